From an optimization exercise on the open Yosys and OpenROAD flow, aimed at small area, a short achievable clock period and few clock cycles; shortcuts taken in it are not production practice.
RTL that was checked went through simulation tests only; none was proved equivalent to the original.
The runs stand in the order in which they began. Some may have run side by side, so a run need not build on the results above it, and the first need not be the original design.
The series may have gaps, and a smaller design here may also do less where the tests do not look.
Function not checked in runs 3 to 11, 14 to 16, 21, 22, 24, 25, 27, 30, 35, 37, 38, 40, 44, 45, 47, 49, 50, 52, 53, 57, 58, 61 and 62: the RTL went through the layout flow alone.
Power and IR drop assume default switching activity.

==> design.v <==
module drawLine
    (
        output logic [18:0] addr  ,
        output logic [31:0] data  ,
        output logic        wr    ,
        input  logic        busy  ,
        input  logic        clk   ,  
        input  logic        reset ,
        input  logic        clk_en,
        input  logic        start ,
        output logic        done  ,
        input  logic [31:0] dataa ,
        input  logic [31:0] datab ,
        input  logic  [7:0] n     ,
        output logic [31:0] result
    );
    typedef enum logic[5:0] {FETCH_DATA, WRITE_TO_VGA, CALCUL_LINE, CALCUL_INIT, CALC_TRANS1, CALC_TRANS2, CALC_TRANS3, CALC_NEXT_COOR, FINISH} etat_t;
    etat_t etat;
    logic [31:0] x0_temp;
    logic [31:0] y0_temp;
    logic [31:0] x1_temp;
    logic [31:0] y1_temp;
    logic [31:0] color;
    logic signed [31:0] xDraw;
    logic signed [31:0] yDraw;
    logic signed [31:0] x0;
    logic signed [31:0] y0;
    logic signed [31:0] x1;
    logic signed [31:0] y1;
    logic signed [31:0] Dx;
    logic signed [31:0] Dy;
    logic signed [31:0] steep;
    logic signed [31:0] ystep;
    logic signed [31:0] xstep;
    logic signed [31:0] TwoDy;
    logic signed [31:0] TwoDx;
    logic signed [31:0] TwoDyTwoDx;
    logic signed [31:0] DiffE;
    logic signed [31:0] x;
    logic signed [31:0] y;
    logic signed [31:0] abs_Dx;
    logic signed [31:0] abs_Dy;
    always @(posedge clk) begin
        if(reset) begin
            wr         <= 1'b0;
            etat       <= FETCH_DATA;
            done       <= 1'b0;
            addr       <= {19{1'b0}};
            result     <= {32{1'b0}};
            data       <= {32{1'b0}};
            xDraw      <= 0;
            yDraw      <= 0;
            TwoDy      <= 0;
            TwoDx      <= 0;
            TwoDyTwoDx <= 0;
            DiffE      <= 0;
            x          <= 0;
            y          <= 0;
            x0         <= 0;
            y0         <= 0;
            x1         <= 0;
            y1         <= 0;
            Dx         <= 0;
            Dy         <= 0;    
            steep      <= 0;
            ystep      <= 0;
            xstep      <= 0;
            abs_Dx     <= 0;
            abs_Dy     <= 0;
            end else begin
            if(clk_en) begin
                case(etat)
                    FETCH_DATA:
                        begin
                            if( start == 1'b1 ) begin
                                x0_temp   <= 32'(dataa[9:0]);
                                y0_temp   <= 32'(dataa[19:10]);
                                x1_temp   <= 32'(dataa[29:20]);
                                y1_temp   <= 32'(datab[9:0]);
                                color     <= 32'(datab[19:10]);
                                x0        <= 32'(dataa[9:0]);
                                y0        <= 32'(dataa[19:10]);
                                x1        <= 32'(dataa[29:20]);
                                y1        <= 32'(datab[9:0]);
                                Dx        <= dataa[29:20] - dataa[9:0];
                                Dy        <= datab[9:0]   - dataa[19:10];
                                etat      <= (n==0) ? WRITE_TO_VGA : CALC_TRANS1;
                            end else begin
                                etat   <=  FETCH_DATA;
                            end;
                            done   <= 1'b0;
                            wr     <= 1'b0;
                        end
                    CALC_TRANS1:
                        begin
                            abs_Dy <= (signed'(Dy)<0) ? -Dy : Dy;
                            abs_Dx <= (signed'(Dx)<0) ? -Dx : Dx;
                            etat <= CALC_TRANS2;
                       end
                    CALC_TRANS2:
                        begin
                            steep  <= (abs_Dy >= abs_Dx) ? 1:0;
                            if (abs_Dy >= abs_Dx) begin
                                x0 <= y0_temp;
                                x1 <= y1_temp;
                                y0 <= x0_temp;
                                y1 <= x1_temp;
                                Dx <= (y1_temp - y0_temp);
                                Dy <= (x1_temp - x0_temp);
                            end
                            etat <= CALC_TRANS3;
                        end                     
                    CALC_TRANS3:
                        begin
                            if((signed'(Dx)<0)) begin
                                xstep <= -1;
                                Dx    <= -Dx;
                            end else begin
                                xstep <= 1;
                            end
                            if((signed'(Dy))<0) begin
                                ystep <= -1;
                                Dy    <= -Dy;
                            end else begin
                                ystep <= 1;
                            end
                            etat <= CALCUL_INIT;
                        end
                    CALCUL_INIT:
                        begin
                            TwoDyTwoDx <= (Dy<<1) - (Dx<<1);
                            DiffE      <= (Dy<<1) - Dx;
                            y          <= y0;
                            x          <= x0;
                            etat       <= CALCUL_LINE;
                        end
                    CALCUL_LINE:
                        begin
                            if(x != x1) begin
                                if(steep) begin
                                    xDraw <= y;
                                    yDraw <= x;
                                end else begin
                                    xDraw <= x;
                                    yDraw <= y;
                                end
                                etat <= WRITE_TO_VGA;
                            end else begin
                                etat <= FINISH;                            
                            end
                        end 
                    WRITE_TO_VGA:
                        begin
                            if( busy == 1'b0 ) begin 
                                if(n==0) begin
                                    done   <= 1'b1;
                                    wr     <= 1'b1;
                                    result <= datab;
                                    addr   <= 19'(x0_temp + (y0_temp<<9) + (y0_temp<<7)) ;
                                    data   <= 32'(color);
                                    etat   <= FETCH_DATA  ;
                                end else begin
                                    wr     <= 1'b1;
                                    result <= datab;
                                    addr   <= 19'(xDraw + (yDraw<<9) + (yDraw<<7)) ;
                                    data   <= 32'(color);
                                    etat   <= CALC_NEXT_COOR;
                                end
                            end else begin
                                etat   <=  WRITE_TO_VGA ;
                            end
                        end
                    CALC_NEXT_COOR:
                        begin
                            wr     <= 1'b0;
                            if(signed'(DiffE)>0) begin
                                DiffE <= DiffE + TwoDyTwoDx;
                                y     <= y + ystep;
                            end else begin
                                DiffE <= DiffE + (Dy<<1);
                            end
                            x      <= x + xstep;
                            etat   <= CALCUL_LINE;
                        end
                    FINISH:
                        begin
                            done   <= 1'b1;
                            etat   <= FETCH_DATA;
                        end
                endcase
            end
        end
    end
endmodule  
==> run.sh <==
#!/bin/bash
# synth_recipe.tcl (not shown) runs the flow's synth.tcl, then flattens the netlist and writes it again
# the make line also repeats each setting of config.mk as NAME=value (left out here)
make -C /OpenROAD-flow-scripts/flow DESIGN_CONFIG=/design/flow/config.mk WORK_HOME=/design/flow/orfs CLKGATE_MAP_FILE= SYNTH_SCRIPT=/design/flow/synth_recipe.tcl finish
==> config.mk <==
export PLATFORM = sky130hd
export DESIGN_NAME = drawLine
export DESIGN_NICKNAME = drawLine
export VERILOG_FILES = /design/flow/design.v
export SDC_FILE = /design/flow/constraint.sdc
export NUM_CORES = 4
export LEC_CHECK = 0
export CAP_MARGIN = 20
export CORE_MARGIN = 2
export CORE_UTILIZATION = 40
export PLACE_DENSITY = 0.6
export SLEW_MARGIN = 20
==> constraint.sdc <==
create_clock -name core_clock -period 6.0 [get_ports {clk}]
set_input_delay 1.2000 -clock core_clock [delete_from_list [all_inputs] [get_ports {clk}]]
set_output_delay 1.2000 -clock core_clock [all_outputs]
set_load 0.01 [all_outputs]
==> results of run 1 <==
## worst paths after layout
check / startpoint / end / slack, ns / cells past startpoint
worst min-delay path: TwoDyTwoDx[5] / TwoDyTwoDx[5] / 0.45 / 2
worst max register to register: DiffE[3] / DiffE[29] / 0.96 / 18
worst max-delay path: DiffE[3] / DiffE[29] / 0.96 / 18
worst min register to register: TwoDyTwoDx[5] / TwoDyTwoDx[5] / 0.45 / 2
## metrics by stage
step | cells | power (W) | utilization (%) | area, um2 | setup WS (ns)
2_1_floorplan | 3525 | 0.00637 | - | 28500 | 0.879
3_3_place_gp | 4436 | 0.00740 | 43.6 | 30600 | 0.895
3_5_place_dp | 4436 | 0.00741 | 43.6 | 30600 | 0.944
4_1_cts | 4533 | 0.0106 | 46.0 | 32300 | 0.933
5_1_grt | 4537 | 0.0113 | 46.0 | 32300 | 0.477
6_report | 4537 | 0.0106 | 46.0 | 32300 | 0.961
## worst max-delay path, cell delays in order, from the launching register on
cell	delay, ns
dfxtp_1	0.33
nor4_1	0.35
nand4_1	0.22
nor2_1	0.24
or2_2	0.37
mux2_2	0.39
ha_1	0.21
fa_1	0.41
a21o_1	0.19
a221oi_1	0.42
o21ai_0	0.29
a21o_1	0.22
nor3_1	0.13
buf_4	0.15
o21a_1	0.17
o21ai_0	0.10
a21oi_1	0.31
xor2_1	0.12
a221oi_1	0.29
## registers in the layout, indices dropped and copies added, names as in the netlist, 31 cells and up
name / count
x: 32
DiffE: 32
Dx: 32
result: 32
Dy: 32
TwoDyTwoDx: 31
abs_Dx: 32
abs_Dy: 32
## synthesized netlist by cell type, types with 9 or more instances
cell type	number	area [um2]
edfxtp_1	50	1500
xor2_1	103	902
o31ai_1	24	180
inv_1	155	582
nand2b_1	23	144
clkbuf_1	174	653
nor3_1	81	405
o22ai_1	15	93.8
and3_1	23	144
a22o_1	9	78.8
or2_2	10	62.6
nor2b_1	38	238
mux2i_1	47	470
o221ai_1	9	78.8
nand4_1	24	150
a311oi_1	50	438
nand2_1	432	1620
buf_4	22	165
mux2_2	31	349
o211ai_1	22	165
a211oi_1	168	1260
nand3_1	44	220
a21oi_1	289	1450
or3_1	32	200
a21o_1	109	818
o21ai_0	161	806
dfxtp_1	374	7490
o21bai_1	20	150
nor2_1	353	1330
a22oi_1	13	97.6
nor4_1	30	188
fa_1	21	420
and2_1	10	62.6
o21a_1	31	233
a211o_1	10	87.6
ha_1	244	3050
a31oi_1	22	138
xnor2_1	131	1150
## layout by cell type, fill, tap and decap left out, types with 42 or more instances in the layout
master / netlist / layout
a211oi_1: 168 / 168
a21o_1: 109 / 109
a21oi_1: 289 / 289
a311oi_1: 50 / 50
clkbuf_16: 0 / 53
clkdlybuf4s50_1: 0 / 136
dfxtp_1: 374 / 373
edfxtp_1: 50 / 50
ha_1: 244 / 244
inv_1: 155 / 155
mux2i_1: 47 / 47
nand2_1: 432 / 432
nand3_1: 44 / 42
nor2_1: 353 / 350
nor3_1: 81 / 79
o21ai_0: 161 / 161
xnor2_1: 131 / 131
xor2_1: 103 / 103
## cells by family (layout without fill, tap and decap cells)
kind of cell / count (synthesis) / in the layout / share of synthesized area (%)
flip-flops: 424 / 424 / 31.6
AND/OR/NAND/NOR: 1135 / 1135 / 17.8
buffers and inverters: 358 / 426 / 5.02
other: 1 / 26 / 0.0132
multiplexers: 78 / 78 / 2.88
adder cells (fa/ha/maj): 265 / 265 / 12.2
AO/OA/AOI/OAI: 1009 / 1009 / 23.2
XOR/XNOR: 234 / 234 / 7.21
## area by class of cell
cell class / instances / area share, %
multi-input cells: 2743 / 56.3
flip-flops and latches: 424 / 27.9
repair buffers: 174 / 5.12
clock buffers: 75 / 4.55
well taps: 940 / 3.64
inverters: 155 / 1.80
clock inverters: 22 / 0.725
diodes: 4 / 0.0310
## report_power, final
group	internal [W]	leakage [nW]	switching, W
sequential	0.00307	3.48	0.000271
clock	0.00184	0.832	0.00133
combinational	0.00168	8.45	0.00241
total	0.00658	12.8	0.00401
## routing by layer
| layer | track usage, % | vias up |
|---|---|---|
| met1 | 32.3 | 11600 |
| met3 | 4.15 | 116 |
| li1 | - | 12600 |
| met4 | 6.09 | 0 |
| met5 | 0 | - |
| met2 | 33.8 | 541 |
==> flow_summary.json, run 1 <==
{
  "wl_met3_um": 4910,
  "grt_pass1_wl_um": 132000,
  "die_w_um": 271,
  "holdWs_ns": 0.449,
  "fin_crit_sh_pct": 84.0,
  "clk_latency_ns": 0.65,
  "p_leak_nw": 12.8,
  "syn_avg_cell_area_um2": 8.11,
  "skew_ns": 0.0697,
  "netlist_area_um2": 28400,
  "tns_ns": 0,
  "num_vias": 24900,
  "viasPerCell": 5.48,
  "cp.arrival_ns": 5.53,
  "end_kind": "register",
  "portBuffers": 137,
  "drive_above_1_share_pct": 5.26,
  "seqCellArea_um2": 8990,
  "grt.total_usage_pct": 22.3,
  "grt_pass1_vias": 23300,
  "fillCellCount": 7132,
  "wl_per_cell_um": 18.5,
  "drc": 0,
  "wl_met2_um": 36000,
  "hold_class": "register to register",
  "wirelength_um": 83800,
  "fin_nets": 3892,
  "ys_seq_area_share_pct": 31.6,
  "hold_buffers": 0,
  "synthDistinctLibCells": 75,
  "ys.flop_type": "dfxtp_1",
  "max-slew-margin-rel_pct": 28.0,
  "cts_max_path_buffers": 3,
  "cts-buffers-inserted": 52,
  "synth_enable_flop_cells": 50,
  "antenna_found_initial": 4,
  "cts_htree_levels": 2,
  "synth_cells": 3504,
  "fin_crit_ns": 5.04,
  "tightestPinTransition_ns": 1.08,
  "drv_cap": 0,
  "ys_seq_elements": 424,
  "drt_iter0_drc": 1947,
  "firstDrtPassIters": 5,
  "ant_nets": 0,
  "synth.yosys.warnings": 1,
  "critPathRequiredTime_ns": 6.49,
  "finalHoldViolCount": 0,
  "wl_met1_um": 41100,
  "place_congestion": 0.878,
  "io_pins": 162,
  "multi_input_area_um2": 18200,
  "core_area_um2": 70100,
  "grt_overflow": 0,
  "ys_async_sr_fraction_pct": 0,
  "dp_hpwl_um": 61300,
  "root_buffer": "clkbuf_16",
  "rsz0062_at_grt": "false",
  "initial_utilization_pct": 40.5,
  "area_growth_pct": 13.6,
  "run_status": "no timing/DRC/antenna violations",
  "cp_max_fo": 11,
  "cts_resized": 0,
  "fp-row-count": 97,
  "post_cts_buffers": 0,
  "die_h_um": 271,
  "setup_viol": 0,
  "top_layer_used": "met4",
  "grt_start_max_net_pins": 90,
  "crit_type": "register to register",
  "die_area_um2": 73200,
  "drv_slew": 0,
  "clk_pin_slew_worst_paths_ns": 0.06,
  "cp-start-kind": "register",
  "ir_drop_mv": 0.238,
  "cts_tree": "yes",
  "fmax_ghz": 0.198,
  "powerDensity_nw_per_um2": 328,
  "cts.sinks": 424
}
Testbench counts, summed over its fixed seeds: cycles 202,584.
==> run 2, diff against run 1 <==
==> design.v (replaced) <==
module drawLine
    (
        output logic [18:0] addr  ,
        output logic [31:0] data  ,
        output logic        wr    ,
        input  logic        busy  ,
        input  logic        clk   ,
        input  logic        reset ,
        input  logic        clk_en,
        input  logic        start ,
        output logic        done  ,
        input  logic [31:0] dataa ,
        input  logic [31:0] datab ,
        input  logic  [7:0] n     ,
        output logic [31:0] result
    );
    logic        s1, s2, run;     
    logic        single;          
    logic        first;           
    logic        steep, sgx, sgy;
    logic [10:0] kreg;            
    logic [11:0] ereg;            
    logic  [9:0] dreg;            
    logic  [9:0] cnt;             
    wire idle = ~(s1 | s2 | run);
    wire [9:0] x0 = dataa[9:0];
    wire [9:0] y0 = dataa[19:10];
    wire [9:0] x1 = dataa[29:20];
    wire [9:0] y1 = datab[9:0];
    wire [9:0] adx  = kreg[10] ? 10'(-kreg[9:0]) : kreg[9:0];
    wire [9:0] ady  = ereg[10] ? 10'(-ereg[9:0]) : ereg[9:0];
    wire       zero = (kreg == 11'd0) && (ereg[10:0] == 11'd0);
    wire [10:0] dyx   = {1'b0, cnt} - {1'b0, dreg};
    wire [10:0] dxy   = {1'b0, dreg} - {1'b0, cnt};
    wire        stp   = ~dyx[10];
    wire [11:0] e_st  = {1'b0, dreg, 1'b0} - {2'b0, cnt} - 12'd1;
    wire [11:0] e_fl  = {1'b0, cnt, 1'b0} - {2'b0, dreg} - 12'd1;
    wire  [9:0] bigD  = stp ? cnt : dreg;
    wire  [9:0] smalld = stp ? dreg : cnt;
    wire        d_is1 = ((dreg | cnt) == 10'd1);
    wire        g    = ~ereg[11];               
    wire        movx = ~steep | g;
    wire        movy = steep | g;
    wire [18:0] stepx = movx ? (sgx ? 19'h7FFFF : 19'd1) : 19'd0;
    wire [18:0] stepy = movy ? (sgy ? 19'(-640) : 19'd640) : 19'd0;
    wire [18:0] addend = first ? 19'd0 : 19'(stepx + stepy);
    wire [11:0] einc = g ? {kreg, 1'b0} : {1'b0, dreg, 1'b0};
    assign data = {22'd0, result[19:10]};
    always_ff @(posedge clk) begin
        if (reset) begin
            s1     <= 1'b0;
            s2     <= 1'b0;
            run    <= 1'b0;
            wr     <= 1'b0;
            done   <= 1'b0;
            result <= 32'd0;
        end else if (clk_en) begin
            wr   <= 1'b0;
            done <= 1'b0;
            if (idle) begin
                if (start) begin
                    s1         <= 1'b1;
                    single     <= (n == 8'd0);
                    kreg       <= {1'b0, x1} - {1'b0, x0};
                    ereg       <= {2'b0, y1} - {2'b0, y0};
                    addr[18:7] <= 12'({y0, 2'b00} + {2'b00, y0});
                    addr[6:0]  <= x0[6:0];
                end
            end
            if (s1) begin
                s1         <= 1'b0;
                addr[18:7] <= addr[18:7] + 12'(x0[9:7]);
                sgx        <= kreg[10];
                sgy        <= ereg[10];
                dreg       <= adx;
                cnt        <= single ? 10'd1 : ady;
                if (single || !zero)
                    result <= datab;
                if (single) begin
                    if (!busy) begin
                        wr   <= 1'b1;
                        done <= 1'b1;
                    end else begin
                        run   <= 1'b1;
                        first <= 1'b1;
                    end
                end else if (zero) begin
                    done <= 1'b1;
                end else begin
                    s2 <= 1'b1;
                end
            end
            if (s2) begin
                s2    <= 1'b0;
                steep <= stp;
                ereg  <= stp ? e_st : e_fl;
                kreg  <= stp ? dxy : dyx;
                dreg  <= smalld;
                if (!busy) begin
                    wr    <= 1'b1;
                    cnt   <= bigD - 10'd1;
                    first <= 1'b0;
                    if (d_is1) done <= 1'b1;
                    else       run  <= 1'b1;
                end else begin
                    cnt   <= bigD;
                    first <= 1'b1;
                    run   <= 1'b1;
                end
            end
            if (run && !busy) begin
                wr    <= 1'b1;
                addr  <= addr + addend;
                first <= 1'b0;
                if (!first)
                    ereg <= ereg + einc;
                cnt   <= cnt - 10'd1;
                if (cnt == 10'd1) begin
                    done <= 1'b1;
                    run  <= 1'b0;
                end
            end
        end
    end
endmodule
==> run 2 against run 1 <==
Total power down 81%; sequential power down 75%; first-iteration DRC count fell by 63%; via count decreased by 63%; global-route usage rose by 0.26 points; combinational power is 86% lower; non-clock buffer count shrank 19; utilization increased by 2.1 points; design area is 63% lower; sequential cell count fell by 320; largest power group is now sequential cells.
==> flow_summary.json, run 2 <==
{
  "syn_avg_cell_area_um2": 8.14,
  "end_kind": "register",
  "final_util_pct": 48.1,
  "die_w_um": 164,
  "r2r_slack_ns": 1.72,
  "largest_register_ffs": 32,
  "p_sw_share_pct": 32.1,
  "crit_start": "cnt[0]",
  "holdWs_ns": 0.453,
  "netlist_area_um2": 10200,
  "seq-power_w": 0.000836,
  "drive_above_1_share_pct": 4.54,
  "grt_start_max_net_pins": 68,
  "initial_utilization_pct": 40.6,
  "p_clk_w": 0.000627,
  "skew_ns": 0.0111,
  "cp-start-kind": "register",
  "cp.arrival_ns": 4.39,
  "cp_max_fo": 18,
  "cts_resized": 0,
  "crit_type": "register to register",
  "critPathRequiredTime_ns": 6.11,
  "largest_registers": "result x32, addr x19, ereg x12",
  "rr_endpoint": "cnt[6]",
  "viasPerCell": 5.44,
  "cpMostUsedCell": "a21oi_1",
  "cts_htree_levels": 3,
  "yosysTopAreaCellShare_pct": 19.7,
  "synthDistinctLibCells": 72,
  "max-slew-margin-rel_pct": 36.2,
  "crit_chain": "inv_1 -> ha_1 -> fa_1 -> o21ba_1 -> or4_4 -> nand4b_2 -> buf_4 -> a21oi_1 -> a21oi_1 -> ha_1 -> nor2b_1 -> buf_4 -> o2111ai_1 -> xor2_1 -> a221oi_1 -> a21oi_1",
  "critical-path-slowest-cell": "edfxtp_1",
  "synth_most_common_cell": "nand2_1",
  "fin_crit_sh_pct": 71.4,
  "p_comb_w": 0.000577,
  "portBuffers": 137,
  "area_growth_pct": 18.4,
  "layout_setup_ws_ns": 1.72,
  "clk_pin_slew_worst_paths_ns": 0.08,
  "synth.yosys.warnings": 1,
  "clk_latency_ns": 0.37,
  "synth_cells": 1252,
  "num_antenna_cells": 0,
  "cts.sinks": 104,
  "tightestPinTransition_ns": 0.953,
  "clkPwrFrac_pct": 30.7,
  "core_area_um2": 25100,
  "worst-path-buf-inv": 3,
  "cts_tree": "yes",
  "synth_enable_flop_cells": 67,
  "wirelength_um": 30200,
  "hold_class": "register to register",
  "dp_hpwl_um": 23800,
  "seq_power_share_pct": 41.0,
  "cp.depth": 16,
  "cts-buffers-inserted": 9,
  "stdcell_count": 1695,
  "grt.total_usage_pct": 22.6,
  "finalHoldViolCount": 0,
  "tns_ns": 0,
  "die_h_um": 164,
  "timing.rr.start": "cnt[0]",
  "firstDrtPassIters": 5,
  "grt_pass1_vias": 8723,
  "rsz0062_at_grt": "false",
  "fin_crit_ns": 4.28,
  "run_status": "no timing/DRC/antenna violations",
  "antenna_found_initial": 0,
  "fmax_ghz": 0.233,
  "power.switching_w": 0.000654,
  "cts_max_path_buffers": 2
}
run 2: cell types whose count changed in the layout (fill, tap and decap cells not counted), moves of 71 or more:
| cell | delta |
|---|---|
| ha_1 | -132 |
| o21ai_0 | -87 |
| a211oi_1 | -156 |
| a21o_1 | -99 |
| nand2_1 | -269 |
| nor2_1 | -278 |
| a21oi_1 | -156 |
| dfxtp_1 | -337 |
| inv_1 | -71 |
run 2: how the worst min path moves through the flow:
stage / cells after the start / to / start
final: 2 / result[28] / result[28]
after detailed placement: 2 / result[28] / result[28]
after floorplan: 0 / sgx / kreg[10]
after CTS: 2 / result[28] / result[28]
after global placement: 2 / result[22] / result[22]
after global routing: 2 / result[21] / result[21]
run 2: routing by layer:
layer  track usage, %  wire length (um)  up-vias
met5                0                 0        -
met4             6.78               641        0
met3             3.02              1450       27
met2             35.7             14000      256
met1             32.0             14100     4315
li1                 -                 -     4626
run 2: cell type report:
cell class | count | area [um2]
multi-input cells | 1004 | 6770
flip-flops and latches | 104 | 2750
clock buffers | 10 | 250
well taps | 330 | 413
clock inverters | 6 | 57.6
inverters | 86 | 323
repair buffers | 155 | 1510
fillers | 2494 | 13000
run 2: cell families (layout without fill, tap and decap cells):
logic type	count (synthesis)	in the layout	synth area share [%]
AND/OR/NAND/NOR	399	399	18.4
AO/OA/AOI/OAI	335	335	20.3
buffers and inverters	165	257	7.37
adder cells (fa/ha/maj)	122	122	15.7
XOR/XNOR	104	104	8.93
flip-flops	104	104	27.0
multiplexers	22	22	2.26
other	1	22	0.0368
run 2: through the flow:
stage	cell area, um2	total power (W)
6_report	12100	0.00204
5_1_grt	12100	0.00215
4_1_cts	12100	0.00205
3_5_place_dp	11800	0.00142
3_3_place_gp	11800	0.00142
2_1_floorplan	10300	0.00124
Testbench counts for the RTL of run 2, summed over its fixed seeds: cycles 73,697.
==> run 3, diff against run 2 <==
==> design.v (replaced) <==
module drawLine
    (
        output logic [18:0] addr  ,
        output logic [31:0] data  ,
        output logic        wr    ,
        input  logic        busy  ,
        input  logic        clk   ,
        input  logic        reset ,
        input  logic        clk_en,
        input  logic        start ,
        output logic        done  ,
        input  logic [31:0] dataa ,
        input  logic [31:0] datab ,
        input  logic  [7:0] n     ,
        output logic [31:0] result
    );
    logic        sb, sc, sd, se, sw, run;   
    logic        single;                    
    logic        first;                     
    logic        steep, sgx, sgy;
    logic  [9:0] mreg;                      
    logic [10:0] freg;                      
    logic  [9:0] dreg;                      
    logic  [9:0] cnt;                       
    wire idle = ~(sb | sc | sd | se | sw | run);
    wire [9:0] x0 = dataa[9:0];
    wire [9:0] y0 = dataa[19:10];
    wire [9:0] x1 = dataa[29:20];
    wire [9:0] y1 = datab[9:0];
    wire        cix = ~(sb & sgx);
    wire        ciy = ~(sb & sgy);
    wire [10:0] sx  = {1'b0, x1} + {1'b0, ~x0} + 11'(cix);
    wire [10:0] sy  = {1'b0, y1} + {1'b0, ~y0} + 11'(ciy);
    wire        cic = ~sd | steep;
    wire [10:0] sc_sum = {1'b0, cnt} + {1'b0, ~dreg} + 11'(cic);
    wire        zero = (dreg == 10'd0) && (cnt == 10'd0);
    wire  [9:0] bigD = steep ? cnt : dreg;
    wire        g    = ~freg[10];               
    wire        selk = run & g;
    wire [10:0] fop  = selk ? ~{1'b0, mreg} : {1'b0, dreg};
    wire [10:0] fsum = freg + fop + 11'(selk);
    wire        movx = ~steep | g;
    wire        movy = steep | g;
    wire [18:0] stepx = movx ? (sgx ? 19'h7FFFF : 19'd1) : 19'd0;
    wire [18:0] stepy = movy ? (sgy ? 19'(-640) : 19'd640) : 19'd0;
    wire [18:0] addend = sb ? {2'b00, mreg, 7'd0} :
                         sc ? {9'd0, freg[2:0], 7'd0} :
                         first ? 19'd0 : 19'(stepx + stepy);
    wire [18:0] asum = addr + addend;
    wire issue = ~busy;
    assign data = {22'd0, result[19:10]};
    always_ff @(posedge clk) begin
        if (reset) begin
            sb     <= 1'b0;
            sc     <= 1'b0;
            sd     <= 1'b0;
            se     <= 1'b0;
            sw     <= 1'b0;
            run    <= 1'b0;
            wr     <= 1'b0;
            done   <= 1'b0;
            result <= 32'd0;
        end else if (clk_en) begin
            wr   <= 1'b0;
            done <= 1'b0;
            if (idle && start) begin
                sb     <= 1'b1;
                single <= (n == 8'd0);
                sgx    <= ~sx[10];
                sgy    <= ~sy[10];
                addr   <= {y0, 2'b00, x0[6:0]};
                mreg   <= y0;
                freg   <= {8'd0, x0[9:7]};
            end
            if (sb) begin
                sb   <= 1'b0;
                sc   <= 1'b1;
                addr <= asum;
                dreg <= sx[9:0] ^ {10{sgx}};
                cnt  <= sy[9:0] ^ {10{sgy}};
            end
            if (sc) begin
                sc    <= 1'b0;
                addr  <= asum;
                steep <= sc_sum[10];
                if (single || !zero)
                    result <= datab;
                if (single) begin
                    if (issue) begin
                        wr   <= 1'b1;
                        done <= 1'b1;
                    end else begin
                        sw <= 1'b1;
                    end
                end else if (zero) begin
                    done <= 1'b1;
                end else begin
                    sd <= 1'b1;
                end
            end
            if (sw && issue) begin
                sw   <= 1'b0;
                wr   <= 1'b1;
                done <= 1'b1;
            end
            if (sd) begin
                sd   <= 1'b0;
                se   <= 1'b1;
                mreg <= sc_sum[9:0] ^ {10{~steep}};
                freg <= ~{2'b00, bigD[9:1]};
                if (!steep) begin
                    dreg <= cnt;
                    cnt  <= dreg;
                end
            end
            if (se) begin
                se   <= 1'b0;
                run  <= 1'b1;
                freg <= fsum;
                first <= 1'b1;
            end
            if ((se || run) && issue) begin
                wr    <= 1'b1;
                first <= 1'b0;
                cnt   <= cnt - 10'd1;
                if (cnt == 10'd1) begin
                    done <= 1'b1;
                    run  <= 1'b0;
                end
            end
            if (run && issue) begin
                addr <= asum;
                if (!first)
                    freg <= fsum;
            end
        end
    end
endmodule
--- a/config.mk
+++ b/config.mk
@@ -6,7 +6,9 @@
 export NUM_CORES = 4
 export LEC_CHECK = 0
+export ABC_CLOCK_PERIOD_IN_PS = 2500
 export CAP_MARGIN = 20
 export CORE_MARGIN = 2
 export CORE_UTILIZATION = 40
 export PLACE_DENSITY = 0.6
+export SETUP_SLACK_MARGIN = 3.3
 export SLEW_MARGIN = 20
==> run 3 against run 2 <==
Still clean on timing, DRC and antenna; worst setup slack improved by 1.2 ns; cell count decreased by 19%; sequential cell count increased by 1; area after synthesis decreased by 19%; clock skew increased by 0.0048 ns; maximum frequency increased by 38%; worst hold slack improved by 0.027 ns; synthesized cell count decreased by 26%; non-clock buffer count increased by 68; combinational power increased by 17%; largest cell class unchanged.
==> flow_summary.json, run 3 <==
{
  "final_common_cell": "clkdlybuf4s50_1",
  "ys.flop_type": "edfxtp_1",
  "cts_htree_levels": 3,
  "largest_register_ffs": 32,
  "wl_per_cell_um": 18.5,
  "max-slew-margin-rel_pct": 52.2,
  "ys_seq_elements": 105,
  "grt-busiest-layer": "met2",
  "cts_max_path_buffers": 2,
  "ant_nets": 0,
  "synth_top_cell_by_area": "edfxtp_1",
  "area_growth_pct": 40.2,
  "synth.yosys.warnings": 1,
  "rsz0062_at_grt": "true",
  "place_congestion": 0.895,
  "ir_drop_mv": 0.142,
  "finalHoldViolCount": 0,
  "crit_chain": "buf_6 -> buf_12 -> nand2b_4 -> o21ai_4 -> a21o_4 -> inv_4 -> a221o_1 -> ha_4 -> buf_6 -> and3_4 -> o221ai_4 -> a21boi_2 -> a31oi_2 -> xor2_1 -> a21oi_1",
  "synth_enable_flop_cells": 65,
  "fillCellCount": 1780,
  "grt_pass1_vias": 7295,
  "grt_use_met2_pct": 37.9,
  "tns_ns": 0,
  "grt_pass1_wl_um": 38900,
  "cp_max_fo": 4,
  "p_total_w": 0.00212,
  "dp_hpwl_um": 17100,
  "grt_util_met1_pct": 29.7,
  "end_kind": "register",
  "hold_class": "register to register",
  "run_status": "no timing/DRC/antenna violations",
  "num_antenna_cells": 0,
  "viasPerCell": 5.36,
  "largest_registers": "result x32, addr x19, freg x11",
  "num_vias": 7408,
  "grt_overflow": 0,
  "drc": 0,
  "yosys-top-cells-count": "87 x nor2_1, 81 x nand2_1, 69 x a21oi_1",
  "clk_pin_slew_worst_paths_ns": 0.08,
  "cts-buffers-inserted": 9,
  "initial_utilization_pct": 40.7,
  "ys_async_sr_fraction_pct": 0,
  "holdWs_ns": 0.480,
  "io_pins": 162,
  "root_buffer": "clkbuf_16",
  "powerDensity_nw_per_um2": 183,
  "final_cell_mix": "116 x clkdlybuf4s50_1, 80 x nor2_1, 71 x nand2_1",
  "drv_slew": 0,
  "hold_buffers": 0,
  "core_area_um2": 20200,
  "clk_latency_ns": 0.37,
  "firstDrtPassIters": 5,
  "setup_viol": 0,
  "netlist_area_um2": 8240,
  "top_register": "result",
  "critPathRequiredTime_ns": 6.11,
  "yosysTopAreaCellShare_pct": 23.7,
  "crit_type": "register to register",
  "cts_tree": "yes",
  "fin_crit_ns": 3.11,
  "wirelength_um": 25600,
  "fp-row-count": 52,
  "die_area_um2": 21800,
  "ys_seq_area_share_pct": 33.4,
  "drv_cap": 0,
  "cpPeakStageDelay_ns": 0.40,
  "cp-start-kind": "register",
  "antenna_found_initial": 0,
  "grt.total_usage_pct": 22.7,
  "critical-path-slowest-cell": "edfxtp_1",
  "synth_most_common_cell": "nor2_1",
  "cpMostUsedCell": "buf_6",
  "synth_area_leaders": "edfxtp_1 24%, dfxtp_1 9.7%, ha_1 8.8%, xnor2_1 6.3%, mux2i_1 5.3%",
  "cp.arrival_ns": 3.22,
  "fin_nets": 1250,
  "cts.sinks": 105,
  "tightestPinTransition_ns": 0.714,
  "drive_above_1_share_pct": 24.4,
  "die_w_um": 148,
  "portBuffers": 137,
  "place_area_um2": 9760,
  "p_leak_nw": 4.68,
  "synthDistinctLibCells": 67,
  "grtUsageMet3_pct": 3.92,
  "fin_area_um2": 11600,
  "syn_avg_cell_area_um2": 8.88,
  "skew_ns": 0.0159,
  "die_h_um": 148,
  "fin_crit_sh_pct": 51.9,
  "fmax_ghz": 0.321,
  "synth_cells": 928,
  "drt_iter0_drc": 559,
  "grt_start_max_net_pins": 46
}
## run 3: worst paths after layout
kind / start / to / slack, ns / cells after the start
setup / recovery: steep / addr[17] / 2.89 / 15
hold / removal: done / done / 0.48 / 2
setup reg to reg: steep / addr[17] / 2.89 / 15
hold reg to reg: done / done / 0.48 / 2
## run 3: cell type report
class	count	area (um2)	share of cell area, %
sequential	105	2760	23.9
clock buffer	10	229	1.98
tap	270	338	2.92
clock inverter	6	58.8	0.509
inverter	49	211	1.83
timing repair buffer	223	2130	18.4
multi-input combinational	718	5830	50.4
## run 3: timing repair
action | 4_1_cts | 5_1_grt
gates resized for setup | 167 | 66
buffers inserted | 54 | 23
pin swaps | 97 | 82
endpoints found under the setup margin | 149 | 58
endpoints found under the hold margin | 0 | 0
cloned | 3 | 0
## run 3: routing by layer
metal / part of all wire, % / up-vias
li1: - / 3602
met1: 43 / 3517
met2: 49 / 241
met3: 5.2 / 48
met4: 2.7 / 0
met5: 0 / -
## run 3: logic make-up after synthesis
group | count (synthesis) | synth area share (%)
xor+xnor | 77 | 8.18
simple gates | 257 | 15.0
compound gates | 247 | 18.6
other cells | 1 | 0.0455
mux | 46 | 5.62
fa+ha+maj | 67 | 11.0
buf+inv | 128 | 8.23
flops | 105 | 33.4
## run 3: worst max-delay path: cells and delay by family (launching register included)
family	cells	cell delay, ns
flops	1	0.40
buf+inv	4	0.39
compound gates	7	1.23
simple gates	2	0.33
xor+xnor	1	0.18
fa+ha+maj	1	0.33
## run 3: where the power goes
group / switching (W) / internal, W
sequential: 0.0000419 / 0.000802
combinational: 0.000329 / 0.000346
clock: 0.000308 / 0.000292
total: 0.000679 / 0.00144
## run 3: through the flow
step / worst slack, ns / instances / util, %
floorplan: 2.73 / 949 / -
global placement: 2.07 / 1285 / 48.2
detailed placement: 2.05 / 1285 / 48.2
CTS: 2.81 / 1358 / 55.0
global route: 2.77 / 1381 / 57.1
finish: 2.89 / 1381 / 57.1
==> run 4, diff against run 3 <==
--- a/config.mk
+++ b/config.mk
@@ -6,9 +6,7 @@
 export NUM_CORES = 4
 export LEC_CHECK = 0
-export ABC_CLOCK_PERIOD_IN_PS = 2500
 export CAP_MARGIN = 20
 export CORE_MARGIN = 2
 export CORE_UTILIZATION = 40
 export PLACE_DENSITY = 0.6
-export SETUP_SLACK_MARGIN = 3.3
 export SLEW_MARGIN = 20
==> run 4 against run 3 <==
Critical path depth decreased by 2; total power decreased by 8.9%; clock power decreased by 1%; routed wire length decreased by 11%; design area decreased by 14%; cell count decreased by 5.7%; highest routed layer unchanged.
==> flow_summary.json, run 4 <==
{
  "crit_type": "register to register",
  "clk_pin_slew_worst_paths_ns": 0.08,
  "fin_area_um2": 9890,
  "p_comb_w": 0.000502,
  "hold_buffers": 0,
  "drc": 0,
  "tightestPinTransition_ns": 0.988,
  "hold_end": "done",
  "post_cts_buffers": 0,
  "top_register": "result",
  "end_kind": "register",
  "grt_start_max_net_pins": 47,
  "place_ws_ns": 1.82,
  "grtUsageMet3_pct": 4.57,
  "num_antenna_cells": 0,
  "synth_most_common_cell": "nor2_1",
  "p_int_w": 0.00133,
  "hp-start": "done",
  "die_w_um": 148,
  "ant_nets": 0,
  "cp-start-kind": "register",
  "stdcell_count": 1302,
  "powerDensity_nw_per_um2": 195,
  "cpPeakStageDelay_ns": 0.49,
  "seq-power_w": 0.000836,
  "fin_crit_ns": 3.98,
  "synth.yosys.warnings": 1,
  "run_status": "no timing/DRC/antenna violations",
  "initial_utilization_pct": 40.7,
  "firstDrtPassIters": 5,
  "area_growth_pct": 20.0,
  "place_congestion": 0.883,
  "skew_ns": 0.00701,
  "die_area_um2": 21800,
  "io_pins": 162,
  "yosysTopAreaCellShare_pct": 23.7,
  "grt_overflow": 0,
  "clkPwrFrac_pct": 30.8,
  "p_total_w": 0.00193,
  "syn_avg_cell_area_um2": 8.88,
  "ys_seq_area_share_pct": 33.4,
  "cts_tree": "yes",
  "timing.rr.start": "freg[10]",
  "grt.total_usage_pct": 21.1,
  "synth_enable_flop_cells": 65,
  "setup_viol": 0,
  "rr_endpoint": "freg[10]",
  "final_cell_mix": "137 x clkdlybuf4s50_1, 87 x nor2_1, 81 x nand2_1",
  "fmax_ghz": 0.252,
  "place_area_um2": 9620,
  "yosys-top-cells-count": "87 x nor2_1, 81 x nand2_1, 69 x a21oi_1",
  "p_sw_share_pct": 31.1,
  "ir_drop_mv": 0.140,
  "cts-buffers-inserted": 9,
  "hold_class": "register to register",
  "clk_latency_ns": 0.36,
  "finalHoldViolCount": 0,
  "core_area_um2": 20200,
  "critPathRequiredTime_ns": 6.08,
  "fin_nets": 1171,
  "largest_registers": "result x32, addr x19, freg x11",
  "ys_async_sr_fraction_pct": 0,
  "final_common_cell": "clkdlybuf4s50_1",
  "synth_cells": 928,
  "dp_hpwl_um": 17200,
  "reg2reg_depth": 13,
  "wirelength_um": 22600,
  "min_path_cells": 2,
  "die_h_um": 148,
  "viasPerCell": 5.26,
  "drive_above_1_share_pct": 3.97
}
==> run 4: cell types whose count changed in the layout (fill, tap and decap cells not counted), sizes merged, moves of 2 or more <==
| cell | previous run | this run |
|---|---|---|
| buf | 89 | 9 |
| clkdlybuf4s15 | 2 | 0 |
| clkdlybuf4s50 | 116 | 137 |
| dlygate4sd2 | 11 | 0 |
| dlymetal6s2s | 3 | 0 |
==> run 4: routing by layer <==
layer  up-vias  part of all wire (%)  routed length (um)
met5         -                     0                   0
met4         0                   1.4                 312
met3        16                   6.1                1390
met2       204                    46               10300
met1      3198                    47               10600
li1       3433                     -                   -
==> run 4: area by class of cell <==
cell class / instances / area [um2] / share of cell area, %
clock inverter: 6 / 50.0 / 0.506
multi-input combinational: 716 / 4900 / 49.5
tap: 270 / 338 / 3.41
sequential: 105 / 2750 / 27.8
inverter: 49 / 184 / 1.86
clock buffer: 10 / 229 / 2.31
timing repair buffer: 146 / 1440 / 14.5
==> run 4: critical path: cells and delay by family (launching register included) <==
kind | cells | cell delay (ns)
buf+inv | 1 | 0.17
mux | 1 | 0.21
fa+ha+maj | 2 | 0.92
compound gates | 6 | 1.06
flops | 1 | 0.49
simple gates | 3 | 0.82
==> run 4: cell families (layout without fill, tap and decap cells) <==
logic type               after synthesis  after routing  share of synthesized area, %
adder cells (fa/ha/maj)               67             67                          11.0
XOR/XNOR                              77             77                          8.18
flip-flops                           105            105                          33.4
multiplexers                          46             46                          5.62
AND/OR/NAND/NOR                      257            257                          15.0
AO/OA/AOI/OAI                        247            247                          18.6
buffers and inverters                128            211                          8.23
other                                  1             22                        0.0455
==> run 4: worst max-delay path by stage <==
stage	start	endpoint	cells past startpoint
after floorplan	dataa[0]	dreg[8]	10
after global placement	dataa[0]	dreg[8]	11
after detailed placement	dataa[0]	dreg[8]	11
after CTS	freg[10]	freg[10]	13
after global routing	freg[10]	freg[10]	13
final	freg[10]	freg[10]	13
==> run 5, diff against run 4 <==
==> design.v (replaced) <==
module drawLine
    (
        output logic [18:0] addr  ,
        output logic [31:0] data  ,
        output logic        wr    ,
        input  logic        busy  ,
        input  logic        clk   ,
        input  logic        reset ,
        input  logic        clk_en,
        input  logic        start ,
        output logic        done  ,
        input  logic [31:0] dataa ,
        input  logic [31:0] datab ,
        input  logic  [7:0] n     ,
        output logic [31:0] result
    );
    logic        sb, sc, sd, se, sw, run;   
    logic        single;                    
    logic        first;                     
    logic        steep, sgx, sgy;
    logic [10:0] freg;                      
    logic  [9:0] cnt;                       
    wire [9:0] ra = result[9:0];            
    wire [9:0] rb = result[29:20];          
    wire idle = ~(sb | sc | sd | se | sw | run);
    wire [9:0] x0 = dataa[9:0];
    wire [9:0] y0 = dataa[19:10];
    wire [9:0] x1 = dataa[29:20];
    wire [9:0] y1 = datab[9:0];
    wire        cix = ~(sb & sgx);
    wire        ciy = ~(sb & sgy);
    wire [11:0] sxw = {1'b0, x1, 1'b1} + {1'b0, ~x0, cix};
    wire [11:0] syw = {1'b0, y1, 1'b1} + {1'b0, ~y0, ciy};
    wire        empty = (x0 == x1) && (y0 == y1) && (n != 8'd0);
    wire        cic = ~sd | steep;
    wire [11:0] ccw = {1'b0, cnt, 1'b1} + {1'b0, ~rb, cic};
    wire  [9:0] bigD = steep ? cnt : rb;
    wire        g    = ~freg[10];               
    wire        selk = run & g;
    wire [10:0] fop  = selk ? ~{1'b0, ra} : {1'b0, rb};
    wire [11:0] fsw  = {freg, 1'b1} + {fop, selk};
    wire        movx = ~steep | g;
    wire        movy = steep | g;
    logic [18:0] step;
    always_comb begin
        case ({movx, sgx, movy, sgy})
            4'b1000, 4'b1001: step = 19'd1;
            4'b1100, 4'b1101: step = 19'h7FFFF;
            4'b0010, 4'b0110: step = 19'd640;
            4'b0011, 4'b0111: step = 19'(-640);
            4'b1010:          step = 19'd641;
            4'b1011:          step = 19'(-639);
            4'b1110:          step = 19'd639;
            4'b1111:          step = 19'(-641);
            default:          step = 19'd0;
        endcase
    end
    wire [18:0] addend = sb ? {2'b00, ra, 7'd0} :
                         sc ? {9'd0, freg[2:0], 7'd0} :
                         first ? 19'd0 : step;
    wire [18:0] asum = addr + addend;
    wire issue = ~busy;
    assign data = {22'd0, result[19:10]};
    always_ff @(posedge clk) begin
        if (reset) begin
            sb     <= 1'b0;
            sc     <= 1'b0;
            sd     <= 1'b0;
            se     <= 1'b0;
            sw     <= 1'b0;
            run    <= 1'b0;
            wr     <= 1'b0;
            done   <= 1'b0;
            result <= 32'd0;
        end else if (clk_en) begin
            wr   <= 1'b0;
            done <= 1'b0;
            if (idle && start) begin
                if (empty) begin
                    done <= 1'b1;
                end else begin
                    sb             <= 1'b1;
                    single         <= (n == 8'd0);
                    sgx            <= ~sxw[11];
                    sgy            <= ~syw[11];
                    addr           <= {y0, 2'b00, x0[6:0]};
                    result[9:0]    <= y0;
                    result[19:10]  <= datab[19:10];
                    freg           <= {8'd0, x0[9:7]};
                end
            end
            if (sb) begin
                sb             <= 1'b0;
                sc             <= 1'b1;
                addr           <= asum;
                result[29:20]  <= sxw[10:1] ^ {10{sgx}};
                cnt            <= syw[10:1] ^ {10{sgy}};
            end
            if (sc) begin
                sc    <= 1'b0;
                addr  <= asum;
                steep <= ccw[11];
                if (single) begin
                    if (issue) begin
                        wr     <= 1'b1;
                        done   <= 1'b1;
                        result <= datab;
                    end else begin
                        sw <= 1'b1;
                    end
                end else begin
                    sd <= 1'b1;
                end
            end
            if (sw && issue) begin
                sw     <= 1'b0;
                wr     <= 1'b1;
                done   <= 1'b1;
                result <= datab;
            end
            if (sd) begin
                sd          <= 1'b0;
                se          <= 1'b1;
                result[9:0] <= ccw[10:1] ^ {10{~steep}};
                freg        <= ~{2'b00, bigD[9:1]};
                if (!steep) begin
                    result[29:20] <= cnt;
                    cnt           <= rb;
                end
            end
            if (se) begin
                se    <= 1'b0;
                run   <= 1'b1;
                freg  <= fsw[11:1];
                first <= 1'b1;
            end
            if ((se || run) && issue) begin
                wr    <= 1'b1;
                first <= 1'b0;
                cnt   <= cnt - 10'd1;
                if (cnt == 10'd1) begin
                    done   <= 1'b1;
                    run    <= 1'b0;
                    result <= datab;
                end
            end
            if (run && issue) begin
                addr <= asum;
                if (!first)
                    freg <= fsw[11:1];
            end
        end
    end
endmodule
--- a/config.mk
+++ b/config.mk
@@ -6,7 +6,9 @@
 export NUM_CORES = 4
 export LEC_CHECK = 0
+export ABC_CLOCK_PERIOD_IN_PS = 2500
 export CAP_MARGIN = 20
 export CORE_MARGIN = 2
 export CORE_UTILIZATION = 40
 export PLACE_DENSITY = 0.6
+export SETUP_SLACK_MARGIN = 3.3
 export SLEW_MARGIN = 20
==> run 5 against run 4 <==
Via count rose by 27%; synthesized cell count grew 7.1%; critical path type unchanged; highest routed layer unchanged; critical path depth grew 1; worst hold slack lost 0.027 ns; sequential power is 16% lower; sequential share of layout area fell by 10 points; routed wire length is 40% higher; cell count increased by 15%; maximum frequency is 22% higher; still clean on timing, DRC and antenna.
==> flow_summary.json, run 5 <==
{
  "place_congestion": 0.924,
  "cp-start-kind": "register",
  "num_vias": 8691,
  "syn_avg_cell_area_um2": 8.12,
  "skew_ns": 0.0110,
  "ys_async_sr_fraction_pct": 0,
  "min_path_cells": 2,
  "cpMostUsedCell": "a21o_1",
  "cts_max_path_buffers": 2,
  "grt_pass1_wl_um": 46600,
  "max-slew-margin-rel_pct": 32.5,
  "p_leak_nw": 4.97,
  "area_growth_pct": 52.4,
  "layout_setup_ws_ns": 2.75,
  "drt_iter0_drc": 875,
  "fin_area_um2": 12300,
  "synth.yosys.warnings": 1,
  "synth_area_leaders": "edfxtp_1 17%, dfxtp_1 9.9%, ha_1 9.3%, xnor2_1 5.4%, a21oi_1 5.1%",
  "portBuffers": 137,
  "worst-path-buf-inv": 2,
  "drv_cap": 0,
  "timing.rr.start": "steep",
  "crit_type": "register to register",
  "holdWs_ns": 0.459,
  "place_area_um2": 9970,
  "root_buffer": "clkbuf_16",
  "yosys-top-cells-count": "96 x nor2_1, 83 x a21oi_1, 80 x nand2_1",
  "grt_start_max_net_pins": 53,
  "core_area_um2": 19700,
  "final_cell_mix": "101 x buf_4, 89 x nor2_1, 86 x clkdlybuf4s50_1",
  "critical-path-slowest-cell": "edfxtp_1",
  "dpl.cell_count": 1346,
  "run_status": "no timing/DRC/antenna violations",
  "final_util_pct": 62.6,
  "grt-busiest-layer": "met2",
  "synth_top_cell_by_area": "edfxtp_1",
  "synthDistinctLibCells": 82,
  "crit_family": "compound AO/OA/AOI/OAI gates",
  "rr_endpoint": "addr[18]",
  "fmax_ghz": 0.308,
  "ir_drop_mv": 0.164,
  "tightestPinTransition_ns": 1.01,
  "fin_crit_ns": 3.25,
  "ys_seq_elements": 85,
  "cp_max_fo": 4,
  "powerDensity_nw_per_um2": 176,
  "reg2reg_depth": 14,
  "top_register": "result",
  "wl_met1_um": 13000,
  "cts_htree_levels": 3,
  "clk_pin_slew_worst_paths_ns": 0.07,
  "stdcell_count": 1492,
  "drive_above_1_share_pct": 33.9,
  "cp.arrival_ns": 3.36,
  "io_pins": 162,
  "setup_viol": 0,
  "critPathRequiredTime_ns": 6.11,
  "die_area_um2": 21300,
  "grt_overflow": 0,
  "seqCellArea_um2": 2170,
  "firstDrtPassIters": 5,
  "hp-start": "result[31]",
  "grt_pass1_vias": 8049,
  "grt_util_met1_pct": 37.2,
  "finalHoldViolCount": 0,
  "dp_hpwl_um": 21200,
  "cts_tree": "yes",
  "yosysTopAreaCellShare_pct": 16.7,
  "p_total_w": 0.00216,
  "ys.flop_type": "edfxtp_1",
  "hold_end": "result[31]",
  "die_h_um": 146,
  "largest_register_ffs": 32,
  "ys_seq_area_share_pct": 26.7,
  "fp-row-count": 51,
  "fin_nets": 1363,
  "synth_enable_flop_cells": 45,
  "antenna_found_initial": 1,
  "synth_most_common_cell": "nor2_1",
  "place_ws_ns": 1.49,
  "grtUsageMet3_pct": 6.22,
  "die_w_um": 146,
  "wl_per_cell_um": 21.3,
  "viasPerCell": 5.83,
  "grt_use_met2_pct": 44.7,
  "cts-buffers-inserted": 9,
  "end_kind": "register",
  "fillCellCount": 1698,
  "multi_input_area_um2": 6610,
  "rsz0062_at_grt": "true",
  "hold_class": "register to register",
  "drc": 0,
  "wirelength_um": 31700,
  "top_layer_used": "met4",
  "drv_slew": 0,
  "ant_nets": 0,
  "synth_cells": 994,
  "tns_ns": 0,
  "largest_registers": "result x32, addr x19, freg x11",
  "clk_latency_ns": 0.36,
  "fin_crit_sh_pct": 54.1,
  "wl_met3_um": 2890
}
-- run 5: cell count changes in the layout (fill, tap and decap cells not counted), moves of 24 or more --
cell | previous run | this run
buf_4 | 9 | 101
ha_4 | 0 | 29
clkdlybuf4s50_1 | 137 | 86
buf_6 | 0 | 45
ha_1 | 58 | 31
o21ai_0 | 64 | 40
-- run 5: layout make-up --
| class | count | share of cell area, % |
|---|---|---|
| diodes | 1 | 0.0203 |
| flip-flops and latches | 85 | 17.6 |
| inverters | 59 | 2.37 |
| repair buffers | 274 | 21.2 |
| multi-input cells | 792 | 53.7 |
| clock inverters | 7 | 0.529 |
| well taps | 265 | 2.69 |
| clock buffers | 9 | 1.83 |
-- run 5: worst max-delay path by stage --
| stage | startpoint | endpoint | depth (start not counted) |
|---|---|---|---|
| floorplan | dataa[2] | result[5] | 11 |
| global placement | dataa[13] | result[9] | 11 |
| detailed placement | dataa[12] | result[9] | 11 |
| CTS | freg[10] | addr[18] | 13 |
| global route | steep | addr[18] | 14 |
| finish | steep | addr[18] | 14 |
-- run 5: cell families after synthesis --
kind of cell	count (synthesis)	synth area share, %
buffers and inverters	140	8.37
multiplexers	27	3.46
AND/OR/NAND/NOR	280	16.3
other	1	0.0464
AO/OA/AOI/OAI	323	26.7
XOR/XNOR	73	7.92
adder cells (fa/ha/maj)	65	10.5
flip-flops	85	26.7
-- run 5: tightest hold or removal path, cell delays in order, from the launching register on --
cell and delay [ns]:
dfxtp_1 0.31, nand2_1 0.05, a21oi_1 0.05
-- run 5: power by group --
| part | internal, W | switching (W) |
|---|---|---|
| clock | 0.000321 | 0.000263 |
| sequential | 0.000651 | 0.0000527 |
| combinational | 0.000439 | 0.000438 |
| total | 0.00141 | 0.000754 |
-- run 5: repair_timing --
item                                    in CTS  in global routing
buffers inserted                            77                 46
hold buffers                                 0                  0
cloned                                       4                  2
endpoints found under the setup margin     108                 96
pin swaps                                  108                 98
gates resized for setup                    306                137
==> run 6, diff against run 5 <==
==> design.v (replaced) <==
module drawLine
    (
        output logic [18:0] addr  ,
        output logic [31:0] data  ,
        output logic        wr    ,
        input  logic        busy  ,
        input  logic        clk   ,
        input  logic        reset ,
        input  logic        clk_en,
        input  logic        start ,
        output logic        done  ,
        input  logic [31:0] dataa ,
        input  logic [31:0] datab ,
        input  logic  [7:0] n     ,
        output logic [31:0] result
    );
    logic        sb, sc, sd, se, sf, sg, sw, run;   
    logic        single;                            
    logic        first;                             
    logic        steep, sgx, sgy;
    logic [10:0] freg;
    logic  [9:0] cnt;
    wire [9:0] rp = result[9:0];
    wire [9:0] rq = result[29:20];
    wire idle = ~(sb | sc | sd | se | sf | sg | sw | run);
    wire [9:0] x0 = dataa[9:0];
    wire [9:0] y0 = dataa[19:10];
    wire [9:0] x1 = dataa[29:20];
    wire [9:0] y1 = datab[9:0];
    wire       empty = (x0 == x1) && (y0 == y1) && (n != 8'd0);
    wire        cci = sb | (sc & ~sgx) | (sf & ~steep);
    wire [11:0] ccw = {1'b0, cnt, 1'b1} + {1'b0, ~rq, cci};
    wire        ccout = ccw[11];
    wire  [9:0] cc = ccw[10:1];
    wire        g    = ~freg[10];               
    wire        fsel = sb | sc | (run & g);
    wire        fci  = sb | (sc & ~freg[10]) | (run & g);
    wire [10:0] fop  = fsel ? ~{1'b0, rp} : {1'b0, rq};
    wire [11:0] fsw  = {freg, 1'b1} + {fop, fci};
    wire [10:0] fs   = fsw[11:1];
    wire  [9:0] bigD = steep ? rq : cnt;
    wire        movx = ~first & (~steep | g);
    wire        movy = ~first & (steep | g);
    wire        xneg = movx & sgx;
    logic [11:0] hstep;                         
    always_comb begin
        case ({movy, sgy, xneg})
            3'b100:  hstep = 12'd5;
            3'b101:  hstep = 12'd4;
            3'b110:  hstep = 12'hFFB;           
            3'b111:  hstep = 12'hFFA;           
            3'b001, 3'b011: hstep = 12'hFFF;    
            default: hstep = 12'd0;
        endcase
    end
    wire [18:0] rstep  = {hstep, {6{xneg}}, movx};
    wire [18:0] addend = sb ? {2'b00, rp, 7'd0} :
                         sc ? {9'd0, rq[9:7], 7'd0} : rstep;
    wire [18:0] asum = addr + addend;
    wire issue = ~busy;
    assign data = {22'd0, result[19:10]};
    always_ff @(posedge clk) begin
        if (reset) begin
            sb     <= 1'b0;
            sc     <= 1'b0;
            sd     <= 1'b0;
            se     <= 1'b0;
            sf     <= 1'b0;
            sg     <= 1'b0;
            sw     <= 1'b0;
            run    <= 1'b0;
            wr     <= 1'b0;
            done   <= 1'b0;
            result <= 32'd0;
        end else if (clk_en) begin
            wr   <= 1'b0;
            done <= 1'b0;
            if (idle && start) begin
                if (empty) begin
                    done <= 1'b1;
                end else begin
                    sb             <= 1'b1;
                    single         <= (n == 8'd0);
                    addr           <= {y0, 2'b00, x0[6:0]};
                    result[29:20]  <= x0;
                    result[19:10]  <= datab[19:10];
                    result[9:0]    <= y0;
                    cnt            <= x1;
                    freg           <= {1'b0, y1};
                end
            end
            if (sb) begin
                sb          <= 1'b0;
                sc          <= 1'b1;
                sgx         <= ~ccout;
                freg        <= fs;
                result[9:0] <= 10'd0;
                addr        <= asum;
            end
            if (sc) begin
                sc    <= 1'b0;
                cnt   <= cc ^ {10{sgx}};
                sgy   <= freg[10];
                freg  <= fs;
                addr  <= asum;
                if (single) begin
                    if (issue) begin
                        wr     <= 1'b1;
                        done   <= 1'b1;
                        result <= datab;
                    end else begin
                        sw <= 1'b1;
                    end
                end else begin
                    sd <= 1'b1;
                end
            end
            if (sw && issue) begin
                sw     <= 1'b0;
                wr     <= 1'b1;
                done   <= 1'b1;
                result <= datab;
            end
            if (sd) begin
                sd            <= 1'b0;
                se            <= 1'b1;
                result[29:20] <= freg[9:0] ^ {10{sgy}};
            end
            if (se) begin
                se    <= 1'b0;
                sf    <= 1'b1;
                steep <= ~ccout;
            end
            if (sf) begin
                sf          <= 1'b0;
                sg          <= 1'b1;
                result[9:0] <= cc ^ {10{steep}};
                freg        <= ~{2'b00, bigD[9:1]};
                if (steep) begin
                    result[29:20] <= cnt;
                    cnt           <= rq;
                end
            end
            if (sg) begin
                sg    <= 1'b0;
                run   <= 1'b1;
                freg  <= fs;
                first <= 1'b1;
            end
            if ((sg || run) && issue) begin
                wr    <= 1'b1;
                first <= 1'b0;
                cnt   <= cnt - 10'd1;
                if (cnt == 10'd1) begin
                    done   <= 1'b1;
                    run    <= 1'b0;
                    result <= datab;
                end
            end
            if (run && issue) begin
                addr <= asum;
                if (!first)
                    freg <= fs;
            end
        end
    end
endmodule
==> run 6 against run 5 <==
Clock-buffer cell count is 1 higher; maximum frequency is 1.3% lower; register-to-register slack worse by 0.04 ns; highest routed layer unchanged; area after synthesis is 2.5% lower; non-clock buffer count is 24 lower.
==> flow_summary.json, run 6 <==
{
  "run_status": "no timing/DRC/antenna violations",
  "end_kind": "register",
  "cts_max_path_buffers": 2,
  "critPathRequiredTime_ns": 6.10,
  "ys_seq_area_share_pct": 27.8,
  "cp.arrival_ns": 3.38,
  "rsz0062_at_grt": "true",
  "final_util_pct": 59.0,
  "die_h_um": 144,
  "fin_area_um2": 11400,
  "synth.yosys.warnings": 1,
  "p_leak_nw": 4.61,
  "clk_latency_ns": 0.37,
  "p_sw_share_pct": 35.1,
  "crit_type": "register to register",
  "ys_seq_elements": 87,
  "wl_per_cell_um": 21.5,
  "crit_family": "simple AND/OR/NAND/NOR gates",
  "ant_nets": 0,
  "grt_start_max_net_pins": 58,
  "num_vias": 8189,
  "drv_slew": 0,
  "ys.flop_type": "edfxtp_1",
  "synth_cells": 942,
  "finalHoldViolCount": 0,
  "wl_met2_um": 14400,
  "area_growth_pct": 45.4,
  "synth_enable_flop_cells": 45,
  "critical-path-slowest-cell": "edfxtp_1",
  "grt_use_met2_pct": 45.5,
  "wl_met3_um": 2230,
  "grt-busiest-layer": "met2",
  "die_area_um2": 20800,
  "viasPerCell": 5.83,
  "power.switching_w": 0.000751,
  "yosysTopAreaCellShare_pct": 17.2,
  "p_comb_share_pct": 38.2,
  "cpMostUsedCell": "buf_4",
  "cts.sinks": 87,
  "place_congestion": 0.932,
  "io_pins": 162,
  "max-slew-margin-rel_pct": 53.6,
  "post_cts_buffers": 63,
  "wl_met1_um": 12700,
  "grtUsageMet3_pct": 3.44,
  "drive_above_1_share_pct": 29.7,
  "top_register": "result",
  "seq_power_share_pct": 33.5,
  "powerDensity_nw_per_um2": 187,
  "initial_utilization_pct": 40.6,
  "largest_register_ffs": 32,
  "firstDrtPassIters": 7,
  "drt_iter0_drc": 769,
  "tightestPinTransition_ns": 0.695,
  "clk_pin_slew_worst_paths_ns": 0.07,
  "hold_buffers": 0,
  "drv_cap": 0,
  "dpl.cell_count": 1293,
  "crit_chain": "and2b_2 -> mux2i_4 -> nor4_4 -> buf_4 -> buf_4 -> a21o_1 -> ha_1 -> and3_4 -> a41o_1 -> o41a_1 -> xnor2_1 -> a21oi_1",
  "synth_most_common_cell": "nor2_1",
  "yosys-top-cells-count": "104 x nor2_1, 79 x a21oi_1, 65 x nand2_1",
  "fmax_ghz": 0.304,
  "synth_top_cell_by_area": "edfxtp_1",
  "antenna_found_initial": 0,
  "dp_hpwl_um": 20400,
  "grt_overflow": 0,
  "cp_max_fo": 7,
  "p_total_w": 0.00214,
  "drc": 0,
  "grt_pass1_wl_um": 43200,
  "cp-start-kind": "register",
  "cpPeakStageDelay_ns": 0.49,
  "grt_util_met1_pct": 37.3,
  "synthDistinctLibCells": 70,
  "top_layer_used": "met4",
  "grt.total_usage_pct": 27.7,
  "place_area_um2": 9430,
  "grt_pass1_vias": 7444,
  "core_area_um2": 19400,
  "cts_resized": 345,
  "tns_ns": 0,
  "portBuffers": 137,
  "syn_avg_cell_area_um2": 8.36,
  "die_w_um": 144,
  "largest_registers": "result x32, addr x19, freg x11",
  "ys_async_sr_fraction_pct": 0,
  "clkPwrFrac_pct": 28.3,
  "root_buffer": "clkbuf_16",
  "hold_class": "register to register",
  "final_cell_mix": "100 x nor2_1, 86 x clkdlybuf4s50_1, 82 x buf_4",
  "netlist_area_um2": 7870,
  "wirelength_um": 30300,
  "num_antenna_cells": 0,
  "fp-row-count": 51,
  "fin_crit_sh_pct": 54.8,
  "fin_nets": 1255,
  "worst-path-buf-inv": 2,
  "stdcell_count": 1405,
  "p_int_w": 0.00139,
  "fin_crit_ns": 3.29,
  "setup_viol": 0,
  "cts_htree_levels": 3
}
run 6: power by group through the flow:
stage | sequential, W | combinational [W] | clock [W]
final | 0.000717 | 0.000818 | 0.000607
after detailed placement | 0.000728 | 0.000615 | 0
after global routing | 0.000720 | 0.000875 | 0.000635
after CTS | 0.000715 | 0.000731 | 0.000611
after floorplan | 0.000714 | 0.000430 | 0
after global placement | 0.000727 | 0.000611 | 0
run 6: worst register-to-register path, stage by stage, from the launching register on:
cell and delay, ns:
edfxtp_1 0.49, and2b_2 0.29, mux2i_4 0.20, nor4_4 0.30, buf_4 0.18, buf_4 0.15
a21o_1 0.09, ha_1 0.27, and3_4 0.24, a41o_1 0.26, o41a_1 0.33, xnor2_1 0.15
a21oi_1 0.08
run 6: area by class of cell:
| cell class | instances | area, um2 |
|---|---|---|
| inverters | 25 | 98.8 |
| multi-input cells | 762 | 6130 |
| clock inverters | 6 | 57.6 |
| clock buffers | 10 | 250 |
| repair buffers | 250 | 2370 |
| fillers | 1714 | 7950 |
| flip-flops and latches | 87 | 2210 |
| well taps | 265 | 332 |
run 6: kinds of logic (layout without fill, tap and decap cells):
family	after synthesis	in the layout	synth area share, %
and+or+nand+nor	297	297	18.7
muxes	47	47	6.17
adders and majority gates	43	43	7.12
AOI/OAI and AO/OA	263	265	22.5
buffers and inverters	116	291	7.53
other	1	22	0.0476
xor gates and xnor gates	88	88	10.1
DFF	87	87	27.8
run 6: worst paths after layout:
path                    from         end  slack [ns]  cells after the start
setup / recovery    freg[10]    addr[17]        2.71                     12
hold / removal    result[31]  result[31]        0.46                      2
setup reg to reg    freg[10]    addr[17]        2.71                     12
hold reg to reg   result[31]  result[31]        0.46                      2
run 6: through the flow:
stage	worst slack (ns)	hold WS, ns
global route	2.59	0.503
CTS	2.74	0.461
floorplan	2.61	0.421
finish	2.71	0.458
global placement	1.62	0.449
detailed placement	1.55	0.451
==> run 7, diff against run 6 <==
==> flow/run.sh (new file) <==
#!/bin/bash
# Standard layout, with the port buffers made of the smallest buffer cell
# (the resizer upsizes them where timing needs it).
set -euo pipefail
export BUFFER_PORTS_ARGS="-buffer_cell sky130_fd_sc_hd__buf_1"
bash standard.sh finish > make_finish.log 2>&1
==> standard.sh (new file) <==
#!/bin/bash
# synth_recipe.tcl (not shown) runs the flow's synth.tcl, then flattens the netlist and writes it again
# the make line also repeats each setting of config.mk as NAME=value (left out here)
make -C /OpenROAD-flow-scripts/flow DESIGN_CONFIG=/design/flow/config.mk WORK_HOME=/design/flow/orfs CLKGATE_MAP_FILE= SYNTH_SCRIPT=/design/flow/synth_recipe.tcl "${@:-finish}"
--- a/config.mk
+++ b/config.mk
@@ -11,4 +11,4 @@
 export CORE_UTILIZATION = 40
 export PLACE_DENSITY = 0.6
-export SETUP_SLACK_MARGIN = 3.3
+export SETUP_SLACK_MARGIN = 2.5
 export SLEW_MARGIN = 20
removed: run.sh
==> run 7 against run 6 <==
Still clean on timing, DRC and antenna; via count is 5.6% lower; largest power group is now sequential cells; combinational power is 28% lower; clock power is 5.3% lower; global-route usage is 3.2 points lower.
==> flow_summary.json, run 7 <==
{
  "run_status": "no timing/DRC/antenna violations",
  "setup_viol": 0,
  "netlist_area_um2": 7870,
  "hp-start": "result[31]",
  "num_antenna_cells": 0,
  "hold_buffers": 0,
  "cts_tree": "yes",
  "yosys-top-cells-count": "104 x nor2_1, 79 x a21oi_1, 65 x nand2_1",
  "hold_class": "register to register",
  "wl_met1_um": 12300,
  "drv_cap": 0,
  "tns_ns": 0,
  "die_h_um": 144,
  "wl_met2_um": 11900,
  "fmax_ghz": 0.290,
  "dp_hpwl_um": 19100,
  "ys_seq_area_share_pct": 27.8,
  "power.switching_w": 0.000670,
  "grt_start_max_net_pins": 58,
  "firstDrtPassIters": 5,
  "die_w_um": 144,
  "ys_seq_elements": 87,
  "area_growth_pct": 17.6,
  "synth_cells": 942,
  "drt_iter0_drc": 917,
  "core_area_um2": 19400,
  "grt-busiest-layer": "met2",
  "root_buffer": "clkbuf_16",
  "skew_ns": 0.0113,
  "r2r_slack_ns": 2.55,
  "top_register": "result",
  "min_path_cells": 2,
  "rsz0062_at_grt": "true",
  "ant_nets": 0,
  "synth.yosys.warnings": 1,
  "grt.total_usage_pct": 24.5,
  "cp-endpoint": "addr[18]",
  "ys.flop_type": "edfxtp_1",
  "die_area_um2": 20800,
  "drive_above_1_share_pct": 11.9,
  "end_kind": "register",
  "wl_met3_um": 2170,
  "cp-start-kind": "register",
  "synth_most_common_cell": "nor2_1",
  "antenna_found_initial": 0,
  "grt_use_met2_pct": 37.1,
  "hold_end": "result[31]",
  "syn_avg_cell_area_um2": 8.36,
  "cp.arrival_ns": 3.56,
  "synth_area_leaders": "edfxtp_1 17%, dfxtp_1 11%, ha_1 6.4%, xor2_1 5.3%, a21oi_1 5.0%",
  "cp_max_fo": 6,
  "largest_register_ffs": 32,
  "crit_type": "register to register",
  "cts.sinks": 87,
  "timing.rr.start": "sb",
  "max-slew-margin-rel_pct": 24.9,
  "place_congestion": 0.944,
  "initial_utilization_pct": 40.6,
  "clk_latency_ns": 0.36,
  "grt_util_met1_pct": 35.4,
  "largest_registers": "result x32, addr x19, freg x11",
  "cts-buffers-inserted": 9,
  "p_int_w": 0.00120,
  "p_sw_share_pct": 35.7,
  "ys_async_sr_fraction_pct": 0,
  "fin_crit_sh_pct": 57.5,
  "wl_per_cell_um": 20.2,
  "fin_crit_ns": 3.45,
  "finalHoldViolCount": 0,
  "rr_endpoint": "addr[18]",
  "final_common_cell": "buf_1",
  "viasPerCell": 5.75,
  "grtUsageMet3_pct": 4.57,
  "fin_nets": 1195,
  "synth_enable_flop_cells": 45,
  "final_cell_mix": "135 x buf_1, 102 x nor2_1, 74 x a21oi_1",
  "synthDistinctLibCells": 70,
  "crit_start": "sb",
  "p_comb_share_pct": 31.3,
  "top_layer_used": "met4",
  "drv_slew": 0,
  "grt_pass1_wl_um": 38700,
  "dpl.cell_count": 1289,
  "grt_overflow": 0,
  "io_pins": 162,
  "stdcell_count": 1345,
  "drc": 0,
  "synth_top_cell_by_area": "edfxtp_1",
  "clk_pin_slew_worst_paths_ns": 0.07,
  "p_leak_nw": 3.65,
  "powerDensity_nw_per_um2": 202,
  "ir_drop_mv": 0.164,
  "wirelength_um": 27100,
  "fp-row-count": 51,
  "seq_power_share_pct": 38.0,
  "portBuffers": 137,
  "critPathRequiredTime_ns": 6.10,
  "holdWs_ns": 0.464,
  "grt_pass1_vias": 6705,
  "tightestPinTransition_ns": 1.12,
  "num_vias": 7729,
  "yosysTopAreaCellShare_pct": 17.2,
  "cts_htree_levels": 3,
  "cts_max_path_buffers": 2,
  "clkPwrFrac_pct": 30.7,
  "reg2reg_depth": 14
}
## run 7: cells by family (layout without fill, tap and decap cells)
group           Yosys count  after routing  synth area share [%]
simple gates            297            297                  18.7
compound gates          263            263                  22.5
buf+inv                 116            233                  7.53
xor+xnor                 88             88                  10.1
flops                    87             87                  27.8
mux                      47             47                  6.17
fa+ha+maj                43             43                  7.12
other cells               1             22                0.0476
## run 7: critical path, cell delays in order, from the launching register on
cell	delay, ns
dfxtp_4	0.35
buf_12	0.13
or2_4	0.26
a211oi_4	0.29
nand2_2	0.12
inv_4	0.11
ha_4	0.22
nor2b_4	0.13
o31a_1	0.34
o41ai_2	0.36
o311ai_2	0.17
a31o_2	0.30
a21oi_2	0.16
a32oi_1	0.12
o31a_1	0.12
## run 7: stage by stage
step / total power, W / instance area [um2] / setup WS [ns] / util [%]
after detailed placement: 0.00127 / 8420 / 1.82 / 43.4
after CTS: 0.00185 / 8820 / 2.46 / 45.5
after global placement: 0.00126 / 8410 / 1.85 / 43.4
after global routing: 0.00197 / 9260 / 2.41 / 47.7
final: 0.00187 / 9260 / 2.55 / 47.7
after floorplan: 0.00112 / 7960 / 2.50 / -
## run 7: area by class of cell
type,instances,area [um2]
multi-input cells,760,5320
flip-flops and latches,87,2200
repair buffers,192,1030
well taps,265,332
clock inverters,7,61.3
fillers,1936,10100
clock buffers,9,225
inverters,25,96.3
## run 7: what timing repair did
action	CTS	global route
pin swaps	4	20
gates resized for setup	11	36
cloned	0	3
endpoints found under the setup margin	47	16
setup buffers	9	28
## run 7: power by group through the flow
stage / Clock, W / Combinational (W) / Sequential, W
after floorplan: 0 / 0.000410 / 0.000714
after global placement: 0 / 0.000538 / 0.000726
after detailed placement: 0 / 0.000542 / 0.000726
after CTS: 0.000584 / 0.000552 / 0.000712
after global routing: 0.000611 / 0.000644 / 0.000716
final: 0.000575 / 0.000587 / 0.000712
==> run 8, diff against run 7 <==
--- a/config.mk
+++ b/config.mk
@@ -11,4 +11,4 @@
 export CORE_UTILIZATION = 40
 export PLACE_DENSITY = 0.6
-export SETUP_SLACK_MARGIN = 2.5
+export SETUP_SLACK_MARGIN = 3.3
 export SLEW_MARGIN = 20
==> run 8 against run 7 <==
Still clean on timing, DRC and antenna; combinational power increased by 37%; clock power increased by 2%; via count rose by 7.5%; worst hold slack worse by 0.0066 ns; clock-buffer cell count up 2; largest power group is now combinational logic.
==> flow_summary.json, run 8 <==
{
  "run_status": "no timing/DRC/antenna violations",
  "holdWs_ns": 0.458,
  "grt_start_max_net_pins": 59,
  "rsz0062_at_grt": "true",
  "portBuffers": 137,
  "ys_seq_area_share_pct": 27.8,
  "synth.yosys.warnings": 1,
  "yosys-top-cells-count": "104 x nor2_1, 79 x a21oi_1, 65 x nand2_1",
  "dpl.cell_count": 1290,
  "hold_end": "result[30]",
  "synthSimpleGateAreaFrac_pct": 18.7,
  "cpMostUsedCell": "a21o_1",
  "num_antenna_cells": 0,
  "grt.total_usage_pct": 27.5,
  "wl_per_cell_um": 21.5,
  "synth_cells": 942,
  "antenna_found_initial": 0,
  "io_pins": 162,
  "cts_max_path_buffers": 2,
  "viasPerCell": 5.89,
  "power.switching_w": 0.000737,
  "worst-path-buf-inv": 1,
  "synth_most_common_cell": "nor2_1",
  "min_path_cells": 2,
  "root_buffer": "clkbuf_16",
  "finalHoldViolCount": 0,
  "drive_above_1_share_pct": 28.3,
  "drc": 0,
  "cp_max_fo": 3,
  "largest_registers": "result x32, addr x19, freg x11",
  "synth.area.mux_share_pct": 6.17,
  "hold_buffers": 0,
  "crit_chain": "and2b_2 -> mux2i_4 -> nor4_4 -> buf_4 -> a21o_1 -> ha_4 -> a21o_1 -> a21oi_2 -> o21ai_1 -> a41o_1 -> o41a_1 -> xnor2_1 -> a21oi_1",
  "powerDensity_nw_per_um2": 191,
  "cts-buffers-inserted": 9,
  "p_int_w": 0.00137,
  "crit_type": "register to register",
  "fp-row-count": 51,
  "final_cell_mix": "100 x nor2_1, 100 x buf_1, 73 x buf_4",
  "core_area_um2": 19400,
  "fmax_ghz": 0.293,
  "critical-path-slowest-cell": "edfxtp_1",
  "drt_iter0_drc": 826,
  "hold_class": "register to register",
  "dp_hpwl_um": 19700,
  "largest_register_ffs": 32,
  "clkPwrFrac_pct": 27.8,
  "synth_compound_area_share_pct": 22.5,
  "final_util_pct": 56.9,
  "clk_pin_slew_worst_paths_ns": 0.07,
  "initial_utilization_pct": 40.6,
  "cts_tree": "yes",
  "clk_latency_ns": 0.36,
  "die_h_um": 144,
  "stdcell_count": 1411,
  "end_kind": "register",
  "yosys.area_share.adder_pct": 7.12,
  "top_register": "result",
  "cts.sinks": 87,
  "p_comb_share_pct": 38.2,
  "cpPeakStageDelay_ns": 0.50,
  "ir_drop_mv": 0.130,
  "grt_pass1_wl_um": 42700,
  "r2r_slack_ns": 2.58,
  "num_vias": 8308,
  "hp-start": "result[30]",
  "drv_slew": 0,
  "cts_htree_levels": 3,
  "netlist_area_um2": 7870,
  "drv_cap": 0,
  "fin_nets": 1261
}
-- run 8: stage by stage --
stage               cell area, um2  setup WS, ns
global placement              8560          1.87
detailed placement            8570          1.83
floorplan                     8130          2.61
finish                       11000          2.58
global route                 11000          2.48
CTS                          10300          2.66
-- run 8: timing repair --
action                     4_1_cts  5_1_grt
setup buffers                   67       28
gates cloned                     9        1
setup endpoints to repair       88       87
gates resized for setup        174      121
pin swaps                       75       81
-- run 8: routing by layer --
layer  global-route usage [%]  vias up  routed length (um)
met5                        0        -                   0
met2                     43.4      451               14200
met3                     5.73       84                2770
met1                     36.7     3988               12200
li1                         -     3785                   -
met4                     11.3        0                1130
-- run 8: power groups by stage --
stage | clock [W] | sequential [W] | combinational [W]
floorplan | 0 | 0.000714 | 0.000430
global placement | 0 | 0.000726 | 0.000550
detailed placement | 0 | 0.000726 | 0.000555
CTS | 0.000596 | 0.000712 | 0.000696
global route | 0.000613 | 0.000718 | 0.000866
finish | 0.000588 | 0.000716 | 0.000807
-- run 8: area by class of cell --
cell class | count | area [um2]
Inverter | 25 | 98.8
Tap cell | 265 | 332
Sequential cell | 87 | 2200
Clock buffer | 11 | 264
Clock inverter | 5 | 37.5
Fill cell | 1711 | 8360
Timing Repair Buffer | 256 | 2010
Multi-Input combinational cell | 762 | 6090
-- run 8: worst max path at each step --
| stage | slack, ns | startpoint | end |
|---|---|---|---|
| CTS | 2.66 | freg[10] | addr[17] |
| detailed placement | 1.83 | dataa[5] | cnt[4] |
| floorplan | 2.61 | sc | addr[18] |
| global route | 2.48 | freg[10] | addr[17] |
| global placement | 1.87 | dataa[2] | cnt[9] |
| finish | 2.58 | freg[10] | addr[17] |
-- run 8: tightest hold or removal path, cell delays in order, from the launching register on --
cell	delay (ns)
dfxtp_1	0.31
nand2_1	0.05
a21oi_1	0.05
==> run 9, diff against run 8 <==
--- a/design.v
+++ b/design.v
@@ -15,5 +15,5 @@
         output logic [31:0] result
     );
-    logic        sb, sc, sd, se, sf, sg, sw, run;   
+    logic        sa, sb, sc, sd, se, sf, sg, sw, run;   
     logic        single;                            
     logic        first;                             
@@ -23,5 +23,5 @@
     wire [9:0] rp = result[9:0];
     wire [9:0] rq = result[29:20];
-    wire idle = ~(sb | sc | sd | se | sf | sg | sw | run);
+    wire idle = ~(sa | sb | sc | sd | se | sf | sg | sw | run);
     wire [9:0] x0 = dataa[9:0];
     wire [9:0] y0 = dataa[19:10];
@@ -62,4 +62,5 @@
     always_ff @(posedge clk) begin
         if (reset) begin
+            sa     <= 1'b0;
             sb     <= 1'b0;
             sc     <= 1'b0;
@@ -77,16 +78,19 @@
             done <= 1'b0;
             if (idle && start) begin
-                if (empty) begin
+                if (empty)
                     done <= 1'b1;
-                end else begin
-                    sb             <= 1'b1;
-                    single         <= (n == 8'd0);
-                    addr           <= {y0, 2'b00, x0[6:0]};
-                    result[29:20]  <= x0;
-                    result[19:10]  <= datab[19:10];
-                    result[9:0]    <= y0;
-                    cnt            <= x1;
-                    freg           <= {1'b0, y1};
-                end
+                else
+                    sa <= 1'b1;
+                single <= (n == 8'd0);
+                addr   <= {y0, 2'b00, x0[6:0]};
+                cnt    <= x1;
+                freg   <= {1'b0, y1};
+            end
+            if (sa) begin
+                sa            <= 1'b0;
+                sb            <= 1'b1;
+                result[29:20] <= x0;
+                result[19:10] <= datab[19:10];
+                result[9:0]   <= y0;
             end
             if (sb) begin
--- a/config.mk
+++ b/config.mk
@@ -11,4 +11,4 @@
 export CORE_UTILIZATION = 40
 export PLACE_DENSITY = 0.6
-export SETUP_SLACK_MARGIN = 3.3
+export SETUP_SLACK_MARGIN = 2.5
 export SLEW_MARGIN = 20
==> run 9 against run 8 <==
Still clean; clock skew up 0.00062 ns; worst setup slack gained 0.0059 ns; sequential share of layout area rose by 3.9 points; routed wire length down 5.7%; sequential power decreased by 3%; combinational power shrank 47%; first-iteration DRC count decreased by 16%; maximum frequency grew 0.17%; worst hold slack gained 0.032 ns; utilization shrank 11 points; critical path type unchanged; critical endpoint is now addr[16].
==> flow_summary.json, run 9 <==
{
  "rsz0062_at_grt": "true",
  "num_antenna_cells": 0,
  "yosysTopAreaCellShare_pct": 16.3,
  "io_pins": 162,
  "ys_async_sr_fraction_pct": 0,
  "p_total_w": 0.00168,
  "clk_pin_slew_worst_paths_ns": 0.07,
  "fmax_ghz": 0.293,
  "die_area_um2": 21900,
  "cpPeakStageDelay_ns": 0.45,
  "top_register": "result",
  "skew_ns": 0.0124,
  "end_kind": "register",
  "final_common_cell": "buf_1",
  "clk_latency_ns": 0.36,
  "rr_endpoint": "addr[16]",
  "largest_registers": "result x32, addr x19, freg x11",
  "final_cell_mix": "135 x buf_1, 93 x a21oi_1, 89 x nor2_1",
  "root_buffer": "clkbuf_16",
  "run_status": "no timing/DRC/antenna violations",
  "cts_tree": "yes",
  "dpl.cell_count": 1362,
  "drc": 0,
  "hold_buffers": 0,
  "critPathRequiredTime_ns": 6.10,
  "antenna_found_initial": 0,
  "wl_per_cell_um": 20.6,
  "finalHoldViolCount": 0,
  "critical-path-slowest-cell": "or3b_2",
  "final_util_pct": 45.8,
  "portBuffers": 137,
  "die_w_um": 148,
  "crit_type": "register to register",
  "synth_cells": 1010,
  "grt.total_usage_pct": 25.0,
  "fin_nets": 1234,
  "powerDensity_nw_per_um2": 180,
  "core_area_um2": 20300,
  "place_congestion": 0.935,
  "cts_max_path_buffers": 2,
  "grt_pass1_wl_um": 41800,
  "area_growth_pct": 12.0,
  "min_path_cells": 2,
  "synth_enable_flop_cells": 45,
  "tightestPinTransition_ns": 0.996,
  "grt_start_max_net_pins": 45,
  "ys_seq_area_share_pct": 26.7,
  "ir_drop_mv": 0.131,
  "synth.yosys.warnings": 1,
  "drv_slew": 0,
  "cp-endpoint": "addr[16]",
  "ant_nets": 0,
  "initial_utilization_pct": 40.9,
  "num_vias": 8027,
  "grt_pass1_vias": 7121,
  "drive_above_1_share_pct": 9.38,
  "stdcell_count": 1389,
  "r2r_slack_ns": 2.59,
  "synth_top_cell_by_area": "edfxtp_1",
  "synth_area_leaders": "edfxtp_1 16%, dfxtp_1 10%, ha_1 6.0%, mux2i_1 5.9%, a21oi_1 5.7%",
  "wirelength_um": 28600,
  "tns_ns": 0,
  "cts-buffers-inserted": 9,
  "layout_setup_ws_ns": 2.59,
  "drv_cap": 0,
  "timing.rr.start": "steep",
  "cp-start-kind": "register",
  "yosys-top-cells-count": "94 x a21oi_1, 92 x nor2_1, 89 x nand2_1",
  "synthDistinctLibCells": 85,
  "die_h_um": 148,
  "drt_iter0_drc": 696
}
==> run 9: changes by cell type after synthesis, sizes merged, moves of 9 or more <==
cell and delta:
o211ai +24, mux2i +14, nand2 +25, xnor2 +9
a22oi -17, nor3 +11, xor2 -17, nor2 -9
a21oi +15
==> run 9: layout make-up <==
| cell class | instances | area share (%) |
|---|---|---|
| clock buffer | 11 | 2.61 |
| clock inverter | 5 | 0.323 |
| inverter | 32 | 1.32 |
| multi-input combinational | 818 | 60.1 |
| sequential | 88 | 23.8 |
| tap | 270 | 3.63 |
| timing repair buffer | 165 | 8.19 |
==> run 9: what timing repair did <==
action	CTS	global route
pin swaps	2	2
endpoints found under the setup margin	11	14
setup buffers	6	4
gates cloned	0	1
gates resized for setup	3	21
==> run 9: worst max-delay path, delay by kind of cell (launching register included) <==
family	cells	cell delay, ns
AO/OA/AOI/OAI	3	0.58
buffers and inverters	3	0.50
adder cells (fa/ha/maj)	1	0.39
multiplexers	1	0.23
flip-flops	1	0.43
AND/OR/NAND/NOR	5	1.01
==> run 9: logic make-up (layout without fill, tap and decap cells) <==
family	Yosys count	after routing	share of synthesized area [%]
other cells	1	22	0.0452
xor+xnor	80	80	8.77
buf+inv	125	213	8.11
compound gates	283	283	21.9
fa+ha+maj	43	43	6.75
flops	88	88	26.7
mux	68	68	8.53
simple gates	322	322	19.3
==> run 9: how the worst min path moves through the flow <==
stage             start   end  slack, ns
3_5_place_dp       done  done       0.47
4_1_cts            done  done       0.48
3_3_place_gp       done  done       0.47
5_1_grt              wr    wr       0.52
2_1_floorplan  freg[10]   sgy       0.44
6_report           done  done       0.49
==> run 9: routing by layer <==
metal	GRT usage (%)	vias up	wire length (um)
met1	35.2	3783	12300
met3	4.66	41	2540
met5	0	-	0
met2	39.2	380	13000
li1	-	3823	-
met4	7.14	0	710
==> run 9: where the power goes <==
part           internal [W]  switching (W)
Combinational      0.000176       0.000251
Sequential         0.000660      0.0000369
Clock              0.000292       0.000261
==> run 10, diff against run 9 <==
--- a/config.mk
+++ b/config.mk
@@ -9,6 +9,6 @@
 export CAP_MARGIN = 20
 export CORE_MARGIN = 2
-export CORE_UTILIZATION = 40
-export PLACE_DENSITY = 0.6
-export SETUP_SLACK_MARGIN = 2.5
+export CORE_UTILIZATION = 60
+export PLACE_DENSITY = 0.7
+export SETUP_SLACK_MARGIN = 2.9
 export SLEW_MARGIN = 20
==> run 10 against run 9 <==
Still clean on timing, DRC and antenna; die area is 33% lower; clock power is 5.2% higher; register-to-register slack improved by 0.09 ns; critical path depth unchanged; worst setup slack improved by 0.092 ns; non-clock buffer count grew 36; clock-buffer cell count fell by 1; sequential cell count stayed put.
==> flow_summary.json, run 10 <==
{
  "run_status": "no timing/DRC/antenna violations",
  "hold_buffers": 0,
  "ys_seq_elements": 88,
  "post_cts_buffers": 19,
  "synth_enable_flop_cells": 45,
  "cts_resized": 40,
  "dp_hpwl_um": 19600,
  "synth_most_common_cell": "a21oi_1",
  "cts_htree_levels": 3,
  "cp.arrival_ns": 3.43,
  "synth_top_cell_by_area": "edfxtp_1",
  "cpMostUsedCell": "a21o_1",
  "final_util_pct": 74.6,
  "fin_nets": 1272,
  "num_vias": 8628,
  "synthDistinctLibCells": 85,
  "p_leak_nw": 3.88,
  "yosys.area_share.adder_pct": 6.75,
  "num_antenna_cells": 0,
  "critPathRequiredTime_ns": 6.11,
  "synthSimpleGateAreaFrac_pct": 19.3,
  "fin_crit_sh_pct": 55.3,
  "root_buffer": "clkbuf_16",
  "area_growth_pct": 20.5,
  "largest_register_ffs": 32,
  "place_congestion": 0.953,
  "grt.total_usage_pct": 37.8,
  "critical-path-slowest-cell": "edfxtp_1",
  "syn_avg_cell_area_um2": 8.22,
  "clk_latency_ns": 0.36,
  "grt_start_max_net_pins": 45,
  "finalHoldViolCount": 0,
  "viasPerCell": 6.47,
  "ys_seq_area_share_pct": 26.7,
  "cp_max_fo": 5,
  "wl_per_cell_um": 22.0,
  "grt_overflow": 0,
  "grt_pass1_vias": 7542,
  "initial_utilization_pct": 61.9,
  "netlist_area_um2": 8300,
  "synth_area_leaders": "edfxtp_1 16%, dfxtp_1 10%, ha_1 6.0%, mux2i_1 5.9%, a21oi_1 5.7%",
  "portBuffers": 137,
  "die_area_um2": 14800,
  "largest_registers": "result x32, addr x19, freg x11",
  "max-slew-margin-rel_pct": 31.7,
  "skew_ns": 0.00675,
  "die_h_um": 122,
  "setup_viol": 0,
  "cts_tree": "yes",
  "fp-row-count": 42,
  "firstDrtPassIters": 8,
  "ys_async_sr_fraction_pct": 0,
  "place_area_um2": 8670,
  "antenna_found_initial": 0,
  "die_w_um": 122,
  "cts-buffers-inserted": 9,
  "final_common_cell": "buf_1",
  "clk_pin_slew_worst_paths_ns": 0.07,
  "tightestPinTransition_ns": 1.02,
  "wirelength_um": 29300,
  "drive_above_1_share_pct": 17.3,
  "cts.sinks": 88,
  "drt_iter0_drc": 1037,
  "top_layer_used": "met4",
  "fin_crit_ns": 3.32,
  "fmax_ghz": 0.301,
  "drc": 0,
  "tns_ns": 0,
  "synth.area.mux_share_pct": 8.53,
  "powerDensity_nw_per_um2": 177,
  "ant_nets": 0
}
-- run 10: cell counts after synthesis --
No cell type changed its count.
-- run 10: path summary, 6_finish.rpt --
| check | cells past startpoint | from | end |
|---|---|---|---|
| max | 13 | freg[10] | addr[16] |
| min | 2 | sf | sf |
| max reg2reg | 13 | freg[10] | addr[16] |
| min reg2reg | 2 | sf | sf |
-- run 10: routing by layer --
layer | vias to the layer above | track usage (%)
met4 | 0 | 13.6
met1 | 4040 | 53.4
met3 | 97 | 7.68
met2 | 584 | 57.6
met5 | - | 0
li1 | 3907 | -
-- run 10: kinds of logic (layout without fill, tap and decap cells) --
group | Yosys count | in the layout
buffers and inverters | 125 | 250
xor gates and xnor gates | 80 | 80
adders and majority gates | 43 | 43
and+or+nand+nor | 322 | 323
muxes | 68 | 68
AOI/OAI and AO/OA | 283 | 283
DFF | 88 | 88
other | 1 | 22
-- run 10: worst register-to-register path, stage by stage, from the launching register on --
cell and delay, ns:
edfxtp_1 0.41, buf_6 0.16, and2b_2 0.23, mux2i_4 0.20
buf_4 0.16, nor4_4 0.26, a21o_1 0.13, ha_1 0.27
a21o_1 0.22, a21oi_2 0.20, nor3b_2 0.21, nand3_2 0.14
nand3_1 0.11, or3b_4 0.37
-- run 10: where the power goes --
group / leakage [nW] / switching [W] / internal [W]
sequential: 0.769 / 0.0000359 / 0.000660
clock: 0.149 / 0.000271 / 0.000311
combinational: 2.97 / 0.000280 / 0.000209
total: 3.88 / 0.000588 / 0.00118
-- run 10: layout make-up --
cell class              count  area, um2
multi-input cells         819       6000
flip-flops and latches     88       2220
repair inverters            1       5.00
fillers                  1065       3400
inverters                  32        131
clock buffers              10        250
well taps                 176        220
repair buffers            201       1130
clock inverters             6       48.8
-- run 10: through the flow --
stage          worst slack, ns  hold slack [ns]
2_1_floorplan             2.83            0.442
3_3_place_gp              2.08            0.461
3_5_place_dp              2.02            0.467
4_1_cts                   2.75            0.477
5_1_grt                   2.58            0.514
6_report                  2.68            0.476
==> run 11, diff against run 10 <==
--- a/design.v
+++ b/design.v
@@ -34,28 +34,23 @@
     wire  [9:0] cc = ccw[10:1];
     wire        g    = ~freg[10];               
-    wire        fsel = sb | sc | (run & g);
-    wire        fci  = sb | (sc & ~freg[10]) | (run & g);
+    wire        fsel = sb | sc | g;
+    wire        fci  = sb | g;
     wire [10:0] fop  = fsel ? ~{1'b0, rp} : {1'b0, rq};
     wire [11:0] fsw  = {freg, 1'b1} + {fop, fci};
     wire [10:0] fs   = fsw[11:1];
     wire  [9:0] bigD = steep ? rq : cnt;
-    wire        movx = ~first & (~steep | g);
-    wire        movy = ~first & (steep | g);
-    wire        xneg = movx & sgx;
-    logic [11:0] hstep;                         
-    always_comb begin
-        case ({movy, sgy, xneg})
-            3'b100:  hstep = 12'd5;
-            3'b101:  hstep = 12'd4;
-            3'b110:  hstep = 12'hFFB;           
-            3'b111:  hstep = 12'hFFA;           
-            3'b001, 3'b011: hstep = 12'hFFF;    
-            default: hstep = 12'd0;
-        endcase
-    end
-    wire [18:0] rstep  = {hstep, {6{xneg}}, movx};
-    wire [18:0] addend = sb ? {2'b00, rp, 7'd0} :
-                         sc ? {9'd0, rq[9:7], 7'd0} : rstep;
-    wire [18:0] asum = addr + addend;
+    wire        mx  = ~first & (~steep | g);
+    wire        my  = ~first & (steep | g);
+    wire        xn  = mx & sgx;
+    wire        h0  = my ^ xn;
+    wire        h1  = my ? sgy : xn;
+    wire        h2  = my ? ~sgy : xn;
+    wire [18:0] addend = {{9{h1}}, h2, h1, h0, {6{xn}}, mx}
+                       | {2'b00, rp & {10{sb}}, 7'd0}
+                       | {9'd0, rq[9:7] & {3{sc}}, 7'd0};
+    wire [10:0] alo   = {1'b0, addr[9:0]} + {1'b0, addend[9:0]};
+    wire  [8:0] ahi0  = addr[18:10] + addend[18:10];
+    wire  [8:0] ahi1  = addr[18:10] + addend[18:10] + 9'd1;
+    wire [18:0] asum  = {alo[10] ? ahi1 : ahi0, alo[9:0]};
     wire issue = ~busy;
     assign data = {22'd0, result[19:10]};
@@ -83,4 +78,5 @@
                     sa <= 1'b1;
                 single <= (n == 8'd0);
+                first  <= 1'b1;
                 addr   <= {y0, 2'b00, x0[6:0]};
                 cnt    <= x1;
@@ -150,5 +146,4 @@
                 run   <= 1'b1;
                 freg  <= fs;
-                first <= 1'b1;
             end
             if ((sg || run) && issue) begin
--- a/config.mk
+++ b/config.mk
@@ -9,6 +9,6 @@
 export CAP_MARGIN = 20
 export CORE_MARGIN = 2
-export CORE_UTILIZATION = 60
-export PLACE_DENSITY = 0.7
+export CORE_UTILIZATION = 40
+export PLACE_DENSITY = 0.6
 export SETUP_SLACK_MARGIN = 2.9
 export SLEW_MARGIN = 20
==> run 11 against run 10 <==
Combinational power is 5.3% lower; worst hold slack worse by 0.011 ns; sequential share of layout area up 1.1 points; critical path type unchanged.
==> flow_summary.json, run 11 <==
{
  "initial_utilization_pct": 40.9,
  "yosys-top-cells-count": "91 x nor2_1, 81 x nand2_1, 67 x a21oi_1",
  "area_growth_pct": 18.4,
  "drv_cap": 0,
  "crit_family": "simple AND/OR/NAND/NOR gates",
  "wl_per_cell_um": 21.2,
  "tns_ns": 0,
  "io_pins": 162,
  "ys_async_sr_fraction_pct": 0,
  "cp_max_fo": 8,
  "root_buffer": "clkbuf_16",
  "skew_ns": 0.00955,
  "num_antenna_cells": 0,
  "critPathRequiredTime_ns": 6.22,
  "fin_crit_ns": 3.26,
  "die_w_um": 146,
  "die_h_um": 146,
  "grt.total_usage_pct": 26.1,
  "multi_input_area_um2": 5490,
  "grt_overflow": 0,
  "holdWs_ns": 0.465,
  "power_top_consumer": "sequential cells",
  "core_area_um2": 19600,
  "fmax_ghz": 0.307,
  "worst-path-buf-inv": 2,
  "syn_avg_cell_area_um2": 8.32,
  "synth_top_cell_by_area": "edfxtp_1",
  "fillCellCount": 1986,
  "ys.flop_type": "edfxtp_1",
  "grt_start_max_net_pins": 46,
  "seq_power_share_pct": 38.8,
  "p_int_w": 0.00124,
  "drt_iter0_drc": 791,
  "drv_slew": 0,
  "largest_registers": "result x32, addr x19, freg x11",
  "cp.arrival_ns": 3.48,
  "place_congestion": 0.925,
  "antenna_found_initial": 0,
  "max-slew-margin-rel_pct": 28.4,
  "seqCellArea_um2": 2210,
  "clk_latency_ns": 0.36,
  "rsz0062_at_grt": "true",
  "final_util_pct": 48.5,
  "viasPerCell": 5.83,
  "p_leak_nw": 3.57,
  "netlist_area_um2": 8020,
  "p_comb_share_pct": 25.5,
  "cts_tree": "yes",
  "end_kind": "register",
  "cts_max_path_buffers": 2,
  "num_vias": 7911,
  "synthDistinctLibCells": 78,
  "yosysTopAreaCellShare_pct": 16.8,
  "grt_pass1_wl_um": 42500,
  "final_common_cell": "buf_1",
  "final_cell_mix": "134 x buf_1, 88 x nor2_1, 79 x nand2_1",
  "cts_htree_levels": 3,
  "cp-start-kind": "register",
  "hold_class": "register to register",
  "dp_hpwl_um": 20600,
  "powerDensity_nw_per_um2": 191,
  "synth_enable_flop_cells": 45,
  "portBuffers": 137,
  "critical-path-slowest-cell": "edfxtp_1",
  "firstDrtPassIters": 8,
  "seq-power_w": 0.000705,
  "fp-row-count": 51,
  "synth_most_common_cell": "nor2_1",
  "p_clk_w": 0.000647,
  "ant_nets": 0,
  "synth_area_leaders": "edfxtp_1 17%, dfxtp_1 11%, ha_1 6.6%, xnor2_1 6.6%, mux2i_1 4.6%",
  "tightestPinTransition_ns": 1.07,
  "p_comb_w": 0.000463,
  "fin_nets": 1210,
  "drive_above_1_share_pct": 14.3,
  "run_status": "no timing/DRC/antenna violations",
  "hold_buffers": 0,
  "power.switching_w": 0.000577,
  "wirelength_um": 28700,
  "top_register": "result",
  "synth_cells": 964,
  "setup_viol": 0,
  "ir_drop_mv": 0.134,
  "cpPeakStageDelay_ns": 0.58,
  "ys_seq_elements": 88,
  "grt_pass1_vias": 7317,
  "ys_seq_area_share_pct": 27.6,
  "finalHoldViolCount": 0,
  "clkPwrFrac_pct": 35.7,
  "cts.sinks": 88,
  "p_sw_share_pct": 31.8,
  "die_area_um2": 21200,
  "drc": 0,
  "fin_crit_sh_pct": 54.3,
  "crit_chain": "nor2b_4 -> nand2_2 -> a21oi_4 -> buf_6 -> a21o_1 -> ha_4 -> o21ai_2 -> a21oi_4 -> buf_6 -> o31a_1 -> a21oi_2 -> nand3_1 -> or4b_1 -> nand3_1",
  "clk_pin_slew_worst_paths_ns": 0.07,
  "crit_type": "register to register",
  "largest_register_ffs": 32,
  "cts-buffers-inserted": 9,
  "synth.yosys.warnings": 1
}
run 11: changes by cell type in the layout (fill, tap and decap cells not counted), sizes merged, moves of 11 or more:
cell / before / now
xnor2: 47 / 60
mux2i: 49 / 37
o211ai: 28 / 14
o21ai: 45 / 62
buf: 197 / 181
xor2: 31 / 19
a21oi: 95 / 68
a21o: 25 / 14
run 11: kinds of logic after synthesis:
logic type | share of synthesized area, %
flops | 27.6
other cells | 0.0467
buf+inv | 7.91
xor+xnor | 10.3
mux | 7.71
simple gates | 17.5
compound gates | 21.4
fa+ha+maj | 7.55
run 11: final cells by class:
cell class / instances / area share (%)
Clock inverter: 2 / 0.119
Sequential cell: 88 / 23.3
Multi-Input combinational cell: 766 / 57.8
Clock buffer: 14 / 3.45
Inverter: 38 / 1.54
Tap cell: 265 / 3.49
Timing Repair Buffer: 184 / 10.3
run 11: path summary, 6_finish.rpt:
kind         slack [ns]    endpoint       start  cells past startpoint
max                2.74    addr[17]    freg[10]                     14
min                0.46  result[31]  result[31]                      2
min reg2reg        0.46  result[31]  result[31]                      2
max reg2reg        2.74    addr[17]    freg[10]                     14
run 11: per-layer routing:
layer | track usage (%) | vias up | share of wire [%]
met5 | 0 | - | 0
met4 | 10.8 | 0 | 3.4
met3 | 4.45 | 60 | 8.0
met1 | 35.9 | 3762 | 43
li1 | - | 3701 | -
met2 | 40.6 | 388 | 45
run 11: through the flow:
step                      area [um2]  power, W  worst slack, ns  instances
after floorplan                 8120   0.00102             2.76        985
after global placement          8570   0.00114             2.09       1306
after detailed placement        8580   0.00115             2.06       1307
after CTS                       9230   0.00180             2.75       1338
after global routing            9500   0.00189             2.63       1357
final                           9500   0.00182             2.74       1357
run 11: timing repair:
item | in CTS | in global routing
endpoints found under the setup margin | 52 | 53
pin swaps | 17 | 19
buffers inserted | 14 | 17
gates resized for setup | 43 | 33
gates cloned | 1 | 2
==> run 12, diff against run 11 <==
==> design.v (replaced) <==
module drawLine
    (
        output logic [18:0] addr  ,
        output logic [31:0] data  ,
        output logic        wr    ,
        input  logic        busy  ,
        input  logic        clk   ,
        input  logic        reset ,
        input  logic        clk_en,
        input  logic        start ,
        output logic        done  ,
        input  logic [31:0] dataa ,
        input  logic [31:0] datab ,
        input  logic  [7:0] n     ,
        output logic [31:0] result
    );
    logic        sa, sb, sc, sd, se, sf, sg, sw, run;   
    logic        single;                            
    logic        first;                             
    logic        steep, sgx, sgy;
    logic [10:0] freg;
    logic  [9:0] cnt;
    wire [9:0] rp = result[9:0];
    wire [9:0] rq = result[29:20];
    wire idle = ~(sa | sb | sc | sd | se | sf | sg | sw | run);
    wire [9:0] x0 = dataa[9:0];
    wire [9:0] y0 = dataa[19:10];
    wire [9:0] x1 = dataa[29:20];
    wire [9:0] y1 = datab[9:0];
    wire       empty = (x0 == x1) && (y0 == y1) && (n != 8'd0);
    wire        cci = sb | (sc & ~sgx) | (sf & ~steep);
    wire [11:0] ccw = {1'b0, cnt, 1'b1} + {1'b0, ~rq, cci};
    wire        ccout = ccw[11];
    wire  [9:0] cc = ccw[10:1];
    wire        g    = ~freg[10];               
    wire        fsel = sb | sc | g;
    wire        fci  = sb | g;
    wire [10:0] fop  = fsel ? ~{1'b0, rp} : {1'b0, rq};
    wire [11:0] fsw  = {freg, 1'b1} + {fop, fci};
    wire [10:0] fs   = fsw[11:1];
    wire  [9:0] bigD = steep ? rq : cnt;
    wire        mx  = ~first & (~steep | g);
    wire        my  = ~first & (steep | g);
    wire        xn  = mx & sgx;
    wire        h0  = my ^ xn;
    wire        h1  = my ? sgy : xn;
    wire        h2  = my ? ~sgy : xn;
    wire [18:0] addend = {{9{h1}}, h2, h1, h0, {6{xn}}, mx}
                       | {2'b00, rp & {10{sb}}, 7'd0}
                       | {9'd0, rq[9:7] & {3{sc}}, 7'd0};
    wire [10:0] alo   = {1'b0, addr[9:0]} + {1'b0, addend[9:0]};
    wire  [8:0] ahi0  = addr[18:10] + addend[18:10];
    wire  [8:0] ahi1  = addr[18:10] + addend[18:10] + 9'd1;
    wire [18:0] asum  = {alo[10] ? ahi1 : ahi0, alo[9:0]};
    wire issue = ~busy;
    wire start_e = idle & start;
    wire ev_run  = (sg | run) & issue;           
    wire last    = (cnt == 10'd1);
    wire ev_one  = ((sc & single) | sw) & issue;  
    wire fin     = (ev_run & last) | ev_one;      
    wire        en_cnt  = start_e | sc | (sf & steep) | ev_run;
    wire  [9:0] d_cnt   = (sg | run) ? cnt - 10'd1 :
                          sc ? cc ^ {10{sgx}} :
                          sf ? rq : x1;
    wire        en_freg = start_e | sb | sc | sf | sg | (run & issue & ~first);
    wire [10:0] d_freg  = sf ? ~{2'b00, bigD[9:1]} :
                          idle ? {1'b0, y1} : fs;
    wire        en_addr = start_e | sb | sc | (run & issue);
    wire [18:0] d_addr  = idle ? {y0, 2'b00, x0[6:0]} : asum;
    wire        en_rp   = sa | sb | sf | fin;
    wire  [9:0] d_rp    = sa ? y0 : sb ? 10'd0 : sf ? cc ^ {10{steep}} : datab[9:0];
    wire        en_rq   = sa | sd | (sf & steep) | fin;
    wire  [9:0] d_rq    = sa ? x0 : sd ? freg[9:0] ^ {10{sgy}} : sf ? cnt : datab[29:20];
    wire        en_col  = sa | fin;
    assign data = {22'd0, result[19:10]};
    always_ff @(posedge clk) begin
        if (reset) begin
            sa     <= 1'b0;
            sb     <= 1'b0;
            sc     <= 1'b0;
            sd     <= 1'b0;
            se     <= 1'b0;
            sf     <= 1'b0;
            sg     <= 1'b0;
            sw     <= 1'b0;
            run    <= 1'b0;
            wr     <= 1'b0;
            done   <= 1'b0;
            result <= 32'd0;
        end else if (clk_en) begin
            sa   <= start_e & ~empty;
            sb   <= sa;
            sc   <= sb;
            sd   <= sc & ~single;
            se   <= sd;
            sf   <= se;
            sg   <= sf;
            sw   <= ((sc & single) | sw) & ~issue;
            run  <= (sg | run) & ~(issue & last);
            wr   <= ev_run | ev_one;
            done <= (start_e & empty) | fin;
            if (en_rp)  result[9:0]   <= d_rp;
            if (en_col) result[19:10] <= datab[19:10];
            if (en_rq)  result[29:20] <= d_rq;
            if (fin)    result[31:30] <= datab[31:30];
        end
    end
    always_ff @(posedge clk) begin
        if (clk_en) begin
            if (start_e) begin
                single <= (n == 8'd0);
            end
            if (start_e | ev_run)
                first <= start_e;
            if (sb)
                sgx <= ~ccout;
            if (sc)
                sgy <= freg[10];
            if (se)
                steep <= ~ccout;
            if (en_cnt)
                cnt <= d_cnt;
            if (en_freg)
                freg <= d_freg;
            if (en_addr)
                addr <= d_addr;
        end
    end
endmodule
--- a/config.mk
+++ b/config.mk
@@ -11,4 +11,4 @@
 export CORE_UTILIZATION = 40
 export PLACE_DENSITY = 0.6
-export SETUP_SLACK_MARGIN = 2.9
+export SETUP_SLACK_MARGIN = 2.5
 export SLEW_MARGIN = 20
==> run 12 against run 11 <==
Critical path depth did not move; critical path type unchanged; maximum frequency fell by 3.9%; clock power fell by 11%; still clean on timing, DRC and antenna; largest power group unchanged; first-iteration DRC count fell by 15%; total power fell by 1.1%; critical endpoint is now addr[18]; highest routed layer unchanged; via count fell by 17%; sequential share of layout area rose by 3.8 points.
==> flow_summary.json, run 12 <==
{
  "cp_max_fo": 6,
  "cts_tree": "yes",
  "drive_above_1_share_pct": 6.38,
  "portBuffers": 137,
  "drt_iter0_drc": 672,
  "place_congestion": 0.884,
  "tightestPinTransition_ns": 1.00,
  "yosysTopAreaCellShare_pct": 18.7,
  "ys_seq_elements": 88,
  "grt.total_usage_pct": 22.9,
  "hold_end": "result[30]",
  "fp-row-count": 49,
  "fin_crit_ns": 3.39,
  "powerDensity_nw_per_um2": 219,
  "synth_most_common_cell": "nor2_1",
  "largest_registers": "result x32, addr x19, freg x11",
  "cts_max_path_buffers": 2,
  "ys.flop_type": "edfxtp_1",
  "holdWs_ns": 0.514,
  "grt_pass1_wl_um": 34200,
  "drv_slew": 0,
  "fin_nets": 1090,
  "p_total_w": 0.00179,
  "reg2reg_depth": 14,
  "finalHoldViolCount": 0,
  "layout_setup_ws_ns": 2.61,
  "ir_drop_mv": 0.148,
  "die_area_um2": 19200,
  "synth_enable_flop_cells": 45,
  "tns_ns": 0,
  "cp-start-kind": "register",
  "ys_seq_area_share_pct": 30.5,
  "core_area_um2": 17800,
  "drc": 0,
  "synthDistinctLibCells": 61,
  "clk_latency_ns": 0.36,
  "fin_crit_sh_pct": 56.5,
  "netlist_area_um2": 7240,
  "synth_cells": 861,
  "crit_start": "steep",
  "num_antenna_cells": 0,
  "rr_endpoint": "addr[18]",
  "final_common_cell": "buf_1",
  "yosys-top-cells-count": "103 x nor2_1, 95 x a21oi_1, 71 x xnor2_1",
  "skew_ns": 0.00904,
  "fillCellCount": 1826,
  "stdcell_count": 1201,
  "initial_utilization_pct": 40.6,
  "r2r_slack_ns": 2.61,
  "setup_viol": 0,
  "grt_start_max_net_pins": 64,
  "place_ws_ns": 2.30,
  "die_h_um": 139,
  "die_w_um": 139,
  "largest_register_ffs": 32,
  "synth.yosys.warnings": 1,
  "grt_pass1_vias": 6057,
  "firstDrtPassIters": 5,
  "area_growth_pct": 12.9,
  "multi_input_area_um2": 4620,
  "io_pins": 162,
  "wirelength_um": 22500,
  "crit_type": "register to register",
  "cp.arrival_ns": 3.49,
  "p_leak_nw": 3.10,
  "dpl.cell_count": 1179,
  "num_vias": 6588,
  "hp-start": "result[30]",
  "end_kind": "register",
  "seqCellArea_um2": 2210,
  "critPathRequiredTime_ns": 6.10,
  "place_area_um2": 7780,
  "cts-buffers-inserted": 9,
  "root_buffer": "clkbuf_16",
  "synth_area_leaders": "edfxtp_1 19%, dfxtp_1 12%, xnor2_1 8.6%, ha_1 7.3%, a21oi_1 6.6%",
  "final_util_pct": 45.8,
  "fmax_ghz": 0.295,
  "antenna_found_initial": 0,
  "fin_area_um2": 8180,
  "timing.rr.start": "steep",
  "hold_class": "register to register",
  "top_register": "result",
  "viasPerCell": 5.49,
  "synth_top_cell_by_area": "edfxtp_1",
  "cts.sinks": 88,
  "cts_resized": 3,
  "wl_per_cell_um": 18.7,
  "max-slew-margin-rel_pct": 33.3,
  "cts_htree_levels": 3,
  "rsz0062_at_grt": "true",
  "min_path_cells": 2,
  "grt_overflow": 0,
  "syn_avg_cell_area_um2": 8.41,
  "drv_cap": 0,
  "hold_buffers": 0,
  "final_cell_mix": "136 x buf_1, 103 x nor2_1, 95 x a21oi_1",
  "dp_hpwl_um": 17100,
  "post_cts_buffers": 1,
  "ant_nets": 0,
  "clk_pin_slew_worst_paths_ns": 0.07,
  "run_status": "no timing/DRC/antenna violations",
  "ys_async_sr_fraction_pct": 0
}
==> run 12: power by group <==
part	switching, W	internal, W	total, W	leakage, nW
sequential	0.0000367	0.000672	0.000709	0.771
combinational	0.000302	0.000209	0.000511	2.18
clock	0.000276	0.000299	0.000575	0.146
total	0.000615	0.00118	0.00179	3.10
==> run 12: how the worst max path moves through the flow <==
stage | to | slack, ns
2_1_floorplan | addr[15] | 2.58
3_3_place_gp | addr[18] | 2.34
3_5_place_dp | addr[18] | 2.30
4_1_cts | addr[18] | 2.49
5_1_grt | addr[18] | 2.44
6_report | addr[18] | 2.61
==> run 12: cells by family (layout without fill, tap and decap cells) <==
family	Yosys count	after routing	share of synthesized area (%)
xor gates and xnor gates	95	95	11.7
and+or+nand+nor	243	243	15.7
other	1	22	0.0518
adders and majority gates	46	46	8.36
DFF	88	88	30.5
AOI/OAI and AO/OA	242	242	21.1
buffers and inverters	110	200	7.48
muxes	36	36	5.08
==> run 12: layer usage <==
metal | global-route usage (%) | vias to the layer above | wire [um]
li1 | - | 3233 | -
met1 | 31.2 | 3076 | 9840
met2 | 37.4 | 242 | 10500
met3 | 3.11 | 37 | 1430
met4 | 7.68 | 0 | 658
met5 | 0 | - | 0
==> run 12: cell type report <==
cell class / instances / share of cell area (%)
clock buffers: 10 / 2.92
clock inverters: 6 / 0.581
inverters: 32 / 1.47
multi-input cells: 684 / 56.5
flip-flops and latches: 88 / 27.1
well taps: 229 / 3.50
repair buffers: 152 / 7.93
==> run 12: critical path, cell delays in order, from the launching register on <==
cell      delay (ns)
edfxtp_1        0.47
nor2b_2         0.22
mux2i_2         0.29
nor2_4          0.09
buf_12          0.15
a21o_1          0.15
ha_1            0.33
a21oi_1         0.16
nand2_1         0.11
a221oi_2        0.32
xnor2_1         0.21
inv_1           0.09
nor4_1          0.32
xnor2_1         0.16
a21oi_1         0.08
Testbench counts for the RTL of run 12, summed over its fixed seeds: cycles 75,107.
==> run 13, diff against run 12 <==
--- a/config.mk
+++ b/config.mk
@@ -11,4 +11,4 @@
 export CORE_UTILIZATION = 40
 export PLACE_DENSITY = 0.6
-export SETUP_SLACK_MARGIN = 2.5
+export SETUP_SLACK_MARGIN = 3.2
 export SLEW_MARGIN = 20
==> run 13 against run 12 <==
Synthesized cell count is the same; cell count rose by 5.2%; worst hold slack got worse by 0.0084 ns; first-iteration DRC count fell by 14%; sequential power hardly changed; largest power group unchanged.
==> flow_summary.json, run 13 <==
{
  "ir_drop_mv": 0.160,
  "grt_pass1_vias": 6633,
  "wl_per_cell_um": 19.9,
  "multi_input_area_um2": 5170,
  "critPathRequiredTime_ns": 6.10,
  "seq_cells": 88,
  "ys_seq_area_share_pct": 30.5,
  "synth_top_cell_by_area": "edfxtp_1",
  "firstDrtPassIters": 5,
  "grt_overflow": 0,
  "tns_ns": 0,
  "clk_pin_slew_worst_paths_ns": 0.07,
  "synthDistinctLibCells": 61,
  "critical-path-slowest-cell": "edfxtp_1",
  "crit_type": "register to register",
  "yosys-top-cells-count": "103 x nor2_1, 95 x a21oi_1, 71 x xnor2_1",
  "synth_area_leaders": "edfxtp_1 19%, dfxtp_1 12%, xnor2_1 8.6%, ha_1 7.3%, a21oi_1 6.6%",
  "finalHoldViolCount": 0,
  "tapCellCount": 229,
  "fmax_ghz": 0.315,
  "die_area_um2": 19200,
  "signal_buffers": 213,
  "yosysTopAreaCellShare_pct": 18.7,
  "drive_above_1_share_pct": 20.6,
  "multi_input_area_share_pct": 55.5,
  "drv_slew": 0,
  "seq_share_pct": 23.9,
  "clk_latency_ns": 0.37,
  "final_cell_mix": "135 x buf_1, 98 x nor2_1, 79 x a21oi_1",
  "fp-row-count": 49,
  "multi_input_gates": 686,
  "top_register": "result",
  "ys_seq_elements": 88,
  "num_vias": 7005,
  "largest_register_ffs": 32,
  "portBuffers": 137,
  "fin_nets": 1153,
  "crit_chain": "buf_6 -> nor2b_4 -> mux2i_2 -> nor2_4 -> buf_6 -> a221o_1 -> ha_4 -> nand2_4 -> o31ai_4 -> buf_4 -> nand3_4 -> nor4_4 -> xnor2_1 -> a21oi_1",
  "netlist_area_um2": 7240,
  "cts-buffers-inserted": 9,
  "ant_nets": 0,
  "p_sw_share_pct": 34.8,
  "setup_viol": 0,
  "die_h_um": 139,
  "grt_pass1_wl_um": 37500,
  "worst-path-buf-inv": 3,
  "num_antenna_cells": 0,
  "synth_enable_flop_cells": 45,
  "clkPwrFrac_pct": 30.8,
  "clkCellAreaFrac_pct": 3.28,
  "drv_cap": 0,
  "largest_registers": "result x32, addr x19, freg x11",
  "rsz0062_at_grt": "true",
  "cpPeakStageDelay_ns": 0.38,
  "max-slew-margin-rel_pct": 29.5,
  "cpMostUsedCell": "buf_6",
  "num-clock-buffers": 11,
  "cts_htree_levels": 3,
  "synth_most_common_cell": "nor2_1",
  "cp-start-kind": "register",
  "run_status": "no timing/DRC/antenna violations",
  "antenna_found_initial": 0,
  "drt_iter0_drc": 578,
  "seqCellArea_um2": 2220,
  "grt_start_max_net_pins": 64,
  "ys_async_sr_fraction_pct": 0,
  "syn_avg_cell_area_um2": 8.41,
  "end_kind": "register",
  "p_int_w": 0.00129,
  "synth.yosys.warnings": 1,
  "stdcell_count": 1264,
  "dpl.cell_count": 1177,
  "root_buffer": "clkbuf_16",
  "cts.sinks": 88,
  "powerDensity_nw_per_um2": 212,
  "crit_family": "compound AO/OA/AOI/OAI gates",
  "viasPerCell": 5.54,
  "place_congestion": 0.883,
  "power.switching_w": 0.000687,
  "cts_tree": "yes",
  "p_total_w": 0.00198,
  "cts_max_path_buffers": 2,
  "fillCellCount": 1683,
  "initial_utilization_pct": 40.6,
  "holdWs_ns": 0.506,
  "wirelength_um": 25100,
  "synth_cells": 861,
  "largest_class": "multi-input combinational cells",
  "final_util_pct": 52.2,
  "area_growth_pct": 28.6,
  "fin_crit_ns": 3.17,
  "ys.flop_type": "edfxtp_1",
  "core_area_um2": 17800,
  "io_pins": 162,
  "tightestPinTransition_ns": 1.06,
  "drc": 0,
  "seq_power_share_pct": 35.9,
  "grt.total_usage_pct": 25.1,
  "layout.nonclk_buf_share_pct": 12.9,
  "p_comb_share_pct": 33.3,
  "hold_class": "register to register",
  "fin_crit_sh_pct": 52.9
}
[run 13: path summary, 6_finish.rpt]
path | from | to | slack, ns | cells after the start
setup / recovery | steep | addr[18] | 2.83 | 14
hold / removal | result[30] | result[30] | 0.51 | 2
setup reg to reg | steep | addr[18] | 2.83 | 14
hold reg to reg | result[30] | result[30] | 0.51 | 2
[run 13: through the flow]
stage	cell area (um2)	setup WS [ns]
after floorplan	7480	2.99
final	9320	2.83
after detailed placement	7880	2.31
after global placement	7880	2.33
after global routing	9320	2.63
after CTS	8940	2.88
[run 13: timing repair]
item,4_1_cts,5_1_grt
hold buffers,0,0
buffers inserted,52,16
hold endpoints to repair,0,0
cloned,3,0
setup endpoints to repair,92,72
pin swaps,54,59
gates resized for setup,74,59
[run 13: logic make-up (layout without fill, tap and decap cells)]
family          Yosys count  after routing  synth area share [%]
compound gates          242            242                  21.1
xor+xnor                 95             95                  11.7
fa+ha+maj                46             46                  8.36
buf+inv                 110            261                  7.48
flops                    88             88                  30.5
mux                      36             36                  5.08
other cells               1             22                0.0518
simple gates            243            245                  15.7
[run 13: power by group through the flow]
stage          logic [W]  clock network, W  registers, W
6_report        0.000658          0.000608      0.000710
5_1_grt         0.000714          0.000630      0.000713
4_1_cts         0.000584          0.000606      0.000709
2_1_floorplan   0.000386                 0      0.000717
3_5_place_dp    0.000507                 0      0.000725
3_3_place_gp    0.000504                 0      0.000723
[run 13: per-layer routing]
layer  track usage, %  vias up  share of wire, %
li1                 -     3361                 -
met1             33.7     3261                42
met2             39.9      314                47
met3             4.14       69               7.2
met4             11.5        0               4.1
met5                0        -                 0
[run 13: tightest hold or removal path: stages (launching register included)]
cell and delay (ns):
dfxtp_1 0.33, mux2i_1 0.07, nor2_1 0.07
==> run 14, diff against run 13 <==
--- a/design.v
+++ b/design.v
@@ -40,17 +40,10 @@
     wire [10:0] fs   = fsw[11:1];
     wire  [9:0] bigD = steep ? rq : cnt;
-    wire        mx  = ~first & (~steep | g);
-    wire        my  = ~first & (steep | g);
-    wire        xn  = mx & sgx;
-    wire        h0  = my ^ xn;
-    wire        h1  = my ? sgy : xn;
-    wire        h2  = my ? ~sgy : xn;
-    wire [18:0] addend = {{9{h1}}, h2, h1, h0, {6{xn}}, mx}
-                       | {2'b00, rp & {10{sb}}, 7'd0}
-                       | {9'd0, rq[9:7] & {3{sc}}, 7'd0};
-    wire [10:0] alo   = {1'b0, addr[9:0]} + {1'b0, addend[9:0]};
-    wire  [8:0] ahi0  = addr[18:10] + addend[18:10];
-    wire  [8:0] ahi1  = addr[18:10] + addend[18:10] + 9'd1;
-    wire [18:0] asum  = {alo[10] ? ahi1 : ahi0, alo[9:0]};
+    logic nf, kx, nkx, ky, nky, s_hi, s_9, s_7, s_lo, s_0;
+    wire [18:0] setup_op = {2'b00, rp & {10{sb}}, 7'd0}
+                         | {9'd0, rq[9:7] & {3{sc}}, 7'd0};
+    wire [18:0] add_d = {{9{ky}}, nky, ky, nkx, {6{kx}}, nf};
+    wire [18:0] add_s = {{9{s_hi}}, s_9, s_hi, s_7, {6{s_lo}}, s_0};
+    wire [18:0] asum = addr + ((g & run) ? add_d : (add_s | setup_op));
     wire issue = ~busy;
     wire start_e = idle & start;
@@ -113,4 +106,16 @@
             if (start_e | ev_run)
                 first <= start_e;
+            if (start_e | (ev_run & first)) begin
+                nf   <= ~start_e;
+                kx   <= ~start_e & sgx;
+                nkx  <= ~start_e & ~sgx;
+                ky   <= ~start_e & sgy;
+                nky  <= ~start_e & ~sgy;
+                s_hi <= ~start_e & (steep ? sgy : sgx);
+                s_9  <= ~start_e & (steep ? ~sgy : sgx);
+                s_7  <= ~start_e & (steep | sgx);
+                s_lo <= ~start_e & ~steep & sgx;
+                s_0  <= ~start_e & ~steep;
+            end
             if (sb)
                 sgx <= ~ccout;
--- a/config.mk
+++ b/config.mk
@@ -11,4 +11,4 @@
 export CORE_UTILIZATION = 40
 export PLACE_DENSITY = 0.6
-export SETUP_SLACK_MARGIN = 3.2
+export SETUP_SLACK_MARGIN = 2.9
 export SLEW_MARGIN = 20
==> run 14 against run 13 <==
Via count is 3.0% higher; synthesized cell count is 5.8% higher; clock skew is 0.0032 ns higher; largest power group unchanged; sequential share of layout area is 3.8 points higher; critical endpoint is now addr[12].
==> flow_summary.json, run 14 <==
{
  "top_register": "result",
  "cpPeakStageDelay_ns": 0.43,
  "cpMostUsedCell": "a21o_1",
  "synth_top_family_by_area": "compound AO/OA/AOI/OAI gates",
  "synth_compound_area_share_pct": 20.8,
  "largest_register_ffs": 32,
  "tightestPinTransition_ns": 0.845,
  "multi_input_area_um2": 5140,
  "grt_pass1_wl_um": 38200,
  "hold_end": "result[30]",
  "synth-xor-area-share_pct": 10.5,
  "drv_cap": 0,
  "stdcell_count": 1290,
  "fillCellCount": 1933,
  "end_kind": "register",
  "max-slew-margin-rel_pct": 43.5,
  "hold_class": "register to register",
  "ys_seq_area_share_pct": 31.7,
  "synth_enable_flop_cells": 55,
  "synthSimpleGateAreaFrac_pct": 16.7,
  "fin_crit_sh_pct": 51.7,
  "initial_utilization_pct": 40.7,
  "setup_viol": 0,
  "synth.area.mux_share_pct": 5.26,
  "cp-start-kind": "register",
  "fin_nets": 1139,
  "grt_pass1_vias": 6542,
  "critPathRequiredTime_ns": 6.10,
  "drv_slew": 0,
  "grt.total_usage_pct": 24.5,
  "cts-buffers-inserted": 9,
  "yosys.area_share.adder_pct": 7.07,
  "worst-path-buf-inv": 1,
  "final_common_cell": "buf_1",
  "cp_max_fo": 4,
  "rr_endpoint": "addr[12]",
  "power.switching_w": 0.000666,
  "clkPwrFrac_pct": 30.9,
  "wl_per_cell_um": 20.3,
  "crit_family": "compound AO/OA/AOI/OAI gates",
  "crit_type": "register to register",
  "hp-start": "result[30]",
  "reg2reg_depth": 12,
  "synthDistinctLibCells": 84,
  "firstDrtPassIters": 5,
  "rsz0062_at_grt": "true",
  "area_growth_pct": 14.9,
  "seq-power_w": 0.000793,
  "synth_cells": 911,
  "io_pins": 162,
  "core_area_um2": 19500,
  "place_congestion": 0.936,
  "skew_ns": 0.0120,
  "finalHoldViolCount": 0,
  "fin_crit_ns": 3.10,
  "seqCellArea_um2": 2520,
  "yosys-top-cells-count": "99 x nor2_1, 94 x a21oi_1, 67 x nand2_1",
  "ir_drop_mv": 0.135,
  "yosysTopAreaCellShare_pct": 20.8,
  "p_leak_nw": 3.35,
  "critical-path-slowest-cell": "edfxtp_1",
  "largest_registers": "result x32, addr x19, freg x11",
  "p_clk_w": 0.000615,
  "root_buffer": "clkbuf_16",
  "r2r_slack_ns": 2.90,
  "die_area_um2": 21000,
  "min_path_cells": 2,
  "cts_max_path_buffers": 2,
  "synth_most_common_cell": "nor2_1",
  "grt_overflow": 0,
  "syn_avg_cell_area_um2": 8.70,
  "synth_top_cell_by_area": "edfxtp_1",
  "p_int_w": 0.00132,
  "die_w_um": 145,
  "grt_start_max_net_pins": 46,
  "num_vias": 7217,
  "clk_latency_ns": 0.36,
  "cp.arrival_ns": 3.20,
  "antenna_found_initial": 1,
  "synth.yosys.warnings": 1,
  "netlist_area_um2": 7930,
  "p_sw_share_pct": 33.4,
  "cts.sinks": 98,
  "ys_async_sr_fraction_pct": 0,
  "fmax_ghz": 0.322,
  "drc": 0,
  "viasPerCell": 5.59,
  "dpl.cell_count": 1257,
  "ant_nets": 0,
  "run_status": "no timing/DRC/antenna violations",
  "seq_power_share_pct": 39.9,
  "powerDensity_nw_per_um2": 219,
  "p_comb_w": 0.000582,
  "timing.rr.start": "freg[10]",
  "final_util_pct": 46.8,
  "wirelength_um": 26200,
  "power_top_consumer": "sequential cells",
  "tns_ns": 0,
  "portBuffers": 137,
  "p_comb_share_pct": 29.2,
  "clk_pin_slew_worst_paths_ns": 0.08,
  "synth_area_leaders": "edfxtp_1 21%, dfxtp_1 11%, ha_1 6.3%, a21oi_1 5.9%, xnor2_1 5.1%"
}
-- run 14: cell types whose count changed in the layout (fill, tap and decap cells not counted), moves of 6 or more --
cell / delta
xor2_1: +16
a21oi_1: +7
nand2_1: +16
edfxtp_1: +10
a221oi_1: +6
buf_4: -37
buf_6: -12
o21ai_0: +18
xnor2_2: -10
a21oi_2: -8
xnor2_1: -13
-- run 14: through the flow --
stage               hold slack [ns]  instance area [um2]  total power [W]  setup WS (ns)
CTS                           0.462                 8850          0.00196           2.82
global route                  0.503                 9100          0.00208           2.77
finish                        0.462                 9100          0.00199           2.90
global placement              0.451                 8410          0.00133           2.41
floorplan                     0.449                 8010          0.00119           2.96
detailed placement            0.449                 8410          0.00133           2.35
-- run 14: worst max-delay path by stage --
| stage | startpoint | to | slack, ns | cells after the start |
|---|---|---|---|---|
| global route | freg[10] | addr[16] | 2.77 | 11 |
| global placement | freg[10] | addr[16] | 2.41 | 11 |
| detailed placement | freg[10] | addr[16] | 2.35 | 11 |
| CTS | freg[10] | freg[10] | 2.82 | 13 |
| floorplan | freg[10] | addr[16] | 2.96 | 12 |
| finish | freg[10] | addr[12] | 2.90 | 12 |
-- run 14: repair_timing --
item	4_1_cts	5_1_grt
gates resized for setup	21	45
setup buffers	8	6
hold buffers	0	0
gates cloned	1	1
endpoints found under the setup margin	62	49
pin swaps	5	19
-- run 14: routing by layer --
layer	vias up	GRT usage, %	routed length [um]	part of all wire, %
li1	3462	-	-	-
met1	3355	33.1	11300	43
met2	347	38.8	11600	44
met3	53	4.44	2270	8.7
met4	0	9.91	1030	3.9
met5	-	0	0	0
-- run 14: area by class of cell --
cell class	count	area share, %
tap	265	3.64
multi-input combinational	723	56.4
clock buffer	11	2.67
clock inverter	5	0.673
sequential	98	27.7
antenna	1	0.0275
timing repair buffer	160	7.64
inverter	27	1.25
==> run 15, diff against run 14 <==
--- a/design.v
+++ b/design.v
@@ -15,5 +15,5 @@
         output logic [31:0] result
     );
-    logic        sa, sb, sc, sd, se, sf, sg, sw, run;   
+    logic        sa, sb, sc, se, sf, sg, sw, run;   
     logic        single;                            
     logic        first;                             
@@ -23,5 +23,5 @@
     wire [9:0] rp = result[9:0];
     wire [9:0] rq = result[29:20];
-    wire idle = ~(sa | sb | sc | sd | se | sf | sg | sw | run);
+    wire idle = ~(sa | sb | sc | se | sf | sg | sw | run);
     wire [9:0] x0 = dataa[9:0];
     wire [9:0] y0 = dataa[19:10];
@@ -40,10 +40,17 @@
     wire [10:0] fs   = fsw[11:1];
     wire  [9:0] bigD = steep ? rq : cnt;
-    logic nf, kx, nkx, ky, nky, s_hi, s_9, s_7, s_lo, s_0;
-    wire [18:0] setup_op = {2'b00, rp & {10{sb}}, 7'd0}
-                         | {9'd0, rq[9:7] & {3{sc}}, 7'd0};
-    wire [18:0] add_d = {{9{ky}}, nky, ky, nkx, {6{kx}}, nf};
-    wire [18:0] add_s = {{9{s_hi}}, s_9, s_hi, s_7, {6{s_lo}}, s_0};
-    wire [18:0] asum = addr + ((g & run) ? add_d : (add_s | setup_op));
+    wire        mx  = ~first & (~steep | g);
+    wire        my  = ~first & (steep | g);
+    wire        xn  = mx & sgx;
+    wire        h0  = my ^ xn;
+    wire        h1  = my ? sgy : xn;
+    wire        h2  = my ? ~sgy : xn;
+    wire [18:0] addend = {{9{h1}}, h2, h1, h0, {6{xn}}, mx}
+                       | {2'b00, rp & {10{sb}}, 7'd0}
+                       | {9'd0, rq[9:7] & {3{sc}}, 7'd0};
+    wire [10:0] alo   = {1'b0, addr[9:0]} + {1'b0, addend[9:0]};
+    wire  [8:0] ahi0  = addr[18:10] + addend[18:10];
+    wire  [8:0] ahi1  = addr[18:10] + addend[18:10] + 9'd1;
+    wire [18:0] asum  = {alo[10] ? ahi1 : ahi0, alo[9:0]};
     wire issue = ~busy;
     wire start_e = idle & start;
@@ -63,6 +70,6 @@
     wire        en_rp   = sa | sb | sf | fin;
     wire  [9:0] d_rp    = sa ? y0 : sb ? 10'd0 : sf ? cc ^ {10{steep}} : datab[9:0];
-    wire        en_rq   = sa | sd | (sf & steep) | fin;
-    wire  [9:0] d_rq    = sa ? x0 : sd ? freg[9:0] ^ {10{sgy}} : sf ? cnt : datab[29:20];
+    wire        en_rq   = sa | (sc & ~single) | (sf & steep) | fin;
+    wire  [9:0] d_rq    = sa ? x0 : (sc & ~single) ? fs[9:0] ^ {10{freg[10]}} : sf ? cnt : datab[29:20];
     wire        en_col  = sa | fin;
     assign data = {22'd0, result[19:10]};
@@ -72,5 +79,4 @@
             sb     <= 1'b0;
             sc     <= 1'b0;
-            sd     <= 1'b0;
             se     <= 1'b0;
             sf     <= 1'b0;
@@ -85,6 +91,5 @@
             sb   <= sa;
             sc   <= sb;
-            sd   <= sc & ~single;
-            se   <= sd;
+            se   <= sc & ~single;
             sf   <= se;
             sg   <= sf;
@@ -106,16 +111,4 @@
             if (start_e | ev_run)
                 first <= start_e;
-            if (start_e | (ev_run & first)) begin
-                nf   <= ~start_e;
-                kx   <= ~start_e & sgx;
-                nkx  <= ~start_e & ~sgx;
-                ky   <= ~start_e & sgy;
-                nky  <= ~start_e & ~sgy;
-                s_hi <= ~start_e & (steep ? sgy : sgx);
-                s_9  <= ~start_e & (steep ? ~sgy : sgx);
-                s_7  <= ~start_e & (steep | sgx);
-                s_lo <= ~start_e & ~steep & sgx;
-                s_0  <= ~start_e & ~steep;
-            end
             if (sb)
                 sgx <= ~ccout;
==> run 15 against run 14 <==
Sequential cell count is 11 lower; utilization grew 2.8 points; register-to-register slack worse by 0.07 ns; non-clock buffer count rose by 25; critical endpoint is now addr[18]; sequential power fell by 12%; largest power group unchanged; area after synthesis fell by 7.6%; highest routed layer unchanged; worst hold slack better by 0.036 ns; largest cell class unchanged; clock power grew 4.1%.
==> flow_summary.json, run 15 <==
{
  "grt_util_met1_pct": 32.3,
  "wl_met1_um": 10700,
  "crit_family": "compound AO/OA/AOI/OAI gates",
  "final_cell_mix": "135 x buf_1, 93 x nor2_1, 71 x a21oi_1",
  "non_clock_inverter_count": 29,
  "fmax_ghz": 0.315,
  "yosys-top-cells-count": "97 x nor2_1, 81 x a21oi_1, 49 x nand2_1, 49 x xnor2_1, 45 x edfxtp_1",
  "die_h_um": 139,
  "place_ws_ns": 1.99,
  "syn_avg_cell_area_um2": 8.61,
  "yosysTopAreaCellShare_pct": 18.5,
  "tns_ns": 0,
  "grtUsageMet3_pct": 2.75,
  "largest_class": "multi-input combinational cells",
  "skew_ns": 0.0116,
  "stdcell_count": 1225,
  "root_buffer": "clkbuf_16",
  "ys_seq_area_share_pct": 29.9,
  "drc": 0,
  "synth_cells": 850,
  "initial_utilization_pct": 40.8,
  "cpPeakStageDelay_ns": 0.40,
  "multi_input_area_um2": 5030,
  "wl_met2_um": 11100,
  "ant_nets": 0,
  "seq_share_pct": 24.7,
  "clkCellAreaFrac_pct": 3.75,
  "drive_above_1_share_pct": 15.4,
  "fp-row-count": 49,
  "cts-buffers-inserted": 9,
  "cp-endpoint": "addr[18]",
  "fin_crit_ns": 3.18,
  "clk_latency_ns": 0.36,
  "synth_top_cell_by_area": "edfxtp_1",
  "critPathRequiredTime_ns": 6.11,
  "place_area_um2": 7900,
  "finalHoldViolCount": 0,
  "run_status": "no timing/DRC/antenna violations",
  "io_pins": 162,
  "die_area_um2": 19400,
  "grt_pass1_wl_um": 35400,
  "top_layer_used": "met4",
  "p_total_w": 0.00199,
  "seqCellArea_um2": 2190,
  "num_antenna_cells": 0,
  "synth_area_leaders": "edfxtp_1 18%, dfxtp_1 11%, ha_1 7.2%, xnor2_1 5.9%, a21oi_1 5.5%",
  "crit_type": "register to register",
  "layout.nonclk_buf_share_pct": 10.6,
  "num-clock-buffers": 10,
  "cts_max_path_buffers": 2,
  "wl_per_cell_um": 19.5,
  "setup_viol": 0,
  "drt_iter0_drc": 494,
  "largest_register_ffs": 32,
  "wirelength_um": 23900,
  "clk_pin_slew_worst_paths_ns": 0.07,
  "fin_crit_sh_pct": 53.0,
  "timing.rr.start": "freg[10]",
  "fillCellCount": 1715,
  "drv_slew": 0,
  "grt_start_max_net_pins": 70,
  "powerDensity_nw_per_um2": 223,
  "drv_cap": 0,
  "grt.total_usage_pct": 23.5,
  "max-slew-margin-rel_pct": 26.5,
  "cp.arrival_ns": 3.29,
  "reg2reg_depth": 16,
  "multi_input_gates": 679,
  "critical-path-slowest-cell": "edfxtp_1",
  "seq_cells": 87,
  "worst-path-buf-inv": 2
}
-- run 15: power by group --
part / switching (W) / internal, W / leakage [nW]
sequential: 0.0000347 / 0.000664 / 0.763
clock: 0.000281 / 0.000359 / 0.163
combinational: 0.000367 / 0.000280 / 2.57
-- run 15: worst min path at each step --
stage | startpoint | end | slack (ns) | cells past startpoint
2_1_floorplan | freg[10] | sgy | 0.43 | 0
3_3_place_gp | result[30] | result[30] | 0.48 | 2
3_5_place_dp | result[30] | result[30] | 0.49 | 2
4_1_cts | result[30] | result[30] | 0.51 | 2
5_1_grt | result[30] | result[30] | 0.54 | 2
6_report | result[30] | result[30] | 0.50 | 2
-- run 15: worst register-to-register path, cell delays in order (launching register included) --
cell	delay [ns]
edfxtp_1	0.40
buf_4	0.19
nand2b_4	0.10
mux2i_4	0.24
nor2_4	0.07
a21o_1	0.16
ha_2	0.18
inv_2	0.05
fa_2	0.23
nand2b_4	0.15
a21oi_4	0.06
o22a_4	0.24
or3b_4	0.38
a21oi_2	0.16
o211ai_2	0.10
xnor2_1	0.15
a21oi_1	0.08
-- run 15: repair_timing --
action,in CTS,in global routing
hold buffers,0,0
hold endpoints to repair,0,0
endpoints found under the setup margin,48,38
resized for setup,44,34
gates cloned,3,0
pin swaps,25,26
setup buffers,20,15
-- run 15: cell families (layout without fill, tap and decap cells) --
| logic type | count (synthesis) | count (layout) | share of synthesized area (%) |
|---|---|---|---|
| AOI/OAI and AO/OA | 237 | 237 | 21.2 |
| buffers and inverters | 107 | 230 | 7.49 |
| other | 1 | 22 | 0.0512 |
| DFF | 87 | 87 | 29.9 |
| adders and majority gates | 46 | 46 | 8.27 |
| xor gates and xnor gates | 93 | 93 | 11.2 |
| and+or+nand+nor | 233 | 235 | 15.4 |
| muxes | 46 | 46 | 6.43 |
==> run 16, diff against run 15 <==
--- a/config.mk
+++ b/config.mk
@@ -9,6 +9,8 @@
 export CAP_MARGIN = 20
 export CORE_MARGIN = 2
-export CORE_UTILIZATION = 40
-export PLACE_DENSITY = 0.6
+export CORE_UTILIZATION = 55
+export CTS_BUF_LIST = sky130_fd_sc_hd__clkbuf_4 sky130_fd_sc_hd__clkbuf_8
+export CTS_CLUSTER_SIZE = 30
+export PLACE_DENSITY = 0.65
 export SETUP_SLACK_MARGIN = 2.9
 export SLEW_MARGIN = 20
==> run 16 against run 15 <==
Clock power shrank 34%; utilization increased by 18 points; routed wire length fell by 3.3%; still clean on timing, DRC and antenna; total power down 9.4%; non-clock buffer count increased by 11; combinational power is 4.9% higher; critical endpoint unchanged; sequential cell count did not move.
==> flow_summary.json, run 16 <==
{
  "p_sw_share_pct": 37.2,
  "top_register": "result",
  "r2r_slack_ns": 2.76,
  "ir_drop_mv": 0.145,
  "drive_above_1_share_pct": 17.9,
  "synth_cells": 850,
  "ys_async_sr_fraction_pct": 0,
  "die_area_um2": 14200,
  "rsz0062_at_grt": "true",
  "power.switching_w": 0.000669,
  "critPathRequiredTime_ns": 6.15,
  "portBuffers": 137,
  "grt_overflow": 0,
  "cp.arrival_ns": 3.39,
  "wirelength_um": 23100,
  "synth_enable_flop_cells": 45,
  "crit_chain": "nand2b_4 -> mux2i_4 -> nor2_4 -> a21o_1 -> ha_2 -> inv_2 -> fa_2 -> nand2b_4 -> a21oi_4 -> o22a_4 -> xnor2_2 -> a211o_1 -> o211ai_2 -> xnor2_1 -> a21oi_1",
  "grt_util_met1_pct": 42.8,
  "viasPerCell": 5.94,
  "area_growth_pct": 21.5,
  "reg2reg_depth": 15,
  "fin_nets": 1125,
  "io_pins": 162,
  "synth_top_cell_by_area": "edfxtp_1",
  "wl_met3_um": 1880,
  "dp_hpwl_um": 16300,
  "wl_met1_um": 9660,
  "grt.total_usage_pct": 32.0,
  "grt-busiest-layer": "met2",
  "synth_most_common_cell": "nor2_1",
  "rr_endpoint": "addr[18]",
  "timing.rr.start": "steep",
  "tns_ns": 0,
  "largest_registers": "result x32, addr x19, freg x11",
  "tightestPinTransition_ns": 1.07,
  "fin_area_um2": 8890,
  "fp-row-count": 42,
  "root_buffer": "clkbuf_8",
  "worst-path-buf-inv": 1,
  "initial_utilization_pct": 55.7,
  "antenna_found_initial": 0,
  "drt_iter0_drc": 520,
  "drv_slew": 0,
  "yosys.area_share.adder_pct": 8.27,
  "final_common_cell": "buf_1",
  "fillCellCount": 1129,
  "final_util_pct": 67.7,
  "syn_avg_cell_area_um2": 8.61,
  "largest_register_ffs": 32,
  "ys_seq_area_share_pct": 29.9,
  "p_comb_share_pct": 37.7,
  "synth_top_family_by_area": "compound AO/OA/AOI/OAI gates",
  "cts_htree_levels": 3,
  "crit_start": "steep",
  "hp-start": "result[30]",
  "finalHoldViolCount": 0,
  "yosys-top-cells-count": "97 x nor2_1, 81 x a21oi_1, 49 x nand2_1, 49 x xnor2_1, 45 x edfxtp_1",
  "cts.sinks": 87,
  "end_kind": "register",
  "clk_latency_ns": 0.40,
  "clk_pin_slew_worst_paths_ns": 0.10,
  "cp-start-kind": "register",
  "netlist_area_um2": 7320,
  "die_w_um": 119,
  "crit_type": "register to register",
  "core_area_um2": 13100,
  "wl_per_cell_um": 19.5,
  "run_status": "no timing/DRC/antenna violations",
  "wl_met2_um": 10600,
  "synthDistinctLibCells": 71,
  "max-slew-margin-rel_pct": 28.9
}
-- run 16: cell types whose count changed in the layout (fill, tap and decap cells not counted), sizes merged --
cell    previous run  this run
bufinv             1         0
inv               32        35
bufbuf             1         2
buf              183       192
clkinv             2         0
clkbuf            11        12
-- run 16: logic make-up after synthesis --
kind of cell	Yosys count
flops	87
compound gates	237
buf+inv	107
other cells	1
xor+xnor	93
simple gates	233
fa+ha+maj	46
mux	46
-- run 16: layout make-up --
class	instances	area [um2]	share of cell area, %
Clock buffer	10	138	1.55
Clock inverter	6	47.5	0.535
Inverter	29	109	1.22
Multi-Input combinational cell	679	5110	57.5
Sequential cell	87	2200	24.7
Tap cell	176	220	2.48
Timing Repair Buffer	196	1060	12.0
-- run 16: power groups by stage --
stage	sequential, W	combinational [W]	clock (W)
2_1_floorplan	0.000706	0.000404	0
6_report	0.000698	0.000679	0.000423
3_3_place_gp	0.000709	0.000522	0
4_1_cts	0.000695	0.000595	0.000427
3_5_place_dp	0.000711	0.000534	0
5_1_grt	0.000701	0.000732	0.000453
-- run 16: repair_timing --
action,CTS,global route
pin swaps,27,44
hold buffers,0,0
gates resized for setup,43,59
cloned,4,0
buffers inserted,27,18
setup endpoints to repair,39,44
-- run 16: worst max path at each step --
stage                  to  slack, ns  depth (start not counted)
4_1_cts          addr[18]       2.78                         15
6_report         addr[18]       2.76                         15
2_1_floorplan    addr[18]       2.88                         15
5_1_grt          addr[18]       2.66                         15
3_3_place_gp      freg[9]       2.02                         13
3_5_place_dp   result[29]       1.95                         13
-- run 16: per-stage QoR --
stage	instances	setup slack [ns]	total power, W
floorplan	871	2.88	0.00111
global placement	1118	2.02	0.00123
detailed placement	1118	1.95	0.00125
CTS	1165	2.78	0.00172
global route	1183	2.66	0.00189
finish	1183	2.76	0.00180
==> run 17, diff against run 16 <==
--- a/design.v
+++ b/design.v
@@ -15,5 +15,5 @@
         output logic [31:0] result
     );
-    logic        sa, sb, sc, se, sf, sg, sw, run;   
+    logic        sa, sb, sc, sd, se, sf, sg, sw, run;   
     logic        single;                            
     logic        first;                             
@@ -23,5 +23,5 @@
     wire [9:0] rp = result[9:0];
     wire [9:0] rq = result[29:20];
-    wire idle = ~(sa | sb | sc | se | sf | sg | sw | run);
+    wire idle = ~(sa | sb | sc | sd | se | sf | sg | sw | run);
     wire [9:0] x0 = dataa[9:0];
     wire [9:0] y0 = dataa[19:10];
@@ -70,6 +70,6 @@
     wire        en_rp   = sa | sb | sf | fin;
     wire  [9:0] d_rp    = sa ? y0 : sb ? 10'd0 : sf ? cc ^ {10{steep}} : datab[9:0];
-    wire        en_rq   = sa | (sc & ~single) | (sf & steep) | fin;
-    wire  [9:0] d_rq    = sa ? x0 : (sc & ~single) ? fs[9:0] ^ {10{freg[10]}} : sf ? cnt : datab[29:20];
+    wire        en_rq   = sa | sd | (sf & steep) | fin;
+    wire  [9:0] d_rq    = sa ? x0 : sd ? freg[9:0] ^ {10{sgy}} : sf ? cnt : datab[29:20];
     wire        en_col  = sa | fin;
     assign data = {22'd0, result[19:10]};
@@ -79,4 +79,5 @@
             sb     <= 1'b0;
             sc     <= 1'b0;
+            sd     <= 1'b0;
             se     <= 1'b0;
             sf     <= 1'b0;
@@ -91,5 +92,6 @@
             sb   <= sa;
             sc   <= sb;
-            se   <= sc & ~single;
+            sd   <= sc & ~single;
+            se   <= sd;
             sf   <= se;
             sg   <= sf;
==> run 17 against run 16 <==
Largest cell class unchanged; maximum frequency up 1.0%; routed wire length up 3.9%; synthesized cell count up 1.3%; sequential share of layout area up 1.5 points; total power down 2.5%; non-clock buffer count down 24; largest power group unchanged; sequential cell count up 1; critical path depth down 2; via count down 1.2%; still clean on timing, DRC and antenna.
==> flow_summary.json, run 17 <==
{
  "run_status": "no timing/DRC/antenna violations",
  "end_kind": "register",
  "netlist_area_um2": 7240,
  "top_register": "result",
  "skew_ns": 0.0153,
  "drc": 0,
  "cpPeakStageDelay_ns": 0.45,
  "synthDistinctLibCells": 61,
  "finalHoldViolCount": 0,
  "p_leak_nw": 3.23,
  "fin_crit_ns": 3.21,
  "cts.sinks": 88,
  "drv_cap": 0,
  "synth_top_cell_by_area": "edfxtp_1",
  "crit_type": "register to register",
  "setup_viol": 0,
  "timing.rr.start": "steep",
  "viasPerCell": 5.95,
  "place_congestion": 0.936,
  "place_area_um2": 7730,
  "fmax_ghz": 0.311,
  "grt_pass1_vias": 6398,
  "dpl.cell_count": 1119,
  "holdWs_ns": 0.512,
  "cp-start-kind": "register",
  "clk_latency_ns": 0.39,
  "reg2reg_depth": 13,
  "hold_end": "result[30]",
  "stdcell_count": 1166,
  "p_total_w": 0.00175,
  "yosysTopAreaCellShare_pct": 18.7,
  "ys.flop_type": "edfxtp_1",
  "area_growth_pct": 16.7,
  "final_common_cell": "buf_1",
  "min_path_cells": 2,
  "firstDrtPassIters": 6,
  "antenna_found_initial": 0,
  "io_pins": 162,
  "synth.yosys.warnings": 1,
  "clk_pin_slew_worst_paths_ns": 0.10,
  "grt_pass1_wl_um": 35500,
  "fin_area_um2": 8450,
  "largest_register_ffs": 32,
  "cp.arrival_ns": 3.32,
  "crit_family": "compound AO/OA/AOI/OAI gates",
  "yosys-top-cells-count": "103 x nor2_1, 95 x a21oi_1, 71 x xnor2_1",
  "fin_crit_sh_pct": 53.5,
  "r2r_slack_ns": 2.79,
  "grt.total_usage_pct": 33.0,
  "worst-path-buf-inv": 1,
  "largest_registers": "result x32, addr x19, freg x11",
  "fillCellCount": 1131,
  "num_vias": 6940,
  "rsz0062_at_grt": "true",
  "cts_htree_levels": 3,
  "tns_ns": 0,
  "max-slew-margin-rel_pct": 32.1,
  "die_w_um": 119,
  "syn_avg_cell_area_um2": 8.41,
  "rr_endpoint": "addr[18]",
  "ys_seq_elements": 88,
  "final_util_pct": 66.4,
  "hp-start": "result[30]",
  "wirelength_um": 24000,
  "ant_nets": 0,
  "root_buffer": "clkbuf_8",
  "fin_nets": 1112,
  "num_antenna_cells": 0,
  "critPathRequiredTime_ns": 6.11,
  "grt_overflow": 0,
  "grt_start_max_net_pins": 64
}
run 17: changes by cell type in the layout (fill, tap and decap cells not counted), moves of 10 or more:
| cell | delta |
|---|---|
| xnor2_1 | +25 |
| a211oi_1 | +22 |
| a21oi_1 | +22 |
| buf_4 | -19 |
| xor2_1 | -19 |
| nor2_1 | +10 |
| nor2b_1 | +10 |
run 17: cell type report:
type	count	share of cell area [%]
flip-flops and latches	88	26.2
well taps	172	2.55
repair buffers	172	10.2
clock inverters	7	1.17
clock buffers	9	1.47
inverters	32	1.47
multi-input cells	686	57.0
run 17: worst max-delay path by stage:
stage | startpoint | to | slack, ns | depth (start not counted)
2_1_floorplan | steep | addr[18] | 2.91 | 13
3_3_place_gp | sgx | addr[18] | 2.34 | 13
3_5_place_dp | sgx | addr[18] | 2.28 | 13
4_1_cts | steep | addr[18] | 2.77 | 16
5_1_grt | steep | addr[18] | 2.64 | 13
6_report | steep | addr[18] | 2.79 | 13
run 17: layer usage:
layer  wire (um)  track usage (%)  vias to the layer above
met5           0                0                        -
met4        1030             15.5                        0
met3        2120             5.07                       66
met2       10900             51.5                      321
met1        9970             44.7                     3268
li1            -                -                     3285
run 17: cells by family after synthesis:
| family | after synthesis | synth area share, % |
|---|---|---|
| AOI/OAI and AO/OA | 242 | 21.1 |
| xor gates and xnor gates | 95 | 11.7 |
| adders and majority gates | 46 | 8.36 |
| buffers and inverters | 110 | 7.48 |
| DFF | 88 | 30.5 |
| muxes | 36 | 5.08 |
| other | 1 | 0.0518 |
| and+or+nand+nor | 243 | 15.7 |
run 17: what timing repair did:
action / in CTS / in global routing
gates resized for setup: 27 / 22
setup buffers: 17 / 10
pin swaps: 13 / 20
setup endpoints to repair: 24 / 23
gates cloned: 3 / 1
run 17: power breakdown:
| group | internal (W) | switching (W) |
|---|---|---|
| combinational | 0.000230 | 0.000323 |
| clock | 0.000238 | 0.000250 |
| sequential | 0.000672 | 0.0000397 |
| total | 0.00114 | 0.000613 |
Testbench counts for the RTL of run 17, summed over its fixed seeds: cycles 75,107.
==> run 18, diff against run 17 <==
--- a/config.mk
+++ b/config.mk
@@ -9,8 +9,6 @@
 export CAP_MARGIN = 20
 export CORE_MARGIN = 2
-export CORE_UTILIZATION = 55
-export CTS_BUF_LIST = sky130_fd_sc_hd__clkbuf_4 sky130_fd_sc_hd__clkbuf_8
-export CTS_CLUSTER_SIZE = 30
-export PLACE_DENSITY = 0.65
-export SETUP_SLACK_MARGIN = 2.9
+export CORE_UTILIZATION = 40
+export PLACE_DENSITY = 0.6
+export SETUP_SLACK_MARGIN = 2.7
 export SLEW_MARGIN = 20
==> run 18 against run 17 <==
Routed wire length fell by 4.0%; area after synthesis unchanged; clock skew fell by 0.0042 ns; sequential power is essentially flat; die area increased by 36%; synthesized cell count stayed put; worst hold slack lost 0.0089 ns; sequential cell count unchanged; global-route usage decreased by 9.9 points; clock-buffer cell count stayed put; non-clock buffer count fell by 7; critical endpoint unchanged; largest power group unchanged.
==> flow_summary.json, run 18 <==
{
  "p_leak_nw": 3.20,
  "fin_nets": 1104,
  "area_growth_pct": 16.8,
  "fp-row-count": 49,
  "io_pins": 162,
  "die_w_um": 139,
  "num_antenna_cells": 0,
  "die_h_um": 139,
  "synth_most_common_cell": "nor2_1",
  "ys.flop_type": "edfxtp_1",
  "synthDistinctLibCells": 61,
  "clkPwrFrac_pct": 32.3,
  "skew_ns": 0.0111,
  "grt.total_usage_pct": 23.1,
  "fillCellCount": 1766,
  "ys_async_sr_fraction_pct": 0,
  "drive_above_1_share_pct": 9.84,
  "place_congestion": 0.906,
  "drc": 0,
  "p_clk_w": 0.000595,
  "portBuffers": 137,
  "cts.sinks": 88,
  "drv_cap": 0,
  "p_int_w": 0.00119,
  "p_sw_share_pct": 35.3,
  "cts_htree_levels": 3,
  "end_kind": "register",
  "cp.arrival_ns": 3.34,
  "hold_class": "register to register",
  "fmax_ghz": 0.308,
  "r2r_slack_ns": 2.76,
  "syn_avg_cell_area_um2": 8.41,
  "cp_max_fo": 8,
  "place_ws_ns": 2.24,
  "synth_area_leaders": "edfxtp_1 19%, dfxtp_1 12%, xnor2_1 8.6%, ha_1 7.3%, a21oi_1 6.6%",
  "crit_chain": "buf_12 -> nor2b_4 -> mux2i_2 -> nor2_4 -> a21o_1 -> ha_2 -> inv_2 -> fa_2 -> nand3b_1 -> nand2_2 -> a221oi_4 -> xnor2_2 -> inv_2 -> nor4_4 -> xnor2_1 -> a21oi_1",
  "yosysTopAreaCellShare_pct": 18.7,
  "clk_pin_slew_worst_paths_ns": 0.08,
  "ant_nets": 0,
  "synth.yosys.warnings": 1,
  "yosys-top-cells-count": "103 x nor2_1, 95 x a21oi_1, 71 x xnor2_1",
  "multi_input_area_um2": 4740,
  "ys_seq_elements": 88,
  "final_cell_mix": "136 x buf_1, 102 x nor2_1, 92 x a21oi_1",
  "clk_latency_ns": 0.36,
  "p_comb_share_pct": 29.2,
  "power_top_consumer": "sequential cells",
  "cts_tree": "yes",
  "grt_start_max_net_pins": 64,
  "layout_setup_ws_ns": 2.76,
  "initial_utilization_pct": 40.6,
  "num_vias": 6695,
  "tightestPinTransition_ns": 1.06,
  "seq_power_share_pct": 38.5,
  "viasPerCell": 5.51,
  "tns_ns": 0,
  "setup_viol": 0,
  "powerDensity_nw_per_um2": 218,
  "rsz0062_at_grt": "true",
  "run_status": "no timing/DRC/antenna violations",
  "worst-path-buf-inv": 3,
  "place_area_um2": 7780,
  "firstDrtPassIters": 5,
  "crit_type": "register to register",
  "power.switching_w": 0.000650,
  "final_common_cell": "buf_1",
  "synth_top_cell_by_area": "edfxtp_1",
  "root_buffer": "clkbuf_16",
  "netlist_area_um2": 7240,
  "wirelength_um": 23000,
  "drv_slew": 0
}
## run 18: cell counts after synthesis
No cell type changed its count.
## run 18: logic make-up (layout without fill, tap and decap cells)
group           Yosys count  after routing  synth area share [%]
simple gates            243            244                  15.7
compound gates          242            242                  21.1
buf+inv                 110            213                  7.48
xor+xnor                 95             95                  11.7
flops                    88             88                  30.5
fa+ha+maj                46             46                  8.36
mux                      36             36                  5.08
other cells               1             22                0.0518
## run 18: tightest hold or removal path: stages (launching register included)
cell     delay (ns)
dfxtp_1        0.33
mux2i_1        0.07
nor2_1         0.07
## run 18: final timing paths
| path | from | endpoint | cells after the start |
|---|---|---|---|
| worst max-delay path | steep | addr[18] | 16 |
| worst min-delay path | result[31] | result[31] | 2 |
| worst max register to register | steep | addr[18] | 16 |
| worst min register to register | result[31] | result[31] | 2 |
## run 18: metal layers
metal / GRT usage [%] / wire [um] / up-vias / share of wire [%]
li1: - / - / 3264 / -
met1: 31.2 / 10100 / 3160 / 44
met5: 0 / 0 / - / 0
met2: 36.6 / 10700 / 226 / 47
met3: 2.97 / 1230 / 45 / 5.3
met4: 11.6 / 948 / 0 / 4.1
## run 18: timing repair
item | CTS | global route
gates cloned | 0 | 2
resized for setup | 18 | 27
buffers inserted | 5 | 13
pin swaps | 5 | 9
endpoints found under the setup margin | 14 | 8
## run 18: metrics by stage
stage	util (%)	hold slack, ns	power (W)
after floorplan	-	0.477	0.00109
after global placement	43.6	0.474	0.00121
after detailed placement	43.6	0.483	0.00122
after CTS	46.1	0.505	0.00183
after global routing	47.4	0.527	0.00193
final	47.4	0.503	0.00184
## run 18: layout make-up
type / instances / share of cell area [%]
clock buffers: 9 / 2.66
clock inverters: 7 / 0.961
inverters: 32 / 1.46
multi-input cells: 685 / 56.1
flip-flops and latches: 88 / 26.2
well taps: 229 / 3.39
repair buffers: 165 / 9.30
==> run 19, diff against run 18 <==
--- a/config.mk
+++ b/config.mk
@@ -11,4 +11,4 @@
 export CORE_UTILIZATION = 40
 export PLACE_DENSITY = 0.6
-export SETUP_SLACK_MARGIN = 2.7
+export SETUP_SLACK_MARGIN = 3.0
 export SLEW_MARGIN = 20
==> run 19 against run 18 <==
Design area rose by 6.6%; clock-buffer cell count rose by 2; maximum frequency rose by 2.2%; highest routed layer unchanged; routed wire length rose by 6.7%; sequential power barely moved; total power rose by 6.6%; largest cell class unchanged; sequential share of layout area fell by 1.6 points; still clean on timing, DRC and antenna; worst setup slack improved by 0.070 ns; utilization rose by 3.1 points; worst hold slack improved by 0.0033 ns; cell count rose by 2.3%.
==> flow_summary.json, run 19 <==
{
  "run_status": "no timing/DRC/antenna violations",
  "setup_viol": 0,
  "signal_buffers": 193,
  "post_cts_buffers": 17,
  "holdWs_ns": 0.507,
  "firstDrtPassIters": 5,
  "ys_seq_elements": 88,
  "end_kind": "register",
  "rr_endpoint": "addr[18]",
  "drive_above_1_share_pct": 16.4,
  "dp_hpwl_um": 17200,
  "fin_crit_sh_pct": 52.9,
  "largest_class": "multi-input combinational cells",
  "synth-xor-area-share_pct": 11.7,
  "synth_most_common_cell": "nor2_1",
  "drc": 0,
  "critPathRequiredTime_ns": 6.11,
  "final_common_cell": "buf_1",
  "clkCellAreaFrac_pct": 3.59,
  "fp-row-count": 49,
  "rsz0062_at_grt": "true",
  "drt_iter0_drc": 517,
  "wirelength_um": 24600,
  "fin_crit_ns": 3.17,
  "synth.area.mux_share_pct": 5.08,
  "grt-busiest-layer": "met2",
  "root_buffer": "clkbuf_16",
  "num-clock-buffers": 11,
  "grt.total_usage_pct": 24.2,
  "final_cell_mix": "135 x buf_1, 100 x nor2_1, 86 x a21oi_1",
  "place_area_um2": 7860,
  "initial_utilization_pct": 40.6,
  "fmax_ghz": 0.315,
  "tapCellCount": 229,
  "drv_slew": 0,
  "p_comb_share_pct": 31.3,
  "synth_enable_flop_cells": 45,
  "tightestPinTransition_ns": 1.06,
  "netlist_area_um2": 7240,
  "core_area_um2": 17800,
  "top_register": "result",
  "synth_compound_area_share_pct": 21.1,
  "clk_pin_slew_worst_paths_ns": 0.07,
  "fin_area_um2": 9020,
  "ys_seq_area_share_pct": 30.5,
  "tns_ns": 0,
  "crit_start": "freg[10]",
  "num_antenna_cells": 0,
  "powerDensity_nw_per_um2": 218,
  "grt_start_max_net_pins": 64,
  "cts-buffers-inserted": 9,
  "area_growth_pct": 24.5,
  "syn_avg_cell_area_um2": 8.41,
  "synth.yosys.warnings": 1,
  "cp-endpoint": "addr[18]",
  "hold_class": "register to register",
  "cts_htree_levels": 3,
  "largest_register_ffs": 32,
  "synthDistinctLibCells": 61,
  "grt_util_met1_pct": 32.7,
  "place_congestion": 0.930,
  "multi_input_area_share_pct": 55.8,
  "yosysTopAreaCellShare_pct": 18.7,
  "max-slew-margin-rel_pct": 29.7,
  "cp.arrival_ns": 3.28,
  "grtUsageMet3_pct": 4.52,
  "synth_area_leaders": "edfxtp_1 19%, dfxtp_1 12%, xnor2_1 8.6%, ha_1 7.3%, a21oi_1 6.6%",
  "seq_cells": 88,
  "fillCellCount": 1746,
  "fin_nets": 1132,
  "non_clock_inverter_count": 32
}
-- run 19: cell count changes in the layout (fill, tap and decap cells not counted), sizes merged --
cell,previous run,this run
clkbuf,11,15
inv,36,35
clkinv,2,1
buf,163,189
-- run 19: layer usage --
metal  up-vias  routed length, um
met4         0                821
met1      3276              10600
met2       271              11500
li1       3313                  -
met3        45               1650
met5         -                  0
-- run 19: worst min-delay path by stage --
stage,start,end,slack (ns)
finish,result[31],result[31],0.51
global route,result[30],result[30],0.54
CTS,result[30],result[30],0.51
detailed placement,result[30],result[30],0.49
global placement,wr,wr,0.47
floorplan,se,se,0.48
-- run 19: power by group through the flow --
stage	combinational (W)	clock [W]	sequential, W
after floorplan	0.000378	0	0.000717
after global placement	0.000498	0	0.000723
after detailed placement	0.000502	0	0.000724
after CTS	0.000532	0.000641	0.000709
after global routing	0.000668	0.000677	0.000715
final	0.000616	0.000637	0.000711
-- run 19: cells by family after synthesis --
group | count (synthesis)
and+or+nand+nor | 243
AOI/OAI and AO/OA | 242
buffers and inverters | 110
xor gates and xnor gates | 95
DFF | 88
adders and majority gates | 46
muxes | 36
other | 1
-- run 19: per-stage QoR --
| step | instances | power (W) | util [%] | worst slack [ns] |
|---|---|---|---|---|
| floorplan | 882 | 0.00110 | - | 3.00 |
| finish | 1243 | 0.00196 | 50.5 | 2.83 |
| detailed placement | 1178 | 0.00123 | 44.0 | 2.36 |
| CTS | 1212 | 0.00188 | 47.2 | 2.85 |
| global route | 1243 | 0.00206 | 50.5 | 2.74 |
| global placement | 1178 | 0.00122 | 44.0 | 2.35 |
-- run 19: critical path, stage by stage (launching register included) --
cell and delay, ns:
edfxtp_1 0.47, nor2b_4 0.18, mux2i_2 0.17, nor2_4 0.24
a21o_1 0.12, ha_2 0.18, inv_2 0.04, fa_2 0.33
nand3b_1 0.20, nand2_4 0.12, xor2_4 0.21, nand3_4 0.12
nor4_4 0.30, xnor2_1 0.15, a21oi_1 0.08
==> run 20, diff against run 19 <==
--- a/config.mk
+++ b/config.mk
@@ -9,6 +9,6 @@
 export CAP_MARGIN = 20
 export CORE_MARGIN = 2
-export CORE_UTILIZATION = 40
-export PLACE_DENSITY = 0.6
-export SETUP_SLACK_MARGIN = 3.0
+export CORE_UTILIZATION = 50
+export PLACE_DENSITY = 0.65
+export SETUP_SLACK_MARGIN = 2.9
 export SLEW_MARGIN = 20
==> run 20 against run 19 <==
Still clean; worst hold slack got worse by 0.0050 ns; worst setup slack lost 0.17 ns; clock-buffer cell count is 1 lower.
==> flow_summary.json, run 20 <==
{
  "synth_cells": 861,
  "dpl.cell_count": 1130,
  "cp-endpoint": "addr[18]",
  "fp-row-count": 43,
  "synth_enable_flop_cells": 45,
  "rsz0062_at_grt": "true",
  "largest_register_ffs": 32,
  "ys_seq_area_share_pct": 30.5,
  "root_buffer": "clkbuf_16",
  "r2r_slack_ns": 2.66,
  "cpPeakStageDelay_ns": 0.43,
  "grt_start_max_net_pins": 64,
  "crit_start": "steep",
  "final_cell_mix": "135 x buf_1, 99 x nor2_1, 91 x a21oi_1",
  "hold_class": "register to register",
  "ir_drop_mv": 0.144,
  "final_common_cell": "buf_1",
  "cts_htree_levels": 3,
  "synthDistinctLibCells": 61,
  "reg2reg_depth": 14,
  "num_antenna_cells": 0,
  "place_area_um2": 7750,
  "p_leak_nw": 3.25,
  "critPathRequiredTime_ns": 6.10,
  "rr_endpoint": "addr[18]",
  "grt_overflow": 0,
  "ant_nets": 0,
  "p_total_w": 0.00187,
  "critical-path-slowest-cell": "edfxtp_1",
  "cp.arrival_ns": 3.44,
  "tightestPinTransition_ns": 0.980,
  "final_util_pct": 60.7,
  "area_growth_pct": 17.7,
  "yosysTopAreaCellShare_pct": 18.7,
  "fin_nets": 1106,
  "top_register": "result",
  "drt_iter0_drc": 492,
  "wirelength_um": 22400,
  "grt_pass1_wl_um": 34000,
  "largest_registers": "result x32, addr x19, freg x11",
  "synth_most_common_cell": "nor2_1",
  "fin_crit_sh_pct": 55.7,
  "ys.flop_type": "edfxtp_1",
  "yosys-top-cells-count": "103 x nor2_1, 95 x a21oi_1, 71 x xnor2_1",
  "finalHoldViolCount": 0,
  "cts_max_path_buffers": 2,
  "drc": 0,
  "clk_pin_slew_worst_paths_ns": 0.07,
  "ys_async_sr_fraction_pct": 0,
  "run_status": "no timing/DRC/antenna violations",
  "dp_hpwl_um": 16000,
  "end_kind": "register",
  "portBuffers": 137,
  "ys_seq_elements": 88,
  "wl_per_cell_um": 19.2,
  "synth_top_cell_by_area": "edfxtp_1",
  "die_h_um": 124,
  "drv_slew": 0,
  "antenna_found_initial": 0,
  "grt_pass1_vias": 6221,
  "num_vias": 6763,
  "netlist_area_um2": 7240,
  "crit_type": "register to register",
  "crit_family": "compound AO/OA/AOI/OAI gates",
  "skew_ns": 0.00796,
  "synth_area_leaders": "edfxtp_1 19%, dfxtp_1 12%, xnor2_1 8.6%, ha_1 7.3%, a21oi_1 6.6%",
  "timing.rr.start": "steep",
  "viasPerCell": 5.79,
  "tns_ns": 0,
  "drv_cap": 0,
  "cts-buffers-inserted": 9,
  "fin_crit_ns": 3.34,
  "firstDrtPassIters": 5,
  "core_area_um2": 14000,
  "fin_area_um2": 8530,
  "syn_avg_cell_area_um2": 8.41,
  "cp.depth": 14,
  "min_path_cells": 2,
  "clk_latency_ns": 0.36,
  "die_area_um2": 15500,
  "powerDensity_nw_per_um2": 219,
  "stdcell_count": 1168,
  "cts_tree": "yes",
  "setup_viol": 0,
  "die_w_um": 124,
  "cp-start-kind": "register",
  "cp_max_fo": 7,
  "max-slew-margin-rel_pct": 34.7,
  "cts.sinks": 88,
  "synth.yosys.warnings": 1,
  "worst-path-buf-inv": 2,
  "initial_utilization_pct": 51.6,
  "place_congestion": 0.925,
  "drive_above_1_share_pct": 11.3,
  "io_pins": 162,
  "grt.total_usage_pct": 27.9,
  "fmax_ghz": 0.299,
  "crit_chain": "buf_12 -> nor2b_4 -> mux2i_4 -> nor2_4 -> a21o_1 -> ha_1 -> a211oi_2 -> a21oi_2 -> o41ai_2 -> xor2_1 -> buf_4 -> nor4_4 -> xnor2_1 -> a21oi_1"
}
-- run 20: cell count changes in the layout (fill, tap and decap cells not counted), moves of 4 or more --
cell,before,now
a21oi_2,9,5
clkbuf_16,14,10
a21oi_1,86,91
ha_1,32,38
ha_2,5,1
buf_4,48,23
-- run 20: how the worst min path moves through the flow --
| stage | from | end | slack [ns] |
|---|---|---|---|
| floorplan | se | se | 0.48 |
| global placement | wr | wr | 0.47 |
| detailed placement | result[31] | result[31] | 0.49 |
| CTS | result[31] | result[31] | 0.51 |
| global route | result[30] | result[30] | 0.54 |
| finish | result[31] | result[31] | 0.50 |
-- run 20: routing by layer --
metal	part of all wire, %	track usage (%)
met1	43	37.9
met3	8.8	5.71
met4	2.6	9.12
met5	0	0
met2	46	44.5
-- run 20: stage by stage --
stage,worst slack (ns),hold WS (ns)
6_report,2.66,0.502
3_5_place_dp,2.35,0.487
4_1_cts,2.75,0.506
2_1_floorplan,2.91,0.477
5_1_grt,2.54,0.540
3_3_place_gp,2.38,0.474
-- run 20: logic make-up after synthesis --
family                     share of synthesized area, %
xor gates and xnor gates                           11.7
other                                            0.0518
DFF                                                30.5
and+or+nand+nor                                    15.7
AOI/OAI and AO/OA                                  21.1
buffers and inverters                              7.48
adders and majority gates                          8.36
muxes                                              5.08
-- run 20: report_power, final --
group	switching [W]	leakage (nW)	internal, W	total (W)
combinational	0.000327	2.32	0.000234	0.000561
sequential	0.0000363	0.771	0.000672	0.000708
clock	0.000285	0.153	0.000316	0.000601
-- run 20: what timing repair did --
action	in CTS	in global routing
resized for setup	26	35
hold buffers	0	0
endpoints found under the setup margin	39	69
cloned	2	0
pin swaps	12	21
setup buffers	15	4
-- run 20: area by class of cell --
cell class                      instances  area (um2)
Clock buffer                           10         250
Clock inverter                          6        55.1
Fill cell                            1326        5510
Inverter                               32         123
Multi-Input combinational cell        685        4860
Sequential cell                        88        2210
Tap cell                              180         225
Timing Repair Buffer                  167         802
==> run 21, diff against run 20 <==
--- a/design.v
+++ b/design.v
@@ -15,5 +15,5 @@
         output logic [31:0] result
     );
-    logic        sa, sb, sc, sd, se, sf, sg, sw, run;   
+    logic        sa, sb, sc, se, sf, sg, sw, run;   
     logic        single;                            
     logic        first;                             
@@ -23,5 +23,5 @@
     wire [9:0] rp = result[9:0];
     wire [9:0] rq = result[29:20];
-    wire idle = ~(sa | sb | sc | sd | se | sf | sg | sw | run);
+    wire idle = ~(sa | sb | sc | se | sf | sg | sw | run);
     wire [9:0] x0 = dataa[9:0];
     wire [9:0] y0 = dataa[19:10];
@@ -70,6 +70,6 @@
     wire        en_rp   = sa | sb | sf | fin;
     wire  [9:0] d_rp    = sa ? y0 : sb ? 10'd0 : sf ? cc ^ {10{steep}} : datab[9:0];
-    wire        en_rq   = sa | sd | (sf & steep) | fin;
-    wire  [9:0] d_rq    = sa ? x0 : sd ? freg[9:0] ^ {10{sgy}} : sf ? cnt : datab[29:20];
+    wire        en_rq   = sa | (sc & ~single) | (sf & steep) | fin;
+    wire  [9:0] d_rq    = sa ? x0 : (sc & ~single) ? fs[9:0] ^ {10{freg[10]}} : sf ? cnt : datab[29:20];
     wire        en_col  = sa | fin;
     assign data = {22'd0, result[19:10]};
@@ -79,5 +79,4 @@
             sb     <= 1'b0;
             sc     <= 1'b0;
-            sd     <= 1'b0;
             se     <= 1'b0;
             sf     <= 1'b0;
@@ -92,6 +91,5 @@
             sb   <= sa;
             sc   <= sb;
-            sd   <= sc & ~single;
-            se   <= sd;
+            se   <= sc & ~single;
             sf   <= se;
             sg   <= sf;
--- a/config.mk
+++ b/config.mk
@@ -9,6 +9,6 @@
 export CAP_MARGIN = 20
 export CORE_MARGIN = 2
-export CORE_UTILIZATION = 50
-export PLACE_DENSITY = 0.65
-export SETUP_SLACK_MARGIN = 2.9
+export CORE_UTILIZATION = 40
+export PLACE_DENSITY = 0.6
+export SETUP_SLACK_MARGIN = 2.7
 export SLEW_MARGIN = 20
==> run 21 against run 20 <==
Routed wire length rose by 5.2%; first-iteration DRC count rose by 20%; sequential cell count fell by 1; combinational power rose by 6.4%; maximum frequency rose by 3.4%; worst hold slack got worse by 0.0045 ns; sequential share of layout area fell by 0.45 points; global-route usage fell by 4.8 points; area after synthesis rose by 1.1%; cell count rose by 3.6%; critical endpoint is now result[29]; largest cell class unchanged; largest power group unchanged.
==> flow_summary.json, run 21 <==
{
  "synth_top_cell_by_area": "edfxtp_1",
  "yosysTopAreaCellShare_pct": 18.5,
  "crit_family": "compound AO/OA/AOI/OAI gates",
  "p_leak_nw": 3.40,
  "fin_nets": 1099,
  "dpl.cell_count": 1171,
  "fin_crit_ns": 3.23,
  "crit_type": "register to register",
  "cts_tree": "yes",
  "worst-path-buf-inv": 1,
  "ys_async_sr_fraction_pct": 0,
  "rsz0062_at_grt": "true",
  "ys_seq_area_share_pct": 29.9,
  "end_kind": "register",
  "final_common_cell": "buf_1",
  "tightestPinTransition_ns": 1.01,
  "place_area_um2": 7860,
  "synth_area_leaders": "edfxtp_1 18%, dfxtp_1 11%, ha_1 7.2%, xnor2_1 5.9%, a21oi_1 5.5%",
  "fp-row-count": 49,
  "drive_above_1_share_pct": 12.2,
  "wl_met2_um": 11000,
  "synth_most_common_cell": "nor2_1",
  "cts.sinks": 87,
  "stdcell_count": 1210,
  "place_ws_ns": 1.82,
  "tns_ns": 0,
  "synth_enable_flop_cells": 45,
  "critPathRequiredTime_ns": 6.25,
  "viasPerCell": 5.60,
  "setup_viol": 0,
  "die_area_um2": 19400,
  "grt_overflow": 0,
  "ant_nets": 0,
  "max-slew-margin-rel_pct": 32.4,
  "initial_utilization_pct": 40.8,
  "cts_max_path_buffers": 2,
  "core_area_um2": 18000,
  "final_cell_mix": "135 x buf_1, 96 x nor2_1, 74 x a21oi_1",
  "skew_ns": 0.00975,
  "layout_setup_ws_ns": 2.77,
  "ys_seq_elements": 87,
  "run_status": "no timing/DRC/antenna violations",
  "fillCellCount": 1779,
  "drt_iter0_drc": 588,
  "cp.arrival_ns": 3.48,
  "top_layer_used": "met4",
  "antenna_found_initial": 0,
  "place_congestion": 0.950,
  "area_growth_pct": 17.7,
  "grt_pass1_wl_um": 35200,
  "wl_per_cell_um": 19.5,
  "critical-path-slowest-cell": "ha_1",
  "root_buffer": "clkbuf_16",
  "grt_pass1_vias": 6244,
  "cpMostUsedCell": "o21ai_1",
  "die_h_um": 139,
  "largest_registers": "result x32, addr x19, freg x11",
  "seqCellArea_um2": 2200,
  "wirelength_um": 23600,
  "fin_area_um2": 8620,
  "synth.yosys.warnings": 1,
  "cp_max_fo": 8,
  "dp_hpwl_um": 17300,
  "finalHoldViolCount": 0,
  "largest_register_ffs": 32,
  "hold_class": "register to register",
  "num_vias": 6782,
  "wl_met3_um": 1570,
  "io_pins": 162,
  "cts_htree_levels": 3,
  "powerDensity_nw_per_um2": 219
}
[run 21: final timing paths]
kind	start	to	slack [ns]	depth (start not counted)
worst max register to register	sb	result[29]	2.77	14
worst min register to register	result[31]	result[31]	0.50	2
worst min-delay path	result[31]	result[31]	0.50	2
worst max-delay path	sb	result[29]	2.77	14
[run 21: cell type report]
class / count / area share [%]
Sequential cell: 87 / 25.5
Multi-Input combinational cell: 679 / 56.9
Clock buffer: 11 / 3.06
Clock inverter: 5 / 0.508
Tap cell: 229 / 3.33
Inverter: 29 / 1.26
Timing Repair Buffer: 170 / 9.48
[run 21: timing repair]
action,in CTS,in global routing
hold buffers,0,0
hold endpoints to repair,0,0
cloned,1,2
resized for setup,21,42
endpoints found under the setup margin,29,30
pin swaps,6,20
setup buffers,6,14
[run 21: metal layers]
metal / global-route usage, % / up-vias
li1: - / 3254
met1: 31.7 / 3225
met2: 36.7 / 259
met3: 3.30 / 44
met4: 9.36 / 0
met5: 0 / -
[run 21: worst register-to-register path: cells and delay by family, from the launching register on]
family / cells / cell delay (ns)
XOR/XNOR: 1 / 0.27
AO/OA/AOI/OAI: 8 / 1.35
flip-flops: 1 / 0.35
buffers and inverters: 1 / 0.13
adder cells (fa/ha/maj): 1 / 0.39
AND/OR/NAND/NOR: 3 / 0.62
[run 21: report_power, final]
group          internal (W)  total (W)  switching [W]
clock network      0.000324   0.000596       0.000272
registers          0.000664   0.000697      0.0000334
logic              0.000247   0.000597       0.000350
[run 21: logic make-up (layout without fill, tap and decap cells)]
| group | count (synthesis) | after routing | share of synthesized area, % |
|---|---|---|---|
| DFF | 87 | 87 | 29.9 |
| buffers and inverters | 107 | 215 | 7.49 |
| xor gates and xnor gates | 93 | 93 | 11.2 |
| muxes | 46 | 46 | 6.43 |
| adders and majority gates | 46 | 46 | 8.27 |
| AOI/OAI and AO/OA | 237 | 237 | 21.2 |
| other | 1 | 22 | 0.0512 |
| and+or+nand+nor | 233 | 235 | 15.4 |
==> run 22, diff against run 21 <==
--- a/design.v
+++ b/design.v
@@ -40,6 +40,7 @@
     wire [10:0] fs   = fsw[11:1];
     wire  [9:0] bigD = steep ? rq : cnt;
-    wire        mx  = ~first & (~steep | g);
-    wire        my  = ~first & (steep | g);
+    logic       mxs, mys;                       
+    wire        mx  = g ? ~first : mxs;
+    wire        my  = g ? ~first : mys;
     wire        xn  = mx & sgx;
     wire        h0  = my ^ xn;
@@ -111,4 +112,8 @@
             if (start_e | ev_run)
                 first <= start_e;
+            if (start_e | (ev_run & first)) begin
+                mxs <= ~start_e & ~steep;
+                mys <= ~start_e & steep;
+            end
             if (sb)
                 sgx <= ~ccout;
--- a/config.mk
+++ b/config.mk
@@ -11,4 +11,4 @@
 export CORE_UTILIZATION = 40
 export PLACE_DENSITY = 0.6
-export SETUP_SLACK_MARGIN = 2.7
+export SETUP_SLACK_MARGIN = 2.9
 export SLEW_MARGIN = 20
==> run 22 against run 21 <==
Still clean; design area increased by 7.3%; total power increased by 5.3%; clock power decreased by 6.0%; first-iteration DRC count increased by 27%; area after synthesis increased by 3.3%; register-to-register slack about the same; utilization increased by 1.6 points; critical path type unchanged; largest power group is now combinational logic.
==> flow_summary.json, run 22 <==
{
  "clk_latency_ns": 0.36,
  "die_w_um": 141,
  "p_leak_nw": 3.52,
  "holdWs_ns": 0.459,
  "power.switching_w": 0.000717,
  "place_congestion": 0.895,
  "yosysTopAreaCellShare_pct": 18.7,
  "drv_slew": 0,
  "cp_max_fo": 5,
  "top_register": "result",
  "synthDistinctLibCells": 74,
  "drc": 0,
  "p_clk_w": 0.000560,
  "critPathRequiredTime_ns": 6.08,
  "fmax_ghz": 0.309,
  "largest_register_ffs": 32,
  "dp_hpwl_um": 17500,
  "finalHoldViolCount": 0,
  "fp-row-count": 50,
  "crit_type": "register to register",
  "synth.yosys.warnings": 1,
  "cts_htree_levels": 3,
  "max-slew-margin-rel_pct": 31.4,
  "seq_power_share_pct": 35.9,
  "ys_async_sr_fraction_pct": 0,
  "powerDensity_nw_per_um2": 215,
  "p_sw_share_pct": 36.0,
  "clk_pin_slew_worst_paths_ns": 0.07,
  "wl_per_cell_um": 20.0,
  "die_h_um": 141,
  "setup_viol": 0,
  "dpl.cell_count": 1198,
  "tightestPinTransition_ns": 1.03,
  "place_area_um2": 8090,
  "grt_start_max_net_pins": 52,
  "num_antenna_cells": 0,
  "fin_crit_sh_pct": 54.0,
  "hold_buffers": 0,
  "grt_pass1_wl_um": 37500,
  "run_status": "no timing/DRC/antenna violations",
  "grt_pass1_vias": 6522,
  "rsz0062_at_grt": "true",
  "skew_ns": 0.00753,
  "io_pins": 162,
  "layout_setup_ws_ns": 2.76,
  "drv_cap": 0,
  "fin_nets": 1150,
  "root_buffer": "clkbuf_16",
  "drt_iter0_drc": 749,
  "final_cell_mix": "136 x buf_1, 80 x nor2_1, 72 x a21oi_1",
  "p_int_w": 0.00127,
  "hold_class": "register to register",
  "portBuffers": 137,
  "viasPerCell": 5.70,
  "netlist_area_um2": 7560,
  "place_ws_ns": 2.14,
  "ir_drop_mv": 0.159,
  "synth_top_cell_by_area": "edfxtp_1",
  "ys_seq_elements": 89,
  "area_growth_pct": 22.3,
  "cts.sinks": 89,
  "synth_most_common_cell": "nor2_1",
  "core_area_um2": 18600,
  "min_path_cells": 2,
  "fin_area_um2": 9250,
  "post_cts_buffers": 26,
  "fin_crit_ns": 3.24,
  "tns_ns": 0,
  "final_common_cell": "buf_1",
  "grt_overflow": 0,
  "yosys-top-cells-count": "90 x nor2_1, 83 x a21oi_1, 62 x nand2_1",
  "seq-power_w": 0.000714,
  "p_comb_share_pct": 36.0,
  "largest_registers": "result x32, addr x19, freg x11",
  "ys.flop_type": "edfxtp_1",
  "p_comb_w": 0.000717,
  "synth_area_leaders": "edfxtp_1 19%, dfxtp_1 11%, ha_1 7.0%, xor2_1 5.7%, a21oi_1 5.5%",
  "final_util_pct": 49.6,
  "firstDrtPassIters": 5,
  "cp-start-kind": "register",
  "end_kind": "register",
  "cts_resized": 41,
  "cp.arrival_ns": 3.32,
  "wirelength_um": 25400,
  "synth_enable_flop_cells": 47,
  "drive_above_1_share_pct": 16.5,
  "initial_utilization_pct": 40.6,
  "clkPwrFrac_pct": 28.1,
  "cts-buffers-inserted": 9,
  "die_area_um2": 20000,
  "num_vias": 7217,
  "syn_avg_cell_area_um2": 8.61,
  "synth_cells": 878,
  "ant_nets": 0,
  "stdcell_count": 1266,
  "power_top_consumer": "combinational logic",
  "ys_seq_area_share_pct": 29.8,
  "cts_tree": "yes",
  "reg2reg_depth": 12,
  "p_total_w": 0.00199,
  "grt.total_usage_pct": 24.5,
  "cts_max_path_buffers": 2,
  "antenna_found_initial": 0
}
==> run 22: cell count changes after synthesis, moves of 5 or more <==
cell | previous run | this run
or3_1 | 3 | 8
nor2_1 | 97 | 90
nand2_1 | 49 | 62
a211oi_1 | 26 | 19
nand3_1 | 7 | 14
a311oi_1 | 0 | 10
a221oi_1 | 10 | 2
xor2_1 | 43 | 49
o21ai_0 | 39 | 45
==> run 22: final cells by class <==
type	count	area, um2
Sequential cell	89	2260
Timing Repair Buffer	194	1060
Multi-Input combinational cell	703	5230
Inverter	30	120
Fill cell	1808	9400
Clock inverter	7	50.0
Clock buffer	9	225
Tap cell	234	293
==> run 22: kinds of logic after synthesis <==
| group | Yosys count | synth area share, % |
|---|---|---|
| other | 1 | 0.0496 |
| AND/OR/NAND/NOR | 252 | 16.1 |
| adder cells (fa/ha/maj) | 46 | 8.01 |
| buffers and inverters | 110 | 7.53 |
| multiplexers | 50 | 6.79 |
| AO/OA/AOI/OAI | 234 | 20.2 |
| XOR/XNOR | 96 | 11.5 |
| flip-flops | 89 | 29.8 |
==> run 22: path summary, 6_finish.rpt <==
path / from / end / slack, ns
max: freg[10] / addr[18] / 2.76
min: result[30] / result[30] / 0.46
max reg2reg: freg[10] / addr[18] / 2.76
min reg2reg: result[30] / result[30] / 0.46
==> run 22: critical path: stages (launching register included) <==
cell      delay (ns)
edfxtp_1        0.40
buf_6           0.17
inv_8           0.07
mux2_4          0.34
xor2_1          0.15
a221o_1         0.31
ha_4            0.30
a21oi_4         0.07
o41ai_4         0.44
nand4_4         0.23
nor3_4          0.22
and4_1          0.19
o31ai_1         0.06
==> run 22: layer usage <==
| metal | track usage [%] | part of all wire (%) | vias to the layer above |
|---|---|---|---|
| met4 | 8.32 | 3.1 | 0 |
| met2 | 38.4 | 45 | 341 |
| li1 | - | - | 3407 |
| met3 | 3.54 | 7.9 | 46 |
| met5 | 0 | 0 | - |
| met1 | 34.6 | 44 | 3423 |
==> run 23, diff against run 22 <==
--- a/design.v
+++ b/design.v
@@ -15,5 +15,5 @@
         output logic [31:0] result
     );
-    logic        sa, sb, sc, se, sf, sg, sw, run;   
+    logic        sa, sb, sc, sd, se, sf, sg, sw, run;   
     logic        single;                            
     logic        first;                             
@@ -23,5 +23,5 @@
     wire [9:0] rp = result[9:0];
     wire [9:0] rq = result[29:20];
-    wire idle = ~(sa | sb | sc | se | sf | sg | sw | run);
+    wire idle = ~(sa | sb | sc | sd | se | sf | sg | sw | run);
     wire [9:0] x0 = dataa[9:0];
     wire [9:0] y0 = dataa[19:10];
@@ -40,7 +40,6 @@
     wire [10:0] fs   = fsw[11:1];
     wire  [9:0] bigD = steep ? rq : cnt;
-    logic       mxs, mys;                       
-    wire        mx  = g ? ~first : mxs;
-    wire        my  = g ? ~first : mys;
+    wire        mx  = ~first & (~steep | g);
+    wire        my  = ~first & (steep | g);
     wire        xn  = mx & sgx;
     wire        h0  = my ^ xn;
@@ -71,6 +70,6 @@
     wire        en_rp   = sa | sb | sf | fin;
     wire  [9:0] d_rp    = sa ? y0 : sb ? 10'd0 : sf ? cc ^ {10{steep}} : datab[9:0];
-    wire        en_rq   = sa | (sc & ~single) | (sf & steep) | fin;
-    wire  [9:0] d_rq    = sa ? x0 : (sc & ~single) ? fs[9:0] ^ {10{freg[10]}} : sf ? cnt : datab[29:20];
+    wire        en_rq   = sa | sd | (sf & steep) | fin;
+    wire  [9:0] d_rq    = sa ? x0 : sd ? freg[9:0] ^ {10{sgy}} : sf ? cnt : datab[29:20];
     wire        en_col  = sa | fin;
     assign data = {22'd0, result[19:10]};
@@ -80,4 +79,5 @@
             sb     <= 1'b0;
             sc     <= 1'b0;
+            sd     <= 1'b0;
             se     <= 1'b0;
             sf     <= 1'b0;
@@ -92,5 +92,6 @@
             sb   <= sa;
             sc   <= sb;
-            se   <= sc & ~single;
+            sd   <= sc & ~single;
+            se   <= sd;
             sf   <= se;
             sg   <= sf;
@@ -112,8 +113,4 @@
             if (start_e | ev_run)
                 first <= start_e;
-            if (start_e | (ev_run & first)) begin
-                mxs <= ~start_e & ~steep;
-                mys <= ~start_e & steep;
-            end
             if (sb)
                 sgx <= ~ccout;
==> run 23 against run 22 <==
Clock skew up 0.0033 ns; total power down 6.9%; design area down 8.3%; critical endpoint unchanged.
==> flow_summary.json, run 23 <==
{
  "root_buffer": "clkbuf_16",
  "antenna_found_initial": 0,
  "initial_utilization_pct": 40.6,
  "seq-power_w": 0.000709,
  "ys.flop_type": "edfxtp_1",
  "final_cell_mix": "135 x buf_1, 103 x nor2_1, 91 x a21oi_1",
  "crit_family": "simple AND/OR/NAND/NOR gates",
  "largest_register_ffs": 32,
  "die_area_um2": 19200,
  "cp.arrival_ns": 3.27,
  "fin_crit_sh_pct": 52.8,
  "drc": 0,
  "fin_nets": 1105,
  "p_leak_nw": 3.20,
  "yosys-top-cells-count": "103 x nor2_1, 95 x a21oi_1, 71 x xnor2_1",
  "stdcell_count": 1216,
  "grt_start_max_net_pins": 64,
  "clkPwrFrac_pct": 31.9,
  "dp_hpwl_um": 17200,
  "fmax_ghz": 0.315,
  "grt_pass1_vias": 6183,
  "ys_seq_area_share_pct": 30.5,
  "power.switching_w": 0.000655,
  "p_clk_w": 0.000590,
  "drv_slew": 0,
  "synth_area_leaders": "edfxtp_1 19%, dfxtp_1 12%, xnor2_1 8.6%, ha_1 7.3%, a21oi_1 6.6%",
  "synth.yosys.warnings": 1,
  "die_w_um": 139,
  "place_area_um2": 7810,
  "setup_viol": 0,
  "p_comb_share_pct": 29.9,
  "grt.total_usage_pct": 23.5,
  "hold_buffers": 0,
  "worst-path-buf-inv": 1,
  "seq_power_share_pct": 38.3,
  "cts_htree_levels": 3,
  "tightestPinTransition_ns": 1.07,
  "ys_async_sr_fraction_pct": 0,
  "synth_cells": 861,
  "powerDensity_nw_per_um2": 218,
  "critPathRequiredTime_ns": 6.10,
  "num_vias": 6632,
  "cpPeakStageDelay_ns": 0.48,
  "critical-path-slowest-cell": "edfxtp_1",
  "p_int_w": 0.00120,
  "drv_cap": 0,
  "yosys.area_share.adder_pct": 8.36,
  "die_h_um": 139,
  "viasPerCell": 5.45,
  "fp-row-count": 49,
  "holdWs_ns": 0.506,
  "synth_top_family_by_area": "compound AO/OA/AOI/OAI gates",
  "hold_class": "register to register",
  "ys_seq_elements": 88,
  "final_common_cell": "buf_1",
  "run_status": "no timing/DRC/antenna violations",
  "cts_tree": "yes",
  "cp-start-kind": "register",
  "syn_avg_cell_area_um2": 8.41,
  "top_register": "result",
  "drt_iter0_drc": 579,
  "dpl.cell_count": 1178,
  "power_top_consumer": "sequential cells",
  "ant_nets": 0,
  "fin_crit_ns": 3.17,
  "netlist_area_um2": 7240,
  "p_comb_w": 0.000553,
  "synthDistinctLibCells": 61,
  "clk_pin_slew_worst_paths_ns": 0.07,
  "cp_max_fo": 7,
  "area_growth_pct": 17.1,
  "p_sw_share_pct": 35.3,
  "cts_max_path_buffers": 2,
  "max-slew-margin-rel_pct": 28.9,
  "firstDrtPassIters": 5,
  "place_congestion": 0.890,
  "grt_pass1_wl_um": 35200,
  "synth_most_common_cell": "nor2_1",
  "largest_registers": "result x32, addr x19, freg x11",
  "crit_chain": "nor2b_2 -> mux2i_2 -> nor2_4 -> buf_4 -> a221o_1 -> ha_4 -> nand2_2 -> o31ai_4 -> nand3_2 -> nor4_4 -> xnor2_1 -> a21oi_1",
  "place_ws_ns": 2.25,
  "tns_ns": 0,
  "end_kind": "register",
  "synth-xor-area-share_pct": 11.7,
  "cts-buffers-inserted": 9,
  "core_area_um2": 17800,
  "portBuffers": 137,
  "clk_latency_ns": 0.36,
  "num_antenna_cells": 0,
  "p_total_w": 0.00185,
  "crit_type": "register to register",
  "finalHoldViolCount": 0,
  "rsz0062_at_grt": "true",
  "fin_area_um2": 8480,
  "synth_compound_area_share_pct": 21.1,
  "yosysTopAreaCellShare_pct": 18.7,
  "wirelength_um": 23100,
  "ir_drop_mv": 0.156,
  "synth.area.mux_share_pct": 5.08,
  "drive_above_1_share_pct": 10.7,
  "io_pins": 162,
  "wl_per_cell_um": 19.0
}
==> run 23: cell types whose count changed after synthesis, sizes merged, moves of 13 or more <==
cell,change
a211oi,+27
xnor2,+26
xor2,-26
nor2,+14
a21oi,+13
nor2b,+13
==> run 23: final cells by class <==
cell class / count / area [um2]
well taps: 229 / 287
inverters: 32 / 120
flip-flops and latches: 88 / 2210
multi-input cells: 685 / 4810
repair buffers: 166 / 751
fillers: 1783 / 9360
clock inverters: 7 / 71.3
clock buffers: 9 / 225
==> run 23: worst paths after layout <==
check        cells past startpoint  slack [ns]          to  startpoint
max reg2reg                     12        2.83    addr[18]       steep
min reg2reg                      2        0.51  result[30]  result[30]
min                              2        0.51  result[30]  result[30]
max                             12        2.83    addr[18]       steep
==> run 23: repair_timing <==
| item | in CTS | in global routing |
|---|---|---|
| pin swaps | 11 | 12 |
| buffers inserted | 13 | 8 |
| gates resized for setup | 26 | 24 |
| setup endpoints to repair | 20 | 22 |
| cloned | 1 | 0 |
==> run 23: worst register-to-register path, delay by kind of cell (launching register included) <==
family                   cells  cell delay (ns)
XOR/XNOR                     1             0.14
flip-flops                   1             0.48
multiplexers                 1             0.29
AND/OR/NAND/NOR              5             0.82
adder cells (fa/ha/maj)      1             0.30
buffers and inverters        1             0.15
AO/OA/AOI/OAI                3             0.73
==> run 23: cells by family after synthesis <==
kind of cell | after synthesis
AO/OA/AOI/OAI | 242
XOR/XNOR | 95
adder cells (fa/ha/maj) | 46
buffers and inverters | 110
flip-flops | 88
multiplexers | 36
other | 1
AND/OR/NAND/NOR | 243
==> run 23: routing by layer <==
metal | global-route usage (%) | up-vias | routed length, um
li1 | - | 3261 | -
met1 | 31.8 | 3083 | 9900
met2 | 38.5 | 260 | 11100
met3 | 4.28 | 28 | 1590
met4 | 7.25 | 0 | 535
met5 | 0 | - | 0
Testbench counts for the RTL of run 23, summed over its fixed seeds: cycles 75,107.
==> run 24, diff against run 23 <==
--- a/design.v
+++ b/design.v
@@ -15,5 +15,5 @@
         output logic [31:0] result
     );
-    logic        sa, sb, sc, sd, se, sf, sg, sw, run;   
+    logic        sa, sb, sc, se, sf, sg, sw, run;   
     logic        single;                            
     logic        first;                             
@@ -23,5 +23,5 @@
     wire [9:0] rp = result[9:0];
     wire [9:0] rq = result[29:20];
-    wire idle = ~(sa | sb | sc | sd | se | sf | sg | sw | run);
+    wire idle = ~(sa | sb | sc | se | sf | sg | sw | run);
     wire [9:0] x0 = dataa[9:0];
     wire [9:0] y0 = dataa[19:10];
@@ -70,6 +70,6 @@
     wire        en_rp   = sa | sb | sf | fin;
     wire  [9:0] d_rp    = sa ? y0 : sb ? 10'd0 : sf ? cc ^ {10{steep}} : datab[9:0];
-    wire        en_rq   = sa | sd | (sf & steep) | fin;
-    wire  [9:0] d_rq    = sa ? x0 : sd ? freg[9:0] ^ {10{sgy}} : sf ? cnt : datab[29:20];
+    wire        en_rq   = sa | (sc & ~single) | (sf & steep) | fin;
+    wire  [9:0] d_rq    = sa ? x0 : (sc & ~single) ? fs[9:0] ^ {10{freg[10]}} : sf ? cnt : datab[29:20];
     wire        en_col  = sa | fin;
     assign data = {22'd0, result[19:10]};
@@ -79,5 +79,4 @@
             sb     <= 1'b0;
             sc     <= 1'b0;
-            sd     <= 1'b0;
             se     <= 1'b0;
             sf     <= 1'b0;
@@ -92,6 +91,5 @@
             sb   <= sa;
             sc   <= sb;
-            sd   <= sc & ~single;
-            se   <= sd;
+            se   <= sc & ~single;
             sf   <= se;
             sg   <= sf;
--- a/config.mk
+++ b/config.mk
@@ -9,6 +9,6 @@
 export CAP_MARGIN = 20
 export CORE_MARGIN = 2
-export CORE_UTILIZATION = 40
-export PLACE_DENSITY = 0.6
+export CORE_UTILIZATION = 50
+export PLACE_DENSITY = 0.65
 export SETUP_SLACK_MARGIN = 2.9
 export SLEW_MARGIN = 20
==> run 24 against run 23 <==
Worst hold slack lost 0.015 ns; routed wire length down 3.1%; critical path depth increased by 4; sequential cell count decreased by 1; clock skew rose by 0.00089 ns; via count rose by 1.7%; sequential power fell by 2%; maximum frequency fell by 1.0%; global-route usage is 4.3 points higher; critical path type unchanged; critical endpoint unchanged; largest cell class unchanged.
==> flow_summary.json, run 24 <==
{
  "cp.arrival_ns": 3.27,
  "place_ws_ns": 1.98,
  "clkPwrFrac_pct": 30.1,
  "cts_htree_levels": 3,
  "num_antenna_cells": 0,
  "die_w_um": 125,
  "finalHoldViolCount": 0,
  "final_common_cell": "buf_1",
  "final_util_pct": 60.4,
  "num_vias": 6744,
  "seq-power_w": 0.000697,
  "grt.total_usage_pct": 27.9,
  "powerDensity_nw_per_um2": 218,
  "cts-buffers-inserted": 9,
  "yosys-top-cells-count": "97 x nor2_1, 81 x a21oi_1, 49 x nand2_1, 49 x xnor2_1, 45 x edfxtp_1",
  "synthDistinctLibCells": 71,
  "ir_drop_mv": 0.123,
  "root_buffer": "clkbuf_16",
  "firstDrtPassIters": 5,
  "p_clk_w": 0.000571,
  "die_area_um2": 15600,
  "p_comb_share_pct": 33.1,
  "syn_avg_cell_area_um2": 8.61,
  "grt_start_max_net_pins": 69,
  "power.switching_w": 0.000654,
  "synth_most_common_cell": "nor2_1",
  "largest_registers": "result x32, addr x19, freg x11",
  "p_total_w": 0.00190,
  "layout_setup_ws_ns": 2.80,
  "p_leak_nw": 3.44,
  "grt_pass1_vias": 6235,
  "synth_cells": 850,
  "antenna_found_initial": 0,
  "drv_slew": 0,
  "rsz0062_at_grt": "true",
  "post_cts_buffers": 22,
  "place_area_um2": 7830,
  "dp_hpwl_um": 16100,
  "setup_viol": 0,
  "cts_tree": "yes",
  "cts_resized": 37,
  "end_kind": "register",
  "synth_top_cell_by_area": "edfxtp_1",
  "wirelength_um": 22400,
  "drv_cap": 0,
  "holdWs_ns": 0.491,
  "cp-start-kind": "register",
  "stdcell_count": 1173,
  "die_h_um": 125,
  "clk_pin_slew_worst_paths_ns": 0.07,
  "core_area_um2": 14400,
  "synth.yosys.warnings": 1,
  "largest_register_ffs": 32,
  "ys_seq_elements": 87,
  "hold_class": "register to register",
  "viasPerCell": 5.75,
  "ys.flop_type": "edfxtp_1",
  "cts_max_path_buffers": 2,
  "drt_iter0_drc": 436,
  "area_growth_pct": 19.0,
  "drc": 0,
  "fmax_ghz": 0.312,
  "power_top_consumer": "sequential cells",
  "place_congestion": 0.915,
  "p_int_w": 0.00124,
  "ys_seq_area_share_pct": 29.9,
  "ys_async_sr_fraction_pct": 0,
  "run_status": "no timing/DRC/antenna violations",
  "fin_crit_sh_pct": 53.4,
  "seq_power_share_pct": 36.7,
  "final_cell_mix": "135 x buf_1, 95 x nor2_1, 72 x a21oi_1",
  "fin_nets": 1107,
  "synth_area_leaders": "edfxtp_1 18%, dfxtp_1 11%, ha_1 7.2%, xnor2_1 5.9%, a21oi_1 5.5%",
  "skew_ns": 0.0117,
  "clk_latency_ns": 0.36,
  "fin_area_um2": 8710,
  "tightestPinTransition_ns": 1.05,
  "portBuffers": 137,
  "p_comb_w": 0.000628,
  "cts.sinks": 87,
  "grt_pass1_wl_um": 34300,
  "netlist_area_um2": 7320,
  "p_sw_share_pct": 34.5,
  "fillCellCount": 1337,
  "io_pins": 162,
  "crit_type": "register to register",
  "ant_nets": 0,
  "synth_enable_flop_cells": 45,
  "dpl.cell_count": 1124,
  "initial_utilization_pct": 50.8,
  "grt_overflow": 0,
  "fp-row-count": 44,
  "top_register": "result",
  "drive_above_1_share_pct": 15.0,
  "cp_max_fo": 8,
  "yosysTopAreaCellShare_pct": 18.5,
  "fin_crit_ns": 3.20,
  "wl_per_cell_um": 19.1,
  "max-slew-margin-rel_pct": 30.2,
  "tns_ns": 0,
  "critPathRequiredTime_ns": 6.07,
  "hold_buffers": 0
}
run 24: changes by cell type after synthesis, moves of 6 or more:
| cell | previous run | this run |
|---|---|---|
| xnor2_1 | 71 | 49 |
| a211oi_1 | 46 | 26 |
| xor2_1 | 23 | 43 |
| a21oi_1 | 95 | 81 |
| nor2b_1 | 18 | 7 |
| mux2i_1 | 30 | 38 |
| a221oi_1 | 4 | 10 |
| nor2_1 | 103 | 97 |
run 24: cells by family after synthesis:
family / share of synthesized area, %
buffers and inverters: 7.49
and+or+nand+nor: 15.4
other: 0.0512
DFF: 29.9
AOI/OAI and AO/OA: 21.2
adders and majority gates: 8.27
xor gates and xnor gates: 11.2
muxes: 6.43
run 24: worst paths after layout:
kind | depth (start not counted) | slack (ns) | start | end
worst max-delay path | 16 | 2.80 | freg[10] | addr[18]
worst min-delay path | 2 | 0.49 | wr | wr
worst max register to register | 16 | 2.80 | freg[10] | addr[18]
worst min register to register | 2 | 0.49 | wr | wr
run 24: cell type report:
type	count	area [um2]	share of cell area [%]
tap	184	230	2.64
multi-input combinational	679	5010	57.6
clock inverter	5	37.5	0.431
sequential	87	2200	25.2
inverter	29	109	1.25
timing repair buffer	178	870	9.98
clock buffer	11	254	2.92
run 24: metal layers:
layer	vias up	global-route usage [%]	routed length [um]
li1	3266	-	-
met1	3176	37.9	9790
met2	263	45.4	10500
met3	39	5.01	1610
met4	0	8.69	548
met5	-	0	0
run 24: worst max-delay path, stage by stage, from the launching register on:
cell	delay (ns)
edfxtp_1	0.44
buf_6	0.15
nand2b_4	0.08
mux2i_4	0.25
nor2_4	0.08
a21o_1	0.18
ha_2	0.17
inv_2	0.05
fa_2	0.22
nand2b_4	0.14
a21oi_4	0.06
o22a_4	0.25
or3b_4	0.38
a21oi_2	0.15
o211ai_2	0.10
xnor2_1	0.14
a21oi_1	0.09
==> run 25, diff against run 24 <==
--- a/design.v
+++ b/design.v
@@ -29,10 +29,11 @@
     wire [9:0] y1 = datab[9:0];
     wire       empty = (x0 == x1) && (y0 == y1) && (n != 8'd0);
-    wire        cci = sb | (sc & ~sgx) | (sf & ~steep);
+    logic       cci;
     wire [11:0] ccw = {1'b0, cnt, 1'b1} + {1'b0, ~rq, cci};
     wire        ccout = ccw[11];
     wire  [9:0] cc = ccw[10:1];
     wire        g    = ~freg[10];               
-    wire        fsel = sb | sc | g;
+    logic       sbc;                            
+    wire        fsel = sbc | g;
     wire        fci  = sb | g;
     wire [10:0] fop  = fsel ? ~{1'b0, rp} : {1'b0, rq};
@@ -40,6 +41,7 @@
     wire [10:0] fs   = fsw[11:1];
     wire  [9:0] bigD = steep ? rq : cnt;
-    wire        mx  = ~first & (~steep | g);
-    wire        my  = ~first & (steep | g);
+    logic       mxs, mys;                       
+    wire        mx  = g ? ~first : mxs;
+    wire        my  = g ? ~first : mys;
     wire        xn  = mx & sgx;
     wire        h0  = my ^ xn;
@@ -109,6 +111,12 @@
                 single <= (n == 8'd0);
             end
+            cci <= sa | ((sb | se) & ccout);
+            sbc <= sa | sb;
             if (start_e | ev_run)
                 first <= start_e;
+            if (start_e | (ev_run & first)) begin
+                mxs <= ~start_e & ~steep;
+                mys <= ~start_e & steep;
+            end
             if (sb)
                 sgx <= ~ccout;
--- a/config.mk
+++ b/config.mk
@@ -9,6 +9,6 @@
 export CAP_MARGIN = 20
 export CORE_MARGIN = 2
-export CORE_UTILIZATION = 50
-export PLACE_DENSITY = 0.65
+export CORE_UTILIZATION = 40
+export PLACE_DENSITY = 0.6
 export SETUP_SLACK_MARGIN = 2.9
 export SLEW_MARGIN = 20
==> run 25 against run 24 <==
Via count up 8.4%; clock-buffer cell count down 2; register-to-register slack better by 0.07 ns; utilization shrank 11 points; largest power group is now combinational logic; non-clock buffer count up 7; first-iteration DRC count is 81% higher; sequential cell count increased by 4; largest cell class unchanged; highest routed layer unchanged; total power up 9.8%.
==> flow_summary.json, run 25 <==
{
  "run_status": "no timing/DRC/antenna violations",
  "cp-start-kind": "register",
  "grt.total_usage_pct": 24.5,
  "yosysTopAreaCellShare_pct": 19.3,
  "tightestPinTransition_ns": 1.10,
  "fp-row-count": 50,
  "setup_viol": 0,
  "grt_pass1_vias": 6596,
  "cts.sinks": 91,
  "drc": 0,
  "num_antenna_cells": 0,
  "viasPerCell": 5.69,
  "ir_drop_mv": 0.150,
  "wirelength_um": 25600,
  "drive_above_1_share_pct": 14.3,
  "die_area_um2": 20200,
  "tns_ns": 0,
  "cts_max_path_buffers": 2,
  "max-slew-margin-rel_pct": 26.3,
  "cts_resized": 25,
  "drv_cap": 0,
  "p_int_w": 0.00131,
  "powerDensity_nw_per_um2": 227,
  "top_register": "result",
  "drv_slew": 0,
  "crit_chain": "buf_12 -> a21o_1 -> and2_4 -> nand2_2 -> o21ai_2 -> a221o_1 -> ha_4 -> a21oi_2 -> and2_1 -> a22oi_2 -> nand4_1 -> buf_4 -> buf_4 -> xnor2_2 -> o21ai_1",
  "r2r_slack_ns": 2.87,
  "fin_crit_sh_pct": 52.2,
  "fin_nets": 1169,
  "reg2reg_depth": 15,
  "synth_top_cell_by_area": "edfxtp_1",
  "cts-buffers-inserted": 9,
  "critical-path-slowest-cell": "edfxtp_1",
  "place_congestion": 0.943,
  "clk_pin_slew_worst_paths_ns": 0.07,
  "p_comb_share_pct": 36.0,
  "cts_htree_levels": 3,
  "p_total_w": 0.00208,
  "power_top_consumer": "combinational logic",
  "place_ws_ns": 2.21,
  "final_util_pct": 49.0,
  "post_cts_buffers": 18,
  "critPathRequiredTime_ns": 6.10,
  "die_h_um": 142,
  "min_path_cells": 2,
  "portBuffers": 137,
  "hold_buffers": 0,
  "end_kind": "register",
  "largest_registers": "result x32, addr x19, freg x11",
  "netlist_area_um2": 7610,
  "crit_type": "register to register",
  "die_w_um": 142,
  "ys_seq_area_share_pct": 30.4,
  "rr_endpoint": "addr[15]",
  "power.switching_w": 0.000767,
  "fin_crit_ns": 3.13,
  "io_pins": 162,
  "synth_area_leaders": "edfxtp_1 19%, dfxtp_1 11%, ha_1 6.9%, a21oi_1 5.8%, nor2_1 5.3%",
  "grt_overflow": 0,
  "p_sw_share_pct": 36.8,
  "cts_tree": "yes",
  "largest_register_ffs": 32,
  "hold_end": "se",
  "ys_seq_elements": 91,
  "root_buffer": "clkbuf_16",
  "area_growth_pct": 20.5,
  "cpMostUsedCell": "buf_4",
  "p_clk_w": 0.000596,
  "core_area_um2": 18700,
  "ys_async_sr_fraction_pct": 0,
  "num_vias": 7313
}
## run 25: routing by layer
metal | share of wire (%) | wire length (um) | up-vias | global-route usage, %
met2 | 45 | 11500 | 377 | 38.2
met5 | 0 | 0 | - | 0
met3 | 8.6 | 2190 | 48 | 3.80
met4 | 2.5 | 630 | 0 | 8.63
met1 | 44 | 11200 | 3424 | 34.6
li1 | - | - | 3464 | -
## run 25: how the worst max path moves through the flow
stage / startpoint / endpoint / slack (ns) / depth (start not counted)
6_report: freg[10] / addr[15] / 2.87 / 15
3_3_place_gp: sgx / addr[18] / 2.23 / 12
5_1_grt: sgx / addr[17] / 2.79 / 15
4_1_cts: freg[10] / addr[17] / 2.85 / 14
3_5_place_dp: sgx / addr[17] / 2.21 / 12
2_1_floorplan: freg[10] / freg[9] / 2.93 / 13
## run 25: per-stage QoR
stage	std cells	hold WS, ns	cell area (um2)
6_report	1285	0.505	9170
5_1_grt	1285	0.534	9170
4_1_cts	1264	0.497	8730
3_5_place_dp	1229	0.486	8150
3_3_place_gp	1229	0.480	8150
2_1_floorplan	927	0.467	7710
## run 25: layout make-up
class	instances	area, um2
Sequential cell	91	2310
Clock inverter	7	68.8
Fill cell	1788	9530
Inverter	33	124
Tap cell	234	293
Clock buffer	9	225
Timing Repair Buffer	185	958
Multi-Input combinational cell	726	5190
## run 25: cells by family after synthesis
group           count (synthesis)  share of synthesized area, %
compound gates                238                          20.3
xor+xnor                       92                          11.2
fa+ha+maj                      46                          7.95
buf+inv                       112                          7.30
flops                          91                          30.4
mux                            42                          5.65
other cells                     1                        0.0492
simple gates                  284                          17.2
## run 25: critical path, delay by kind of cell, from the launching register on
kind | cells | cell delay [ns]
XOR/XNOR | 1 | 0.13
adder cells (fa/ha/maj) | 1 | 0.30
AO/OA/AOI/OAI | 6 | 0.93
buffers and inverters | 3 | 0.50
flip-flops | 1 | 0.43
AND/OR/NAND/NOR | 4 | 0.57
==> run 26, diff against run 25 <==
==> design.v: back to that of run 12 <==
==> flow/run.sh (replaced) <==
#!/bin/bash
# Standard layout, with the port buffers made of the smallest buffer cell
# (the resizer upsizes them where timing needs it), and the resizer's power
# recovery (downsizing gates off the critical paths) after global routing.
set -euo pipefail
export BUFFER_PORTS_ARGS="-buffer_cell sky130_fd_sc_hd__buf_1"
export RECOVER_POWER=100
bash standard.sh finish > make_finish.log 2>&1
==> run 26 against run 25 <==
Now fails the layout checks on max-capacitance violations, max-slew violations; total power fell by 12%; maximum frequency decreased by 28%; routed wire length is 9.6% lower; utilization down 2.2 points; sequential power down 3.7%; worst hold slack improved by 0.0010 ns; area after synthesis down 4.9%; combinational power is 28% lower; non-clock buffer count shrank 19; clock power down 2%; clock skew is 0.0017 ns higher; critical path type unchanged.
==> flow_summary.json, run 26 <==
{
  "drive_above_1_share_pct": 8.51,
  "crit_type": "register to register",
  "tns_ns": 0,
  "rr_endpoint": "addr[18]",
  "synthDistinctLibCells": 61,
  "cp_max_fo": 22,
  "grt_util_met1_pct": 31.8,
  "ir_drop_mv": 0.157,
  "die_area_um2": 19200,
  "final_common_cell": "buf_1",
  "cts-buffers-inserted": 9,
  "dpl.cell_count": 1178,
  "core_area_um2": 17800,
  "drv_cap": 4,
  "area_growth_pct": 15.3,
  "fin_crit_sh_pct": 72.1,
  "grt.total_usage_pct": 23.5,
  "syn_avg_cell_area_um2": 8.41,
  "synth.area.mux_share_pct": 5.08,
  "finalHoldViolCount": 0,
  "holdWs_ns": 0.506,
  "ys_seq_area_share_pct": 30.5,
  "fp-row-count": 49,
  "p_int_w": 0.00119,
  "synth-xor-area-share_pct": 11.7,
  "fin_area_um2": 8360,
  "skew_ns": 0.0104,
  "p_leak_nw": 3.14,
  "top_register": "result",
  "p_total_w": 0.00184,
  "synth_cells": 861,
  "antenna_found_initial": 0,
  "cp-start-kind": "register",
  "cp.arrival_ns": 4.43,
  "hold_buffers": 0,
  "synth_top_family_by_area": "compound AO/OA/AOI/OAI gates",
  "critPathRequiredTime_ns": 6.10,
  "synth.yosys.warnings": 1,
  "drc": 0,
  "wl_met2_um": 11100,
  "synth_area_leaders": "edfxtp_1 19%, dfxtp_1 12%, xnor2_1 8.6%, ha_1 7.3%, a21oi_1 6.6%",
  "grt-busiest-layer": "met2",
  "clk_pin_slew_worst_paths_ns": 0.07,
  "place_area_um2": 7810,
  "rsz0062_at_grt": "true",
  "netlist_area_um2": 7240,
  "grt_pass1_vias": 6183,
  "root_buffer": "clkbuf_16",
  "largest_registers": "result x32, addr x19, freg x11",
  "wl_met3_um": 1610,
  "synth_top_cell_by_area": "edfxtp_1",
  "fmax_ghz": 0.231,
  "portBuffers": 137,
  "synth_compound_area_share_pct": 21.1,
  "hold_class": "register to register",
  "grtUsageMet3_pct": 4.28,
  "r2r_slack_ns": 1.67,
  "stdcell_count": 1216,
  "clk_latency_ns": 0.36,
  "layout_setup_ws_ns": 1.67,
  "final_cell_mix": "136 x buf_1, 103 x nor2_1, 94 x a21oi_1",
  "io_pins": 162,
  "timing.rr.start": "steep",
  "cts_max_path_buffers": 2,
  "power.switching_w": 0.000644,
  "grt_use_met2_pct": 38.5,
  "min_path_cells": 2,
  "tightestPinTransition_ns": 2.23,
  "grt_pass1_wl_um": 35200,
  "die_w_um": 139,
  "seq_power_share_pct": 38.6,
  "dp_hpwl_um": 17200,
  "wl_met1_um": 9900,
  "synthSimpleGateAreaFrac_pct": 15.7,
  "so_faults": "max-capacitance violations, max-slew violations",
  "reg2reg_depth": 12,
  "end_kind": "register",
  "place_ws_ns": 2.25,
  "cts.sinks": 88,
  "wl_per_cell_um": 19.0,
  "synth_most_common_cell": "nor2_1",
  "ys.flop_type": "edfxtp_1",
  "final_util_pct": 46.8,
  "synth_enable_flop_cells": 45,
  "wirelength_um": 23100,
  "drv_slew": 116,
  "p_comb_share_pct": 29.4,
  "grt_overflow": 0,
  "cts_htree_levels": 3,
  "clkPwrFrac_pct": 32.0,
  "initial_utilization_pct": 40.6,
  "yosys.area_share.adder_pct": 8.36,
  "largest_register_ffs": 32,
  "run_status": "finished with violations",
  "fin_nets": 1105,
  "place_congestion": 0.890,
  "hp-start": "result[30]",
  "max-slew-margin-rel_pct": -48.6,
  "drt_iter0_drc": 535,
  "ys_seq_elements": 88,
  "setup_viol": 0,
  "viasPerCell": 5.43
}
## run 26: worst max-delay path, cell delays in order (launching register included)
cell,delay (ns)
edfxtp_1,0.40
clkbuf_1,1.18
a21oi_4,0.11
and2_0,0.39
ha_1,0.41
a21o_1,0.15
nand4_1,0.13
and3_1,0.21
o31ai_4,0.27
nand3_1,0.20
nor4_1,0.36
xnor2_1,0.16
a21oi_1,0.09
## run 26: cell families after synthesis
kind of cell,Yosys count
flip-flops,88
XOR/XNOR,95
AND/OR/NAND/NOR,243
AO/OA/AOI/OAI,242
other,1
adder cells (fa/ha/maj),46
multiplexers,36
buffers and inverters,110
## run 26: power by group through the flow
stage               Sequential (W)  Combinational, W  Clock (W)
floorplan                 0.000717          0.000374          0
global placement          0.000723          0.000496          0
detailed placement        0.000722          0.000500          0
CTS                       0.000709          0.000529   0.000601
global route              0.000714          0.000593   0.000627
finish                    0.000709          0.000540   0.000587
## run 26: timing repair
item / in CTS / in global routing
endpoints found under the setup margin: 20 / 22
cloned: 1 / 0
setup buffers: 13 / 8
resized for setup: 26 / 24
pin swaps: 11 / 12
## run 26: layout make-up
cell class / instances / area (um2)
tap: 229 / 287
clock inverter: 7 / 71.3
inverter: 32 / 120
fill: 1809 / 9490
clock buffer: 9 / 225
timing repair buffer: 166 / 713
sequential: 88 / 2210
multi-input combinational: 685 / 4730
## run 26: worst max path at each step
stage,start,to,slack (ns),depth (start not counted)
2_1_floorplan,steep,addr[18],2.91,13
3_3_place_gp,sgx,addr[18],2.28,13
3_5_place_dp,sgx,addr[18],2.25,13
4_1_cts,steep,addr[18],2.90,15
5_1_grt,steep,addr[18],1.38,12
6_report,steep,addr[18],1.67,12
Testbench counts for the RTL of run 26, summed over its fixed seeds: cycles 75,107.
==> run 27, diff against run 26 <==
==> design.v: back to that of run 25 <==
==> flow/run.sh (replaced) <==
#!/bin/bash
# Standard layout, with the port buffers made of the smallest buffer cell
# (the resizer upsizes them where timing needs it).
set -euo pipefail
export BUFFER_PORTS_ARGS="-buffer_cell sky130_fd_sc_hd__buf_1"
bash standard.sh finish > make_finish.log 2>&1
--- a/config.mk
+++ b/config.mk
@@ -11,4 +11,4 @@
 export CORE_UTILIZATION = 40
 export PLACE_DENSITY = 0.6
-export SETUP_SLACK_MARGIN = 2.9
+export SETUP_SLACK_MARGIN = 2.7
 export SLEW_MARGIN = 20
==> run 27 against run 26 <==
The run now finishes clean; combinational power is 25% higher; maximum frequency is 34% higher; first-iteration DRC count is 1.5% higher; worst hold slack worse by 0.0070 ns; routed wire length is 5.4% higher; clock power is 4.3% higher; critical path type unchanged; highest routed layer is now met5.
==> flow_summary.json, run 27 <==
{
  "finalHoldViolCount": 0,
  "place_congestion": 0.902,
  "io_pins": 162,
  "ys_async_sr_fraction_pct": 0,
  "firstDrtPassIters": 5,
  "tns_ns": 0,
  "run_status": "no timing/DRC/antenna violations",
  "synth_area_leaders": "edfxtp_1 19%, dfxtp_1 11%, ha_1 6.9%, a21oi_1 5.8%, nor2_1 5.3%",
  "p_total_w": 0.00202,
  "hold_class": "register to register",
  "powerDensity_nw_per_um2": 230,
  "timing.rr.start": "freg[10]",
  "fin_crit_ns": 3.24,
  "wl_per_cell_um": 19.3,
  "p_leak_nw": 3.28,
  "fin_nets": 1148,
  "clk_pin_slew_worst_paths_ns": 0.07,
  "ys_seq_area_share_pct": 30.4,
  "hold_end": "se",
  "hold_buffers": 0,
  "crit_type": "register to register",
  "largest_register_ffs": 32,
  "r2r_slack_ns": 2.76,
  "root_buffer": "clkbuf_16",
  "cts.sinks": 91,
  "dp_hpwl_um": 17700,
  "cts_htree_levels": 3,
  "synthSimpleGateAreaFrac_pct": 17.2,
  "grt.total_usage_pct": 23.9,
  "tightestPinTransition_ns": 1.05,
  "drive_above_1_share_pct": 9.32,
  "layout_setup_ws_ns": 2.76,
  "end_kind": "register",
  "synth_cells": 906,
  "die_h_um": 142,
  "min_path_cells": 2,
  "die_area_um2": 20200,
  "fp-row-count": 50,
  "cp_max_fo": 8,
  "top_register": "result",
  "fin_crit_sh_pct": 53.9,
  "post_cts_buffers": 9,
  "drc": 0,
  "grt_overflow": 0,
  "ys.flop_type": "edfxtp_1",
  "yosys.area_share.adder_pct": 7.95,
  "cp-start-kind": "register",
  "synthDistinctLibCells": 79,
  "hp-start": "se",
  "setup_viol": 0,
  "cts-buffers-inserted": 9,
  "rr_endpoint": "addr[17]",
  "drt_iter0_drc": 543,
  "area_growth_pct": 15.3,
  "place_ws_ns": 2.16,
  "grt_start_max_net_pins": 57,
  "initial_utilization_pct": 40.7,
  "viasPerCell": 5.65,
  "skew_ns": 0.0144,
  "ant_nets": 0,
  "fmax_ghz": 0.309,
  "largest_registers": "result x32, addr x19, freg x11",
  "synth.area.mux_share_pct": 5.65,
  "synth_enable_flop_cells": 49,
  "cp.arrival_ns": 3.35,
  "core_area_um2": 18700,
  "num_antenna_cells": 0,
  "yosys-top-cells-count": "107 x nor2_1, 89 x a21oi_1, 84 x nand2_1",
  "antenna_found_initial": 1,
  "cts_max_path_buffers": 2,
  "yosysTopAreaCellShare_pct": 19.3,
  "critPathRequiredTime_ns": 6.11,
  "max-slew-margin-rel_pct": 30.3,
  "die_w_um": 142,
  "drv_slew": 0,
  "synth_most_common_cell": "nor2_1",
  "drv_cap": 0,
  "ir_drop_mv": 0.140,
  "grt_pass1_vias": 6346,
  "cts_tree": "yes",
  "netlist_area_um2": 7610,
  "synth.yosys.warnings": 1,
  "synth_top_cell_by_area": "edfxtp_1",
  "ys_seq_elements": 91,
  "final_cell_mix": "136 x buf_1, 106 x nor2_1, 86 x a21oi_1",
  "synth_top_family_by_area": "compound AO/OA/AOI/OAI gates",
  "cts_resized": 11,
  "rsz0062_at_grt": "true",
  "wirelength_um": 24400,
  "grt_pass1_wl_um": 36600,
  "synth_compound_area_share_pct": 20.3,
  "syn_avg_cell_area_um2": 8.40,
  "portBuffers": 137,
  "clk_latency_ns": 0.37,
  "reg2reg_depth": 14,
  "holdWs_ns": 0.499,
  "synth-xor-area-share_pct": 11.2,
  "num_vias": 7142,
  "final_common_cell": "buf_1"
}
run 27: kinds of logic (layout without fill, tap and decap cells):
family	count (synthesis)	in the layout
multiplexers	42	42
other	1	22
flip-flops	91	91
buffers and inverters	112	215
AND/OR/NAND/NOR	284	284
XOR/XNOR	92	92
AO/OA/AOI/OAI	238	238
adder cells (fa/ha/maj)	46	46
run 27: routing by layer:
metal  track usage (%)  wire length (um)  vias up
li1                  -                 -     3433
met1              34.2             11000     3367
met2              36.8             10800      298
met3              3.94              1960       42
met4              7.79               610        2
met5                 0                17        -
run 27: final cells by class:
cell class	instances	area (um2)
multi-input cells	724	4960
well taps	234	293
fillers	1881	9920
repair buffers	166	778
flip-flops and latches	91	2310
clock buffers	10	250
inverters	33	124
clock inverters	6	62.6
run 27: stage by stage:
step                      instance area (um2)  util [%]  std cells
final                                    8780      47.0       1264
after global routing                     8780      47.0       1264
after CTS                                8620      46.1       1255
after detailed placement                 8150      43.6       1229
after global placement                   8150      43.6       1229
after floorplan                          7690         -        927
run 27: how the worst max path moves through the flow:
stage | cells after the start | slack (ns) | end | from
after floorplan | 15 | 2.72 | addr[17] | freg[10]
after global placement | 12 | 2.22 | addr[17] | sgx
after detailed placement | 12 | 2.16 | addr[17] | sgx
after CTS | 16 | 2.70 | addr[15] | freg[10]
after global routing | 12 | 2.66 | addr[18] | sgy
final | 14 | 2.76 | addr[17] | freg[10]
run 27: report_power, final:
group,leakage (nW),switching (W),internal (W)
Clock,0.154,0.000293,0.000319
Combinational,2.33,0.000399,0.000277
Sequential,0.803,0.0000363,0.000697
Total,3.28,0.000728,0.00129
run 27: worst max-delay path, stage by stage (launching register included):
cell and delay, ns:
edfxtp_1 0.43, buf_12 0.16, a21o_1 0.21, and2_4 0.20, nand2_2 0.07, o21ai_2 0.05, a221o_1 0.35, ha_4 0.31
a21oi_2 0.06, and2_1 0.15, a22oi_2 0.23, nand4_1 0.19, nor3_2 0.23, xnor2_1 0.09, mux2_2 0.26
==> run 28, diff against run 27 <==
==> design.v: back to that of run 12 <==
--- a/config.mk
+++ b/config.mk
@@ -6,9 +6,9 @@
 export NUM_CORES = 4
 export LEC_CHECK = 0
-export ABC_CLOCK_PERIOD_IN_PS = 2500
+export ABC_CLOCK_PERIOD_IN_PS = 3500
 export CAP_MARGIN = 20
 export CORE_MARGIN = 2
 export CORE_UTILIZATION = 40
 export PLACE_DENSITY = 0.6
-export SETUP_SLACK_MARGIN = 2.7
+export SETUP_SLACK_MARGIN = 2.9
 export SLEW_MARGIN = 20
==> run 28 against run 27 <==
Still clean on timing, DRC and antenna; utilization up 0.58 points; first-iteration DRC count grew 6.6%; critical path depth shrank 2; maximum frequency is 2.1% higher; non-clock buffer count unchanged; worst setup slack better by 0.067 ns; area after synthesis down 4.9%; cell count shrank 3.8%; die area fell by 4.7%; sequential cell count is 3 lower; clock skew down 0.0035 ns; combinational power shrank 18%; highest routed layer is now met4.
==> flow_summary.json, run 28 <==
{
  "run_status": "no timing/DRC/antenna violations",
  "seqCellArea_um2": 2210,
  "cts-buffers-inserted": 9,
  "place_ws_ns": 2.25,
  "largest_class": "multi-input combinational cells",
  "synth.yosys.warnings": 1,
  "yosysTopAreaCellShare_pct": 18.7,
  "grt_start_max_net_pins": 64,
  "end_kind": "register",
  "rsz0062_at_grt": "true",
  "tapCellCount": 229,
  "grtUsageMet3_pct": 4.28,
  "cts_htree_levels": 3,
  "powerDensity_nw_per_um2": 218,
  "firstDrtPassIters": 5,
  "tns_ns": 0,
  "fp-row-count": 49,
  "layout.nonclk_buf_share_pct": 8.85,
  "critPathRequiredTime_ns": 6.10,
  "multi_input_area_share_pct": 56.8,
  "drv_slew": 0,
  "top_register": "result",
  "wl_met1_um": 9900,
  "wl_per_cell_um": 19.0,
  "num-clock-buffers": 9,
  "grt_pass1_vias": 6183,
  "tightestPinTransition_ns": 1.07,
  "fin_crit_ns": 3.17,
  "ys.flop_type": "edfxtp_1",
  "ys_seq_area_share_pct": 30.5,
  "cts.sinks": 88,
  "wirelength_um": 23100,
  "drt_iter0_drc": 579,
  "grt.total_usage_pct": 23.5,
  "fillCellCount": 1783,
  "cts_tree": "yes",
  "seq_cells": 88,
  "synth_area_leaders": "edfxtp_1 19%, dfxtp_1 12%, xnor2_1 8.6%, ha_1 7.3%, a21oi_1 6.6%",
  "synth_top_cell_by_area": "edfxtp_1",
  "fin_crit_sh_pct": 52.8,
  "antenna_found_initial": 0,
  "fin_nets": 1105,
  "num_antenna_cells": 0,
  "p_total_w": 0.00185,
  "synth_top_family_by_area": "compound AO/OA/AOI/OAI gates",
  "dp_hpwl_um": 17200,
  "multi_input_gates": 685,
  "layout_setup_ws_ns": 2.83,
  "grt-busiest-layer": "met2",
  "io_pins": 162,
  "crit_type": "register to register",
  "finalHoldViolCount": 0,
  "drv_cap": 0,
  "wl_met3_um": 1590,
  "clk_latency_ns": 0.36,
  "critical-path-slowest-cell": "edfxtp_1",
  "signal_buffers": 166,
  "ir_drop_mv": 0.156,
  "ys_seq_elements": 88,
  "root_buffer": "clkbuf_16",
  "synth-xor-area-share_pct": 11.7,
  "drive_above_1_share_pct": 10.7,
  "setup_viol": 0,
  "num_vias": 6632,
  "cp_max_fo": 7,
  "top_layer_used": "met4",
  "crit_chain": "nor2b_2 -> mux2i_2 -> nor2_4 -> buf_4 -> a221o_1 -> ha_4 -> nand2_2 -> o31ai_4 -> nand3_2 -> nor4_4 -> xnor2_1 -> a21oi_1",
  "area_growth_pct": 17.1,
  "die_h_um": 139,
  "clk_pin_slew_worst_paths_ns": 0.07,
  "wl_met2_um": 11100
}
run 28: changes by cell type after synthesis, moves of 5 or more:
cell,delta
nand2_1,-32
xnor2_1,+28
a211oi_1,+24
xor2_1,-22
o21ai_1,-12
a21o_1,+9
nor2b_1,+7
a21oi_1,+6
a311oi_1,-6
o211ai_1,-6
or2_2,+5
run 28: through the flow:
stage	cells	instance area, um2	hold WS (ns)	util, %
after floorplan	882	7370	0.477	-
after global placement	1178	7810	0.474	43.8
after detailed placement	1178	7810	0.491	43.8
after CTS	1208	8350	0.512	46.8
after global routing	1216	8480	0.537	47.5
final	1216	8480	0.506	47.5
run 28: logic make-up (layout without fill, tap and decap cells):
group | after synthesis | count (layout)
XOR/XNOR | 95 | 95
buffers and inverters | 110 | 214
flip-flops | 88 | 88
multiplexers | 36 | 36
other | 1 | 22
AND/OR/NAND/NOR | 243 | 244
AO/OA/AOI/OAI | 242 | 242
adder cells (fa/ha/maj) | 46 | 46
run 28: worst paths after layout:
path                              endpoint  cells after the start       start  slack, ns
worst max-delay path              addr[18]                     12       steep       2.83
worst min-delay path            result[30]                      2  result[30]       0.51
worst max register to register    addr[18]                     12       steep       2.83
worst min register to register  result[30]                      2  result[30]       0.51
run 28: power breakdown:
part           internal [W]  total, W  leakage (nW)  switching, W
Clock              0.000295  0.000590         0.146      0.000295
Sequential         0.000672  0.000709         0.771     0.0000374
Combinational      0.000231  0.000553          2.28      0.000322
run 28: timing repair:
action                                  CTS  global route
gates resized for setup                  26            24
endpoints found under the setup margin   20            22
pin swaps                                11            12
hold endpoints to repair                  0             0
gates cloned                              1             0
setup buffers                            13             8
run 28: worst max-delay path: cells and delay by family (launching register included):
kind	cells	cell delay, ns
AOI/OAI and AO/OA	3	0.73
xor gates and xnor gates	1	0.14
buffers and inverters	1	0.15
muxes	1	0.29
DFF	1	0.48
adders and majority gates	1	0.30
and+or+nand+nor	5	0.82
Testbench counts for the RTL of run 28, summed over its fixed seeds: cycles 75,107.
==> run 29, diff against run 28 <==
--- a/config.mk
+++ b/config.mk
@@ -6,5 +6,5 @@
 export NUM_CORES = 4
 export LEC_CHECK = 0
-export ABC_CLOCK_PERIOD_IN_PS = 3500
+export ABC_CLOCK_PERIOD_IN_PS = 2000
 export CAP_MARGIN = 20
 export CORE_MARGIN = 2
==> run 29 against run 28 <==
Routed wire length unchanged; maximum frequency unchanged; highest routed layer unchanged; synthesized cell count stayed put; die area did not move; non-clock buffer count unchanged; worst hold slack stayed put; critical path type unchanged; register-to-register slack barely moved.
==> flow_summary.json, run 29 <==
{
  "finalHoldViolCount": 0,
  "end_kind": "register",
  "cts-buffers-inserted": 9,
  "fin_crit_sh_pct": 52.8,
  "max-slew-margin-rel_pct": 28.9,
  "dp_hpwl_um": 17200,
  "ant_nets": 0,
  "reg2reg_depth": 12,
  "grt_start_max_net_pins": 64,
  "clkPwrFrac_pct": 31.9,
  "synth_enable_flop_cells": 45,
  "drv_cap": 0,
  "power.switching_w": 0.000655,
  "grt.total_usage_pct": 23.5,
  "largest_registers": "result x32, addr x19, freg x11",
  "p_total_w": 0.00185,
  "ys_async_sr_fraction_pct": 0,
  "fin_nets": 1105,
  "drc": 0,
  "core_area_um2": 17800,
  "dpl.cell_count": 1178,
  "die_w_um": 139,
  "p_comb_share_pct": 29.9,
  "seq_power_share_pct": 38.3,
  "tns_ns": 0,
  "powerDensity_nw_per_um2": 218,
  "grt_pass1_vias": 6183,
  "ys_seq_elements": 88,
  "wirelength_um": 23100,
  "fin_crit_ns": 3.17,
  "place_area_um2": 7810,
  "largest_register_ffs": 32,
  "cp_max_fo": 7,
  "cp-start-kind": "register",
  "clk_latency_ns": 0.36,
  "cp.arrival_ns": 3.27,
  "clk_pin_slew_worst_paths_ns": 0.07,
  "area_growth_pct": 17.1,
  "skew_ns": 0.0109,
  "wl_per_cell_um": 19.0,
  "wl_met1_um": 9900,
  "final_common_cell": "buf_1",
  "netlist_area_um2": 7240,
  "final_cell_mix": "135 x buf_1, 103 x nor2_1, 91 x a21oi_1",
  "wl_met3_um": 1590,
  "synthDistinctLibCells": 61,
  "grtUsageMet3_pct": 4.28,
  "critPathRequiredTime_ns": 6.10,
  "top_register": "result",
  "num_antenna_cells": 0,
  "cts_htree_levels": 3,
  "cp-endpoint": "addr[18]",
  "die_h_um": 139,
  "grt_pass1_wl_um": 35200,
  "setup_viol": 0,
  "rsz0062_at_grt": "true",
  "die_area_um2": 19200,
  "yosys-top-cells-count": "103 x nor2_1, 95 x a21oi_1, 71 x xnor2_1",
  "p_sw_share_pct": 35.3,
  "syn_avg_cell_area_um2": 8.41,
  "portBuffers": 137,
  "cts_max_path_buffers": 2,
  "cts.sinks": 88,
  "antenna_found_initial": 0,
  "ys_seq_area_share_pct": 30.5,
  "top_layer_used": "met4",
  "viasPerCell": 5.45,
  "fp-row-count": 49,
  "wl_met2_um": 11100,
  "ys.flop_type": "edfxtp_1",
  "initial_utilization_pct": 40.6,
  "cts_tree": "yes",
  "tightestPinTransition_ns": 1.07,
  "drv_slew": 0,
  "r2r_slack_ns": 2.83,
  "p_int_w": 0.00120,
  "firstDrtPassIters": 5,
  "holdWs_ns": 0.506,
  "layout_setup_ws_ns": 2.83,
  "drive_above_1_share_pct": 10.7,
  "crit_type": "register to register",
  "fin_area_um2": 8480,
  "synth.yosys.warnings": 1,
  "hold_class": "register to register",
  "grt_overflow": 0,
  "root_buffer": "clkbuf_16",
  "synth_area_leaders": "edfxtp_1 19%, dfxtp_1 12%, xnor2_1 8.6%, ha_1 7.3%, a21oi_1 6.6%",
  "timing.rr.start": "steep",
  "grt_util_met1_pct": 31.8,
  "hold_buffers": 0,
  "place_congestion": 0.890,
  "synth_most_common_cell": "nor2_1",
  "fmax_ghz": 0.315,
  "yosysTopAreaCellShare_pct": 18.7,
  "p_leak_nw": 3.20,
  "synth_top_cell_by_area": "edfxtp_1",
  "place_ws_ns": 2.25,
  "final_util_pct": 47.5,
  "num_vias": 6632,
  "io_pins": 162,
  "drt_iter0_drc": 579,
  "rr_endpoint": "addr[18]",
  "run_status": "no timing/DRC/antenna violations",
  "stdcell_count": 1216,
  "grt_use_met2_pct": 38.5,
  "crit_start": "steep",
  "synth_cells": 861,
  "ir_drop_mv": 0.156,
  "grt-busiest-layer": "met2"
}
run 29: cell counts after synthesis:
Identical to the previous run, type by type.
run 29: kinds of logic after synthesis:
| group | Yosys count | share of synthesized area [%] |
|---|---|---|
| simple gates | 243 | 15.7 |
| buf+inv | 110 | 7.48 |
| xor+xnor | 95 | 11.7 |
| other cells | 1 | 0.0518 |
| flops | 88 | 30.5 |
| fa+ha+maj | 46 | 8.36 |
| compound gates | 242 | 21.1 |
| mux | 36 | 5.08 |
run 29: worst min path at each step:
| stage | slack (ns) | from | endpoint | depth (start not counted) |
|---|---|---|---|---|
| after detailed placement | 0.49 | result[30] | result[30] | 2 |
| after CTS | 0.51 | result[30] | result[30] | 2 |
| after floorplan | 0.48 | se | se | 2 |
| final | 0.51 | result[30] | result[30] | 2 |
| after global placement | 0.47 | wr | wr | 2 |
| after global routing | 0.54 | wr | wr | 2 |
run 29: repair_timing:
item,in CTS,in global routing
setup endpoints to repair,20,22
hold endpoints to repair,0,0
cloned,1,0
pin swaps,11,12
resized for setup,26,24
setup buffers,13,8
run 29: critical path, stage by stage, from the launching register on:
cell	delay (ns)
edfxtp_1	0.48
nor2b_2	0.20
mux2i_2	0.29
nor2_4	0.09
buf_4	0.15
a221o_1	0.31
ha_4	0.30
nand2_2	0.06
o31ai_4	0.33
nand3_2	0.18
nor4_4	0.29
xnor2_1	0.14
a21oi_1	0.09
run 29: power groups by stage:
stage               Sequential, W  Combinational [W]  Clock (W)
floorplan                0.000717           0.000374          0
global placement         0.000723           0.000496          0
detailed placement       0.000722           0.000500          0
CTS                      0.000709           0.000529   0.000601
global route             0.000713           0.000607   0.000627
finish                   0.000709           0.000553   0.000590
run 29: area by class of cell:
class	instances	area, um2
clock buffers	9	225
flip-flops and latches	88	2210
inverters	32	120
fillers	1783	9360
multi-input cells	685	4810
clock inverters	7	71.3
well taps	229	287
repair buffers	166	751
==> run 30, diff against run 29 <==
--- a/design.v
+++ b/design.v
@@ -49,8 +49,5 @@
                        | {2'b00, rp & {10{sb}}, 7'd0}
                        | {9'd0, rq[9:7] & {3{sc}}, 7'd0};
-    wire [10:0] alo   = {1'b0, addr[9:0]} + {1'b0, addend[9:0]};
-    wire  [8:0] ahi0  = addr[18:10] + addend[18:10];
-    wire  [8:0] ahi1  = addr[18:10] + addend[18:10] + 9'd1;
-    wire [18:0] asum  = {alo[10] ? ahi1 : ahi0, alo[9:0]};
+    wire [18:0] asum = addr + addend;
     wire issue = ~busy;
     wire start_e = idle & start;
--- a/config.mk
+++ b/config.mk
@@ -6,5 +6,5 @@
 export NUM_CORES = 4
 export LEC_CHECK = 0
-export ABC_CLOCK_PERIOD_IN_PS = 2000
+export ABC_CLOCK_PERIOD_IN_PS = 2500
 export CAP_MARGIN = 20
 export CORE_MARGIN = 2
==> run 30 against run 29 <==
Still clean; sequential share of layout area is 0.35 points lower; global-route usage rose by 0.60 points; via count rose by 4.9%; combinational power is 3% lower; critical path depth increased by 1; clock skew decreased by 0.0034 ns; sequential cell count stayed put.
==> flow_summary.json, run 30 <==
{
  "drive_above_1_share_pct": 11.8,
  "num_vias": 6957,
  "synth_cells": 877,
  "r2r_slack_ns": 2.77,
  "largest_registers": "result x32, addr x19, freg x11",
  "layout.nonclk_buf_share_pct": 8.80,
  "largest_class": "multi-input combinational cells",
  "fp-row-count": 49,
  "min_path_cells": 2,
  "netlist_area_um2": 7340,
  "grt_start_max_net_pins": 78,
  "cts_tree": "yes",
  "grt_pass1_wl_um": 36300,
  "synth_most_common_cell": "a21oi_1",
  "critical-path-slowest-cell": "edfxtp_1",
  "seq_share_pct": 25.8,
  "finalHoldViolCount": 0,
  "holdWs_ns": 0.462,
  "antenna_found_initial": 0,
  "clk_pin_slew_worst_paths_ns": 0.08,
  "cts_max_path_buffers": 2,
  "fin_nets": 1119,
  "cp.depth": 13,
  "cpPeakStageDelay_ns": 0.39,
  "cts-buffers-inserted": 9,
  "initial_utilization_pct": 40.9,
  "rr_endpoint": "addr[15]",
  "drc": 0,
  "hold_end": "result[30]",
  "critPathRequiredTime_ns": 6.10,
  "final_util_pct": 47.9,
  "drv_cap": 0,
  "powerDensity_nw_per_um2": 214,
  "yosys-top-cells-count": "100 x a21oi_1, 99 x nor2_1, 51 x a211oi_1",
  "firstDrtPassIters": 5,
  "run_status": "no timing/DRC/antenna violations",
  "p_leak_nw": 3.25,
  "synth.yosys.warnings": 1,
  "fin_crit_sh_pct": 53.8,
  "reg2reg_depth": 13,
  "core_area_um2": 18000,
  "place_ws_ns": 2.14,
  "seq_cells": 88,
  "end_kind": "register",
  "clk_latency_ns": 0.37,
  "synth_enable_flop_cells": 45,
  "portBuffers": 137,
  "non_clock_inverter_count": 29,
  "setup_viol": 0,
  "crit_type": "register to register",
  "fmax_ghz": 0.310,
  "multi_input_area_um2": 4940,
  "grt_overflow": 0,
  "signal_buffers": 168,
  "ir_drop_mv": 0.138,
  "yosysTopAreaCellShare_pct": 18.4,
  "hold_class": "register to register",
  "syn_avg_cell_area_um2": 8.37,
  "rsz0062_at_grt": "true",
  "cp.arrival_ns": 3.33,
  "die_area_um2": 19500,
  "final_cell_mix": "136 x buf_1, 97 x nor2_1, 93 x a21oi_1",
  "seqCellArea_um2": 2210,
  "tapCellCount": 229,
  "crit_family": "compound AO/OA/AOI/OAI gates",
  "grt_pass1_vias": 6285,
  "skew_ns": 0.00748,
  "synth_top_cell_by_area": "edfxtp_1",
  "largest_register_ffs": 32,
  "area_growth_pct": 17.1,
  "hp-start": "result[30]",
  "cp_max_fo": 22,
  "fin_crit_ns": 3.23,
  "io_pins": 162,
  "die_w_um": 139,
  "num-clock-buffers": 9,
  "num_antenna_cells": 0,
  "final_common_cell": "buf_1",
  "place_congestion": 0.942,
  "grt.total_usage_pct": 24.1,
  "top_register": "result",
  "synth_area_leaders": "edfxtp_1 18%, dfxtp_1 12%, a21oi_1 6.8%, ha_1 6.8%, xnor2_1 5.2%",
  "multi_input_area_share_pct": 57.4,
  "dp_hpwl_um": 17600,
  "ys_seq_elements": 88,
  "ys_async_sr_fraction_pct": 0,
  "tightestPinTransition_ns": 1.08,
  "multi_input_gates": 703,
  "clkCellAreaFrac_pct": 3.42,
  "root_buffer": "clkbuf_16",
  "tns_ns": 0,
  "viasPerCell": 5.64,
  "ys_seq_area_share_pct": 30.1,
  "synthDistinctLibCells": 65,
  "cp-start-kind": "register",
  "ant_nets": 0,
  "wirelength_um": 24100,
  "wl_per_cell_um": 19.6,
  "cts_htree_levels": 3,
  "max-slew-margin-rel_pct": 27.2,
  "fillCellCount": 1785,
  "layout_setup_ws_ns": 2.77
}
run 30: stage by stage:
stage          area [um2]  std cells  power, W
2_1_floorplan        7430        898   0.00107
3_3_place_gp         7890       1196   0.00121
3_5_place_dp         7900       1197   0.00121
4_1_cts              8390       1228   0.00182
5_1_grt              8600       1233   0.00192
6_report             8600       1233   0.00184
run 30: power by group:
group | internal [W] | leakage, nW | total (W) | switching, W
Clock | 0.000296 | 0.147 | 0.000596 | 0.000300
Sequential | 0.000672 | 0.771 | 0.000710 | 0.0000386
Combinational | 0.000217 | 2.33 | 0.000535 | 0.000318
run 30: logic make-up after synthesis:
family,after synthesis,share of synthesized area [%]
xor+xnor,83,10.2
flops,88,30.1
other cells,1,0.0511
buf+inv,108,7.35
simple gates,244,15.9
compound gates,275,23.8
mux,35,4.93
fa+ha+maj,43,7.64
run 30: metal layers:
layer / vias to the layer above / share of wire (%) / GRT usage (%)
met3: 34 / 7.2 / 3.61
li1: 3386 / - / -
met5: - / 0 / 0
met2: 266 / 44 / 36.8
met1: 3271 / 46 / 35.2
met4: 0 / 2.2 / 7.34
run 30: worst register-to-register path, cell delays in order (launching register included):
cell,delay (ns)
edfxtp_1,0.39
buf_6,0.20
nor2b_4,0.16
mux2i_2,0.27
nor2_4,0.06
a221o_1,0.30
ha_4,0.26
and4_1,0.19
and3_1,0.16
a21oi_2,0.22
a21boi_2,0.11
o311a_1,0.32
o311ai_2,0.23
a21oi_1,0.10
run 30: worst max-delay path by stage:
stage,slack [ns],endpoint,from
after detailed placement,2.14,addr[15],sgx
after floorplan,2.86,addr[15],steep
final,2.77,addr[15],steep
after global routing,2.70,addr[15],steep
after CTS,2.81,addr[15],freg[10]
after global placement,2.23,addr[15],sgx
run 30: timing repair:
item,in CTS,in global routing
setup buffers,15,4
hold buffers,0,0
pin swaps,10,14
gates cloned,0,1
setup endpoints to repair,27,30
gates resized for setup,25,45
==> run 31, diff against run 30 <==
--- a/design.v
+++ b/design.v
@@ -49,5 +49,8 @@
                        | {2'b00, rp & {10{sb}}, 7'd0}
                        | {9'd0, rq[9:7] & {3{sc}}, 7'd0};
-    wire [18:0] asum = addr + addend;
+    wire [10:0] alo   = {1'b0, addr[9:0]} + {1'b0, addend[9:0]};
+    wire  [8:0] ahi0  = addr[18:10] + addend[18:10];
+    wire  [8:0] ahi1  = addr[18:10] + addend[18:10] + 9'd1;
+    wire [18:0] asum  = {alo[10] ? ahi1 : ahi0, alo[9:0]};
     wire issue = ~busy;
     wire start_e = idle & start;
--- a/config.mk
+++ b/config.mk
@@ -11,4 +11,4 @@
 export CORE_UTILIZATION = 40
 export PLACE_DENSITY = 0.6
-export SETUP_SLACK_MARGIN = 2.9
+export SETUP_SLACK_MARGIN = 2.8
 export SLEW_MARGIN = 20
==> run 31 against run 30 <==
Still clean on timing, DRC and antenna; routed wire length decreased by 4.6%; total power increased by 1.6%; area after synthesis decreased by 1.3%; sequential power about the same; clock power increased by 4.9%; register-to-register slack improved by 0.03 ns; critical endpoint is now addr[18].
==> flow_summary.json, run 31 <==
{
  "top_layer_used": "met4",
  "drv_cap": 0,
  "cp.arrival_ns": 3.28,
  "grt-busiest-layer": "met2",
  "yosysTopAreaCellShare_pct": 18.7,
  "finalHoldViolCount": 0,
  "clk_latency_ns": 0.36,
  "wirelength_um": 23000,
  "ant_nets": 0,
  "drv_slew": 0,
  "antenna_found_initial": 0,
  "run_status": "no timing/DRC/antenna violations",
  "reg2reg_depth": 16,
  "cts-buffers-inserted": 9,
  "cts_tree": "yes",
  "ys_async_sr_fraction_pct": 0,
  "synth.area.mux_share_pct": 5.08,
  "hold_class": "register to register",
  "dp_hpwl_um": 17100,
  "hold_end": "result[31]",
  "synth-xor-area-share_pct": 11.7,
  "synth_cells": 861,
  "rsz0062_at_grt": "true",
  "clk_pin_slew_worst_paths_ns": 0.07,
  "drive_above_1_share_pct": 9.57,
  "synth_most_common_cell": "nor2_1",
  "end_kind": "register",
  "grt_start_max_net_pins": 64,
  "initial_utilization_pct": 40.6,
  "grt_overflow": 0,
  "synth_compound_area_share_pct": 21.1,
  "cts_htree_levels": 3,
  "largest_register_ffs": 32,
  "setup_viol": 0,
  "synthSimpleGateAreaFrac_pct": 15.7,
  "drt_iter0_drc": 553,
  "r2r_slack_ns": 2.80,
  "hold_buffers": 0,
  "final_common_cell": "buf_1",
  "cts_max_path_buffers": 2,
  "num_antenna_cells": 0,
  "fin_crit_ns": 3.20,
  "fin_crit_sh_pct": 53.3,
  "powerDensity_nw_per_um2": 222,
  "layout_setup_ws_ns": 2.80,
  "largest_registers": "result x32, addr x19, freg x11",
  "viasPerCell": 5.46,
  "fmax_ghz": 0.313,
  "die_h_um": 139,
  "fillCellCount": 1791,
  "grt_pass1_vias": 6155,
  "firstDrtPassIters": 5,
  "synth_top_cell_by_area": "edfxtp_1",
  "cpPeakStageDelay_ns": 0.50,
  "synth.yosys.warnings": 1,
  "fin_nets": 1100,
  "fp-row-count": 49,
  "wl_met3_um": 1340,
  "crit_start": "steep",
  "cp_max_fo": 7,
  "area_growth_pct": 16.1,
  "ys.flop_type": "edfxtp_1",
  "skew_ns": 0.00810,
  "timing.rr.start": "steep",
  "num_vias": 6615,
  "portBuffers": 137,
  "place_congestion": 0.879,
  "drc": 0,
  "hp-start": "result[31]",
  "ys_seq_elements": 88,
  "ir_drop_mv": 0.145
}
==> run 31: cell count changes after synthesis, moves of 6 or more <==
cell / before / now
nand2b_1: 10 / 3
nand2_1: 44 / 52
xnor2_1: 44 / 71
xor2_1: 37 / 23
o21a_1: 12 / 6
==> run 31: metrics by stage <==
stage | std cells | total power [W] | cell area (um2) | hold slack (ns)
2_1_floorplan | 882 | 0.00109 | 7330 | 0.477
3_3_place_gp | 1178 | 0.00122 | 7780 | 0.476
3_5_place_dp | 1179 | 0.00122 | 7790 | 0.494
4_1_cts | 1204 | 0.00186 | 8250 | 0.510
5_1_grt | 1211 | 0.00195 | 8410 | 0.539
6_report | 1211 | 0.00187 | 8410 | 0.509
==> run 31: layout make-up <==
| type | count | area (um2) | area share, % |
|---|---|---|---|
| clock inverters | 4 | 28.8 | 0.342 |
| inverters | 32 | 120 | 1.43 |
| flip-flops and latches | 88 | 2210 | 26.3 |
| repair buffers | 161 | 721 | 8.57 |
| well taps | 229 | 287 | 3.41 |
| clock buffers | 12 | 300 | 3.57 |
| multi-input cells | 685 | 4740 | 56.4 |
==> run 31: worst max-delay path, delay by kind of cell (launching register included) <==
kind | cells | cell delay, ns
multiplexers | 1 | 0.28
adder cells (fa/ha/maj) | 2 | 0.38
AO/OA/AOI/OAI | 5 | 0.76
XOR/XNOR | 2 | 0.29
flip-flops | 1 | 0.50
AND/OR/NAND/NOR | 4 | 0.51
buffers and inverters | 2 | 0.21
==> run 31: worst max-delay path by stage <==
stage                     to  slack, ns  cells past startpoint
detailed placement  addr[18]       2.30                     13
finish              addr[18]       2.80                     16
CTS                 addr[18]       2.72                     15
global placement    addr[18]       2.29                     14
floorplan           addr[18]       2.82                     15
global route        addr[18]       2.67                     16
==> run 31: power breakdown <==
group,switching [W],internal [W]
clock,0.000267,0.000358
sequential,0.0000368,0.000672
combinational,0.000315,0.000222
Testbench counts for the RTL of run 31, summed over its fixed seeds: cycles 75,107.
==> run 32, diff against run 31 <==
--- a/config.mk
+++ b/config.mk
@@ -10,5 +10,6 @@
 export CORE_MARGIN = 2
 export CORE_UTILIZATION = 40
+export GPL_TIMING_DRIVEN = 1
 export PLACE_DENSITY = 0.6
-export SETUP_SLACK_MARGIN = 2.8
+export SETUP_SLACK_MARGIN = 2.9
 export SLEW_MARGIN = 20
==> run 32 against run 31 <==
Total power decreased by 0.98%; sequential power is essentially flat; maximum frequency is 0.94% higher; non-clock buffer count increased by 5; utilization up 0.39 points; critical path depth decreased by 4; area after synthesis unchanged; global-route usage increased by 0.41 points; sequential cell count unchanged; still clean; routed wire length up 0.51%.
==> flow_summary.json, run 32 <==
{
  "portBuffers": 137,
  "fmax_ghz": 0.315,
  "synth.area.mux_share_pct": 5.08,
  "die_h_um": 139,
  "root_buffer": "clkbuf_16",
  "synth_top_family_by_area": "compound AO/OA/AOI/OAI gates",
  "largest_registers": "result x32, addr x19, freg x11",
  "cp-start-kind": "register",
  "antenna_found_initial": 0,
  "num_antenna_cells": 0,
  "final_common_cell": "buf_1",
  "cts-buffers-inserted": 9,
  "ys_seq_elements": 88,
  "drv_cap": 0,
  "synth_enable_flop_cells": 45,
  "drc": 0,
  "critPathRequiredTime_ns": 6.10,
  "fin_crit_sh_pct": 52.8,
  "dpl.cell_count": 1178,
  "p_sw_share_pct": 35.3,
  "fin_area_um2": 8480,
  "synth_top_cell_by_area": "edfxtp_1",
  "synthSimpleGateAreaFrac_pct": 15.7,
  "run_status": "no timing/DRC/antenna violations",
  "clkPwrFrac_pct": 31.9,
  "grt_pass1_vias": 6183,
  "syn_avg_cell_area_um2": 8.41,
  "clk_pin_slew_worst_paths_ns": 0.07,
  "ys_async_sr_fraction_pct": 0,
  "grt_start_max_net_pins": 64,
  "initial_utilization_pct": 40.6,
  "skew_ns": 0.0109,
  "io_pins": 162,
  "p_int_w": 0.00120,
  "place_area_um2": 7810,
  "grt_pass1_wl_um": 35200,
  "cts_htree_levels": 3,
  "seq-power_w": 0.000709,
  "cts.sinks": 88,
  "die_w_um": 139,
  "viasPerCell": 5.45,
  "drive_above_1_share_pct": 10.7,
  "crit_type": "register to register",
  "dp_hpwl_um": 17200,
  "setup_viol": 0,
  "stdcell_count": 1216,
  "holdWs_ns": 0.506,
  "drv_slew": 0,
  "powerDensity_nw_per_um2": 218,
  "drt_iter0_drc": 579,
  "synth-xor-area-share_pct": 11.7,
  "cts_max_path_buffers": 2,
  "synth_area_leaders": "edfxtp_1 19%, dfxtp_1 12%, xnor2_1 8.6%, ha_1 7.3%, a21oi_1 6.6%",
  "synth.yosys.warnings": 1,
  "grt_overflow": 0,
  "place_congestion": 0.890,
  "p_clk_w": 0.000590,
  "p_total_w": 0.00185,
  "cts_tree": "yes",
  "p_comb_w": 0.000553,
  "synth_cells": 861,
  "p_leak_nw": 3.20,
  "ant_nets": 0,
  "die_area_um2": 19200,
  "fin_crit_ns": 3.17,
  "yosys.area_share.adder_pct": 8.36,
  "fin_nets": 1105,
  "ys.flop_type": "edfxtp_1",
  "ir_drop_mv": 0.156,
  "largest_register_ffs": 32,
  "fillCellCount": 1783,
  "final_cell_mix": "135 x buf_1, 103 x nor2_1, 91 x a21oi_1",
  "wirelength_um": 23100,
  "num_vias": 6632,
  "ys_seq_area_share_pct": 30.5,
  "finalHoldViolCount": 0,
  "top_register": "result",
  "cp_max_fo": 7,
  "max-slew-margin-rel_pct": 28.9,
  "p_comb_share_pct": 29.9,
  "synthDistinctLibCells": 61,
  "core_area_um2": 17800,
  "firstDrtPassIters": 5,
  "yosysTopAreaCellShare_pct": 18.7,
  "hold_class": "register to register",
  "netlist_area_um2": 7240,
  "tns_ns": 0,
  "wl_per_cell_um": 19.0,
  "synth_compound_area_share_pct": 21.1,
  "seq_power_share_pct": 38.3,
  "power.switching_w": 0.000655,
  "area_growth_pct": 17.1,
  "yosys-top-cells-count": "103 x nor2_1, 95 x a21oi_1, 71 x xnor2_1",
  "end_kind": "register",
  "hold_buffers": 0,
  "synth_most_common_cell": "nor2_1",
  "tightestPinTransition_ns": 1.07,
  "clk_latency_ns": 0.36,
  "cp.arrival_ns": 3.27,
  "grt.total_usage_pct": 23.5,
  "rsz0062_at_grt": "true",
  "power_top_consumer": "sequential cells",
  "fp-row-count": 49
}
## run 32: cells by family (layout without fill, tap and decap cells)
logic type      after synthesis  count (layout)
simple gates                243             244
xor+xnor                     95              95
flops                        88              88
buf+inv                     110             214
compound gates              242             242
fa+ha+maj                    46              46
other cells                   1              22
mux                          36              36
## run 32: final timing paths
kind              startpoint          to  slack, ns  cells after the start
hold / removal    result[30]  result[30]       0.51                      2
setup reg to reg       steep    addr[18]       2.83                     12
setup / recovery       steep    addr[18]       2.83                     12
hold reg to reg   result[30]  result[30]       0.51                      2
## run 32: critical path: stages, from the launching register on
cell	delay (ns)
edfxtp_1	0.48
nor2b_2	0.20
mux2i_2	0.29
nor2_4	0.09
buf_4	0.15
a221o_1	0.31
ha_4	0.30
nand2_2	0.06
o31ai_4	0.33
nand3_2	0.18
nor4_4	0.29
xnor2_1	0.14
a21oi_1	0.09
## run 32: final cells by class
type	count	area, um2	area share (%)
Clock buffer	9	225	2.66
Clock inverter	7	71.3	0.841
Inverter	32	120	1.42
Multi-Input combinational cell	685	4810	56.8
Sequential cell	88	2210	26.1
Tap cell	229	287	3.38
Timing Repair Buffer	166	751	8.85
## run 32: metrics by stage
step | utilization, % | setup slack, ns
after global placement | 43.8 | 2.28
after floorplan | - | 2.91
after detailed placement | 43.8 | 2.25
final | 47.5 | 2.83
after CTS | 46.8 | 2.90
after global routing | 47.5 | 2.72
## run 32: timing repair
| action | in CTS | in global routing |
|---|---|---|
| pin swaps | 11 | 12 |
| endpoints found under the setup margin | 20 | 22 |
| gates resized for setup | 26 | 24 |
| setup buffers | 13 | 8 |
| cloned | 1 | 0 |
## run 32: routing by layer
layer  wire [um]  part of all wire (%)  GRT usage (%)  vias up
li1            -                     -              -     3261
met1        9900                    43           31.8     3083
met2       11100                    48           38.5      260
met3        1590                   6.9           4.28       28
met4         535                   2.3           7.25        0
met5           0                     0              0        -
==> run 33, diff against run 32 <==
--- a/config.mk
+++ b/config.mk
@@ -6,10 +6,8 @@
 export NUM_CORES = 4
 export LEC_CHECK = 0
-export ABC_CLOCK_PERIOD_IN_PS = 2500
 export CAP_MARGIN = 20
 export CORE_MARGIN = 2
 export CORE_UTILIZATION = 40
-export GPL_TIMING_DRIVEN = 1
 export PLACE_DENSITY = 0.6
-export SETUP_SLACK_MARGIN = 2.9
+export SETUP_SLACK_MARGIN = 2.85
 export SLEW_MARGIN = 20
==> run 33 against run 32 <==
Still clean on timing, DRC and antenna; area after synthesis did not move; clock-buffer cell count up 2; maximum frequency down 3.1%; clock power is 4.6% higher; register-to-register slack got worse by 0.10 ns; sequential cell count unchanged; total power is 2.4% higher; routed wire length rose by 3.4%; highest routed layer unchanged.
==> flow_summary.json, run 33 <==
{
  "run_status": "no timing/DRC/antenna violations",
  "tightestPinTransition_ns": 1.05,
  "p_sw_share_pct": 34.0,
  "tns_ns": 0,
  "synth_top_cell_by_area": "edfxtp_1",
  "num_vias": 6832,
  "cts.sinks": 88,
  "synth.yosys.warnings": 1,
  "core_area_um2": 17800,
  "final_common_cell": "buf_1",
  "netlist_area_um2": 7240,
  "place_congestion": 0.852,
  "stdcell_count": 1244,
  "drv_cap": 0,
  "portBuffers": 137,
  "drc": 0,
  "die_h_um": 139,
  "critPathRequiredTime_ns": 6.11,
  "root_buffer": "clkbuf_16",
  "fin_crit_ns": 3.27,
  "yosys-top-cells-count": "103 x nor2_1, 95 x a21oi_1, 71 x xnor2_1",
  "end_kind": "register",
  "p_int_w": 0.00125,
  "hold_buffers": 0,
  "grt.total_usage_pct": 23.4,
  "fmax_ghz": 0.306,
  "drive_above_1_share_pct": 13.5,
  "yosysTopAreaCellShare_pct": 18.7,
  "cts_tree": "yes",
  "setup_viol": 0,
  "p_total_w": 0.00190,
  "ir_drop_mv": 0.148,
  "largest_register_ffs": 32,
  "cts_htree_levels": 3,
  "dpl.cell_count": 1178,
  "drt_iter0_drc": 718,
  "clk_pin_slew_worst_paths_ns": 0.08,
  "die_area_um2": 19200,
  "cts_max_path_buffers": 2,
  "cp-start-kind": "register",
  "clkPwrFrac_pct": 32.5,
  "dp_hpwl_um": 16900,
  "synthDistinctLibCells": 61,
  "drv_slew": 0,
  "fillCellCount": 1733,
  "power.switching_w": 0.000644,
  "synth_most_common_cell": "nor2_1",
  "grtUsageMet3_pct": 3.31,
  "clk_latency_ns": 0.36,
  "place_area_um2": 7780,
  "cts-buffers-inserted": 9,
  "crit_chain": "nor2b_2 -> mux2i_2 -> nor2_4 -> a21o_1 -> ha_1 -> a211oi_2 -> a21oi_2 -> o41ai_2 -> xor2_1 -> nor4_4 -> xnor2_1 -> a21oi_1",
  "layout_setup_ws_ns": 2.73,
  "ys_seq_area_share_pct": 30.5,
  "ys.flop_type": "edfxtp_1",
  "ys_seq_elements": 88,
  "fp-row-count": 49,
  "rsz0062_at_grt": "true",
  "cpPeakStageDelay_ns": 0.50,
  "holdWs_ns": 0.510,
  "area_growth_pct": 22.0,
  "grt_use_met2_pct": 38.4,
  "top_register": "result",
  "grt_pass1_vias": 6085,
  "place_ws_ns": 2.15,
  "powerDensity_nw_per_um2": 215,
  "largest_registers": "result x32, addr x19, freg x11",
  "cp.arrival_ns": 3.37,
  "cp_max_fo": 5,
  "max-slew-margin-rel_pct": 29.8,
  "grt_overflow": 0,
  "grt_pass1_wl_um": 34900,
  "wl_per_cell_um": 19.2,
  "initial_utilization_pct": 40.6,
  "critical-path-slowest-cell": "edfxtp_1",
  "hold_class": "register to register",
  "fin_crit_sh_pct": 54.5,
  "synth_area_leaders": "edfxtp_1 19%, dfxtp_1 12%, xnor2_1 8.6%, ha_1 7.3%, a21oi_1 6.6%",
  "finalHoldViolCount": 0,
  "io_pins": 162,
  "fin_nets": 1133,
  "syn_avg_cell_area_um2": 8.41,
  "die_w_um": 139,
  "grt-busiest-layer": "met2",
  "fin_area_um2": 8840,
  "synth_enable_flop_cells": 45,
  "num_antenna_cells": 0,
  "p_leak_nw": 3.38,
  "ys_async_sr_fraction_pct": 0,
  "final_cell_mix": "135 x buf_1, 102 x nor2_1, 91 x a21oi_1",
  "ant_nets": 0,
  "firstDrtPassIters": 5,
  "skew_ns": 0.00952,
  "wirelength_um": 23900,
  "viasPerCell": 5.49,
  "synth_cells": 861,
  "grt_util_met1_pct": 31.6,
  "r2r_slack_ns": 2.73,
  "final_util_pct": 49.5,
  "antenna_found_initial": 0,
  "p_comb_share_pct": 30.1,
  "grt_start_max_net_pins": 64,
  "seq_power_share_pct": 37.4,
  "crit_type": "register to register"
}
-- run 33: kinds of logic after synthesis --
group,count (synthesis),synth area share [%]
simple gates,243,15.7
buf+inv,110,7.48
xor+xnor,95,11.7
other cells,1,0.0518
fa+ha+maj,46,8.36
mux,36,5.08
flops,88,30.5
compound gates,242,21.1
-- run 33: path summary, 6_finish.rpt --
path	start	end	cells after the start
min reg2reg	result[31]	result[31]	2
min	result[31]	result[31]	2
max	steep	addr[18]	12
max reg2reg	steep	addr[18]	12
-- run 33: power groups by stage --
| stage | Combinational [W] | Clock [W] | Sequential, W |
|---|---|---|---|
| after detailed placement | 0.000494 | 0 | 0.000723 |
| after CTS | 0.000521 | 0.000623 | 0.000709 |
| after global placement | 0.000492 | 0 | 0.000723 |
| after global routing | 0.000623 | 0.000646 | 0.000713 |
| final | 0.000571 | 0.000617 | 0.000709 |
| after floorplan | 0.000370 | 0 | 0.000716 |
-- run 33: layer usage --
metal / vias up / routed length, um
li1: 3323 / -
met1: 3207 / 10300
met2: 268 / 11300
met3: 34 / 1590
met4: 0 / 726
met5: - / 0
-- run 33: layout make-up --
class	instances	area (um2)	area share, %
clock buffers	11	275	3.12
clock inverters	5	42.5	0.481
inverters	32	124	1.40
multi-input cells	685	4820	54.6
flip-flops and latches	88	2220	25.1
well taps	229	287	3.24
repair buffers	194	1070	12.1
-- run 33: what timing repair did --
action                                  4_1_cts  5_1_grt
endpoints found under the setup margin       22       20
resized for setup                            24       44
buffers inserted                             14       32
cloned                                        1        3
pin swaps                                     9       24
-- run 33: critical path: cells and delay by family, from the launching register on --
kind	cells	cell delay, ns
compound gates	5	0.92
xor+xnor	2	0.37
fa+ha+maj	1	0.33
flops	1	0.50
mux	1	0.28
simple gates	3	0.62
==> run 34, diff against run 33 <==
--- a/config.mk
+++ b/config.mk
@@ -10,4 +10,4 @@
 export CORE_UTILIZATION = 40
 export PLACE_DENSITY = 0.6
-export SETUP_SLACK_MARGIN = 2.85
+export SETUP_SLACK_MARGIN = 2.95
 export SLEW_MARGIN = 20
==> run 34 against run 33 <==
Die area stayed put; cell count down 0.96%; via count up 0.56%; sequential share of layout area up 0.21 points; register-to-register slack gained 0.04 ns; sequential power about the same; worst setup slack improved by 0.039 ns; first-iteration DRC count fell by 15%; global-route usage increased by 0.31 points; critical endpoint is now cnt[9]; highest routed layer unchanged.
==> flow_summary.json, run 34 <==
{
  "run_status": "no timing/DRC/antenna violations",
  "ys_seq_elements": 88,
  "p_comb_w": 0.000578,
  "setup_viol": 0,
  "grt_pass1_vias": 6155,
  "finalHoldViolCount": 0,
  "ant_nets": 0,
  "powerDensity_nw_per_um2": 213,
  "final_common_cell": "buf_1",
  "cts_htree_levels": 3,
  "p_leak_nw": 3.33,
  "top_register": "result",
  "firstDrtPassIters": 6,
  "critPathRequiredTime_ns": 6.09,
  "cts-buffers-inserted": 9,
  "drc": 0,
  "hold_class": "register to register",
  "multi_input_area_um2": 4920,
  "drv_cap": 0,
  "fillCellCount": 1737,
  "p_comb_share_pct": 31.0,
  "largest_registers": "result x32, addr x19, freg x11",
  "die_h_um": 139,
  "crit_type": "register to register",
  "grt_overflow": 0,
  "yosysTopAreaCellShare_pct": 18.7,
  "p_sw_share_pct": 35.2,
  "fmax_ghz": 0.310,
  "drive_above_1_share_pct": 14.3,
  "syn_avg_cell_area_um2": 8.41,
  "synth_enable_flop_cells": 45,
  "skew_ns": 0.00958,
  "seq_power_share_pct": 38.1,
  "final_util_pct": 49.1,
  "die_w_um": 139,
  "wl_met3_um": 1780,
  "portBuffers": 137,
  "num_vias": 6870,
  "power.switching_w": 0.000657,
  "seqCellArea_um2": 2220,
  "rsz0062_at_grt": "true",
  "antenna_found_initial": 0,
  "synth_top_cell_by_area": "edfxtp_1",
  "seq-power_w": 0.000710,
  "largest_register_ffs": 32,
  "area_growth_pct": 20.9,
  "viasPerCell": 5.58,
  "p_clk_w": 0.000577,
  "ir_drop_mv": 0.140,
  "power_top_consumer": "sequential cells",
  "drv_slew": 0,
  "ys.flop_type": "edfxtp_1",
  "cp_max_fo": 4,
  "tns_ns": 0,
  "cp-start-kind": "register",
  "num_antenna_cells": 0,
  "p_int_w": 0.00121,
  "synth_area_leaders": "edfxtp_1 19%, dfxtp_1 12%, xnor2_1 8.6%, ha_1 7.3%, a21oi_1 6.6%",
  "fin_crit_ns": 3.23,
  "wl_per_cell_um": 19.4,
  "tightestPinTransition_ns": 1.02,
  "drt_iter0_drc": 609,
  "wl_met2_um": 11200,
  "die_area_um2": 19200,
  "ys_async_sr_fraction_pct": 0,
  "final_cell_mix": "135 x buf_1, 100 x nor2_1, 86 x a21oi_1",
  "fin_nets": 1121,
  "synthDistinctLibCells": 61,
  "fin_crit_sh_pct": 53.8,
  "grt_util_met1_pct": 31.8,
  "clkPwrFrac_pct": 30.9,
  "cts_max_path_buffers": 2,
  "synth_cells": 861,
  "cp.arrival_ns": 3.32,
  "core_area_um2": 17800,
  "grt_start_max_net_pins": 64,
  "place_congestion": 0.893,
  "grt_use_met2_pct": 37.6,
  "end_kind": "register",
  "io_pins": 162,
  "max-slew-margin-rel_pct": 31.8,
  "cts.sinks": 88,
  "synth_most_common_cell": "nor2_1",
  "yosys-top-cells-count": "103 x nor2_1, 95 x a21oi_1, 71 x xnor2_1",
  "ys_seq_area_share_pct": 30.5,
  "fp-row-count": 49,
  "grt_pass1_wl_um": 35300,
  "grt.total_usage_pct": 23.7,
  "wl_met1_um": 10000,
  "clk_latency_ns": 0.36,
  "wirelength_um": 23900,
  "top_layer_used": "met4",
  "dp_hpwl_um": 17000,
  "grtUsageMet3_pct": 3.69,
  "cts_tree": "yes",
  "grt-busiest-layer": "met2",
  "clk_pin_slew_worst_paths_ns": 0.07,
  "initial_utilization_pct": 40.6,
  "root_buffer": "clkbuf_16",
  "synth.yosys.warnings": 1,
  "netlist_area_um2": 7240
}
## run 34: cell counts after synthesis
Identical to the previous run, type by type.
## run 34: critical path, stage by stage (launching register included)
cell and delay [ns]:
edfxtp_1 0.52, buf_4 0.18, buf_6 0.09, buf_6 0.09, buf_12 0.09, nor2b_4 0.04, nor3_2 0.10, inv_1 0.08
fa_2 0.41, a21o_4 0.23, a221oi_4 0.28, o21a_1 0.24, buf_6 0.13, o21ai_4 0.06, xnor2_1 0.17, nand2_1 0.07
o211ai_1 0.08, o21ai_1 0.09
## run 34: cell type report
cell class	instances	share of cell area (%)
well taps	229	3.27
flip-flops and latches	88	25.3
multi-input cells	685	56.2
clock inverters	7	0.729
repair buffers	182	10.5
inverters	32	1.44
clock buffers	9	2.57
## run 34: path summary, 6_finish.rpt
path | depth (start not counted) | end | slack [ns] | start
max | 17 | cnt[9] | 2.77 | steep
min | 2 | wr | 0.50 | wr
max reg2reg | 17 | cnt[9] | 2.77 | steep
min reg2reg | 2 | wr | 0.50 | wr
## run 34: what timing repair did
| action | 4_1_cts | 5_1_grt |
|---|---|---|
| pin swaps | 19 | 37 |
| hold buffers | 0 | 0 |
| cloned | 1 | 1 |
| endpoints found under the setup margin | 45 | 43 |
| buffers inserted | 24 | 12 |
| gates resized for setup | 35 | 45 |
## run 34: cell families after synthesis
logic type	Yosys count	synth area share [%]
buf+inv	110	7.48
flops	88	30.5
compound gates	242	21.1
xor+xnor	95	11.7
other cells	1	0.0518
simple gates	243	15.7
mux	36	5.08
fa+ha+maj	46	8.36
## run 34: per-stage QoR
stage          total power [W]  instance area, um2  setup WS (ns)  std cells  hold WS (ns)
6_report               0.00187                8760           2.77       1232         0.502
5_1_grt                0.00195                8760           2.58       1232         0.540
4_1_cts                0.00182                8460           2.79       1219         0.510
3_5_place_dp           0.00122                7830           2.28       1178         0.487
3_3_place_gp           0.00122                7830           2.30       1178         0.473
2_1_floorplan          0.00109                7400           2.95        882         0.477
==> run 35, diff against run 34 <==
--- a/design.v
+++ b/design.v
@@ -15,5 +15,5 @@
         output logic [31:0] result
     );
-    logic        sa, sb, sc, sd, se, sf, sg, sw, run;   
+    logic        sb, sc, se, sf, sg, sw, run;   
     logic        single;                            
     logic        first;                             
@@ -23,5 +23,5 @@
     wire [9:0] rp = result[9:0];
     wire [9:0] rq = result[29:20];
-    wire idle = ~(sa | sb | sc | sd | se | sf | sg | sw | run);
+    wire idle = ~(sb | sc | se | sf | sg | sw | run);
     wire [9:0] x0 = dataa[9:0];
     wire [9:0] y0 = dataa[19:10];
@@ -68,16 +68,15 @@
     wire        en_addr = start_e | sb | sc | (run & issue);
     wire [18:0] d_addr  = idle ? {y0, 2'b00, x0[6:0]} : asum;
-    wire        en_rp   = sa | sb | sf | fin;
-    wire  [9:0] d_rp    = sa ? y0 : sb ? 10'd0 : sf ? cc ^ {10{steep}} : datab[9:0];
-    wire        en_rq   = sa | sd | (sf & steep) | fin;
-    wire  [9:0] d_rq    = sa ? x0 : sd ? freg[9:0] ^ {10{sgy}} : sf ? cnt : datab[29:20];
-    wire        en_col  = sa | fin;
+    wire        go      = start_e & ~empty;
+    wire        en_rp   = go | sb | sf | fin;
+    wire  [9:0] d_rp    = idle ? y0 : sb ? 10'd0 : sf ? cc ^ {10{steep}} : datab[9:0];
+    wire        en_rq   = go | (sc & ~single) | (sf & steep) | fin;
+    wire  [9:0] d_rq    = idle ? x0 : (sc & ~single) ? fs[9:0] ^ {10{freg[10]}} : sf ? cnt : datab[29:20];
+    wire        en_col  = go | fin;
     assign data = {22'd0, result[19:10]};
     always_ff @(posedge clk) begin
         if (reset) begin
-            sa     <= 1'b0;
             sb     <= 1'b0;
             sc     <= 1'b0;
-            sd     <= 1'b0;
             se     <= 1'b0;
             sf     <= 1'b0;
@@ -89,9 +88,7 @@
             result <= 32'd0;
         end else if (clk_en) begin
-            sa   <= start_e & ~empty;
-            sb   <= sa;
+            sb   <= start_e & ~empty;
             sc   <= sb;
-            sd   <= sc & ~single;
-            se   <= sd;
+            se   <= sc & ~single;
             sf   <= se;
             sg   <= sf;
--- a/config.mk
+++ b/config.mk
@@ -6,8 +6,9 @@
 export NUM_CORES = 4
 export LEC_CHECK = 0
+export ABC_CLOCK_PERIOD_IN_PS = 2500
 export CAP_MARGIN = 20
 export CORE_MARGIN = 2
 export CORE_UTILIZATION = 40
 export PLACE_DENSITY = 0.6
-export SETUP_SLACK_MARGIN = 2.95
+export SETUP_SLACK_MARGIN = 2.9
 export SLEW_MARGIN = 20
==> run 35 against run 34 <==
Still clean; die area down 0.77%; area after synthesis down 0.79%; sequential power rose by 1%; clock-buffer cell count rose by 1; clock power rose by 3.6%; critical path depth shrank 2; sequential cell count down 2; worst setup slack gained 0.064 ns; utilization grew 1.1 points; clock skew about the same; via count decreased by 2.3%; synthesized cell count decreased by 2.7%.
==> flow_summary.json, run 35 <==
{
  "end_kind": "register",
  "p_comb_share_pct": 39.6,
  "worst-path-buf-inv": 1,
  "ant_nets": 0,
  "crit_family": "simple AND/OR/NAND/NOR gates",
  "ys.flop_type": "edfxtp_1",
  "grt_overflow": 0,
  "synth_most_common_cell": "nor2_1",
  "dp_hpwl_um": 16800,
  "die_w_um": 138,
  "hp-start": "wr",
  "cp_max_fo": 4,
  "timing.rr.start": "steep",
  "critPathRequiredTime_ns": 6.09,
  "ir_drop_mv": 0.146,
  "antenna_found_initial": 0,
  "cts-buffers-inserted": 9,
  "drive_above_1_share_pct": 17.0,
  "crit_chain": "nand2b_4 -> mux2i_4 -> nor2_4 -> a21o_1 -> ha_2 -> inv_2 -> fa_2 -> nand2b_4 -> a21oi_4 -> o21ai_2 -> a21oi_2 -> and3_4 -> nand4_1 -> xnor2_1 -> o21ai_1",
  "top_layer_used": "met4",
  "synth_enable_flop_cells": 45,
  "wirelength_um": 23600,
  "largest_register_ffs": 32,
  "clkPwrFrac_pct": 27.4,
  "top_register": "result",
  "cp.depth": 15,
  "netlist_area_um2": 7190,
  "setup_viol": 0,
  "io_pins": 162,
  "fp-row-count": 49,
  "die_h_um": 138,
  "hold_class": "register to register",
  "portBuffers": 137,
  "run_status": "no timing/DRC/antenna violations",
  "firstDrtPassIters": 6,
  "die_area_um2": 19100,
  "wl_met2_um": 11400,
  "skew_ns": 0.00969,
  "rr_endpoint": "addr[18]",
  "max-slew-margin-rel_pct": 48.0,
  "drv_cap": 0,
  "cpPeakStageDelay_ns": 0.45,
  "tightestPinTransition_ns": 0.779,
  "grtUsageMet3_pct": 3.95,
  "cpMostUsedCell": "nand2b_4",
  "hold_buffers": 0,
  "synthDistinctLibCells": 67,
  "num_antenna_cells": 0,
  "grt_util_met1_pct": 32.3,
  "cp-start-kind": "register",
  "cts.sinks": 86,
  "power_top_consumer": "combinational logic",
  "cts_max_path_buffers": 2,
  "seq-power_w": 0.000719,
  "critical-path-slowest-cell": "edfxtp_1",
  "drc": 0,
  "drt_iter0_drc": 609,
  "synth_area_leaders": "edfxtp_1 19%, dfxtp_1 11%, ha_1 7.3%, xnor2_1 7.1%, mux2i_1 5.6%",
  "final_cell_mix": "136 x buf_1, 96 x nor2_1, 58 x a21oi_1",
  "p_int_w": 0.00137,
  "final_common_cell": "buf_1",
  "min_path_cells": 2,
  "p_leak_nw": 3.50,
  "synth_cells": 838,
  "rsz0062_at_grt": "true",
  "cts_htree_levels": 3,
  "fin_crit_sh_pct": 52.8,
  "fmax_ghz": 0.316,
  "synth_top_cell_by_area": "edfxtp_1",
  "r2r_slack_ns": 2.83,
  "hold_end": "wr"
}
-- run 35: final cells by class --
type,instances,area (um2),area share (%)
well taps,229,287,3.21
repair buffers,190,995,11.1
clock buffers,10,250,2.80
multi-input cells,670,5060,56.6
flip-flops and latches,86,2180,24.4
inverters,29,109,1.22
clock inverters,6,57.6,0.644
-- run 35: worst max-delay path by stage --
stage	start	end
floorplan	steep	addr[18]
global placement	datab[4]	result[15]
detailed placement	datab[9]	result[11]
CTS	steep	addr[18]
global route	steep	addr[18]
finish	steep	addr[18]
-- run 35: repair_timing --
item,CTS,global route
setup endpoints to repair,94,44
endpoints found under the hold margin,0,0
resized for setup,56,46
setup buffers,25,17
pin swaps,24,52
cloned,4,0
-- run 35: worst register-to-register path: stages, from the launching register on --
cell,delay [ns]
edfxtp_1,0.45
nand2b_4,0.20
mux2i_4,0.20
nor2_4,0.23
a21o_1,0.12
ha_2,0.18
inv_2,0.04
fa_2,0.34
nand2b_4,0.17
a21oi_4,0.18
o21ai_2,0.07
a21oi_2,0.15
and3_4,0.20
nand4_1,0.11
xnor2_1,0.19
o21ai_1,0.08
-- run 35: cell families after synthesis --
kind of cell             count (synthesis)  share of synthesized area, %
buffers and inverters                  106                          7.36
other                                    1                        0.0522
XOR/XNOR                                93                          12.1
adder cells (fa/ha/maj)                 46                          8.43
AND/OR/NAND/NOR                        240                          15.7
flip-flops                              86                          30.2
multiplexers                            47                          6.67
AO/OA/AOI/OAI                          219                          19.5
-- run 35: metrics by stage --
step	setup WS (ns)	instance area, um2	power (W)	util (%)	cells
2_1_floorplan	2.90	7310	0.00125	-	859
3_3_place_gp	1.86	7750	0.00142	43.6	1158
3_5_place_dp	1.79	7750	0.00142	43.6	1158
4_1_cts	2.81	8560	0.00211	48.2	1203
5_1_grt	2.67	8930	0.00230	50.2	1220
6_report	2.83	8930	0.00218	50.2	1220
==> run 36, diff against run 35 <==
--- a/design.v
+++ b/design.v
@@ -15,5 +15,5 @@
         output logic [31:0] result
     );
-    logic        sb, sc, se, sf, sg, sw, run;   
+    logic        sa, sb, sc, sd, se, sf, sg, sw, run;   
     logic        single;                            
     logic        first;                             
@@ -23,5 +23,5 @@
     wire [9:0] rp = result[9:0];
     wire [9:0] rq = result[29:20];
-    wire idle = ~(sb | sc | se | sf | sg | sw | run);
+    wire idle = ~(sa | sb | sc | sd | se | sf | sg | sw | run);
     wire [9:0] x0 = dataa[9:0];
     wire [9:0] y0 = dataa[19:10];
@@ -68,15 +68,16 @@
     wire        en_addr = start_e | sb | sc | (run & issue);
     wire [18:0] d_addr  = idle ? {y0, 2'b00, x0[6:0]} : asum;
-    wire        go      = start_e & ~empty;
-    wire        en_rp   = go | sb | sf | fin;
-    wire  [9:0] d_rp    = idle ? y0 : sb ? 10'd0 : sf ? cc ^ {10{steep}} : datab[9:0];
-    wire        en_rq   = go | (sc & ~single) | (sf & steep) | fin;
-    wire  [9:0] d_rq    = idle ? x0 : (sc & ~single) ? fs[9:0] ^ {10{freg[10]}} : sf ? cnt : datab[29:20];
-    wire        en_col  = go | fin;
+    wire        en_rp   = sa | sb | sf | fin;
+    wire  [9:0] d_rp    = sa ? y0 : sb ? 10'd0 : sf ? cc ^ {10{steep}} : datab[9:0];
+    wire        en_rq   = sa | sd | (sf & steep) | fin;
+    wire  [9:0] d_rq    = sa ? x0 : sd ? freg[9:0] ^ {10{sgy}} : sf ? cnt : datab[29:20];
+    wire        en_col  = sa | fin;
     assign data = {22'd0, result[19:10]};
     always_ff @(posedge clk) begin
         if (reset) begin
+            sa     <= 1'b0;
             sb     <= 1'b0;
             sc     <= 1'b0;
+            sd     <= 1'b0;
             se     <= 1'b0;
             sf     <= 1'b0;
@@ -88,7 +89,9 @@
             result <= 32'd0;
         end else if (clk_en) begin
-            sb   <= start_e & ~empty;
+            sa   <= start_e & ~empty;
+            sb   <= sa;
             sc   <= sb;
-            se   <= sc & ~single;
+            sd   <= sc & ~single;
+            se   <= sd;
             sf   <= se;
             sg   <= sf;
--- a/config.mk
+++ b/config.mk
@@ -10,4 +10,5 @@
 export CORE_MARGIN = 2
 export CORE_UTILIZATION = 40
+export CTS_CLUSTER_SIZE = 30
 export PLACE_DENSITY = 0.6
 export SETUP_SLACK_MARGIN = 2.9
==> run 36 against run 35 <==
Still clean on timing, DRC and antenna; critical endpoint unchanged; utilization is 2.7 points lower; area after synthesis rose by 0.80%; clock skew up 0.0012 ns; global-route usage fell by 0.28 points; via count fell by 1.2%.
==> flow_summary.json, run 36 <==
{
  "run_status": "no timing/DRC/antenna violations",
  "p_comb_share_pct": 29.9,
  "num_antenna_cells": 0,
  "power_top_consumer": "sequential cells",
  "portBuffers": 137,
  "drv_cap": 0,
  "antenna_found_initial": 0,
  "ys_seq_area_share_pct": 30.5,
  "ys_async_sr_fraction_pct": 0,
  "largest_register_ffs": 32,
  "initial_utilization_pct": 40.6,
  "dp_hpwl_um": 17200,
  "ys.flop_type": "edfxtp_1",
  "grt_pass1_wl_um": 35200,
  "ys_seq_elements": 88,
  "synth_top_family_by_area": "compound AO/OA/AOI/OAI gates",
  "netlist_area_um2": 7240,
  "fillCellCount": 1783,
  "final_cell_mix": "135 x buf_1, 103 x nor2_1, 91 x a21oi_1",
  "cts_tree": "yes",
  "yosys.area_share.adder_pct": 8.36,
  "synth_cells": 861,
  "p_int_w": 0.00120,
  "synth_most_common_cell": "nor2_1",
  "drc": 0,
  "fmax_ghz": 0.315,
  "die_w_um": 139,
  "p_comb_w": 0.000553,
  "max-slew-margin-rel_pct": 28.9,
  "cts-buffers-inserted": 9,
  "synth_area_leaders": "edfxtp_1 19%, dfxtp_1 12%, xnor2_1 8.6%, ha_1 7.3%, a21oi_1 6.6%",
  "multi_input_area_um2": 4810,
  "cp_max_fo": 7,
  "synthDistinctLibCells": 61,
  "grt.total_usage_pct": 23.5,
  "cts_htree_levels": 3,
  "yosysTopAreaCellShare_pct": 18.7,
  "clk_latency_ns": 0.36,
  "seqCellArea_um2": 2210,
  "synth-xor-area-share_pct": 11.7,
  "setup_viol": 0,
  "core_area_um2": 17800,
  "ir_drop_mv": 0.156,
  "skew_ns": 0.0109,
  "synth_top_cell_by_area": "edfxtp_1",
  "fin_area_um2": 8480,
  "fp-row-count": 49,
  "top_register": "result",
  "seq_power_share_pct": 38.3,
  "rsz0062_at_grt": "true",
  "largest_registers": "result x32, addr x19, freg x11",
  "clkPwrFrac_pct": 31.9,
  "place_area_um2": 7810,
  "fin_nets": 1105,
  "p_clk_w": 0.000590,
  "synth_compound_area_share_pct": 21.1,
  "io_pins": 162,
  "die_h_um": 139,
  "yosys-top-cells-count": "103 x nor2_1, 95 x a21oi_1, 71 x xnor2_1",
  "tightestPinTransition_ns": 1.07,
  "synth.yosys.warnings": 1,
  "p_sw_share_pct": 35.3,
  "cp-start-kind": "register",
  "grt_pass1_vias": 6183,
  "clk_pin_slew_worst_paths_ns": 0.07,
  "end_kind": "register",
  "fin_crit_ns": 3.17,
  "power.switching_w": 0.000655,
  "place_congestion": 0.890,
  "cp.arrival_ns": 3.27,
  "num_vias": 6632,
  "critPathRequiredTime_ns": 6.10,
  "p_leak_nw": 3.20,
  "wirelength_um": 23100,
  "syn_avg_cell_area_um2": 8.41,
  "final_common_cell": "buf_1",
  "holdWs_ns": 0.506,
  "viasPerCell": 5.45,
  "drv_slew": 0,
  "firstDrtPassIters": 5,
  "synth.area.mux_share_pct": 5.08,
  "grt_start_max_net_pins": 64,
  "root_buffer": "clkbuf_16",
  "seq-power_w": 0.000709,
  "drt_iter0_drc": 579,
  "cts.sinks": 88,
  "synth_enable_flop_cells": 45,
  "crit_type": "register to register",
  "grt_overflow": 0,
  "fin_crit_sh_pct": 52.8,
  "drive_above_1_share_pct": 10.7,
  "cts_max_path_buffers": 2,
  "hold_buffers": 0,
  "area_growth_pct": 17.1,
  "hold_class": "register to register",
  "p_total_w": 0.00185,
  "final_util_pct": 47.5,
  "wl_per_cell_um": 19.0,
  "powerDensity_nw_per_um2": 218,
  "die_area_um2": 19200,
  "synthSimpleGateAreaFrac_pct": 15.7,
  "tns_ns": 0,
  "finalHoldViolCount": 0,
  "ant_nets": 0
}
## run 36: cell count changes after synthesis, sizes merged, moves of 5 or more
cell    delta
xnor2     +13
a211o      -6
a31oi      -8
nand3      -5
xor2       -8
o21ai      -8
nand2b     -7
nor2b     +18
a21oi     +24
mux2i     -10
a211oi    +26
## run 36: per-layer routing
layer,GRT usage (%),up-vias,wire length [um]
met4,7.25,0,535
met2,38.5,260,11100
met3,4.28,28,1590
met5,0,-,0
li1,-,3261,-
met1,31.8,3083,9900
## run 36: path summary, 6_finish.rpt
| kind | cells after the start | startpoint | slack, ns | end |
|---|---|---|---|---|
| setup reg to reg | 12 | steep | 2.83 | addr[18] |
| hold / removal | 2 | result[30] | 0.51 | result[30] |
| setup / recovery | 12 | steep | 2.83 | addr[18] |
| hold reg to reg | 2 | result[30] | 0.51 | result[30] |
## run 36: final cells by class
| type | count | share of cell area, % |
|---|---|---|
| multi-input combinational | 685 | 56.8 |
| sequential | 88 | 26.1 |
| timing repair buffer | 166 | 8.85 |
| tap | 229 | 3.38 |
| clock buffer | 9 | 2.66 |
| inverter | 32 | 1.42 |
| clock inverter | 7 | 0.841 |
## run 36: timing repair
action                                  CTS  global route
endpoints found under the setup margin   20            22
buffers inserted                         13             8
pin swaps                                11            12
gates cloned                              1             0
hold endpoints to repair                  0             0
gates resized for setup                  26            24
## run 36: critical path: stages, from the launching register on
cell and delay, ns:
edfxtp_1 0.48, nor2b_2 0.20, mux2i_2 0.29, nor2_4 0.09
buf_4 0.15, a221o_1 0.31, ha_4 0.30, nand2_2 0.06
o31ai_4 0.33, nand3_2 0.18, nor4_4 0.29, xnor2_1 0.14
a21oi_1 0.09
## run 36: metrics by stage
step	instances	setup slack, ns
6_report	1216	2.83
5_1_grt	1216	2.72
4_1_cts	1208	2.90
3_5_place_dp	1178	2.25
3_3_place_gp	1178	2.28
2_1_floorplan	882	2.91
Testbench counts for the RTL of run 36, summed over its fixed seeds: cycles 75,107.
==> run 37, diff against run 36 <==
--- a/design.v
+++ b/design.v
@@ -15,5 +15,5 @@
         output logic [31:0] result
     );
-    logic        sa, sb, sc, sd, se, sf, sg, sw, run;   
+    logic        sb, sc, se, sf, sg, sw, run;   
     logic        single;                            
     logic        first;                             
@@ -23,5 +23,5 @@
     wire [9:0] rp = result[9:0];
     wire [9:0] rq = result[29:20];
-    wire idle = ~(sa | sb | sc | sd | se | sf | sg | sw | run);
+    wire idle = ~(sb | sc | se | sf | sg | sw | run);
     wire [9:0] x0 = dataa[9:0];
     wire [9:0] y0 = dataa[19:10];
@@ -29,10 +29,11 @@
     wire [9:0] y1 = datab[9:0];
     wire       empty = (x0 == x1) && (y0 == y1) && (n != 8'd0);
-    wire        cci = sb | (sc & ~sgx) | (sf & ~steep);
+    logic       cci;
     wire [11:0] ccw = {1'b0, cnt, 1'b1} + {1'b0, ~rq, cci};
     wire        ccout = ccw[11];
     wire  [9:0] cc = ccw[10:1];
     wire        g    = ~freg[10];               
-    wire        fsel = sb | sc | g;
+    logic       sbc;                            
+    wire        fsel = sbc | g;
     wire        fci  = sb | g;
     wire [10:0] fop  = fsel ? ~{1'b0, rp} : {1'b0, rq};
@@ -49,8 +50,5 @@
                        | {2'b00, rp & {10{sb}}, 7'd0}
                        | {9'd0, rq[9:7] & {3{sc}}, 7'd0};
-    wire [10:0] alo   = {1'b0, addr[9:0]} + {1'b0, addend[9:0]};
-    wire  [8:0] ahi0  = addr[18:10] + addend[18:10];
-    wire  [8:0] ahi1  = addr[18:10] + addend[18:10] + 9'd1;
-    wire [18:0] asum  = {alo[10] ? ahi1 : ahi0, alo[9:0]};
+    wire [18:0] asum = addr + addend;
     wire issue = ~busy;
     wire start_e = idle & start;
@@ -68,16 +66,15 @@
     wire        en_addr = start_e | sb | sc | (run & issue);
     wire [18:0] d_addr  = idle ? {y0, 2'b00, x0[6:0]} : asum;
-    wire        en_rp   = sa | sb | sf | fin;
-    wire  [9:0] d_rp    = sa ? y0 : sb ? 10'd0 : sf ? cc ^ {10{steep}} : datab[9:0];
-    wire        en_rq   = sa | sd | (sf & steep) | fin;
-    wire  [9:0] d_rq    = sa ? x0 : sd ? freg[9:0] ^ {10{sgy}} : sf ? cnt : datab[29:20];
-    wire        en_col  = sa | fin;
+    wire        go      = start_e & ~empty;
+    wire        en_rp   = go | sb | sf | fin;
+    wire  [9:0] d_rp    = idle ? y0 : sb ? 10'd0 : sf ? cc ^ {10{steep}} : datab[9:0];
+    wire        en_rq   = go | (sc & ~single) | (sf & steep) | fin;
+    wire  [9:0] d_rq    = idle ? x0 : (sc & ~single) ? fs[9:0] ^ {10{freg[10]}} : sf ? cnt : datab[29:20];
+    wire        en_col  = go | fin;
     assign data = {22'd0, result[19:10]};
     always_ff @(posedge clk) begin
         if (reset) begin
-            sa     <= 1'b0;
             sb     <= 1'b0;
             sc     <= 1'b0;
-            sd     <= 1'b0;
             se     <= 1'b0;
             sf     <= 1'b0;
@@ -89,9 +86,7 @@
             result <= 32'd0;
         end else if (clk_en) begin
-            sa   <= start_e & ~empty;
-            sb   <= sa;
+            sb   <= start_e & ~empty;
             sc   <= sb;
-            sd   <= sc & ~single;
-            se   <= sd;
+            se   <= sc & ~single;
             sf   <= se;
             sg   <= sf;
@@ -111,4 +106,6 @@
                 single <= (n == 8'd0);
             end
+            cci <= go | ((sb | se) & ccout);
+            sbc <= go | sb;
             if (start_e | ev_run)
                 first <= start_e;
--- a/config.mk
+++ b/config.mk
@@ -10,5 +10,4 @@
 export CORE_MARGIN = 2
 export CORE_UTILIZATION = 40
-export CTS_CLUSTER_SIZE = 30
 export PLACE_DENSITY = 0.6
 export SETUP_SLACK_MARGIN = 2.9
==> run 37 against run 36 <==
Via count grew 2.4%; largest power group is now combinational logic; utilization rose by 1.2 points; combinational power grew 37%; area after synthesis shrank 0.48%; die area decreased by 0.47%; register-to-register slack worse by 0.02 ns; critical endpoint is now freg[10]; still clean.
==> flow_summary.json, run 37 <==
{
  "grt.total_usage_pct": 23.7,
  "antenna_found_initial": 0,
  "crit_chain": "buf_6 -> nand2b_4 -> nor2_1 -> a21oi_2 -> ha_4 -> a21o_1 -> a31oi_4 -> o211ai_1 -> a2111o_1 -> a31o_2 -> a21oi_4 -> xnor2_2 -> a21o_1",
  "clk_pin_slew_worst_paths_ns": 0.07,
  "max-slew-margin-rel_pct": 32.5,
  "cts.sinks": 88,
  "grt_pass1_vias": 6139,
  "die_h_um": 138,
  "wl_met1_um": 10400,
  "cts_max_path_buffers": 2,
  "end_kind": "register",
  "synth_most_common_cell": "nor2_1",
  "skew_ns": 0.00793,
  "wirelength_um": 23700,
  "cp.arrival_ns": 3.31,
  "syn_avg_cell_area_um2": 8.54,
  "final_common_cell": "buf_1",
  "dp_hpwl_um": 17300,
  "grt_overflow": 0,
  "largest_registers": "result x32, addr x19, freg x11",
  "clk_latency_ns": 0.37,
  "drc": 0,
  "cpMostUsedCell": "a21o_1",
  "cts_htree_levels": 3,
  "ant_nets": 0,
  "netlist_area_um2": 7210,
  "run_status": "no timing/DRC/antenna violations",
  "drive_above_1_share_pct": 13.2,
  "top_layer_used": "met4",
  "top_register": "result",
  "finalHoldViolCount": 0,
  "die_area_um2": 19100,
  "critPathRequiredTime_ns": 6.12,
  "yosys-top-cells-count": "90 x nor2_1, 76 x a21oi_1, 59 x nand2_1",
  "root_buffer": "clkbuf_16",
  "synthSimpleGateAreaFrac_pct": 15.9,
  "r2r_slack_ns": 2.81,
  "synth_area_leaders": "edfxtp_1 20%, dfxtp_1 11%, ha_1 6.9%, xnor2_1 5.3%, a21oi_1 5.3%",
  "wl_per_cell_um": 19.6,
  "yosysTopAreaCellShare_pct": 19.6,
  "yosys.area_share.adder_pct": 7.78,
  "grt_pass1_wl_um": 35200,
  "crit_type": "register to register",
  "final_util_pct": 48.7,
  "drv_slew": 0,
  "area_growth_pct": 20.5,
  "p_leak_nw": 3.39,
  "viasPerCell": 5.59,
  "worst-path-buf-inv": 1,
  "synth_top_cell_by_area": "edfxtp_1",
  "synth_cells": 844,
  "core_area_um2": 17800,
  "tightestPinTransition_ns": 1.01,
  "cts_tree": "yes",
  "drv_cap": 0,
  "num_vias": 6792,
  "fp-row-count": 49,
  "place_area_um2": 7780,
  "final_cell_mix": "135 x buf_1, 87 x nor2_1, 65 x a21oi_1",
  "grt_util_met1_pct": 33.2,
  "synth_enable_flop_cells": 47,
  "synth-xor-area-share_pct": 10.7,
  "cpPeakStageDelay_ns": 0.53,
  "fin_crit_ns": 3.19,
  "ys.flop_type": "edfxtp_1",
  "fmax_ghz": 0.314,
  "firstDrtPassIters": 6,
  "num_antenna_cells": 0,
  "ys_async_sr_fraction_pct": 0,
  "synth_top_family_by_area": "compound AO/OA/AOI/OAI gates",
  "powerDensity_nw_per_um2": 240
}
==> run 37: cell types whose count changed after synthesis, moves of 8 or more <==
| cell | before | now |
|---|---|---|
| a211oi_1 | 46 | 17 |
| xnor2_1 | 71 | 44 |
| a21oi_1 | 95 | 76 |
| xor2_1 | 23 | 39 |
| nor2_1 | 103 | 90 |
| nor2b_1 | 18 | 8 |
| o21ai_0 | 37 | 46 |
| and2_1 | 7 | 15 |
| mux2i_1 | 30 | 38 |
| nand2b_1 | 3 | 11 |
| o211ai_1 | 2 | 10 |
==> run 37: through the flow <==
stage	hold slack [ns]	std cells
after global placement	0.455	1166
after CTS	0.470	1202
after detailed placement	0.459	1166
after global routing	0.525	1214
after floorplan	0.486	865
final	0.466	1214
==> run 37: power by group <==
group	switching (W)	internal [W]	total, W
logic	0.000437	0.000319	0.000755
registers	0.0000512	0.000686	0.000737
clock network	0.000283	0.000313	0.000596
==> run 37: what timing repair did <==
action	in CTS	in global routing
resized for setup	41	40
setup buffers	18	12
endpoints found under the setup margin	40	35
hold buffers	0	0
pin swaps	15	39
gates cloned	2	0
==> run 37: path summary, 6_finish.rpt <==
kind                            startpoint       end  cells after the start
worst max-delay path              freg[10]  freg[10]                     13
worst min register to register        done      done                      2
worst min-delay path                  done      done                      2
worst max register to register    freg[10]  freg[10]                     13
==> run 37: area by class of cell <==
cell class                      count  area [um2]  share of cell area (%)
Sequential cell                    88        2230                    25.7
Multi-Input combinational cell    673        4870                    56.1
Clock inverter                      5        42.5                   0.490
Clock buffer                       11         254                    2.92
Timing Repair Buffer              178         877                    10.1
Tap cell                          229         287                    3.30
Inverter                           30         118                    1.35
==> run 37: worst min-delay path, stage by stage, from the launching register on <==
cell and delay [ns]:
dfxtp_1 0.31, nand2_1 0.06, a21oi_1 0.05
==> run 38, diff against run 37 <==
--- a/design.v
+++ b/design.v
@@ -29,11 +29,10 @@
     wire [9:0] y1 = datab[9:0];
     wire       empty = (x0 == x1) && (y0 == y1) && (n != 8'd0);
-    logic       cci;
+    wire        cci = sb | (sc & ~sgx) | (sf & ~steep);
     wire [11:0] ccw = {1'b0, cnt, 1'b1} + {1'b0, ~rq, cci};
     wire        ccout = ccw[11];
     wire  [9:0] cc = ccw[10:1];
     wire        g    = ~freg[10];               
-    logic       sbc;                            
-    wire        fsel = sbc | g;
+    wire        fsel = sb | sc | g;
     wire        fci  = sb | g;
     wire [10:0] fop  = fsel ? ~{1'b0, rp} : {1'b0, rq};
@@ -50,5 +49,8 @@
                        | {2'b00, rp & {10{sb}}, 7'd0}
                        | {9'd0, rq[9:7] & {3{sc}}, 7'd0};
-    wire [18:0] asum = addr + addend;
+    wire [10:0] alo   = {1'b0, addr[9:0]} + {1'b0, addend[9:0]};
+    wire  [8:0] ahi0  = addr[18:10] + addend[18:10];
+    wire  [8:0] ahi1  = addr[18:10] + addend[18:10] + 9'd1;
+    wire [18:0] asum  = {alo[10] ? ahi1 : ahi0, alo[9:0]};
     wire issue = ~busy;
     wire start_e = idle & start;
@@ -106,6 +108,4 @@
                 single <= (n == 8'd0);
             end
-            cci <= go | ((sb | se) & ccout);
-            sbc <= go | sb;
             if (start_e | ev_run)
                 first <= start_e;
--- a/config.mk
+++ b/config.mk
@@ -11,4 +11,4 @@
 export CORE_UTILIZATION = 40
 export PLACE_DENSITY = 0.6
-export SETUP_SLACK_MARGIN = 2.9
+export SETUP_SLACK_MARGIN = 2.7
 export SLEW_MARGIN = 20
==> run 38 against run 37 <==
Clock-buffer cell count down 2; maximum frequency down 5.2%; global-route usage down 0.12 points; critical path type unchanged.
==> flow_summary.json, run 38 <==
{
  "run_status": "no timing/DRC/antenna violations",
  "p_total_w": 0.00217,
  "rr_endpoint": "result[27]",
  "finalHoldViolCount": 0,
  "crit_start": "freg[10]",
  "critPathRequiredTime_ns": 6.29,
  "drive_above_1_share_pct": 16.9,
  "drv_cap": 0,
  "reg2reg_depth": 17,
  "crit_type": "register to register",
  "top_register": "result",
  "wl_met2_um": 11600,
  "drv_slew": 0,
  "grtUsageMet3_pct": 2.42,
  "drc": 0,
  "cts_htree_levels": 3,
  "grt_overflow": 0,
  "tightestPinTransition_ns": 0.823,
  "grt_pass1_wl_um": 35100,
  "place_area_um2": 7730,
  "grt_use_met2_pct": 39.6,
  "ant_nets": 0,
  "hp-start": "wr",
  "grt_pass1_vias": 6165,
  "ys_seq_elements": 86,
  "drt_iter0_drc": 590,
  "initial_utilization_pct": 40.4,
  "ys.flop_type": "edfxtp_1",
  "die_w_um": 138,
  "setup_viol": 0,
  "netlist_area_um2": 7190,
  "max-slew-margin-rel_pct": 45.0,
  "grt_util_met1_pct": 32.0,
  "synth_area_leaders": "edfxtp_1 19%, dfxtp_1 11%, ha_1 7.3%, xnor2_1 7.1%, mux2i_1 5.6%",
  "synthDistinctLibCells": 67,
  "yosysTopAreaCellShare_pct": 18.8,
  "io_pins": 162,
  "viasPerCell": 5.59,
  "largest_register_ffs": 32,
  "powerDensity_nw_per_um2": 245,
  "min_path_cells": 2,
  "cp-start-kind": "register",
  "grt.total_usage_pct": 23.6,
  "rsz0062_at_grt": "true",
  "syn_avg_cell_area_um2": 8.58,
  "synth_top_cell_by_area": "edfxtp_1",
  "layout_setup_ws_ns": 2.64,
  "fin_nets": 1102,
  "clk_latency_ns": 0.36,
  "die_h_um": 138,
  "fp-row-count": 49,
  "synth_cells": 838,
  "cp_max_fo": 7,
  "hold_class": "register to register",
  "tns_ns": 0,
  "ys_seq_area_share_pct": 30.2,
  "final_common_cell": "buf_1",
  "end_kind": "register",
  "portBuffers": 137,
  "num_antenna_cells": 0,
  "cts_tree": "yes",
  "skew_ns": 0.00630,
  "antenna_found_initial": 0,
  "wl_met3_um": 1430,
  "area_growth_pct": 23.5,
  "grt-busiest-layer": "met2",
  "largest_registers": "result x32, addr x19, freg x11",
  "holdWs_ns": 0.496,
  "synth.yosys.warnings": 1,
  "final_cell_mix": "136 x buf_1, 94 x nor2_1, 58 x a21oi_1",
  "clk_pin_slew_worst_paths_ns": 0.07,
  "yosys-top-cells-count": "103 x nor2_1, 70 x a21oi_1, 58 x xnor2_1",
  "cts_max_path_buffers": 2,
  "timing.rr.start": "freg[10]",
  "cts.sinks": 86,
  "cp.arrival_ns": 3.65,
  "ir_drop_mv": 0.156,
  "hold_end": "wr",
  "p_leak_nw": 3.42,
  "place_ws_ns": 1.81,
  "cts-buffers-inserted": 9,
  "num_vias": 6784,
  "synth_most_common_cell": "nor2_1",
  "dp_hpwl_um": 16900,
  "fin_crit_ns": 3.36,
  "cp-endpoint": "result[27]",
  "core_area_um2": 17800,
  "die_area_um2": 19100,
  "fin_crit_sh_pct": 56.0,
  "place_congestion": 0.881,
  "grt_start_max_net_pins": 56,
  "ys_async_sr_fraction_pct": 0,
  "wl_per_cell_um": 19.9,
  "fmax_ghz": 0.298,
  "r2r_slack_ns": 2.64,
  "root_buffer": "clkbuf_16",
  "wl_met1_um": 10500,
  "firstDrtPassIters": 5,
  "fin_area_um2": 8870,
  "wirelength_um": 24200,
  "synth_enable_flop_cells": 45,
  "top_layer_used": "met4"
}
## run 38: logic make-up (layout without fill, tap and decap cells)
logic type / count (synthesis) / count (layout) / share of synthesized area (%)
multiplexers: 47 / 47 / 6.67
AND/OR/NAND/NOR: 240 / 243 / 15.7
buffers and inverters: 106 / 228 / 7.36
adder cells (fa/ha/maj): 46 / 46 / 8.43
other: 1 / 22 / 0.0522
AO/OA/AOI/OAI: 219 / 219 / 19.5
flip-flops: 86 / 86 / 30.2
XOR/XNOR: 93 / 93 / 12.1
## run 38: cell type report
class / count / area [um2]
inverters: 29 / 109
repair buffers: 183 / 918
flip-flops and latches: 86 / 2180
clock inverters: 7 / 60.1
multi-input cells: 670 / 5100
well taps: 229 / 287
clock buffers: 9 / 225
fillers: 1701 / 8910
## run 38: report_power, final
group / leakage [nW] / total, W / switching, W / internal (W)
sequential: 0.760 / 0.000722 / 0.0000507 / 0.000671
combinational: 2.51 / 0.000879 / 0.000496 / 0.000383
clock: 0.145 / 0.000571 / 0.000279 / 0.000291
total: 3.42 / 0.00217 / 0.000826 / 0.00135
## run 38: timing repair
item / CTS / global route
hold buffers: 0 / 0
setup buffers: 25 / 11
endpoints found under the setup margin: 79 / 31
pin swaps: 16 / 41
hold endpoints to repair: 0 / 0
gates resized for setup: 61 / 58
cloned: 1 / 2
## run 38: metrics by stage
step                      cells  util [%]
after floorplan             859         -
after global placement     1158      43.5
after detailed placement   1158      43.5
after CTS                  1200      47.8
after global routing       1213      49.9
final                      1213      49.9
## run 38: worst max-delay path, cell delays in order (launching register included)
cell and delay (ns):
edfxtp_1 0.40, buf_4 0.13, buf_6 0.08, buf_6 0.11
nand2b_4 0.08, or2_4 0.29, buf_4 0.16, nor2_2 0.08
a21oi_1 0.06, ha_2 0.22, or3_4 0.37, or2_4 0.25
nand3_4 0.10, xor2_4 0.20, xnor2_2 0.15, nor2_1 0.07
or3_4 0.41, a21oi_2 0.12
==> run 39, diff against run 38 <==
--- a/design.v
+++ b/design.v
@@ -15,5 +15,5 @@
         output logic [31:0] result
     );
-    logic        sb, sc, se, sf, sg, sw, run;   
+    logic        sa, sb, sc, sd, se, sf, sg, sw, run;   
     logic        single;                            
     logic        first;                             
@@ -23,5 +23,5 @@
     wire [9:0] rp = result[9:0];
     wire [9:0] rq = result[29:20];
-    wire idle = ~(sb | sc | se | sf | sg | sw | run);
+    wire idle = ~(sa | sb | sc | sd | se | sf | sg | sw | run);
     wire [9:0] x0 = dataa[9:0];
     wire [9:0] y0 = dataa[19:10];
@@ -29,10 +29,11 @@
     wire [9:0] y1 = datab[9:0];
     wire       empty = (x0 == x1) && (y0 == y1) && (n != 8'd0);
-    wire        cci = sb | (sc & ~sgx) | (sf & ~steep);
+    logic       cci;
     wire [11:0] ccw = {1'b0, cnt, 1'b1} + {1'b0, ~rq, cci};
     wire        ccout = ccw[11];
     wire  [9:0] cc = ccw[10:1];
     wire        g    = ~freg[10];               
-    wire        fsel = sb | sc | g;
+    logic       sbc;                            
+    wire        fsel = sbc | g;
     wire        fci  = sb | g;
     wire [10:0] fop  = fsel ? ~{1'b0, rp} : {1'b0, rq};
@@ -49,8 +50,5 @@
                        | {2'b00, rp & {10{sb}}, 7'd0}
                        | {9'd0, rq[9:7] & {3{sc}}, 7'd0};
-    wire [10:0] alo   = {1'b0, addr[9:0]} + {1'b0, addend[9:0]};
-    wire  [8:0] ahi0  = addr[18:10] + addend[18:10];
-    wire  [8:0] ahi1  = addr[18:10] + addend[18:10] + 9'd1;
-    wire [18:0] asum  = {alo[10] ? ahi1 : ahi0, alo[9:0]};
+    wire [18:0] asum = addr + addend;
     wire issue = ~busy;
     wire start_e = idle & start;
@@ -68,15 +66,16 @@
     wire        en_addr = start_e | sb | sc | (run & issue);
     wire [18:0] d_addr  = idle ? {y0, 2'b00, x0[6:0]} : asum;
-    wire        go      = start_e & ~empty;
-    wire        en_rp   = go | sb | sf | fin;
-    wire  [9:0] d_rp    = idle ? y0 : sb ? 10'd0 : sf ? cc ^ {10{steep}} : datab[9:0];
-    wire        en_rq   = go | (sc & ~single) | (sf & steep) | fin;
-    wire  [9:0] d_rq    = idle ? x0 : (sc & ~single) ? fs[9:0] ^ {10{freg[10]}} : sf ? cnt : datab[29:20];
-    wire        en_col  = go | fin;
+    wire        en_rp   = sa | sb | sf | fin;
+    wire  [9:0] d_rp    = sa ? y0 : sb ? 10'd0 : sf ? cc ^ {10{steep}} : datab[9:0];
+    wire        en_rq   = sa | sd | (sf & steep) | fin;
+    wire  [9:0] d_rq    = sa ? x0 : sd ? freg[9:0] ^ {10{sgy}} : sf ? cnt : datab[29:20];
+    wire        en_col  = sa | fin;
     assign data = {22'd0, result[19:10]};
     always_ff @(posedge clk) begin
         if (reset) begin
+            sa     <= 1'b0;
             sb     <= 1'b0;
             sc     <= 1'b0;
+            sd     <= 1'b0;
             se     <= 1'b0;
             sf     <= 1'b0;
@@ -88,7 +87,9 @@
             result <= 32'd0;
         end else if (clk_en) begin
-            sb   <= start_e & ~empty;
+            sa   <= start_e & ~empty;
+            sb   <= sa;
             sc   <= sb;
-            se   <= sc & ~single;
+            sd   <= sc & ~single;
+            se   <= sd;
             sf   <= se;
             sg   <= sf;
@@ -108,4 +109,6 @@
                 single <= (n == 8'd0);
             end
+            cci <= sa | ((sb | se) & ccout);
+            sbc <= sa | sb;
             if (start_e | ev_run)
                 first <= start_e;
--- a/config.mk
+++ b/config.mk
@@ -11,4 +11,5 @@
 export CORE_UTILIZATION = 40
 export PLACE_DENSITY = 0.6
-export SETUP_SLACK_MARGIN = 2.7
+export SETUP_SLACK_MARGIN = 2.9
 export SLEW_MARGIN = 20
+export TNS_END_PERCENT = 0
==> run 39 against run 38 <==
Register-to-register slack improved by 0.23 ns; die area rose by 3.4%; cell count rose by 2.3%; still clean on timing, DRC and antenna; critical path depth is 2 lower; combinational power down 41%.
==> flow_summary.json, run 39 <==
{
  "p_comb_share_pct": 28.7,
  "fmax_ghz": 0.319,
  "die_area_um2": 19700,
  "drt_iter0_drc": 584,
  "crit_start": "steep",
  "seq-power_w": 0.000730,
  "cpPeakStageDelay_ns": 0.45,
  "max-slew-margin-rel_pct": 30.6,
  "clk_latency_ns": 0.36,
  "skew_ns": 0.00967,
  "stdcell_count": 1241,
  "final_util_pct": 47.7,
  "cp.arrival_ns": 3.24,
  "die_h_um": 140,
  "cts_max_path_buffers": 2,
  "hold_class": "register to register",
  "hold_end": "done",
  "hp-start": "done",
  "final_common_cell": "buf_1",
  "critPathRequiredTime_ns": 6.10,
  "layout_setup_ws_ns": 2.87,
  "crit_family": "compound AO/OA/AOI/OAI gates",
  "synth_most_common_cell": "nor2_1",
  "num_antenna_cells": 0,
  "firstDrtPassIters": 8,
  "top_layer_used": "met4",
  "place_ws_ns": 2.25,
  "drv_cap": 0,
  "synth_cells": 879,
  "ys_seq_elements": 90,
  "dp_hpwl_um": 17900,
  "fin_crit_sh_pct": 52.2,
  "core_area_um2": 18100,
  "largest_register_ffs": 32,
  "portBuffers": 137,
  "viasPerCell": 5.74,
  "worst-path-buf-inv": 3,
  "critical-path-slowest-cell": "edfxtp_1",
  "initial_utilization_pct": 41.1,
  "wirelength_um": 24900,
  "seq_power_share_pct": 40.4,
  "p_leak_nw": 3.31,
  "ys.flop_type": "edfxtp_1",
  "synth.yosys.warnings": 1,
  "grt_overflow": 0,
  "p_sw_share_pct": 33.6,
  "ir_drop_mv": 0.147,
  "io_pins": 162,
  "cts-buffers-inserted": 9,
  "wl_met2_um": 11600,
  "reg2reg_depth": 15,
  "p_int_w": 0.00120,
  "tns_ns": 0,
  "tightestPinTransition_ns": 1.04,
  "yosys-top-cells-count": "115 x nor2_1, 79 x a21oi_1, 60 x a211oi_1",
  "fillCellCount": 1795,
  "grt_util_met1_pct": 33.0,
  "min_path_cells": 2,
  "cts.sinks": 90,
  "die_w_um": 140,
  "netlist_area_um2": 7440,
  "synthDistinctLibCells": 66,
  "crit_type": "register to register",
  "p_clk_w": 0.000559,
  "drive_above_1_share_pct": 9.58,
  "power_top_consumer": "sequential cells",
  "powerDensity_nw_per_um2": 210,
  "grt-busiest-layer": "met2",
  "run_status": "no timing/DRC/antenna violations",
  "place_congestion": 0.949,
  "wl_met3_um": 1930,
  "root_buffer": "clkbuf_16",
  "antenna_found_initial": 0,
  "syn_avg_cell_area_um2": 8.46,
  "grtUsageMet3_pct": 4.14,
  "ys_async_sr_fraction_pct": 0,
  "ant_nets": 0,
  "cts_htree_levels": 3,
  "grt.total_usage_pct": 24.0,
  "drv_slew": 0,
  "clkPwrFrac_pct": 30.9,
  "num_vias": 7125,
  "synth_enable_flop_cells": 47,
  "finalHoldViolCount": 0,
  "grt_start_max_net_pins": 61,
  "wl_met1_um": 10800,
  "drc": 0,
  "final_cell_mix": "135 x buf_1, 113 x nor2_1, 78 x a21oi_1",
  "fin_crit_ns": 3.13,
  "yosysTopAreaCellShare_pct": 19.0,
  "synth_area_leaders": "edfxtp_1 19%, dfxtp_1 12%, ha_1 6.7%, xnor2_1 6.7%, a211oi_1 6.1%",
  "rr_endpoint": "addr[11]",
  "wl_per_cell_um": 20.1,
  "grt_pass1_wl_um": 36500,
  "fin_nets": 1127,
  "ys_seq_area_share_pct": 30.6,
  "cpMostUsedCell": "nor2_1",
  "cp-start-kind": "register",
  "cts_tree": "yes",
  "area_growth_pct": 16.0,
  "clk_pin_slew_worst_paths_ns": 0.07,
  "hold_buffers": 0
}
==> run 39: changes by cell type after synthesis, sizes merged, moves of 7 or more <==
cell,previous run,this run
a2111oi,0,7
a211oi,20,60
mux2i,40,30
nand2,54,43
nor2b,1,22
xor2,31,21
a21oi,72,80
o21ai,47,38
nor2,103,117
a21o,16,23
nor3,13,20
==> run 39: logic make-up after synthesis <==
family | count (synthesis) | share of synthesized area [%]
other | 1 | 0.0504
AND/OR/NAND/NOR | 266 | 17.0
multiplexers | 35 | 4.79
flip-flops | 90 | 30.6
XOR/XNOR | 79 | 9.49
buffers and inverters | 105 | 7.57
adder cells (fa/ha/maj) | 43 | 7.54
AO/OA/AOI/OAI | 260 | 23.0
==> run 39: area by class of cell <==
cell class | count | area [um2] | share of cell area, %
clock buffer | 13 | 260 | 3.02
clock inverter | 3 | 15.0 | 0.174
inverter | 26 | 97.6 | 1.13
multi-input combinational | 705 | 4830 | 56.0
sequential | 90 | 2270 | 26.4
tap | 229 | 287 | 3.32
timing repair buffer | 175 | 866 | 10.0
==> run 39: per-stage QoR <==
| step | power [W] | hold slack, ns | area (um2) |
|---|---|---|---|
| after global placement | 0.00122 | 0.478 | 7920 |
| after detailed placement | 0.00123 | 0.487 | 7930 |
| after floorplan | 0.00109 | 0.500 | 7520 |
| after CTS | 0.00179 | 0.505 | 8260 |
| after global routing | 0.00189 | 0.539 | 8630 |
| final | 0.00181 | 0.509 | 8630 |
==> run 39: worst max path at each step <==
stage,end,depth (start not counted)
2_1_floorplan,addr[15],11
3_3_place_gp,addr[16],11
3_5_place_dp,result[22],7
4_1_cts,addr[16],12
5_1_grt,addr[14],13
6_report,addr[11],15
==> run 39: tightest hold or removal path: stages (launching register included) <==
cell and delay [ns]:
dfxtp_1 0.32, nand2_1 0.06, a31oi_1 0.08
==> run 39: repair_timing <==
item	CTS	global route
gates cloned	0	2
pin swaps	1	11
setup endpoints to repair	38	54
resized for setup	7	30
setup buffers	4	24
Testbench counts for the RTL of run 39, summed over its fixed seeds: cycles 75,107.
==> run 40, diff against run 39 <==
--- a/design.v
+++ b/design.v
@@ -15,5 +15,5 @@
         output logic [31:0] result
     );
-    logic        sa, sb, sc, sd, se, sf, sg, sw, run;   
+    logic        sb, sc, se, sf, sg, sw, run;   
     logic        single;                            
     logic        first;                             
@@ -23,5 +23,5 @@
     wire [9:0] rp = result[9:0];
     wire [9:0] rq = result[29:20];
-    wire idle = ~(sa | sb | sc | sd | se | sf | sg | sw | run);
+    wire idle = ~(sb | sc | se | sf | sg | sw | run);
     wire [9:0] x0 = dataa[9:0];
     wire [9:0] y0 = dataa[19:10];
@@ -66,16 +66,15 @@
     wire        en_addr = start_e | sb | sc | (run & issue);
     wire [18:0] d_addr  = idle ? {y0, 2'b00, x0[6:0]} : asum;
-    wire        en_rp   = sa | sb | sf | fin;
-    wire  [9:0] d_rp    = sa ? y0 : sb ? 10'd0 : sf ? cc ^ {10{steep}} : datab[9:0];
-    wire        en_rq   = sa | sd | (sf & steep) | fin;
-    wire  [9:0] d_rq    = sa ? x0 : sd ? freg[9:0] ^ {10{sgy}} : sf ? cnt : datab[29:20];
-    wire        en_col  = sa | fin;
+    wire        go      = start_e & ~empty;
+    wire        en_rp   = go | sb | sf | fin;
+    wire  [9:0] d_rp    = idle ? y0 : sb ? 10'd0 : sf ? cc ^ {10{steep}} : datab[9:0];
+    wire        en_rq   = go | (sc & ~single) | (sf & steep) | fin;
+    wire  [9:0] d_rq    = idle ? x0 : (sc & ~single) ? fs[9:0] ^ {10{freg[10]}} : sf ? cnt : datab[29:20];
+    wire        en_col  = go | fin;
     assign data = {22'd0, result[19:10]};
     always_ff @(posedge clk) begin
         if (reset) begin
-            sa     <= 1'b0;
             sb     <= 1'b0;
             sc     <= 1'b0;
-            sd     <= 1'b0;
             se     <= 1'b0;
             sf     <= 1'b0;
@@ -87,9 +86,7 @@
             result <= 32'd0;
         end else if (clk_en) begin
-            sa   <= start_e & ~empty;
-            sb   <= sa;
+            sb   <= start_e & ~empty;
             sc   <= sb;
-            sd   <= sc & ~single;
-            se   <= sd;
+            se   <= sc & ~single;
             sf   <= se;
             sg   <= sf;
@@ -109,6 +106,6 @@
                 single <= (n == 8'd0);
             end
-            cci <= sa | ((sb | se) & ccout);
-            sbc <= sa | sb;
+            cci <= go | ((sb | se) & ccout);
+            sbc <= go | sb;
             if (start_e | ev_run)
                 first <= start_e;
--- a/config.mk
+++ b/config.mk
@@ -11,5 +11,4 @@
 export CORE_UTILIZATION = 40
 export PLACE_DENSITY = 0.6
-export SETUP_SLACK_MARGIN = 2.9
+export SETUP_SLACK_MARGIN = 2.8
 export SLEW_MARGIN = 20
-export TNS_END_PERCENT = 0
==> run 40 against run 39 <==
Still clean; via count shrank 5.8%; combinational power rose by 39%; worst hold slack worse by 0.029 ns; clock-buffer cell count fell by 3; sequential share of layout area shrank 0.34 points; sequential power rose by 1%; total power up 15%; critical endpoint is now freg[10]; largest power group unchanged.
==> flow_summary.json, run 40 <==
{
  "ys.flop_type": "edfxtp_1",
  "die_area_um2": 19100,
  "worst-path-buf-inv": 1,
  "drv_slew": 0,
  "final_common_cell": "buf_1",
  "tns_ns": 0,
  "grt_start_max_net_pins": 65,
  "reg2reg_depth": 13,
  "ys_seq_elements": 88,
  "power.switching_w": 0.000746,
  "timing.rr.start": "freg[10]",
  "die_w_um": 138,
  "setup_viol": 0,
  "ir_drop_mv": 0.157,
  "max-slew-margin-rel_pct": 38.5,
  "fin_crit_ns": 3.19,
  "critPathRequiredTime_ns": 6.12,
  "num_vias": 6714,
  "synthDistinctLibCells": 67,
  "grt_pass1_vias": 6166,
  "crit_type": "register to register",
  "yosysTopAreaCellShare_pct": 19.6,
  "hold_class": "register to register",
  "fin_crit_sh_pct": 53.2,
  "yosys-top-cells-count": "90 x nor2_1, 76 x a21oi_1, 59 x nand2_1",
  "cts_tree": "yes",
  "crit_start": "freg[10]",
  "post_cts_buffers": 9,
  "seqCellArea_um2": 2230,
  "p_sw_share_pct": 36.0,
  "clkPwrFrac_pct": 29.5,
  "portBuffers": 137,
  "rsz0062_at_grt": "true",
  "io_pins": 162,
  "drc": 0,
  "place_congestion": 0.957,
  "drive_above_1_share_pct": 11.9,
  "skew_ns": 0.00664,
  "synth_enable_flop_cells": 47,
  "fin_nets": 1100,
  "r2r_slack_ns": 2.81,
  "grt_pass1_wl_um": 35900,
  "viasPerCell": 5.53,
  "clk_pin_slew_worst_paths_ns": 0.07,
  "rr_endpoint": "freg[10]",
  "seq_power_share_pct": 35.6,
  "fmax_ghz": 0.313,
  "ys_seq_area_share_pct": 31.0,
  "powerDensity_nw_per_um2": 242,
  "final_util_pct": 48.1,
  "initial_utilization_pct": 40.4,
  "largest_register_ffs": 32,
  "hp-start": "done",
  "cts-buffers-inserted": 9,
  "layout_setup_ws_ns": 2.81,
  "tightestPinTransition_ns": 0.923,
  "root_buffer": "clkbuf_16",
  "critical-path-slowest-cell": "edfxtp_1",
  "top_register": "result",
  "cts_resized": 23,
  "wl_per_cell_um": 19.4,
  "wirelength_um": 23600,
  "clk_latency_ns": 0.35,
  "multi_input_area_um2": 4760,
  "netlist_area_um2": 7210,
  "place_ws_ns": 1.74,
  "p_leak_nw": 3.37,
  "cts_max_path_buffers": 2,
  "synth_cells": 844,
  "core_area_um2": 17800,
  "syn_avg_cell_area_um2": 8.54,
  "hold_buffers": 0,
  "fillCellCount": 1762,
  "antenna_found_initial": 0,
  "synth.yosys.warnings": 1,
  "synth_area_leaders": "edfxtp_1 20%, dfxtp_1 11%, ha_1 6.9%, xnor2_1 5.3%, a21oi_1 5.3%",
  "num_antenna_cells": 0,
  "grt_overflow": 0,
  "area_growth_pct": 19.1,
  "end_kind": "register",
  "largest_registers": "result x32, addr x19, freg x11",
  "cpMostUsedCell": "a21o_1",
  "cp_max_fo": 10,
  "ys_async_sr_fraction_pct": 0,
  "die_h_um": 138,
  "synth_top_cell_by_area": "edfxtp_1",
  "crit_chain": "buf_4 -> nand2b_4 -> nor2_1 -> a21oi_1 -> ha_1 -> a21o_1 -> a31oi_4 -> o211ai_1 -> a2111o_1 -> a31o_2 -> a21oi_2 -> xnor2_1 -> a21o_1",
  "firstDrtPassIters": 5,
  "run_status": "no timing/DRC/antenna violations",
  "ant_nets": 0,
  "cts_htree_levels": 3,
  "fp-row-count": 49,
  "cts.sinks": 88,
  "finalHoldViolCount": 0,
  "drv_cap": 0,
  "cp.depth": 13,
  "cp-start-kind": "register",
  "synth_most_common_cell": "nor2_1",
  "cp.arrival_ns": 3.31,
  "p_int_w": 0.00133,
  "crit_family": "compound AO/OA/AOI/OAI gates",
  "final_cell_mix": "136 x buf_1, 89 x nor2_1, 69 x a21oi_1"
}
==> run 40: worst max path at each step <==
stage	end	slack, ns
finish	freg[10]	2.81
global route	addr[17]	2.66
CTS	addr[18]	2.73
detailed placement	addr[18]	1.74
global placement	addr[18]	1.87
floorplan	addr[18]	2.81
==> run 40: kinds of logic (layout without fill, tap and decap cells) <==
kind of cell / Yosys count / after routing / synth area share (%)
compound gates: 231 / 231 / 20.4
xor+xnor: 85 / 85 / 10.7
fa+ha+maj: 43 / 43 / 7.78
buf+inv: 105 / 224 / 7.32
flops: 88 / 88 / 31.0
mux: 48 / 48 / 6.84
other cells: 1 / 22 / 0.0520
simple gates: 243 / 244 / 15.9
==> run 40: metal layers <==
layer	share of wire, %	GRT usage (%)	up-vias
li1	-	-	3256
met1	45	34.0	3164
met2	45	36.8	258
met3	7.1	4.47	36
met4	3.0	8.92	0
met5	0	0	-
==> run 40: final cells by class <==
class,count,area share (%)
Timing Repair Buffer,178,10.2
Clock buffer,10,2.78
Clock inverter,6,0.860
Sequential cell,88,26.0
Inverter,30,1.40
Multi-Input combinational cell,673,55.4
Tap cell,229,3.34
==> run 40: power groups by stage <==
stage          Combinational [W]  Clock (W)  Sequential [W]
2_1_floorplan           0.000478          0        0.000739
3_3_place_gp            0.000636          0        0.000753
3_5_place_dp            0.000637          0        0.000753
4_1_cts                 0.000668   0.000626        0.000737
5_1_grt                 0.000789   0.000645        0.000743
6_report                0.000723   0.000613        0.000739
==> run 40: metrics by stage <==
step	area [um2]	std cells	hold slack, ns	power, W
4_1_cts	8300	1193	0.490	0.00203
6_report	8590	1214	0.480	0.00207
3_5_place_dp	7760	1166	0.466	0.00139
3_3_place_gp	7760	1166	0.451	0.00139
5_1_grt	8590	1214	0.528	0.00218
2_1_floorplan	7310	865	0.486	0.00122
==> run 41, diff against run 40 <==
==> design.v: back to that of run 12 <==
--- a/config.mk
+++ b/config.mk
@@ -11,4 +11,5 @@
 export CORE_UTILIZATION = 40
 export PLACE_DENSITY = 0.6
-export SETUP_SLACK_MARGIN = 2.8
+export SETUP_SLACK_MARGIN = 2.9
 export SLEW_MARGIN = 20
+export TNS_END_PERCENT = 0
==> run 41 against run 40 <==
Global-route usage is 0.19 points lower; synthesized cell count grew 2.0%; worst hold slack gained 0.028 ns; utilization down 1.5 points; total power shrank 12%.
==> flow_summary.json, run 41 <==
{
  "run_status": "no timing/DRC/antenna violations",
  "cp_max_fo": 19,
  "drt_iter0_drc": 576,
  "syn_avg_cell_area_um2": 8.41,
  "viasPerCell": 5.51,
  "grt_overflow": 0,
  "grt_pass1_wl_um": 35500,
  "cp-start-kind": "register",
  "cts_htree_levels": 3,
  "synth.yosys.warnings": 1,
  "fp-row-count": 49,
  "grtUsageMet3_pct": 3.04,
  "place_area_um2": 7800,
  "fin_crit_ns": 3.23,
  "grt_pass1_vias": 6200,
  "netlist_area_um2": 7240,
  "clkPwrFrac_pct": 32.3,
  "fin_crit_sh_pct": 53.9,
  "drc": 0,
  "power_top_consumer": "sequential cells",
  "initial_utilization_pct": 40.6,
  "yosysTopAreaCellShare_pct": 18.7,
  "clk_pin_slew_worst_paths_ns": 0.08,
  "cts_max_path_buffers": 2,
  "drv_cap": 0,
  "ys_async_sr_fraction_pct": 0,
  "finalHoldViolCount": 0,
  "cts.sinks": 88,
  "crit_type": "register to register",
  "r2r_slack_ns": 2.77,
  "synth_enable_flop_cells": 45,
  "dpl.cell_count": 1178,
  "die_h_um": 139,
  "final_common_cell": "buf_1",
  "p_clk_w": 0.000590,
  "holdWs_ns": 0.508,
  "ys.flop_type": "edfxtp_1",
  "largest_register_ffs": 32,
  "num_vias": 6664,
  "critPathRequiredTime_ns": 6.10,
  "skew_ns": 0.00917,
  "core_area_um2": 17800,
  "hold_buffers": 0,
  "cts_tree": "yes",
  "place_ws_ns": 2.21,
  "tns_ns": 0,
  "synth_most_common_cell": "nor2_1",
  "grt_util_met1_pct": 32.2,
  "portBuffers": 137,
  "p_total_w": 0.00183,
  "largest_registers": "result x32, addr x19, freg x11",
  "final_util_pct": 46.6,
  "ant_nets": 0,
  "crit_start": "sb",
  "fmax_ghz": 0.309,
  "p_leak_nw": 3.15,
  "grt_start_max_net_pins": 64,
  "powerDensity_nw_per_um2": 220,
  "clk_latency_ns": 0.36,
  "max-slew-margin-rel_pct": 31.5,
  "drv_slew": 0,
  "synth_top_cell_by_area": "edfxtp_1",
  "drive_above_1_share_pct": 8.06,
  "antenna_found_initial": 0,
  "rr_endpoint": "freg[9]",
  "hp-start": "result[31]",
  "cp.arrival_ns": 3.34,
  "fillCellCount": 1802,
  "yosys-top-cells-count": "103 x nor2_1, 95 x a21oi_1, 71 x xnor2_1",
  "power.switching_w": 0.000646,
  "synth_area_leaders": "edfxtp_1 19%, dfxtp_1 12%, xnor2_1 8.6%, ha_1 7.3%, a21oi_1 6.6%",
  "num_antenna_cells": 0,
  "seq_power_share_pct": 38.7,
  "timing.rr.start": "sb",
  "firstDrtPassIters": 6,
  "dp_hpwl_um": 17200,
  "fin_nets": 1098,
  "final_cell_mix": "135 x buf_1, 103 x nor2_1, 94 x a21oi_1",
  "grt_use_met2_pct": 38.4,
  "stdcell_count": 1209,
  "place_congestion": 0.904,
  "grt-busiest-layer": "met2",
  "cts-buffers-inserted": 9,
  "grt.total_usage_pct": 23.9,
  "synth_cells": 861,
  "setup_viol": 0,
  "p_int_w": 0.00118,
  "ys_seq_elements": 88,
  "hold_end": "result[31]",
  "seqCellArea_um2": 2210,
  "area_growth_pct": 14.8,
  "top_register": "result",
  "wl_per_cell_um": 19.3,
  "fin_area_um2": 8310,
  "seq-power_w": 0.000709,
  "p_comb_w": 0.000531,
  "end_kind": "register",
  "root_buffer": "clkbuf_16",
  "rsz0062_at_grt": "true",
  "ys_seq_area_share_pct": 30.5,
  "layout_setup_ws_ns": 2.77,
  "p_sw_share_pct": 35.3,
  "multi_input_area_um2": 4700,
  "min_path_cells": 2,
  "die_area_um2": 19200,
  "tightestPinTransition_ns": 1.03,
  "reg2reg_depth": 15,
  "hold_class": "register to register",
  "io_pins": 162,
  "p_comb_share_pct": 29.0,
  "ir_drop_mv": 0.156,
  "die_w_um": 139,
  "synthDistinctLibCells": 61,
  "wirelength_um": 23400
}
==> run 41: repair_timing <==
action,CTS,global route
resized for setup,22,1
buffers inserted,13,0
cloned,2,0
pin swaps,11,0
endpoints found under the setup margin,24,33
==> run 41: worst max-delay path: stages, from the launching register on <==
cell	delay, ns
dfxtp_1	0.31
buf_6	0.17
nand2b_1	0.18
inv_1	0.17
nand2_4	0.13
nor2_1	0.13
a21oi_1	0.06
ha_1	0.33
nor2b_1	0.15
o21ai_0	0.15
nand2b_1	0.11
a21o_1	0.22
a31o_2	0.27
a311oi_2	0.29
xor2_1	0.20
o21ai_0	0.09
==> run 41: area by class of cell <==
type,instances,area share [%]
multi-input combinational,686,56.6
sequential,88,26.6
timing repair buffer,158,8.35
tap,229,3.45
clock buffer,9,2.71
inverter,32,1.44
clock inverter,7,0.858
==> run 41: how the worst max path moves through the flow <==
| stage | end | cells after the start |
|---|---|---|
| floorplan | addr[18] | 13 |
| global placement | addr[18] | 13 |
| detailed placement | addr[18] | 13 |
| CTS | addr[18] | 15 |
| global route | addr[18] | 15 |
| finish | freg[9] | 15 |
==> run 41: kinds of logic (layout without fill, tap and decap cells) <==
kind of cell / Yosys count / count (layout) / synth area share (%)
simple gates: 243 / 245 / 15.7
mux: 36 / 36 / 5.08
fa+ha+maj: 46 / 46 / 8.36
buf+inv: 110 / 206 / 7.48
compound gates: 242 / 242 / 21.1
xor+xnor: 95 / 95 / 11.7
other cells: 1 / 22 / 0.0518
flops: 88 / 88 / 30.5
==> run 41: per-layer routing <==
metal / routed length [um] / up-vias / part of all wire, %
li1: - / 3251 / -
met1: 10300 / 3107 / 44
met2: 10800 / 265 / 46
met3: 1460 / 41 / 6.2
met4: 879 / 0 / 3.8
met5: 0 / - / 0
Testbench counts for the RTL of run 41, summed over its fixed seeds: cycles 75,107.
==> run 42, diff against run 41 <==
--- a/design.v
+++ b/design.v
@@ -29,10 +29,11 @@
     wire [9:0] y1 = datab[9:0];
     wire       empty = (x0 == x1) && (y0 == y1) && (n != 8'd0);
-    wire        cci = sb | (sc & ~sgx) | (sf & ~steep);
+    logic       cci;
     wire [11:0] ccw = {1'b0, cnt, 1'b1} + {1'b0, ~rq, cci};
     wire        ccout = ccw[11];
     wire  [9:0] cc = ccw[10:1];
     wire        g    = ~freg[10];               
-    wire        fsel = sb | sc | g;
+    logic       sbc;                            
+    wire        fsel = sbc | g;
     wire        fci  = sb | g;
     wire [10:0] fop  = fsel ? ~{1'b0, rp} : {1'b0, rq};
@@ -49,8 +50,5 @@
                        | {2'b00, rp & {10{sb}}, 7'd0}
                        | {9'd0, rq[9:7] & {3{sc}}, 7'd0};
-    wire [10:0] alo   = {1'b0, addr[9:0]} + {1'b0, addend[9:0]};
-    wire  [8:0] ahi0  = addr[18:10] + addend[18:10];
-    wire  [8:0] ahi1  = addr[18:10] + addend[18:10] + 9'd1;
-    wire [18:0] asum  = {alo[10] ? ahi1 : ahi0, alo[9:0]};
+    wire [18:0] asum = addr + addend;
     wire issue = ~busy;
     wire start_e = idle & start;
@@ -111,4 +109,6 @@
                 single <= (n == 8'd0);
             end
+            cci <= sa | ((sb | se) & ccout);
+            sbc <= sa | sb;
             if (start_e | ev_run)
                 first <= start_e;
--- a/config.mk
+++ b/config.mk
@@ -13,3 +13,2 @@
 export SETUP_SLACK_MARGIN = 2.9
 export SLEW_MARGIN = 20
-export TNS_END_PERCENT = 0
==> run 42 against run 41 <==
Critical path depth is 1 lower; design area is 3.5% higher; first-iteration DRC count is 16% higher; worst hold slack better by 0.0012 ns; critical endpoint is now addr[15].
==> flow_summary.json, run 42 <==
{
  "fin_crit_sh_pct": 51.3,
  "drv_slew": 0,
  "yosys-top-cells-count": "115 x nor2_1, 79 x a21oi_1, 60 x a211oi_1",
  "final_cell_mix": "135 x buf_1, 112 x nor2_1, 78 x a21oi_1",
  "largest_registers": "result x32, addr x19, freg x11",
  "root_buffer": "clkbuf_16",
  "cts_tree": "yes",
  "place_congestion": 0.949,
  "ys_seq_elements": 90,
  "fillCellCount": 1796,
  "num_vias": 7099,
  "run_status": "no timing/DRC/antenna violations",
  "portBuffers": 137,
  "place_area_um2": 7930,
  "timing.rr.start": "steep",
  "reg2reg_depth": 14,
  "wl_per_cell_um": 19.9,
  "hold_buffers": 0,
  "synth_top_family_by_area": "compound AO/OA/AOI/OAI gates",
  "syn_avg_cell_area_um2": 8.46,
  "layout_setup_ws_ns": 2.92,
  "firstDrtPassIters": 5,
  "synthSimpleGateAreaFrac_pct": 17.0,
  "fp-row-count": 49,
  "clk_latency_ns": 0.36,
  "r2r_slack_ns": 2.92,
  "rsz0062_at_grt": "true",
  "end_kind": "register",
  "top_register": "result",
  "ant_nets": 0,
  "cts_htree_levels": 3,
  "cp.arrival_ns": 3.17,
  "largest_register_ffs": 32,
  "critPathRequiredTime_ns": 6.09,
  "yosysTopAreaCellShare_pct": 19.0,
  "rr_endpoint": "addr[15]",
  "cp_max_fo": 4,
  "hold_class": "register to register",
  "num_antenna_cells": 0,
  "die_w_um": 140,
  "holdWs_ns": 0.510,
  "final_common_cell": "buf_1",
  "core_area_um2": 18100,
  "die_area_um2": 19700,
  "viasPerCell": 5.74,
  "cts.sinks": 90,
  "antenna_found_initial": 0,
  "cts-buffers-inserted": 9,
  "ir_drop_mv": 0.147,
  "final_util_pct": 47.6,
  "synthDistinctLibCells": 66,
  "powerDensity_nw_per_um2": 211,
  "min_path_cells": 2,
  "drv_cap": 0,
  "fin_area_um2": 8600,
  "place_ws_ns": 2.25,
  "area_growth_pct": 15.7,
  "dp_hpwl_um": 17900,
  "cp-start-kind": "register",
  "synth_enable_flop_cells": 47,
  "netlist_area_um2": 7440,
  "crit_start": "steep",
  "crit_type": "register to register",
  "drc": 0,
  "fmax_ghz": 0.325,
  "tns_ns": 0,
  "yosys.area_share.adder_pct": 7.54,
  "grt_pass1_wl_um": 36800,
  "drive_above_1_share_pct": 9.63,
  "drt_iter0_drc": 667,
  "hp-start": "done",
  "ys_seq_area_share_pct": 30.6,
  "stdcell_count": 1236,
  "initial_utilization_pct": 41.1,
  "wirelength_um": 24700,
  "die_h_um": 140,
  "io_pins": 162,
  "synth.yosys.warnings": 1,
  "max-slew-margin-rel_pct": 32.4,
  "fin_crit_ns": 3.08,
  "synth_most_common_cell": "nor2_1",
  "setup_viol": 0,
  "synth_area_leaders": "edfxtp_1 19%, dfxtp_1 12%, ha_1 6.7%, xnor2_1 6.7%, a211oi_1 6.1%",
  "finalHoldViolCount": 0,
  "grt_start_max_net_pins": 61,
  "grt_pass1_vias": 6372,
  "hold_end": "done",
  "fin_nets": 1122,
  "ys_async_sr_fraction_pct": 0,
  "clk_pin_slew_worst_paths_ns": 0.07,
  "grt_overflow": 0,
  "synth.area.mux_share_pct": 4.79,
  "p_total_w": 0.00181,
  "dpl.cell_count": 1195,
  "cts_max_path_buffers": 2,
  "p_leak_nw": 3.28,
  "ys.flop_type": "edfxtp_1",
  "skew_ns": 0.00773,
  "synth_top_cell_by_area": "edfxtp_1",
  "synth_cells": 879,
  "grt.total_usage_pct": 24.2,
  "synth_compound_area_share_pct": 23.0,
  "synth-xor-area-share_pct": 9.49,
  "tightestPinTransition_ns": 1.01
}
run 42: cell count changes in the layout (fill, tap and decap cells not counted), moves of 8 or more:
cell      delta
xnor2_1     -13
a21oi_1     -16
a211oi_1    +10
nor2_1       +9
nand2_1      -8
buf_4       +12
run 42: worst max-delay path, stage by stage (launching register included):
cell      delay, ns
edfxtp_1       0.43
buf_12         0.16
nor2b_4        0.13
mux2i_2        0.28
nor2_4         0.08
a221o_1        0.31
ha_4           0.32
nand2_4        0.05
a211oi_2       0.23
a221oi_2       0.10
buf_4          0.16
o21ai_1        0.17
a31oi_2        0.12
xor2_1         0.17
o21ai_0        0.09
run 42: what timing repair did:
item / 4_1_cts / 5_1_grt
hold endpoints to repair: 0 / 0
buffers inserted: 9 / 15
gates resized for setup: 18 / 25
pin swaps: 4 / 20
endpoints found under the setup margin: 38 / 49
cloned: 1 / 0
run 42: routing by layer:
layer	wire [um]	vias up	GRT usage [%]
met5	0	-	0
met4	758	0	7.18
met3	1890	53	4.17
met2	11500	323	39.4
met1	10600	3330	33.0
li1	-	3393	-
run 42: where the power goes:
part | switching, W | total [W] | internal (W)
registers | 0.0000417 | 0.000730 | 0.000688
logic | 0.000312 | 0.000525 | 0.000214
clock network | 0.000254 | 0.000556 | 0.000302
total | 0.000607 | 0.00181 | 0.00120
run 42: final cells by class:
cell class	instances	area, um2	area share, %
Clock buffer	13	260	3.03
Clock inverter	3	15.0	0.175
Inverter	26	97.6	1.13
Multi-Input combinational cell	705	4860	56.5
Sequential cell	90	2270	26.4
Tap cell	229	287	3.33
Timing Repair Buffer	170	806	9.37
run 42: worst max-delay path by stage:
stage,end,slack [ns]
6_report,addr[15],2.92
5_1_grt,addr[15],2.81
4_1_cts,addr[16],2.83
3_5_place_dp,result[22],2.25
3_3_place_gp,addr[16],2.25
2_1_floorplan,addr[15],2.93
Testbench counts for the RTL of run 42, summed over its fixed seeds: cycles 75,107.
==> run 43, diff against run 42 <==
--- a/config.mk
+++ b/config.mk
@@ -11,4 +11,4 @@
 export CORE_UTILIZATION = 40
 export PLACE_DENSITY = 0.6
-export SETUP_SLACK_MARGIN = 2.9
+export SETUP_SLACK_MARGIN = 3.1
 export SLEW_MARGIN = 20
==> run 43 against run 42 <==
First-iteration DRC count is 12% lower; sequential share of layout area down 0.98 points; critical path depth is the same; synthesized cell count is the same; critical endpoint is now addr[14]; largest cell class unchanged.
==> flow_summary.json, run 43 <==
{
  "netlist_area_um2": 7440,
  "antenna_found_initial": 0,
  "final_common_cell": "buf_1",
  "crit_family": "compound AO/OA/AOI/OAI gates",
  "synth_area_leaders": "edfxtp_1 19%, dfxtp_1 12%, ha_1 6.7%, xnor2_1 6.7%, a211oi_1 6.1%",
  "grt_overflow": 0,
  "fin_crit_ns": 3.09,
  "finalHoldViolCount": 0,
  "seq_power_share_pct": 38.2,
  "wl_met1_um": 10700,
  "die_h_um": 140,
  "hold_class": "register to register",
  "p_total_w": 0.00190,
  "synth_top_cell_by_area": "edfxtp_1",
  "grt_use_met2_pct": 39.6,
  "syn_avg_cell_area_um2": 8.46,
  "ant_nets": 0,
  "setup_viol": 0,
  "viasPerCell": 5.75,
  "powerDensity_nw_per_um2": 213,
  "yosys-top-cells-count": "115 x nor2_1, 79 x a21oi_1, 60 x a211oi_1",
  "largest_register_ffs": 32,
  "grt.total_usage_pct": 24.4,
  "fmax_ghz": 0.324,
  "die_area_um2": 19700,
  "hold_end": "result[31]",
  "cpPeakStageDelay_ns": 0.43,
  "rr_endpoint": "addr[14]",
  "io_pins": 162,
  "clkPwrFrac_pct": 32.1,
  "cts_max_path_buffers": 2,
  "crit_chain": "buf_12 -> nor2b_4 -> mux2i_2 -> nor2_4 -> buf_6 -> a21o_1 -> ha_4 -> nand3_4 -> nor2_2 -> a2111oi_4 -> nand2_1 -> a21o_1 -> a211oi_2 -> o31ai_2",
  "worst-path-buf-inv": 2,
  "clk_pin_slew_worst_paths_ns": 0.07,
  "drt_iter0_drc": 584,
  "end_kind": "register",
  "ir_drop_mv": 0.156,
  "skew_ns": 0.00885,
  "portBuffers": 137,
  "wl_per_cell_um": 19.9,
  "cts_htree_levels": 3,
  "fp-row-count": 49,
  "fin_crit_sh_pct": 51.5,
  "area_growth_pct": 20.1,
  "p_leak_nw": 3.40,
  "drv_cap": 0,
  "place_congestion": 0.883,
  "cp.arrival_ns": 3.18,
  "grt_pass1_vias": 6472,
  "p_int_w": 0.00126,
  "synth_most_common_cell": "nor2_1",
  "ys.flop_type": "edfxtp_1",
  "synth_cells": 879,
  "cts.sinks": 90,
  "drv_slew": 0,
  "hp-start": "result[31]",
  "tightestPinTransition_ns": 0.955,
  "num_antenna_cells": 0,
  "power.switching_w": 0.000642,
  "wirelength_um": 25000,
  "initial_utilization_pct": 41.1,
  "p_comb_share_pct": 29.7,
  "final_util_pct": 49.4,
  "p_sw_share_pct": 33.7,
  "cp-endpoint": "addr[14]",
  "fillCellCount": 1785,
  "grt_start_max_net_pins": 45,
  "grtUsageMet3_pct": 4.65,
  "reg2reg_depth": 14,
  "firstDrtPassIters": 5,
  "timing.rr.start": "steep",
  "critical-path-slowest-cell": "edfxtp_1",
  "wl_met3_um": 1900,
  "wl_met2_um": 11600,
  "num_vias": 7206,
  "tns_ns": 0,
  "drive_above_1_share_pct": 13.2,
  "synth_enable_flop_cells": 47,
  "grt_pass1_wl_um": 37000,
  "ys_async_sr_fraction_pct": 0,
  "top_register": "result",
  "cts-buffers-inserted": 9,
  "dp_hpwl_um": 17500,
  "clk_latency_ns": 0.36,
  "grt_util_met1_pct": 32.4,
  "hold_buffers": 0,
  "cp_max_fo": 5,
  "core_area_um2": 18100,
  "run_status": "no timing/DRC/antenna violations",
  "max-slew-margin-rel_pct": 36.2,
  "r2r_slack_ns": 2.91,
  "cpMostUsedCell": "a21o_1",
  "final_cell_mix": "135 x buf_1, 109 x nor2_1, 73 x a21oi_1",
  "crit_type": "register to register",
  "top_layer_used": "met4",
  "ys_seq_elements": 90,
  "rsz0062_at_grt": "true",
  "drc": 0,
  "fin_nets": 1140,
  "cts_tree": "yes",
  "grt-busiest-layer": "met2",
  "crit_start": "steep"
}
## run 43: cell counts after synthesis
Identical to the previous run, type by type.
## run 43: power by group through the flow
stage / sequential (W) / clock, W / combinational (W)
2_1_floorplan: 0.000732 / 0 / 0.000362
3_3_place_gp: 0.000740 / 0 / 0.000488
6_report: 0.000728 / 0.000610 / 0.000565
3_5_place_dp: 0.000740 / 0 / 0.000490
4_1_cts: 0.000726 / 0.000623 / 0.000518
5_1_grt: 0.000731 / 0.000644 / 0.000614
## run 43: kinds of logic after synthesis
| group | synth area share [%] |
|---|---|
| other | 0.0504 |
| muxes | 4.79 |
| adders and majority gates | 7.54 |
| DFF | 30.6 |
| buffers and inverters | 7.57 |
| and+or+nand+nor | 17.0 |
| AOI/OAI and AO/OA | 23.0 |
| xor gates and xnor gates | 9.49 |
## run 43: final cells by class
type / instances / area (um2) / share of cell area, %
timing repair buffer: 186 / 941 / 10.5
inverter: 26 / 101 / 1.13
sequential: 90 / 2270 / 25.5
clock inverter: 5 / 37.5 / 0.420
tap: 229 / 287 / 3.21
clock buffer: 11 / 275 / 3.08
multi-input combinational: 707 / 5020 / 56.2
## run 43: metrics by stage
| stage | hold slack, ns | cells | setup slack, ns | instance area (um2) |
|---|---|---|---|---|
| 3_3_place_gp | 0.478 | 1199 | 2.31 | 7980 |
| 6_report | 0.499 | 1254 | 2.91 | 8930 |
| 4_1_cts | 0.505 | 1239 | 2.87 | 8630 |
| 3_5_place_dp | 0.485 | 1199 | 2.30 | 7980 |
| 2_1_floorplan | 0.500 | 900 | 3.09 | 7560 |
| 5_1_grt | 0.549 | 1254 | 2.76 | 8930 |
## run 43: repair_timing
action                                  in CTS  in global routing
resized for setup                           28                 44
cloned                                       1                  2
endpoints found under the setup margin      57                 42
setup buffers                               23                 13
pin swaps                                   22                 30
==> run 44, diff against run 43 <==
--- a/design.v
+++ b/design.v
@@ -15,5 +15,5 @@
         output logic [31:0] result
     );
-    logic        sa, sb, sc, sd, se, sf, sg, sw, run;   
+    logic        sb, sc, se, sf, sg, sw, run;   
     logic        single;                            
     logic        first;                             
@@ -23,5 +23,5 @@
     wire [9:0] rp = result[9:0];
     wire [9:0] rq = result[29:20];
-    wire idle = ~(sa | sb | sc | sd | se | sf | sg | sw | run);
+    wire idle = ~(sb | sc | se | sf | sg | sw | run);
     wire [9:0] x0 = dataa[9:0];
     wire [9:0] y0 = dataa[19:10];
@@ -66,16 +66,15 @@
     wire        en_addr = start_e | sb | sc | (run & issue);
     wire [18:0] d_addr  = idle ? {y0, 2'b00, x0[6:0]} : asum;
-    wire        en_rp   = sa | sb | sf | fin;
-    wire  [9:0] d_rp    = sa ? y0 : sb ? 10'd0 : sf ? cc ^ {10{steep}} : datab[9:0];
-    wire        en_rq   = sa | sd | (sf & steep) | fin;
-    wire  [9:0] d_rq    = sa ? x0 : sd ? freg[9:0] ^ {10{sgy}} : sf ? cnt : datab[29:20];
-    wire        en_col  = sa | fin;
+    wire        go      = start_e & ~empty;
+    wire        en_rp   = go | sb | sf | fin;
+    wire  [9:0] d_rp    = idle ? y0 : sb ? 10'd0 : sf ? cc ^ {10{steep}} : datab[9:0];
+    wire        en_rq   = go | (sc & ~single) | (sf & steep) | fin;
+    wire  [9:0] d_rq    = idle ? x0 : (sc & ~single) ? fs[9:0] ^ {10{freg[10]}} : sf ? cnt : datab[29:20];
+    wire        en_col  = go | fin;
     assign data = {22'd0, result[19:10]};
     always_ff @(posedge clk) begin
         if (reset) begin
-            sa     <= 1'b0;
             sb     <= 1'b0;
             sc     <= 1'b0;
-            sd     <= 1'b0;
             se     <= 1'b0;
             sf     <= 1'b0;
@@ -87,9 +86,7 @@
             result <= 32'd0;
         end else if (clk_en) begin
-            sa   <= start_e & ~empty;
-            sb   <= sa;
+            sb   <= start_e & ~empty;
             sc   <= sb;
-            sd   <= sc & ~single;
-            se   <= sd;
+            se   <= sc & ~single;
             sf   <= se;
             sg   <= sf;
@@ -109,6 +106,6 @@
                 single <= (n == 8'd0);
             end
-            cci <= sa | ((sb | se) & ccout);
-            sbc <= sa | sb;
+            cci <= go | ((sb | se) & ccout);
+            sbc <= go | sb;
             if (start_e | ev_run)
                 first <= start_e;
--- a/config.mk
+++ b/config.mk
@@ -11,4 +11,5 @@
 export CORE_UTILIZATION = 40
 export PLACE_DENSITY = 0.6
-export SETUP_SLACK_MARGIN = 3.1
+export SETUP_SLACK_MARGIN = 2.9
 export SLEW_MARGIN = 20
+export TNS_END_PERCENT = 0
==> run 44 against run 43 <==
Still clean on timing, DRC and antenna; sequential share of layout area up 0.70 points; register-to-register slack worse by 0.08 ns; sequential cell count down 2; clock skew up 0.0015 ns; clock power about the same; cell count down 3.7%; worst hold slack better by 0.0035 ns; critical endpoint is now freg[10].
==> flow_summary.json, run 44 <==
{
  "run_status": "no timing/DRC/antenna violations",
  "fin_crit_sh_pct": 52.8,
  "p_total_w": 0.00206,
  "skew_ns": 0.0104,
  "place_congestion": 0.927,
  "antenna_found_initial": 0,
  "fin_crit_ns": 3.17,
  "fp-row-count": 49,
  "rr_endpoint": "freg[10]",
  "final_util_pct": 47.9,
  "grt_pass1_vias": 6198,
  "io_pins": 162,
  "area_growth_pct": 18.5,
  "grt.total_usage_pct": 24.0,
  "wl_met2_um": 10900,
  "cp-start-kind": "register",
  "cp.arrival_ns": 3.29,
  "netlist_area_um2": 7210,
  "synth.yosys.warnings": 1,
  "dp_hpwl_um": 17400,
  "grt_overflow": 0,
  "cts_tree": "yes",
  "grt-busiest-layer": "met2",
  "viasPerCell": 5.59,
  "reg2reg_depth": 13,
  "r2r_slack_ns": 2.83,
  "largest_registers": "result x32, addr x19, freg x11",
  "synthDistinctLibCells": 67,
  "powerDensity_nw_per_um2": 241,
  "synth_top_cell_by_area": "edfxtp_1",
  "wl_met3_um": 1580,
  "portBuffers": 137,
  "cts_max_path_buffers": 2,
  "syn_avg_cell_area_um2": 8.54,
  "firstDrtPassIters": 6,
  "drv_slew": 0,
  "num_vias": 6743,
  "largest_register_ffs": 32,
  "final_cell_mix": "136 x buf_1, 89 x nor2_1, 69 x a21oi_1",
  "grt_util_met1_pct": 33.3,
  "synth_area_leaders": "edfxtp_1 20%, dfxtp_1 11%, ha_1 6.9%, xnor2_1 5.3%, a21oi_1 5.3%",
  "yosys-top-cells-count": "90 x nor2_1, 76 x a21oi_1, 59 x nand2_1",
  "ys_async_sr_fraction_pct": 0,
  "wl_per_cell_um": 19.9,
  "dpl.cell_count": 1165,
  "grt_use_met2_pct": 37.3,
  "synth_most_common_cell": "nor2_1",
  "cts.sinks": 88,
  "timing.rr.start": "freg[10]",
  "drive_above_1_share_pct": 11.0,
  "core_area_um2": 17800,
  "clk_latency_ns": 0.36,
  "top_register": "result",
  "ant_nets": 0,
  "critPathRequiredTime_ns": 6.12,
  "setup_viol": 0,
  "die_w_um": 138,
  "tightestPinTransition_ns": 0.875,
  "synth_enable_flop_cells": 47,
  "end_kind": "register",
  "holdWs_ns": 0.502,
  "ir_drop_mv": 0.156,
  "die_h_um": 138,
  "ys.flop_type": "edfxtp_1",
  "place_area_um2": 7750,
  "fin_nets": 1093,
  "hold_class": "register to register",
  "grtUsageMet3_pct": 4.05,
  "wirelength_um": 24000,
  "wl_met1_um": 10600,
  "final_common_cell": "buf_1",
  "yosysTopAreaCellShare_pct": 19.6,
  "cts-buffers-inserted": 9,
  "drt_iter0_drc": 570,
  "num_antenna_cells": 0,
  "grt_pass1_wl_um": 35800,
  "rsz0062_at_grt": "true",
  "grt_start_max_net_pins": 65,
  "cp-endpoint": "freg[10]",
  "clk_pin_slew_worst_paths_ns": 0.07,
  "cts_htree_levels": 3,
  "stdcell_count": 1207,
  "finalHoldViolCount": 0,
  "ys_seq_area_share_pct": 31.0,
  "layout_setup_ws_ns": 2.83,
  "cp_max_fo": 5,
  "drc": 0,
  "die_area_um2": 19100,
  "fin_area_um2": 8540,
  "top_layer_used": "met4",
  "place_ws_ns": 1.69,
  "max-slew-margin-rel_pct": 41.7,
  "crit_type": "register to register",
  "tns_ns": 0,
  "drv_cap": 0,
  "ys_seq_elements": 88,
  "initial_utilization_pct": 40.4,
  "root_buffer": "clkbuf_16",
  "synth_cells": 844,
  "fmax_ghz": 0.316,
  "p_leak_nw": 3.35,
  "crit_start": "freg[10]"
}
==> run 44: cell types whose count changed after synthesis, moves of 9 or more <==
cell | previous run | this run
a211oi_1 | 60 | 17
nor2_1 | 115 | 90
xor2_1 | 21 | 39
nand2_1 | 43 | 59
nor2b_1 | 22 | 8
xnor2_1 | 57 | 44
and2_1 | 6 | 15
o21ai_0 | 37 | 46
==> run 44: worst min-delay path by stage <==
stage | cells after the start | to | from
global route | 2 | wr | wr
finish | 2 | done | done
CTS | 2 | wr | wr
global placement | 2 | done | done
detailed placement | 2 | done | done
floorplan | 2 | done | done
==> run 44: cell type report <==
cell class	count	area [um2]
Clock buffer	9	225
Clock inverter	7	87.6
Fill cell	1773	9300
Inverter	30	115
Multi-Input combinational cell	674	4770
Sequential cell	88	2230
Tap cell	229	287
Timing Repair Buffer	170	822
==> run 44: what timing repair did <==
action                     4_1_cts  5_1_grt
setup endpoints to repair       39       46
resized for setup               30       27
hold buffers                     0        0
cloned                           2        2
buffers inserted                 6       16
pin swaps                        5       14
==> run 44: logic make-up after synthesis <==
family,synth area share (%)
XOR/XNOR,10.7
AND/OR/NAND/NOR,15.9
AO/OA/AOI/OAI,20.4
other,0.0520
buffers and inverters,7.32
adder cells (fa/ha/maj),7.78
multiplexers,6.84
flip-flops,31.0
==> run 44: report_power, final <==
group	total, W	switching, W	internal [W]	leakage, nW
logic	0.000709	0.000419	0.000290	2.42
registers	0.000740	0.0000535	0.000686	0.779
clock network	0.000613	0.000281	0.000333	0.154
total	0.00206	0.000753	0.00131	3.35
==> run 44: worst max-delay path: stages, from the launching register on <==
cell and delay [ns]:
edfxtp_1 0.40, buf_4 0.20, nand2b_4 0.13, nor2_1 0.06, a21oi_1 0.16, ha_2 0.32
a21o_1 0.19, a31oi_4 0.17, o211ai_1 0.14, a2111o_1 0.44, a31o_2 0.25, a21oi_2 0.17
xnor2_1 0.09, a21o_1 0.18
==> run 45, diff against run 44 <==
--- a/design.v
+++ b/design.v
@@ -15,5 +15,5 @@
         output logic [31:0] result
     );
-    logic        sb, sc, se, sf, sg, sw, run;   
+    logic        sa, sb, sc, sd, se, sf, sg, sw, run;   
     logic        single;                            
     logic        first;                             
@@ -23,5 +23,5 @@
     wire [9:0] rp = result[9:0];
     wire [9:0] rq = result[29:20];
-    wire idle = ~(sb | sc | se | sf | sg | sw | run);
+    wire idle = ~(sa | sb | sc | sd | se | sf | sg | sw | run);
     wire [9:0] x0 = dataa[9:0];
     wire [9:0] y0 = dataa[19:10];
@@ -57,4 +57,5 @@
     wire ev_one  = ((sc & single) | sw) & issue;  
     wire fin     = (ev_run & last) | ev_one;      
+    wire fin_ld  = ((sg | run) & last) | (sc & single) | sw;
     wire        en_cnt  = start_e | sc | (sf & steep) | ev_run;
     wire  [9:0] d_cnt   = (sg | run) ? cnt - 10'd1 :
@@ -66,15 +67,16 @@
     wire        en_addr = start_e | sb | sc | (run & issue);
     wire [18:0] d_addr  = idle ? {y0, 2'b00, x0[6:0]} : asum;
-    wire        go      = start_e & ~empty;
-    wire        en_rp   = go | sb | sf | fin;
-    wire  [9:0] d_rp    = idle ? y0 : sb ? 10'd0 : sf ? cc ^ {10{steep}} : datab[9:0];
-    wire        en_rq   = go | (sc & ~single) | (sf & steep) | fin;
-    wire  [9:0] d_rq    = idle ? x0 : (sc & ~single) ? fs[9:0] ^ {10{freg[10]}} : sf ? cnt : datab[29:20];
-    wire        en_col  = go | fin;
+    wire        en_rp   = sa | sb | sf | fin_ld;
+    wire  [9:0] d_rp    = sa ? y0 : sb ? 10'd0 : sf ? cc ^ {10{steep}} : datab[9:0];
+    wire        en_rq   = sa | sd | (sf & steep) | fin_ld;
+    wire  [9:0] d_rq    = sa ? x0 : sd ? freg[9:0] ^ {10{sgy}} : sf ? cnt : datab[29:20];
+    wire        en_col  = sa | fin_ld;
     assign data = {22'd0, result[19:10]};
     always_ff @(posedge clk) begin
         if (reset) begin
+            sa     <= 1'b0;
             sb     <= 1'b0;
             sc     <= 1'b0;
+            sd     <= 1'b0;
             se     <= 1'b0;
             sf     <= 1'b0;
@@ -86,7 +88,9 @@
             result <= 32'd0;
         end else if (clk_en) begin
-            sb   <= start_e & ~empty;
+            sa   <= start_e & ~empty;
+            sb   <= sa;
             sc   <= sb;
-            se   <= sc & ~single;
+            sd   <= sc & ~single;
+            se   <= sd;
             sf   <= se;
             sg   <= sf;
@@ -98,5 +102,5 @@
             if (en_col) result[19:10] <= datab[19:10];
             if (en_rq)  result[29:20] <= d_rq;
-            if (fin)    result[31:30] <= datab[31:30];
+            if (fin_ld) result[31:30] <= datab[31:30];
         end
     end
@@ -106,6 +110,6 @@
                 single <= (n == 8'd0);
             end
-            cci <= go | ((sb | se) & ccout);
-            sbc <= go | sb;
+            cci <= sa | ((sb | se) & ccout);
+            sbc <= sa | sb;
             if (start_e | ev_run)
                 first <= start_e;
--- a/config.mk
+++ b/config.mk
@@ -13,3 +13,2 @@
 export SETUP_SLACK_MARGIN = 2.9
 export SLEW_MARGIN = 20
-export TNS_END_PERCENT = 0
==> run 45 against run 44 <==
Global-route usage increased by 1.0 points; still clean; worst setup slack improved by 0.098 ns; combinational power decreased by 27%; clock-buffer cell count unchanged; critical endpoint is now addr[16]; via count increased by 6.3%; clock power decreased by 4.1%.
==> flow_summary.json, run 45 <==
{
  "skew_ns": 0.0106,
  "crit_type": "register to register",
  "ys.flop_type": "edfxtp_1",
  "hp-start": "result[16]",
  "fin_crit_ns": 3.07,
  "die_area_um2": 19700,
  "cts_max_path_buffers": 2,
  "netlist_area_um2": 7430,
  "top_register": "result",
  "synth_enable_flop_cells": 47,
  "place_congestion": 0.938,
  "synth_top_family_by_area": "compound AO/OA/AOI/OAI gates",
  "critical-path-slowest-cell": "edfxtp_1",
  "final_cell_mix": "136 x buf_1, 93 x nor2_1, 89 x a21oi_1",
  "wirelength_um": 25300,
  "hold_buffers": 0,
  "largest_register_ffs": 32,
  "cpPeakStageDelay_ns": 0.44,
  "cp_max_fo": 7,
  "drv_cap": 0,
  "largest_registers": "result x32, addr x19, freg x11",
  "post_cts_buffers": 14,
  "finalHoldViolCount": 0,
  "io_pins": 162,
  "drc": 0,
  "fin_crit_sh_pct": 51.1,
  "ys_seq_elements": 90,
  "fin_nets": 1138,
  "cp-start-kind": "register",
  "synth.yosys.warnings": 1,
  "grt_start_max_net_pins": 65,
  "reg2reg_depth": 12,
  "fp-row-count": 49,
  "num_vias": 7166,
  "cp.arrival_ns": 3.17,
  "max-slew-margin-rel_pct": 34.5,
  "powerDensity_nw_per_um2": 214,
  "synth_compound_area_share_pct": 22.9,
  "num_antenna_cells": 0,
  "grt_overflow": 0,
  "ys_async_sr_fraction_pct": 0,
  "hold_class": "register to register",
  "die_h_um": 140,
  "crit_chain": "buf_12 -> nor2b_4 -> mux2i_2 -> nor2_4 -> a221o_1 -> ha_4 -> nand4_1 -> buf_4 -> o311ai_4 -> a31oi_1 -> xor2_1 -> a21oi_1",
  "run_status": "no timing/DRC/antenna violations",
  "viasPerCell": 5.72,
  "firstDrtPassIters": 5,
  "synth_top_cell_by_area": "edfxtp_1",
  "antenna_found_initial": 0,
  "grt.total_usage_pct": 25.1,
  "synth_cells": 891,
  "tns_ns": 0,
  "final_util_pct": 47.5,
  "initial_utilization_pct": 41.1,
  "grt_pass1_vias": 6556,
  "synth_area_leaders": "edfxtp_1 19%, dfxtp_1 12%, ha_1 6.7%, a21oi_1 6.3%, xor2_1 4.8%",
  "seqCellArea_um2": 2270,
  "yosys.area_share.adder_pct": 7.55,
  "setup_viol": 0,
  "ys_seq_area_share_pct": 30.6,
  "cts-buffers-inserted": 9,
  "crit_family": "compound AO/OA/AOI/OAI gates",
  "cts_htree_levels": 3,
  "worst-path-buf-inv": 2,
  "dp_hpwl_um": 18000,
  "p_leak_nw": 3.26,
  "cts.sinks": 90,
  "yosysTopAreaCellShare_pct": 19.0,
  "ir_drop_mv": 0.148,
  "drt_iter0_drc": 623,
  "holdWs_ns": 0.474
}
-- run 45: cell count changes after synthesis, sizes merged, moves of 6 or more --
cell	change
a211oi	+25
a21oi	+20
nand3	+19
mux2i	-12
nor2b	+12
and2	-8
o211ai	-8
xnor2	-8
clkbuf	+6
inv	+6
o21a	+6
-- run 45: worst max-delay path by stage --
stage	startpoint	to	slack (ns)	cells past startpoint
global route	steep	addr[18]	2.78	13
finish	steep	addr[16]	2.93	12
floorplan	steep	addr[18]	2.91	12
CTS	sb	addr[18]	2.90	10
global placement	freg[10]	freg[9]	2.56	12
detailed placement	freg[10]	freg[9]	2.52	12
-- run 45: where the power goes --
group          internal [W]  leakage, nW  switching [W]
Sequential         0.000688        0.791      0.0000438
Combinational      0.000208         2.33       0.000311
Clock              0.000294        0.146       0.000294
Total               0.00119         3.26       0.000649
-- run 45: worst register-to-register path, delay by kind of cell (launching register included) --
kind                     cells  cell delay (ns)
AO/OA/AOI/OAI                4             0.89
flip-flops                   1             0.44
AND/OR/NAND/NOR              3             0.36
buffers and inverters        2             0.36
multiplexers                 1             0.29
adder cells (fa/ha/maj)      1             0.29
XOR/XNOR                     1             0.18
-- run 45: through the flow --
step / instance area (um2) / setup WS [ns] / cells
final: 8590 / 2.93 / 1252
after global routing: 8590 / 2.78 / 1252
after CTS: 8460 / 2.90 / 1240
after detailed placement: 7950 / 2.52 / 1209
after global placement: 7950 / 2.56 / 1209
after floorplan: 7510 / 2.91 / 912
-- run 45: metal layers --
layer | track usage (%) | vias to the layer above | share of wire (%)
li1 | - | 3420 | -
met4 | 8.51 | 0 | 3.1
met3 | 4.89 | 47 | 8.4
met5 | 0 | - | 0
met1 | 35.0 | 3372 | 43
met2 | 38.9 | 327 | 45
-- run 45: cell type report --
cell class,instances,share of cell area [%]
Multi-Input combinational cell,709,55.7
Sequential cell,90,26.5
Timing Repair Buffer,174,9.67
Tap cell,229,3.33
Clock buffer,9,2.62
Inverter,34,1.49
Clock inverter,7,0.743
==> run 46, diff against run 45 <==
--- a/design.v
+++ b/design.v
@@ -57,5 +57,4 @@
     wire ev_one  = ((sc & single) | sw) & issue;  
     wire fin     = (ev_run & last) | ev_one;      
-    wire fin_ld  = ((sg | run) & last) | (sc & single) | sw;
     wire        en_cnt  = start_e | sc | (sf & steep) | ev_run;
     wire  [9:0] d_cnt   = (sg | run) ? cnt - 10'd1 :
@@ -67,9 +66,9 @@
     wire        en_addr = start_e | sb | sc | (run & issue);
     wire [18:0] d_addr  = idle ? {y0, 2'b00, x0[6:0]} : asum;
-    wire        en_rp   = sa | sb | sf | fin_ld;
+    wire        en_rp   = sa | sb | sf | fin;
     wire  [9:0] d_rp    = sa ? y0 : sb ? 10'd0 : sf ? cc ^ {10{steep}} : datab[9:0];
-    wire        en_rq   = sa | sd | (sf & steep) | fin_ld;
+    wire        en_rq   = sa | sd | (sf & steep) | fin;
     wire  [9:0] d_rq    = sa ? x0 : sd ? freg[9:0] ^ {10{sgy}} : sf ? cnt : datab[29:20];
-    wire        en_col  = sa | fin_ld;
+    wire        en_col  = sa | fin;
     assign data = {22'd0, result[19:10]};
     always_ff @(posedge clk) begin
@@ -102,5 +101,5 @@
             if (en_col) result[19:10] <= datab[19:10];
             if (en_rq)  result[29:20] <= d_rq;
-            if (fin_ld) result[31:30] <= datab[31:30];
+            if (fin)    result[31:30] <= datab[31:30];
         end
     end
--- a/config.mk
+++ b/config.mk
@@ -11,4 +11,4 @@
 export CORE_UTILIZATION = 40
 export PLACE_DENSITY = 0.6
-export SETUP_SLACK_MARGIN = 2.9
+export SETUP_SLACK_MARGIN = 2.7
 export SLEW_MARGIN = 20
==> run 46 against run 45 <==
Still clean on timing, DRC and antenna; utilization shrank 0.53 points; clock skew shrank 0.0046 ns; worst setup slack got worse by 0.12 ns; synthesized cell count down 1.3%; via count down 1.8%; register-to-register slack worse by 0.12 ns; global-route usage shrank 1.0 points; highest routed layer unchanged.
==> flow_summary.json, run 46 <==
{
  "fmax_ghz": 0.314,
  "grt_pass1_vias": 6373,
  "seq_power_share_pct": 40.3,
  "final_cell_mix": "135 x buf_1, 112 x nor2_1, 77 x a21oi_1",
  "dp_hpwl_um": 17800,
  "cts_tree": "yes",
  "wl_met1_um": 10600,
  "yosys-top-cells-count": "115 x nor2_1, 79 x a21oi_1, 60 x a211oi_1",
  "rsz0062_at_grt": "false",
  "wl_met2_um": 11100,
  "critical-path-slowest-cell": "edfxtp_1",
  "drv_cap": 0,
  "synth.yosys.warnings": 1,
  "cts_htree_levels": 3,
  "finalHoldViolCount": 0,
  "wirelength_um": 24200,
  "tightestPinTransition_ns": 0.881,
  "antenna_found_initial": 0,
  "syn_avg_cell_area_um2": 8.46,
  "fin_nets": 1115,
  "area_growth_pct": 14.2,
  "max-slew-margin-rel_pct": 41.2,
  "wl_per_cell_um": 19.7,
  "fp-row-count": 49,
  "crit_family": "compound AO/OA/AOI/OAI gates",
  "cp.arrival_ns": 3.29,
  "synth_top_cell_by_area": "edfxtp_1",
  "place_congestion": 0.914,
  "crit_type": "register to register",
  "cts_max_path_buffers": 2,
  "num_vias": 7035,
  "skew_ns": 0.00600,
  "ys_seq_elements": 90,
  "cp-start-kind": "register",
  "drt_iter0_drc": 657,
  "worst-path-buf-inv": 2,
  "place_ws_ns": 2.11,
  "ant_nets": 0,
  "portBuffers": 137,
  "layout_setup_ws_ns": 2.81,
  "drv_slew": 0,
  "firstDrtPassIters": 5,
  "wl_met3_um": 1890,
  "die_w_um": 140,
  "cp_max_fo": 6,
  "synth_cells": 879,
  "io_pins": 162,
  "initial_utilization_pct": 41.1,
  "tns_ns": 0,
  "p_leak_nw": 3.23,
  "clk_latency_ns": 0.36,
  "grt_use_met2_pct": 38.3,
  "clkPwrFrac_pct": 31.6,
  "p_comb_share_pct": 28.1,
  "p_sw_share_pct": 34.6,
  "fin_crit_sh_pct": 53.1,
  "synth_most_common_cell": "nor2_1",
  "die_h_um": 140,
  "synth_area_leaders": "edfxtp_1 19%, dfxtp_1 12%, ha_1 6.7%, xnor2_1 6.7%, a211oi_1 6.1%",
  "cts.sinks": 90,
  "synthDistinctLibCells": 66,
  "grt_pass1_wl_um": 36600,
  "stdcell_count": 1229,
  "fin_area_um2": 8500,
  "grtUsageMet3_pct": 4.44,
  "run_status": "no timing/DRC/antenna violations",
  "cpMostUsedCell": "nor2_1",
  "largest_registers": "result x32, addr x19, freg x11",
  "critPathRequiredTime_ns": 6.10,
  "setup_viol": 0,
  "yosysTopAreaCellShare_pct": 19.0
}
## run 46: changes by cell type after synthesis, sizes merged, moves of 12 or more
cell	change
xnor2	+21
xor2	-20
a21oi	-16
nor2	+21
nand2	-13
a211oi	+18
nand3	-12
## run 46: what timing repair did
| action | 4_1_cts | 5_1_grt |
|---|---|---|
| hold buffers | 0 | 0 |
| gates cloned | 0 | 1 |
| gates resized for setup | 20 | 6 |
| setup buffers | 2 | 14 |
| pin swaps | 1 | 10 |
| setup endpoints to repair | 50 | 38 |
## run 46: path summary, 6_finish.rpt
kind,from,endpoint,slack (ns),cells after the start
worst max register to register,steep,addr[11],2.81,14
worst min-delay path,done,done,0.49,2
worst min register to register,done,done,0.49,2
worst max-delay path,steep,addr[11],2.81,14
## run 46: cell type report
type | count | area, um2
inverters | 26 | 97.6
well taps | 229 | 287
multi-input cells | 705 | 4780
flip-flops and latches | 90 | 2270
repair buffers | 163 | 779
clock inverters | 7 | 56.3
clock buffers | 9 | 225
fillers | 1749 | 9590
## run 46: through the flow
stage	power (W)	util [%]
floorplan	0.00109	-
global placement	0.00122	43.8
detailed placement	0.00123	43.8
CTS	0.00180	45.9
global route	0.00190	47.0
finish	0.00181	47.0
## run 46: cells by family (layout without fill, tap and decap cells)
group | count (synthesis) | in the layout | synth area share (%)
AO/OA/AOI/OAI | 260 | 260 | 23.0
XOR/XNOR | 79 | 79 | 9.49
adder cells (fa/ha/maj) | 43 | 43 | 7.54
buffers and inverters | 105 | 205 | 7.57
flip-flops | 90 | 90 | 30.6
multiplexers | 35 | 35 | 4.79
other | 1 | 22 | 0.0504
AND/OR/NAND/NOR | 266 | 266 | 17.0
## run 46: power by group through the flow
stage,Combinational (W),Sequential [W],Clock [W]
finish,0.000509,0.000729,0.000571
global route,0.000561,0.000732,0.000606
CTS,0.000494,0.000728,0.000583
detailed placement,0.000484,0.000742,0
global placement,0.000481,0.000742,0
floorplan,0.000359,0.000732,0
Testbench counts for the RTL of run 46, summed over its fixed seeds: cycles 75,107.
==> run 47, diff against run 46 <==
--- a/design.v
+++ b/design.v
@@ -57,4 +57,5 @@
     wire ev_one  = ((sc & single) | sw) & issue;  
     wire fin     = (ev_run & last) | ev_one;      
+    wire fin_ld  = ((sg | run) & last) | (sc & single) | sw;
     wire        en_cnt  = start_e | sc | (sf & steep) | ev_run;
     wire  [9:0] d_cnt   = (sg | run) ? cnt - 10'd1 :
@@ -66,9 +67,9 @@
     wire        en_addr = start_e | sb | sc | (run & issue);
     wire [18:0] d_addr  = idle ? {y0, 2'b00, x0[6:0]} : asum;
-    wire        en_rp   = sa | sb | sf | fin;
+    wire        en_rp   = sa | sb | sf | fin_ld;
     wire  [9:0] d_rp    = sa ? y0 : sb ? 10'd0 : sf ? cc ^ {10{steep}} : datab[9:0];
-    wire        en_rq   = sa | sd | (sf & steep) | fin;
+    wire        en_rq   = sa | sd | (sf & steep) | fin_ld;
     wire  [9:0] d_rq    = sa ? x0 : sd ? freg[9:0] ^ {10{sgy}} : sf ? cnt : datab[29:20];
-    wire        en_col  = sa | fin;
+    wire        en_col  = sa | fin_ld;
     assign data = {22'd0, result[19:10]};
     always_ff @(posedge clk) begin
@@ -101,5 +102,5 @@
             if (en_col) result[19:10] <= datab[19:10];
             if (en_rq)  result[29:20] <= d_rq;
-            if (fin)    result[31:30] <= datab[31:30];
+            if (fin_ld) result[31:30] <= datab[31:30];
         end
     end
--- a/config.mk
+++ b/config.mk
@@ -11,4 +11,4 @@
 export CORE_UTILIZATION = 40
 export PLACE_DENSITY = 0.6
-export SETUP_SLACK_MARGIN = 2.7
+export SETUP_SLACK_MARGIN = 3.1
 export SLEW_MARGIN = 20
==> run 47 against run 46 <==
Worst hold slack got worse by 0.019 ns; critical path depth down 2; maximum frequency grew 7.2%; die area is 0.15% lower; still clean; highest routed layer unchanged; first-iteration DRC count up 9.7%; sequential cell count did not move; combinational power grew 8.3%; synthesized cell count increased by 1.4%; cell count increased by 2.8%; worst setup slack better by 0.21 ns.
==> flow_summary.json, run 47 <==
{
  "run_status": "no timing/DRC/antenna violations",
  "num_vias": 7271,
  "largest_registers": "result x32, addr x19, freg x11",
  "layout_setup_ws_ns": 3.03,
  "grt-busiest-layer": "met2",
  "root_buffer": "clkbuf_16",
  "cts_max_path_buffers": 2,
  "drt_iter0_drc": 721,
  "fin_nets": 1150,
  "cts-buffers-inserted": 9,
  "grtUsageMet3_pct": 4.41,
  "cts_htree_levels": 3,
  "fp-row-count": 49,
  "fmax_ghz": 0.336,
  "ys_seq_elements": 90,
  "tightestPinTransition_ns": 0.952,
  "tns_ns": 0,
  "place_congestion": 1.00,
  "cp_max_fo": 5,
  "wl_per_cell_um": 20.1,
  "powerDensity_nw_per_um2": 212,
  "hold_class": "register to register",
  "drv_cap": 0,
  "die_h_um": 140,
  "synth_enable_flop_cells": 47,
  "drv_slew": 0,
  "cp-start-kind": "register",
  "area_growth_pct": 19.1,
  "grt_pass1_vias": 6388,
  "synth.yosys.warnings": 1,
  "viasPerCell": 5.75,
  "synthDistinctLibCells": 69,
  "antenna_found_initial": 0,
  "grt_use_met2_pct": 38.6,
  "die_w_um": 140,
  "ir_drop_mv": 0.123,
  "synth_top_cell_by_area": "edfxtp_1",
  "grt_pass1_wl_um": 37400,
  "final_common_cell": "buf_1",
  "ant_nets": 0,
  "drc": 0,
  "top_register": "result",
  "firstDrtPassIters": 5,
  "p_total_w": 0.00187,
  "wl_met2_um": 11400,
  "yosys-top-cells-count": "94 x a21oi_1, 93 x nor2_1, 56 x nand2_1",
  "grt.total_usage_pct": 24.8,
  "cp.arrival_ns": 3.08,
  "skew_ns": 0.00901,
  "hold_buffers": 0,
  "wirelength_um": 25400,
  "cts.sinks": 90,
  "portBuffers": 137,
  "p_leak_nw": 3.34,
  "critPathRequiredTime_ns": 6.11,
  "fin_crit_sh_pct": 49.5,
  "cp.depth": 12,
  "grt_start_max_net_pins": 65,
  "wl_met1_um": 11100,
  "dpl.cell_count": 1209,
  "io_pins": 162,
  "ys_async_sr_fraction_pct": 0,
  "synth_cells": 891,
  "core_area_um2": 18100,
  "die_area_um2": 19700,
  "syn_avg_cell_area_um2": 8.33,
  "largest_register_ffs": 32,
  "worst-path-buf-inv": 2,
  "clk_pin_slew_worst_paths_ns": 0.08,
  "drive_above_1_share_pct": 12.5,
  "wl_met3_um": 2080,
  "min_path_cells": 2,
  "setup_viol": 0,
  "r2r_slack_ns": 3.03,
  "ys.flop_type": "edfxtp_1",
  "grt_util_met1_pct": 34.7,
  "crit_family": "compound AO/OA/AOI/OAI gates",
  "grt_overflow": 0,
  "place_area_um2": 7980,
  "end_kind": "register",
  "yosysTopAreaCellShare_pct": 19.0,
  "top_layer_used": "met4",
  "post_cts_buffers": 24,
  "cts_resized": 31,
  "crit_chain": "buf_12 -> nor2b_4 -> mux2i_4 -> nor2_4 -> a221o_1 -> ha_4 -> nand4_1 -> buf_4 -> o311ai_4 -> a31oi_2 -> xor2_1 -> a21oi_1",
  "crit_type": "register to register",
  "synth_most_common_cell": "a21oi_1",
  "final_cell_mix": "136 x buf_1, 92 x nor2_1, 88 x a21oi_1",
  "initial_utilization_pct": 41.1,
  "cts_tree": "yes",
  "dp_hpwl_um": 18000,
  "max-slew-margin-rel_pct": 36.4,
  "netlist_area_um2": 7430,
  "rsz0062_at_grt": "true",
  "critical-path-slowest-cell": "edfxtp_1",
  "place_ws_ns": 2.56,
  "num_antenna_cells": 0,
  "clk_latency_ns": 0.36,
  "ys_seq_area_share_pct": 30.6,
  "fin_area_um2": 8850,
  "finalHoldViolCount": 0,
  "stdcell_count": 1264
}
==> run 47: cell count changes in the layout (fill, tap and decap cells not counted), sizes merged, moves of 16 or more <==
cell,delta
buf,+21
xnor2,-21
a211oi,-18
a21oi,+16
nor2,-21
xor2,+20
==> run 47: report_power, final <==
group / leakage, nW / switching (W) / internal, W / total [W]
registers: 0.791 / 0.0000460 / 0.000688 / 0.000734
clock network: 0.147 / 0.000293 / 0.000294 / 0.000587
logic: 2.40 / 0.000322 / 0.000230 / 0.000551
==> run 47: worst register-to-register path, cell delays in order (launching register included) <==
cell and delay [ns]:
edfxtp_1 0.44, buf_12 0.17, nor2b_4 0.15, mux2i_4 0.26, nor2_4 0.07, a221o_1 0.30, ha_4 0.30, nand4_1 0.12
buf_4 0.19, o311ai_4 0.36, a31oi_2 0.14, xor2_1 0.14, a21oi_1 0.08
==> run 47: cell type report <==
| class | instances | area (um2) |
|---|---|---|
| clock buffers | 9 | 225 |
| multi-input cells | 711 | 4940 |
| fillers | 1783 | 9240 |
| inverters | 34 | 131 |
| flip-flops and latches | 90 | 2270 |
| repair buffers | 184 | 917 |
| well taps | 229 | 287 |
| clock inverters | 7 | 71.3 |
==> run 47: worst paths after layout <==
check                                 from         end
worst max-delay path                 steep    addr[16]
worst max register to register       steep    addr[16]
worst min-delay path            result[17]  result[17]
worst min register to register  result[17]  result[17]
==> run 47: cell families after synthesis <==
family          after synthesis  share of synthesized area [%]
xor+xnor                     77                           9.08
fa+ha+maj                    43                           7.55
simple gates                271                           18.0
flops                        90                           30.6
buf+inv                     113                           7.55
compound gates              265                           22.9
other cells                   1                         0.0505
mux                          31                           4.26
==> run 47: metrics by stage <==
stage	utilization (%)	hold slack, ns
global placement	44.1	0.457
finish	48.9	0.473
floorplan	-	0.493
global route	48.9	0.498
detailed placement	44.1	0.465
CTS	47.7	0.477
==> run 48, diff against run 47 <==
--- a/design.v
+++ b/design.v
@@ -41,6 +41,7 @@
     wire [10:0] fs   = fsw[11:1];
     wire  [9:0] bigD = steep ? rq : cnt;
-    wire        mx  = ~first & (~steep | g);
-    wire        my  = ~first & (steep | g);
+    logic       mxs, mys;                       
+    wire        mx  = g ? ~first : mxs;
+    wire        my  = g ? ~first : mys;
     wire        xn  = mx & sgx;
     wire        h0  = my ^ xn;
@@ -114,4 +115,8 @@
             if (start_e | ev_run)
                 first <= start_e;
+            if (start_e | (ev_run & first)) begin
+                mxs <= ~start_e & ~steep;
+                mys <= ~start_e & steep;
+            end
             if (sb)
                 sgx <= ~ccout;
==> run 48 against run 47 <==
Maximum frequency decreased by 0.64%; clock-buffer cell count unchanged; largest cell class unchanged; critical path depth increased by 1; clock power increased by 7.5%; sequential cell count increased by 2; worst hold slack got worse by 0.014 ns; largest power group unchanged; worst setup slack got worse by 0.019 ns.
==> flow_summary.json, run 48 <==
{
  "skew_ns": 0.00859,
  "dpl.cell_count": 1196,
  "reg2reg_depth": 13,
  "die_w_um": 140,
  "max-slew-margin-rel_pct": 34.1,
  "p_leak_nw": 3.26,
  "clk_latency_ns": 0.36,
  "ys_async_sr_fraction_pct": 0,
  "yosys-top-cells-count": "95 x a21oi_1, 88 x nor2_1, 79 x nand2_1",
  "cp.arrival_ns": 3.08,
  "grt_overflow": 0,
  "ys_seq_elements": 92,
  "largest_registers": "result x32, addr x19, freg x11",
  "die_h_um": 140,
  "drc": 0,
  "cp-start-kind": "register",
  "cts_htree_levels": 3,
  "fillCellCount": 1824,
  "portBuffers": 137,
  "synthDistinctLibCells": 62,
  "drt_iter0_drc": 535,
  "place_congestion": 0.880,
  "tightestPinTransition_ns": 0.988,
  "grt_pass1_vias": 6376,
  "crit_type": "register to register",
  "min_path_cells": 2,
  "dp_hpwl_um": 16800,
  "synth_most_common_cell": "a21oi_1",
  "tns_ns": 0,
  "grt_pass1_wl_um": 35700,
  "wl_per_cell_um": 18.9,
  "final_common_cell": "buf_1",
  "wl_met2_um": 10600,
  "top_layer_used": "met4",
  "layout_setup_ws_ns": 3.01,
  "synth_top_cell_by_area": "edfxtp_1",
  "holdWs_ns": 0.459,
  "num_antenna_cells": 0,
  "setup_viol": 0,
  "finalHoldViolCount": 0,
  "synth.yosys.warnings": 1,
  "clk_pin_slew_worst_paths_ns": 0.07,
  "cts.sinks": 92,
  "syn_avg_cell_area_um2": 8.36,
  "ys_seq_area_share_pct": 31.7,
  "place_ws_ns": 2.20,
  "hold_end": "result[31]",
  "ys.flop_type": "edfxtp_1",
  "ir_drop_mv": 0.137,
  "firstDrtPassIters": 5,
  "fin_crit_ns": 2.99,
  "stdcell_count": 1246,
  "place_area_um2": 7900,
  "grt_start_max_net_pins": 74,
  "core_area_um2": 18000,
  "synth_area_leaders": "edfxtp_1 20%, dfxtp_1 12%, ha_1 6.8%, a21oi_1 6.5%, xnor2_1 6.0%",
  "wl_met1_um": 11000,
  "fmax_ghz": 0.334,
  "r2r_slack_ns": 3.01,
  "run_status": "no timing/DRC/antenna violations",
  "hold_class": "register to register",
  "ant_nets": 0,
  "root_buffer": "clkbuf_16",
  "fin_area_um2": 8740,
  "timing.rr.start": "sgx",
  "wl_met3_um": 1260,
  "initial_utilization_pct": 40.8,
  "final_util_pct": 48.5,
  "viasPerCell": 5.49,
  "largest_register_ffs": 32,
  "drive_above_1_share_pct": 11.0,
  "p_total_w": 0.00195,
  "antenna_found_initial": 0,
  "area_growth_pct": 18.9,
  "yosysTopAreaCellShare_pct": 20.0,
  "num_vias": 6844,
  "powerDensity_nw_per_um2": 224,
  "grt.total_usage_pct": 23.4,
  "wirelength_um": 23500,
  "synth_cells": 880,
  "synth_enable_flop_cells": 49,
  "cts_tree": "yes",
  "fin_nets": 1132,
  "drv_slew": 0,
  "critPathRequiredTime_ns": 6.09,
  "rsz0062_at_grt": "true",
  "die_area_um2": 19500,
  "cp_max_fo": 3,
  "drv_cap": 0,
  "top_register": "result",
  "hold_buffers": 0,
  "hp-start": "result[31]",
  "fin_crit_sh_pct": 49.9,
  "io_pins": 162,
  "rr_endpoint": "addr[14]",
  "cts_max_path_buffers": 2,
  "fp-row-count": 49,
  "end_kind": "register",
  "netlist_area_um2": 7350,
  "final_cell_mix": "136 x buf_1, 88 x a21oi_1, 86 x nor2_1",
  "cts-buffers-inserted": 9
}
[run 48: how the worst max path moves through the flow]
| stage | end | from | cells past startpoint | slack, ns |
|---|---|---|---|---|
| finish | addr[14] | sgx | 13 | 3.01 |
| global route | addr[16] | mys | 13 | 2.91 |
| CTS | addr[16] | sgx | 13 | 3.05 |
| detailed placement | addr[16] | sgx | 13 | 2.20 |
| global placement | addr[16] | sgx | 13 | 2.18 |
| floorplan | addr[16] | sgx | 13 | 3.08 |
[run 48: where the power goes]
part	internal (W)	total, W	switching, W
logic	0.000251	0.000579	0.000329
clock network	0.000364	0.000631	0.000267
registers	0.000705	0.000744	0.0000389
[run 48: layer usage]
layer  global-route usage (%)  vias to the layer above
met5                        0                        -
met4                     9.21                        0
met2                     36.5                      213
li1                         -                     3377
met1                     33.7                     3219
met3                     2.17                       35
[run 48: what timing repair did]
action | CTS | global route
setup endpoints to repair | 72 | 56
cloned | 2 | 1
pin swaps | 15 | 19
resized for setup | 32 | 25
buffers inserted | 19 | 12
[run 48: cells by family after synthesis]
kind of cell	share of synthesized area [%]
buffers and inverters	7.23
adder cells (fa/ha/maj)	7.62
AO/OA/AOI/OAI	23.1
multiplexers	3.52
AND/OR/NAND/NOR	15.8
flip-flops	31.7
XOR/XNOR	11.0
other	0.0510
[run 48: area by class of cell]
class | instances | area, um2 | area share [%]
clock inverter | 7 | 90.1 | 1.03
tap | 229 | 287 | 3.28
clock buffer | 9 | 225 | 2.58
timing repair buffer | 178 | 881 | 10.1
sequential | 92 | 2330 | 26.7
inverter | 27 | 106 | 1.22
multi-input combinational | 704 | 4820 | 55.1
[run 48: critical path, cell delays in order (launching register included)]
cell and delay (ns):
edfxtp_1 0.48, nand2_2 0.12, o21ai_2 0.08, a21oi_4 0.18
inv_2 0.05, a221o_1 0.30, ha_4 0.18, or3_4 0.33
a211o_1 0.24, o21ai_2 0.20, o21a_1 0.22, buf_4 0.13
xor2_1 0.14, a21oi_1 0.08
Testbench counts for the RTL of run 48, summed over its fixed seeds: cycles 75,107.
==> run 49, diff against run 48 <==
--- a/design.v
+++ b/design.v
@@ -41,15 +41,10 @@
     wire [10:0] fs   = fsw[11:1];
     wire  [9:0] bigD = steep ? rq : cnt;
-    logic       mxs, mys;                       
-    wire        mx  = g ? ~first : mxs;
-    wire        my  = g ? ~first : mys;
-    wire        xn  = mx & sgx;
-    wire        h0  = my ^ xn;
-    wire        h1  = my ? sgy : xn;
-    wire        h2  = my ? ~sgy : xn;
-    wire [18:0] addend = {{9{h1}}, h2, h1, h0, {6{xn}}, mx}
-                       | {2'b00, rp & {10{sb}}, 7'd0}
-                       | {9'd0, rq[9:7] & {3{sc}}, 7'd0};
-    wire [18:0] asum = addr + addend;
+    logic nf, kx, nkx, ky, nky, s_hi, s_9, s_7, s_lo, s_0;
+    wire [18:0] setup_op = {2'b00, rp & {10{sb}}, 7'd0}
+                         | {9'd0, rq[9:7] & {3{sc}}, 7'd0};
+    wire [18:0] add_d = {{9{ky}}, nky, ky, nkx, {6{kx}}, nf};
+    wire [18:0] add_s = {{9{s_hi}}, s_9, s_hi, s_7, {6{s_lo}}, s_0};
+    wire [18:0] asum = addr + ((g & run) ? add_d : (add_s | setup_op));
     wire issue = ~busy;
     wire start_e = idle & start;
@@ -116,6 +111,14 @@
                 first <= start_e;
             if (start_e | (ev_run & first)) begin
-                mxs <= ~start_e & ~steep;
-                mys <= ~start_e & steep;
+                nf   <= ~start_e;
+                kx   <= ~start_e & sgx;
+                nkx  <= ~start_e & ~sgx;
+                ky   <= ~start_e & sgy;
+                nky  <= ~start_e & ~sgy;
+                s_hi <= ~start_e & (steep ? sgy : sgx);
+                s_9  <= ~start_e & (steep ? ~sgy : sgx);
+                s_7  <= ~start_e & (steep | sgx);
+                s_lo <= ~start_e & ~steep & sgx;
+                s_0  <= ~start_e & ~steep;
             end
             if (sb)
==> run 49 against run 48 <==
Still clean; global-route usage grew 1.6 points; total power grew 2.4%; first-iteration DRC count grew 28%; maximum frequency shrank 8.5%; worst setup slack lost 0.28 ns; worst hold slack gained 0.0080 ns; largest cell class unchanged; largest power group unchanged.
==> flow_summary.json, run 49 <==
{
  "ant_nets": 0,
  "synth_most_common_cell": "nand2_1",
  "fin_nets": 1167,
  "clk_pin_slew_worst_paths_ns": 0.07,
  "die_area_um2": 20800,
  "core_area_um2": 19300,
  "synth_compound_area_share_pct": 23.2,
  "power.switching_w": 0.000684,
  "rr_endpoint": "addr[14]",
  "die_w_um": 144,
  "grt_pass1_vias": 6794,
  "r2r_slack_ns": 2.73,
  "firstDrtPassIters": 5,
  "crit_family": "compound AO/OA/AOI/OAI gates",
  "synth.yosys.warnings": 1,
  "run_status": "no timing/DRC/antenna violations",
  "yosys-top-cells-count": "90 x nand2_1, 86 x a21oi_1, 85 x nor2_1",
  "ys_seq_area_share_pct": 32.8,
  "place_congestion": 0.913,
  "synth_enable_flop_cells": 57,
  "drive_above_1_share_pct": 12.5,
  "viasPerCell": 5.72,
  "final_common_cell": "buf_1",
  "hold_class": "register to register",
  "setup_viol": 0,
  "initial_utilization_pct": 40.6,
  "synthSimpleGateAreaFrac_pct": 17.1,
  "place_area_um2": 8440,
  "cts.sinks": 100,
  "synth_cells": 919,
  "worst-path-buf-inv": 0,
  "crit_type": "register to register",
  "p_int_w": 0.00132,
  "max-slew-margin-rel_pct": 22.6,
  "cts-buffers-inserted": 9,
  "stdcell_count": 1317,
  "holdWs_ns": 0.467,
  "netlist_area_um2": 7850,
  "seq_power_share_pct": 40.7,
  "grt_overflow": 0,
  "dpl.cell_count": 1268,
  "grt_pass1_wl_um": 39000,
  "cp_max_fo": 7,
  "portBuffers": 137,
  "grt.total_usage_pct": 25.0,
  "critical-path-slowest-cell": "edfxtp_1",
  "root_buffer": "clkbuf_16",
  "wl_per_cell_um": 20.0,
  "largest_register_ffs": 32,
  "yosys.area_share.adder_pct": 7.14,
  "rsz0062_at_grt": "true",
  "hold_end": "result[30]",
  "top_register": "result",
  "tightestPinTransition_ns": 1.16,
  "io_pins": 162,
  "drv_cap": 0,
  "yosysTopAreaCellShare_pct": 21.8,
  "cts_htree_levels": 3,
  "ys_seq_elements": 100,
  "final_util_pct": 48.1,
  "num_vias": 7529,
  "hp-start": "result[30]",
  "cp.arrival_ns": 3.36,
  "powerDensity_nw_per_um2": 215,
  "synth_area_leaders": "edfxtp_1 22%, dfxtp_1 11%, ha_1 6.4%, a21oi_1 5.5%, xnor2_1 4.9%",
  "drt_iter0_drc": 683,
  "fp-row-count": 51,
  "ir_drop_mv": 0.147,
  "cts_max_path_buffers": 2,
  "p_comb_share_pct": 30.0,
  "cpPeakStageDelay_ns": 0.46,
  "skew_ns": 0.0118,
  "grt_start_max_net_pins": 77,
  "clk_latency_ns": 0.36,
  "ys.flop_type": "edfxtp_1",
  "fin_crit_sh_pct": 54.5,
  "finalHoldViolCount": 0,
  "critPathRequiredTime_ns": 6.09,
  "syn_avg_cell_area_um2": 8.54,
  "drv_slew": 0,
  "fillCellCount": 1913,
  "synth_top_cell_by_area": "edfxtp_1",
  "die_h_um": 144,
  "crit_chain": "nand2b_4 -> mux2_4 -> ha_4 -> fa_2 -> a211o_1 -> a2111o_1 -> a21oi_4 -> o21bai_1 -> a211oi_1 -> o31ai_1",
  "cts_tree": "yes",
  "synthDistinctLibCells": 68,
  "fin_area_um2": 9300,
  "area_growth_pct": 18.5,
  "dp_hpwl_um": 18900,
  "fin_crit_ns": 3.27,
  "hold_buffers": 0,
  "cp-start-kind": "register",
  "antenna_found_initial": 0,
  "final_cell_mix": "136 x buf_1, 88 x nand2_1, 80 x nor2_1",
  "ys_async_sr_fraction_pct": 0,
  "tns_ns": 0,
  "synth_top_family_by_area": "compound AO/OA/AOI/OAI gates",
  "p_sw_share_pct": 34.2,
  "drc": 0,
  "clkPwrFrac_pct": 29.3,
  "num_antenna_cells": 0,
  "largest_registers": "result x32, addr x19, freg x11"
}
run 49: worst max-delay path by stage:
stage	from	endpoint	slack (ns)	cells after the start
final	freg[10]	addr[14]	2.73	10
after global routing	freg[10]	addr[14]	2.66	10
after CTS	freg[10]	addr[14]	2.82	10
after detailed placement	sb	addr[17]	1.81	9
after global placement	sb	addr[18]	1.88	9
after floorplan	freg[10]	addr[14]	2.88	11
run 49: cell type report:
class,count,area [um2],share of cell area (%)
Clock buffer,10,239,2.57
Clock inverter,6,48.8,0.525
Inverter,32,123,1.32
Multi-Input combinational cell,727,5120,55.1
Sequential cell,100,2580,27.7
Tap cell,265,332,3.57
Timing Repair Buffer,177,856,9.20
run 49: repair_timing:
| action | 4_1_cts | 5_1_grt |
|---|---|---|
| cloned | 1 | 0 |
| pin swaps | 5 | 15 |
| setup endpoints to repair | 99 | 90 |
| resized for setup | 32 | 44 |
| setup buffers | 18 | 13 |
run 49: power by group through the flow:
stage	combinational, W	sequential (W)	clock (W)
after floorplan	0.000379	0.000817	0
after global placement	0.000513	0.000828	0
after detailed placement	0.000515	0.000829	0
after CTS	0.000544	0.000813	0.000592
after global routing	0.000659	0.000817	0.000618
final	0.000601	0.000814	0.000586
run 49: layer usage:
layer / GRT usage [%] / wire length (um) / vias up
met5: 0 / 0 / -
li1: - / - / 3564
met3: 3.51 / 2000 / 75
met1: 33.3 / 11100 / 3506
met2: 41.1 / 12200 / 384
met4: 9.91 / 1090 / 0
run 49: per-stage QoR:
stage               worst slack, ns  total power (W)
detailed placement             1.81          0.00134
global placement               1.88          0.00134
CTS                            2.82          0.00195
global route                   2.66          0.00209
floorplan                      2.88          0.00120
finish                         2.73          0.00200
==> run 50, diff against run 49 <==
--- a/config.mk
+++ b/config.mk
@@ -11,4 +11,4 @@
 export CORE_UTILIZATION = 40
 export PLACE_DENSITY = 0.6
-export SETUP_SLACK_MARGIN = 3.1
+export SETUP_SLACK_MARGIN = 3.3
 export SLEW_MARGIN = 20
==> run 50 against run 49 <==
Maximum frequency rose by 0.80%; sequential power barely moved; register-to-register slack improved by 0.03 ns; first-iteration DRC count fell by 4.8%; worst setup slack improved by 0.026 ns; combinational power rose by 5.2%; area after synthesis did not move; utilization rose by 1.9 points; routed wire length rose by 1.4%; non-clock buffer count rose by 22; design area rose by 4.0%; sequential cell count did not move; critical path type unchanged; critical endpoint unchanged.
==> flow_summary.json, run 50 <==
{
  "synth_enable_flop_cells": 57,
  "drc": 0,
  "hold_buffers": 0,
  "synth_top_cell_by_area": "edfxtp_1",
  "fin_nets": 1189,
  "area_growth_pct": 23.2,
  "root_buffer": "clkbuf_16",
  "stdcell_count": 1339,
  "ant_nets": 0,
  "fp-row-count": 51,
  "p_leak_nw": 3.62,
  "wl_per_cell_um": 20.0,
  "grt_pass1_wl_um": 39300,
  "fmax_ghz": 0.308,
  "antenna_found_initial": 0,
  "ir_drop_mv": 0.161,
  "fin_crit_sh_pct": 54.1,
  "critPathRequiredTime_ns": 6.10,
  "tns_ns": 0,
  "synth_area_leaders": "edfxtp_1 22%, dfxtp_1 11%, ha_1 6.4%, a21oi_1 5.5%, xnor2_1 4.9%",
  "layout_setup_ws_ns": 2.76,
  "seqCellArea_um2": 2580,
  "p_total_w": 0.00207,
  "max-slew-margin-rel_pct": 24.3,
  "final_cell_mix": "135 x buf_1, 88 x nand2_1, 80 x nor2_1",
  "fillCellCount": 1884,
  "synthDistinctLibCells": 68,
  "core_area_um2": 19300,
  "yosys-top-cells-count": "90 x nand2_1, 86 x a21oi_1, 85 x nor2_1",
  "cts.sinks": 100,
  "hold_class": "register to register",
  "place_ws_ns": 1.78,
  "setup_viol": 0,
  "worst-path-buf-inv": 0,
  "largest_registers": "result x32, addr x19, freg x11",
  "holdWs_ns": 0.463,
  "dpl.cell_count": 1268,
  "ys_seq_elements": 100,
  "cp_max_fo": 5,
  "run_status": "no timing/DRC/antenna violations",
  "final_util_pct": 50.0,
  "syn_avg_cell_area_um2": 8.54,
  "rsz0062_at_grt": "true",
  "die_area_um2": 20800,
  "critical-path-slowest-cell": "a2111o_1",
  "firstDrtPassIters": 5,
  "portBuffers": 137,
  "synth.yosys.warnings": 1,
  "crit_type": "register to register",
  "wl_met3_um": 1940,
  "place_area_um2": 8440,
  "io_pins": 162,
  "multi_input_area_um2": 5270,
  "ys.flop_type": "edfxtp_1",
  "grt_pass1_vias": 6973,
  "fin_crit_ns": 3.24,
  "cp.arrival_ns": 3.34,
  "powerDensity_nw_per_um2": 214,
  "drv_cap": 0,
  "cts-buffers-inserted": 9,
  "fin_area_um2": 9670,
  "place_congestion": 0.941,
  "cts_htree_levels": 3,
  "cts_max_path_buffers": 2,
  "drt_iter0_drc": 650,
  "viasPerCell": 5.68,
  "wl_met2_um": 12400,
  "end_kind": "register",
  "num_vias": 7606,
  "top_layer_used": "met4",
  "netlist_area_um2": 7850
}
run 50: cell counts after synthesis:
Identical to the previous run, type by type.
run 50: kinds of logic after synthesis:
kind of cell / count (synthesis) / synth area share, %
simple gates: 285 / 17.1
compound gates: 274 / 23.2
buf+inv: 114 / 6.98
flops: 100 / 32.8
xor+xnor: 73 / 8.87
fa+ha+maj: 43 / 7.14
mux: 29 / 3.86
other cells: 1 / 0.0478
run 50: worst register-to-register path: cells and delay by family (launching register included):
kind | cells | cell delay (ns)
AO/OA/AOI/OAI | 6 | 1.46
adder cells (fa/ha/maj) | 2 | 0.52
flip-flops | 1 | 0.45
multiplexers | 1 | 0.33
AND/OR/NAND/NOR | 1 | 0.22
run 50: worst paths after layout:
check | endpoint | slack [ns] | start | depth (start not counted)
worst max-delay path | addr[14] | 2.76 | freg[10] | 10
worst min-delay path | result[31] | 0.46 | result[31] | 2
worst max register to register | addr[14] | 2.76 | freg[10] | 10
worst min register to register | result[31] | 0.46 | result[31] | 2
run 50: cell type report:
type,count,area share [%]
clock buffer,9,2.33
clock inverter,7,0.802
inverter,32,1.31
multi-input combinational,727,54.5
sequential,100,26.7
tap,265,3.43
timing repair buffer,199,10.9
run 50: where the power goes:
group / switching, W / internal [W]
Combinational: 0.000364 / 0.000268
Sequential: 0.0000436 / 0.000769
Clock: 0.000294 / 0.000331
Total: 0.000702 / 0.00137
run 50: what timing repair did:
| item | 4_1_cts | 5_1_grt |
|---|---|---|
| endpoints found under the setup margin | 127 | 95 |
| cloned | 3 | 0 |
| setup buffers | 20 | 32 |
| gates resized for setup | 56 | 59 |
| pin swaps | 9 | 34 |
run 50: per-layer routing:
layer | track usage [%] | vias up
met1 | 32.9 | 3607
met4 | 10.6 | 0
met3 | 4.34 | 66
li1 | - | 3597
met5 | 0 | -
met2 | 41.4 | 336
==> run 51, diff against run 50 <==
--- a/design.v
+++ b/design.v
@@ -41,10 +41,15 @@
     wire [10:0] fs   = fsw[11:1];
     wire  [9:0] bigD = steep ? rq : cnt;
-    logic nf, kx, nkx, ky, nky, s_hi, s_9, s_7, s_lo, s_0;
-    wire [18:0] setup_op = {2'b00, rp & {10{sb}}, 7'd0}
-                         | {9'd0, rq[9:7] & {3{sc}}, 7'd0};
-    wire [18:0] add_d = {{9{ky}}, nky, ky, nkx, {6{kx}}, nf};
-    wire [18:0] add_s = {{9{s_hi}}, s_9, s_hi, s_7, {6{s_lo}}, s_0};
-    wire [18:0] asum = addr + ((g & run) ? add_d : (add_s | setup_op));
+    logic       mxs, mys;                       
+    wire        mx  = g ? ~first : mxs;
+    wire        my  = g ? ~first : mys;
+    wire        xn  = mx & sgx;
+    wire        h0  = my ^ xn;
+    wire        h1  = my ? sgy : xn;
+    wire        h2  = my ? ~sgy : xn;
+    wire [18:0] addend = {{9{h1}}, h2, h1, h0, {6{xn}}, mx}
+                       | {2'b00, rp & {10{sb}}, 7'd0}
+                       | {9'd0, rq[9:7] & {3{sc}}, 7'd0};
+    wire [18:0] asum = addr + addend;
     wire issue = ~busy;
     wire start_e = idle & start;
@@ -111,14 +116,6 @@
                 first <= start_e;
             if (start_e | (ev_run & first)) begin
-                nf   <= ~start_e;
-                kx   <= ~start_e & sgx;
-                nkx  <= ~start_e & ~sgx;
-                ky   <= ~start_e & sgy;
-                nky  <= ~start_e & ~sgy;
-                s_hi <= ~start_e & (steep ? sgy : sgx);
-                s_9  <= ~start_e & (steep ? ~sgy : sgx);
-                s_7  <= ~start_e & (steep | sgx);
-                s_lo <= ~start_e & ~steep & sgx;
-                s_0  <= ~start_e & ~steep;
+                mxs <= ~start_e & ~steep;
+                mys <= ~start_e & steep;
             end
             if (sb)
--- a/config.mk
+++ b/config.mk
@@ -11,4 +11,4 @@
 export CORE_UTILIZATION = 40
 export PLACE_DENSITY = 0.6
-export SETUP_SLACK_MARGIN = 3.3
+export SETUP_SLACK_MARGIN = 2.9
 export SLEW_MARGIN = 20
==> run 51 against run 50 <==
Sequential cell count shrank 8; sequential power is 8.7% lower; utilization is 2.9 points lower; worst hold slack got worse by 0.0088 ns; area after synthesis fell by 6.3%; clock skew increased by 0.0010 ns; first-iteration DRC count is 25% lower; maximum frequency up 6.4%; total power fell by 5.3%; non-clock buffer count shrank 38; die area down 6.1%; critical endpoint is now freg[10]; highest routed layer unchanged.
==> flow_summary.json, run 51 <==
{
  "grt_use_met2_pct": 36.7,
  "largest_registers": "result x32, addr x19, freg x11",
  "yosys-top-cells-count": "95 x a21oi_1, 88 x nor2_1, 79 x nand2_1",
  "drive_above_1_share_pct": 8.31,
  "critPathRequiredTime_ns": 6.11,
  "grt.total_usage_pct": 23.0,
  "clk_pin_slew_worst_paths_ns": 0.07,
  "wl_met3_um": 1410,
  "cp-start-kind": "register",
  "p_sw_share_pct": 31.7,
  "root_buffer": "clkbuf_16",
  "cts_max_path_buffers": 2,
  "ir_drop_mv": 0.138,
  "ys_async_sr_fraction_pct": 0,
  "wl_met1_um": 10400,
  "drv_cap": 0,
  "grt_overflow": 0,
  "ys_seq_area_share_pct": 31.7,
  "p_leak_nw": 3.17,
  "syn_avg_cell_area_um2": 8.36,
  "wl_per_cell_um": 18.6,
  "layout_setup_ws_ns": 2.95,
  "ys.flop_type": "edfxtp_1",
  "grt_start_max_net_pins": 74,
  "rr_endpoint": "freg[10]",
  "cp_max_fo": 10,
  "place_congestion": 0.913,
  "powerDensity_nw_per_um2": 231,
  "ys_seq_elements": 92,
  "netlist_area_um2": 7350,
  "io_pins": 162,
  "r2r_slack_ns": 2.95,
  "worst-path-buf-inv": 1,
  "min_path_cells": 2,
  "run_status": "no timing/DRC/antenna violations",
  "crit_chain": "buf_4 -> nand2b_4 -> nor2_1 -> a21oi_1 -> ha_1 -> a21oi_2 -> o21ai_2 -> a221o_1 -> or3_4 -> a311oi_2 -> xnor2_1 -> a21o_1",
  "grtUsageMet3_pct": 3.44,
  "die_w_um": 140,
  "fin_nets": 1114,
  "synth_cells": 880,
  "fillCellCount": 1787,
  "hold_end": "result[30]",
  "grt_pass1_wl_um": 35000,
  "setup_viol": 0,
  "rsz0062_at_grt": "true",
  "seq_power_share_pct": 37.9,
  "cts-buffers-inserted": 9,
  "tns_ns": 0,
  "hold_class": "register to register",
  "yosysTopAreaCellShare_pct": 20.0,
  "seqCellArea_um2": 2330,
  "antenna_found_initial": 0,
  "dp_hpwl_um": 16900,
  "ant_nets": 0,
  "hp-start": "result[30]",
  "viasPerCell": 5.49,
  "final_common_cell": "buf_1",
  "num_vias": 6743,
  "skew_ns": 0.0104,
  "end_kind": "register",
  "die_h_um": 140,
  "top_register": "result",
  "top_layer_used": "met4",
  "fin_crit_sh_pct": 50.8,
  "timing.rr.start": "freg[10]",
  "core_area_um2": 18000,
  "critical-path-slowest-cell": "edfxtp_1",
  "wirelength_um": 22900,
  "synth_most_common_cell": "a21oi_1",
  "clkPwrFrac_pct": 34.4,
  "grt_pass1_vias": 6252
}
-- run 51: through the flow --
step                      std cells  cell area, um2  utilization [%]  power [W]
after floorplan                 901            7440                -    0.00113
after CTS                      1220            8340             46.3    0.00194
after global routing           1228            8500             47.1    0.00205
final                          1228            8500             47.1    0.00196
after detailed placement       1195            7870             43.7    0.00126
after global placement         1195            7870             43.7    0.00125
-- run 51: cell families (layout without fill, tap and decap cells) --
| family | count (synthesis) | in the layout | share of synthesized area (%) |
|---|---|---|---|
| DFF | 92 | 92 | 31.7 |
| buffers and inverters | 107 | 204 | 7.23 |
| AOI/OAI and AO/OA | 266 | 266 | 23.1 |
| and+or+nand+nor | 254 | 255 | 15.8 |
| other | 1 | 22 | 0.0510 |
| xor gates and xnor gates | 92 | 92 | 11.0 |
| muxes | 25 | 25 | 3.52 |
| adders and majority gates | 43 | 43 | 7.62 |
-- run 51: worst max path at each step --
stage / end / depth (start not counted) / slack [ns] / from
3_3_place_gp: addr[16] / 13 / 2.00 / sgx
5_1_grt: addr[15] / 13 / 2.81 / freg[10]
6_report: freg[10] / 12 / 2.95 / freg[10]
4_1_cts: addr[17] / 12 / 2.90 / freg[10]
2_1_floorplan: addr[16] / 13 / 2.96 / sgx
3_5_place_dp: addr[18] / 13 / 2.00 / sgx
-- run 51: cell type report --
| class | instances | area share, % |
|---|---|---|
| well taps | 229 | 3.37 |
| multi-input cells | 703 | 55.3 |
| repair buffers | 161 | 8.62 |
| clock inverters | 7 | 1.34 |
| clock buffers | 9 | 2.65 |
| inverters | 27 | 1.19 |
| flip-flops and latches | 92 | 27.5 |
-- run 51: power groups by stage --
stage	combinational, W	sequential (W)	clock, W
floorplan	0.000377	0.000750	0
global placement	0.000496	0.000757	0
detailed placement	0.000501	0.000757	0
CTS	0.000519	0.000742	0.000680
global route	0.000600	0.000746	0.000704
finish	0.000543	0.000742	0.000674
Testbench counts for the RTL of run 51, summed over its fixed seeds: cycles 75,107.
==> run 52, diff against run 51 <==
--- a/design.v
+++ b/design.v
@@ -15,5 +15,5 @@
         output logic [31:0] result
     );
-    logic        sa, sb, sc, sd, se, sf, sg, sw, run;   
+    logic        sb, sc, se, sf, sg, sw, run;   
     logic        single;                            
     logic        first;                             
@@ -23,5 +23,5 @@
     wire [9:0] rp = result[9:0];
     wire [9:0] rq = result[29:20];
-    wire idle = ~(sa | sb | sc | sd | se | sf | sg | sw | run);
+    wire idle = ~(sb | sc | se | sf | sg | sw | run);
     wire [9:0] x0 = dataa[9:0];
     wire [9:0] y0 = dataa[19:10];
@@ -68,16 +68,15 @@
     wire        en_addr = start_e | sb | sc | (run & issue);
     wire [18:0] d_addr  = idle ? {y0, 2'b00, x0[6:0]} : asum;
-    wire        en_rp   = sa | sb | sf | fin_ld;
-    wire  [9:0] d_rp    = sa ? y0 : sb ? 10'd0 : sf ? cc ^ {10{steep}} : datab[9:0];
-    wire        en_rq   = sa | sd | (sf & steep) | fin_ld;
-    wire  [9:0] d_rq    = sa ? x0 : sd ? freg[9:0] ^ {10{sgy}} : sf ? cnt : datab[29:20];
-    wire        en_col  = sa | fin_ld;
+    wire        go      = start_e & ~empty;
+    wire        en_rp   = go | sb | sf | fin_ld;
+    wire  [9:0] d_rp    = idle ? y0 : sb ? 10'd0 : sf ? cc ^ {10{steep}} : datab[9:0];
+    wire        en_rq   = go | (sc & ~single) | (sf & steep) | fin_ld;
+    wire  [9:0] d_rq    = idle ? x0 : (sc & ~single) ? fs[9:0] ^ {10{freg[10]}} : sf ? cnt : datab[29:20];
+    wire        en_col  = go | fin_ld;
     assign data = {22'd0, result[19:10]};
     always_ff @(posedge clk) begin
         if (reset) begin
-            sa     <= 1'b0;
             sb     <= 1'b0;
             sc     <= 1'b0;
-            sd     <= 1'b0;
             se     <= 1'b0;
             sf     <= 1'b0;
@@ -89,9 +88,7 @@
             result <= 32'd0;
         end else if (clk_en) begin
-            sa   <= start_e & ~empty;
-            sb   <= sa;
+            sb   <= start_e & ~empty;
             sc   <= sb;
-            sd   <= sc & ~single;
-            se   <= sd;
+            se   <= sc & ~single;
             sf   <= se;
             sg   <= sf;
@@ -111,6 +108,6 @@
                 single <= (n == 8'd0);
             end
-            cci <= sa | ((sb | se) & ccout);
-            sbc <= sa | sb;
+            cci <= go | ((sb | se) & ccout);
+            sbc <= go | sb;
             if (start_e | ev_run)
                 first <= start_e;
==> run 52 against run 51 <==
Worst setup slack worse by 0.11 ns; via count increased by 4.1%; clock-buffer cell count is the same; clock skew about the same; clock power decreased by 15%; design area increased by 1.9%; combinational power rose by 51%; critical path depth increased by 1; sequential power rose by 3.2%; maximum frequency down 3.5%.
==> flow_summary.json, run 52 <==
{
  "power.switching_w": 0.000835,
  "fmax_ghz": 0.316,
  "fin_crit_ns": 3.16,
  "ys_async_sr_fraction_pct": 0,
  "rr_endpoint": "addr[18]",
  "synthSimpleGateAreaFrac_pct": 16.9,
  "fin_crit_sh_pct": 52.7,
  "synth_compound_area_share_pct": 21.6,
  "drv_cap": 0,
  "seq_power_share_pct": 35.5,
  "multi_input_area_um2": 4960,
  "stdcell_count": 1242,
  "final_cell_mix": "136 x buf_1, 92 x nor2_1, 76 x a21oi_1",
  "die_w_um": 141,
  "run_status": "no timing/DRC/antenna violations",
  "critPathRequiredTime_ns": 6.23,
  "rsz0062_at_grt": "true",
  "timing.rr.start": "freg[10]",
  "die_h_um": 141,
  "synthDistinctLibCells": 74,
  "final_util_pct": 46.6,
  "clkPwrFrac_pct": 26.4,
  "grt_overflow": 0,
  "drt_iter0_drc": 613,
  "ant_nets": 0,
  "final_common_cell": "buf_1",
  "yosys-top-cells-count": "95 x nor2_1, 80 x a21oi_1, 75 x nand2_1",
  "synth_cells": 887,
  "p_leak_nw": 3.37,
  "tightestPinTransition_ns": 0.691,
  "synth.area.mux_share_pct": 5.84,
  "core_area_um2": 18600,
  "crit_start": "freg[10]",
  "fin_nets": 1122,
  "fillCellCount": 1876,
  "crit_family": "compound AO/OA/AOI/OAI gates",
  "p_comb_w": 0.000822,
  "drive_above_1_share_pct": 10.0,
  "portBuffers": 137,
  "tns_ns": 0,
  "wl_per_cell_um": 20.1,
  "crit_chain": "buf_6 -> a21o_1 -> nand2_4 -> mux2i_1 -> a221o_1 -> ha_4 -> a21oi_2 -> nor2_2 -> a211oi_2 -> o31ai_2 -> a31o_1 -> or4b_1 -> nand3_1",
  "cp.depth": 13,
  "synth_top_cell_by_area": "edfxtp_1",
  "syn_avg_cell_area_um2": 8.51,
  "largest_registers": "result x32, addr x19, freg x11",
  "r2r_slack_ns": 2.84,
  "worst-path-buf-inv": 1,
  "synth_area_leaders": "edfxtp_1 19%, dfxtp_1 11%, ha_1 6.6%, a21oi_1 5.3%, xor2_1 5.1%",
  "critical-path-slowest-cell": "or4b_1",
  "end_kind": "register",
  "antenna_found_initial": 1,
  "cts_htree_levels": 3,
  "crit_type": "register to register",
  "cpPeakStageDelay_ns": 0.50,
  "top_register": "result",
  "reg2reg_depth": 13,
  "cp-endpoint": "addr[18]",
  "netlist_area_um2": 7550,
  "powerDensity_nw_per_um2": 249,
  "grt_start_max_net_pins": 49,
  "p_int_w": 0.00132,
  "max-slew-margin-rel_pct": 53.9,
  "firstDrtPassIters": 5,
  "viasPerCell": 5.65,
  "p_total_w": 0.00216,
  "synth_top_family_by_area": "compound AO/OA/AOI/OAI gates",
  "die_area_um2": 20000,
  "seq-power_w": 0.000766,
  "largest_register_ffs": 32,
  "initial_utilization_pct": 40.6
}
==> run 52: cell types whose count changed in the layout (fill, tap and decap cells not counted), moves of 6 or more <==
| cell | change |
|---|---|
| xnor2_1 | -15 |
| a21oi_1 | -13 |
| o21ai_0 | -6 |
| a311oi_1 | +6 |
| mux2i_1 | +17 |
| nor3b_1 | +7 |
| o211ai_1 | +7 |
| nor2_1 | +6 |
| o21a_1 | -6 |
| a211oi_1 | -33 |
| nor2b_1 | -8 |
| a31oi_1 | +6 |
==> run 52: timing repair <==
action,CTS,global route
setup buffers,8,4
cloned,0,1
setup endpoints to repair,61,50
resized for setup,15,24
pin swaps,5,5
==> run 52: cell families after synthesis <==
kind of cell | Yosys count
AOI/OAI and AO/OA | 246
xor gates and xnor gates | 83
adders and majority gates | 43
buffers and inverters | 110
DFF | 90
muxes | 43
other | 1
and+or+nand+nor | 271
==> run 52: layer usage <==
layer | track usage (%) | vias up | wire [um]
met4 | 8.00 | 0 | 706
met5 | 0 | - | 0
met1 | 32.9 | 3331 | 10900
met2 | 39.2 | 269 | 11600
li1 | - | 3383 | -
met3 | 4.35 | 35 | 1750
==> run 52: cell type report <==
type	instances	area share, %
Timing Repair Buffer	160	7.99
Inverter	32	1.39
Clock buffer	9	2.60
Antenna cell	1	0.0289
Tap cell	234	3.38
Multi-Input combinational cell	709	57.4
Clock inverter	7	0.752
Sequential cell	90	26.5
==> run 52: per-stage QoR <==
step | hold slack, ns | instance area (um2) | setup WS, ns
after CTS | 0.480 | 8480 | 2.72
after floorplan | 0.495 | 7630 | 2.92
after global routing | 0.510 | 8650 | 2.71
after detailed placement | 0.464 | 8080 | 2.00
after global placement | 0.463 | 8080 | 2.00
final | 0.478 | 8660 | 2.84
==> run 52: worst min path at each step <==
stage,depth (start not counted),end,from
after detailed placement,2,done,done
after CTS,2,done,done
final,2,done,done
after global placement,2,done,done
after floorplan,2,done,done
after global routing,2,done,done
==> run 53, diff against run 52 <==
--- a/config.mk
+++ b/config.mk
@@ -11,4 +11,4 @@
 export CORE_UTILIZATION = 40
 export PLACE_DENSITY = 0.6
-export SETUP_SLACK_MARGIN = 2.9
+export SETUP_SLACK_MARGIN = 3.1
 export SLEW_MARGIN = 20
==> run 53 against run 52 <==
Still clean; clock power grew 5.1%; cell count is 1.9% higher; sequential power increased by 0.5%; critical path depth stayed put; total power increased by 7.9%; combinational power increased by 17%; sequential share of layout area decreased by 1.8 points; largest power group unchanged.
==> flow_summary.json, run 53 <==
{
  "drv_slew": 0,
  "fin_crit_sh_pct": 52.8,
  "initial_utilization_pct": 40.6,
  "ir_drop_mv": 0.153,
  "largest_registers": "result x32, addr x19, freg x11",
  "clk_pin_slew_worst_paths_ns": 0.08,
  "stdcell_count": 1266,
  "p_sw_share_pct": 38.8,
  "synth_enable_flop_cells": 49,
  "cts_htree_levels": 3,
  "post_cts_buffers": 19,
  "p_comb_w": 0.000958,
  "ys_seq_elements": 90,
  "portBuffers": 137,
  "ys_seq_area_share_pct": 30.4,
  "die_w_um": 141,
  "area_growth_pct": 23.4,
  "synth.yosys.warnings": 1,
  "final_common_cell": "buf_1",
  "skew_ns": 0.0133,
  "crit_type": "register to register",
  "final_cell_mix": "130 x buf_1, 89 x nor2_1, 72 x nand2_1",
  "core_area_um2": 18600,
  "clk_latency_ns": 0.36,
  "grt_pass1_wl_um": 39300,
  "synthDistinctLibCells": 74,
  "netlist_area_um2": 7550,
  "hold_class": "register to register",
  "synth_top_cell_by_area": "edfxtp_1",
  "dp_hpwl_um": 18600,
  "seq_power_share_pct": 33.1,
  "fp-row-count": 50,
  "grt_overflow": 0,
  "cp.arrival_ns": 3.39,
  "cts_max_path_buffers": 2,
  "power.switching_w": 0.000903,
  "p_comb_share_pct": 41.2,
  "layout_setup_ws_ns": 2.83,
  "syn_avg_cell_area_um2": 8.51,
  "cts.sinks": 90,
  "powerDensity_nw_per_um2": 250,
  "yosysTopAreaCellShare_pct": 19.5,
  "wl_per_cell_um": 21.0,
  "drt_iter0_drc": 719,
  "fin_crit_ns": 3.17,
  "place_congestion": 0.885,
  "grt_start_max_net_pins": 49,
  "synth_cells": 887,
  "fin_area_um2": 9310,
  "root_buffer": "clkbuf_16",
  "run_status": "no timing/DRC/antenna violations",
  "seq-power_w": 0.000770,
  "cts-buffers-inserted": 9,
  "max-slew-margin-rel_pct": 14.9,
  "drive_above_1_share_pct": 18.7,
  "p_leak_nw": 3.60,
  "viasPerCell": 5.85,
  "clkPwrFrac_pct": 25.7,
  "hold_buffers": 0,
  "ys.flop_type": "edfxtp_1",
  "io_pins": 162,
  "yosys-top-cells-count": "95 x nor2_1, 80 x a21oi_1, 75 x nand2_1",
  "die_h_um": 141,
  "synth_most_common_cell": "nor2_1",
  "synth_area_leaders": "edfxtp_1 19%, dfxtp_1 11%, ha_1 6.6%, a21oi_1 5.3%, xor2_1 5.1%",
  "end_kind": "register",
  "p_clk_w": 0.000599,
  "fmax_ghz": 0.316,
  "ys_async_sr_fraction_pct": 0,
  "drc": 0,
  "tightestPinTransition_ns": 1.26,
  "largest_register_ffs": 32,
  "num_antenna_cells": 0,
  "setup_viol": 0,
  "place_ws_ns": 2.00,
  "antenna_found_initial": 0,
  "drv_cap": 0,
  "power_top_consumer": "combinational logic",
  "cts_resized": 44,
  "cts_tree": "yes",
  "min_path_cells": 2,
  "firstDrtPassIters": 5,
  "num_vias": 7404,
  "reg2reg_depth": 13,
  "rsz0062_at_grt": "true",
  "finalHoldViolCount": 0,
  "p_int_w": 0.00143,
  "critPathRequiredTime_ns": 6.23,
  "top_register": "result",
  "wirelength_um": 26600,
  "dpl.cell_count": 1211,
  "cp_max_fo": 4,
  "grt_pass1_vias": 6607,
  "die_area_um2": 20000,
  "grt.total_usage_pct": 25.8,
  "place_area_um2": 8100,
  "cp-start-kind": "register",
  "ant_nets": 0,
  "tns_ns": 0,
  "fin_nets": 1147
}
## run 53: cell count changes in the layout (fill, tap and decap cells not counted), moves of 6 or more
cell     before  now
ha_1         35   28
a21oi_2       4   15
a21oi_1      76   62
buf_1       136  130
buf_4        22   38
buf_6         1    7
## run 53: routing by layer
metal | vias to the layer above | part of all wire, % | GRT usage (%)
li1 | 3434 | - | -
met1 | 3527 | 42 | 35.8
met2 | 379 | 46 | 40.5
met3 | 64 | 7.7 | 4.02
met4 | 0 | 3.7 | 10.1
met5 | - | 0 | 0
## run 53: cell families after synthesis
group	Yosys count	share of synthesized area (%)
buffers and inverters	110	7.54
XOR/XNOR	83	10.2
other	1	0.0497
AND/OR/NAND/NOR	271	16.9
AO/OA/AOI/OAI	246	21.6
adder cells (fa/ha/maj)	43	7.43
flip-flops	90	30.4
multiplexers	43	5.84
## run 53: through the flow
stage	utilization (%)	total power (W)	hold WS (ns)
6_report	50.1	0.00233	0.479
2_1_floorplan	-	0.00133	0.495
4_1_cts	47.3	0.00220	0.482
3_5_place_dp	43.6	0.00154	0.467
3_3_place_gp	43.6	0.00154	0.464
5_1_grt	50.1	0.00243	0.521
## run 53: area by class of cell
class | count | area [um2]
clock inverter | 6 | 50.0
multi-input combinational | 713 | 5420
inverter | 32 | 124
sequential | 90 | 2300
timing repair buffer | 180 | 877
fill | 1787 | 9270
clock buffer | 10 | 250
timing repair inverter | 1 | 5.00
tap | 234 | 293
## run 53: final timing paths
check	from	to	slack, ns
setup reg to reg	freg[10]	addr[18]	2.83
setup / recovery	freg[10]	addr[18]	2.83
hold / removal	done	done	0.48
hold reg to reg	done	done	0.48
## run 53: critical path, stage by stage, from the launching register on
cell	delay, ns
edfxtp_1	0.50
buf_6	0.18
a21o_1	0.17
nand2_2	0.12
mux2i_1	0.08
a221o_1	0.33
ha_4	0.26
a21oi_4	0.18
nor2_2	0.05
a211oi_2	0.22
o31ai_4	0.12
a31o_1	0.24
or4b_1	0.50
nand3_1	0.09
==> run 54, diff against run 53 <==
--- a/design.v
+++ b/design.v
@@ -15,5 +15,5 @@
         output logic [31:0] result
     );
-    logic        sb, sc, se, sf, sg, sw, run;   
+    logic        sa, sb, sc, sd, se, sf, sg, sw, run;   
     logic        single;                            
     logic        first;                             
@@ -23,5 +23,5 @@
     wire [9:0] rp = result[9:0];
     wire [9:0] rq = result[29:20];
-    wire idle = ~(sb | sc | se | sf | sg | sw | run);
+    wire idle = ~(sa | sb | sc | sd | se | sf | sg | sw | run);
     wire [9:0] x0 = dataa[9:0];
     wire [9:0] y0 = dataa[19:10];
@@ -68,15 +68,16 @@
     wire        en_addr = start_e | sb | sc | (run & issue);
     wire [18:0] d_addr  = idle ? {y0, 2'b00, x0[6:0]} : asum;
-    wire        go      = start_e & ~empty;
-    wire        en_rp   = go | sb | sf | fin_ld;
-    wire  [9:0] d_rp    = idle ? y0 : sb ? 10'd0 : sf ? cc ^ {10{steep}} : datab[9:0];
-    wire        en_rq   = go | (sc & ~single) | (sf & steep) | fin_ld;
-    wire  [9:0] d_rq    = idle ? x0 : (sc & ~single) ? fs[9:0] ^ {10{freg[10]}} : sf ? cnt : datab[29:20];
-    wire        en_col  = go | fin_ld;
+    wire        en_rp   = sa | sb | sf | fin_ld;
+    wire  [9:0] d_rp    = sa ? y0 : sb ? 10'd0 : sf ? cc ^ {10{steep}} : datab[9:0];
+    wire        en_rq   = sa | sd | (sf & steep) | fin_ld;
+    wire  [9:0] d_rq    = sa ? x0 : sd ? freg[9:0] ^ {10{sgy}} : sf ? cnt : datab[29:20];
+    wire        en_col  = sa | fin_ld;
     assign data = {22'd0, result[19:10]};
     always_ff @(posedge clk) begin
         if (reset) begin
+            sa     <= 1'b0;
             sb     <= 1'b0;
             sc     <= 1'b0;
+            sd     <= 1'b0;
             se     <= 1'b0;
             sf     <= 1'b0;
@@ -88,7 +89,9 @@
             result <= 32'd0;
         end else if (clk_en) begin
-            sb   <= start_e & ~empty;
+            sa   <= start_e & ~empty;
+            sb   <= sa;
             sc   <= sb;
-            se   <= sc & ~single;
+            sd   <= sc & ~single;
+            se   <= sd;
             sf   <= se;
             sg   <= sf;
@@ -108,6 +111,6 @@
                 single <= (n == 8'd0);
             end
-            cci <= go | ((sb | se) & ccout);
-            sbc <= go | sb;
+            cci <= sa | ((sb | se) & ccout);
+            sbc <= sa | sb;
             if (start_e | ev_run)
                 first <= start_e;
--- a/config.mk
+++ b/config.mk
@@ -9,6 +9,6 @@
 export CAP_MARGIN = 20
 export CORE_MARGIN = 2
-export CORE_UTILIZATION = 40
+export CORE_UTILIZATION = 45
 export PLACE_DENSITY = 0.6
-export SETUP_SLACK_MARGIN = 3.1
+export SETUP_SLACK_MARGIN = 2.9
 export SLEW_MARGIN = 20
==> run 54 against run 53 <==
Still clean on timing, DRC and antenna; sequential share of layout area grew 3.0 points; routed wire length shrank 15%; clock-buffer cell count grew 1; die area shrank 13%; area after synthesis shrank 2.6%; utilization grew 2.8 points; register-to-register slack gained 0.09 ns; sequential cell count grew 2; total power shrank 20%; largest power group is now sequential cells; highest routed layer unchanged.
==> flow_summary.json, run 54 <==
{
  "synth_most_common_cell": "a21oi_1",
  "area_growth_pct": 14.8,
  "p_sw_share_pct": 33.2,
  "core_area_um2": 15900,
  "rsz0062_at_grt": "true",
  "synth_top_cell_by_area": "edfxtp_1",
  "skew_ns": 0.0117,
  "cp_max_fo": 4,
  "cts_htree_levels": 3,
  "p_int_w": 0.00124,
  "ys_async_sr_fraction_pct": 0,
  "yosys-top-cells-count": "95 x a21oi_1, 88 x nor2_1, 79 x nand2_1",
  "synth_enable_flop_cells": 49,
  "place_congestion": 0.955,
  "cp-start-kind": "register",
  "hold_class": "register to register",
  "grt_start_max_net_pins": 74,
  "place_area_um2": 7860,
  "cp.arrival_ns": 3.14,
  "power.switching_w": 0.000616,
  "p_comb_share_pct": 29.3,
  "ys.flop_type": "edfxtp_1",
  "fin_area_um2": 8440,
  "synth_area_leaders": "edfxtp_1 20%, dfxtp_1 12%, ha_1 6.8%, a21oi_1 6.5%, xnor2_1 6.0%",
  "synthDistinctLibCells": 62,
  "ys_seq_area_share_pct": 31.7,
  "ir_drop_mv": 0.160,
  "synth_cells": 880,
  "drive_above_1_share_pct": 8.59,
  "ant_nets": 0,
  "portBuffers": 137,
  "worst-path-buf-inv": 2,
  "critical-path-slowest-cell": "edfxtp_1",
  "seq_power_share_pct": 40.0,
  "p_clk_w": 0.000569,
  "initial_utilization_pct": 46.1,
  "num_vias": 6662,
  "setup_viol": 0,
  "synth.yosys.warnings": 1,
  "max-slew-margin-rel_pct": 33.5,
  "drc": 0,
  "layout_setup_ws_ns": 2.93,
  "p_comb_w": 0.000544,
  "die_w_um": 132,
  "critPathRequiredTime_ns": 6.07,
  "clkPwrFrac_pct": 30.7,
  "yosysTopAreaCellShare_pct": 20.0,
  "grt_overflow": 0,
  "powerDensity_nw_per_um2": 220,
  "end_kind": "register",
  "drt_iter0_drc": 546,
  "fp-row-count": 46,
  "fin_crit_ns": 3.07,
  "cts_tree": "yes",
  "drv_slew": 0,
  "final_util_pct": 52.9,
  "p_total_w": 0.00186,
  "final_common_cell": "buf_1",
  "cts-buffers-inserted": 9,
  "viasPerCell": 5.47,
  "largest_registers": "result x32, addr x19, freg x11",
  "ys_seq_elements": 92,
  "seq-power_w": 0.000743,
  "clk_latency_ns": 0.36,
  "power_top_consumer": "sequential cells",
  "finalHoldViolCount": 0,
  "run_status": "no timing/DRC/antenna violations",
  "cpPeakStageDelay_ns": 0.46,
  "crit_type": "register to register",
  "grt.total_usage_pct": 25.4,
  "num_antenna_cells": 0
}
==> run 54: cell types whose count changed after synthesis, moves of 7 or more <==
cell,before,now
clkbuf_1,24,32
xnor2_1,36,50
mux2i_1,35,18
o211ai_1,9,2
nor2_1,95,88
o21ai_0,38,45
a21oi_1,80,95
a211oi_1,11,44
o21a_1,7,14
a31oi_1,12,4
nor2b_1,10,18
==> run 54: routing by layer <==
metal,GRT usage [%],share of wire [%],up-vias
met5,0,0,-
met4,7.13,1.5,0
met3,3.34,5.9,20
met2,40.5,46,219
met1,36.0,47,3091
li1,-,-,3332
==> run 54: what timing repair did <==
| action | 4_1_cts | 5_1_grt |
|---|---|---|
| pin swaps | 2 | 15 |
| gates cloned | 1 | 1 |
| setup endpoints to repair | 55 | 57 |
| hold buffers | 0 | 0 |
| buffers inserted | 9 | 7 |
| gates resized for setup | 9 | 33 |
| hold endpoints to repair | 0 | 0 |
==> run 54: final timing paths <==
kind / depth (start not counted) / from / end
hold reg to reg: 2 / result[30] / result[30]
setup reg to reg: 13 / sgy / addr[14]
hold / removal: 2 / result[30] / result[30]
setup / recovery: 13 / sgy / addr[14]
==> run 54: per-stage QoR <==
step | std cells | hold WS [ns]
2_1_floorplan | 901 | 0.421
3_3_place_gp | 1183 | 0.443
3_5_place_dp | 1183 | 0.449
4_1_cts | 1209 | 0.458
5_1_grt | 1217 | 0.475
6_report | 1217 | 0.456
==> run 54: kinds of logic (layout without fill, tap and decap cells) <==
family	count (synthesis)	count (layout)	synth area share, %
compound gates	266	266	23.1
flops	92	92	31.7
mux	25	25	3.52
xor+xnor	92	92	11.0
other cells	1	22	0.0510
simple gates	254	256	15.8
fa+ha+maj	43	43	7.62
buf+inv	107	205	7.23
==> run 54: final cells by class <==
cell class                 count  area, um2
clock buffer                  11        254
clock inverter                 5       35.0
fill                        1586       7500
inverter                      27        101
multi-input combinational    704       4710
sequential                    92       2330
tap                          216        270
timing repair buffer         162        736
Testbench counts for the RTL of run 54, summed over its fixed seeds: cycles 75,107.
==> run 55, diff against run 54 <==
--- a/config.mk
+++ b/config.mk
@@ -9,6 +9,6 @@
 export CAP_MARGIN = 20
 export CORE_MARGIN = 2
-export CORE_UTILIZATION = 45
-export PLACE_DENSITY = 0.6
+export CORE_UTILIZATION = 40
+export PLACE_DENSITY = 0.7
 export SETUP_SLACK_MARGIN = 2.9
 export SLEW_MARGIN = 20
==> run 55 against run 54 <==
Area after synthesis is the same; global-route usage shrank 2.9 points; maximum frequency grew 0.13%; clock power grew 1%; cell count grew 0.82%; largest cell class unchanged; sequential share of layout area is essentially flat; largest power group unchanged; sequential cell count is the same; first-iteration DRC count shrank 23%; clock skew shrank 0.0041 ns.
==> flow_summary.json, run 55 <==
{
  "min_path_cells": 2,
  "cts_tree": "yes",
  "firstDrtPassIters": 5,
  "crit_chain": "buf_6 -> nand2b_4 -> nor2_2 -> a21oi_2 -> ha_4 -> a21oi_2 -> o21ai_2 -> a221o_1 -> or3_4 -> a311oi_2 -> xnor2_1 -> a21o_1",
  "final_util_pct": 46.9,
  "cpMostUsedCell": "a21oi_2",
  "p_int_w": 0.00126,
  "cts.sinks": 92,
  "final_common_cell": "buf_1",
  "ys_seq_elements": 92,
  "fmax_ghz": 0.326,
  "critical-path-slowest-cell": "edfxtp_1",
  "crit_family": "compound AO/OA/AOI/OAI gates",
  "tns_ns": 0,
  "crit_type": "register to register",
  "layout_setup_ws_ns": 2.93,
  "p_total_w": 0.00187,
  "cp_max_fo": 7,
  "skew_ns": 0.00764,
  "initial_utilization_pct": 40.8,
  "clk_pin_slew_worst_paths_ns": 0.06,
  "setup_viol": 0,
  "core_area_um2": 18000,
  "clk_latency_ns": 0.36,
  "hold_class": "register to register",
  "final_cell_mix": "136 x buf_1, 89 x a21oi_1, 84 x nor2_1",
  "syn_avg_cell_area_um2": 8.36,
  "holdWs_ns": 0.460,
  "cpPeakStageDelay_ns": 0.52,
  "grt.total_usage_pct": 22.4,
  "drt_iter0_drc": 419,
  "wirelength_um": 22600,
  "die_area_um2": 19500,
  "seqCellArea_um2": 2340,
  "antenna_found_initial": 0,
  "end_kind": "register",
  "p_comb_share_pct": 29.3,
  "hold_buffers": 0,
  "fp-row-count": 49,
  "viasPerCell": 5.64,
  "ys_seq_area_share_pct": 31.7,
  "yosysTopAreaCellShare_pct": 20.0,
  "wl_per_cell_um": 18.4,
  "cp-start-kind": "register",
  "ys_async_sr_fraction_pct": 0,
  "root_buffer": "clkbuf_16",
  "portBuffers": 137,
  "cts_resized": 10,
  "cp.arrival_ns": 3.18,
  "power.switching_w": 0.000605,
  "run_status": "no timing/DRC/antenna violations",
  "multi_input_area_um2": 4730,
  "worst-path-buf-inv": 1,
  "grt_pass1_vias": 6300,
  "io_pins": 162,
  "grt_pass1_wl_um": 34500,
  "dp_hpwl_um": 16600,
  "fin_crit_ns": 3.07,
  "top_register": "result",
  "largest_registers": "result x32, addr x19, freg x11",
  "tightestPinTransition_ns": 0.987,
  "rsz0062_at_grt": "true",
  "fillCellCount": 1775,
  "reg2reg_depth": 12,
  "die_w_um": 140,
  "place_congestion": 0.880,
  "fin_nets": 1112,
  "area_growth_pct": 14.9,
  "max-slew-margin-rel_pct": 33.8,
  "grt_start_max_net_pins": 73,
  "fin_area_um2": 8450,
  "drv_cap": 0,
  "ant_nets": 0,
  "synthDistinctLibCells": 62,
  "synth_cells": 880,
  "powerDensity_nw_per_um2": 221,
  "fin_crit_sh_pct": 51.1,
  "netlist_area_um2": 7350,
  "dpl.cell_count": 1195,
  "clkPwrFrac_pct": 30.8,
  "cts-buffers-inserted": 9,
  "largest_register_ffs": 32,
  "stdcell_count": 1227,
  "ir_drop_mv": 0.154,
  "grt_overflow": 0,
  "post_cts_buffers": 9,
  "synth_enable_flop_cells": 49,
  "critPathRequiredTime_ns": 6.11,
  "p_leak_nw": 3.14,
  "synth_most_common_cell": "a21oi_1",
  "cts_max_path_buffers": 2,
  "cp.depth": 12,
  "num_vias": 6924,
  "synth_top_cell_by_area": "edfxtp_1",
  "finalHoldViolCount": 0,
  "cts_htree_levels": 3,
  "synth.yosys.warnings": 1,
  "place_ws_ns": 2.07,
  "drive_above_1_share_pct": 8.83,
  "p_sw_share_pct": 32.5,
  "drv_slew": 0,
  "seq_power_share_pct": 39.9
}
-- run 55: cell counts after synthesis --
Identical to the previous run, type by type.
-- run 55: worst register-to-register path: stages, from the launching register on --
cell and delay [ns]:
edfxtp_1 0.52, buf_6 0.20, nand2b_4 0.11, nor2_2 0.05, a21oi_2 0.17, ha_4 0.24, a21oi_2 0.14, o21ai_2 0.09
a221o_1 0.39, or3_4 0.41, a311oi_2 0.25, xnor2_1 0.10, a21o_1 0.17
-- run 55: final timing paths --
path / startpoint / to / slack (ns)
worst max-delay path: freg[10] / freg[10] / 2.93
worst max register to register: freg[10] / freg[10] / 2.93
worst min-delay path: result[30] / result[30] / 0.46
worst min register to register: result[30] / result[30] / 0.46
-- run 55: layer usage --
layer | global-route usage [%] | wire length [um] | vias up
met5 | 0 | 0 | -
met4 | 9.89 | 911 | 0
met3 | 3.72 | 1890 | 56
met2 | 35.0 | 10300 | 319
met1 | 30.7 | 9480 | 3214
li1 | - | - | 3335
-- run 55: power groups by stage --
| stage | logic, W | clock network, W | registers [W] |
|---|---|---|---|
| after floorplan | 0.000377 | 0 | 0.000750 |
| after global placement | 0.000490 | 0 | 0.000757 |
| after detailed placement | 0.000498 | 0 | 0.000757 |
| after CTS | 0.000515 | 0.000583 | 0.000742 |
| after global routing | 0.000601 | 0.000608 | 0.000748 |
| final | 0.000546 | 0.000575 | 0.000744 |
-- run 55: area by class of cell --
cell class	instances	area share (%)
flip-flops and latches	92	27.7
inverters	27	1.20
repair buffers	158	8.21
multi-input cells	704	56.0
diodes	1	0.0296
clock buffers	15	3.41
well taps	229	3.39
clock inverters	1	0.0593
-- run 55: kinds of logic after synthesis --
kind of cell    count (synthesis)  share of synthesized area [%]
buf+inv                       107                           7.23
compound gates                266                           23.1
simple gates                  254                           15.8
xor+xnor                       92                           11.0
fa+ha+maj                      43                           7.62
flops                          92                           31.7
mux                            25                           3.52
other cells                     1                         0.0510
==> run 56, diff against run 55 <==
--- a/config.mk
+++ b/config.mk
@@ -10,5 +10,5 @@
 export CORE_MARGIN = 2
 export CORE_UTILIZATION = 40
-export PLACE_DENSITY = 0.7
-export SETUP_SLACK_MARGIN = 2.9
+export PLACE_DENSITY = 0.6
+export SETUP_SLACK_MARGIN = 3.0
 export SLEW_MARGIN = 20
==> run 56 against run 55 <==
Die area stayed put; area after synthesis stayed put; maximum frequency is 2.0% higher; global-route usage is 0.56 points higher; combinational power is 1% higher; sequential power hardly changed; sequential share of layout area is 0.078 points lower; utilization is 0.13 points higher; critical path depth stayed put; routed wire length is 2.5% higher; worst setup slack better by 0.060 ns; critical endpoint unchanged; largest power group unchanged.
==> flow_summary.json, run 56 <==
{
  "die_area_um2": 19500,
  "fin_area_um2": 8470,
  "grtUsageMet3_pct": 2.68,
  "rr_endpoint": "freg[10]",
  "cts_tree": "yes",
  "grt_pass1_wl_um": 35100,
  "run_status": "no timing/DRC/antenna violations",
  "grt-busiest-layer": "met2",
  "place_area_um2": 7870,
  "drc": 0,
  "cp-endpoint": "freg[10]",
  "grt_pass1_vias": 6156,
  "grt.total_usage_pct": 23.0,
  "cpPeakStageDelay_ns": 0.45,
  "cts-buffers-inserted": 9,
  "portBuffers": 137,
  "tightestPinTransition_ns": 1.06,
  "area_growth_pct": 15.2,
  "fmax_ghz": 0.332,
  "ant_nets": 0,
  "wl_per_cell_um": 18.8,
  "cts_max_path_buffers": 2,
  "crit_chain": "buf_4 -> nand2b_4 -> nor2_1 -> a21oi_1 -> ha_1 -> a21oi_2 -> o21ai_2 -> a221o_1 -> or3_4 -> a311oi_2 -> xnor2_1 -> a21o_1",
  "cp-start-kind": "register",
  "setup_viol": 0,
  "max-slew-margin-rel_pct": 29.4,
  "grt_util_met1_pct": 32.5,
  "fin_crit_ns": 3.01,
  "firstDrtPassIters": 5,
  "grt_use_met2_pct": 37.1,
  "die_w_um": 140,
  "num_vias": 6759,
  "r2r_slack_ns": 2.99,
  "cp.depth": 12,
  "drv_slew": 0,
  "crit_start": "freg[10]",
  "fin_nets": 1115,
  "dpl.cell_count": 1195,
  "tns_ns": 0,
  "synth_enable_flop_cells": 49,
  "critPathRequiredTime_ns": 6.12,
  "synth.yosys.warnings": 1,
  "yosys-top-cells-count": "95 x a21oi_1, 88 x nor2_1, 79 x nand2_1",
  "ys_seq_area_share_pct": 31.7,
  "synth_most_common_cell": "a21oi_1",
  "drive_above_1_share_pct": 9.60,
  "critical-path-slowest-cell": "edfxtp_1",
  "largest_registers": "result x32, addr x19, freg x11",
  "holdWs_ns": 0.459,
  "crit_family": "compound AO/OA/AOI/OAI gates",
  "synth_cells": 880,
  "netlist_area_um2": 7350,
  "clk_pin_slew_worst_paths_ns": 0.07,
  "cp.arrival_ns": 3.13,
  "antenna_found_initial": 0,
  "wirelength_um": 23100,
  "reg2reg_depth": 12,
  "dp_hpwl_um": 16800,
  "rsz0062_at_grt": "true",
  "fp-row-count": 49,
  "worst-path-buf-inv": 1,
  "top_register": "result",
  "hold_class": "register to register",
  "drt_iter0_drc": 395,
  "finalHoldViolCount": 0,
  "die_h_um": 140,
  "ys_async_sr_fraction_pct": 0,
  "place_congestion": 0.906,
  "clk_latency_ns": 0.36,
  "layout_setup_ws_ns": 2.99,
  "grt_start_max_net_pins": 73
}
==> run 56: layout make-up <==
class	instances	area (um2)
flip-flops and latches	92	2340
inverters	27	104
well taps	229	287
clock buffers	9	225
clock inverters	7	51.3
fillers	1809	9560
multi-input cells	704	4740
repair buffers	161	723
==> run 56: layer usage <==
metal	up-vias	share of wire (%)
met3	25	6.8
met2	266	46
met1	3144	45
li1	3324	-
met4	0	1.8
met5	-	0
==> run 56: worst min-delay path by stage <==
| stage | endpoint | depth (start not counted) | from | slack [ns] |
|---|---|---|---|---|
| detailed placement | result[31] | 2 | result[31] | 0.45 |
| CTS | result[31] | 2 | result[31] | 0.46 |
| floorplan | sgy | 0 | freg[10] | 0.42 |
| finish | result[30] | 2 | result[30] | 0.46 |
| global route | result[15] | 2 | result[15] | 0.49 |
| global placement | result[31] | 2 | result[31] | 0.44 |
==> run 56: cell families after synthesis <==
kind of cell             count (synthesis)  share of synthesized area (%)
AO/OA/AOI/OAI                          266                           23.1
AND/OR/NAND/NOR                        254                           15.8
buffers and inverters                  107                           7.23
XOR/XNOR                                92                           11.0
flip-flops                              92                           31.7
adder cells (fa/ha/maj)                 43                           7.62
multiplexers                            25                           3.52
other                                    1                         0.0510
==> run 56: report_power, final <==
| part | internal [W] | switching [W] |
|---|---|---|
| registers | 0.000705 | 0.0000383 |
| logic | 0.000231 | 0.000322 |
| clock network | 0.000283 | 0.000274 |
| total | 0.00122 | 0.000634 |
==> run 56: tightest hold or removal path: stages (launching register included) <==
cell and delay (ns):
dfxtp_1 0.31, nand2_1 0.05, a21oi_1 0.05
==> run 56: repair_timing <==
action	in CTS	in global routing
hold buffers	0	0
endpoints found under the setup margin	63	39
cloned	1	1
pin swaps	7	14
buffers inserted	10	6
resized for setup	23	33
==> run 57, diff against run 56 <==
--- a/design.v
+++ b/design.v
@@ -15,5 +15,5 @@
         output logic [31:0] result
     );
-    logic        sa, sb, sc, sd, se, sf, sg, sw, run;   
+    logic        sa, sb, sc, se, sf, sg, sw, run;   
     logic        single;                            
     logic        first;                             
@@ -23,5 +23,5 @@
     wire [9:0] rp = result[9:0];
     wire [9:0] rq = result[29:20];
-    wire idle = ~(sa | sb | sc | sd | se | sf | sg | sw | run);
+    wire idle = ~(sa | sb | sc | se | sf | sg | sw | run);
     wire [9:0] x0 = dataa[9:0];
     wire [9:0] y0 = dataa[19:10];
@@ -70,6 +70,6 @@
     wire        en_rp   = sa | sb | sf | fin_ld;
     wire  [9:0] d_rp    = sa ? y0 : sb ? 10'd0 : sf ? cc ^ {10{steep}} : datab[9:0];
-    wire        en_rq   = sa | sd | (sf & steep) | fin_ld;
-    wire  [9:0] d_rq    = sa ? x0 : sd ? freg[9:0] ^ {10{sgy}} : sf ? cnt : datab[29:20];
+    wire        en_rq   = sa | (sc & ~single) | (sf & steep) | fin_ld;
+    wire  [9:0] d_rq    = sa ? x0 : (sc & ~single) ? fs[9:0] ^ {10{freg[10]}} : sf ? cnt : datab[29:20];
     wire        en_col  = sa | fin_ld;
     assign data = {22'd0, result[19:10]};
@@ -79,5 +79,4 @@
             sb     <= 1'b0;
             sc     <= 1'b0;
-            sd     <= 1'b0;
             se     <= 1'b0;
             sf     <= 1'b0;
@@ -92,6 +91,5 @@
             sb   <= sa;
             sc   <= sb;
-            sd   <= sc & ~single;
-            se   <= sd;
+            se   <= sc & ~single;
             sf   <= se;
             sg   <= sf;
==> run 57 against run 56 <==
Clock-buffer cell count did not move; worst setup slack got worse by 0.33 ns; total power rose by 8.9%; critical path type unchanged; maximum frequency fell by 10%; utilization rose by 2.6 points; first-iteration DRC count rose by 100%; largest power group unchanged; largest cell class unchanged; sequential share of layout area fell by 1.8 points; routed wire length rose by 5.4%.
==> flow_summary.json, run 57 <==
{
  "final_common_cell": "buf_1",
  "drv_cap": 0,
  "initial_utilization_pct": 41.0,
  "die_h_um": 140,
  "ant_nets": 0,
  "num_antenna_cells": 0,
  "crit_family": "compound AO/OA/AOI/OAI gates",
  "cts_max_path_buffers": 2,
  "fin_area_um2": 8960,
  "root_buffer": "clkbuf_16",
  "ys_async_sr_fraction_pct": 0,
  "die_area_um2": 19700,
  "powerDensity_nw_per_um2": 225,
  "skew_ns": 0.00880,
  "portBuffers": 137,
  "rsz0062_at_grt": "true",
  "place_congestion": 0.942,
  "place_area_um2": 7960,
  "tightestPinTransition_ns": 1.06,
  "critPathRequiredTime_ns": 6.09,
  "critical-path-slowest-cell": "edfxtp_1",
  "hold_class": "register to register",
  "ir_drop_mv": 0.130,
  "largest_registers": "result x32, addr x19, freg x11",
  "synthDistinctLibCells": 71,
  "netlist_area_um2": 7420,
  "ys_seq_elements": 91,
  "synth_cells": 860,
  "crit_chain": "buf_12 -> clkinv_8 -> mux2_4 -> xnor2_2 -> a221o_1 -> ha_4 -> a21o_1 -> or3_4 -> o2111ai_4 -> a31oi_4 -> buf_6 -> buf_6 -> nor2_4 -> xor2_1 -> o21ai_1",
  "grt_start_max_net_pins": 68,
  "grt_util_met1_pct": 34.0,
  "cts.sinks": 91,
  "clk_pin_slew_worst_paths_ns": 0.07,
  "cpMostUsedCell": "buf_6",
  "worst-path-buf-inv": 4,
  "run_status": "no timing/DRC/antenna violations",
  "viasPerCell": 5.65,
  "stdcell_count": 1224,
  "grt_pass1_wl_um": 36100,
  "num_vias": 6917,
  "tns_ns": 0,
  "grt_overflow": 0,
  "cp.arrival_ns": 3.43,
  "firstDrtPassIters": 5,
  "synth_most_common_cell": "nor2_1",
  "grtUsageMet3_pct": 3.08,
  "grt.total_usage_pct": 23.9,
  "p_leak_nw": 3.41,
  "drc": 0,
  "fillCellCount": 1758,
  "dp_hpwl_um": 17500,
  "syn_avg_cell_area_um2": 8.63,
  "max-slew-margin-rel_pct": 29.1,
  "synth.yosys.warnings": 1,
  "layout_setup_ws_ns": 2.66,
  "largest_register_ffs": 32,
  "fin_crit_sh_pct": 55.7,
  "synth_enable_flop_cells": 49,
  "fin_crit_ns": 3.34,
  "ys_seq_area_share_pct": 31.2,
  "place_ws_ns": 1.72,
  "wirelength_um": 24400,
  "die_w_um": 140,
  "yosysTopAreaCellShare_pct": 19.8,
  "finalHoldViolCount": 0,
  "top_register": "result",
  "crit_type": "register to register",
  "drive_above_1_share_pct": 13.7,
  "cts_htree_levels": 3,
  "yosys-top-cells-count": "94 x nor2_1, 73 x a21oi_1, 68 x nand2_1",
  "grt-busiest-layer": "met2"
}
[run 57: cell count changes after synthesis, moves of 9 or more]
cell and change:
xnor2_1 -9, nand2_1 -11, a211oi_1 -15, nor2b_1 -12
mux2i_1 +19, a21oi_1 -22
[run 57: cells by family (layout without fill, tap and decap cells)]
group | count (synthesis) | in the layout | synth area share (%)
xor+xnor | 83 | 83 | 10.7
flops | 91 | 91 | 31.2
simple gates | 237 | 239 | 14.8
fa+ha+maj | 43 | 43 | 7.55
other cells | 1 | 22 | 0.0505
compound gates | 252 | 252 | 22.2
mux | 44 | 44 | 6.05
buf+inv | 109 | 221 | 7.45
[run 57: what timing repair did]
item	4_1_cts	5_1_grt
setup endpoints to repair	47	32
setup buffers	19	11
resized for setup	51	43
hold endpoints to repair	0	0
cloned	1	1
pin swaps	22	33
[run 57: layout make-up]
| type | count | share of cell area (%) |
|---|---|---|
| clock inverters | 7 | 0.712 |
| repair buffers | 174 | 9.24 |
| inverters | 31 | 1.44 |
| flip-flops and latches | 91 | 25.8 |
| multi-input cells | 683 | 57.1 |
| clock buffers | 9 | 2.51 |
| well taps | 229 | 3.20 |
[run 57: routing by layer]
layer  wire length [um]  vias up
met5                  0        -
met4                415        0
met3               1950       34
met2              11300      336
met1              10700     3202
li1                   -     3345
[run 57: worst min-delay path, stage by stage (launching register included)]
cell and delay, ns:
dfxtp_1 0.31, nand2_1 0.05, a21oi_1 0.05
[run 57: worst paths after layout]
check / cells after the start / end / start / slack, ns
setup / recovery: 15 / addr[16] / freg[10] / 2.66
hold reg to reg: 2 / result[31] / result[31] / 0.46
hold / removal: 2 / result[31] / result[31] / 0.46
setup reg to reg: 15 / addr[16] / freg[10] / 2.66
[run 57: power by group]
group / internal (W) / leakage (nW) / switching (W)
clock network: 0.000293 / 0.145 / 0.000287
registers: 0.000698 / 0.803 / 0.0000379
logic: 0.000304 / 2.47 / 0.000396
==> run 58, diff against run 57 <==
--- a/design.v
+++ b/design.v
@@ -15,5 +15,5 @@
         output logic [31:0] result
     );
-    logic        sa, sb, sc, se, sf, sg, sw, run;   
+    logic        sb, sc, se, sf, sg, sw, run;   
     logic        single;                            
     logic        first;                             
@@ -23,5 +23,5 @@
     wire [9:0] rp = result[9:0];
     wire [9:0] rq = result[29:20];
-    wire idle = ~(sa | sb | sc | se | sf | sg | sw | run);
+    wire idle = ~(sb | sc | se | sf | sg | sw | run);
     wire [9:0] x0 = dataa[9:0];
     wire [9:0] y0 = dataa[19:10];
@@ -68,13 +68,13 @@
     wire        en_addr = start_e | sb | sc | (run & issue);
     wire [18:0] d_addr  = idle ? {y0, 2'b00, x0[6:0]} : asum;
-    wire        en_rp   = sa | sb | sf | fin_ld;
-    wire  [9:0] d_rp    = sa ? y0 : sb ? 10'd0 : sf ? cc ^ {10{steep}} : datab[9:0];
-    wire        en_rq   = sa | (sc & ~single) | (sf & steep) | fin_ld;
-    wire  [9:0] d_rq    = sa ? x0 : (sc & ~single) ? fs[9:0] ^ {10{freg[10]}} : sf ? cnt : datab[29:20];
-    wire        en_col  = sa | fin_ld;
+    wire        go      = start_e & ~empty;
+    wire        en_rp   = go | sb | sf | fin_ld;
+    wire  [9:0] d_rp    = idle ? y0 : sb ? 10'd0 : sf ? cc ^ {10{steep}} : datab[9:0];
+    wire        en_rq   = go | (sc & ~single) | (sf & steep) | fin_ld;
+    wire  [9:0] d_rq    = idle ? x0 : (sc & ~single) ? fs[9:0] ^ {10{freg[10]}} : sf ? cnt : datab[29:20];
+    wire        en_col  = go | fin_ld;
     assign data = {22'd0, result[19:10]};
     always_ff @(posedge clk) begin
         if (reset) begin
-            sa     <= 1'b0;
             sb     <= 1'b0;
             sc     <= 1'b0;
@@ -88,6 +88,5 @@
             result <= 32'd0;
         end else if (clk_en) begin
-            sa   <= start_e & ~empty;
-            sb   <= sa;
+            sb   <= start_e & ~empty;
             sc   <= sb;
             se   <= sc & ~single;
@@ -109,6 +108,6 @@
                 single <= (n == 8'd0);
             end
-            cci <= sa | ((sb | se) & ccout);
-            sbc <= sa | sb;
+            cci <= go | ((sb | se) & ccout);
+            sbc <= go | sb;
             if (start_e | ev_run)
                 first <= start_e;
==> run 58 against run 57 <==
Utilization down 0.42 points; via count up 5.6%; worst hold slack better by 0.016 ns; sequential cell count down 1; register-to-register slack better by 0.21 ns; clock skew up 0.0027 ns; area after synthesis up 1.7%; critical path depth down 2; die area up 1.6%; critical path type unchanged; critical endpoint is now addr[18]; largest power group is now combinational logic.
==> flow_summary.json, run 58 <==
{
  "synth_area_leaders": "edfxtp_1 19%, dfxtp_1 11%, ha_1 6.6%, a21oi_1 5.3%, xor2_1 5.1%",
  "setup_viol": 0,
  "syn_avg_cell_area_um2": 8.51,
  "seq-power_w": 0.000769,
  "final_common_cell": "buf_1",
  "cp-start-kind": "register",
  "crit_start": "freg[10]",
  "wirelength_um": 26700,
  "seq_power_share_pct": 34.1,
  "p_sw_share_pct": 38.9,
  "fin_nets": 1147,
  "finalHoldViolCount": 0,
  "viasPerCell": 5.77,
  "ant_nets": 0,
  "grt.total_usage_pct": 24.6,
  "die_area_um2": 20000,
  "synth_top_cell_by_area": "edfxtp_1",
  "largest_registers": "result x32, addr x19, freg x11",
  "netlist_area_um2": 7550,
  "cpPeakStageDelay_ns": 0.50,
  "power.switching_w": 0.000878,
  "grt_overflow": 0,
  "max-slew-margin-rel_pct": 20.5,
  "cts_htree_levels": 3,
  "synthSimpleGateAreaFrac_pct": 16.9,
  "cp.depth": 13,
  "p_comb_w": 0.000912,
  "clk_latency_ns": 0.36,
  "ys_seq_area_share_pct": 30.4,
  "hold_class": "register to register",
  "tightestPinTransition_ns": 1.18,
  "rr_endpoint": "addr[18]",
  "reg2reg_depth": 13,
  "cts_max_path_buffers": 2,
  "yosysTopAreaCellShare_pct": 19.5,
  "p_comb_share_pct": 40.4,
  "p_clk_w": 0.000575,
  "synth_top_family_by_area": "compound AO/OA/AOI/OAI gates",
  "r2r_slack_ns": 2.87,
  "critical-path-slowest-cell": "or4b_1",
  "crit_chain": "buf_6 -> a21o_1 -> nand2_2 -> mux2i_1 -> a221o_1 -> ha_4 -> a21oi_4 -> nor2_2 -> a211oi_2 -> o31ai_4 -> a31o_1 -> or4b_1 -> nand3_1",
  "dp_hpwl_um": 18800,
  "synth_compound_area_share_pct": 21.6,
  "fin_crit_sh_pct": 52.2,
  "portBuffers": 137,
  "io_pins": 162,
  "core_area_um2": 18600,
  "layout_setup_ws_ns": 2.87,
  "cp.arrival_ns": 3.36,
  "ir_drop_mv": 0.157,
  "synth_enable_flop_cells": 49,
  "cp-endpoint": "addr[18]",
  "hold_buffers": 0,
  "min_path_cells": 2,
  "wl_per_cell_um": 21.1,
  "crit_family": "compound AO/OA/AOI/OAI gates",
  "num_antenna_cells": 0,
  "grt_pass1_wl_um": 37400,
  "p_total_w": 0.00226,
  "place_ws_ns": 1.84,
  "power_top_consumer": "combinational logic",
  "p_leak_nw": 3.54,
  "synth-xor-area-share_pct": 10.2,
  "rsz0062_at_grt": "true",
  "die_w_um": 141,
  "drive_above_1_share_pct": 15.8,
  "synth_cells": 887,
  "hold_end": "done",
  "synthDistinctLibCells": 74,
  "grt_start_max_net_pins": 49,
  "critPathRequiredTime_ns": 6.22,
  "cts.sinks": 90,
  "p_int_w": 0.00138,
  "tns_ns": 0,
  "cp_max_fo": 4,
  "die_h_um": 141,
  "drv_slew": 0,
  "initial_utilization_pct": 40.6,
  "final_cell_mix": "134 x buf_1, 89 x nor2_1, 73 x nand2_1",
  "fillCellCount": 1822,
  "synth.yosys.warnings": 1,
  "worst-path-buf-inv": 1,
  "drc": 0,
  "fmax_ghz": 0.319,
  "antenna_found_initial": 0,
  "ys.flop_type": "edfxtp_1",
  "hp-start": "done",
  "firstDrtPassIters": 5,
  "run_status": "no timing/DRC/antenna violations",
  "end_kind": "register",
  "drv_cap": 0,
  "top_register": "result",
  "powerDensity_nw_per_um2": 247,
  "place_congestion": 0.965,
  "grt_pass1_vias": 6512,
  "cts_tree": "yes",
  "num_vias": 7306,
  "drt_iter0_drc": 772,
  "fin_crit_ns": 3.13,
  "crit_type": "register to register",
  "yosys-top-cells-count": "95 x nor2_1, 80 x a21oi_1, 75 x nand2_1",
  "area_growth_pct": 21.0
}
run 58: changes by cell type after synthesis, moves of 7 or more:
cell      before  now
or3_1          9    2
a21oi_1       73   80
o211ai_1       2    9
a211oi_1      29   11
xor2_1        37   44
o21ai_0       51   38
nand2_1       68   75
nand3_1        7   14
run 58: repair_timing:
item / 4_1_cts / 5_1_grt
pin swaps: 10 / 37
gates resized for setup: 22 / 64
buffers inserted: 15 / 17
cloned: 1 / 5
endpoints found under the setup margin: 54 / 51
run 58: area by class of cell:
| cell class | count | area [um2] | area share [%] |
|---|---|---|---|
| sequential | 90 | 2290 | 25.1 |
| inverter | 32 | 126 | 1.38 |
| clock buffer | 9 | 225 | 2.47 |
| multi-input combinational | 713 | 5240 | 57.4 |
| timing repair inverter | 1 | 5.00 | 0.0548 |
| clock inverter | 7 | 68.8 | 0.754 |
| tap | 234 | 293 | 3.21 |
| timing repair buffer | 180 | 881 | 9.65 |
run 58: through the flow:
stage	instance area (um2)	hold slack [ns]	std cells
2_1_floorplan	7670	0.495	908
4_1_cts	8650	0.481	1244
3_3_place_gp	8100	0.464	1212
6_report	9130	0.479	1266
5_1_grt	9130	0.499	1266
3_5_place_dp	8100	0.464	1212
run 58: routing by layer:
metal	GRT usage, %	wire length, um	vias to the layer above
li1	-	-	3441
met1	32.1	11000	3437
met2	40.0	12400	361
met3	5.47	2290	67
met4	8.95	1020	0
met5	0	0	-
run 58: cell families (layout without fill, tap and decap cells):
| logic type | count (synthesis) | count (layout) |
|---|---|---|
| xor+xnor | 83 | 83 |
| simple gates | 271 | 276 |
| other cells | 1 | 22 |
| buf+inv | 110 | 229 |
| mux | 43 | 43 |
| fa+ha+maj | 43 | 43 |
| flops | 90 | 90 |
| compound gates | 246 | 246 |
==> run 59, diff against run 58 <==
--- a/design.v
+++ b/design.v
@@ -15,5 +15,5 @@
         output logic [31:0] result
     );
-    logic        sb, sc, se, sf, sg, sw, run;   
+    logic        sa, sb, sc, sd, se, sf, sg, sw, run;   
     logic        single;                            
     logic        first;                             
@@ -23,5 +23,5 @@
     wire [9:0] rp = result[9:0];
     wire [9:0] rq = result[29:20];
-    wire idle = ~(sb | sc | se | sf | sg | sw | run);
+    wire idle = ~(sa | sb | sc | sd | se | sf | sg | sw | run);
     wire [9:0] x0 = dataa[9:0];
     wire [9:0] y0 = dataa[19:10];
@@ -68,15 +68,16 @@
     wire        en_addr = start_e | sb | sc | (run & issue);
     wire [18:0] d_addr  = idle ? {y0, 2'b00, x0[6:0]} : asum;
-    wire        go      = start_e & ~empty;
-    wire        en_rp   = go | sb | sf | fin_ld;
-    wire  [9:0] d_rp    = idle ? y0 : sb ? 10'd0 : sf ? cc ^ {10{steep}} : datab[9:0];
-    wire        en_rq   = go | (sc & ~single) | (sf & steep) | fin_ld;
-    wire  [9:0] d_rq    = idle ? x0 : (sc & ~single) ? fs[9:0] ^ {10{freg[10]}} : sf ? cnt : datab[29:20];
-    wire        en_col  = go | fin_ld;
+    wire        en_rp   = sa | sb | sf | fin_ld;
+    wire  [9:0] d_rp    = sa ? y0 : sb ? 10'd0 : sf ? cc ^ {10{steep}} : datab[9:0];
+    wire        en_rq   = sa | sd | (sf & steep) | fin_ld;
+    wire  [9:0] d_rq    = sa ? x0 : sd ? freg[9:0] ^ {10{sgy}} : sf ? cnt : datab[29:20];
+    wire        en_col  = sa | fin_ld;
     assign data = {22'd0, result[19:10]};
     always_ff @(posedge clk) begin
         if (reset) begin
+            sa     <= 1'b0;
             sb     <= 1'b0;
             sc     <= 1'b0;
+            sd     <= 1'b0;
             se     <= 1'b0;
             sf     <= 1'b0;
@@ -88,7 +89,9 @@
             result <= 32'd0;
         end else if (clk_en) begin
-            sb   <= start_e & ~empty;
+            sa   <= start_e & ~empty;
+            sb   <= sa;
             sc   <= sb;
-            se   <= sc & ~single;
+            sd   <= sc & ~single;
+            se   <= sd;
             sf   <= se;
             sg   <= sf;
@@ -108,6 +111,6 @@
                 single <= (n == 8'd0);
             end
-            cci <= go | ((sb | se) & ccout);
-            sbc <= go | sb;
+            cci <= sa | ((sb | se) & ccout);
+            sbc <= sa | sb;
             if (start_e | ev_run)
                 first <= start_e;
--- a/config.mk
+++ b/config.mk
@@ -9,5 +9,5 @@
 export CAP_MARGIN = 20
 export CORE_MARGIN = 2
-export CORE_UTILIZATION = 40
+export CORE_UTILIZATION = 45
 export PLACE_DENSITY = 0.6
 export SETUP_SLACK_MARGIN = 3.0
==> run 59 against run 58 <==
Worst setup slack gained 0.14 ns; via count down 7.5%; die area decreased by 13%; total power down 17%; combinational power fell by about 40%; clock power barely moved; clock skew is 0.0036 ns lower; critical path depth unchanged; sequential power decreased by 3.5%; worst hold slack worse by 0.018 ns; area after synthesis shrank 2.6%.
==> flow_summary.json, run 59 <==
{
  "yosys-top-cells-count": "95 x a21oi_1, 88 x nor2_1, 79 x nand2_1",
  "crit_start": "freg[10]",
  "ys.flop_type": "edfxtp_1",
  "cts_tree": "yes",
  "netlist_area_um2": 7350,
  "fillCellCount": 1607,
  "cts.sinks": 92,
  "rr_endpoint": "addr[17]",
  "place_congestion": 0.931,
  "synth.area.mux_share_pct": 3.52,
  "viasPerCell": 5.54,
  "p_comb_share_pct": 29.5,
  "yosys.area_share.adder_pct": 7.62,
  "clk_latency_ns": 0.35,
  "synth_top_cell_by_area": "edfxtp_1",
  "power.switching_w": 0.000618,
  "hold_buffers": 0,
  "seq_power_share_pct": 39.8,
  "hp-start": "result[30]",
  "p_clk_w": 0.000573,
  "ir_drop_mv": 0.133,
  "cts-buffers-inserted": 9,
  "tns_ns": 0,
  "ys_seq_elements": 92,
  "run_status": "no timing/DRC/antenna violations",
  "wl_per_cell_um": 18.4,
  "cp.arrival_ns": 3.09,
  "grt_pass1_vias": 6412,
  "r2r_slack_ns": 3.00,
  "fin_crit_sh_pct": 50.0,
  "rsz0062_at_grt": "true",
  "cts_max_path_buffers": 2,
  "crit_chain": "buf_4 -> buf_4 -> a21oi_4 -> inv_2 -> a221o_1 -> ha_4 -> a22oi_1 -> and3_1 -> o31a_1 -> o31ai_2 -> a311o_1 -> xnor2_1 -> o21ai_0",
  "powerDensity_nw_per_um2": 220,
  "setup_viol": 0,
  "synth-xor-area-share_pct": 11.0,
  "ant_nets": 0,
  "grt_start_max_net_pins": 73,
  "area_growth_pct": 15.5,
  "synth_cells": 880,
  "largest_register_ffs": 32,
  "cp-start-kind": "register",
  "critPathRequiredTime_ns": 6.09,
  "fin_crit_ns": 3.00,
  "hold_end": "result[30]",
  "die_h_um": 132,
  "top_register": "result",
  "crit_family": "compound AO/OA/AOI/OAI gates",
  "grt_pass1_wl_um": 35400,
  "max-slew-margin-rel_pct": 30.6,
  "wirelength_um": 22500,
  "fin_nets": 1120,
  "grt_overflow": 0,
  "fp-row-count": 46,
  "cts_resized": 27,
  "num_vias": 6759,
  "drt_iter0_drc": 438,
  "cpPeakStageDelay_ns": 0.44,
  "drive_above_1_share_pct": 9.65,
  "post_cts_buffers": 14,
  "die_w_um": 132,
  "drv_slew": 0,
  "largest_registers": "result x32, addr x19, freg x11",
  "syn_avg_cell_area_um2": 8.36,
  "worst-path-buf-inv": 3,
  "root_buffer": "clkbuf_16",
  "p_total_w": 0.00187,
  "die_area_um2": 17400,
  "ys_seq_area_share_pct": 31.7,
  "cts_htree_levels": 3,
  "finalHoldViolCount": 0
}
-- run 59: changes by cell type after synthesis, moves of 7 or more --
| cell | previous run | this run |
|---|---|---|
| a211oi_1 | 11 | 44 |
| mux2i_1 | 35 | 18 |
| a21oi_1 | 80 | 95 |
| xnor2_1 | 36 | 50 |
| a31oi_1 | 12 | 4 |
| clkbuf_1 | 24 | 32 |
| nor2b_1 | 10 | 18 |
| nor2_1 | 95 | 88 |
| o211ai_1 | 9 | 2 |
| o21a_1 | 7 | 14 |
| o21ai_0 | 38 | 45 |
-- run 59: worst max path at each step --
stage	end	slack (ns)	cells after the start
2_1_floorplan	addr[17]	3.01	13
4_1_cts	addr[17]	3.00	13
5_1_grt	addr[17]	2.85	13
3_3_place_gp	freg[3]	1.99	10
6_report	addr[17]	3.00	13
3_5_place_dp	freg[0]	1.91	10
-- run 59: final cells by class --
type	count	area (um2)	share of cell area [%]
clock buffer	11	254	2.99
clock inverter	5	38.8	0.457
inverter	27	104	1.22
multi-input combinational	703	4720	55.6
sequential	92	2330	27.5
tap	216	270	3.18
timing repair buffer	167	772	9.09
-- run 59: through the flow --
step	hold slack (ns)	instance area, um2	instances	utilization [%]	setup slack [ns]
4_1_cts	0.464	8370	1214	52.5	3.00
6_report	0.461	8490	1221	53.3	3.00
2_1_floorplan	0.421	7440	901	-	3.01
3_5_place_dp	0.455	7860	1183	49.3	1.91
3_3_place_gp	0.444	7860	1183	49.3	1.99
5_1_grt	0.479	8490	1221	53.3	2.85
-- run 59: layer usage --
layer  vias up  global-route usage [%]  share of wire [%]
li1       3339                       -                  -
met1      3171                    36.1                 46
met2       218                    41.1                 46
met3        31                    4.08                5.9
met4         0                    7.49                2.0
met5         -                       0                  0
-- run 59: tightest hold or removal path: cells and delay by family (launching register included) --
family	cells	cell delay (ns)
AOI/OAI and AO/OA	1	0.05
DFF	1	0.31
and+or+nand+nor	1	0.05
Testbench counts for the RTL of run 59, summed over its fixed seeds: cycles 75,107.
==> run 60, diff against run 59 <==
--- a/config.mk
+++ b/config.mk
@@ -9,6 +9,6 @@
 export CAP_MARGIN = 20
 export CORE_MARGIN = 2
-export CORE_UTILIZATION = 45
-export PLACE_DENSITY = 0.6
+export CORE_UTILIZATION = 40
+export PLACE_DENSITY = 0.7
 export SETUP_SLACK_MARGIN = 3.0
 export SLEW_MARGIN = 20
==> run 60 against run 59 <==
Area after synthesis did not move; worst setup slack got worse by 0.063 ns; cell count rose by 0.90%; first-iteration DRC count rose by 34%; synthesized cell count did not move; clock skew barely moved; utilization fell by 6.2 points; routed wire length rose by 0.58%; clock-buffer cell count rose by 2; design area fell by 0.19%; global-route usage fell by 3.0 points; combinational power barely moved; critical path type unchanged; critical endpoint unchanged; largest cell class unchanged; largest power group unchanged.
==> flow_summary.json, run 60 <==
{
  "grt_overflow": 0,
  "crit_chain": "buf_6 -> nor3b_1 -> a21oi_4 -> buf_4 -> nand2_1 -> ha_1 -> a21o_1 -> a21o_1 -> a21oi_2 -> o31ai_4 -> a311o_1 -> xnor2_1 -> o21ai_0",
  "fin_area_um2": 8480,
  "p_total_w": 0.00183,
  "rsz0062_at_grt": "true",
  "yosysTopAreaCellShare_pct": 20.0,
  "synth_top_family_by_area": "compound AO/OA/AOI/OAI gates",
  "cts_max_path_buffers": 2,
  "cp.arrival_ns": 3.15,
  "p_leak_nw": 3.14,
  "run_status": "no timing/DRC/antenna violations",
  "grt_pass1_wl_um": 35200,
  "initial_utilization_pct": 40.8,
  "setup_viol": 0,
  "r2r_slack_ns": 2.94,
  "worst-path-buf-inv": 2,
  "ys.flop_type": "edfxtp_1",
  "max-slew-margin-rel_pct": 33.7,
  "hold_buffers": 0,
  "ir_drop_mv": 0.131,
  "clk_latency_ns": 0.35,
  "synth_most_common_cell": "a21oi_1",
  "synth-xor-area-share_pct": 11.0,
  "synth_top_cell_by_area": "edfxtp_1",
  "place_congestion": 0.877,
  "wirelength_um": 22600,
  "cpMostUsedCell": "a21o_1",
  "dp_hpwl_um": 16500,
  "hold_class": "register to register",
  "drt_iter0_drc": 588,
  "cts_htree_levels": 3,
  "fp-row-count": 49,
  "final_cell_mix": "136 x buf_1, 89 x a21oi_1, 85 x nor2_1",
  "ys_seq_area_share_pct": 31.7,
  "firstDrtPassIters": 5,
  "drive_above_1_share_pct": 9.17,
  "cts_tree": "yes",
  "syn_avg_cell_area_um2": 8.36,
  "powerDensity_nw_per_um2": 216,
  "tns_ns": 0,
  "critPathRequiredTime_ns": 6.09,
  "holdWs_ns": 0.456,
  "fin_crit_sh_pct": 51.0,
  "wl_per_cell_um": 18.3,
  "critical-path-slowest-cell": "edfxtp_1",
  "clk_pin_slew_worst_paths_ns": 0.07,
  "grt_pass1_vias": 6424,
  "die_h_um": 140,
  "drc": 0,
  "grt_start_max_net_pins": 73,
  "cp_max_fo": 8,
  "core_area_um2": 18000,
  "fin_crit_ns": 3.06,
  "fin_nets": 1118,
  "netlist_area_um2": 7350,
  "crit_type": "register to register",
  "antenna_found_initial": 0,
  "synthDistinctLibCells": 62,
  "ys_seq_elements": 92,
  "crit_family": "compound AO/OA/AOI/OAI gates",
  "synth.yosys.warnings": 1,
  "cpPeakStageDelay_ns": 0.43,
  "tightestPinTransition_ns": 0.995,
  "root_buffer": "clkbuf_16",
  "synth_compound_area_share_pct": 23.1,
  "ys_async_sr_fraction_pct": 0,
  "final_common_cell": "buf_1",
  "grt.total_usage_pct": 22.8,
  "portBuffers": 137,
  "num_vias": 6936,
  "cp-start-kind": "register"
}
==> run 60: kinds of logic after synthesis <==
kind of cell	Yosys count
DFF	92
xor gates and xnor gates	92
other	1
muxes	25
AOI/OAI and AO/OA	266
adders and majority gates	43
buffers and inverters	107
and+or+nand+nor	254
==> run 60: layer usage <==
metal / part of all wire [%] / track usage [%] / vias to the layer above
met5: 0 / 0 / -
met4: 3.3 / 10.8 / 0
met3: 7.4 / 2.86 / 40
met2: 46 / 35.8 / 307
met1: 43 / 31.2 / 3251
li1: - / - / 3338
==> run 60: final timing paths <==
check / startpoint / end / cells after the start
max: freg[10] / addr[17] / 13
min: result[30] / result[30] / 2
max reg2reg: freg[10] / addr[17] / 13
min reg2reg: result[30] / result[30] / 2
==> run 60: per-stage QoR <==
step,setup slack [ns],util (%)
2_1_floorplan,3.01,-
3_3_place_gp,2.09,43.6
3_5_place_dp,2.08,43.6
4_1_cts,2.95,46.0
5_1_grt,2.83,47.0
6_report,2.94,47.0
==> run 60: area by class of cell <==
type                    count  area [um2]  share of cell area, %
multi-input cells         704        4730                   55.8
flip-flops and latches     92        2340                   27.7
repair buffers            164         746                   8.80
well taps                 229         287                   3.38
clock buffers              13         250                   2.95
inverters                  27         101                   1.20
clock inverters             3        13.8                  0.162
==> run 60: where the power goes <==
part	internal, W	total [W]	switching [W]
clock network	0.000290	0.000536	0.000246
logic	0.000232	0.000548	0.000317
registers	0.000704	0.000744	0.0000398
==> run 60: repair_timing <==
action	in CTS	in global routing
endpoints found under the hold margin	0	0
resized for setup	19	30
setup endpoints to repair	60	53
gates cloned	1	1
pin swaps	4	16
buffers inserted	12	9
==> run 60: worst min-delay path, delay by kind of cell, from the launching register on <==
kind / cells / cell delay (ns)
compound gates: 1 / 0.05
flops: 1 / 0.31
simple gates: 1 / 0.05
==> run 61, diff against run 60 <==
--- a/design.v
+++ b/design.v
@@ -15,5 +15,5 @@
         output logic [31:0] result
     );
-    logic        sa, sb, sc, sd, se, sf, sg, sw, run;   
+    logic        sa, sb, sc, se, sf, sg, sw, run;   
     logic        single;                            
     logic        first;                             
@@ -23,5 +23,5 @@
     wire [9:0] rp = result[9:0];
     wire [9:0] rq = result[29:20];
-    wire idle = ~(sa | sb | sc | sd | se | sf | sg | sw | run);
+    wire idle = ~(sa | sb | sc | se | sf | sg | sw | run);
     wire [9:0] x0 = dataa[9:0];
     wire [9:0] y0 = dataa[19:10];
@@ -70,6 +70,6 @@
     wire        en_rp   = sa | sb | sf | fin_ld;
     wire  [9:0] d_rp    = sa ? y0 : sb ? 10'd0 : sf ? cc ^ {10{steep}} : datab[9:0];
-    wire        en_rq   = sa | sd | (sf & steep) | fin_ld;
-    wire  [9:0] d_rq    = sa ? x0 : sd ? freg[9:0] ^ {10{sgy}} : sf ? cnt : datab[29:20];
+    wire        en_rq   = sa | (sc & ~single) | (sf & steep) | fin_ld;
+    wire  [9:0] d_rq    = sa ? x0 : (sc & ~single) ? fs[9:0] ^ {10{freg[10]}} : sf ? cnt : datab[29:20];
     wire        en_col  = sa | fin_ld;
     assign data = {22'd0, result[19:10]};
@@ -79,5 +79,4 @@
             sb     <= 1'b0;
             sc     <= 1'b0;
-            sd     <= 1'b0;
             se     <= 1'b0;
             sf     <= 1'b0;
@@ -92,6 +91,5 @@
             sb   <= sa;
             sc   <= sb;
-            sd   <= sc & ~single;
-            se   <= sd;
+            se   <= sc & ~single;
             sf   <= se;
             sg   <= sf;
--- a/config.mk
+++ b/config.mk
@@ -10,5 +10,5 @@
 export CORE_MARGIN = 2
 export CORE_UTILIZATION = 40
-export PLACE_DENSITY = 0.7
-export SETUP_SLACK_MARGIN = 3.0
+export PLACE_DENSITY = 0.6
+export SETUP_SLACK_MARGIN = 2.9
 export SLEW_MARGIN = 20
==> run 61 against run 60 <==
Routed wire length rose by 8.5%; worst hold slack improved by 0.0036 ns; worst setup slack worse by 0.24 ns; critical path type unchanged.
==> flow_summary.json, run 61 <==
{
  "run_status": "no timing/DRC/antenna violations",
  "synthDistinctLibCells": 71,
  "grt_start_max_net_pins": 69,
  "yosys-top-cells-count": "94 x nor2_1, 73 x a21oi_1, 68 x nand2_1",
  "hold_end": "result[31]",
  "root_buffer": "clkbuf_16",
  "crit_chain": "buf_6 -> clkinv_8 -> mux2_4 -> xnor2_2 -> a221o_1 -> ha_4 -> a21o_1 -> or3_4 -> o2111ai_4 -> a31oi_4 -> o41ai_4 -> xnor2_1 -> a21oi_1",
  "final_common_cell": "buf_1",
  "initial_utilization_pct": 41.0,
  "wl_per_cell_um": 20.1,
  "p_comb_share_pct": 33.2,
  "finalHoldViolCount": 0,
  "top_register": "result",
  "rr_endpoint": "addr[18]",
  "cp.arrival_ns": 3.40,
  "worst-path-buf-inv": 2,
  "place_congestion": 0.938,
  "ys_async_sr_fraction_pct": 0,
  "hp-start": "result[31]",
  "final_cell_mix": "136 x buf_1, 89 x nor2_1, 67 x nand2_1",
  "hold_class": "register to register",
  "largest_register_ffs": 32,
  "netlist_area_um2": 7420,
  "seq_power_share_pct": 37.1,
  "synth.yosys.warnings": 1,
  "drt_iter0_drc": 603,
  "fmax_ghz": 0.303,
  "drv_slew": 0,
  "timing.rr.start": "freg[10]",
  "max-slew-margin-rel_pct": 30.8,
  "num_antenna_cells": 0,
  "wirelength_um": 24500,
  "grt_overflow": 0,
  "tns_ns": 0,
  "io_pins": 162,
  "fin_nets": 1104,
  "antenna_found_initial": 0,
  "critical-path-slowest-cell": "edfxtp_1",
  "dp_hpwl_um": 17700,
  "grt.total_usage_pct": 24.5,
  "final_util_pct": 48.6,
  "ir_drop_mv": 0.146,
  "hold_buffers": 0,
  "fp-row-count": 49,
  "reg2reg_depth": 13,
  "holdWs_ns": 0.459,
  "largest_registers": "result x32, addr x19, freg x11",
  "cp.depth": 13,
  "crit_type": "register to register",
  "min_path_cells": 2,
  "core_area_um2": 18100,
  "die_h_um": 140,
  "grt_pass1_vias": 6364,
  "cp_max_fo": 5,
  "viasPerCell": 5.67,
  "syn_avg_cell_area_um2": 8.63,
  "cts_tree": "yes",
  "clkPwrFrac_pct": 29.7,
  "drive_above_1_share_pct": 12.1,
  "synth_top_cell_by_area": "edfxtp_1",
  "synth_most_common_cell": "nor2_1",
  "skew_ns": 0.0102,
  "power.switching_w": 0.000717,
  "cpPeakStageDelay_ns": 0.38,
  "num_vias": 6904,
  "powerDensity_nw_per_um2": 226,
  "crit_family": "compound AO/OA/AOI/OAI gates",
  "rsz0062_at_grt": "true",
  "grt_pass1_wl_um": 37100,
  "ant_nets": 0,
  "tightestPinTransition_ns": 1.04,
  "drc": 0,
  "end_kind": "register",
  "synth_area_leaders": "edfxtp_1 20%, dfxtp_1 11%, ha_1 6.7%, mux2i_1 5.0%, a21oi_1 4.9%",
  "ys_seq_area_share_pct": 31.2,
  "cp-endpoint": "addr[18]",
  "ys.flop_type": "edfxtp_1",
  "p_int_w": 0.00127,
  "cts-buffers-inserted": 9,
  "die_w_um": 140,
  "firstDrtPassIters": 5,
  "setup_viol": 0,
  "p_leak_nw": 3.36,
  "area_growth_pct": 18.5,
  "clk_pin_slew_worst_paths_ns": 0.08,
  "clk_latency_ns": 0.36,
  "cp-start-kind": "register",
  "cts_htree_levels": 3,
  "cts.sinks": 91,
  "cts_max_path_buffers": 2,
  "fin_crit_ns": 3.30,
  "r2r_slack_ns": 2.70,
  "yosysTopAreaCellShare_pct": 19.8,
  "p_sw_share_pct": 36.1,
  "ys_seq_elements": 91,
  "portBuffers": 137,
  "critPathRequiredTime_ns": 6.10,
  "fin_crit_sh_pct": 55.1,
  "drv_cap": 0,
  "synth_enable_flop_cells": 49,
  "crit_start": "freg[10]",
  "synth_cells": 860,
  "die_area_um2": 19700
}
-- run 61: cell families after synthesis --
group | Yosys count | share of synthesized area [%]
compound gates | 252 | 22.2
simple gates | 237 | 14.8
buf+inv | 109 | 7.45
flops | 91 | 31.2
xor+xnor | 83 | 10.7
mux | 44 | 6.05
fa+ha+maj | 43 | 7.55
other cells | 1 | 0.0505
-- run 61: per-stage QoR --
stage / worst slack (ns) / area [um2] / std cells / power (W)
floorplan: 2.90 / 7550 / 881 / 0.00117
global placement: 1.85 / 7950 / 1175 / 0.00131
detailed placement: 1.81 / 7950 / 1175 / 0.00131
CTS: 2.62 / 8510 / 1207 / 0.00193
global route: 2.60 / 8800 / 1218 / 0.00208
finish: 2.70 / 8800 / 1218 / 0.00199
-- run 61: timing repair --
action / in CTS / in global routing
resized for setup: 31 / 44
endpoints found under the setup margin: 56 / 22
setup buffers: 15 / 10
pin swaps: 16 / 35
cloned: 1 / 1
-- run 61: layer usage --
metal / routed length [um] / part of all wire [%] / vias up / track usage, %
met4: 396 / 1.6 / 0 / 5.64
met2: 11100 / 45 / 322 / 38.4
met3: 2020 / 8.2 / 27 / 4.17
li1: - / - / 3334 / -
met5: 0 / 0 / - / 0
met1: 11000 / 45 / 3221 / 35.2
-- run 61: power groups by stage --
stage | registers [W] | logic [W] | clock network (W)
final | 0.000737 | 0.000661 | 0.000590
after global routing | 0.000740 | 0.000719 | 0.000616
after CTS | 0.000735 | 0.000601 | 0.000598
after detailed placement | 0.000751 | 0.000563 | 0
after global placement | 0.000751 | 0.000561 | 0
after floorplan | 0.000742 | 0.000424 | 0
-- run 61: layout make-up --
cell class              instances  area [um2]
clock buffers                   9         225
clock inverters                 7        68.8
fillers                      1755        9290
inverters                      31         129
multi-input cells             683        5010
flip-flops and latches         91        2310
well taps                     229         287
repair buffers                168         763
==> run 62, diff against run 61 <==
--- a/config.mk
+++ b/config.mk
@@ -11,4 +11,4 @@
 export CORE_UTILIZATION = 40
 export PLACE_DENSITY = 0.6
-export SETUP_SLACK_MARGIN = 2.9
+export SETUP_SLACK_MARGIN = 3.1
 export SLEW_MARGIN = 20
==> run 62 against run 61 <==
Sequential power about the same; die area is the same; still clean on timing, DRC and antenna; critical path type unchanged; worst hold slack better by 0.0050 ns; maximum frequency is 1.5% lower; area after synthesis unchanged; sequential share of layout area fell by 0.98 points; clock power rose by 3%; critical path depth did not move; routed wire length grew 1.1%; via count grew 1.3%; clock-buffer cell count unchanged; sequential cell count stayed put.
==> flow_summary.json, run 62 <==
{
  "run_status": "no timing/DRC/antenna violations",
  "hold_end": "result[30]",
  "power.switching_w": 0.000752,
  "fin_crit_ns": 3.35,
  "cp.arrival_ns": 3.46,
  "antenna_found_initial": 0,
  "viasPerCell": 5.67,
  "fin_nets": 1120,
  "clkPwrFrac_pct": 29.1,
  "portBuffers": 137,
  "min_path_cells": 2,
  "die_w_um": 140,
  "crit_chain": "buf_12 -> clkinv_8 -> mux2_4 -> xnor2_2 -> a221o_1 -> ha_4 -> a21o_1 -> or3_4 -> o2111ai_4 -> a31oi_4 -> o41ai_2 -> xnor2_1 -> a21oi_1",
  "grt-busiest-layer": "met2",
  "critPathRequiredTime_ns": 6.10,
  "final_util_pct": 50.6,
  "critical-path-slowest-cell": "edfxtp_1",
  "crit_start": "freg[10]",
  "place_area_um2": 8010,
  "fin_crit_sh_pct": 55.9,
  "end_kind": "register",
  "yosys-top-cells-count": "94 x nor2_1, 73 x a21oi_1, 68 x nand2_1",
  "fillCellCount": 1742,
  "stdcell_count": 1234,
  "cp-endpoint": "addr[18]",
  "tightestPinTransition_ns": 1.09,
  "fin_area_um2": 9150,
  "area_growth_pct": 23.3,
  "hold_class": "register to register",
  "wl_met1_um": 11100,
  "ir_drop_mv": 0.127,
  "fp-row-count": 49,
  "drv_slew": 0,
  "num_vias": 6994,
  "grt_util_met1_pct": 34.2,
  "p_total_w": 0.00208,
  "largest_registers": "result x32, addr x19, freg x11",
  "synth_area_leaders": "edfxtp_1 20%, dfxtp_1 11%, ha_1 6.7%, mux2i_1 5.0%, a21oi_1 4.9%",
  "cts.sinks": 91,
  "wirelength_um": 24800,
  "grt.total_usage_pct": 24.6,
  "grt_pass1_wl_um": 37100,
  "cpPeakStageDelay_ns": 0.46,
  "max-slew-margin-rel_pct": 27.4,
  "synthDistinctLibCells": 71,
  "clk_pin_slew_worst_paths_ns": 0.08,
  "cp-start-kind": "register",
  "cts_max_path_buffers": 2,
  "io_pins": 162,
  "place_ws_ns": 2.27,
  "wl_per_cell_um": 20.1,
  "place_congestion": 0.914,
  "crit_type": "register to register",
  "grt_start_max_net_pins": 68,
  "wl_met3_um": 1920,
  "root_buffer": "clkbuf_16",
  "final_cell_mix": "135 x buf_1, 87 x nor2_1, 66 x nand2_1",
  "synth.yosys.warnings": 1,
  "drc": 0,
  "ys.flop_type": "edfxtp_1",
  "cts-buffers-inserted": 9,
  "cts_tree": "yes",
  "largest_register_ffs": 32,
  "p_comb_share_pct": 35.5,
  "synth_cells": 860,
  "timing.rr.start": "freg[10]",
  "tns_ns": 0,
  "p_int_w": 0.00133,
  "synth_most_common_cell": "nor2_1",
  "synth_enable_flop_cells": 49,
  "ant_nets": 0,
  "grt_overflow": 0,
  "ys_seq_area_share_pct": 31.2,
  "yosysTopAreaCellShare_pct": 19.8,
  "num_antenna_cells": 0,
  "initial_utilization_pct": 41.0,
  "rr_endpoint": "addr[18]",
  "dpl.cell_count": 1178,
  "die_h_um": 140,
  "netlist_area_um2": 7420,
  "core_area_um2": 18100,
  "syn_avg_cell_area_um2": 8.63,
  "synth_top_cell_by_area": "edfxtp_1",
  "holdWs_ns": 0.464,
  "reg2reg_depth": 13,
  "drive_above_1_share_pct": 16.5,
  "finalHoldViolCount": 0,
  "final_common_cell": "buf_1",
  "dp_hpwl_um": 17800,
  "cts_htree_levels": 3,
  "clk_latency_ns": 0.36,
  "fmax_ghz": 0.298,
  "p_leak_nw": 3.50,
  "rsz0062_at_grt": "true",
  "drt_iter0_drc": 772,
  "powerDensity_nw_per_um2": 227,
  "wl_met2_um": 11200,
  "grt_use_met2_pct": 39.3,
  "r2r_slack_ns": 2.65,
  "layout_setup_ws_ns": 2.65,
  "cp_max_fo": 3,
  "firstDrtPassIters": 5
}
[run 62: cell type report]
type                       instances  area (um2)  area share (%)
clock buffer                       9         225            2.46
clock inverter                     7        76.3           0.834
inverter                          31         131            1.44
multi-input combinational        683        5190            56.7
sequential                        91        2320            25.3
tap                              229         287            3.13
timing repair buffer             184         925            10.1
[run 62: cell families (layout without fill, tap and decap cells)]
| logic type | Yosys count | in the layout | share of synthesized area [%] |
|---|---|---|---|
| adders and majority gates | 43 | 43 | 7.55 |
| DFF | 91 | 91 | 31.2 |
| buffers and inverters | 109 | 231 | 7.45 |
| AOI/OAI and AO/OA | 252 | 252 | 22.2 |
| xor gates and xnor gates | 83 | 83 | 10.7 |
| other | 1 | 22 | 0.0505 |
| muxes | 44 | 44 | 6.05 |
| and+or+nand+nor | 237 | 239 | 14.8 |
[run 62: what timing repair did]
action                                  4_1_cts  5_1_grt
gates cloned                                  2        0
hold buffers                                  0        0
endpoints found under the hold margin         0        0
pin swaps                                    41       44
endpoints found under the setup margin       41       89
gates resized for setup                      60       61
setup buffers                                23       15
[run 62: critical path, delay by kind of cell, from the launching register on]
kind,cells,cell delay (ns)
xor gates and xnor gates,2,0.31
DFF,1,0.46
and+or+nand+nor,1,0.36
adders and majority gates,1,0.23
AOI/OAI and AO/OA,6,1.20
buffers and inverters,2,0.21
muxes,1,0.33
[run 62: power groups by stage]
stage | Combinational (W) | Clock, W | Sequential [W]
4_1_cts | 0.000646 | 0.000607 | 0.000734
6_report | 0.000737 | 0.000605 | 0.000736
5_1_grt | 0.000796 | 0.000634 | 0.000740
3_5_place_dp | 0.000574 | 0 | 0.000747
2_1_floorplan | 0.000430 | 0 | 0.000742
3_3_place_gp | 0.000571 | 0 | 0.000747
==> run 63, diff against run 62 <==
--- a/design.v
+++ b/design.v
@@ -15,5 +15,5 @@
         output logic [31:0] result
     );
-    logic        sa, sb, sc, se, sf, sg, sw, run;   
+    logic        sa, sb, sc, sd, se, sf, sg, sw, run;   
     logic        single;                            
     logic        first;                             
@@ -23,5 +23,5 @@
     wire [9:0] rp = result[9:0];
     wire [9:0] rq = result[29:20];
-    wire idle = ~(sa | sb | sc | se | sf | sg | sw | run);
+    wire idle = ~(sa | sb | sc | sd | se | sf | sg | sw | run);
     wire [9:0] x0 = dataa[9:0];
     wire [9:0] y0 = dataa[19:10];
@@ -70,6 +70,6 @@
     wire        en_rp   = sa | sb | sf | fin_ld;
     wire  [9:0] d_rp    = sa ? y0 : sb ? 10'd0 : sf ? cc ^ {10{steep}} : datab[9:0];
-    wire        en_rq   = sa | (sc & ~single) | (sf & steep) | fin_ld;
-    wire  [9:0] d_rq    = sa ? x0 : (sc & ~single) ? fs[9:0] ^ {10{freg[10]}} : sf ? cnt : datab[29:20];
+    wire        en_rq   = sa | sd | (sf & steep) | fin_ld;
+    wire  [9:0] d_rq    = sa ? x0 : sd ? freg[9:0] ^ {10{sgy}} : sf ? cnt : datab[29:20];
     wire        en_col  = sa | fin_ld;
     assign data = {22'd0, result[19:10]};
@@ -79,4 +79,5 @@
             sb     <= 1'b0;
             sc     <= 1'b0;
+            sd     <= 1'b0;
             se     <= 1'b0;
             sf     <= 1'b0;
@@ -91,5 +92,6 @@
             sb   <= sa;
             sc   <= sb;
-            se   <= sc & ~single;
+            sd   <= sc & ~single;
+            se   <= sd;
             sf   <= se;
             sg   <= sf;
--- a/config.mk
+++ b/config.mk
@@ -11,4 +11,4 @@
 export CORE_UTILIZATION = 40
 export PLACE_DENSITY = 0.6
-export SETUP_SLACK_MARGIN = 3.1
+export SETUP_SLACK_MARGIN = 3.05
 export SLEW_MARGIN = 20
==> run 63 against run 62 <==
Clock skew fell by 0.0033 ns; sequential power rose by 1%; combinational power fell by 24%; area after synthesis fell by 0.91%; design area fell by 6.3%; die area fell by 0.88%; sequential cell count rose by 1; sequential share of layout area rose by 1.9 points; clock power fell by 4.0%; via count fell by 3.3%; cell count rose by 0.24%; synthesized cell count rose by 2.3%.
==> flow_summary.json, run 63 <==
{
  "cp_max_fo": 4,
  "tightestPinTransition_ns": 1.05,
  "clkPwrFrac_pct": 30.8,
  "largest_registers": "result x32, addr x19, freg x11",
  "netlist_area_um2": 7350,
  "synth_enable_flop_cells": 49,
  "antenna_found_initial": 0,
  "cpPeakStageDelay_ns": 0.42,
  "crit_start": "freg[10]",
  "yosys-top-cells-count": "95 x a21oi_1, 88 x nor2_1, 79 x nand2_1",
  "power.switching_w": 0.000619,
  "crit_family": "compound AO/OA/AOI/OAI gates",
  "die_h_um": 140,
  "initial_utilization_pct": 40.8,
  "grt_pass1_vias": 6348,
  "worst-path-buf-inv": 3,
  "ant_nets": 0,
  "portBuffers": 137,
  "seq-power_w": 0.000743,
  "ys_async_sr_fraction_pct": 0,
  "clk_pin_slew_worst_paths_ns": 0.07,
  "drt_iter0_drc": 469,
  "wl_met2_um": 10700,
  "seq_power_share_pct": 39.4,
  "cts_htree_levels": 3,
  "hold_class": "register to register",
  "drc": 0,
  "grt_use_met2_pct": 37.8,
  "synth_cells": 880,
  "wl_met1_um": 10600,
  "num_vias": 6761,
  "grt_util_met1_pct": 33.0,
  "wirelength_um": 22900,
  "tns_ns": 0,
  "critical-path-slowest-cell": "edfxtp_1",
  "drive_above_1_share_pct": 10.5,
  "powerDensity_nw_per_um2": 220,
  "max-slew-margin-rel_pct": 30.2,
  "ir_drop_mv": 0.144,
  "p_comb_share_pct": 29.8,
  "cts_max_path_buffers": 2,
  "ys.flop_type": "edfxtp_1",
  "timing.rr.start": "freg[10]",
  "drv_cap": 0,
  "crit_type": "register to register",
  "synth_area_leaders": "edfxtp_1 20%, dfxtp_1 12%, ha_1 6.8%, a21oi_1 6.5%, xnor2_1 6.0%",
  "cts-buffers-inserted": 9,
  "finalHoldViolCount": 0,
  "ys_seq_elements": 92,
  "fmax_ghz": 0.341,
  "area_growth_pct": 16.6,
  "crit_chain": "buf_6 -> nor2_2 -> a21o_1 -> nand2_2 -> buf_4 -> buf_4 -> fa_2 -> nor2b_2 -> o31a_1 -> o21ai_2 -> o21a_2 -> o21ai_2 -> xnor2_1 -> a21oi_1",
  "holdWs_ns": 0.459,
  "end_kind": "register",
  "fin_crit_ns": 2.93,
  "rsz0062_at_grt": "true",
  "synth_most_common_cell": "a21oi_1",
  "skew_ns": 0.00739,
  "cts.sinks": 92,
  "fin_nets": 1123,
  "cp-start-kind": "register",
  "io_pins": 162,
  "run_status": "no timing/DRC/antenna violations",
  "critPathRequiredTime_ns": 6.08,
  "largest_register_ffs": 32,
  "grt.total_usage_pct": 23.3,
  "grt-busiest-layer": "met2",
  "top_register": "result",
  "clk_latency_ns": 0.36,
  "top_layer_used": "met4",
  "p_sw_share_pct": 32.9
}
[run 63: changes by cell type after synthesis, moves of 6 or more]
cell      previous run  this run
a21oi_1             73        95
o21ai_0             51        45
mux2i_1             37        18
a311oi_1             8         2
xnor2_1             41        50
a31oi_1             10         4
a211oi_1            29        44
nand2b_1            10         4
nor2b_1              6        18
nor3_1               9        16
nand2_1             68        79
nor2_1              94        88
[run 63: worst paths after layout]
kind,slack [ns],end,cells past startpoint
max,3.07,addr[16],14
min,0.46,result[30],2
max reg2reg,3.07,addr[16],14
min reg2reg,0.46,result[30],2
[run 63: layout make-up]
class / count / area [um2]
Tap cell: 229 / 287
Clock buffer: 9 / 225
Timing Repair Buffer: 169 / 783
Sequential cell: 92 / 2330
Fill cell: 1820 / 9450
Clock inverter: 7 / 66.3
Inverter: 27 / 104
Multi-Input combinational cell: 704 / 4780
[run 63: kinds of logic after synthesis]
logic type               after synthesis  synth area share (%)
XOR/XNOR                              92                  11.0
buffers and inverters                107                  7.23
multiplexers                          25                  3.52
adder cells (fa/ha/maj)               43                  7.62
other                                  1                0.0510
AO/OA/AOI/OAI                        266                  23.1
AND/OR/NAND/NOR                      254                  15.8
flip-flops                            92                  31.7
[run 63: timing repair]
action | 4_1_cts | 5_1_grt
setup buffers | 16 | 7
pin swaps | 14 | 26
gates cloned | 1 | 1
resized for setup | 33 | 22
endpoints found under the setup margin | 72 | 55
endpoints found under the hold margin | 0 | 0
[run 63: metrics by stage]
stage / instance area (um2) / cells / total power (W) / setup WS [ns]
6_report: 8580 / 1237 / 0.00188 / 3.07
3_5_place_dp: 7890 / 1196 / 0.00126 / 2.09
2_1_floorplan: 7450 / 901 / 0.00113 / 3.05
5_1_grt: 8580 / 1237 / 0.00198 / 2.93
4_1_cts: 8440 / 1229 / 0.00186 / 2.98
3_3_place_gp: 7890 / 1196 / 0.00125 / 2.13
Testbench counts for the RTL of run 63, summed over its fixed seeds: cycles 75,107.

[static timing again, ports no longer ideal]
How much do the figures lean on ideal ports? The routed layouts below were timed once more, with nothing changed but the port constraints.
Step 1 sets driving cells, clkbuf_16 on the clock port and buf_2 on the other inputs (assumed; they add their load-dependent delay and slew).
Step 2 times the ports against the registers' clock, not the clock port: input delays grow and output delays shrink by t, the midpoint of the rising clock arrivals with the driver on.
a / b / c = ideal ports / drivers / drivers and shift; a / b = the first two.
run | shift t [ns] | slack for setup (ns) | worst data-port slew with drivers (ns)
run 1 | 0.674 | 0.961 / 0.961 / 0.961 | 0.11
run 2 | 0.410 | 1.716 / 1.716 / 1.515 | 0.05
run 3 | 0.398 | 2.885 / 2.885 / 2.492 | 0.06
run 4 | 0.403 | 2.025 / 2.025 / 1.810 | 0.07
run 5 | 0.401 | 2.755 / 2.755 / 2.394 | 0.06
run 6 | 0.410 | 2.712 / 2.712 / 2.474 | 0.07
run 7 | 0.399 | 2.548 / 2.548 / 2.209 | 0.06
run 8 | 0.401 | 2.585 / 2.585 / 2.377 | 0.08
run 9 | 0.399 | 2.591 / 2.591 / 2.457 | 0.05
run 10 | 0.391 | 2.682 / 2.682 / 2.458 | 0.04
run 11 | 0.396 | 2.742 / 2.742 / 2.647 | 0.07
run 12 | 0.402 | 2.609 / 2.609 / 2.508 | 0.04
run 13 | 0.407 | 2.828 / 2.828 / 2.828 | 0.05
run 14 | 0.391 | 2.896 / 2.896 / 2.797 | 0.07
run 15 | 0.405 | 2.822 / 2.822 / 2.764 | 0.06
run 16 | 0.429 | 2.757 / 2.757 / 2.757 | 0.04
run 17 | 0.418 | 2.790 / 2.790 / 2.790 | 0.06
run 18 | 0.404 | 2.756 / 2.756 / 2.508 | 0.04
run 19 | 0.416 | 2.826 / 2.826 / 2.826 | 0.05
run 20 | 0.400 | 2.656 / 2.656 / 2.656 | 0.05
run 21 | 0.398 | 2.766 / 2.766 / 2.766 | 0.05
run 22 | 0.402 | 2.762 / 2.762 / 2.598 | 0.05
run 23 | 0.402 | 2.830 / 2.830 / 2.830 | 0.04
run 24 | 0.396 | 2.798 / 2.798 / 2.769 | 0.04
run 25 | 0.407 | 2.869 / 2.869 / 2.708 | 0.06
run 26 | 0.401 | 1.672 / 1.672 / 1.672 | 0.04
run 27 | 0.401 | 2.764 / 2.764 / 2.528 | 0.08
run 28 | 0.402 | 2.830 / 2.830 / 2.830 | 0.04
run 29 | 0.402 | 2.830 / 2.830 / 2.830 | 0.04
run 30 | 0.408 | 2.771 / 2.771 / 2.771 | 0.05
run 31 | 0.401 | 2.801 / 2.801 / 2.801 | 0.04
run 32 | 0.402 | 2.830 / 2.830 / 2.830 | 0.04
run 33 | 0.400 | 2.730 / 2.730 / 2.730 | 0.04
run 34 | 0.401 | 2.769 / 2.769 / 2.769 | 0.05
run 35 | 0.404 | 2.834 / 2.834 / 2.584 | 0.06
run 36 | 0.402 | 2.830 / 2.830 / 2.830 | 0.04
run 37 | 0.403 | 2.813 / 2.813 / 2.710 | 0.04
run 38 | 0.403 | 2.639 / 2.639 / 2.387 | 0.06
run 39 | 0.405 | 2.866 / 2.866 / 2.646 | 0.05
run 40 | 0.391 | 2.806 / 2.806 / 2.580 | 0.04
run 41 | 0.403 | 2.767 / 2.767 / 2.767 | 0.05
run 42 | 0.401 | 2.921 / 2.921 / 2.768 | 0.05
run 43 | 0.395 | 2.910 / 2.910 / 2.895 | 0.05
run 44 | 0.398 | 2.833 / 2.833 / 2.570 | 0.03
run 45 | 0.398 | 2.932 / 2.932 / 2.798 | 0.05
run 46 | 0.400 | 2.814 / 2.814 / 2.689 | 0.06
run 47 | 0.404 | 3.027 / 3.027 / 2.875 | 0.05
run 48 | 0.396 | 3.008 / 3.008 / 2.987 | 0.05
run 49 | 0.393 | 2.730 / 2.730 / 2.730 | 0.07
run 50 | 0.397 | 2.756 / 2.756 / 2.756 | 0.06
run 51 | 0.392 | 2.950 / 2.950 / 2.950 | 0.05
run 52 | 0.398 | 2.838 / 2.838 / 2.621 | 0.07
run 53 | 0.398 | 2.834 / 2.834 / 2.724 | 0.05
run 54 | 0.392 | 2.928 / 2.928 / 2.928 | 0.05
run 55 | 0.397 | 2.932 / 2.932 / 2.932 | 0.08
run 56 | 0.400 | 2.991 / 2.991 / 2.991 | 0.05
run 57 | 0.397 | 2.658 / 2.658 / 2.658 | 0.07
run 58 | 0.403 | 2.866 / 2.866 / 2.669 | 0.05
run 59 | 0.391 | 3.001 / 3.001 / 3.001 | 0.04
run 60 | 0.389 | 2.938 / 2.938 / 2.938 | 0.07
run 61 | 0.405 | 2.696 / 2.696 / 2.696 | 0.06
run 62 | 0.406 | 2.647 / 2.647 / 2.647 | 0.07
run 63 | 0.394 | 3.069 / 3.069 / 3.032 | 0.05
The setup slack of run 3, which loses most, moves by 0.000 ns with the drivers and by -0.393 ns with both steps.
